Background: an optimization exercise with open tools, aiming at small area. Do not read the settings as production practice.
At most, simulation tests tie the RTL to the original design; equivalence was not proved.
Order is by start time. A run may have started before the one above it ended, and the first run may already hold edits.
Some runs may be left out. An edit can pass the tests and still lose a function that they never use.
Only the layout flow was run in runs 2, 3, 6, 7, 12 and 13; the RTL was not checked for function there.

<file path="run.sh">
#!/bin/bash
# synth_recipe.tcl (not shown) runs the flow's synth.tcl, then flattens the netlist and writes it again
# the make line also repeats each setting of config.mk as NAME=value (left out here)
make -C /OpenROAD-flow-scripts/flow DESIGN_CONFIG=/design/flow/config.mk WORK_HOME=/design/flow/orfs CLKGATE_MAP_FILE= SYNTH_SCRIPT=/design/flow/synth_recipe.tcl finish
</file>
<file path="config.mk">
export PLATFORM = sky130hd
export DESIGN_NAME = pps_synch
export DESIGN_NICKNAME = pps_synch
export VERILOG_FILES = /design/flow/design.v
export SDC_FILE = /design/flow/constraint.sdc
export NUM_CORES = 4
export LEC_CHECK = 0
export CAP_MARGIN = 20
export CORE_MARGIN = 2
export CORE_UTILIZATION = 40
export SLEW_MARGIN = 20
</file>
<file path="design.v">
module pps_synch(
	input		clk,
	input		rst,
	input	[2:0]	pps,
	input	[2:0]	pps_sel,
	input		sysref,
	input	[31:0]	load_secs,
	input	[31:0]	load_ns,
	input	[7:0]	load_subns,
	input	[5:0]	ns_per_clk,
	input	[7:0]	subns_per_clk,
	input	[31:0]	delay_ns,
	input	[3:0]	mode,
	input	[2:0]	sanity_mode,
	input	[15:0]	lockout_ns,
	input	[31:0]	rollover_thresh_ns,
	input	[1:0]	capture_mode,
	output	[31:0]	captured_secs,
	output	[31:0]	captured_ns,
	output	[7:0]	captured_subns,
	output		captured,
	output	[31:0]	secs,
	output	[31:0]	ns,
	output	[7:0]	subns,
	output		running,
	output  [63:0]  timestamp_us,
	output          timestamp_valid
);
	reg	   started;
	reg [3:0]  mode_r;
	reg [1:0]  capture_mode_r;
	reg [2:0]  sanity_mode_r;
	reg [5:0]  ns_per_clk_r;
	reg [7:0]  subns_per_clk_r;
	reg [31:0] delay_ns_r;
	reg [31:0] rollover_thresh_ns_r;
	reg [15:0] lockout_ns_r;
	reg resync;
	assign running = started;
	reg [31:0] secs_r;
	reg [39:0] ns_r;
	reg [39:0] ns_r_pipe;
	reg [39:0] delay;
	assign secs = secs_r;
	assign ns = ns_r[39:8];
	assign subns = ns_r[7:0];
	reg captured_r;
	reg [31:0] captured_secs_r;
	reg [31:0] captured_ns_r;
	reg [7:0]  captured_subns_r;
	assign captured = captured_r;
	assign captured_secs = captured_secs_r;
	assign captured_ns = captured_ns_r;
	assign captured_subns = captured_subns_r;
	reg pps_internal;
	reg last_pps;
	reg last_pps_ext;
	reg sysref_internal;
	reg last_sysref;
	timestamptous tstous (clk, rst, secs, ns, subns, started, timestamp_valid, timestamp_us);
	always @(posedge clk) begin
		if (rst) begin
			started <= 0;
			mode_r <= 0;
			capture_mode_r <= 0;
			sanity_mode_r <= 0;
			ns_per_clk_r <= 0;
			subns_per_clk_r <= 0;
			delay_ns_r <= 0;
			rollover_thresh_ns_r <= 0;
			lockout_ns_r <= 0;
			resync <= 0;
			secs_r <= 0;
			ns_r <= 0;
			ns_r_pipe <= 0;
			delay <= 0;
			captured_r <= 0;
			captured_secs_r <= 0;
			captured_ns_r <= 0;
			captured_subns_r <= 0;
			pps_internal <= 0;
			last_pps <= 0;
			last_pps_ext <= 0;
			sysref_internal <= 0;
			last_sysref <= 0;
		end else begin
		mode_r <= mode;
		sanity_mode_r <= sanity_mode;
		ns_per_clk_r <= ns_per_clk;
		subns_per_clk_r <= subns_per_clk;
		capture_mode_r <= capture_mode;
		delay_ns_r <= delay_ns;
		rollover_thresh_ns_r <= rollover_thresh_ns;
		lockout_ns_r <= lockout_ns;
		sysref_internal <= sysref;
		last_pps <= pps_internal;
		last_sysref <= sysref_internal;
		last_pps_ext <= |(pps & pps_sel);
		if (pps_internal) pps_internal <= 0;
		if (last_pps_ext == 0 && (|(pps & pps_sel)) == 1) begin
			if (delay_ns_r != 0)
				delay <= delay + {26'b0, ns_per_clk_r, subns_per_clk_r};
			else pps_internal <= 1;
		end
		if (delay != 0) delay <= delay + {26'b0, ns_per_clk_r, subns_per_clk_r};
		if (delay[39:8] >= delay_ns_r && delay_ns_r != 0) begin
			pps_internal <= 1;
			delay <= 0;
		end
		if (captured_r == 0 && capture_mode_r == 1) begin
			if (pps_internal == 1 && last_pps == 0) begin
				captured_r <= 1;
				captured_secs_r <= secs_r;
				captured_ns_r <= ns_r[39:8];
				captured_subns_r <= ns_r[7:0];
			end
		end
		if (captured_r == 0 && capture_mode_r == 2) begin
			if (sysref_internal == 1 && last_sysref == 0) begin
				captured_r <= 1;
				captured_secs_r <= secs_r;
				captured_ns_r <= ns_r[39:8];
				captured_subns_r <= ns_r[7:0];
			end
		end
		if (captured_r == 1 && capture_mode_r == 0) captured_r <= 0;
		if (started == 1) begin
			ns_r <= ns_r + {26'b0, ns_per_clk_r, subns_per_clk_r};
			ns_r_pipe <= ns_r +
				{25'b0, ns_per_clk_r, subns_per_clk_r, 1'b0};
			if (mode_r == 1 || mode_r == 2 || mode_r == 5) begin
				if (ns_r_pipe >= 1000*1000*1000*256) begin
					ns_r <= 0;
					secs_r <= secs_r + 1;
					ns_r_pipe <= 0;
				end
			end
			else begin
				if (pps_internal == 1 && last_pps == 0) begin
					if (ns_r_pipe[39:8] < lockout_ns_r & sanity_mode_r[0]) begin
						resync <= sanity_mode_r[2];
					end
					else if (ns_r_pipe[39:8] >= rollover_thresh_ns_r & ~resync & sanity_mode_r[1]) begin
						ns_r <= 0;
						secs_r <= secs_r + 1;
						ns_r_pipe <= 0;
					end else begin
						resync <= 0;
						ns_r <= 0;
						secs_r <= secs_r + 1;
					end
				end
			end
		end
		if (started == 0) begin
			case (mode_r)
				1: begin
					started <= 1;
					secs_r <= load_secs;
					ns_r <= {load_ns, load_subns};
				end
				2,
			        3: begin
					started <= pps_internal;
					secs_r <= load_secs;
					ns_r <= {load_ns, load_subns};
				end
				4,
				5: begin
					started <= sysref_internal & ~last_sysref;
					secs_r <= load_secs;
					ns_r <= {load_ns, load_subns};
				end
			endcase
		end
		if (started == 1 && mode == 0) started <= 0;
		end
	end
endmodule
module timestamptous(
    input       clk,
    input       rst,
    input   [31:0]  secs,
    input   [31:0]  ns,
    input   [7:0]   subns,
    input           started,
    output          valid,
    output  [63:0]  us
);
    reg     [63:0]  us_oreg;
    reg     [63:0]  us_holdreg;
    reg     [63:0]  us_sumreg;
    reg     [5:0]   validdly;
    wire    [31:0]  div_manual;
    wire    [63:0]  ns_pad;
    wire    [63:0]  secs_pad;
    reg     [63:0]  ns_d0_l0;
    reg     [63:0]  ns_d0_l1;
    reg     [63:0]  ns_d0_l2;
    reg     [63:0]  ns_d0_l3;
    reg     [63:0]  ns_d0_l4;
    reg     [63:0]  ns_d1_l0;
    reg     [63:0]  ns_d1_l1;
    reg     [63:0]  ns_d1_l2;
    reg     [63:0]  ns_d2_l0;
    reg     [63:0]  ns_d2_l1;
    reg     [63:0]  ns_d3;
    reg     [63:0]  secs_d0_l0;
    reg     [63:0]  secs_d0_l1;
    reg     [63:0]  secs_d0_l2;
    reg     [63:0]  secs_d0_l3;
    reg     [63:0]  secs_d1_l0;
    reg     [63:0]  secs_d1_l1;
    reg     [63:0]  secs_d2;
    reg     [63:0]  secs_d3;
    assign us = us_oreg;
    assign valid = validdly[5];
    assign ns_pad = {ns, subns, 24'b0};
    assign secs_pad = {32'b0, secs};
    always @(posedge clk) begin
      if (rst) begin
        us_oreg <= 0;
        us_holdreg <= 0;
        us_sumreg <= 0;
        validdly <= 0;
        ns_d0_l0 <= 0;
        ns_d0_l1 <= 0;
        ns_d0_l2 <= 0;
        ns_d0_l3 <= 0;
        ns_d0_l4 <= 0;
        ns_d1_l0 <= 0;
        ns_d1_l1 <= 0;
        ns_d1_l2 <= 0;
        ns_d2_l0 <= 0;
        ns_d2_l1 <= 0;
        ns_d3 <= 0;
        secs_d0_l0 <= 0;
        secs_d0_l1 <= 0;
        secs_d0_l2 <= 0;
        secs_d0_l3 <= 0;
        secs_d1_l0 <= 0;
        secs_d1_l1 <= 0;
        secs_d2 <= 0;
        secs_d3 <= 0;
      end else begin
        us_oreg <= us_holdreg;
        us_sumreg <= secs_d3 + ns_d3;
        if (us_sumreg > us_holdreg) us_holdreg <= us_sumreg;
        ns_d0_l0 <= (ns_pad >> 10) + (ns_pad >> 16);
        ns_d0_l1 <= (ns_pad >> 17) + (ns_pad >> 21);
        ns_d0_l2 <= (ns_pad >> 24) + (ns_pad >> 27);
        ns_d0_l3 <= (ns_pad >> 28) + (ns_pad >> 30);
        ns_d0_l4 <= (ns_pad >> 31) + (ns_pad >> 32);
        ns_d1_l0 <= ns_d0_l1 + ns_d0_l4;
        ns_d1_l1 <= ns_d0_l2 + ns_d0_l3;
        ns_d1_l2 <= ns_d0_l0;
        ns_d2_l0 <= ns_d1_l2 + ns_d1_l0;
        ns_d2_l1 <= ns_d1_l1;
        ns_d3 <= (ns_d2_l0 + ns_d2_l1) >> 32;
        secs_d0_l0 <= (secs_pad << 19) + (secs_pad << 18);
        secs_d0_l1 <= (secs_pad << 17) + (secs_pad << 16);
        secs_d0_l2 <= (secs_pad << 14) + (secs_pad << 9);
        secs_d0_l3 <= (secs_pad << 6);
        secs_d1_l0 <= secs_d0_l0 + secs_d0_l2;
        secs_d1_l1 <= secs_d0_l1 + secs_d0_l3;
        secs_d2 <= secs_d1_l0 + secs_d1_l1;
        secs_d3 <= secs_d2;
        validdly[5] <= validdly[4];
        validdly[4] <= validdly[3];
        validdly[3] <= validdly[2];
        validdly[2] <= validdly[1];
        validdly[1] <= validdly[0];
        validdly[0] <= started;
      end
    end
endmodule
</file>
<file path="constraint.sdc">
create_clock -name core_clock -period 5.0 [get_ports {clk}]
set_input_delay 1.0000 -clock core_clock [delete_from_list [all_inputs] [get_ports {clk}]]
set_output_delay 1.0000 -clock core_clock [all_outputs]
set_load 0.01 [all_outputs]
</file>
==> results of run 1 <==
[area by class of cell]
| class | count | area [µm²] |
|---|---|---|
| fill | 16100 | 88300 |
| multi-input combinational | 5935 | 39900 |
| sequential | 1237 | 24800 |
| timing repair buffer | 483 | 4640 |
| clock buffer | 187 | 3910 |
| tap | 2204 | 2760 |
| inverter | 346 | 1300 |
| clock inverter | 74 | 1170 |
| antenna | 7 | 17.5 |
[routing by layer]
metal,wire length [µm],GRT usage,vias up
met5,79,0,-
met4,9910,0.106,12
met3,11800,0.0396,396
met2,90900,0.375,1629
met1,96400,0.321,26600
li1,-,-,28200
[flip-flops by register name, indices dropped and copies added (netlist names), 33 cells and up]
register           cells
tstous.us_oreg        55
tstous.secs_d2        48
tstous.ns_d0_l4       34
tstous.ns_d0_l0       47
tstous.ns_d2_l1       42
tstous.ns_d1_l0       49
tstous.ns_d1_l1       42
tstous.us_holdreg     55
tstous.ns_d0_l2       41
tstous.secs_d1_l1     45
ns_r                  40
tstous.ns_d2_l0       56
tstous.secs_d0_l0     33
tstous.ns_d1_l2       47
tstous.secs_d3        48
delay                 40
tstous.ns_d0_l3       37
tstous.us_sumreg      55
tstous.ns_d0_l1       41
tstous.secs_d1_l0     39
tstous.secs_d0_l2     33
[placed cells by master, fill, tap and decap left out, types with 267 or more instances in the layout]
master	count
clkdlybuf4s50_1	384
nor2_1	783
ha_1	671
a21oi_1	610
nand2_1	598
a21o_1	326
dfxtp_1	1235
nor2b_1	434
xnor2_1	267
o21ai_0	334
inv_1	344
[worst paths after layout]
check / end / slack [ns]
max reg2reg: tstous.ns_d0_l0[52] / 0.70
min: tstous.ns_d1_l2[19] / 0.43
max: tstous.ns_d0_l0[52] / 0.70
min reg2reg: tstous.ns_d1_l2[19] / 0.43
[through the flow]
step,hold WS (ns),setup WS [ns],utilization,std cells,area (µm²)
global placement,0.417,0.840,0.440,10200,73400
detailed placement,0.420,0.806,0.440,10200,73400
floorplan,0.414,1.72,-,7796,67100
CTS,0.426,0.768,0.470,10500,78500
finish,0.431,0.702,0.470,10500,78500
global route,0.450,0.347,0.470,10500,78500
[cell families after synthesis]
logic type | share of synthesized area
XOR/XNOR | 0.0592
other | 0.0000559
AND/OR/NAND/NOR | 0.194
adder cells (fa/ha/maj) | 0.130
buffers and inverters | 0.0363
multiplexers | 0.0120
AO/OA/AOI/OAI | 0.198
flip-flops | 0.369
==> flow_summary_export.csv, run 1 <==
group,metric,value,unit
setup_path,end_kind,"flip-flop",
place,portBuffers,385,
setup_path,worst_path_max_delay_cell,"o31ai_1",
sta,slew_viol_final,0,
detailed_routing,viasPerCell,5.43,
min_path,whs_path_depth,1,
floorplan,start_util,0.402,
detailed_routing,drt-wirelength-per-cell,20.0,µm
setup_path,worst-path-stages,13,
sta,max_slew_margin,0.218,
yosys,synth-seq-cells,1237,
sta,hold_viol,0,
detailed_routing,postRouteAntennaNets,0,
sta,fmax,0.233,GHz
floorplan,die_w,413,µm
sta,min_period,4.30,ns
clock_tree,cts.repair.resized,0,
clock_tree,clk_pin_slew_worst_paths,0.06,ns
yosys,synthCells,7788,
setup_path,cp_top_family,"compound AO/OA/AOI/OAI gates",
yosys,ys_async_sr_fraction,0,
clock_tree,clkSinkCount,1237,
sta,tightestPinTransition,1.17,ns
detailed_routing,drt_first_pass_iters,6,
sta,rsz0062_at_grt,"false",
place,gp_congestion,0.980,
job,drv_cap,0,
yosys,synth_edf_count,0,
setup_path,crit_path_frequent_cell,"o21ai_0",
clock_tree,cts_made_buffers,141,
detailed_routing,drt_iter0_markers,3935,
min_path,min_from,"tstous.ns_d0_l0[19]",
setup_path,worstPathCellList,"ha_1 > inv_1 > fa_1 > nor2b_1 > o21ai_0 > a21oi_1 > o22a_1 > a21oi_1 > o21ai_0 > o21ai_0 > o31ai_1 > nor4_1 > a211o_1",
finish,area_delta_synth_final,17.1,%
yosys,avgSynthCellArea,8.61,µm²
detailed_routing,remaining_drc_errors,0,
setup_path,startpoint_type,"flip-flop",
yosys,synthTopCellsByCount,"1237 x dfxtp_1, 787 x nor2_1, 671 x ha_1",
global_routing,grt_overflow_total,0,
sta,setup_viol,0,
finish,nets,9016,
sta,clock_skew,0.0330,ns
setup_path,cp_data_arrival_time,4.97,ns
clock_tree,clk_latency,0.81,ns
yosys,yosysMostFrequentCell,"dfxtp_1",
setup_path,worstPathMaxFanout,13,
min_path,hold_class,"flip-flop to flip-flop",
yosys,syn_area,67000,µm²
clock_tree,hold_buffers,0,
floorplan,die_h,413,µm
yosys,synth-warning-count,2,
global_routing,globalRouteTotalUtil,0.239,
sta,timing.setup.tns,0,ns
setup_path,r2r_cells,13,
place,dp_hpwl,160000,µm
sta,finalCritPeriodShare,0.860,
setup_path,critPathRequiredTime,5.68,ns
clock_tree,cts_max_path_buffers,3,
detailed_routing,vias,56800,
finish,layout-drive-gt1-share,0.0597,
yosys,yosysSeqAreaShare,0.369,
setup_path,crit_buf_inv,1,
global_routing,grt_max_degree,186,
clock_tree,post_cts_buffers,0,
floorplan,dieArea,171000,µm²
floorplan,io_pins,395,
yosys,synth_top_area_frac,0.369,
floorplan,rows,150,
yosys,synthFlopType,"dfxtp_1",
yosys,synth_area_leader_cell,"dfxtp_1",
clock_tree,cts_tree,"yes",
global_routing,grt_pass1_vias,54800,
setup_path,crit_type,"flip-flop to flip-flop",
global_routing,grt_pass1_wl,320000,µm
setup_path,startpoint,"ns_r[6]",
setup_path,cpPeakStageDelay,0.71,ns
detailed_routing,wl,209000,µm
yosys,synth_cell_type_count,101,
clock_tree,root_buffer,"clkbuf_16",
floorplan,core-area,167000,µm²
setup_path,r2r_start,"ns_r[6]",
outcome,outcome,"timing/DRC/antenna clean",
global_routing,grt_antenna_before_repair,11,
yosys,synth_area_leaders,"dfxtp_1 37%, ha_1 13%, a21oi_1 4.6%",
clock_tree,cts_max_level,4,
Power of run 1 is not shown: the default activity estimate is doubtful for this run.
==> run 2, diff against run 1 <==
==> design.v (replaced) <==
module pps_synch(
	input		clk,
	input		rst,
	input	[2:0]	pps,
	input	[2:0]	pps_sel,
	input		sysref,
	input	[31:0]	load_secs,
	input	[31:0]	load_ns,
	input	[7:0]	load_subns,
	input	[5:0]	ns_per_clk,
	input	[7:0]	subns_per_clk,
	input	[31:0]	delay_ns,
	input	[3:0]	mode,
	input	[2:0]	sanity_mode,
	input	[15:0]	lockout_ns,
	input	[31:0]	rollover_thresh_ns,
	input	[1:0]	capture_mode,
	output	[31:0]	captured_secs,
	output	[31:0]	captured_ns,
	output	[7:0]	captured_subns,
	output		captured,
	output	[31:0]	secs,
	output	[31:0]	ns,
	output	[7:0]	subns,
	output		running,
	output  [63:0]  timestamp_us,
	output          timestamp_valid
);
	reg        started;
	reg [2:0]  mode_r;
	reg [1:0]  capture_mode_r;
	reg [2:0]  sanity_mode_r;
	reg [13:0] step_r;
	reg        resync;
	reg        delay_nz_r;     
	reg        delay_ge_r;     
	reg        lock_lt_r;      
	reg        thr_ge_r;       
	reg [31:0] secs_r;
	reg [39:0] ns_r;
	reg [31:0] pipe_r;         
	reg [39:0] delay;
	reg        captured_r;
	reg [31:0] captured_secs_r;
	reg [39:0] captured_ns_r;
	reg pps_internal;
	reg last_pps;
	reg last_pps_ext;
	reg sysref_internal;
	reg last_sysref;
	assign running = started;
	assign secs = secs_r;
	assign ns = ns_r[39:8];
	assign subns = ns_r[7:0];
	assign captured = captured_r;
	assign captured_secs = captured_secs_r;
	assign captured_ns = captured_ns_r[39:8];
	assign captured_subns = captured_ns_r[7:0];
	wire pps_ext  = |(pps & pps_sel);
	wire edge_ext = ~last_pps_ext & pps_ext;
	wire ev_pps   = pps_internal & ~last_pps;
	wire ev_sys   = sysref_internal & ~last_sysref;
	wire delay_hit = delay_ge_r & delay_nz_r;
	wire delay_inc = (edge_ext & delay_nz_r) | (|delay);
	wire [39:0] delay_sum = delay + {26'b0, step_r};
	wire [39:0] delay_nx = (delay_inc & ~delay_hit) ? delay_sum : 40'd0;
	wire pps_int_nx = (edge_ext & ~delay_nz_r) | delay_hit;
	wire freerun = (mode_r == 3'd1) | (mode_r == 3'd2) | (mode_r == 3'd5);
	wire ge_sec  = pipe_r >= 32'd1000000000;
	wire lock    = lock_lt_r & sanity_mode_r[0];
	wire thr     = thr_ge_r & ~resync & sanity_mode_r[1];
	wire pps_roll = ~freerun & ev_pps & ~lock;
	wire roll     = freerun ? ge_sec : pps_roll;
	wire pipe_clr = freerun ? ge_sec : (pps_roll & thr);
	wire [39:0] ns_inc   = ns_r + {26'b0, step_r};
	wire [39:0] pipe_full = ns_r + {25'b0, step_r, 1'b0};
	wire [31:0] pipe_nx = started ? (pipe_clr ? 32'd0 : pipe_full[39:8]) : pipe_r;
	always @(posedge clk) begin
		step_r <= {ns_per_clk, subns_per_clk};
		sanity_mode_r <= sanity_mode;
		capture_mode_r <= capture_mode;
		last_pps <= pps_internal;
		last_sysref <= sysref_internal;
		delay_ge_r <= delay_nx[39:8] >= delay_ns;
		lock_lt_r <= pipe_nx < {16'b0, lockout_ns};
		thr_ge_r <= pipe_nx >= rollover_thresh_ns;
		if (~captured_r & ((capture_mode_r == 2'd1 & ev_pps) | (capture_mode_r == 2'd2 & ev_sys))) begin
			captured_secs_r <= secs_r;
			captured_ns_r <= ns_r;
		end
		if (rst) begin
			started <= 0;
			mode_r <= 0;
			resync <= 0;
			delay_nz_r <= 0;
			secs_r <= 0;
			ns_r <= 0;
			pipe_r <= 0;
			delay <= 0;
			captured_r <= 0;
			pps_internal <= 0;
			last_pps_ext <= 0;
			sysref_internal <= 0;
		end else begin
			mode_r <= (mode[3] | (mode[2:1] == 2'b11)) ? 3'd0 : mode[2:0];
			delay_nz_r <= |delay_ns;
			sysref_internal <= sysref;
			last_pps_ext <= pps_ext;
			delay <= delay_nx;
			pps_internal <= pps_int_nx;
			pipe_r <= pipe_nx;
			if (~captured_r & ((capture_mode_r == 2'd1 & ev_pps) | (capture_mode_r == 2'd2 & ev_sys)))
				captured_r <= 1;
			if (captured_r & (capture_mode_r == 2'd0))
				captured_r <= 0;
			if (started) begin
				ns_r <= roll ? 40'd0 : ns_inc;
				if (roll) secs_r <= secs_r + 1;
				if (~freerun & ev_pps) begin
					if (lock) resync <= sanity_mode_r[2];
					else if (~thr) resync <= 0;
				end
				if (mode == 4'd0) started <= 0;
			end else if (mode_r != 3'd0) begin
				secs_r <= load_secs;
				ns_r <= {load_ns, load_subns};
				case (mode_r)
					3'd1: started <= 1;
					3'd2, 3'd3: started <= pps_internal;
					default: started <= ev_sys;
				endcase
			end
		end
	end
	timestamptous tstous (clk, rst, secs_r, ns_r, started, timestamp_valid, timestamp_us);
endmodule
module timestamptous(
	input         clk,
	input         rst,
	input  [31:0] secs,
	input  [39:0] x,
	input         started,
	output        valid,
	output [63:0] us
);
	wire [31:0] q = x[39:8];
	wire [7:0]  r = x[7:0];
	wire [54:0] s_q = ({q, 22'b0} + {q, 17'b0} + {q, 11'b0} + {q, 8'b0} + {q, 6'b0})
	                - ({q, 15'b0} + {q, 3'b0} + q);
	wire [22:0] s_r = {r, 14'b0} + {r, 8'b0} + {r, 7'b0} + {r, 3'b0} + r
	                + (r >> 3) + (r >> 4) + (r >> 6) + (r >> 7);
	wire [54:0] s_all = s_q + s_r;
	wire [22:0] nsus = s_all[54:32];
	reg [31:0] a_secs;
	reg [22:0] a_us;
	reg [51:0] b, d1, d2, d3, d4, u;
	reg [5:0]  validdly;
	reg [2:0]  cnt;
	wire [45:0] secs_m = ({a_secs, 14'b0} + {a_secs, 8'b0} + {a_secs, 3'b0} + a_secs)
	                   - {a_secs, 10'b0};
	wire [51:0] m = {secs_m, 6'b0} + a_us;
	wire settled = &cnt;
	always @(posedge clk) begin
		a_secs <= secs;
		a_us <= nsus;
		b <= m;
		d1 <= b;
		d2 <= d1;
		d3 <= d2;
		d4 <= d3;
		if (~settled | (d4 > u)) u <= d4;
		if (rst) begin
			validdly <= 0;
			cnt <= 0;
		end else begin
			validdly <= {validdly[4:0], started};
			if (~settled) cnt <= cnt + 1;
		end
	end
	assign us = {12'b0, u};
	assign valid = validdly[5];
endmodule
==> run 2 against run 1 <==
Net effect: the layout now fails its checks (setup timing); non-clock buffer count grew 460; register-to-register slack lost 2.3 ns; final area shrank 34%; synthesized area shrank 42%; count of clock-buffer cells in the layout shrank 89; die area shrank 42%; clock skew grew 0.0039 ns; hold slack lost 0.12 ns; sequential share of layout area shrank 5.0 points; critical endpoint is now tstous.a_us[22]; largest cell class unchanged.
==> flow_summary_export.csv, run 2 <==
group,metric,value,unit
finish,layout-drive-gt1-share,0.196,
detailed_routing,viasPerCell,5.07,
min_path,hold_class,"flip-flop to flip-flop",
finish,layout_common_cells,"536 x buf_4, 501 x inv_1, 472 x dfxtp_1, 417 x ha_1, 381 x clkdlybuf4s50_1",
job,drv_cap,0,
setup_path,critPathRequiredTime,5.51,ns
setup_path,cp_data_arrival_time,7.12,ns
finish,final_common_cell,"buf_4",
finish,fillers,8657,
sta,clock_skew,0.0369,ns
sta,hold_viol,0,
yosys,yosysMostFrequentCell,"inv_1",
global_routing,busiest_layer,"met2",
setup_path,endpoint,"tstous.a_us[22]",
setup_path,crit_type,"flip-flop to flip-flop",
yosys,synth_area_leader_cell,"dfxtp_1",
setup_path,startpoint,"ns_r[8]",
global_routing,use_met1,0.293,
place,gp_congestion,0.920,
place,portBuffers,382,
setup_path,end_kind,"flip-flop",
global_routing,grt_pass1_vias,31100,
detailed_routing,wl,116000,µm
setup_path,r2r-end,"tstous.a_us[22]",
global_routing,grt_max_degree,73,
floorplan,dieArea,99500,µm²
clock_tree,root_buffer,"clkbuf_16",
sta,setup_slack,-1.61,ns
clock_tree,cts_max_path_buffers,3,
yosys,yosysSeqAreaShare,0.355,
global_routing,globalRouteTotalUtil,0.230,
global_routing,met3_usage,0.0594,
sta,setup_viol,31,
detailed_routing,drt_first_pass_iters,6,
global_routing,met2_usage,0.375,
outcome,outcome,"complete, but fails checks",
floorplan,core-area,96400,µm²
yosys,synthCells,3906,
sta,finalCritPeriodShare,1.32,
global_routing,grt_pass1_wl,175000,µm
setup_path,r2r_cells,27,
sta,tightestPinTransition,1.06,ns
floorplan,rows,114,
clock_tree,clk_latency,0.64,ns
detailed_routing,postRouteAntennaNets,0,
yosys,synth_area_leaders,"dfxtp_1 26%, ha_1 14%, fa_1 14%",
sta,slew_viol_final,0,
detailed_routing,drt-wirelength-per-cell,18.8,µm
detailed_routing,remaining_drc_errors,0,
clock_tree,cts_max_level,3,
detailed_routing,vias,31300,
yosys,synth-warning-count,2,
floorplan,start_util,0.402,
floorplan,die_w,315,µm
yosys,synthFlopType,"dfxtp_1",
sta,max_slew_margin,0.290,
finish,instances_no_fill,6165,
yosys,syn_area,38800,µm²
yosys,synth_top_area_frac,0.259,
clock_tree,cts_tree,"yes",
place,dp_hpwl,92000,µm
place,dp.cells,5987,
finish,multi_input_area,24000,µm²
finish,area_delta_synth_final,34.3,%
min_path,whs_path_depth,0,
setup_path,startpoint_type,"flip-flop",
setup_path,r2r_start,"ns_r[8]",
setup_path,rrSetupSlack,-1.61,ns
clock_tree,hold_buffers,0,
setup_path,worstPathMaxFanout,3,
yosys,synth_cell_type_count,79,
sta,min_period,6.61,ns
yosys,synth-seq-cells,626,
floorplan,die_h,315,µm
clock_tree,cts_made_buffers,71,
sta,fmax,0.151,GHz
yosys,synth_edf_count,124,
yosys,synthTopCellsByCount,"514 x inv_1, 502 x dfxtp_1, 447 x ha_1",
clock_tree,clkSinkCount,626,
outcome,violations,"setup timing",
finish,final-seq-area,13800,µm²
sta,rsz0062_at_grt,"true",
clock_tree,clk_pin_slew_worst_paths,0.06,ns
yosys,ys_async_sr_fraction,0,
finish,nets,5721,
yosys,avgSynthCellArea,9.93,µm²
floorplan,io_pins,395,
sta,fin_hold_ws,0.312,ns
global_routing,grt_overflow_total,0,
global_routing,grt_antenna_before_repair,21,
detailed_routing,drt_iter0_markers,1816,
## run 2: cell count changes after synthesis, sizes merged, moves of 142 or more
cell	delta
o21ai	-226
nand2	-433
dfxtp	-735
a21o	-219
inv	+169
nor2	-493
ha	-224
fa	+248
clkbuf	-142
nor2b	-367
a21oi	-376
## run 2: kinds of logic after synthesis
logic type,synth area share
AND/OR/NAND/NOR,0.117
AO/OA/AOI/OAI,0.135
adder cells (fa/ha/maj),0.281
flip-flops,0.355
buffers and inverters,0.0615
XOR/XNOR,0.0454
multiplexers,0.00490
other,0.0000967
## run 2: worst min-delay path by stage
stage	start	endpoint	slack [ns]
floorplan	tstous.a_us[0]	tstous.b[0]	0.31
global placement	tstous.d1[50]	tstous.d2[50]	0.31
detailed placement	tstous.b[19]	tstous.d1[19]	0.31
CTS	tstous.d2[36]	tstous.d3[36]	0.32
global route	tstous.b[32]	tstous.d1[32]	0.32
finish	tstous.d2[36]	tstous.d3[36]	0.31
## run 2: critical path, cell delays in order, from the launching register on
cell and delay [ns]:
dfxtp_4 0.35, ha_4 0.16, fa_2 0.34, a21o_1 0.17, a21oi_2 0.16, o21bai_2 0.09
a21boi_2 0.19, o21ai_2 0.11, o311ai_4 0.27, a311oi_2 0.16, buf_4 0.15, nor2_1 0.09
ha_1 0.25, fa_1 0.52, fa_1 0.55, inv_1 0.06, fa_1 0.47, ha_1 0.32
and3_4 0.20, a221o_1 0.36, a21oi_2 0.16, a21o_1 0.24, a31oi_4 0.13, a21oi_2 0.18
o21bai_1 0.10, a2111o_1 0.43, a31oi_1 0.18, xnor2_1 0.09
## run 2: repair_timing
action                                  in CTS  in global routing
pin swaps                                   74                123
resized for setup                           94                141
endpoints found under the setup margin      42                 48
setup buffers                               32                 32
## run 2: metrics by stage
stage | setup slack (ns) | setup TNS [ns] | cell area [µm²] | utilization
after CTS | -1.73 | -31.60 | 51300 | 0.532
after global routing | -1.92 | -40.92 | 52100 | 0.540
final | -1.61 | -30.90 | 52100 | 0.540
after global placement | -1.78 | -32.89 | 48200 | 0.500
after detailed placement | -1.83 | -34.67 | 48200 | 0.500
after floorplan | -1.47 | -21.92 | 39200 | -
## run 2: cell type report
class,instances,area share
clock inverter,32,0.00723
inverter,515,0.0372
sequential,626,0.265
multi-input combinational,2668,0.461
antenna,7,0.000336
timing repair buffer,943,0.157
clock buffer,98,0.0408
tap,1276,0.0306
## run 2: per-layer routing
| layer | part of all wire | up-vias |
|---|---|---|
| met5 | 0.0013 | - |
| met4 | 0.034 | 24 |
| met3 | 0.073 | 224 |
| met2 | 0.46 | 890 |
| met1 | 0.43 | 14800 |
| li1 | - | 15300 |
Power of run 2 is not shown: the default activity estimate is doubtful for this run.
==> run 3, diff against run 2 <==
--- a/design.v
+++ b/design.v
@@ -147,20 +147,27 @@
 	wire [7:0]  r = x[7:0];
-	wire [54:0] s_q = ({q, 22'b0} + {q, 17'b0} + {q, 11'b0} + {q, 8'b0} + {q, 6'b0})
-	                - ({q, 15'b0} + {q, 3'b0} + q);
-	wire [22:0] s_r = {r, 14'b0} + {r, 8'b0} + {r, 7'b0} + {r, 3'b0} + r
-	                + (r >> 3) + (r >> 4) + (r >> 6) + (r >> 7);
-	wire [54:0] s_all = s_q + s_r;
-	wire [22:0] nsus = s_all[54:32];
-	reg [31:0] a_secs;
-	reg [22:0] a_us;
-	reg [51:0] b, d1, d2, d3, d4, u;
+	wire [35:0] lo = {4'b0, q[9:0], 22'b0} + {4'b0, q[14:0], 17'b0} + {4'b0, q[20:0], 11'b0}
+	               + {4'b0, q[23:0], 8'b0} + {4'b0, q[25:0], 6'b0}
+	               + {r, 14'b0} + {r, 8'b0} + {r, 7'b0} + {r, 3'b0} + r
+	               + (r >> 3) + (r >> 4) + (r >> 6) + (r >> 7)
+	               - {4'b0, q[16:0], 15'b0} - {4'b0, q[28:0], 3'b0} - {4'b0, q};
+	reg [31:0] s1_secs;
+	reg [21:0] s1_q;       
+	reg [3:0]  s1_c;       
+	wire [22:0] nsus = {1'b0, s1_q} + (s1_q >> 5) + (s1_q >> 11) + (s1_q >> 14) + (s1_q >> 16)
+	                 - (s1_q >> 7) - (s1_q >> 19) + {{19{s1_c[3]}}, s1_c};
+	reg [31:0] s2_secs;
+	reg [22:0] s2_us;
+	wire [45:0] secs_m = {s2_secs, 14'b0} + {s2_secs, 8'b0} + {s2_secs, 3'b0} + s2_secs
+	                   - {s2_secs, 10'b0};
+	wire [51:0] m = {secs_m, 6'b0} + s2_us;
+	reg [51:0] b, d1, d2, d3, u;
 	reg [5:0]  validdly;
 	reg [2:0]  cnt;
-	wire [45:0] secs_m = ({a_secs, 14'b0} + {a_secs, 8'b0} + {a_secs, 3'b0} + a_secs)
-	                   - {a_secs, 10'b0};
-	wire [51:0] m = {secs_m, 6'b0} + a_us;
 	wire settled = &cnt;
 	always @(posedge clk) begin
-		a_secs <= secs;
-		a_us <= nsus;
+		s1_secs <= secs;
+		s1_q <= q[31:10];
+		s1_c <= lo[35:32];
+		s2_secs <= s1_secs;
+		s2_us <= nsus;
 		b <= m;
@@ -169,4 +176,3 @@
 		d3 <= d2;
-		d4 <= d3;
-		if (~settled | (d4 > u)) u <= d4;
+		if (~settled | (d3 > u)) u <= d3;
 		if (rst) begin
==> run 3 against run 2 <==
Net effect: the layout still fails its checks (setup timing); largest cell class unchanged; sequential share of layout area is 1.3 points higher; die area down 0.33%; wire length fell by 5.2%; via count is 4.9% lower; final area is 3.7% lower; clock skew down 0.0032 ns; critical path type unchanged; count of clock-buffer cells in the layout shrank 2; critical path depth shrank 1; highest routed layer unchanged; synthesized area shrank 0.33%; fmax is 26% higher.
==> flow_summary_export.csv, run 3 <==
group,metric,value,unit
place,gp_congestion,0.917,
floorplan,start_util,0.401,
sta,setup_slack,-0.250,ns
detailed_routing,drt-wirelength-per-cell,18.6,µm
yosys,synthTopCellsByCount,"577 x inv_1, 508 x dfxtp_1, 439 x ha_1",
detailed_routing,wl,110000,µm
finish,instances_no_fill,5925,
global_routing,grt_overflow_total,0,
setup_path,worstPathMaxFanout,3,
sta,clock_skew,0.0336,ns
global_routing,grt_pass1_vias,30100,
setup_path,r2r-end,"tstous.s1_c[2]",
sta,rsz0062_at_grt,"true",
clock_tree,clkSinkCount,632,
floorplan,core-area,96300,µm²
sta,tightestPinTransition,0.966,ns
sta,hold_viol,0,
sta,timing.setup.tns,-0.747,ns
detailed_routing,drt_first_pass_iters,7,
sta,setup_viol,4,
yosys,synth-warning-count,2,
yosys,synth_cell_type_count,93,
setup_path,r2r_start,"ns_r[8]",
detailed_routing,postRouteAntennaNets,0,
setup_path,end_kind,"flip-flop",
yosys,synthCells,3825,
place,portBuffers,382,
setup_path,startpoint,"ns_r[8]",
yosys,synth_top_area_frac,0.263,
yosys,yosysMostFrequentCell,"inv_1",
floorplan,rows,114,
global_routing,grt_antenna_before_repair,11,
sta,max_slew_margin,0.354,
clock_tree,hold_buffers,0,
finish,fin_area,50100,µm²
clock_tree,cts_tree,"yes",
setup_path,r2r_cells,26,
setup_path,startpoint_type,"flip-flop",
global_routing,globalRouteTotalUtil,0.221,
clock_tree,cts_made_buffers,73,
finish,multi_input_area,23100,µm²
clock_tree,root_buffer,"clkbuf_16",
sta,finalCritPeriodShare,1.05,
finish,layout_common_cells,"559 x inv_1, 482 x dfxtp_1, 412 x ha_1, 381 x clkdlybuf4s50_1, 373 x buf_4",
place,dp.cells,5752,
clock_tree,clk_latency,0.65,ns
setup_path,endpoint,"tstous.s1_c[2]",
yosys,synth_area_leader_cell,"dfxtp_1",
global_routing,grt_pass1_wl,169000,µm
job,drv_cap,0,
detailed_routing,drt_iter0_markers,1691,
place,place_area,46500,µm²
clock_tree,cts_max_path_buffers,3,
global_routing,grt_max_degree,74,
setup_path,cp_data_arrival_time,5.78,ns
sta,min_period,5.25,ns
yosys,syn_area,38700,µm²
finish,fillers,8720,
floorplan,io_pins,395,
floorplan,dieArea,99100,µm²
yosys,avgSynthCellArea,10.1,µm²
floorplan,die_h,315,µm
yosys,ys_async_sr_fraction,0,
yosys,synthFlopType,"dfxtp_1",
finish,area_delta_synth_final,29.7,%
clock_tree,clk_pin_slew_worst_paths,0.07,ns
yosys,synth_edf_count,124,
place,dp_slack,-0.310,ns
setup_path,crit_type,"flip-flop to flip-flop",
detailed_routing,remaining_drc_errors,0,
place,dp_hpwl,87400,µm
clock_tree,cts_max_level,3,
finish,nets,5505,
floorplan,die_w,315,µm
detailed_routing,vias,29700,
sta,slew_viol_final,0,
yosys,synth_area_leaders,"dfxtp_1 26%, fa_1 15%, ha_1 14%",
yosys,synth-seq-cells,632,
sta,fmax,0.190,GHz
outcome,outcome,"complete, but fails checks",
finish,final-seq-area,14000,µm²
min_path,hold_class,"flip-flop to flip-flop",
outcome,violations,"setup timing",
finish,layout-drive-gt1-share,0.153,
yosys,yosysSeqAreaShare,0.359,
setup_path,critPathRequiredTime,5.53,ns
finish,final_common_cell,"inv_1",
setup_path,rrSetupSlack,-0.25,ns
detailed_routing,viasPerCell,5.02,
[run 3: how the worst min path moves through the flow]
stage | from | slack (ns) | to | cells past startpoint
final | tstous.s1_secs[8] | 0.30 | tstous.s2_secs[8] | 0
after global routing | tstous.s1_secs[6] | 0.31 | tstous.s2_secs[6] | 0
after CTS | tstous.s1_secs[8] | 0.30 | tstous.s2_secs[8] | 0
after detailed placement | tstous.s1_secs[14] | 0.31 | tstous.s2_secs[14] | 0
after global placement | tstous.s1_secs[17] | 0.31 | tstous.s2_secs[17] | 0
after floorplan | tstous.s1_secs[14] | 0.31 | tstous.s2_secs[14] | 0
[run 3: cell families (layout without fill, tap and decap cells)]
family                     Yosys count  after routing  synth area share
AOI/OAI and AO/OA                  695            695             0.121
xor gates and xnor gates           164            164            0.0379
adders and majority gates          732            732             0.294
buffers and inverters              665           1473            0.0659
DFF                                632            632             0.359
muxes                               14             14           0.00363
other                                1             17         0.0000970
and+or+nand+nor                    922            922             0.118
[run 3: metal layers]
layer | vias up | GRT usage | wire length (µm)
met5 | - | 0 | 80
met4 | 12 | 0.0775 | 3740
met3 | 212 | 0.0463 | 6780
met2 | 822 | 0.377 | 52900
met1 | 14100 | 0.277 | 46400
li1 | 14600 | - | -
[run 3: worst max-delay path, stage by stage (launching register included)]
cell and delay, ns:
dfxtp_4 0.35, ha_4 0.16, fa_2 0.39, a21oi_2 0.13, nor2_1 0.06, nor2_1 0.14, o21bai_1 0.10, a21oi_2 0.16
o21bai_1 0.09, a21oi_2 0.18, xnor2_1 0.10, fa_1 0.48, inv_1 0.04, fa_1 0.47, inv_1 0.05, fa_1 0.47
inv_1 0.05, fa_1 0.51, inv_2 0.05, ha_4 0.27, nand3_2 0.10, o21ai_2 0.13, a21o_1 0.18, a21oi_4 0.08
a21oi_2 0.16, a21oi_2 0.07, xor2_1 0.15
[run 3: layout make-up]
type | instances | area share
inverter | 577 | 0.0432
multi-input combinational | 2539 | 0.461
clock buffer | 96 | 0.0427
clock inverter | 34 | 0.00754
timing repair buffer | 766 | 0.135
sequential | 632 | 0.278
tap | 1276 | 0.0318
antenna | 5 | 0.000250
[run 3: through the flow]
| step | utilization | hold slack [ns] |
|---|---|---|
| floorplan | - | 0.310 |
| global placement | 0.483 | 0.310 |
| detailed placement | 0.483 | 0.312 |
| CTS | 0.514 | 0.299 |
| global route | 0.521 | 0.314 |
| finish | 0.521 | 0.300 |
[run 3: timing repair]
item                       CTS  global route
setup endpoints to repair   21            34
pin swaps                   74           112
cloned                       0             0
gates resized for setup     85           106
setup buffers               13            25
Power of run 3 is not shown: the default activity estimate is doubtful for this run.
==> run 4, diff against run 3 <==
--- a/design.v
+++ b/design.v
@@ -147,17 +147,749 @@
 	wire [7:0]  r = x[7:0];
-	wire [35:0] lo = {4'b0, q[9:0], 22'b0} + {4'b0, q[14:0], 17'b0} + {4'b0, q[20:0], 11'b0}
-	               + {4'b0, q[23:0], 8'b0} + {4'b0, q[25:0], 6'b0}
-	               + {r, 14'b0} + {r, 8'b0} + {r, 7'b0} + {r, 3'b0} + r
-	               + (r >> 3) + (r >> 4) + (r >> 6) + (r >> 7)
-	               - {4'b0, q[16:0], 15'b0} - {4'b0, q[28:0], 3'b0} - {4'b0, q};
 	reg [31:0] s1_secs;
 	reg [21:0] s1_q;       
-	reg [3:0]  s1_c;       
-	wire [22:0] nsus = {1'b0, s1_q} + (s1_q >> 5) + (s1_q >> 11) + (s1_q >> 14) + (s1_q >> 16)
-	                 - (s1_q >> 7) - (s1_q >> 19) + {{19{s1_c[3]}}, s1_c};
+	reg [3:0]  s1_c;
 	reg [31:0] s2_secs;
 	reg [22:0] s2_us;
-	wire [45:0] secs_m = {s2_secs, 14'b0} + {s2_secs, 8'b0} + {s2_secs, 3'b0} + s2_secs
-	                   - {s2_secs, 10'b0};
-	wire [51:0] m = {secs_m, 6'b0} + s2_us;
+	wire t1_s1 = r[0] ^ r[3];
+	wire t1_c2 = r[0] & r[3];
+	wire t1_s3 = r[0] ^ r[3];
+	wire t1_c4 = r[0] & r[3];
+	wire t1_s5 = q[0] ^ q[2];
+	wire t1_c6 = q[0] & q[2];
+	wire t1_s7 = q[1] ^ q[3] ^ r[1];
+	wire t1_c8 = (q[1] & q[3]) | (q[1] & r[1]) | (q[3] & r[1]);
+	wire t1_s9 = q[2] ^ q[4] ^ r[2];
+	wire t1_c10 = (q[2] & q[4]) | (q[2] & r[2]) | (q[4] & r[2]);
+	wire t1_s11 = q[0] ^ q[3] ^ q[5];
+	wire t1_c12 = (q[0] & q[3]) | (q[0] & q[5]) | (q[3] & q[5]);
+	wire t1_s13 = q[1] ^ q[4] ^ q[6];
+	wire t1_c14 = (q[1] & q[4]) | (q[1] & q[6]) | (q[4] & q[6]);
+	wire t1_s15 = q[2] ^ q[5] ^ q[7];
+	wire t1_c16 = (q[2] & q[5]) | (q[2] & q[7]) | (q[5] & q[7]);
+	wire t1_s17 = q[3] ^ q[6] ^ q[8];
+	wire t1_c18 = (q[3] & q[6]) | (q[3] & q[8]) | (q[6] & q[8]);
+	wire t1_s19 = r[0] ^ r[6];
+	wire t1_c20 = r[0] & r[6];
+	wire t1_s21 = q[4] ^ q[7] ^ q[9];
+	wire t1_c22 = (q[4] & q[7]) | (q[4] & q[9]) | (q[7] & q[9]);
+	wire t1_s23 = r[1] ^ r[7] ^ ~q[0];
+	wire t1_c24 = (r[1] & r[7]) | (r[1] & ~q[0]) | (r[7] & ~q[0]);
+	wire t1_s25 = ~q[12] ^ ~q[15];
+	wire t1_c26 = ~q[12] & ~q[15];
+	wire t1_s27 = q[5] ^ q[8] ^ q[10];
+	wire t1_c28 = (q[5] & q[8]) | (q[5] & q[10]) | (q[8] & q[10]);
+	wire t1_s29 = r[2] ^ ~q[1] ^ ~q[13];
+	wire t1_c30 = (r[2] & ~q[1]) | (r[2] & ~q[13]) | (~q[1] & ~q[13]);
+	wire t1_s31 = q[0] ^ q[6] ^ q[9];
+	wire t1_c32 = (q[0] & q[6]) | (q[0] & q[9]) | (q[6] & q[9]);
+	wire t1_s33 = q[11] ^ r[3] ^ ~q[2];
+	wire t1_c34 = (q[11] & r[3]) | (q[11] & ~q[2]) | (r[3] & ~q[2]);
+	wire t1_s35 = q[1] ^ q[7] ^ q[10];
+	wire t1_c36 = (q[1] & q[7]) | (q[1] & q[10]) | (q[7] & q[10]);
+	wire t1_s37 = q[12] ^ r[4] ^ ~q[3];
+	wire t1_c38 = (q[12] & r[4]) | (q[12] & ~q[3]) | (r[4] & ~q[3]);
+	wire t1_s39 = q[2] ^ q[8] ^ q[11];
+	wire t1_c40 = (q[2] & q[8]) | (q[2] & q[11]) | (q[8] & q[11]);
+	wire t1_s41 = q[13] ^ r[5] ^ ~q[4];
+	wire t1_c42 = (q[13] & r[5]) | (q[13] & ~q[4]) | (r[5] & ~q[4]);
+	wire t1_s43 = q[3] ^ q[9] ^ q[12];
+	wire t1_c44 = (q[3] & q[9]) | (q[3] & q[12]) | (q[9] & q[12]);
+	wire t1_s45 = q[14] ^ r[6] ^ ~q[5];
+	wire t1_c46 = (q[14] & r[6]) | (q[14] & ~q[5]) | (r[6] & ~q[5]);
+	wire t1_s47 = q[4] ^ q[10] ^ q[13];
+	wire t1_c48 = (q[4] & q[10]) | (q[4] & q[13]) | (q[10] & q[13]);
+	wire t1_s49 = q[15] ^ r[7] ^ ~q[6];
+	wire t1_c50 = (q[15] & r[7]) | (q[15] & ~q[6]) | (r[7] & ~q[6]);
+	wire t1_s51 = q[0] ^ q[5] ^ q[11];
+	wire t1_c52 = (q[0] & q[5]) | (q[0] & q[11]) | (q[5] & q[11]);
+	wire t1_s53 = q[14] ^ q[16] ^ ~q[7];
+	wire t1_c54 = (q[14] & q[16]) | (q[14] & ~q[7]) | (q[16] & ~q[7]);
+	wire t1_s55 = q[1] ^ q[6] ^ q[12];
+	wire t1_c56 = (q[1] & q[6]) | (q[1] & q[12]) | (q[6] & q[12]);
+	wire t1_s57 = q[15] ^ q[17] ^ ~q[8];
+	wire t1_c58 = (q[15] & q[17]) | (q[15] & ~q[8]) | (q[17] & ~q[8]);
+	wire t1_s59 = q[2] ^ q[7] ^ q[13];
+	wire t1_c60 = (q[2] & q[7]) | (q[2] & q[13]) | (q[7] & q[13]);
+	wire t1_s61 = q[16] ^ q[18] ^ ~q[9];
+	wire t1_c62 = (q[16] & q[18]) | (q[16] & ~q[9]) | (q[18] & ~q[9]);
+	wire t1_s63 = q[3] ^ q[8] ^ q[14];
+	wire t1_c64 = (q[3] & q[8]) | (q[3] & q[14]) | (q[8] & q[14]);
+	wire t1_s65 = q[17] ^ q[19] ^ ~q[10];
+	wire t1_c66 = (q[17] & q[19]) | (q[17] & ~q[10]) | (q[19] & ~q[10]);
+	wire t1_s67 = q[4] ^ q[9] ^ q[15];
+	wire t1_c68 = (q[4] & q[9]) | (q[4] & q[15]) | (q[9] & q[15]);
+	wire t1_s69 = q[18] ^ q[20] ^ ~q[11];
+	wire t1_c70 = (q[18] & q[20]) | (q[18] & ~q[11]) | (q[20] & ~q[11]);
+	wire t1_s71 = q[5] ^ q[10] ^ q[16];
+	wire t1_c72 = (q[5] & q[10]) | (q[5] & q[16]) | (q[10] & q[16]);
+	wire t1_s73 = q[19] ^ q[21] ^ ~q[12];
+	wire t1_c74 = (q[19] & q[21]) | (q[19] & ~q[12]) | (q[21] & ~q[12]);
+	wire t1_s75 = q[6] ^ q[11] ^ q[17];
+	wire t1_c76 = (q[6] & q[11]) | (q[6] & q[17]) | (q[11] & q[17]);
+	wire t1_s77 = q[20] ^ q[22] ^ ~q[13];
+	wire t1_c78 = (q[20] & q[22]) | (q[20] & ~q[13]) | (q[22] & ~q[13]);
+	wire t1_s79 = q[7] ^ q[12] ^ q[18];
+	wire t1_c80 = (q[7] & q[12]) | (q[7] & q[18]) | (q[12] & q[18]);
+	wire t1_s81 = q[21] ^ q[23] ^ ~q[14];
+	wire t1_c82 = (q[21] & q[23]) | (q[21] & ~q[14]) | (q[23] & ~q[14]);
+	wire t1_s83 = q[8] ^ q[13] ^ q[19];
+	wire t1_c84 = (q[8] & q[13]) | (q[8] & q[19]) | (q[13] & q[19]);
+	wire t1_s85 = q[22] ^ q[24] ^ ~q[15];
+	wire t1_c86 = (q[22] & q[24]) | (q[22] & ~q[15]) | (q[24] & ~q[15]);
+	wire t1_s87 = q[9] ^ q[14] ^ q[20];
+	wire t1_c88 = (q[9] & q[14]) | (q[9] & q[20]) | (q[14] & q[20]);
+	wire t1_s89 = q[23] ^ q[25] ^ ~q[16];
+	wire t1_c90 = (q[23] & q[25]) | (q[23] & ~q[16]) | (q[25] & ~q[16]);
+	wire t1_s91 = t1_s1 ^ r[4] ^ r[6];
+	wire t1_c92 = (t1_s1 & r[4]) | (t1_s1 & r[6]) | (r[4] & r[6]);
+	wire t1_s93 = r[1] ^ r[4] ^ r[5];
+	wire t1_c94 = (r[1] & r[4]) | (r[1] & r[5]) | (r[4] & r[5]);
+	wire t1_s95 = r[7] ^ ~q[1];
+	wire t1_c96 = r[7] & ~q[1];
+	wire t1_s97 = r[2] ^ r[5] ^ r[6];
+	wire t1_c98 = (r[2] & r[5]) | (r[2] & r[6]) | (r[5] & r[6]);
+	wire t1_s99 = t1_s3 ^ r[6] ^ r[7];
+	wire t1_c100 = (t1_s3 & r[6]) | (t1_s3 & r[7]) | (r[6] & r[7]);
+	wire t1_s101 = ~q[0] ^ ~q[3];
+	wire t1_c102 = ~q[0] & ~q[3];
+	wire t1_s103 = r[1] ^ r[4] ^ r[7];
+	wire t1_c104 = (r[1] & r[4]) | (r[1] & r[7]) | (r[4] & r[7]);
+	wire t1_s105 = ~q[1] ^ ~q[4] ^ t1_c4;
+	wire t1_c106 = (~q[1] & ~q[4]) | (~q[1] & t1_c4) | (~q[4] & t1_c4);
+	wire t1_s107 = r[2] ^ r[5] ^ ~q[2];
+	wire t1_c108 = (r[2] & r[5]) | (r[2] & ~q[2]) | (r[5] & ~q[2]);
+	wire t1_s109 = q[0] ^ r[3] ^ r[6];
+	wire t1_c110 = (q[0] & r[3]) | (q[0] & r[6]) | (r[3] & r[6]);
+	wire t1_s111 = q[1] ^ r[0] ^ r[4];
+	wire t1_c112 = (q[1] & r[0]) | (q[1] & r[4]) | (r[0] & r[4]);
+	wire t1_s113 = r[7] ^ ~q[4];
+	wire t1_c114 = r[7] & ~q[4];
+	wire t1_s115 = t1_s5 ^ r[0] ^ r[1];
+	wire t1_c116 = (t1_s5 & r[0]) | (t1_s5 & r[1]) | (r[0] & r[1]);
+	wire t1_s117 = r[5] ^ ~q[5] ^ ~q[8];
+	wire t1_c118 = (r[5] & ~q[5]) | (r[5] & ~q[8]) | (~q[5] & ~q[8]);
+	wire t1_s119 = t1_s7 ^ r[2] ^ r[6];
+	wire t1_c120 = (t1_s7 & r[2]) | (t1_s7 & r[6]) | (r[2] & r[6]);
+	wire t1_s121 = ~q[6] ^ ~q[9] ^ t1_c6;
+	wire t1_c122 = (~q[6] & ~q[9]) | (~q[6] & t1_c6) | (~q[9] & t1_c6);
+	wire t1_s123 = t1_s9 ^ r[3] ^ r[7];
+	wire t1_c124 = (t1_s9 & r[3]) | (t1_s9 & r[7]) | (r[3] & r[7]);
+	wire t1_s125 = ~q[7] ^ ~q[10] ^ t1_c8;
+	wire t1_c126 = (~q[7] & ~q[10]) | (~q[7] & t1_c8) | (~q[10] & t1_c8);
+	wire t1_s127 = t1_s11 ^ r[3] ^ r[4];
+	wire t1_c128 = (t1_s11 & r[3]) | (t1_s11 & r[4]) | (r[3] & r[4]);
+	wire t1_s129 = ~q[8] ^ ~q[11] ^ t1_c10;
+	wire t1_c130 = (~q[8] & ~q[11]) | (~q[8] & t1_c10) | (~q[11] & t1_c10);
+	wire t1_s131 = t1_s13 ^ r[4] ^ r[5];
+	wire t1_c132 = (t1_s13 & r[4]) | (t1_s13 & r[5]) | (r[4] & r[5]);
+	wire t1_s133 = ~q[9] ^ ~q[12] ^ t1_c12;
+	wire t1_c134 = (~q[9] & ~q[12]) | (~q[9] & t1_c12) | (~q[12] & t1_c12);
+	wire t1_s135 = t1_s15 ^ r[5] ^ r[6];
+	wire t1_c136 = (t1_s15 & r[5]) | (t1_s15 & r[6]) | (r[5] & r[6]);
+	wire t1_s137 = ~q[10] ^ ~q[13] ^ t1_c14;
+	wire t1_c138 = (~q[10] & ~q[13]) | (~q[10] & t1_c14) | (~q[13] & t1_c14);
+	wire t1_s139 = t1_s17 ^ t1_s19 ^ r[7];
+	wire t1_c140 = (t1_s17 & t1_s19) | (t1_s17 & r[7]) | (t1_s19 & r[7]);
+	wire t1_s141 = ~q[11] ^ ~q[14] ^ t1_c16;
+	wire t1_c142 = (~q[11] & ~q[14]) | (~q[11] & t1_c16) | (~q[14] & t1_c16);
+	wire t1_s143 = t1_s21 ^ t1_s23 ^ t1_s25;
+	wire t1_c144 = (t1_s21 & t1_s23) | (t1_s21 & t1_s25) | (t1_s23 & t1_s25);
+	wire t1_s145 = 1'b1 ^ t1_c18 ^ t1_c20;
+	wire t1_c146 = (1'b1 & t1_c18) | (1'b1 & t1_c20) | (t1_c18 & t1_c20);
+	wire t1_s147 = t1_s27 ^ t1_s29 ^ ~q[16];
+	wire t1_c148 = (t1_s27 & t1_s29) | (t1_s27 & ~q[16]) | (t1_s29 & ~q[16]);
+	wire t1_s149 = t1_c22 ^ t1_c24 ^ t1_c26;
+	wire t1_c150 = (t1_c22 & t1_c24) | (t1_c22 & t1_c26) | (t1_c24 & t1_c26);
+	wire t1_s151 = t1_s31 ^ t1_s33 ^ ~q[14];
+	wire t1_c152 = (t1_s31 & t1_s33) | (t1_s31 & ~q[14]) | (t1_s33 & ~q[14]);
+	wire t1_s153 = ~q[17] ^ t1_c28 ^ t1_c30;
+	wire t1_c154 = (~q[17] & t1_c28) | (~q[17] & t1_c30) | (t1_c28 & t1_c30);
+	wire t1_s155 = t1_s35 ^ t1_s37 ^ ~q[15];
+	wire t1_c156 = (t1_s35 & t1_s37) | (t1_s35 & ~q[15]) | (t1_s37 & ~q[15]);
+	wire t1_s157 = ~q[18] ^ t1_c32 ^ t1_c34;
+	wire t1_c158 = (~q[18] & t1_c32) | (~q[18] & t1_c34) | (t1_c32 & t1_c34);
+	wire t1_s159 = t1_s39 ^ t1_s41 ^ ~q[16];
+	wire t1_c160 = (t1_s39 & t1_s41) | (t1_s39 & ~q[16]) | (t1_s41 & ~q[16]);
+	wire t1_s161 = ~q[19] ^ t1_c36 ^ t1_c38;
+	wire t1_c162 = (~q[19] & t1_c36) | (~q[19] & t1_c38) | (t1_c36 & t1_c38);
+	wire t1_s163 = t1_s43 ^ t1_s45 ^ ~q[17];
+	wire t1_c164 = (t1_s43 & t1_s45) | (t1_s43 & ~q[17]) | (t1_s45 & ~q[17]);
+	wire t1_s165 = ~q[20] ^ t1_c40 ^ t1_c42;
+	wire t1_c166 = (~q[20] & t1_c40) | (~q[20] & t1_c42) | (t1_c40 & t1_c42);
+	wire t1_s167 = t1_s47 ^ t1_s49 ^ ~q[18];
+	wire t1_c168 = (t1_s47 & t1_s49) | (t1_s47 & ~q[18]) | (t1_s49 & ~q[18]);
+	wire t1_s169 = ~q[21] ^ t1_c44 ^ t1_c46;
+	wire t1_c170 = (~q[21] & t1_c44) | (~q[21] & t1_c46) | (t1_c44 & t1_c46);
+	wire t1_s171 = t1_s51 ^ t1_s53 ^ ~q[19];
+	wire t1_c172 = (t1_s51 & t1_s53) | (t1_s51 & ~q[19]) | (t1_s53 & ~q[19]);
+	wire t1_s173 = ~q[22] ^ t1_c48 ^ t1_c50;
+	wire t1_c174 = (~q[22] & t1_c48) | (~q[22] & t1_c50) | (t1_c48 & t1_c50);
+	wire t1_s175 = t1_s55 ^ t1_s57 ^ ~q[20];
+	wire t1_c176 = (t1_s55 & t1_s57) | (t1_s55 & ~q[20]) | (t1_s57 & ~q[20]);
+	wire t1_s177 = ~q[23] ^ t1_c52 ^ t1_c54;
+	wire t1_c178 = (~q[23] & t1_c52) | (~q[23] & t1_c54) | (t1_c52 & t1_c54);
+	wire t1_s179 = t1_s59 ^ t1_s61 ^ ~q[21];
+	wire t1_c180 = (t1_s59 & t1_s61) | (t1_s59 & ~q[21]) | (t1_s61 & ~q[21]);
+	wire t1_s181 = ~q[24] ^ t1_c56 ^ t1_c58;
+	wire t1_c182 = (~q[24] & t1_c56) | (~q[24] & t1_c58) | (t1_c56 & t1_c58);
+	wire t1_s183 = t1_s63 ^ t1_s65 ^ ~q[22];
+	wire t1_c184 = (t1_s63 & t1_s65) | (t1_s63 & ~q[22]) | (t1_s65 & ~q[22]);
+	wire t1_s185 = ~q[25] ^ t1_c60 ^ t1_c62;
+	wire t1_c186 = (~q[25] & t1_c60) | (~q[25] & t1_c62) | (t1_c60 & t1_c62);
+	wire t1_s187 = t1_s67 ^ t1_s69 ^ ~q[23];
+	wire t1_c188 = (t1_s67 & t1_s69) | (t1_s67 & ~q[23]) | (t1_s69 & ~q[23]);
+	wire t1_s189 = ~q[26] ^ t1_c64 ^ t1_c66;
+	wire t1_c190 = (~q[26] & t1_c64) | (~q[26] & t1_c66) | (t1_c64 & t1_c66);
+	wire t1_s191 = t1_s71 ^ t1_s73 ^ ~q[24];
+	wire t1_c192 = (t1_s71 & t1_s73) | (t1_s71 & ~q[24]) | (t1_s73 & ~q[24]);
+	wire t1_s193 = ~q[27] ^ t1_c68 ^ t1_c70;
+	wire t1_c194 = (~q[27] & t1_c68) | (~q[27] & t1_c70) | (t1_c68 & t1_c70);
+	wire t1_s195 = t1_s75 ^ t1_s77 ^ ~q[25];
+	wire t1_c196 = (t1_s75 & t1_s77) | (t1_s75 & ~q[25]) | (t1_s77 & ~q[25]);
+	wire t1_s197 = ~q[28] ^ t1_c72 ^ t1_c74;
+	wire t1_c198 = (~q[28] & t1_c72) | (~q[28] & t1_c74) | (t1_c72 & t1_c74);
+	wire t1_s199 = t1_s79 ^ t1_s81 ^ ~q[26];
+	wire t1_c200 = (t1_s79 & t1_s81) | (t1_s79 & ~q[26]) | (t1_s81 & ~q[26]);
+	wire t1_s201 = ~q[29] ^ t1_c76 ^ t1_c78;
+	wire t1_c202 = (~q[29] & t1_c76) | (~q[29] & t1_c78) | (t1_c76 & t1_c78);
+	wire t1_s203 = t1_s83 ^ t1_s85 ^ ~q[27];
+	wire t1_c204 = (t1_s83 & t1_s85) | (t1_s83 & ~q[27]) | (t1_s85 & ~q[27]);
+	wire t1_s205 = ~q[30] ^ t1_c80 ^ t1_c82;
+	wire t1_c206 = (~q[30] & t1_c80) | (~q[30] & t1_c82) | (t1_c80 & t1_c82);
+	wire t1_s207 = t1_s87 ^ t1_s89 ^ ~q[28];
+	wire t1_c208 = (t1_s87 & t1_s89) | (t1_s87 & ~q[28]) | (t1_s89 & ~q[28]);
+	wire t1_s209 = ~q[31] ^ t1_c84 ^ t1_c86;
+	wire t1_c210 = (~q[31] & t1_c84) | (~q[31] & t1_c86) | (t1_c84 & t1_c86);
+	wire t1_s211 = 1'b1 ^ t1_c88;
+	wire t1_c212 = 1'b1 & t1_c88;
+	wire t1_s213 = t1_s91 ^ r[7];
+	wire t1_c214 = t1_s91 & r[7];
+	wire t1_s215 = t1_s93 ^ t1_s95 ^ t1_c2;
+	wire t1_c216 = (t1_s93 & t1_s95) | (t1_s93 & t1_c2) | (t1_s95 & t1_c2);
+	wire t1_s217 = t1_s97 ^ ~q[2] ^ t1_c94;
+	wire t1_c218 = (t1_s97 & ~q[2]) | (t1_s97 & t1_c94) | (~q[2] & t1_c94);
+	wire t1_s219 = t1_s99 ^ t1_s101 ^ 1'b1;
+	wire t1_c220 = (t1_s99 & t1_s101) | (t1_s99 & 1'b1) | (t1_s101 & 1'b1);
+	wire t1_s221 = t1_s103 ^ t1_s105 ^ t1_c100;
+	wire t1_c222 = (t1_s103 & t1_s105) | (t1_s103 & t1_c100) | (t1_s105 & t1_c100);
+	wire t1_s223 = t1_s107 ^ ~q[5] ^ t1_c104;
+	wire t1_c224 = (t1_s107 & ~q[5]) | (t1_s107 & t1_c104) | (~q[5] & t1_c104);
+	wire t1_s225 = t1_s109 ^ ~q[3] ^ ~q[6];
+	wire t1_c226 = (t1_s109 & ~q[3]) | (t1_s109 & ~q[6]) | (~q[3] & ~q[6]);
+	wire t1_s227 = t1_s111 ^ t1_s113 ^ ~q[7];
+	wire t1_c228 = (t1_s111 & t1_s113) | (t1_s111 & ~q[7]) | (t1_s113 & ~q[7]);
+	wire t1_s229 = t1_s115 ^ t1_s117 ^ t1_c112;
+	wire t1_c230 = (t1_s115 & t1_s117) | (t1_s115 & t1_c112) | (t1_s117 & t1_c112);
+	wire t1_s231 = t1_s119 ^ t1_s121 ^ t1_c116;
+	wire t1_c232 = (t1_s119 & t1_s121) | (t1_s119 & t1_c116) | (t1_s121 & t1_c116);
+	wire t1_s233 = t1_s123 ^ t1_s125 ^ t1_c120;
+	wire t1_c234 = (t1_s123 & t1_s125) | (t1_s123 & t1_c120) | (t1_s125 & t1_c120);
+	wire t1_s235 = t1_s127 ^ t1_s129 ^ t1_c124;
+	wire t1_c236 = (t1_s127 & t1_s129) | (t1_s127 & t1_c124) | (t1_s129 & t1_c124);
+	wire t1_s237 = t1_s131 ^ t1_s133 ^ t1_c128;
+	wire t1_c238 = (t1_s131 & t1_s133) | (t1_s131 & t1_c128) | (t1_s133 & t1_c128);
+	wire t1_s239 = t1_s135 ^ t1_s137 ^ t1_c132;
+	wire t1_c240 = (t1_s135 & t1_s137) | (t1_s135 & t1_c132) | (t1_s137 & t1_c132);
+	wire t1_s241 = t1_s139 ^ t1_s141 ^ t1_c136;
+	wire t1_c242 = (t1_s139 & t1_s141) | (t1_s139 & t1_c136) | (t1_s141 & t1_c136);
+	wire t1_s243 = t1_s143 ^ t1_s145 ^ t1_c140;
+	wire t1_c244 = (t1_s143 & t1_s145) | (t1_s143 & t1_c140) | (t1_s145 & t1_c140);
+	wire t1_s245 = t1_s147 ^ t1_s149 ^ t1_c144;
+	wire t1_c246 = (t1_s147 & t1_s149) | (t1_s147 & t1_c144) | (t1_s149 & t1_c144);
+	wire t1_s247 = t1_s151 ^ t1_s153 ^ t1_c148;
+	wire t1_c248 = (t1_s151 & t1_s153) | (t1_s151 & t1_c148) | (t1_s153 & t1_c148);
+	wire t1_s249 = t1_s155 ^ t1_s157 ^ t1_c152;
+	wire t1_c250 = (t1_s155 & t1_s157) | (t1_s155 & t1_c152) | (t1_s157 & t1_c152);
+	wire t1_s251 = t1_s159 ^ t1_s161 ^ t1_c156;
+	wire t1_c252 = (t1_s159 & t1_s161) | (t1_s159 & t1_c156) | (t1_s161 & t1_c156);
+	wire t1_s253 = t1_s163 ^ t1_s165 ^ t1_c160;
+	wire t1_c254 = (t1_s163 & t1_s165) | (t1_s163 & t1_c160) | (t1_s165 & t1_c160);
+	wire t1_s255 = t1_s167 ^ t1_s169 ^ t1_c164;
+	wire t1_c256 = (t1_s167 & t1_s169) | (t1_s167 & t1_c164) | (t1_s169 & t1_c164);
+	wire t1_s257 = t1_s171 ^ t1_s173 ^ t1_c168;
+	wire t1_c258 = (t1_s171 & t1_s173) | (t1_s171 & t1_c168) | (t1_s173 & t1_c168);
+	wire t1_s259 = t1_s175 ^ t1_s177 ^ t1_c172;
+	wire t1_c260 = (t1_s175 & t1_s177) | (t1_s175 & t1_c172) | (t1_s177 & t1_c172);
+	wire t1_s261 = t1_s179 ^ t1_s181 ^ t1_c176;
+	wire t1_c262 = (t1_s179 & t1_s181) | (t1_s179 & t1_c176) | (t1_s181 & t1_c176);
+	wire t1_s263 = t1_s183 ^ t1_s185 ^ t1_c180;
+	wire t1_c264 = (t1_s183 & t1_s185) | (t1_s183 & t1_c180) | (t1_s185 & t1_c180);
+	wire t1_s265 = t1_s187 ^ t1_s189 ^ t1_c184;
+	wire t1_c266 = (t1_s187 & t1_s189) | (t1_s187 & t1_c184) | (t1_s189 & t1_c184);
+	wire t1_s267 = t1_s191 ^ t1_s193 ^ t1_c188;
+	wire t1_c268 = (t1_s191 & t1_s193) | (t1_s191 & t1_c188) | (t1_s193 & t1_c188);
+	wire t1_s269 = t1_s195 ^ t1_s197 ^ t1_c192;
+	wire t1_c270 = (t1_s195 & t1_s197) | (t1_s195 & t1_c192) | (t1_s197 & t1_c192);
+	wire t1_s271 = t1_s199 ^ t1_s201 ^ t1_c196;
+	wire t1_c272 = (t1_s199 & t1_s201) | (t1_s199 & t1_c196) | (t1_s201 & t1_c196);
+	wire t1_s273 = t1_s203 ^ t1_s205 ^ t1_c200;
+	wire t1_c274 = (t1_s203 & t1_s205) | (t1_s203 & t1_c200) | (t1_s205 & t1_c200);
+	wire t1_s275 = t1_s207 ^ t1_s209 ^ t1_c204;
+	wire t1_c276 = (t1_s207 & t1_s209) | (t1_s207 & t1_c204) | (t1_s209 & t1_c204);
+	wire t1_s277 = t1_s211 ^ t1_c90 ^ t1_c208;
+	wire t1_c278 = (t1_s211 & t1_c90) | (t1_s211 & t1_c208) | (t1_c90 & t1_c208);
+	wire t1_s279 = t1_s213 ^ ~q[0];
+	wire t1_c280 = t1_s213 & ~q[0];
+	wire t1_s281 = t1_s215 ^ t1_c92 ^ t1_c214;
+	wire t1_c282 = (t1_s215 & t1_c92) | (t1_s215 & t1_c214) | (t1_c92 & t1_c214);
+	wire t1_s283 = t1_s217 ^ t1_c96 ^ t1_c216;
+	wire t1_c284 = (t1_s217 & t1_c96) | (t1_s217 & t1_c216) | (t1_c96 & t1_c216);
+	wire t1_s285 = t1_s219 ^ t1_c98 ^ t1_c218;
+	wire t1_c286 = (t1_s219 & t1_c98) | (t1_s219 & t1_c218) | (t1_c98 & t1_c218);
+	wire t1_s287 = t1_s221 ^ t1_c102 ^ t1_c220;
+	wire t1_c288 = (t1_s221 & t1_c102) | (t1_s221 & t1_c220) | (t1_c102 & t1_c220);
+	wire t1_s289 = t1_s223 ^ t1_c106 ^ t1_c222;
+	wire t1_c290 = (t1_s223 & t1_c106) | (t1_s223 & t1_c222) | (t1_c106 & t1_c222);
+	wire t1_s291 = t1_s225 ^ t1_c108 ^ t1_c224;
+	wire t1_c292 = (t1_s225 & t1_c108) | (t1_s225 & t1_c224) | (t1_c108 & t1_c224);
+	wire t1_s293 = t1_s227 ^ t1_c110 ^ t1_c226;
+	wire t1_c294 = (t1_s227 & t1_c110) | (t1_s227 & t1_c226) | (t1_c110 & t1_c226);
+	wire t1_s295 = t1_s229 ^ t1_c114 ^ t1_c228;
+	wire t1_c296 = (t1_s229 & t1_c114) | (t1_s229 & t1_c228) | (t1_c114 & t1_c228);
+	wire t1_s297 = t1_s231 ^ t1_c118 ^ t1_c230;
+	wire t1_c298 = (t1_s231 & t1_c118) | (t1_s231 & t1_c230) | (t1_c118 & t1_c230);
+	wire t1_s299 = t1_s233 ^ t1_c122 ^ t1_c232;
+	wire t1_c300 = (t1_s233 & t1_c122) | (t1_s233 & t1_c232) | (t1_c122 & t1_c232);
+	wire t1_s301 = t1_s235 ^ t1_c126 ^ t1_c234;
+	wire t1_c302 = (t1_s235 & t1_c126) | (t1_s235 & t1_c234) | (t1_c126 & t1_c234);
+	wire t1_s303 = t1_s237 ^ t1_c130 ^ t1_c236;
+	wire t1_c304 = (t1_s237 & t1_c130) | (t1_s237 & t1_c236) | (t1_c130 & t1_c236);
+	wire t1_s305 = t1_s239 ^ t1_c134 ^ t1_c238;
+	wire t1_c306 = (t1_s239 & t1_c134) | (t1_s239 & t1_c238) | (t1_c134 & t1_c238);
+	wire t1_s307 = t1_s241 ^ t1_c138 ^ t1_c240;
+	wire t1_c308 = (t1_s241 & t1_c138) | (t1_s241 & t1_c240) | (t1_c138 & t1_c240);
+	wire t1_s309 = t1_s243 ^ t1_c142 ^ t1_c242;
+	wire t1_c310 = (t1_s243 & t1_c142) | (t1_s243 & t1_c242) | (t1_c142 & t1_c242);
+	wire t1_s311 = t1_s245 ^ t1_c146 ^ t1_c244;
+	wire t1_c312 = (t1_s245 & t1_c146) | (t1_s245 & t1_c244) | (t1_c146 & t1_c244);
+	wire t1_s313 = t1_s247 ^ t1_c150 ^ t1_c246;
+	wire t1_c314 = (t1_s247 & t1_c150) | (t1_s247 & t1_c246) | (t1_c150 & t1_c246);
+	wire t1_s315 = t1_s249 ^ t1_c154 ^ t1_c248;
+	wire t1_c316 = (t1_s249 & t1_c154) | (t1_s249 & t1_c248) | (t1_c154 & t1_c248);
+	wire t1_s317 = t1_s251 ^ t1_c158 ^ t1_c250;
+	wire t1_c318 = (t1_s251 & t1_c158) | (t1_s251 & t1_c250) | (t1_c158 & t1_c250);
+	wire t1_s319 = t1_s253 ^ t1_c162 ^ t1_c252;
+	wire t1_c320 = (t1_s253 & t1_c162) | (t1_s253 & t1_c252) | (t1_c162 & t1_c252);
+	wire t1_s321 = t1_s255 ^ t1_c166 ^ t1_c254;
+	wire t1_c322 = (t1_s255 & t1_c166) | (t1_s255 & t1_c254) | (t1_c166 & t1_c254);
+	wire t1_s323 = t1_s257 ^ t1_c170 ^ t1_c256;
+	wire t1_c324 = (t1_s257 & t1_c170) | (t1_s257 & t1_c256) | (t1_c170 & t1_c256);
+	wire t1_s325 = t1_s259 ^ t1_c174 ^ t1_c258;
+	wire t1_c326 = (t1_s259 & t1_c174) | (t1_s259 & t1_c258) | (t1_c174 & t1_c258);
+	wire t1_s327 = t1_s261 ^ t1_c178 ^ t1_c260;
+	wire t1_c328 = (t1_s261 & t1_c178) | (t1_s261 & t1_c260) | (t1_c178 & t1_c260);
+	wire t1_s329 = t1_s263 ^ t1_c182 ^ t1_c262;
+	wire t1_c330 = (t1_s263 & t1_c182) | (t1_s263 & t1_c262) | (t1_c182 & t1_c262);
+	wire t1_s331 = t1_s265 ^ t1_c186 ^ t1_c264;
+	wire t1_c332 = (t1_s265 & t1_c186) | (t1_s265 & t1_c264) | (t1_c186 & t1_c264);
+	wire t1_s333 = t1_s267 ^ t1_c190 ^ t1_c266;
+	wire t1_c334 = (t1_s267 & t1_c190) | (t1_s267 & t1_c266) | (t1_c190 & t1_c266);
+	wire t1_s335 = t1_s269 ^ t1_c194 ^ t1_c268;
+	wire t1_c336 = (t1_s269 & t1_c194) | (t1_s269 & t1_c268) | (t1_c194 & t1_c268);
+	wire t1_s337 = t1_s271 ^ t1_c198 ^ t1_c270;
+	wire t1_c338 = (t1_s271 & t1_c198) | (t1_s271 & t1_c270) | (t1_c198 & t1_c270);
+	wire t1_s339 = t1_s273 ^ t1_c202 ^ t1_c272;
+	wire t1_c340 = (t1_s273 & t1_c202) | (t1_s273 & t1_c272) | (t1_c202 & t1_c272);
+	wire t1_s341 = t1_s275 ^ t1_c206 ^ t1_c274;
+	wire t1_c342 = (t1_s275 & t1_c206) | (t1_s275 & t1_c274) | (t1_c206 & t1_c274);
+	wire t1_s343 = t1_s277 ^ t1_c210 ^ t1_c276;
+	wire t1_c344 = (t1_s277 & t1_c210) | (t1_s277 & t1_c276) | (t1_c210 & t1_c276);
+	wire t1_s345 = t1_c212 ^ t1_c278;
+	wire t1_c346 = t1_c212 & t1_c278;
+	wire [35:0] lo = {1'b1, 1'b1, t1_s345, t1_s343, t1_s341, t1_s339, t1_s337, t1_s335, t1_s333, t1_s331, t1_s329, t1_s327, t1_s325, t1_s323, t1_s321, t1_s319, t1_s317, t1_s315, t1_s313, t1_s311, t1_s309, t1_s307, t1_s305, t1_s303, t1_s301, t1_s299, t1_s297, t1_s295, t1_s293, t1_s291, t1_s289, t1_s287, t1_s285, t1_s283, t1_s281, t1_s279}
+	               + {1'b0, t1_c346, t1_c344, t1_c342, t1_c340, t1_c338, t1_c336, t1_c334, t1_c332, t1_c330, t1_c328, t1_c326, t1_c324, t1_c322, t1_c320, t1_c318, t1_c316, t1_c314, t1_c312, t1_c310, t1_c308, t1_c306, t1_c304, t1_c302, t1_c300, t1_c298, t1_c296, t1_c294, t1_c292, t1_c290, t1_c288, t1_c286, t1_c284, t1_c282, t1_c280, 1'b1};
+	wire t2_s1 = s1_q[0] ^ s1_q[5] ^ s1_q[11];
+	wire t2_c2 = (s1_q[0] & s1_q[5]) | (s1_q[0] & s1_q[11]) | (s1_q[5] & s1_q[11]);
+	wire t2_s3 = s1_q[1] ^ s1_q[6] ^ s1_q[12];
+	wire t2_c4 = (s1_q[1] & s1_q[6]) | (s1_q[1] & s1_q[12]) | (s1_q[6] & s1_q[12]);
+	wire t2_s5 = s1_q[15] ^ s1_q[17] ^ ~s1_q[8];
+	wire t2_c6 = (s1_q[15] & s1_q[17]) | (s1_q[15] & ~s1_q[8]) | (s1_q[17] & ~s1_q[8]);
+	wire t2_s7 = s1_q[2] ^ s1_q[7] ^ s1_q[13];
+	wire t2_c8 = (s1_q[2] & s1_q[7]) | (s1_q[2] & s1_q[13]) | (s1_q[7] & s1_q[13]);
+	wire t2_s9 = s1_q[16] ^ s1_q[18] ^ ~s1_q[9];
+	wire t2_c10 = (s1_q[16] & s1_q[18]) | (s1_q[16] & ~s1_q[9]) | (s1_q[18] & ~s1_q[9]);
+	wire t2_s11 = s1_q[3] ^ s1_q[8] ^ s1_q[14];
+	wire t2_c12 = (s1_q[3] & s1_q[8]) | (s1_q[3] & s1_q[14]) | (s1_q[8] & s1_q[14]);
+	wire t2_s13 = s1_q[17] ^ s1_q[19] ^ ~s1_q[10];
+	wire t2_c14 = (s1_q[17] & s1_q[19]) | (s1_q[17] & ~s1_q[10]) | (s1_q[19] & ~s1_q[10]);
+	wire t2_s15 = s1_q[4] ^ s1_q[9] ^ s1_q[15];
+	wire t2_c16 = (s1_q[4] & s1_q[9]) | (s1_q[4] & s1_q[15]) | (s1_q[9] & s1_q[15]);
+	wire t2_s17 = s1_q[18] ^ s1_q[20];
+	wire t2_c18 = s1_q[18] & s1_q[20];
+	wire t2_s19 = s1_q[5] ^ s1_q[10] ^ s1_q[16];
+	wire t2_c20 = (s1_q[5] & s1_q[10]) | (s1_q[5] & s1_q[16]) | (s1_q[10] & s1_q[16]);
+	wire t2_s21 = s1_q[19] ^ s1_q[21];
+	wire t2_c22 = s1_q[19] & s1_q[21];
+	wire t2_s23 = s1_q[6] ^ s1_q[11] ^ s1_q[17];
+	wire t2_c24 = (s1_q[6] & s1_q[11]) | (s1_q[6] & s1_q[17]) | (s1_q[11] & s1_q[17]);
+	wire t2_s25 = s1_q[7] ^ s1_q[12];
+	wire t2_c26 = s1_q[7] & s1_q[12];
+	wire t2_s27 = t2_s1 ^ s1_q[14] ^ s1_q[16];
+	wire t2_c28 = (t2_s1 & s1_q[14]) | (t2_s1 & s1_q[16]) | (s1_q[14] & s1_q[16]);
+	wire t2_s29 = t2_s3 ^ t2_s5 ^ ~s1_q[20];
+	wire t2_c30 = (t2_s3 & t2_s5) | (t2_s3 & ~s1_q[20]) | (t2_s5 & ~s1_q[20]);
+	wire t2_s31 = s1_c[1] ^ 1'b1;
+	wire t2_c32 = s1_c[1] & 1'b1;
+	wire t2_s33 = t2_s7 ^ t2_s9 ^ ~s1_q[21];
+	wire t2_c34 = (t2_s7 & t2_s9) | (t2_s7 & ~s1_q[21]) | (t2_s9 & ~s1_q[21]);
+	wire t2_s35 = s1_c[2] ^ t2_c4 ^ t2_c6;
+	wire t2_c36 = (s1_c[2] & t2_c4) | (s1_c[2] & t2_c6) | (t2_c4 & t2_c6);
+	wire t2_s37 = t2_s11 ^ t2_s13 ^ ~s1_c[3];
+	wire t2_c38 = (t2_s11 & t2_s13) | (t2_s11 & ~s1_c[3]) | (t2_s13 & ~s1_c[3]);
+	wire t2_s39 = ~1'b1 ^ t2_c8 ^ t2_c10;
+	wire t2_c40 = (~1'b1 & t2_c8) | (~1'b1 & t2_c10) | (t2_c8 & t2_c10);
+	wire t2_s41 = t2_s15 ^ t2_s17 ^ ~s1_q[11];
+	wire t2_c42 = (t2_s15 & t2_s17) | (t2_s15 & ~s1_q[11]) | (t2_s17 & ~s1_q[11]);
+	wire t2_s43 = 1'b1 ^ t2_c12 ^ t2_c14;
+	wire t2_c44 = (1'b1 & t2_c12) | (1'b1 & t2_c14) | (t2_c12 & t2_c14);
+	wire t2_s45 = t2_s19 ^ t2_s21 ^ ~s1_q[12];
+	wire t2_c46 = (t2_s19 & t2_s21) | (t2_s19 & ~s1_q[12]) | (t2_s21 & ~s1_q[12]);
+	wire t2_s47 = 1'b1 ^ t2_c16 ^ t2_c18;
+	wire t2_c48 = (1'b1 & t2_c16) | (1'b1 & t2_c18) | (t2_c16 & t2_c18);
+	wire t2_s49 = t2_s23 ^ s1_q[20] ^ ~s1_q[13];
+	wire t2_c50 = (t2_s23 & s1_q[20]) | (t2_s23 & ~s1_q[13]) | (s1_q[20] & ~s1_q[13]);
+	wire t2_s51 = 1'b1 ^ t2_c20 ^ t2_c22;
+	wire t2_c52 = (1'b1 & t2_c20) | (1'b1 & t2_c22) | (t2_c20 & t2_c22);
+	wire t2_s53 = t2_s25 ^ s1_q[18] ^ s1_q[21];
+	wire t2_c54 = (t2_s25 & s1_q[18]) | (t2_s25 & s1_q[21]) | (s1_q[18] & s1_q[21]);
+	wire t2_s55 = ~s1_q[14] ^ 1'b1 ^ t2_c24;
+	wire t2_c56 = (~s1_q[14] & 1'b1) | (~s1_q[14] & t2_c24) | (1'b1 & t2_c24);
+	wire t2_s57 = s1_q[8] ^ s1_q[13] ^ s1_q[19];
+	wire t2_c58 = (s1_q[8] & s1_q[13]) | (s1_q[8] & s1_q[19]) | (s1_q[13] & s1_q[19]);
+	wire t2_s59 = ~s1_q[15] ^ 1'b1 ^ t2_c26;
+	wire t2_c60 = (~s1_q[15] & 1'b1) | (~s1_q[15] & t2_c26) | (1'b1 & t2_c26);
+	wire t2_s61 = s1_q[9] ^ s1_q[14] ^ s1_q[20];
+	wire t2_c62 = (s1_q[9] & s1_q[14]) | (s1_q[9] & s1_q[20]) | (s1_q[14] & s1_q[20]);
+	wire t2_s63 = ~s1_q[16] ^ 1'b1;
+	wire t2_c64 = ~s1_q[16] & 1'b1;
+	wire t2_s65 = s1_q[10] ^ s1_q[15] ^ s1_q[21];
+	wire t2_c66 = (s1_q[10] & s1_q[15]) | (s1_q[10] & s1_q[21]) | (s1_q[15] & s1_q[21]);
+	wire t2_s67 = ~s1_q[17] ^ 1'b1;
+	wire t2_c68 = ~s1_q[17] & 1'b1;
+	wire t2_s69 = s1_q[11] ^ s1_q[16] ^ ~s1_q[18];
+	wire t2_c70 = (s1_q[11] & s1_q[16]) | (s1_q[11] & ~s1_q[18]) | (s1_q[16] & ~s1_q[18]);
+	wire t2_s71 = s1_q[12] ^ s1_q[17];
+	wire t2_c72 = s1_q[12] & s1_q[17];
+	wire t2_s73 = s1_q[13] ^ s1_q[18];
+	wire t2_c74 = s1_q[13] & s1_q[18];
+	wire t2_s75 = s1_q[14] ^ s1_q[19];
+	wire t2_c76 = s1_q[14] & s1_q[19];
+	wire t2_s77 = t2_s27 ^ ~s1_q[7];
+	wire t2_c78 = t2_s27 & ~s1_q[7];
+	wire t2_s79 = t2_s29 ^ t2_s31 ^ t2_c2;
+	wire t2_c80 = (t2_s29 & t2_s31) | (t2_s29 & t2_c2) | (t2_s31 & t2_c2);
+	wire t2_s81 = t2_s33 ^ t2_s35 ^ t2_c30;
+	wire t2_c82 = (t2_s33 & t2_s35) | (t2_s33 & t2_c30) | (t2_s35 & t2_c30);
+	wire t2_s83 = t2_s37 ^ t2_s39 ^ t2_c34;
+	wire t2_c84 = (t2_s37 & t2_s39) | (t2_s37 & t2_c34) | (t2_s39 & t2_c34);
+	wire t2_s85 = t2_s41 ^ t2_s43 ^ t2_c38;
+	wire t2_c86 = (t2_s41 & t2_s43) | (t2_s41 & t2_c38) | (t2_s43 & t2_c38);
+	wire t2_s87 = t2_s45 ^ t2_s47 ^ t2_c42;
+	wire t2_c88 = (t2_s45 & t2_s47) | (t2_s45 & t2_c42) | (t2_s47 & t2_c42);
+	wire t2_s89 = t2_s49 ^ t2_s51 ^ t2_c46;
+	wire t2_c90 = (t2_s49 & t2_s51) | (t2_s49 & t2_c46) | (t2_s51 & t2_c46);
+	wire t2_s91 = t2_s53 ^ t2_s55 ^ t2_c50;
+	wire t2_c92 = (t2_s53 & t2_s55) | (t2_s53 & t2_c50) | (t2_s55 & t2_c50);
+	wire t2_s93 = t2_s57 ^ t2_s59 ^ t2_c54;
+	wire t2_c94 = (t2_s57 & t2_s59) | (t2_s57 & t2_c54) | (t2_s59 & t2_c54);
+	wire t2_s95 = t2_s61 ^ t2_s63 ^ t2_c58;
+	wire t2_c96 = (t2_s61 & t2_s63) | (t2_s61 & t2_c58) | (t2_s63 & t2_c58);
+	wire t2_s97 = t2_s65 ^ t2_s67 ^ t2_c62;
+	wire t2_c98 = (t2_s65 & t2_s67) | (t2_s65 & t2_c62) | (t2_s67 & t2_c62);
+	wire t2_s99 = t2_s69 ^ 1'b1 ^ t2_c66;
+	wire t2_c100 = (t2_s69 & 1'b1) | (t2_s69 & t2_c66) | (1'b1 & t2_c66);
+	wire t2_s101 = t2_s71 ^ ~s1_q[19] ^ 1'b1;
+	wire t2_c102 = (t2_s71 & ~s1_q[19]) | (t2_s71 & 1'b1) | (~s1_q[19] & 1'b1);
+	wire t2_s103 = t2_s73 ^ ~s1_q[20] ^ 1'b1;
+	wire t2_c104 = (t2_s73 & ~s1_q[20]) | (t2_s73 & 1'b1) | (~s1_q[20] & 1'b1);
+	wire t2_s105 = t2_s75 ^ ~s1_q[21] ^ 1'b1;
+	wire t2_c106 = (t2_s75 & ~s1_q[21]) | (t2_s75 & 1'b1) | (~s1_q[21] & 1'b1);
+	wire t2_s107 = s1_q[15] ^ s1_q[20];
+	wire t2_c108 = s1_q[15] & s1_q[20];
+	wire t2_s109 = s1_q[16] ^ s1_q[21];
+	wire t2_c110 = s1_q[16] & s1_q[21];
+	wire t2_s111 = t2_s77 ^ ~s1_q[19];
+	wire t2_c112 = t2_s77 & ~s1_q[19];
+	wire t2_s113 = t2_s79 ^ t2_c28 ^ t2_c78;
+	wire t2_c114 = (t2_s79 & t2_c28) | (t2_s79 & t2_c78) | (t2_c28 & t2_c78);
+	wire t2_s115 = t2_s81 ^ t2_c32 ^ t2_c80;
+	wire t2_c116 = (t2_s81 & t2_c32) | (t2_s81 & t2_c80) | (t2_c32 & t2_c80);
+	wire t2_s117 = t2_s83 ^ t2_c36 ^ t2_c82;
+	wire t2_c118 = (t2_s83 & t2_c36) | (t2_s83 & t2_c82) | (t2_c36 & t2_c82);
+	wire t2_s119 = t2_s85 ^ t2_c40 ^ t2_c84;
+	wire t2_c120 = (t2_s85 & t2_c40) | (t2_s85 & t2_c84) | (t2_c40 & t2_c84);
+	wire t2_s121 = t2_s87 ^ t2_c44 ^ t2_c86;
+	wire t2_c122 = (t2_s87 & t2_c44) | (t2_s87 & t2_c86) | (t2_c44 & t2_c86);
+	wire t2_s123 = t2_s89 ^ t2_c48 ^ t2_c88;
+	wire t2_c124 = (t2_s89 & t2_c48) | (t2_s89 & t2_c88) | (t2_c48 & t2_c88);
+	wire t2_s125 = t2_s91 ^ t2_c52 ^ t2_c90;
+	wire t2_c126 = (t2_s91 & t2_c52) | (t2_s91 & t2_c90) | (t2_c52 & t2_c90);
+	wire t2_s127 = t2_s93 ^ t2_c56 ^ t2_c92;
+	wire t2_c128 = (t2_s93 & t2_c56) | (t2_s93 & t2_c92) | (t2_c56 & t2_c92);
+	wire t2_s129 = t2_s95 ^ t2_c60 ^ t2_c94;
+	wire t2_c130 = (t2_s95 & t2_c60) | (t2_s95 & t2_c94) | (t2_c60 & t2_c94);
+	wire t2_s131 = t2_s97 ^ t2_c64 ^ t2_c96;
+	wire t2_c132 = (t2_s97 & t2_c64) | (t2_s97 & t2_c96) | (t2_c64 & t2_c96);
+	wire t2_s133 = t2_s99 ^ t2_c68 ^ t2_c98;
+	wire t2_c134 = (t2_s99 & t2_c68) | (t2_s99 & t2_c98) | (t2_c68 & t2_c98);
+	wire t2_s135 = t2_s101 ^ t2_c70 ^ t2_c100;
+	wire t2_c136 = (t2_s101 & t2_c70) | (t2_s101 & t2_c100) | (t2_c70 & t2_c100);
+	wire t2_s137 = t2_s103 ^ t2_c72 ^ t2_c102;
+	wire t2_c138 = (t2_s103 & t2_c72) | (t2_s103 & t2_c102) | (t2_c72 & t2_c102);
+	wire t2_s139 = t2_s105 ^ t2_c74 ^ t2_c104;
+	wire t2_c140 = (t2_s105 & t2_c74) | (t2_s105 & t2_c104) | (t2_c74 & t2_c104);
+	wire t2_s141 = t2_s107 ^ t2_c76 ^ t2_c106;
+	wire t2_c142 = (t2_s107 & t2_c76) | (t2_s107 & t2_c106) | (t2_c76 & t2_c106);
+	wire t2_s143 = t2_s109 ^ 1'b1 ^ t2_c108;
+	wire t2_c144 = (t2_s109 & 1'b1) | (t2_s109 & t2_c108) | (1'b1 & t2_c108);
+	wire t2_s145 = s1_q[17] ^ 1'b1 ^ t2_c110;
+	wire t2_c146 = (s1_q[17] & 1'b1) | (s1_q[17] & t2_c110) | (1'b1 & t2_c110);
+	wire t2_s147 = s1_q[18] ^ 1'b1;
+	wire t2_c148 = s1_q[18] & 1'b1;
+	wire t2_s149 = s1_q[19] ^ 1'b1;
+	wire t2_c150 = s1_q[19] & 1'b1;
+	wire t2_s151 = s1_q[20] ^ 1'b1;
+	wire t2_c152 = s1_q[20] & 1'b1;
+	wire t2_s153 = s1_q[21] ^ 1'b1;
+	wire t2_c154 = s1_q[21] & 1'b1;
+	wire [22:0] nsus = {1'b1, t2_s153, t2_s151, t2_s149, t2_s147, t2_s145, t2_s143, t2_s141, t2_s139, t2_s137, t2_s135, t2_s133, t2_s131, t2_s129, t2_s127, t2_s125, t2_s123, t2_s121, t2_s119, t2_s117, t2_s115, t2_s113, t2_s111}
+	                 + {t2_c154, t2_c152, t2_c150, t2_c148, t2_c146, t2_c144, t2_c142, t2_c140, t2_c138, t2_c136, t2_c134, t2_c132, t2_c130, t2_c128, t2_c126, t2_c124, t2_c122, t2_c120, t2_c118, t2_c116, t2_c114, t2_c112, s1_c[0]};
+	wire t3_s1 = ~s2_secs[0] ^ s2_secs[2] ^ s2_secs[7];
+	wire t3_c2 = (~s2_secs[0] & s2_secs[2]) | (~s2_secs[0] & s2_secs[7]) | (s2_secs[2] & s2_secs[7]);
+	wire t3_s3 = ~s2_secs[1] ^ s2_secs[3] ^ s2_secs[8];
+	wire t3_c4 = (~s2_secs[1] & s2_secs[3]) | (~s2_secs[1] & s2_secs[8]) | (s2_secs[3] & s2_secs[8]);
+	wire t3_s5 = ~s2_secs[2] ^ s2_secs[4] ^ s2_secs[9];
+	wire t3_c6 = (~s2_secs[2] & s2_secs[4]) | (~s2_secs[2] & s2_secs[9]) | (s2_secs[4] & s2_secs[9]);
+	wire t3_s7 = ~s2_secs[3] ^ s2_secs[5] ^ s2_secs[10];
+	wire t3_c8 = (~s2_secs[3] & s2_secs[5]) | (~s2_secs[3] & s2_secs[10]) | (s2_secs[5] & s2_secs[10]);
+	wire t3_s9 = s2_secs[0] ^ ~s2_secs[4] ^ s2_secs[6];
+	wire t3_c10 = (s2_secs[0] & ~s2_secs[4]) | (s2_secs[0] & s2_secs[6]) | (~s2_secs[4] & s2_secs[6]);
+	wire t3_s11 = s2_secs[11] ^ s2_secs[14];
+	wire t3_c12 = s2_secs[11] & s2_secs[14];
+	wire t3_s13 = s2_secs[1] ^ ~s2_secs[5] ^ s2_secs[7];
+	wire t3_c14 = (s2_secs[1] & ~s2_secs[5]) | (s2_secs[1] & s2_secs[7]) | (~s2_secs[5] & s2_secs[7]);
+	wire t3_s15 = s2_secs[12] ^ s2_secs[15] ^ s2_us[21];
+	wire t3_c16 = (s2_secs[12] & s2_secs[15]) | (s2_secs[12] & s2_us[21]) | (s2_secs[15] & s2_us[21]);
+	wire t3_s17 = s2_secs[2] ^ ~s2_secs[6] ^ s2_secs[8];
+	wire t3_c18 = (s2_secs[2] & ~s2_secs[6]) | (s2_secs[2] & s2_secs[8]) | (~s2_secs[6] & s2_secs[8]);
+	wire t3_s19 = s2_secs[13] ^ s2_secs[16] ^ s2_us[22];
+	wire t3_c20 = (s2_secs[13] & s2_secs[16]) | (s2_secs[13] & s2_us[22]) | (s2_secs[16] & s2_us[22]);
+	wire t3_s21 = s2_secs[3] ^ ~s2_secs[7] ^ s2_secs[9];
+	wire t3_c22 = (s2_secs[3] & ~s2_secs[7]) | (s2_secs[3] & s2_secs[9]) | (~s2_secs[7] & s2_secs[9]);
+	wire t3_s23 = s2_secs[14] ^ s2_secs[17];
+	wire t3_c24 = s2_secs[14] & s2_secs[17];
+	wire t3_s25 = s2_secs[4] ^ ~s2_secs[8] ^ s2_secs[10];
+	wire t3_c26 = (s2_secs[4] & ~s2_secs[8]) | (s2_secs[4] & s2_secs[10]) | (~s2_secs[8] & s2_secs[10]);
+	wire t3_s27 = s2_secs[15] ^ s2_secs[18];
+	wire t3_c28 = s2_secs[15] & s2_secs[18];
+	wire t3_s29 = s2_secs[5] ^ ~s2_secs[9] ^ s2_secs[11];
+	wire t3_c30 = (s2_secs[5] & ~s2_secs[9]) | (s2_secs[5] & s2_secs[11]) | (~s2_secs[9] & s2_secs[11]);
+	wire t3_s31 = s2_secs[16] ^ s2_secs[19];
+	wire t3_c32 = s2_secs[16] & s2_secs[19];
+	wire t3_s33 = s2_secs[6] ^ ~s2_secs[10] ^ s2_secs[12];
+	wire t3_c34 = (s2_secs[6] & ~s2_secs[10]) | (s2_secs[6] & s2_secs[12]) | (~s2_secs[10] & s2_secs[12]);
+	wire t3_s35 = s2_secs[17] ^ s2_secs[20];
+	wire t3_c36 = s2_secs[17] & s2_secs[20];
+	wire t3_s37 = s2_secs[7] ^ ~s2_secs[11] ^ s2_secs[13];
+	wire t3_c38 = (s2_secs[7] & ~s2_secs[11]) | (s2_secs[7] & s2_secs[13]) | (~s2_secs[11] & s2_secs[13]);
+	wire t3_s39 = s2_secs[18] ^ s2_secs[21];
+	wire t3_c40 = s2_secs[18] & s2_secs[21];
+	wire t3_s41 = s2_secs[8] ^ ~s2_secs[12] ^ s2_secs[14];
+	wire t3_c42 = (s2_secs[8] & ~s2_secs[12]) | (s2_secs[8] & s2_secs[14]) | (~s2_secs[12] & s2_secs[14]);
+	wire t3_s43 = s2_secs[19] ^ s2_secs[22];
+	wire t3_c44 = s2_secs[19] & s2_secs[22];
+	wire t3_s45 = s2_secs[9] ^ ~s2_secs[13] ^ s2_secs[15];
+	wire t3_c46 = (s2_secs[9] & ~s2_secs[13]) | (s2_secs[9] & s2_secs[15]) | (~s2_secs[13] & s2_secs[15]);
+	wire t3_s47 = s2_secs[20] ^ s2_secs[23];
+	wire t3_c48 = s2_secs[20] & s2_secs[23];
+	wire t3_s49 = s2_secs[10] ^ ~s2_secs[14] ^ s2_secs[16];
+	wire t3_c50 = (s2_secs[10] & ~s2_secs[14]) | (s2_secs[10] & s2_secs[16]) | (~s2_secs[14] & s2_secs[16]);
+	wire t3_s51 = s2_secs[21] ^ s2_secs[24];
+	wire t3_c52 = s2_secs[21] & s2_secs[24];
+	wire t3_s53 = s2_secs[11] ^ ~s2_secs[15] ^ s2_secs[17];
+	wire t3_c54 = (s2_secs[11] & ~s2_secs[15]) | (s2_secs[11] & s2_secs[17]) | (~s2_secs[15] & s2_secs[17]);
+	wire t3_s55 = s2_secs[22] ^ s2_secs[25];
+	wire t3_c56 = s2_secs[22] & s2_secs[25];
+	wire t3_s57 = s2_secs[12] ^ ~s2_secs[16] ^ s2_secs[18];
+	wire t3_c58 = (s2_secs[12] & ~s2_secs[16]) | (s2_secs[12] & s2_secs[18]) | (~s2_secs[16] & s2_secs[18]);
+	wire t3_s59 = s2_secs[23] ^ s2_secs[26];
+	wire t3_c60 = s2_secs[23] & s2_secs[26];
+	wire t3_s61 = s2_secs[13] ^ ~s2_secs[17] ^ s2_secs[19];
+	wire t3_c62 = (s2_secs[13] & ~s2_secs[17]) | (s2_secs[13] & s2_secs[19]) | (~s2_secs[17] & s2_secs[19]);
+	wire t3_s63 = s2_secs[24] ^ s2_secs[27];
+	wire t3_c64 = s2_secs[24] & s2_secs[27];
+	wire t3_s65 = s2_secs[14] ^ ~s2_secs[18] ^ s2_secs[20];
+	wire t3_c66 = (s2_secs[14] & ~s2_secs[18]) | (s2_secs[14] & s2_secs[20]) | (~s2_secs[18] & s2_secs[20]);
+	wire t3_s67 = s2_secs[25] ^ s2_secs[28];
+	wire t3_c68 = s2_secs[25] & s2_secs[28];
+	wire t3_s69 = s2_secs[15] ^ ~s2_secs[19] ^ s2_secs[21];
+	wire t3_c70 = (s2_secs[15] & ~s2_secs[19]) | (s2_secs[15] & s2_secs[21]) | (~s2_secs[19] & s2_secs[21]);
+	wire t3_s71 = s2_secs[26] ^ s2_secs[29];
+	wire t3_c72 = s2_secs[26] & s2_secs[29];
+	wire t3_s73 = s2_secs[16] ^ ~s2_secs[20] ^ s2_secs[22];
+	wire t3_c74 = (s2_secs[16] & ~s2_secs[20]) | (s2_secs[16] & s2_secs[22]) | (~s2_secs[20] & s2_secs[22]);
+	wire t3_s75 = s2_secs[27] ^ s2_secs[30];
+	wire t3_c76 = s2_secs[27] & s2_secs[30];
+	wire t3_s77 = s2_secs[17] ^ ~s2_secs[21] ^ s2_secs[23];
+	wire t3_c78 = (s2_secs[17] & ~s2_secs[21]) | (s2_secs[17] & s2_secs[23]) | (~s2_secs[21] & s2_secs[23]);
+	wire t3_s79 = s2_secs[28] ^ s2_secs[31];
+	wire t3_c80 = s2_secs[28] & s2_secs[31];
+	wire t3_s81 = s2_secs[18] ^ ~s2_secs[22] ^ s2_secs[24];
+	wire t3_c82 = (s2_secs[18] & ~s2_secs[22]) | (s2_secs[18] & s2_secs[24]) | (~s2_secs[22] & s2_secs[24]);
+	wire t3_s83 = s2_secs[19] ^ ~s2_secs[23];
+	wire t3_c84 = s2_secs[19] & ~s2_secs[23];
+	wire t3_s85 = s2_secs[20] ^ ~s2_secs[24];
+	wire t3_c86 = s2_secs[20] & ~s2_secs[24];
+	wire t3_s87 = s2_secs[0] ^ s2_secs[5];
+	wire t3_c88 = s2_secs[0] & s2_secs[5];
+	wire t3_s89 = s2_secs[1] ^ s2_secs[6] ^ s2_secs[9];
+	wire t3_c90 = (s2_secs[1] & s2_secs[6]) | (s2_secs[1] & s2_secs[9]) | (s2_secs[6] & s2_secs[9]);
+	wire t3_s91 = t3_s1 ^ s2_secs[10] ^ s2_us[16];
+	wire t3_c92 = (t3_s1 & s2_secs[10]) | (t3_s1 & s2_us[16]) | (s2_secs[10] & s2_us[16]);
+	wire t3_s93 = t3_s3 ^ s2_secs[11] ^ s2_us[17];
+	wire t3_c94 = (t3_s3 & s2_secs[11]) | (t3_s3 & s2_us[17]) | (s2_secs[11] & s2_us[17]);
+	wire t3_s95 = t3_s5 ^ s2_secs[12] ^ s2_us[18];
+	wire t3_c96 = (t3_s5 & s2_secs[12]) | (t3_s5 & s2_us[18]) | (s2_secs[12] & s2_us[18]);
+	wire t3_s97 = t3_s7 ^ s2_secs[13] ^ s2_us[19];
+	wire t3_c98 = (t3_s7 & s2_secs[13]) | (t3_s7 & s2_us[19]) | (s2_secs[13] & s2_us[19]);
+	wire t3_s99 = t3_s9 ^ t3_s11 ^ s2_us[20];
+	wire t3_c100 = (t3_s9 & t3_s11) | (t3_s9 & s2_us[20]) | (t3_s11 & s2_us[20]);
+	wire t3_s101 = t3_s13 ^ t3_s15 ^ t3_c10;
+	wire t3_c102 = (t3_s13 & t3_s15) | (t3_s13 & t3_c10) | (t3_s15 & t3_c10);
+	wire t3_s103 = t3_s17 ^ t3_s19 ^ t3_c14;
+	wire t3_c104 = (t3_s17 & t3_s19) | (t3_s17 & t3_c14) | (t3_s19 & t3_c14);
+	wire t3_s105 = t3_s21 ^ t3_s23 ^ t3_c18;
+	wire t3_c106 = (t3_s21 & t3_s23) | (t3_s21 & t3_c18) | (t3_s23 & t3_c18);
+	wire t3_s107 = t3_s25 ^ t3_s27 ^ t3_c22;
+	wire t3_c108 = (t3_s25 & t3_s27) | (t3_s25 & t3_c22) | (t3_s27 & t3_c22);
+	wire t3_s109 = t3_s29 ^ t3_s31 ^ t3_c26;
+	wire t3_c110 = (t3_s29 & t3_s31) | (t3_s29 & t3_c26) | (t3_s31 & t3_c26);
+	wire t3_s111 = t3_s33 ^ t3_s35 ^ t3_c30;
+	wire t3_c112 = (t3_s33 & t3_s35) | (t3_s33 & t3_c30) | (t3_s35 & t3_c30);
+	wire t3_s113 = t3_s37 ^ t3_s39 ^ t3_c34;
+	wire t3_c114 = (t3_s37 & t3_s39) | (t3_s37 & t3_c34) | (t3_s39 & t3_c34);
+	wire t3_s115 = t3_s41 ^ t3_s43 ^ t3_c38;
+	wire t3_c116 = (t3_s41 & t3_s43) | (t3_s41 & t3_c38) | (t3_s43 & t3_c38);
+	wire t3_s117 = t3_s45 ^ t3_s47 ^ t3_c42;
+	wire t3_c118 = (t3_s45 & t3_s47) | (t3_s45 & t3_c42) | (t3_s47 & t3_c42);
+	wire t3_s119 = t3_s49 ^ t3_s51 ^ t3_c46;
+	wire t3_c120 = (t3_s49 & t3_s51) | (t3_s49 & t3_c46) | (t3_s51 & t3_c46);
+	wire t3_s121 = t3_s53 ^ t3_s55 ^ t3_c50;
+	wire t3_c122 = (t3_s53 & t3_s55) | (t3_s53 & t3_c50) | (t3_s55 & t3_c50);
+	wire t3_s123 = t3_s57 ^ t3_s59 ^ t3_c54;
+	wire t3_c124 = (t3_s57 & t3_s59) | (t3_s57 & t3_c54) | (t3_s59 & t3_c54);
+	wire t3_s125 = t3_s61 ^ t3_s63 ^ t3_c58;
+	wire t3_c126 = (t3_s61 & t3_s63) | (t3_s61 & t3_c58) | (t3_s63 & t3_c58);
+	wire t3_s127 = t3_s65 ^ t3_s67 ^ t3_c62;
+	wire t3_c128 = (t3_s65 & t3_s67) | (t3_s65 & t3_c62) | (t3_s67 & t3_c62);
+	wire t3_s129 = t3_s69 ^ t3_s71 ^ t3_c66;
+	wire t3_c130 = (t3_s69 & t3_s71) | (t3_s69 & t3_c66) | (t3_s71 & t3_c66);
+	wire t3_s131 = t3_s73 ^ t3_s75 ^ t3_c70;
+	wire t3_c132 = (t3_s73 & t3_s75) | (t3_s73 & t3_c70) | (t3_s75 & t3_c70);
+	wire t3_s133 = t3_s77 ^ t3_s79 ^ t3_c74;
+	wire t3_c134 = (t3_s77 & t3_s79) | (t3_s77 & t3_c74) | (t3_s79 & t3_c74);
+	wire t3_s135 = t3_s81 ^ s2_secs[29] ^ t3_c78;
+	wire t3_c136 = (t3_s81 & s2_secs[29]) | (t3_s81 & t3_c78) | (s2_secs[29] & t3_c78);
+	wire t3_s137 = t3_s83 ^ s2_secs[25] ^ s2_secs[30];
+	wire t3_c138 = (t3_s83 & s2_secs[25]) | (t3_s83 & s2_secs[30]) | (s2_secs[25] & s2_secs[30]);
+	wire t3_s139 = t3_s85 ^ s2_secs[26] ^ s2_secs[31];
+	wire t3_c140 = (t3_s85 & s2_secs[26]) | (t3_s85 & s2_secs[31]) | (s2_secs[26] & s2_secs[31]);
+	wire t3_s141 = s2_secs[21] ^ ~s2_secs[25] ^ s2_secs[27];
+	wire t3_c142 = (s2_secs[21] & ~s2_secs[25]) | (s2_secs[21] & s2_secs[27]) | (~s2_secs[25] & s2_secs[27]);
+	wire t3_s143 = s2_secs[22] ^ ~s2_secs[26];
+	wire t3_c144 = s2_secs[22] & ~s2_secs[26];
+	wire t3_s145 = s2_secs[23] ^ ~s2_secs[27];
+	wire t3_c146 = s2_secs[23] & ~s2_secs[27];
+	wire t3_s147 = s2_secs[24] ^ ~s2_secs[28];
+	wire t3_c148 = s2_secs[24] & ~s2_secs[28];
+	wire t3_s149 = s2_secs[25] ^ ~s2_secs[29];
+	wire t3_c150 = s2_secs[25] & ~s2_secs[29];
+	wire t3_s151 = s2_secs[0] ^ s2_secs[3];
+	wire t3_c152 = s2_secs[0] & s2_secs[3];
+	wire t3_s153 = s2_secs[1] ^ s2_secs[4] ^ s2_us[10];
+	wire t3_c154 = (s2_secs[1] & s2_secs[4]) | (s2_secs[1] & s2_us[10]) | (s2_secs[4] & s2_us[10]);
+	wire t3_s155 = s2_secs[2] ^ s2_secs[5] ^ s2_us[11];
+	wire t3_c156 = (s2_secs[2] & s2_secs[5]) | (s2_secs[2] & s2_us[11]) | (s2_secs[5] & s2_us[11]);
+	wire t3_s157 = s2_secs[3] ^ s2_secs[6] ^ s2_us[12];
+	wire t3_c158 = (s2_secs[3] & s2_secs[6]) | (s2_secs[3] & s2_us[12]) | (s2_secs[6] & s2_us[12]);
+	wire t3_s159 = s2_secs[4] ^ s2_secs[7] ^ s2_us[13];
+	wire t3_c160 = (s2_secs[4] & s2_secs[7]) | (s2_secs[4] & s2_us[13]) | (s2_secs[7] & s2_us[13]);
+	wire t3_s161 = t3_s87 ^ s2_secs[8] ^ s2_us[14];
+	wire t3_c162 = (t3_s87 & s2_secs[8]) | (t3_s87 & s2_us[14]) | (s2_secs[8] & s2_us[14]);
+	wire t3_s163 = t3_s89 ^ s2_us[15] ^ t3_c88;
+	wire t3_c164 = (t3_s89 & s2_us[15]) | (t3_s89 & t3_c88) | (s2_us[15] & t3_c88);
+	wire t3_s165 = t3_s91 ^ 1'b1 ^ t3_c90;
+	wire t3_c166 = (t3_s91 & 1'b1) | (t3_s91 & t3_c90) | (1'b1 & t3_c90);
+	wire t3_s167 = t3_s93 ^ t3_c2 ^ t3_c92;
+	wire t3_c168 = (t3_s93 & t3_c2) | (t3_s93 & t3_c92) | (t3_c2 & t3_c92);
+	wire t3_s169 = t3_s95 ^ t3_c4 ^ t3_c94;
+	wire t3_c170 = (t3_s95 & t3_c4) | (t3_s95 & t3_c94) | (t3_c4 & t3_c94);
+	wire t3_s171 = t3_s97 ^ t3_c6 ^ t3_c96;
+	wire t3_c172 = (t3_s97 & t3_c6) | (t3_s97 & t3_c96) | (t3_c6 & t3_c96);
+	wire t3_s173 = t3_s99 ^ t3_c8 ^ t3_c98;
+	wire t3_c174 = (t3_s99 & t3_c8) | (t3_s99 & t3_c98) | (t3_c8 & t3_c98);
+	wire t3_s175 = t3_s101 ^ t3_c12 ^ t3_c100;
+	wire t3_c176 = (t3_s101 & t3_c12) | (t3_s101 & t3_c100) | (t3_c12 & t3_c100);
+	wire t3_s177 = t3_s103 ^ t3_c16 ^ t3_c102;
+	wire t3_c178 = (t3_s103 & t3_c16) | (t3_s103 & t3_c102) | (t3_c16 & t3_c102);
+	wire t3_s179 = t3_s105 ^ t3_c20 ^ t3_c104;
+	wire t3_c180 = (t3_s105 & t3_c20) | (t3_s105 & t3_c104) | (t3_c20 & t3_c104);
+	wire t3_s181 = t3_s107 ^ t3_c24 ^ t3_c106;
+	wire t3_c182 = (t3_s107 & t3_c24) | (t3_s107 & t3_c106) | (t3_c24 & t3_c106);
+	wire t3_s183 = t3_s109 ^ t3_c28 ^ t3_c108;
+	wire t3_c184 = (t3_s109 & t3_c28) | (t3_s109 & t3_c108) | (t3_c28 & t3_c108);
+	wire t3_s185 = t3_s111 ^ t3_c32 ^ t3_c110;
+	wire t3_c186 = (t3_s111 & t3_c32) | (t3_s111 & t3_c110) | (t3_c32 & t3_c110);
+	wire t3_s187 = t3_s113 ^ t3_c36 ^ t3_c112;
+	wire t3_c188 = (t3_s113 & t3_c36) | (t3_s113 & t3_c112) | (t3_c36 & t3_c112);
+	wire t3_s189 = t3_s115 ^ t3_c40 ^ t3_c114;
+	wire t3_c190 = (t3_s115 & t3_c40) | (t3_s115 & t3_c114) | (t3_c40 & t3_c114);
+	wire t3_s191 = t3_s117 ^ t3_c44 ^ t3_c116;
+	wire t3_c192 = (t3_s117 & t3_c44) | (t3_s117 & t3_c116) | (t3_c44 & t3_c116);
+	wire t3_s193 = t3_s119 ^ t3_c48 ^ t3_c118;
+	wire t3_c194 = (t3_s119 & t3_c48) | (t3_s119 & t3_c118) | (t3_c48 & t3_c118);
+	wire t3_s195 = t3_s121 ^ t3_c52 ^ t3_c120;
+	wire t3_c196 = (t3_s121 & t3_c52) | (t3_s121 & t3_c120) | (t3_c52 & t3_c120);
+	wire t3_s197 = t3_s123 ^ t3_c56 ^ t3_c122;
+	wire t3_c198 = (t3_s123 & t3_c56) | (t3_s123 & t3_c122) | (t3_c56 & t3_c122);
+	wire t3_s199 = t3_s125 ^ t3_c60 ^ t3_c124;
+	wire t3_c200 = (t3_s125 & t3_c60) | (t3_s125 & t3_c124) | (t3_c60 & t3_c124);
+	wire t3_s201 = t3_s127 ^ t3_c64 ^ t3_c126;
+	wire t3_c202 = (t3_s127 & t3_c64) | (t3_s127 & t3_c126) | (t3_c64 & t3_c126);
+	wire t3_s203 = t3_s129 ^ t3_c68 ^ t3_c128;
+	wire t3_c204 = (t3_s129 & t3_c68) | (t3_s129 & t3_c128) | (t3_c68 & t3_c128);
+	wire t3_s205 = t3_s131 ^ t3_c72 ^ t3_c130;
+	wire t3_c206 = (t3_s131 & t3_c72) | (t3_s131 & t3_c130) | (t3_c72 & t3_c130);
+	wire t3_s207 = t3_s133 ^ t3_c76 ^ t3_c132;
+	wire t3_c208 = (t3_s133 & t3_c76) | (t3_s133 & t3_c132) | (t3_c76 & t3_c132);
+	wire t3_s209 = t3_s135 ^ t3_c80 ^ t3_c134;
+	wire t3_c210 = (t3_s135 & t3_c80) | (t3_s135 & t3_c134) | (t3_c80 & t3_c134);
+	wire t3_s211 = t3_s137 ^ t3_c82 ^ t3_c136;
+	wire t3_c212 = (t3_s137 & t3_c82) | (t3_s137 & t3_c136) | (t3_c82 & t3_c136);
+	wire t3_s213 = t3_s139 ^ t3_c84 ^ t3_c138;
+	wire t3_c214 = (t3_s139 & t3_c84) | (t3_s139 & t3_c138) | (t3_c84 & t3_c138);
+	wire t3_s215 = t3_s141 ^ t3_c86 ^ t3_c140;
+	wire t3_c216 = (t3_s141 & t3_c86) | (t3_s141 & t3_c140) | (t3_c86 & t3_c140);
+	wire t3_s217 = t3_s143 ^ s2_secs[28] ^ t3_c142;
+	wire t3_c218 = (t3_s143 & s2_secs[28]) | (t3_s143 & t3_c142) | (s2_secs[28] & t3_c142);
+	wire t3_s219 = t3_s145 ^ s2_secs[29] ^ t3_c144;
+	wire t3_c220 = (t3_s145 & s2_secs[29]) | (t3_s145 & t3_c144) | (s2_secs[29] & t3_c144);
+	wire t3_s221 = t3_s147 ^ s2_secs[30] ^ t3_c146;
+	wire t3_c222 = (t3_s147 & s2_secs[30]) | (t3_s147 & t3_c146) | (s2_secs[30] & t3_c146);
+	wire t3_s223 = t3_s149 ^ s2_secs[31] ^ t3_c148;
+	wire t3_c224 = (t3_s149 & s2_secs[31]) | (t3_s149 & t3_c148) | (s2_secs[31] & t3_c148);
+	wire t3_s225 = s2_secs[26] ^ ~s2_secs[30] ^ t3_c150;
+	wire t3_c226 = (s2_secs[26] & ~s2_secs[30]) | (s2_secs[26] & t3_c150) | (~s2_secs[30] & t3_c150);
+	wire t3_s227 = s2_secs[27] ^ ~s2_secs[31];
+	wire t3_c228 = s2_secs[27] & ~s2_secs[31];
+	wire t3_s229 = s2_secs[28] ^ 1'b1;
+	wire t3_c230 = s2_secs[28] & 1'b1;
+	wire t3_s231 = s2_secs[29] ^ 1'b1;
+	wire t3_c232 = s2_secs[29] & 1'b1;
+	wire t3_s233 = s2_secs[30] ^ 1'b1;
+	wire t3_c234 = s2_secs[30] & 1'b1;
+	wire t3_s235 = s2_secs[31] ^ 1'b1;
+	wire t3_c236 = s2_secs[31] & 1'b1;
+	wire [51:0] m = {t3_s235, t3_s233, t3_s231, t3_s229, t3_s227, t3_s225, t3_s223, t3_s221, t3_s219, t3_s217, t3_s215, t3_s213, t3_s211, t3_s209, t3_s207, t3_s205, t3_s203, t3_s201, t3_s199, t3_s197, t3_s195, t3_s193, t3_s191, t3_s189, t3_s187, t3_s185, t3_s183, t3_s181, t3_s179, t3_s177, t3_s175, t3_s173, t3_s171, t3_s169, t3_s167, t3_s165, t3_s163, t3_s161, t3_s159, t3_s157, t3_s155, t3_s153, t3_s151, s2_secs[2], s2_secs[1], s2_secs[0], s2_us[5], s2_us[4], s2_us[3], s2_us[2], s2_us[1], s2_us[0]}
+	              + {t3_c234, t3_c232, t3_c230, t3_c228, t3_c226, t3_c224, t3_c222, t3_c220, t3_c218, t3_c216, t3_c214, t3_c212, t3_c210, t3_c208, t3_c206, t3_c204, t3_c202, t3_c200, t3_c198, t3_c196, t3_c194, t3_c192, t3_c190, t3_c188, t3_c186, t3_c184, t3_c182, t3_c180, t3_c178, t3_c176, t3_c174, t3_c172, t3_c170, t3_c168, t3_c166, t3_c164, t3_c162, t3_c160, t3_c158, t3_c156, t3_c154, t3_c152, s2_us[9], s2_us[8], s2_us[7], s2_us[6], 1'b0, 1'b0, 1'b0, 1'b0, 1'b0, 1'b0};
 	reg [51:0] b, d1, d2, d3, u;
==> run 4 against run 3 <==
Net effect: non-clock buffer count fell by 232; sequential share of layout area grew 3.5 points; via count fell by 13%; critical path type unchanged; now clean on timing, DRC and antenna; final area shrank 11%; synthesized area decreased by 7.7%.
==> flow_summary_export.csv, run 4 <==
group,metric,value,unit
yosys,syn_area,35700,µm²
sta,clock_skew,0.0195,ns
yosys,ys_async_sr_fraction,0,
setup_path,worstPathMaxFanout,5,
yosys,synth_cell_type_count,74,
setup_path,critPathRequiredTime,5.54,ns
clock_tree,cts_max_path_buffers,3,
setup_path,worstPathCellList,"inv_1 > fa_1 > inv_1 > fa_1 > fa_1 > fa_1 > ha_1 > a21o_1 > a21o_1 > a211o_1 > o41ai_1 > o211ai_1 > a21oi_2 > nor2_1 > nor2_1 > xor2_1",
floorplan,dieArea,91600,µm²
sta,min_period,4.78,ns
job,drv_cap,0,
yosys,yosysMostFrequentCell,"dfxtp_1",
yosys,yosysSeqAreaShare,0.390,
global_routing,grt_max_degree,59,
detailed_routing,drt-wirelength-per-cell,19.0,µm
sta,finalCritPeriodShare,0.956,
setup_path,cpPeakStageDelay,0.53,ns
floorplan,core-area,88400,µm²
yosys,synth_top_area_frac,0.285,
finish,layout-drive-gt1-share,0.0841,
detailed_routing,drt_iter0_markers,1337,
clock_tree,root_buffer,"clkbuf_16",
floorplan,rows,109,
setup_path,startpoint_type,"flip-flop",
place,portBuffers,382,
global_routing,globalRouteTotalUtil,0.213,
global_routing,grt_antenna_before_repair,3,
clock_tree,cts_made_buffers,71,
detailed_routing,remaining_drc_errors,0,
yosys,synthTopCellsByCount,"508 x dfxtp_1, 493 x inv_1, 335 x ha_1",
place,gp_congestion,0.912,
min_path,hold_class,"flip-flop to flip-flop",
yosys,synth-warning-count,2,
floorplan,start_util,0.404,
clock_tree,cts_tree,"yes",
place,dp_slack,-0.126,ns
setup_path,worst_path_max_delay_cell,"fa_1",
sta,max_slew_margin,0.400,
sta,slew_viol_final,0,
clock_tree,clk_pin_slew_worst_paths,0.07,ns
detailed_routing,vias,25900,
sta,setup_viol,0,
floorplan,io_pins,395,
yosys,synthFlopType,"dfxtp_1",
detailed_routing,drt_first_pass_iters,5,
detailed_routing,viasPerCell,5.01,
setup_path,crit_type,"flip-flop to flip-flop",
global_routing,grt_pass1_vias,25800,
yosys,synth_area_leaders,"dfxtp_1 29%, fa_1 17%, ha_1 12%",
outcome,outcome,"timing/DRC/antenna clean",
global_routing,grt_pass1_wl,149000,µm
floorplan,die_w,303,µm
yosys,avgSynthCellArea,10.5,µm²
yosys,synth_edf_count,124,
global_routing,grt_overflow_total,0,
clock_tree,clk_latency,0.62,ns
sta,hold_viol,0,
place,dp_hpwl,78800,µm
yosys,synth_area_leader_cell,"dfxtp_1",
setup_path,crit_path_frequent_cell,"fa_1",
setup_path,end_kind,"flip-flop",
detailed_routing,postRouteAntennaNets,0,
yosys,synth-seq-cells,632,
finish,final_common_cell,"dfxtp_1",
finish,layout_common_cells,"495 x dfxtp_1, 485 x inv_1, 381 x clkdlybuf4s50_1, 334 x ha_1, 299 x fa_1",
finish,nets,4770,
clock_tree,clkSinkCount,632,
yosys,synthCells,3413,
sta,setup_slack,0.220,ns
finish,area_delta_synth_final,24.6,%
clock_tree,hold_buffers,0,
floorplan,die_h,303,µm
setup_path,cp_data_arrival_time,5.32,ns
sta,tightestPinTransition,0.901,ns
detailed_routing,wl,98200,µm
clock_tree,cts_max_level,3,
sta,fmax,0.209,GHz
[run 4: cells by family (layout without fill, tap and decap cells)]
logic type               after synthesis  count (layout)  share of synthesized area
flip-flops                           632             632                      0.390
AO/OA/AOI/OAI                        625             625                      0.113
AND/OR/NAND/NOR                      785             785                      0.109
XOR/XNOR                             134             134                     0.0329
other                                  1              14                   0.000105
adder cells (fa/ha/maj)              635             635                      0.286
buffers and inverters                573            1158                     0.0616
multiplexers                          28              28                    0.00786
[run 4: path summary, 6_finish.rpt]
| path | endpoint | start | cells past startpoint | slack (ns) |
|---|---|---|---|---|
| min | tstous.d2[4] | tstous.d1[4] | 0 | 0.31 |
| min reg2reg | tstous.d2[4] | tstous.d1[4] | 0 | 0.31 |
| max | tstous.s1_c[2] | ns_r[7] | 16 | 0.22 |
| max reg2reg | tstous.s1_c[2] | ns_r[7] | 16 | 0.22 |
[run 4: area by class of cell]
| cell class | count | area, µm² |
|---|---|---|
| Tap cell | 1165 | 1460 |
| Multi-Input combinational cell | 2219 | 19800 |
| Fill cell | 8080 | 43900 |
| Clock inverter | 32 | 338 |
| Timing Repair Buffer | 534 | 5010 |
| Clock buffer | 99 | 2110 |
| Inverter | 493 | 1860 |
| Antenna cell | 2 | 5.00 |
| Sequential cell | 632 | 13900 |
[run 4: layer usage]
metal,vias up,global-route usage,wire (µm)
li1,12600,-,-
met1,12300,0.277,42600
met2,776,0.358,46900
met3,183,0.0344,5490
met4,0,0.0742,3270
met5,-,0,0
[run 4: worst max-delay path: cells and delay by family, from the launching register on]
family                   cells  cell delay [ns]
flip-flops                   1             0.46
adder cells (fa/ha/maj)      5             2.26
AND/OR/NAND/NOR              2             0.16
AO/OA/AOI/OAI                6             1.51
XOR/XNOR                     1             0.14
buffers and inverters        2             0.19
[run 4: what timing repair did]
action | in CTS | in global routing
resized for setup | 8 | 32
buffers inserted | 0 | 4
endpoints found under the setup margin | 2 | 12
pin swaps | 14 | 18
[run 4: stage by stage]
step	util	hold slack (ns)	instances	TNS, ns	instance area (µm²)
after CTS	0.501	0.307	5169	0	44300
after global routing	0.503	0.313	5176	-0.0249	44500
final	0.503	0.308	5176	0	44500
after detailed placement	0.473	0.312	5038	-0.126	41800
after global placement	0.473	0.310	5038	-0.0661	41800
after floorplan	-	0.310	3424	0	35700
Power of run 4 is not shown: the default activity estimate is doubtful for this run.
==> run 5, diff against run 4 <==
==> flow/run.sh (new file) <==
#!/bin/bash
export BUFFER_PORTS_ARGS="-buffer_cell sky130_fd_sc_hd__buf_1"
bash standard.sh > standard.log 2>&1
==> standard.sh (new file) <==
#!/bin/bash
# synth_recipe.tcl (not shown) runs the flow's synth.tcl, then flattens the netlist and writes it again
# the make line also repeats each setting of config.mk as NAME=value (left out here)
make -C /OpenROAD-flow-scripts/flow DESIGN_CONFIG=/design/flow/config.mk WORK_HOME=/design/flow/orfs CLKGATE_MAP_FILE= SYNTH_SCRIPT=/design/flow/synth_recipe.tcl "${@:-finish}"
removed: run.sh
==> run 5 against run 4 <==
Net effect: die area is the same; via count grew 0.40%; fmax shrank 1.5%; wire length shrank 0.23%; highest routed layer is now met5.
==> flow_summary_export.csv, run 5 <==
group,metric,value,unit
setup_path,cp_data_arrival_time,5.37,ns
min_path,hold_class,"flip-flop to flip-flop",
sta,setup_viol,0,
global_routing,grt_overflow_total,0,
setup_path,end_kind,"flip-flop",
floorplan,die_w,303,µm
clock_tree,cts_made_buffers,71,
finish,nets,4769,
job,drv_cap,0,
place,dp_slack,-0.168,ns
sta,min_period,4.85,ns
detailed_routing,viasPerCell,5.03,
yosys,synth_area_leaders,"dfxtp_1 29%, fa_1 17%, ha_1 12%",
clock_tree,root_buffer,"clkbuf_16",
sta,max_slew_margin,0.389,
finish,area_delta_synth_final,18.4,%
finish,multi_input_area,19800,µm²
detailed_routing,vias,26000,
sta,fin_hold_ws,0.316,ns
yosys,syn_area,35700,µm²
place,dp_hpwl,77900,µm
setup_path,crit_type,"flip-flop to flip-flop",
global_routing,grt_pass1_wl,149000,µm
setup_path,crit_path_frequent_cell,"fa_1",
clock_tree,hold_buffers,0,
setup_path,startpoint_type,"flip-flop",
setup_path,worst_path_max_delay_cell,"fa_1",
floorplan,die_h,303,µm
place,gp_congestion,0.924,
finish,fillers,8325,
yosys,synthFlopType,"dfxtp_1",
setup_path,critPathRequiredTime,5.52,ns
global_routing,met3_usage,0.0350,
yosys,avgSynthCellArea,10.5,µm²
sta,rsz0062_at_grt,"true",
global_routing,use_met1,0.277,
setup_path,crit_buf_inv,4,
global_routing,grt_antenna_before_repair,6,
global_routing,grt_max_degree,55,
clock_tree,cts_max_level,3,
finish,layout_common_cells,"497 x dfxtp_1, 487 x inv_1, 381 x buf_1, 335 x ha_1, 299 x fa_1",
clock_tree,cts_max_path_buffers,3,
sta,tightestPinTransition,0.917,ns
yosys,yosysSeqAreaShare,0.390,
setup_path,cp_top_family,"adder cells",
floorplan,start_util,0.404,
yosys,ys_async_sr_fraction,0,
clock_tree,clkSinkCount,632,
sta,fmax,0.206,GHz
yosys,yosysMostFrequentCell,"dfxtp_1",
place,place_area,39500,µm²
yosys,synth_area_leader_cell,"dfxtp_1",
finish,layout-drive-gt1-share,0.0824,
detailed_routing,drt-wirelength-per-cell,18.9,µm
yosys,synthCells,3413,
yosys,synthTopCellsByCount,"508 x dfxtp_1, 493 x inv_1, 335 x ha_1",
outcome,outcome,"timing/DRC/antenna clean",
finish,final-seq-area,13900,µm²
detailed_routing,remaining_drc_errors,0,
setup_path,worstPathCellList,"inv_2 > fa_1 > inv_2 > fa_1 > fa_1 > inv_1 > fa_1 > inv_2 > fa_2 > a21o_1 > a21oi_2 > o21bai_1 > a221o_1 > a31oi_4 > nor3_4 > o41ai_2 > a21boi_1 > nor2_1 > xnor2_1",
detailed_routing,drt_first_pass_iters,7,
floorplan,io_pins,395,
floorplan,rows,109,
detailed_routing,wl,98000,µm
floorplan,core-area,88400,µm²
sta,finalCritPeriodShare,0.970,
yosys,synth_cell_type_count,74,
yosys,synth_top_area_frac,0.285,
clock_tree,clk_latency,0.63,ns
sta,hold_viol,0,
yosys,synth_edf_count,124,
place,portBuffers,382,
setup_path,cpPeakStageDelay,0.55,ns
sta,clock_skew,0.0207,ns
sta,slew_viol_final,0,
global_routing,met2_usage,0.361,
global_routing,busiest_layer,"met2",
clock_tree,clk_pin_slew_worst_paths,0.06,ns
global_routing,grt_pass1_vias,26000,
floorplan,dieArea,91600,µm²
clock_tree,cts_tree,"yes",
sta,setup_slack,0.149,ns
finish,final_common_cell,"dfxtp_1",
setup_path,worstPathMaxFanout,3,
global_routing,globalRouteTotalUtil,0.214,
detailed_routing,drt_iter0_markers,1369,
detailed_routing,postRouteAntennaNets,0,
finish,fin_area,42200,µm²
yosys,synth-warning-count,2,
yosys,synth-seq-cells,632,
run 5: changes by cell type in the layout (fill, tap and decap cells not counted), moves of 3 or more:
cell,change
clkinv_2,-9
clkdlybuf4s50_1,-381
clkbuf_16,-3
buf_4,-3
bufinv_16,+8
clkinv_1,+6
clkbuf_1,-5
buf_1,+381
run 5: kinds of logic (layout without fill, tap and decap cells):
group | after synthesis | count (layout) | synth area share
simple gates | 785 | 785 | 0.109
fa+ha+maj | 635 | 635 | 0.286
flops | 632 | 632 | 0.390
compound gates | 625 | 625 | 0.113
buf+inv | 573 | 1156 | 0.0616
xor+xnor | 134 | 134 | 0.0329
mux | 28 | 28 | 0.00786
other cells | 1 | 16 | 0.000105
run 5: cell type report:
type                            count  share of cell area
Antenna cell                        4            0.000237
Clock buffer                       89              0.0471
Clock inverter                     41              0.0140
Inverter                          493              0.0439
Multi-Input combinational cell   2219               0.469
Sequential cell                   632               0.329
Tap cell                         1165              0.0345
Timing Repair Buffer              533              0.0621
run 5: path summary, 6_finish.rpt:
check | endpoint | cells past startpoint | slack [ns] | start
setup / recovery | tstous.s2_us[22] | 19 | 0.15 | tstous.s1_q[15]
hold / removal | tstous.d2[15] | 0 | 0.32 | tstous.d1[15]
setup reg to reg | tstous.s2_us[22] | 19 | 0.15 | tstous.s1_q[15]
hold reg to reg | tstous.d2[15] | 0 | 0.32 | tstous.d1[15]
run 5: layer usage:
layer	part of all wire	wire length [µm]
met1	0.43	42400
met2	0.48	46800
met3	0.059	5750
met4	0.031	3000
met5	0.00023	23
run 5: through the flow:
| step | cells | utilization | setup TNS (ns) |
|---|---|---|---|
| floorplan | 3424 | - | 0 |
| global placement | 5038 | 0.447 | -0.116 |
| detailed placement | 5038 | 0.447 | -0.169 |
| CTS | 5168 | 0.476 | 0 |
| global route | 5174 | 0.478 | -0.119 |
| finish | 5176 | 0.478 | 0 |
run 5: timing repair:
item	in CTS	in global routing
gates cloned	0	0
resized for setup	3	35
buffers inserted	0	4
setup endpoints to repair	2	12
pin swaps	1	18
Power of run 5 is not shown: the default activity estimate is doubtful for this run.
## Run 6: large edit since run 5, in outline
design.v: 920 -> 976 lines; modules unchanged: 0
  pps_synch: edited, 136 -> 147 lines
  pfx_and: new, 20 lines
  timestamptous: edited, 784 -> 809 lines, shown in part
==> module pps_synch, changes in run 6 <==
@@ -64,3 +64,6 @@
 	wire delay_inc = (edge_ext & delay_nz_r) | (|delay);
-	wire [39:0] delay_sum = delay + {26'b0, step_r};
+	wire [14:0] delay_lo = {1'b0, delay[13:0]} + {1'b0, step_r};
+	wire [26:0] delay_p;
+	pfx_and #(26) u_dp (delay[39:14], delay_p);
+	wire [39:0] delay_sum = {delay[39:14] ^ ({26{delay_lo[14]}} & delay_p[25:0]), delay_lo[13:0]};
 	wire [39:0] delay_nx = (delay_inc & ~delay_hit) ? delay_sum : 40'd0;
@@ -74,4 +77,12 @@
 	wire pipe_clr = freerun ? ge_sec : (pps_roll & thr);
-	wire [39:0] ns_inc   = ns_r + {26'b0, step_r};
-	wire [39:0] pipe_full = ns_r + {25'b0, step_r, 1'b0};
+	wire [14:0] ns_lo   = {1'b0, ns_r[13:0]} + {1'b0, step_r};
+	wire [15:0] pipe_lo = {1'b0, ns_r[14:0]} + {1'b0, step_r, 1'b0};
+	wire [25:0] ns_p;
+	pfx_and #(25) u_nsp (ns_r[39:15], ns_p);
+	wire        ns_c15 = ns_lo[14] & ns_r[14];
+	wire [39:0] ns_inc = {ns_r[39:15] ^ ({25{ns_c15}} & ns_p[24:0]), ns_r[14] ^ ns_lo[14], ns_lo[13:0]};
+	wire [39:0] pipe_full = {ns_r[39:15] ^ ({25{pipe_lo[15]}} & ns_p[24:0]), pipe_lo[14:0]};
+	wire [32:0] secs_p;
+	pfx_and #(32) u_sp (secs_r, secs_p);
+	wire [31:0] secs_inc = secs_r ^ secs_p[31:0];
 	wire [31:0] pipe_nx = started ? (pipe_clr ? 32'd0 : pipe_full[39:8]) : pipe_r;
@@ -83,3 +94,3 @@
 		last_sysref <= sysref_internal;
-		delay_ge_r <= delay_nx[39:8] >= delay_ns;
+		delay_ge_r <= (delay_inc & ~delay_hit) & (delay_sum[39:8] >= delay_ns);
 		lock_lt_r <= pipe_nx < {16'b0, lockout_ns};
@@ -117,3 +128,3 @@
 				ns_r <= roll ? 40'd0 : ns_inc;
-				if (roll) secs_r <= secs_r + 1;
+				if (roll) secs_r <= secs_inc;
 				if (~freerun & ev_pps) begin
==> module pfx_and as of run 6 <==
module pfx_and #(parameter W = 8) (
	input  [W-1:0] x,
	output [W:0]   p
);
	localparam NG = (W + 3) / 4;
	wire [4*NG-1:0] xp = {{(4*NG-W){1'b1}}, x};
	wire [NG:0] gc;
	wire [4*NG:0] pp;
	assign gc[0] = 1'b1;
	genvar j;
	generate for (j = 0; j < NG; j = j + 1) begin : g
		assign gc[j+1] = gc[j] & (&xp[4*j+3:4*j]);
		assign pp[4*j]   = gc[j];
		assign pp[4*j+1] = gc[j] & xp[4*j];
		assign pp[4*j+2] = gc[j] & (&xp[4*j+1:4*j]);
		assign pp[4*j+3] = gc[j] & (&xp[4*j+2:4*j]);
	end endgenerate
	assign pp[4*NG] = gc[NG];
	assign p = pp[W:0];
endmodule
==> module timestamptous as of run 6, first 49 of 809 lines <==
module timestamptous(
	input         clk,
	input         rst,
	input  [31:0] secs,
	input  [39:0] x,
	input         started,
	output        valid,
	output [63:0] us
);
	wire [31:0] q = x[39:8];
	wire [7:0]  r = x[7:0];
	reg [31:0] s1_secs;
	reg [22:0] s1_hi;
	reg [3:0]  s1_c;
	wire t1_s1 = r[0] ^ r[3];
	wire t1_c2 = r[0] & r[3];
	wire t1_s3 = r[0] ^ r[3];
	wire t1_c4 = r[0] & r[3];
	wire t1_s5 = q[0] ^ q[2];
	wire t1_c6 = q[0] & q[2];
	wire t1_s7 = q[1] ^ q[3] ^ r[1];
	wire t1_c8 = (q[1] & q[3]) | (q[1] & r[1]) | (q[3] & r[1]);
	wire t1_s9 = q[2] ^ q[4] ^ r[2];
	wire t1_c10 = (q[2] & q[4]) | (q[2] & r[2]) | (q[4] & r[2]);
	wire t1_s11 = q[0] ^ q[3] ^ q[5];
	wire t1_c12 = (q[0] & q[3]) | (q[0] & q[5]) | (q[3] & q[5]);
	wire t1_s13 = q[1] ^ q[4] ^ q[6];
	wire t1_c14 = (q[1] & q[4]) | (q[1] & q[6]) | (q[4] & q[6]);
	wire t1_s15 = q[2] ^ q[5] ^ q[7];
	wire t1_c16 = (q[2] & q[5]) | (q[2] & q[7]) | (q[5] & q[7]);
	wire t1_s17 = q[3] ^ q[6] ^ q[8];
	wire t1_c18 = (q[3] & q[6]) | (q[3] & q[8]) | (q[6] & q[8]);
	wire t1_s19 = r[0] ^ r[6];
	wire t1_c20 = r[0] & r[6];
	wire t1_s21 = q[4] ^ q[7] ^ q[9];
	wire t1_c22 = (q[4] & q[7]) | (q[4] & q[9]) | (q[7] & q[9]);
	wire t1_s23 = r[1] ^ r[7] ^ ~q[0];
	wire t1_c24 = (r[1] & r[7]) | (r[1] & ~q[0]) | (r[7] & ~q[0]);
	wire t1_s25 = ~q[12] ^ ~q[15];
	wire t1_c26 = ~q[12] & ~q[15];
	wire t1_s27 = q[5] ^ q[8] ^ q[10];
	wire t1_c28 = (q[5] & q[8]) | (q[5] & q[10]) | (q[8] & q[10]);
	wire t1_s29 = r[2] ^ ~q[1] ^ ~q[13];
	wire t1_c30 = (r[2] & ~q[1]) | (r[2] & ~q[13]) | (~q[1] & ~q[13]);
	wire t1_s31 = q[0] ^ q[6] ^ q[9];
	wire t1_c32 = (q[0] & q[6]) | (q[0] & q[9]) | (q[6] & q[9]);
	wire t1_s33 = q[11] ^ r[3] ^ ~q[2];
	wire t1_c34 = (q[11] & r[3]) | (q[11] & ~q[2]) | (r[3] & ~q[2]);
	wire t1_s35 = q[1] ^ q[7] ^ q[10];
==> flow/run.sh (replaced) <==
#!/bin/bash
export BUFFER_PORTS_ARGS="-buffer_cell sky130_fd_sc_hd__buf_1"
export CTS_ARGS="-sink_clustering_enable -repair_clock_nets -dont_use_dummy_load -buf_list {sky130_fd_sc_hd__clkbuf_4 sky130_fd_sc_hd__clkbuf_8} -root_buf sky130_fd_sc_hd__clkbuf_8"
bash standard.sh > standard.log 2>&1
--- a/config.mk
+++ b/config.mk
@@ -10,2 +10,3 @@
 export CORE_UTILIZATION = 40
+export SETUP_SLACK_MARGIN = 0.08
 export SLEW_MARGIN = 20
==> run 6 against run 5 <==
Net effect: sequential share of layout area rose by 0.085 points; largest cell class unchanged; highest routed layer unchanged; wire length fell by 1.0%; still clean on timing, DRC and antenna; hold slack got worse by 0.036 ns; synthesized area rose by 1.4%; utilization fell by 0.89 points.
==> flow_summary_export.csv, run 6 <==
group,metric,value,unit
outcome,outcome,"timing/DRC/antenna clean",
sta,fin_hold_ws,0.280,ns
setup_path,worst_path_max_delay_cell,"fa_2",
sta,max_slew_margin,0.371,
global_routing,grt_overflow_total,0,
finish,fillers,8515,
yosys,synthTopCellsByCount,"548 x inv_1, 506 x dfxtp_1, 368 x ha_1",
floorplan,rows,110,
global_routing,globalRouteTotalUtil,0.206,
setup_path,crit_path_frequent_cell,"fa_2",
detailed_routing,drt_iter0_markers,1411,
detailed_routing,postRouteAntennaNets,0,
place,gp_congestion,0.906,
setup_path,r2r_start,"ns_r[24]",
finish,layout_common_cells,"530 x inv_1, 484 x dfxtp_1, 381 x buf_1, 362 x ha_1, 293 x fa_1",
finish,multi_input_area,20200,µm²
detailed_routing,vias,26200,
floorplan,io_pins,395,
setup_path,startpoint_type,"flip-flop",
sta,setup_viol,0,
sta,clock_skew,0.0743,ns
setup_path,worstPathCellList,"buf_6 > fa_1 > inv_2 > fa_2 > fa_2 > inv_2 > fa_2 > ha_4 > a21o_1 > nor3_2 > o21ai_2 > a2111oi_2 > buf_4 > o31ai_4 > nor4_2 > nor3_2 > a211o_1 > a21oi_2 > xnor2_1",
sta,min_period,4.78,ns
sta,tightestPinTransition,0.944,ns
yosys,syn_area,36100,µm²
detailed_routing,wl,97000,µm
min_path,hold_class,"flip-flop to flip-flop",
yosys,synthFlopType,"dfxtp_1",
clock_tree,hold_buffers,0,
finish,final-seq-area,13900,µm²
global_routing,grt_pass1_wl,148000,µm
setup_path,crit_type,"flip-flop to flip-flop",
yosys,synth_cell_type_count,75,
yosys,synth_area_leaders,"dfxtp_1 28%, fa_1 16%, ha_1 13%",
yosys,synth_top_area_frac,0.280,
setup_path,rrSetupSlack,0.22,ns
setup_path,cp_top_family,"adder cells",
yosys,synth-warning-count,2,
setup_path,end_kind,"flip-flop",
detailed_routing,drt_first_pass_iters,5,
place,dp_hpwl,77200,µm
sta,slew_viol_final,0,
yosys,synthCells,3448,
sta,fmax,0.209,GHz
setup_path,r2r_cells,19,
setup_path,r2r-end,"tstous.s1_hi[22]",
min_path,whs_path_depth,0,
detailed_routing,viasPerCell,5.00,
sta,rsz0062_at_grt,"true",
setup_path,cp_data_arrival_time,5.40,ns
finish,area_delta_synth_final,16.4,%
yosys,synth_edf_count,124,
floorplan,start_util,0.403,
floorplan,dieArea,92800,µm²
clock_tree,cts_max_level,3,
yosys,yosysSeqAreaShare,0.383,
detailed_routing,remaining_drc_errors,0,
global_routing,grt_max_degree,73,
yosys,synth-seq-cells,630,
clock_tree,clk_latency,0.74,ns
clock_tree,root_buffer,"clkbuf_8",
global_routing,grt_pass1_vias,26100,
yosys,yosysMostFrequentCell,"inv_1",
sta,hold_viol,0,
floorplan,die_w,305,µm
clock_tree,cts_tree,"yes",
clock_tree,clk_pin_slew_worst_paths,0.06,ns
clock_tree,cts_made_buffers,107,
yosys,ys_async_sr_fraction,0,
yosys,synth_area_leader_cell,"dfxtp_1",
setup_path,worstPathMaxFanout,4,
setup_path,crit_buf_inv,4,
place,portBuffers,382,
setup_path,critPathRequiredTime,5.62,ns
detailed_routing,drt-wirelength-per-cell,18.5,µm
job,drv_cap,0,
global_routing,grt_antenna_before_repair,8,
clock_tree,cts_max_path_buffers,3,
yosys,avgSynthCellArea,10.5,µm²
finish,nets,4900,
clock_tree,clkSinkCount,630,
floorplan,core-area,89700,µm²
finish,final_common_cell,"inv_1",
floorplan,die_h,305,µm
finish,layout-drive-gt1-share,0.102,
setup_path,cpPeakStageDelay,0.57,ns
min_path,hold_end,"tstous.d1[15]",
sta,finalCritPeriodShare,0.956,
min_path,min_from,"tstous.b[15]",
-- run 6: cell types whose count changed after synthesis, sizes merged, moves of 11 or more --
cell     change
a21o        +18
ha          +33
inv         +56
mux2i       -12
nor2        -61
o22ai       -11
o2bb2ai     +12
xnor2       +11
-- run 6: worst max-delay path by stage --
stage | depth (start not counted) | slack [ns] | to | start
after floorplan | 19 | 0.08 | tstous.s1_hi[21] | ns_r[22]
after global placement | 17 | -0.16 | tstous.b[49] | tstous.s1_secs[13]
after detailed placement | 17 | -0.18 | tstous.b[49] | tstous.s1_secs[13]
after CTS | 18 | 0.03 | tstous.s1_hi[22] | ns_r[24]
after global routing | 19 | 0.008 | tstous.s1_hi[22] | ns_r[24]
final | 19 | 0.22 | tstous.s1_hi[22] | ns_r[24]
-- run 6: worst register-to-register path, cell delays in order, from the launching register on --
cell       delay [ns]
dfxtp_4          0.34
buf_6            0.11
fa_1             0.53
inv_2            0.05
fa_2             0.57
fa_2             0.43
inv_2            0.06
fa_2             0.44
ha_4             0.18
a21o_1           0.19
nor3_2           0.18
o21ai_2          0.10
a2111oi_2        0.37
buf_4            0.20
o31ai_4          0.06
nor4_2           0.20
nor3_2           0.12
a211o_1          0.31
a21oi_2          0.14
xnor2_1          0.08
-- run 6: timing repair --
action,CTS,global route
setup buffers,3,12
gates resized for setup,17,68
pin swaps,4,50
setup endpoints to repair,14,26
cloned,0,0
-- run 6: cell type report --
| class | instances | area share |
|---|---|---|
| diodes | 5 | 0.000297 |
| repair buffers | 570 | 0.0689 |
| flip-flops and latches | 630 | 0.330 |
| inverters | 549 | 0.0494 |
| multi-input cells | 2193 | 0.481 |
| well taps | 1176 | 0.0350 |
| clock buffers | 107 | 0.0350 |
-- run 6: routing by layer --
layer / vias up / track usage / part of all wire
met5: - / 0 / 0.00019
met4: 4 / 0.0629 / 0.022
met3: 140 / 0.0390 / 0.063
met2: 755 / 0.358 / 0.50
met1: 12400 / 0.259 / 0.42
li1: 12800 / - / -
-- run 6: metrics by stage --
step | util | instance area [µm²] | setup TNS [ns] | cells | setup slack (ns)
after global placement | 0.447 | 40100 | -0.530 | 5101 | -0.156
after global routing | 0.469 | 42100 | 0 | 5228 | 0.00794
after detailed placement | 0.447 | 40100 | -0.738 | 5102 | -0.183
final | 0.469 | 42100 | 0 | 5230 | 0.220
after floorplan | - | 36200 | 0 | 3459 | 0.0810
after CTS | 0.464 | 41700 | 0 | 5212 | 0.0342
-- run 6: cell families after synthesis --
family / share of synthesized area
and+or+nand+nor: 0.0992
adders and majority gates: 0.292
AOI/OAI and AO/OA: 0.120
buffers and inverters: 0.0679
DFF: 0.383
xor gates and xnor gates: 0.0337
muxes: 0.00443
other: 0.000104
Power of run 6 is not shown: the default activity estimate is doubtful for this run.
==> run 7, diff against run 6 <==
==> flow/run.sh (replaced) <==
#!/bin/bash
export BUFFER_PORTS_ARGS="-buffer_cell sky130_fd_sc_hd__buf_1"
export CTS_ARGS="-sink_clustering_enable -repair_clock_nets -dont_use_dummy_load -buf_list {sky130_fd_sc_hd__clkbuf_4} -root_buf sky130_fd_sc_hd__clkbuf_8"
bash standard.sh > standard.log 2>&1
==> run 7 against run 6 <==
Net effect: first-iteration DRC count grew 8.4%; utilization shrank 0.19 points; fmax shrank 0.73%; final area shrank 0.40%; clock skew grew 0.028 ns; final cell count grew 1.2%; hold slack lost 0.023 ns; sequential cell count is the same; still clean on timing, DRC and antenna.
==> flow_summary_export.csv, run 7 <==
group,metric,value,unit
finish,layout-drive-gt1-share,0.117,
floorplan,core-area,89700,µm²
clock_tree,cts_made_buffers,171,
setup_path,startpoint_type,"flip-flop",
floorplan,die_w,305,µm
yosys,syn_area,36100,µm²
clock_tree,root_buffer,"clkbuf_8",
finish,nets,4965,
global_routing,grt_max_degree,73,
sta,clock_skew,0.103,ns
setup_path,critPathRequiredTime,5.68,ns
yosys,ys_async_sr_fraction,0,
global_routing,grt_pass1_wl,149000,µm
sta,hold_viol,0,
sta,setup_viol,0,
detailed_routing,vias,26500,
floorplan,die_h,305,µm
finish,final_common_cell,"inv_1",
yosys,yosysSeqAreaShare,0.383,
finish,fillers,8571,
clock_tree,cts_tree,"yes",
yosys,synthFlopType,"dfxtp_1",
yosys,synth-seq-cells,630,
clock_tree,clk_pin_slew_worst_paths,0.06,ns
finish,area_delta_synth_final,15.9,%
setup_path,worstPathMaxFanout,4,
clock_tree,cts_max_level,4,
setup_path,end_kind,"flip-flop",
global_routing,globalRouteTotalUtil,0.208,
finish,layout_common_cells,"528 x inv_1, 483 x dfxtp_1, 381 x buf_1, 363 x ha_1, 293 x fa_1",
yosys,synth_area_leader_cell,"dfxtp_1",
clock_tree,clk_latency,0.82,ns
sta,finalCritPeriodShare,0.963,
place,portBuffers,382,
outcome,outcome,"timing/DRC/antenna clean",
sta,rsz0062_at_grt,"true",
yosys,synthCells,3448,
yosys,synth-warning-count,2,
sta,fmax,0.208,GHz
clock_tree,clkSinkCount,630,
detailed_routing,drt_first_pass_iters,5,
min_path,hold_class,"flip-flop to flip-flop",
detailed_routing,viasPerCell,5.00,
floorplan,start_util,0.403,
finish,final_util,0.467,
setup_path,crit_type,"flip-flop to flip-flop",
yosys,synthTopCellsByCount,"548 x inv_1, 506 x dfxtp_1, 368 x ha_1",
global_routing,grt_overflow_total,0,
detailed_routing,drt_iter0_markers,1530,
place,place_area,40100,µm²
sta,fin_hold_ws,0.257,ns
global_routing,grt_pass1_vias,26500,
detailed_routing,drt-wirelength-per-cell,18.3,µm
place,dp_slack,-0.183,ns
clock_tree,cts_max_path_buffers,3,
sta,slew_viol_final,0,
sta,min_period,4.81,ns
floorplan,dieArea,92800,µm²
yosys,synth_cell_type_count,75,
sta,tightestPinTransition,0.951,ns
clock_tree,hold_buffers,0,
sta,setup_slack,0.185,ns
yosys,yosysMostFrequentCell,"inv_1",
detailed_routing,remaining_drc_errors,0,
job,drv_cap,0,
place,dp_hpwl,77200,µm
yosys,synth_area_leaders,"dfxtp_1 28%, fa_1 16%, ha_1 13%",
floorplan,io_pins,395,
global_routing,grt_antenna_before_repair,9,
yosys,synth_edf_count,124,
place,gp_congestion,0.906,
detailed_routing,wl,96900,µm
setup_path,cp_data_arrival_time,5.49,ns
yosys,avgSynthCellArea,10.5,µm²
detailed_routing,postRouteAntennaNets,0,
yosys,synth_top_area_frac,0.280,
sta,max_slew_margin,0.366,
finish,fin_area,41900,µm²
floorplan,rows,110,
[run 7: changes by cell type in the layout (fill, tap and decap cells not counted), sizes merged]
cell	delta
clkbuf	+64
buf	+1
[run 7: layout make-up]
class	count	area, µm²	share of cell area
antenna	5	12.5	0.000299
multi-input combinational	2193	20200	0.483
clock buffer	171	1290	0.0308
inverter	549	2080	0.0496
tap	1176	1470	0.0351
sequential	630	13900	0.332
timing repair buffer	571	2900	0.0693
[run 7: path summary, 6_finish.rpt]
kind	startpoint	cells past startpoint	slack (ns)	endpoint
worst max-delay path	ns_r[24]	18	0.19	tstous.s1_hi[22]
worst max register to register	ns_r[24]	18	0.19	tstous.s1_hi[22]
worst min-delay path	tstous.d2[16]	0	0.26	tstous.d3[16]
worst min register to register	tstous.d2[16]	0	0.26	tstous.d3[16]
[run 7: layer usage]
| layer | track usage | part of all wire | routed length (µm) | vias up |
|---|---|---|---|---|
| met4 | 0.0710 | 0.026 | 2500 | 6 |
| met3 | 0.0485 | 0.063 | 6090 | 177 |
| li1 | - | - | - | 13000 |
| met2 | 0.357 | 0.49 | 47900 | 758 |
| met5 | 0 | 0.00033 | 32 | - |
| met1 | 0.256 | 0.42 | 40400 | 12500 |
[run 7: cell families (layout without fill, tap and decap cells)]
| group | count (synthesis) | count (layout) | share of synthesized area |
|---|---|---|---|
| xor gates and xnor gates | 139 | 139 | 0.0337 |
| DFF | 630 | 630 | 0.383 |
| buffers and inverters | 636 | 1291 | 0.0679 |
| other | 1 | 17 | 0.000104 |
| AOI/OAI and AO/OA | 650 | 650 | 0.120 |
| muxes | 16 | 16 | 0.00443 |
| and+or+nand+nor | 711 | 711 | 0.0992 |
| adders and majority gates | 665 | 665 | 0.292 |
[run 7: timing repair]
item | 4_1_cts | 5_1_grt
resized for setup | 23 | 69
endpoints found under the setup margin | 15 | 24
buffers inserted | 2 | 14
pin swaps | 9 | 56
[run 7: worst max-delay path, cell delays in order (launching register included)]
cell and delay, ns:
dfxtp_4 0.35, fa_1 0.56, fa_1 0.44, fa_1 0.54, inv_2 0.04, fa_1 0.49
inv_2 0.05, fa_2 0.33, a21o_1 0.17, a21oi_2 0.17, o21ai_2 0.10, a2111oi_2 0.36
buf_4 0.19, o31ai_4 0.06, nor4_2 0.19, nor3_2 0.11, a211o_1 0.31, a21oi_2 0.14
xnor2_1 0.08
[run 7: stage by stage]
step	instances	TNS [ns]
after floorplan	3459	0
final	5295	0
after global placement	5101	-0.530
after CTS	5275	0
after global routing	5293	-0.0396
after detailed placement	5102	-0.738
Power of run 7 is not shown: the default activity estimate is doubtful for this run.
==> run 8, diff against run 7 <==
==> design.v: back to that of run 4 <==
==> flow/run.sh (replaced) <==
#!/bin/bash
export BUFFER_PORTS_ARGS="-buffer_cell sky130_fd_sc_hd__buf_1"
export CTS_ARGS="-sink_clustering_enable -repair_clock_nets -dont_use_dummy_load -buf_list {sky130_fd_sc_hd__clkbuf_4 sky130_fd_sc_hd__clkbuf_8} -root_buf sky130_fd_sc_hd__clkbuf_8"
bash standard.sh > standard.log 2>&1
--- a/config.mk
+++ b/config.mk
@@ -10,3 +10,2 @@
 export CORE_UTILIZATION = 40
-export SETUP_SLACK_MARGIN = 0.08
 export SLEW_MARGIN = 20
==> run 8 against run 7 <==
Net effect: still clean on timing, DRC and antenna; sequential cell count increased by 2; synthesized area decreased by 1.3%; via count decreased by 2.1%; setup slack got worse by 0.050 ns; sequential share of layout area increased by 0.67 points; non-clock buffer count decreased by 38; fmax decreased by 1.0%; critical path depth increased by 1; final area decreased by 1.9%; die area decreased by 1.3%; clock skew decreased by 0.014 ns; largest cell class unchanged; highest routed layer unchanged.
==> flow_summary_export.csv, run 8 <==
group,metric,value,unit
clock_tree,clkSinkCount,632,
yosys,synth_xor_area_frac,0.0329,
min_path,min_from,"tstous.d1[42]",
floorplan,rows,109,
detailed_routing,viasPerCell,5.03,
setup_path,worst_path_max_delay_cell,"fa_1",
clock_tree,clk_pin_slew_worst_paths,0.06,ns
yosys,synth_area_leader_cell,"dfxtp_1",
place,gp_congestion,0.924,
floorplan,dieArea,91600,µm²
min_path,hold_class,"flip-flop to flip-flop",
setup_path,startpoint_type,"flip-flop",
setup_path,cp_data_arrival_time,5.46,ns
finish,area_delta_synth_final,15.2,%
sta,finalCritPeriodShare,0.973,
clock_tree,cts_max_level,3,
finish,final_common_cell,"dfxtp_1",
setup_path,startpoint,"tstous.s1_q[17]",
clock_tree,cts_made_buffers,106,
yosys,synth_compound_gate_area_share,0.113,
yosys,synth_area_leaders,"dfxtp_1 29%, fa_1 17%, ha_1 12%",
yosys,synth-seq-cells,632,
setup_path,r2r_start,"tstous.s1_q[17]",
setup_path,crit_path_frequent_cell,"fa_1",
setup_path,cp_top_family,"adder cells",
yosys,synth_edf_count,124,
yosys,synth-warning-count,2,
sta,setup_viol,0,
finish,final-seq-area,13900,µm²
floorplan,die_h,303,µm
yosys,synthTopCellsByCount,"508 x dfxtp_1, 493 x inv_1, 335 x ha_1",
setup_path,crit_type,"flip-flop to flip-flop",
detailed_routing,drt-wirelength-per-cell,19.0,µm
detailed_routing,postRouteAntennaNets,0,
setup_path,worstPathCellList,"inv_2 > fa_1 > inv_2 > fa_1 > fa_1 > inv_1 > fa_1 > inv_2 > fa_2 > a21o_1 > a21oi_2 > o21bai_1 > a221o_1 > a31oi_4 > nor3_4 > o41ai_2 > a21boi_1 > nor2_1 > xnor2_1",
sta,tightestPinTransition,0.890,ns
clock_tree,clk_latency,0.76,ns
setup_path,critPathRequiredTime,5.59,ns
sta,max_slew_margin,0.406,
sta,clock_skew,0.0889,ns
clock_tree,root_buffer,"clkbuf_8",
global_routing,grt_max_degree,55,
clock_tree,hold_buffers,0,
place,dp_slack,-0.168,ns
finish,layout_common_cells,"500 x dfxtp_1, 488 x inv_1, 381 x buf_1, 335 x ha_1, 299 x fa_1",
yosys,synth_cell_type_count,74,
global_routing,grt_pass1_wl,150000,µm
job,drv_cap,0,
yosys,ys_async_sr_fraction,0,
yosys,yosysMostFrequentCell,"dfxtp_1",
floorplan,die_w,303,µm
detailed_routing,vias,25900,
outcome,outcome,"timing/DRC/antenna clean",
detailed_routing,remaining_drc_errors,0,
detailed_routing,drt_first_pass_iters,5,
yosys,synth_fa_ha_area_frac,0.286,
place,dp_hpwl,77900,µm
sta,timing.setup.tns,0,ns
setup_path,crit_buf_inv,4,
finish,fin_area,41100,µm²
global_routing,grt_pass1_vias,26200,
yosys,synthSimpleGateAreaFrac,0.109,
floorplan,start_util,0.404,
sta,setup_slack,0.135,ns
yosys,syn_area,35700,µm²
clock_tree,cts_tree,"yes",
yosys,avgSynthCellArea,10.5,µm²
finish,fillers,8481,
place,portBuffers,382,
detailed_routing,drt_iter0_markers,1352,
yosys,synthCells,3413,
finish,final_util,0.465,
yosys,yosysSeqAreaShare,0.390,
sta,fmax,0.206,GHz
yosys,synthFlopType,"dfxtp_1",
sta,min_period,4.87,ns
sta,hold_viol,0,
floorplan,core-area,88400,µm²
yosys,synth_top_area_frac,0.285,
setup_path,cpPeakStageDelay,0.55,ns
global_routing,grt_antenna_before_repair,7,
finish,nets,4804,
finish,multi_input_area,19800,µm²
yosys,synthMuxAreaShare,0.00786,
setup_path,worstPathMaxFanout,3,
global_routing,grt_overflow_total,0,
finish,layout-drive-gt1-share,0.0783,
yosys,synth_top_family_by_area,"adder cells",
clock_tree,cts_max_path_buffers,3,
sta,rsz0062_at_grt,"true",
place,place_area,39500,µm²
setup_path,end_kind,"flip-flop",
detailed_routing,wl,97900,µm
floorplan,io_pins,395,
global_routing,globalRouteTotalUtil,0.214,
sta,slew_viol_final,0,
## run 8: final timing paths
check,slack [ns],to,cells after the start
setup / recovery,0.13,tstous.s2_us[22],19
hold / removal,0.28,tstous.d2[42],0
setup reg to reg,0.13,tstous.s2_us[22],19
hold reg to reg,0.28,tstous.d2[42],0
## run 8: kinds of logic (layout without fill, tap and decap cells)
logic type	after synthesis	after routing
other	1	18
adders and majority gates	635	635
xor gates and xnor gates	134	134
AOI/OAI and AO/OA	625	625
buffers and inverters	573	1132
DFF	632	632
muxes	28	28
and+or+nand+nor	785	785
## run 8: repair_timing
action,in CTS,in global routing
gates resized for setup,3,29
buffers inserted,0,4
pin swaps,1,18
endpoints found under the setup margin,2,12
## run 8: cell type report
type,count,share of cell area
Multi-Input combinational cell,2219,0.481
Sequential cell,632,0.338
Timing Repair Buffer,533,0.0638
Inverter,493,0.0451
Clock buffer,106,0.0355
Tap cell,1165,0.0355
Antenna cell,6,0.000365
## run 8: stage by stage
step,hold WS (ns),cells
global route,0.285,5153
CTS,0.286,5144
floorplan,0.310,3424
detailed placement,0.312,5038
global placement,0.310,5038
finish,0.284,5154
## run 8: per-layer routing
layer / GRT usage / wire [µm] / vias to the layer above
met1: 0.277 / 42200 / 12400
met3: 0.0351 / 5660 / 174
met4: 0.0799 / 3030 / 2
li1: - / - / 12600
met2: 0.361 / 47100 / 750
met5: 0 / 12 / -
Power of run 8 is not shown: the default activity estimate is doubtful for this run.
==> run 9, diff against run 8 <==
==> flow/run.sh (replaced) <==
#!/bin/bash
export BUFFER_PORTS_ARGS="-buffer_cell sky130_fd_sc_hd__buf_1"
export CTS_ARGS="-sink_clustering_enable -repair_clock_nets -dont_use_dummy_load -buf_list {sky130_fd_sc_hd__clkbuf_8} -root_buf sky130_fd_sc_hd__clkbuf_8 -sink_clustering_size 14 -sink_clustering_max_diameter 60"
bash standard.sh > standard.log 2>&1
--- a/config.mk
+++ b/config.mk
@@ -9,3 +9,3 @@
 export CORE_MARGIN = 2
-export CORE_UTILIZATION = 40
+export CORE_UTILIZATION = 55
 export SLEW_MARGIN = 20
==> run 9 against run 8 <==
Net effect: critical endpoint unchanged; die area fell by 27%; critical path type unchanged; hold slack got worse by 0.010 ns; synthesized cell count is the same; sequential share of layout area is 0.86 points higher; fmax grew 0.28%; largest cell class unchanged; wire length barely moved; count of clock-buffer cells in the layout fell by 48; clock skew grew 0.0026 ns.
==> flow_summary_export.csv, run 9 <==
group,metric,value,unit
outcome,outcome,"timing/DRC/antenna clean",
setup_path,startpoint,"tstous.s1_q[17]",
clock_tree,cts_max_path_buffers,3,
detailed_routing,wl,98000,µm
finish,nets,4758,
yosys,synth_top_area_frac,0.285,
yosys,synth_cell_type_count,74,
place,gp_congestion,0.979,
setup_path,r2r_cells,19,
floorplan,core-area,64200,µm²
setup_path,startpoint_type,"flip-flop",
global_routing,grt_pass1_vias,27100,
clock_tree,cts_tree,"yes",
sta,fmax,0.206,GHz
clock_tree,clk_latency,0.71,ns
sta,slew_viol_final,0,
yosys,synth-warning-count,2,
global_routing,met2_usage,0.501,
detailed_routing,postRouteAntennaNets,0,
sta,max_slew_margin,0.360,
finish,layout-drive-gt1-share,0.0686,
sta,min_period,4.85,ns
global_routing,globalRouteTotalUtil,0.292,
yosys,synthFlopType,"dfxtp_1",
min_path,whs_path_depth,0,
yosys,synth_edf_count,124,
sta,setup_viol,0,
setup_path,crit_path_frequent_cell,"fa_1",
setup_path,r2r-end,"tstous.s2_us[22]",
min_path,hold_end,"tstous.d2[30]",
floorplan,io_pins,395,
setup_path,critPathRequiredTime,5.56,ns
floorplan,rows,93,
place,dp_slack,-0.204,ns
global_routing,grt_overflow_total,0,
detailed_routing,drt-wirelength-per-cell,20.4,µm
clock_tree,cts_max_level,2,
min_path,min_from,"tstous.d1[30]",
yosys,yosysMostFrequentCell,"dfxtp_1",
floorplan,dieArea,66900,µm²
yosys,synthCells,3413,
setup_path,crit_type,"flip-flop to flip-flop",
global_routing,grt_pass1_wl,151000,µm
yosys,syn_area,35700,µm²
floorplan,start_util,0.555,
global_routing,grt_antenna_before_repair,6,
finish,fillers,5357,
global_routing,use_met1,0.375,
finish,final_common_cell,"dfxtp_1",
yosys,yosysSeqAreaShare,0.390,
setup_path,cpPeakStageDelay,0.53,ns
detailed_routing,remaining_drc_errors,0,
clock_tree,cts_made_buffers,58,
sta,setup_slack,0.148,ns
place,portBuffers,382,
finish,layout_common_cells,"497 x dfxtp_1, 489 x inv_1, 381 x buf_1, 334 x ha_1, 299 x fa_1",
sta,rsz0062_at_grt,"true",
floorplan,die_h,259,µm
setup_path,worst_path_max_delay_cell,"fa_1",
detailed_routing,viasPerCell,5.57,
setup_path,end_kind,"flip-flop",
yosys,synth-seq-cells,632,
sta,clock_skew,0.0915,ns
finish,area_delta_synth_final,12.4,%
yosys,ys_async_sr_fraction,0,
yosys,avgSynthCellArea,10.5,µm²
setup_path,r2r_start,"tstous.s1_q[17]",
detailed_routing,drt_iter0_markers,1747,
clock_tree,clkSinkCount,632,
global_routing,busiest_layer,"met2",
floorplan,die_w,259,µm
sta,hold_viol,0,
global_routing,grt_max_degree,87,
global_routing,met3_usage,0.0477,
job,drv_cap,0,
setup_path,cp_data_arrival_time,5.42,ns
clock_tree,root_buffer,"clkbuf_8",
detailed_routing,vias,26700,
detailed_routing,drt_first_pass_iters,6,
yosys,synth_area_leader_cell,"dfxtp_1",
sta,tightestPinTransition,0.960,ns
setup_path,worstPathCellList,"inv_2 > fa_1 > inv_1 > fa_1 > fa_1 > inv_2 > fa_1 > inv_2 > fa_2 > a21o_1 > a21oi_2 > o21bai_1 > a221o_1 > a31oi_4 > nor3_4 > o41ai_2 > a21boi_1 > nor2_1 > xnor2_1",
sta,finalCritPeriodShare,0.970,
clock_tree,clk_pin_slew_worst_paths,0.09,ns
place,dp_hpwl,78000,µm
setup_path,worstPathMaxFanout,2,
yosys,synth_area_leaders,"dfxtp_1 29%, fa_1 17%, ha_1 12%",
yosys,synthTopCellsByCount,"508 x dfxtp_1, 493 x inv_1, 335 x ha_1",
min_path,hold_class,"flip-flop to flip-flop",
setup_path,rrSetupSlack,0.15,ns
[run 9: cell counts after synthesis]
Identical to the previous run, type by type.
[run 9: area by class of cell]
type	instances	area, µm²	share of cell area
Sequential cell	632	13900	0.347
Clock buffer	58	798	0.0199
Timing Repair Buffer	535	2670	0.0666
Antenna cell	3	7.51	0.000187
Multi-Input combinational cell	2219	19800	0.493
Inverter	493	1850	0.0462
Tap cell	855	1070	0.0267
[run 9: per-layer routing]
layer	vias to the layer above	routed length (µm)
met5	-	41
li1	12600	-
met1	13000	40400
met4	6	3700
met2	974	47400
met3	216	6430
[run 9: repair_timing]
action	CTS	global route
setup buffers	1	5
hold buffers	0	0
resized for setup	6	30
hold endpoints to repair	0	0
endpoints found under the setup margin	2	11
pin swaps	4	18
[run 9: how the worst max path moves through the flow]
stage / end / slack [ns]
after floorplan: tstous.s2_us[22] / 0.007
after global placement: tstous.s2_us[22] / -0.20
after detailed placement: tstous.s2_us[22] / -0.20
after CTS: tstous.s2_us[22] / 0.03
after global routing: tstous.s2_us[22] / -0.1
final: tstous.s2_us[22] / 0.15
[run 9: cells by family (layout without fill, tap and decap cells)]
family | after synthesis | in the layout | synth area share
adders and majority gates | 635 | 635 | 0.286
and+or+nand+nor | 785 | 785 | 0.109
xor gates and xnor gates | 134 | 134 | 0.0329
DFF | 632 | 632 | 0.390
other | 1 | 15 | 0.000105
muxes | 28 | 28 | 0.00786
AOI/OAI and AO/OA | 625 | 625 | 0.113
buffers and inverters | 573 | 1086 | 0.0616
[run 9: critical path, delay by kind of cell, from the launching register on]
| kind | cells | cell delay (ns) |
|---|---|---|
| AOI/OAI and AO/OA | 7 | 1.55 |
| xor gates and xnor gates | 1 | 0.13 |
| adders and majority gates | 5 | 2.35 |
| buffers and inverters | 4 | 0.18 |
| DFF | 1 | 0.34 |
| and+or+nand+nor | 2 | 0.19 |
[run 9: stage by stage]
step	cells	utilization	instance area [µm²]	hold slack, ns	TNS, ns
after floorplan	3424	-	35700	0.310	0
after global placement	4726	0.608	39100	0.310	-0.206
after detailed placement	4727	0.608	39100	0.312	-0.236
after CTS	4786	0.621	39900	0.275	0
after global routing	4795	0.624	40100	0.268	-0.0961
final	4795	0.624	40100	0.274	0
Power of run 9 is not shown: the default activity estimate is doubtful for this run.
==> run 10, diff against run 9 <==
--- a/config.mk
+++ b/config.mk
@@ -7,5 +7,5 @@
 export LEC_CHECK = 0
-export CAP_MARGIN = 20
+export CAP_MARGIN = 0
 export CORE_MARGIN = 2
 export CORE_UTILIZATION = 55
-export SLEW_MARGIN = 20
+export SLEW_MARGIN = 0
==> run 10 against run 9 <==
Net effect: final cell count hardly changed; synthesized area did not move; hold slack got worse by 0.0030 ns; first-iteration DRC count grew 4.4%; critical path depth did not move; via count fell by 0.26%; wire length shrank 0.12%; non-clock buffer count fell by 1; utilization decreased by 0.080 points; clock skew decreased by 0.036 ns; highest routed layer unchanged.
==> flow_summary_export.csv, run 10 <==
group,metric,value,unit
yosys,yosysSeqAreaShare,0.390,
clock_tree,clk_pin_slew_worst_paths,0.08,ns
global_routing,use_met1,0.373,
yosys,yosysMostFrequentCell,"dfxtp_1",
place,portBuffers,382,
sta,min_period,4.84,ns
global_routing,globalRouteTotalUtil,0.291,
min_path,hold_class,"flip-flop to flip-flop",
detailed_routing,remaining_drc_errors,0,
yosys,synth-seq-cells,632,
clock_tree,cts_max_path_buffers,3,
yosys,syn_area,35700,µm²
sta,max_slew_margin,0.231,
sta,setup_viol,0,
finish,area_delta_synth_final,12.2,%
global_routing,grt_overflow_total,0,
setup_path,r2r_start,"tstous.s1_q[18]",
setup_path,worstPathMaxFanout,2,
sta,tightestPinTransition,1.15,ns
sta,rsz0062_at_grt,"true",
yosys,synth_area_leader_cell,"dfxtp_1",
sta,timing.setup.tns,0,ns
clock_tree,cts_made_buffers,56,
setup_path,crit_buf_inv,4,
yosys,avgSynthCellArea,10.5,µm²
job,drv_cap,0,
setup_path,r2r-end,"tstous.s2_us[22]",
detailed_routing,vias,26700,
setup_path,cp_top_family,"adder cells",
detailed_routing,drt_iter0_markers,1824,
setup_path,critPathRequiredTime,5.56,ns
global_routing,busiest_layer,"met2",
clock_tree,cts_max_level,2,
detailed_routing,drt_first_pass_iters,8,
yosys,synth_xor_area_frac,0.0329,
clock_tree,root_buffer,"clkbuf_8",
min_path,hold_end,"tstous.d1[30]",
place,gp_congestion,0.979,
global_routing,grt_max_degree,87,
clock_tree,clk_latency,0.67,ns
sta,slew_viol_final,0,
yosys,synth_cell_type_count,74,
yosys,synth_top_area_frac,0.285,
floorplan,start_util,0.555,
clock_tree,cts_tree,"yes",
sta,hold_viol,0,
place,dp_hpwl,78200,µm
finish,layout-drive-gt1-share,0.0686,
finish,layout_common_cells,"495 x dfxtp_1, 488 x inv_1, 381 x buf_1, 334 x ha_1, 299 x fa_1",
floorplan,die_w,259,µm
setup_path,r2r_cells,19,
yosys,synth_top_family_by_area,"adder cells",
yosys,synth_compound_gate_area_share,0.113,
setup_path,cpPeakStageDelay,0.56,ns
floorplan,dieArea,66900,µm²
detailed_routing,drt-wirelength-per-cell,20.4,µm
setup_path,worst_path_max_delay_cell,"fa_1",
floorplan,core-area,64200,µm²
yosys,synthCells,3413,
min_path,min_from,"tstous.b[30]",
sta,clock_skew,0.0554,ns
global_routing,grt_pass1_vias,27200,
setup_path,rrSetupSlack,0.16,ns
global_routing,grt_pass1_wl,151000,µm
outcome,outcome,"timing/DRC/antenna clean",
setup_path,worstPathCellList,"inv_1 > fa_1 > inv_1 > fa_1 > inv_1 > fa_1 > inv_1 > fa_1 > ha_4 > a21o_1 > a21oi_2 > o21bai_1 > a221o_1 > a31oi_4 > nor3_4 > o41ai_2 > a21boi_1 > nor2_1 > xnor2_1",
clock_tree,clkSinkCount,632,
detailed_routing,viasPerCell,5.56,
floorplan,rows,93,
yosys,synth_area_leaders,"dfxtp_1 29%, fa_1 17%, ha_1 12%",
yosys,synthMuxAreaShare,0.00786,
detailed_routing,postRouteAntennaNets,0,
finish,final_common_cell,"dfxtp_1",
detailed_routing,wl,97900,µm
floorplan,io_pins,395,
yosys,synth_edf_count,124,
yosys,synthFlopType,"dfxtp_1",
min_path,whs_path_depth,0,
finish,nets,4755,
setup_path,crit_type,"flip-flop to flip-flop",
global_routing,met2_usage,0.494,
floorplan,die_h,259,µm
setup_path,cp_data_arrival_time,5.40,ns
yosys,synthSimpleGateAreaFrac,0.109,
global_routing,grt_antenna_before_repair,6,
yosys,synthTopCellsByCount,"508 x dfxtp_1, 493 x inv_1, 335 x ha_1",
sta,fmax,0.207,GHz
yosys,synth-warning-count,2,
setup_path,startpoint_type,"flip-flop",
setup_path,end_kind,"flip-flop",
yosys,synth_fa_ha_area_frac,0.286,
yosys,ys_async_sr_fraction,0,
global_routing,met3_usage,0.0496,
sta,finalCritPeriodShare,0.968,
[run 10: logic make-up (layout without fill, tap and decap cells)]
group,Yosys count,after routing
AND/OR/NAND/NOR,785,785
flip-flops,632,632
AO/OA/AOI/OAI,625,625
multiplexers,28,28
buffers and inverters,573,1083
XOR/XNOR,134,134
other,1,14
adder cells (fa/ha/maj),635,635
[run 10: per-layer routing]
metal	wire, µm	part of all wire	up-vias
li1	-	-	12600
met5	33	0.00034	-
met1	40200	0.41	12900
met4	3910	0.040	6
met2	47100	0.48	989
met3	6650	0.068	233
[run 10: layout make-up]
cell class,instances,area [µm²]
multi-input cells,2219,19800
diodes,2,5.00
repair buffers,534,2640
inverters,493,1850
clock buffers,56,771
well taps,855,1070
flip-flops and latches,632,13900
fillers,5388,24200
[run 10: worst max-delay path by stage]
| stage | slack (ns) | cells past startpoint | to | start |
|---|---|---|---|---|
| floorplan | 0.007 | 19 | tstous.s2_us[22] | tstous.s1_q[17] |
| global placement | -0.20 | 19 | tstous.s2_us[22] | tstous.s1_q[17] |
| detailed placement | -0.19 | 19 | tstous.s2_us[22] | tstous.s1_q[17] |
| CTS | 0.0006 | 19 | tstous.s2_us[22] | tstous.s1_q[17] |
| global route | -0.06 | 24 | delay_ge_r | step_r[0] |
| finish | 0.16 | 19 | tstous.s2_us[22] | tstous.s1_q[18] |
[run 10: worst reg2reg max path, cell delays in order (launching register included)]
cell      delay [ns]
dfxtp_1         0.33
inv_1           0.07
fa_1            0.56
inv_1           0.06
fa_1            0.48
inv_1           0.06
fa_1            0.53
inv_1           0.05
fa_1            0.55
ha_4            0.22
a21o_1          0.16
a21oi_2         0.14
o21bai_1        0.11
a221o_1         0.40
a31oi_4         0.27
nor3_4          0.07
o41ai_2         0.33
a21boi_1        0.11
nor2_1          0.14
xnor2_1         0.12
[run 10: per-stage QoR]
| stage | hold WS, ns | util | instance area, µm² | std cells | worst slack (ns) |
|---|---|---|---|---|---|
| final | 0.271 | 0.623 | 40000 | 4791 | 0.159 |
| after global routing | 0.283 | 0.623 | 40000 | 4791 | -0.0626 |
| after CTS | 0.273 | 0.621 | 39900 | 4783 | 0.000624 |
| after detailed placement | 0.312 | 0.608 | 39100 | 4726 | -0.192 |
| after global placement | 0.310 | 0.608 | 39100 | 4726 | -0.204 |
| after floorplan | 0.310 | - | 35700 | 3424 | 0.00708 |
[run 10: repair_timing]
action,4_1_cts,5_1_grt
hold buffers,0,0
gates resized for setup,4,33
cloned,0,0
endpoints found under the setup margin,2,12
pin swaps,3,20
buffers inserted,1,5
Power of run 10 is not shown: the default activity estimate is doubtful for this run.
==> run 11, diff against run 10 <==
==> flow/run.sh (replaced) <==
#!/bin/bash
export BUFFER_PORTS_ARGS="-buffer_cell sky130_fd_sc_hd__buf_1"
export CTS_ARGS="-sink_clustering_enable -repair_clock_nets -dont_use_dummy_load -buf_list {sky130_fd_sc_hd__clkbuf_8} -root_buf sky130_fd_sc_hd__clkbuf_8 -sink_clustering_size 18 -sink_clustering_max_diameter 70"
bash standard.sh > standard.log 2>&1
--- a/config.mk
+++ b/config.mk
@@ -7,5 +7,5 @@
 export LEC_CHECK = 0
-export CAP_MARGIN = 0
+export CAP_MARGIN = 20
 export CORE_MARGIN = 2
-export CORE_UTILIZATION = 55
-export SLEW_MARGIN = 0
+export CORE_UTILIZATION = 60
+export SLEW_MARGIN = 20
==> run 11 against run 10 <==
Net effect: still clean; count of clock-buffer cells in the layout shrank 8; final area shrank 0.55%; utilization grew 5.3 points; wire length shrank 2.4%; fmax shrank 0.73%; sequential cell count is the same; critical path depth shrank 5; sequential share of layout area grew 0.20 points; largest cell class unchanged; highest routed layer unchanged.
==> flow_summary_export.csv, run 11 <==
group,metric,value,unit
outcome,outcome,"timing/DRC/antenna clean",
sta,finalCritPeriodShare,0.975,
place,portBuffers,382,
detailed_routing,vias,26600,
setup_path,worstPathMaxFanout,5,
floorplan,die_w,248,µm
clock_tree,cts_max_level,2,
clock_tree,root_buffer,"clkbuf_8",
setup_path,crit_path_frequent_cell,"fa_1",
sta,setup_viol,0,
clock_tree,cts_tree,"yes",
floorplan,start_util,0.605,
yosys,synth_area_leaders,"dfxtp_1 29%, fa_1 17%, ha_1 12%",
sta,hold_viol,0,
global_routing,grt_overflow_total,0,
clock_tree,clk_pin_slew_worst_paths,0.10,ns
detailed_routing,viasPerCell,5.67,
yosys,synthTopCellsByCount,"508 x dfxtp_1, 493 x inv_1, 335 x ha_1",
yosys,yosysSeqAreaShare,0.390,
sta,setup_slack,0.124,ns
finish,nets,4734,
detailed_routing,drt_iter0_markers,1822,
yosys,synth_top_area_frac,0.285,
place,dp_slack,-0.217,ns
finish,layout_common_cells,"494 x dfxtp_1, 488 x inv_1, 381 x buf_1, 333 x ha_1, 299 x fa_1",
place,dp_hpwl,76300,µm
detailed_routing,remaining_drc_errors,0,
sta,max_slew_margin,0.409,
finish,final_common_cell,"dfxtp_1",
floorplan,die_h,248,µm
sta,slew_viol_final,0,
setup_path,critPathRequiredTime,5.56,ns
global_routing,grt_pass1_wl,146000,µm
setup_path,crit_buf_inv,0,
finish,layout-drive-gt1-share,0.0654,
yosys,synthFlopType,"dfxtp_1",
yosys,synth-seq-cells,632,
yosys,ys_async_sr_fraction,0,
sta,min_period,4.88,ns
setup_path,end_kind,"flip-flop",
finish,area_delta_synth_final,11.6,%
clock_tree,hold_buffers,0,
yosys,yosysMostFrequentCell,"dfxtp_1",
yosys,avgSynthCellArea,10.5,µm²
floorplan,io_pins,395,
clock_tree,clk_latency,0.67,ns
sta,tightestPinTransition,0.886,ns
clock_tree,cts_max_path_buffers,3,
setup_path,cp_data_arrival_time,5.44,ns
setup_path,worstPathCellList,"fa_1 > fa_1 > fa_1 > fa_1 > ha_1 > a21o_1 > a21o_1 > a211o_1 > o41ai_2 > o211ai_1 > a21oi_2 > nor2_1 > nor2_1 > xor2_1",
job,drv_cap,0,
finish,final-seq-area,13900,µm²
sta,rsz0062_at_grt,"true",
yosys,synthCells,3413,
global_routing,grt_max_degree,87,
sta,fmax,0.205,GHz
floorplan,core-area,58900,µm²
detailed_routing,postRouteAntennaNets,0,
sta,clock_skew,0.0550,ns
setup_path,startpoint_type,"flip-flop",
detailed_routing,drt_first_pass_iters,5,
detailed_routing,wl,95600,µm
setup_path,cpPeakStageDelay,0.54,ns
global_routing,grt_pass1_vias,26900,
yosys,synth_area_leader_cell,"dfxtp_1",
finish,multi_input_area,19800,µm²
global_routing,grt_antenna_before_repair,9,
floorplan,dieArea,61400,µm²
yosys,synth_edf_count,124,
floorplan,rows,89,
global_routing,globalRouteTotalUtil,0.309,
yosys,synth-warning-count,2,
detailed_routing,drt-wirelength-per-cell,20.4,µm
setup_path,crit_type,"flip-flop to flip-flop",
setup_path,cp_top_family,"adder cells",
setup_path,rrSetupSlack,0.12,ns
yosys,syn_area,35700,µm²
setup_path,worst_path_max_delay_cell,"fa_1",
clock_tree,clkSinkCount,632,
clock_tree,cts_made_buffers,48,
finish,fillers,4754,
place,gp_congestion,0.951,
min_path,hold_class,"flip-flop to flip-flop",
yosys,synth_cell_type_count,74,
==> run 11: worst register-to-register path: stages, from the launching register on <==
cell	delay (ns)
dfxtp_1	0.53
fa_1	0.51
fa_1	0.51
fa_1	0.54
fa_1	0.50
ha_1	0.32
a21o_1	0.18
a21o_1	0.16
a211o_1	0.32
o41ai_2	0.31
o211ai_1	0.27
a21oi_2	0.24
nor2_1	0.07
nor2_1	0.14
xor2_1	0.20
==> run 11: worst paths after layout <==
kind | start | end | cells past startpoint
worst max-delay path | ns_r[19] | tstous.s1_c[2] | 14
worst max register to register | ns_r[19] | tstous.s1_c[2] | 14
worst min-delay path | tstous.b[6] | tstous.d1[6] | 0
worst min register to register | tstous.b[6] | tstous.d1[6] | 0
==> run 11: final cells by class <==
| type | count | share of cell area |
|---|---|---|
| multi-input combinational | 2219 | 0.498 |
| sequential | 632 | 0.349 |
| timing repair buffer | 521 | 0.0644 |
| inverter | 493 | 0.0466 |
| tap | 773 | 0.0243 |
| clock buffer | 48 | 0.0166 |
| antenna | 7 | 0.000440 |
==> run 11: timing repair <==
item / 4_1_cts / 5_1_grt
hold endpoints to repair: 0 / 0
pin swaps: 1 / 19
gates cloned: 0 / 0
gates resized for setup: 5 / 42
setup buffers: 0 / 5
endpoints found under the setup margin: 3 / 16
==> run 11: through the flow <==
step / hold slack (ns) / cells / setup TNS, ns / area, µm² / util
floorplan: 0.310 / 3424 / 0 / 35700 / -
detailed placement: 0.312 / 4632 / -0.260 / 38900 / 0.660
CTS: 0.289 / 4680 / 0 / 39600 / 0.672
finish: 0.286 / 4693 / 0 / 39800 / 0.676
global route: 0.282 / 4692 / -0.152 / 39800 / 0.676
global placement: 0.310 / 4632 / -0.143 / 38900 / 0.660
==> run 11: cells by family (layout without fill, tap and decap cells) <==
family          after synthesis  count (layout)  synth area share
xor+xnor                    134             134            0.0329
flops                       632             632             0.390
compound gates              625             625             0.113
other cells                   1              19          0.000105
fa+ha+maj                   635             635             0.286
buf+inv                     573            1062            0.0616
mux                          28              28           0.00786
simple gates                785             785             0.109
==> run 11: routing by layer <==
metal	vias up	wire length, µm	global-route usage
met3	212	5350	0.0402
met5	-	13	0
li1	12500	-	-
met4	2	3950	0.124
met1	12900	39600	0.399
met2	954	46600	0.526
Power of run 11 is not shown: the default activity estimate is doubtful for this run.
==> run 12, diff against run 11 <==
==> design.v: back to that of run 6 <==
==> run 12 against run 11 <==
Net effect: clock skew increased by 0.022 ns; highest routed layer unchanged; wire length increased by 0.80%; non-clock buffer count increased by 57; via count increased by 1.5%; setup slack improved by 0.0027 ns; die area increased by 1.3%; critical endpoint is now lock_lt_r.
==> flow_summary_export.csv, run 12 <==
group,metric,value,unit
clock_tree,hold_buffers,0,
detailed_routing,viasPerCell,5.64,
yosys,synth_top_area_frac,0.280,
global_routing,met3_usage,0.0461,
finish,area_delta_synth_final,12.6,%
finish,final_common_cell,"inv_1",
finish,layout-drive-gt1-share,0.0828,
sta,setup_slack,0.127,ns
place,portBuffers,382,
clock_tree,root_buffer,"clkbuf_8",
sta,tightestPinTransition,0.998,ns
clock_tree,cts_tree,"yes",
outcome,outcome,"timing/DRC/antenna clean",
global_routing,met2_usage,0.536,
setup_path,worst-path-stages,23,
yosys,synth_cell_type_count,75,
setup_path,cp_top_family,"compound AO/OA/AOI/OAI gates",
sta,clock_skew,0.0773,ns
floorplan,die_w,249,µm
yosys,synthFlopType,"dfxtp_1",
yosys,avgSynthCellArea,10.5,µm²
min_path,whs_path_depth,0,
finish,nets,4851,
setup_path,cp_data_arrival_time,5.45,ns
clock_tree,clk_pin_slew_worst_paths,0.11,ns
global_routing,grt_pass1_vias,27600,
sta,timing.setup.tns,0,ns
setup_path,startpoint_type,"flip-flop",
setup_path,worst_path_max_delay_cell,"or4_1",
global_routing,grt_max_degree,73,
clock_tree,clk_latency,0.67,ns
setup_path,crit_buf_inv,1,
yosys,yosysMostFrequentCell,"inv_1",
detailed_routing,drt-wirelength-per-cell,20.1,µm
global_routing,grt_antenna_before_repair,15,
floorplan,rows,89,
sta,fmax,0.205,GHz
sta,setup_viol,0,
global_routing,busiest_layer,"met2",
floorplan,start_util,0.610,
detailed_routing,drt_iter0_markers,1934,
clock_tree,cts_max_level,2,
place,gp_congestion,0.966,
sta,hold_viol,0,
job,drv_cap,0,
global_routing,grt_overflow_total,0,
detailed_routing,vias,27000,
global_routing,use_met1,0.379,
sta,max_slew_margin,0.333,
detailed_routing,drt_first_pass_iters,8,
global_routing,globalRouteTotalUtil,0.308,
detailed_routing,postRouteAntennaNets,0,
clock_tree,cts_made_buffers,50,
place,dp_hpwl,77800,µm
finish,final_util,0.687,
finish,layout_common_cells,"537 x inv_1, 493 x dfxtp_1, 381 x buf_1, 365 x ha_1, 295 x fa_1",
yosys,synth-seq-cells,630,
setup_path,cpPeakStageDelay,0.54,ns
sta,rsz0062_at_grt,"true",
setup_path,crit_type,"flip-flop to flip-flop",
floorplan,die_h,249,µm
yosys,synth_edf_count,124,
sta,slew_viol_final,0,
min_path,hold_class,"flip-flop to flip-flop",
sta,finalCritPeriodShare,0.975,
detailed_routing,wl,96300,µm
yosys,synth_area_leader_cell,"dfxtp_1",
setup_path,worstPathMaxFanout,5,
yosys,synthTopCellsByCount,"548 x inv_1, 506 x dfxtp_1, 368 x ha_1",
setup_path,worstPathCellList,"buf_6 > ha_1 > a21o_1 > a21o_1 > o2111ai_4 > a21oi_1 > or2_2 > a21o_1 > a21oi_2 > xnor2_1 > nand2_1 > nand2_2 > ha_1 > a21oi_1 > nor2b_1 > o21ai_0 > nand2b_1 > a21oi_1 > o21ai_0 > a221oi_1 > nand4_1 > or4_1 > nor4b_2",
setup_path,r2r_cells,23,
yosys,syn_area,36100,µm²
setup_path,critPathRequiredTime,5.58,ns
clock_tree,clkSinkCount,630,
yosys,synthCells,3448,
yosys,synth-warning-count,2,
yosys,synth_area_leaders,"dfxtp_1 28%, fa_1 16%, ha_1 13%",
floorplan,dieArea,62200,µm²
global_routing,grt_pass1_wl,150000,µm
floorplan,io_pins,395,
place,dp_slack,-0.294,ns
sta,min_period,4.87,ns
floorplan,core-area,59200,µm²
setup_path,end_kind,"flip-flop",
yosys,ys_async_sr_fraction,0,
detailed_routing,remaining_drc_errors,0,
yosys,yosysSeqAreaShare,0.383,
clock_tree,cts_max_path_buffers,3,
[run 12: cells by family (layout without fill, tap and decap cells)]
group,Yosys count,in the layout,share of synthesized area
AOI/OAI and AO/OA,650,650,0.120
xor gates and xnor gates,139,139,0.0337
adders and majority gates,665,665,0.292
buffers and inverters,636,1177,0.0679
DFF,630,630,0.383
muxes,16,16,0.00443
other,1,26,0.000104
and+or+nand+nor,711,711,0.0992
[run 12: metal layers]
metal  up-vias  wire length (µm)
met5         -                43
met4         6              4430
met3       228              5300
met2       883             47700
met1     13200             38900
li1      12700                 -
[run 12: worst paths after layout]
path / from / endpoint / slack, ns
setup / recovery: ns_r[5] / lock_lt_r / 0.13
hold / removal: tstous.b[20] / tstous.d1[20] / 0.28
setup reg to reg: ns_r[5] / lock_lt_r / 0.13
hold reg to reg: tstous.b[20] / tstous.d1[20] / 0.28
[run 12: cell type report]
| type | count | area [µm²] |
|---|---|---|
| multi-input combinational | 2193 | 20100 |
| fill | 4665 | 18500 |
| sequential | 630 | 13900 |
| timing repair buffer | 578 | 2960 |
| inverter | 549 | 2070 |
| tap | 773 | 967 |
| clock buffer | 50 | 688 |
| antenna | 14 | 35.0 |
[run 12: metrics by stage]
step                      std cells  instance area (µm²)  hold slack (ns)
after floorplan                3459                36200            0.310
after global placement         4710                39600            0.310
after detailed placement       4710                39600            0.312
after CTS                      4760                40300            0.282
after global routing           4785                40700            0.285
final                          4787                40700            0.277
[run 12: timing repair]
| item | CTS | global route |
|---|---|---|
| resized for setup | 7 | 39 |
| endpoints found under the setup margin | 8 | 16 |
| cloned | 0 | 0 |
| pin swaps | 3 | 26 |
| buffers inserted | 0 | 11 |
Power of run 12 is not shown: the default activity estimate is doubtful for this run.
==> run 13, diff against run 12 <==
==> design.v (replaced) <==
module pps_synch(
	input		clk,
	input		rst,
	input	[2:0]	pps,
	input	[2:0]	pps_sel,
	input		sysref,
	input	[31:0]	load_secs,
	input	[31:0]	load_ns,
	input	[7:0]	load_subns,
	input	[5:0]	ns_per_clk,
	input	[7:0]	subns_per_clk,
	input	[31:0]	delay_ns,
	input	[3:0]	mode,
	input	[2:0]	sanity_mode,
	input	[15:0]	lockout_ns,
	input	[31:0]	rollover_thresh_ns,
	input	[1:0]	capture_mode,
	output	[31:0]	captured_secs,
	output	[31:0]	captured_ns,
	output	[7:0]	captured_subns,
	output		captured,
	output	[31:0]	secs,
	output	[31:0]	ns,
	output	[7:0]	subns,
	output		running,
	output  [63:0]  timestamp_us,
	output          timestamp_valid
);
	reg        started;
	reg [2:0]  mode_r;
	reg [1:0]  capture_mode_r;
	reg [2:0]  sanity_mode_r;
	reg [13:0] step_r;
	reg        resync;
	reg        delay_nz_r;     
	reg        delay_ge_r;     
	reg        lock_lt_r;      
	reg        thr_ge_r;       
	reg [31:0] secs_r;
	reg [39:0] ns_r;
	reg [31:0] pipe_r;         
	reg [39:0] delay;
	reg        captured_r;
	reg [31:0] captured_secs_r;
	reg [39:0] captured_ns_r;
	reg pps_internal;
	reg last_pps;
	reg last_pps_ext;
	reg sysref_internal;
	reg last_sysref;
	assign running = started;
	assign secs = secs_r;
	assign ns = ns_r[39:8];
	assign subns = ns_r[7:0];
	assign captured = captured_r;
	assign captured_secs = captured_secs_r;
	assign captured_ns = captured_ns_r[39:8];
	assign captured_subns = captured_ns_r[7:0];
	wire pps_ext  = |(pps & pps_sel);
	wire edge_ext = ~last_pps_ext & pps_ext;
	wire ev_pps   = pps_internal & ~last_pps;
	wire ev_sys   = sysref_internal & ~last_sysref;
	wire delay_hit = delay_ge_r & delay_nz_r;
	wire delay_inc = (edge_ext & delay_nz_r) | (|delay);
	wire [14:0] delay_lo = {1'b0, delay[13:0]} + {1'b0, step_r};
	wire [26:0] delay_p;
	pfx_and #(26) u_dp (delay[39:14], delay_p);
	wire [39:0] delay_sum = {delay[39:14] ^ ({26{delay_lo[14]}} & delay_p[25:0]), delay_lo[13:0]};
	wire [39:0] delay_nx = (delay_inc & ~delay_hit) ? delay_sum : 40'd0;
	wire pps_int_nx = (edge_ext & ~delay_nz_r) | delay_hit;
	wire freerun = (mode_r == 3'd1) | (mode_r == 3'd2) | (mode_r == 3'd5);
	wire ge_sec  = pipe_r >= 32'd1000000000;
	wire lock    = lock_lt_r & sanity_mode_r[0];
	wire thr     = thr_ge_r & ~resync & sanity_mode_r[1];
	wire pps_roll = ~freerun & ev_pps & ~lock;
	wire roll     = freerun ? ge_sec : pps_roll;
	wire pipe_clr = freerun ? ge_sec : (pps_roll & thr);
	wire [14:0] ns_lo   = {1'b0, ns_r[13:0]} + {1'b0, step_r};
	wire [15:0] pipe_lo = {1'b0, ns_r[14:0]} + {1'b0, step_r, 1'b0};
	wire [25:0] ns_p;
	pfx_and #(25) u_nsp (ns_r[39:15], ns_p);
	wire        ns_c15 = ns_lo[14] & ns_r[14];
	wire [39:0] ns_inc = {ns_r[39:15] ^ ({25{ns_c15}} & ns_p[24:0]), ns_r[14] ^ ns_lo[14], ns_lo[13:0]};
	wire [39:0] pipe_full = {ns_r[39:15] ^ ({25{pipe_lo[15]}} & ns_p[24:0]), pipe_lo[14:0]};
	wire [32:0] secs_p;
	pfx_and #(32) u_sp (secs_r, secs_p);
	wire [31:0] secs_inc = secs_r ^ secs_p[31:0];
	wire [31:0] pipe_nx = started ? (pipe_clr ? 32'd0 : pipe_full[39:8]) : pipe_r;
	always @(posedge clk) begin
		step_r <= {ns_per_clk, subns_per_clk};
		sanity_mode_r <= sanity_mode;
		capture_mode_r <= capture_mode;
		last_pps <= pps_internal;
		last_sysref <= sysref_internal;
		delay_ge_r <= (delay_inc & ~delay_hit) & (delay_sum[39:8] >= delay_ns);
		lock_lt_r <= pipe_nx < {16'b0, lockout_ns};
		thr_ge_r <= pipe_nx >= rollover_thresh_ns;
		if (~captured_r & ((capture_mode_r == 2'd1 & ev_pps) | (capture_mode_r == 2'd2 & ev_sys))) begin
			captured_secs_r <= secs_r;
			captured_ns_r <= ns_r;
		end
		if (rst) begin
			started <= 0;
			mode_r <= 0;
			resync <= 0;
			delay_nz_r <= 0;
			secs_r <= 0;
			ns_r <= 0;
			pipe_r <= 0;
			delay <= 0;
			captured_r <= 0;
			pps_internal <= 0;
			last_pps_ext <= 0;
			sysref_internal <= 0;
		end else begin
			mode_r <= (mode[3] | (mode[2:1] == 2'b11)) ? 3'd0 : mode[2:0];
			delay_nz_r <= |delay_ns;
			sysref_internal <= sysref;
			last_pps_ext <= pps_ext;
			delay <= delay_nx;
			pps_internal <= pps_int_nx;
			pipe_r <= pipe_nx;
			if (~captured_r & ((capture_mode_r == 2'd1 & ev_pps) | (capture_mode_r == 2'd2 & ev_sys)))
				captured_r <= 1;
			if (captured_r & (capture_mode_r == 2'd0))
				captured_r <= 0;
			if (started) begin
				ns_r <= roll ? 40'd0 : ns_inc;
				if (roll) secs_r <= secs_inc;
				if (~freerun & ev_pps) begin
					if (lock) resync <= sanity_mode_r[2];
					else if (~thr) resync <= 0;
				end
				if (mode == 4'd0) started <= 0;
			end else if (mode_r != 3'd0) begin
				secs_r <= load_secs;
				ns_r <= {load_ns, load_subns};
				case (mode_r)
					3'd1: started <= 1;
					3'd2, 3'd3: started <= pps_internal;
					default: started <= ev_sys;
				endcase
			end
		end
	end
	timestamptous tstous (clk, rst, secs_r, ns_r, started, timestamp_valid, timestamp_us);
endmodule
module pfx_and #(parameter W = 8) (
	input  [W-1:0] x,
	output [W:0]   p
);
	localparam NG = (W + 3) / 4;
	wire [4*NG-1:0] xp = {{(4*NG-W){1'b1}}, x};
	wire [NG:0] gc;
	wire [4*NG:0] pp;
	assign gc[0] = 1'b1;
	genvar j;
	generate for (j = 0; j < NG; j = j + 1) begin : g
		assign gc[j+1] = gc[j] & (&xp[4*j+3:4*j]);
		assign pp[4*j]   = gc[j];
		assign pp[4*j+1] = gc[j] & xp[4*j];
		assign pp[4*j+2] = gc[j] & (&xp[4*j+1:4*j]);
		assign pp[4*j+3] = gc[j] & (&xp[4*j+2:4*j]);
	end endgenerate
	assign pp[4*NG] = gc[NG];
	assign p = pp[W:0];
endmodule
module timestamptous(
	input         clk,
	input         rst,
	input  [31:0] secs,
	input  [39:0] x,
	input         started,
	output        valid,
	output [63:0] us
);
	wire [31:0] q = x[39:8];
	wire [7:0]  r = x[7:0];
	reg [31:0] s1_secs;
	reg [21:0] s1_q;       
	reg [3:0]  s1_c;
	reg [31:0] s2_secs;
	reg [22:0] s2_us;
	wire t1_s1 = r[0] ^ r[3];
	wire t1_c2 = r[0] & r[3];
	wire t1_s3 = r[0] ^ r[3];
	wire t1_c4 = r[0] & r[3];
	wire t1_s5 = q[0] ^ q[2];
	wire t1_c6 = q[0] & q[2];
	wire t1_s7 = q[1] ^ q[3] ^ r[1];
	wire t1_c8 = (q[1] & q[3]) | (q[1] & r[1]) | (q[3] & r[1]);
	wire t1_s9 = q[2] ^ q[4] ^ r[2];
	wire t1_c10 = (q[2] & q[4]) | (q[2] & r[2]) | (q[4] & r[2]);
	wire t1_s11 = q[0] ^ q[3] ^ q[5];
	wire t1_c12 = (q[0] & q[3]) | (q[0] & q[5]) | (q[3] & q[5]);
	wire t1_s13 = q[1] ^ q[4] ^ q[6];
	wire t1_c14 = (q[1] & q[4]) | (q[1] & q[6]) | (q[4] & q[6]);
	wire t1_s15 = q[2] ^ q[5] ^ q[7];
	wire t1_c16 = (q[2] & q[5]) | (q[2] & q[7]) | (q[5] & q[7]);
	wire t1_s17 = q[3] ^ q[6] ^ q[8];
	wire t1_c18 = (q[3] & q[6]) | (q[3] & q[8]) | (q[6] & q[8]);
	wire t1_s19 = r[0] ^ r[6];
	wire t1_c20 = r[0] & r[6];
	wire t1_s21 = q[4] ^ q[7] ^ q[9];
	wire t1_c22 = (q[4] & q[7]) | (q[4] & q[9]) | (q[7] & q[9]);
	wire t1_s23 = r[1] ^ r[7] ^ ~q[0];
	wire t1_c24 = (r[1] & r[7]) | (r[1] & ~q[0]) | (r[7] & ~q[0]);
	wire t1_s25 = ~q[12] ^ ~q[15];
	wire t1_c26 = ~q[12] & ~q[15];
	wire t1_s27 = q[5] ^ q[8] ^ q[10];
	wire t1_c28 = (q[5] & q[8]) | (q[5] & q[10]) | (q[8] & q[10]);
	wire t1_s29 = r[2] ^ ~q[1] ^ ~q[13];
	wire t1_c30 = (r[2] & ~q[1]) | (r[2] & ~q[13]) | (~q[1] & ~q[13]);
	wire t1_s31 = q[0] ^ q[6] ^ q[9];
	wire t1_c32 = (q[0] & q[6]) | (q[0] & q[9]) | (q[6] & q[9]);
	wire t1_s33 = q[11] ^ r[3] ^ ~q[2];
	wire t1_c34 = (q[11] & r[3]) | (q[11] & ~q[2]) | (r[3] & ~q[2]);
	wire t1_s35 = q[1] ^ q[7] ^ q[10];
	wire t1_c36 = (q[1] & q[7]) | (q[1] & q[10]) | (q[7] & q[10]);
	wire t1_s37 = q[12] ^ r[4] ^ ~q[3];
	wire t1_c38 = (q[12] & r[4]) | (q[12] & ~q[3]) | (r[4] & ~q[3]);
	wire t1_s39 = q[2] ^ q[8] ^ q[11];
	wire t1_c40 = (q[2] & q[8]) | (q[2] & q[11]) | (q[8] & q[11]);
	wire t1_s41 = q[13] ^ r[5] ^ ~q[4];
	wire t1_c42 = (q[13] & r[5]) | (q[13] & ~q[4]) | (r[5] & ~q[4]);
	wire t1_s43 = q[3] ^ q[9] ^ q[12];
	wire t1_c44 = (q[3] & q[9]) | (q[3] & q[12]) | (q[9] & q[12]);
	wire t1_s45 = q[14] ^ r[6] ^ ~q[5];
	wire t1_c46 = (q[14] & r[6]) | (q[14] & ~q[5]) | (r[6] & ~q[5]);
	wire t1_s47 = q[4] ^ q[10] ^ q[13];
	wire t1_c48 = (q[4] & q[10]) | (q[4] & q[13]) | (q[10] & q[13]);
	wire t1_s49 = q[15] ^ r[7] ^ ~q[6];
	wire t1_c50 = (q[15] & r[7]) | (q[15] & ~q[6]) | (r[7] & ~q[6]);
	wire t1_s51 = q[0] ^ q[5] ^ q[11];
	wire t1_c52 = (q[0] & q[5]) | (q[0] & q[11]) | (q[5] & q[11]);
	wire t1_s53 = q[14] ^ q[16] ^ ~q[7];
	wire t1_c54 = (q[14] & q[16]) | (q[14] & ~q[7]) | (q[16] & ~q[7]);
	wire t1_s55 = q[1] ^ q[6] ^ q[12];
	wire t1_c56 = (q[1] & q[6]) | (q[1] & q[12]) | (q[6] & q[12]);
	wire t1_s57 = q[15] ^ q[17] ^ ~q[8];
	wire t1_c58 = (q[15] & q[17]) | (q[15] & ~q[8]) | (q[17] & ~q[8]);
	wire t1_s59 = q[2] ^ q[7] ^ q[13];
	wire t1_c60 = (q[2] & q[7]) | (q[2] & q[13]) | (q[7] & q[13]);
	wire t1_s61 = q[16] ^ q[18] ^ ~q[9];
	wire t1_c62 = (q[16] & q[18]) | (q[16] & ~q[9]) | (q[18] & ~q[9]);
	wire t1_s63 = q[3] ^ q[8] ^ q[14];
	wire t1_c64 = (q[3] & q[8]) | (q[3] & q[14]) | (q[8] & q[14]);
	wire t1_s65 = q[17] ^ q[19] ^ ~q[10];
	wire t1_c66 = (q[17] & q[19]) | (q[17] & ~q[10]) | (q[19] & ~q[10]);
	wire t1_s67 = q[4] ^ q[9] ^ q[15];
	wire t1_c68 = (q[4] & q[9]) | (q[4] & q[15]) | (q[9] & q[15]);
	wire t1_s69 = q[18] ^ q[20] ^ ~q[11];
	wire t1_c70 = (q[18] & q[20]) | (q[18] & ~q[11]) | (q[20] & ~q[11]);
	wire t1_s71 = q[5] ^ q[10] ^ q[16];
	wire t1_c72 = (q[5] & q[10]) | (q[5] & q[16]) | (q[10] & q[16]);
	wire t1_s73 = q[19] ^ q[21] ^ ~q[12];
	wire t1_c74 = (q[19] & q[21]) | (q[19] & ~q[12]) | (q[21] & ~q[12]);
	wire t1_s75 = q[6] ^ q[11] ^ q[17];
	wire t1_c76 = (q[6] & q[11]) | (q[6] & q[17]) | (q[11] & q[17]);
	wire t1_s77 = q[20] ^ q[22] ^ ~q[13];
	wire t1_c78 = (q[20] & q[22]) | (q[20] & ~q[13]) | (q[22] & ~q[13]);
	wire t1_s79 = q[7] ^ q[12] ^ q[18];
	wire t1_c80 = (q[7] & q[12]) | (q[7] & q[18]) | (q[12] & q[18]);
	wire t1_s81 = q[21] ^ q[23] ^ ~q[14];
	wire t1_c82 = (q[21] & q[23]) | (q[21] & ~q[14]) | (q[23] & ~q[14]);
	wire t1_s83 = q[8] ^ q[13] ^ q[19];
	wire t1_c84 = (q[8] & q[13]) | (q[8] & q[19]) | (q[13] & q[19]);
	wire t1_s85 = q[22] ^ q[24] ^ ~q[15];
	wire t1_c86 = (q[22] & q[24]) | (q[22] & ~q[15]) | (q[24] & ~q[15]);
	wire t1_s87 = q[9] ^ q[14] ^ q[20];
	wire t1_c88 = (q[9] & q[14]) | (q[9] & q[20]) | (q[14] & q[20]);
	wire t1_s89 = q[23] ^ q[25] ^ ~q[16];
	wire t1_c90 = (q[23] & q[25]) | (q[23] & ~q[16]) | (q[25] & ~q[16]);
	wire t1_s91 = t1_s1 ^ r[4] ^ r[6];
	wire t1_c92 = (t1_s1 & r[4]) | (t1_s1 & r[6]) | (r[4] & r[6]);
	wire t1_s93 = r[1] ^ r[4] ^ r[5];
	wire t1_c94 = (r[1] & r[4]) | (r[1] & r[5]) | (r[4] & r[5]);
	wire t1_s95 = r[7] ^ ~q[1];
	wire t1_c96 = r[7] & ~q[1];
	wire t1_s97 = r[2] ^ r[5] ^ r[6];
	wire t1_c98 = (r[2] & r[5]) | (r[2] & r[6]) | (r[5] & r[6]);
	wire t1_s99 = t1_s3 ^ r[6] ^ r[7];
	wire t1_c100 = (t1_s3 & r[6]) | (t1_s3 & r[7]) | (r[6] & r[7]);
	wire t1_s101 = ~q[0] ^ ~q[3];
	wire t1_c102 = ~q[0] & ~q[3];
	wire t1_s103 = r[1] ^ r[4] ^ r[7];
	wire t1_c104 = (r[1] & r[4]) | (r[1] & r[7]) | (r[4] & r[7]);
	wire t1_s105 = ~q[1] ^ ~q[4] ^ t1_c4;
	wire t1_c106 = (~q[1] & ~q[4]) | (~q[1] & t1_c4) | (~q[4] & t1_c4);
	wire t1_s107 = r[2] ^ r[5] ^ ~q[2];
	wire t1_c108 = (r[2] & r[5]) | (r[2] & ~q[2]) | (r[5] & ~q[2]);
	wire t1_s109 = q[0] ^ r[3] ^ r[6];
	wire t1_c110 = (q[0] & r[3]) | (q[0] & r[6]) | (r[3] & r[6]);
	wire t1_s111 = q[1] ^ r[0] ^ r[4];
	wire t1_c112 = (q[1] & r[0]) | (q[1] & r[4]) | (r[0] & r[4]);
	wire t1_s113 = r[7] ^ ~q[4];
	wire t1_c114 = r[7] & ~q[4];
	wire t1_s115 = t1_s5 ^ r[0] ^ r[1];
	wire t1_c116 = (t1_s5 & r[0]) | (t1_s5 & r[1]) | (r[0] & r[1]);
	wire t1_s117 = r[5] ^ ~q[5] ^ ~q[8];
	wire t1_c118 = (r[5] & ~q[5]) | (r[5] & ~q[8]) | (~q[5] & ~q[8]);
	wire t1_s119 = t1_s7 ^ r[2] ^ r[6];
	wire t1_c120 = (t1_s7 & r[2]) | (t1_s7 & r[6]) | (r[2] & r[6]);
	wire t1_s121 = ~q[6] ^ ~q[9] ^ t1_c6;
	wire t1_c122 = (~q[6] & ~q[9]) | (~q[6] & t1_c6) | (~q[9] & t1_c6);
	wire t1_s123 = t1_s9 ^ r[3] ^ r[7];
	wire t1_c124 = (t1_s9 & r[3]) | (t1_s9 & r[7]) | (r[3] & r[7]);
	wire t1_s125 = ~q[7] ^ ~q[10] ^ t1_c8;
	wire t1_c126 = (~q[7] & ~q[10]) | (~q[7] & t1_c8) | (~q[10] & t1_c8);
	wire t1_s127 = t1_s11 ^ r[3] ^ r[4];
	wire t1_c128 = (t1_s11 & r[3]) | (t1_s11 & r[4]) | (r[3] & r[4]);
	wire t1_s129 = ~q[8] ^ ~q[11] ^ t1_c10;
	wire t1_c130 = (~q[8] & ~q[11]) | (~q[8] & t1_c10) | (~q[11] & t1_c10);
	wire t1_s131 = t1_s13 ^ r[4] ^ r[5];
	wire t1_c132 = (t1_s13 & r[4]) | (t1_s13 & r[5]) | (r[4] & r[5]);
	wire t1_s133 = ~q[9] ^ ~q[12] ^ t1_c12;
	wire t1_c134 = (~q[9] & ~q[12]) | (~q[9] & t1_c12) | (~q[12] & t1_c12);
	wire t1_s135 = t1_s15 ^ r[5] ^ r[6];
	wire t1_c136 = (t1_s15 & r[5]) | (t1_s15 & r[6]) | (r[5] & r[6]);
	wire t1_s137 = ~q[10] ^ ~q[13] ^ t1_c14;
	wire t1_c138 = (~q[10] & ~q[13]) | (~q[10] & t1_c14) | (~q[13] & t1_c14);
	wire t1_s139 = t1_s17 ^ t1_s19 ^ r[7];
	wire t1_c140 = (t1_s17 & t1_s19) | (t1_s17 & r[7]) | (t1_s19 & r[7]);
	wire t1_s141 = ~q[11] ^ ~q[14] ^ t1_c16;
	wire t1_c142 = (~q[11] & ~q[14]) | (~q[11] & t1_c16) | (~q[14] & t1_c16);
	wire t1_s143 = t1_s21 ^ t1_s23 ^ t1_s25;
	wire t1_c144 = (t1_s21 & t1_s23) | (t1_s21 & t1_s25) | (t1_s23 & t1_s25);
	wire t1_s145 = 1'b1 ^ t1_c18 ^ t1_c20;
	wire t1_c146 = (1'b1 & t1_c18) | (1'b1 & t1_c20) | (t1_c18 & t1_c20);
	wire t1_s147 = t1_s27 ^ t1_s29 ^ ~q[16];
	wire t1_c148 = (t1_s27 & t1_s29) | (t1_s27 & ~q[16]) | (t1_s29 & ~q[16]);
	wire t1_s149 = t1_c22 ^ t1_c24 ^ t1_c26;
	wire t1_c150 = (t1_c22 & t1_c24) | (t1_c22 & t1_c26) | (t1_c24 & t1_c26);
	wire t1_s151 = t1_s31 ^ t1_s33 ^ ~q[14];
	wire t1_c152 = (t1_s31 & t1_s33) | (t1_s31 & ~q[14]) | (t1_s33 & ~q[14]);
	wire t1_s153 = ~q[17] ^ t1_c28 ^ t1_c30;
	wire t1_c154 = (~q[17] & t1_c28) | (~q[17] & t1_c30) | (t1_c28 & t1_c30);
	wire t1_s155 = t1_s35 ^ t1_s37 ^ ~q[15];
	wire t1_c156 = (t1_s35 & t1_s37) | (t1_s35 & ~q[15]) | (t1_s37 & ~q[15]);
	wire t1_s157 = ~q[18] ^ t1_c32 ^ t1_c34;
	wire t1_c158 = (~q[18] & t1_c32) | (~q[18] & t1_c34) | (t1_c32 & t1_c34);
	wire t1_s159 = t1_s39 ^ t1_s41 ^ ~q[16];
	wire t1_c160 = (t1_s39 & t1_s41) | (t1_s39 & ~q[16]) | (t1_s41 & ~q[16]);
	wire t1_s161 = ~q[19] ^ t1_c36 ^ t1_c38;
	wire t1_c162 = (~q[19] & t1_c36) | (~q[19] & t1_c38) | (t1_c36 & t1_c38);
	wire t1_s163 = t1_s43 ^ t1_s45 ^ ~q[17];
	wire t1_c164 = (t1_s43 & t1_s45) | (t1_s43 & ~q[17]) | (t1_s45 & ~q[17]);
	wire t1_s165 = ~q[20] ^ t1_c40 ^ t1_c42;
	wire t1_c166 = (~q[20] & t1_c40) | (~q[20] & t1_c42) | (t1_c40 & t1_c42);
	wire t1_s167 = t1_s47 ^ t1_s49 ^ ~q[18];
	wire t1_c168 = (t1_s47 & t1_s49) | (t1_s47 & ~q[18]) | (t1_s49 & ~q[18]);
	wire t1_s169 = ~q[21] ^ t1_c44 ^ t1_c46;
	wire t1_c170 = (~q[21] & t1_c44) | (~q[21] & t1_c46) | (t1_c44 & t1_c46);
	wire t1_s171 = t1_s51 ^ t1_s53 ^ ~q[19];
	wire t1_c172 = (t1_s51 & t1_s53) | (t1_s51 & ~q[19]) | (t1_s53 & ~q[19]);
	wire t1_s173 = ~q[22] ^ t1_c48 ^ t1_c50;
	wire t1_c174 = (~q[22] & t1_c48) | (~q[22] & t1_c50) | (t1_c48 & t1_c50);
	wire t1_s175 = t1_s55 ^ t1_s57 ^ ~q[20];
	wire t1_c176 = (t1_s55 & t1_s57) | (t1_s55 & ~q[20]) | (t1_s57 & ~q[20]);
	wire t1_s177 = ~q[23] ^ t1_c52 ^ t1_c54;
	wire t1_c178 = (~q[23] & t1_c52) | (~q[23] & t1_c54) | (t1_c52 & t1_c54);
	wire t1_s179 = t1_s59 ^ t1_s61 ^ ~q[21];
	wire t1_c180 = (t1_s59 & t1_s61) | (t1_s59 & ~q[21]) | (t1_s61 & ~q[21]);
	wire t1_s181 = ~q[24] ^ t1_c56 ^ t1_c58;
	wire t1_c182 = (~q[24] & t1_c56) | (~q[24] & t1_c58) | (t1_c56 & t1_c58);
	wire t1_s183 = t1_s63 ^ t1_s65 ^ ~q[22];
	wire t1_c184 = (t1_s63 & t1_s65) | (t1_s63 & ~q[22]) | (t1_s65 & ~q[22]);
	wire t1_s185 = ~q[25] ^ t1_c60 ^ t1_c62;
	wire t1_c186 = (~q[25] & t1_c60) | (~q[25] & t1_c62) | (t1_c60 & t1_c62);
	wire t1_s187 = t1_s67 ^ t1_s69 ^ ~q[23];
	wire t1_c188 = (t1_s67 & t1_s69) | (t1_s67 & ~q[23]) | (t1_s69 & ~q[23]);
	wire t1_s189 = ~q[26] ^ t1_c64 ^ t1_c66;
	wire t1_c190 = (~q[26] & t1_c64) | (~q[26] & t1_c66) | (t1_c64 & t1_c66);
	wire t1_s191 = t1_s71 ^ t1_s73 ^ ~q[24];
	wire t1_c192 = (t1_s71 & t1_s73) | (t1_s71 & ~q[24]) | (t1_s73 & ~q[24]);
	wire t1_s193 = ~q[27] ^ t1_c68 ^ t1_c70;
	wire t1_c194 = (~q[27] & t1_c68) | (~q[27] & t1_c70) | (t1_c68 & t1_c70);
	wire t1_s195 = t1_s75 ^ t1_s77 ^ ~q[25];
	wire t1_c196 = (t1_s75 & t1_s77) | (t1_s75 & ~q[25]) | (t1_s77 & ~q[25]);
	wire t1_s197 = ~q[28] ^ t1_c72 ^ t1_c74;
	wire t1_c198 = (~q[28] & t1_c72) | (~q[28] & t1_c74) | (t1_c72 & t1_c74);
	wire t1_s199 = t1_s79 ^ t1_s81 ^ ~q[26];
	wire t1_c200 = (t1_s79 & t1_s81) | (t1_s79 & ~q[26]) | (t1_s81 & ~q[26]);
	wire t1_s201 = ~q[29] ^ t1_c76 ^ t1_c78;
	wire t1_c202 = (~q[29] & t1_c76) | (~q[29] & t1_c78) | (t1_c76 & t1_c78);
	wire t1_s203 = t1_s83 ^ t1_s85 ^ ~q[27];
	wire t1_c204 = (t1_s83 & t1_s85) | (t1_s83 & ~q[27]) | (t1_s85 & ~q[27]);
	wire t1_s205 = ~q[30] ^ t1_c80 ^ t1_c82;
	wire t1_c206 = (~q[30] & t1_c80) | (~q[30] & t1_c82) | (t1_c80 & t1_c82);
	wire t1_s207 = t1_s87 ^ t1_s89 ^ ~q[28];
	wire t1_c208 = (t1_s87 & t1_s89) | (t1_s87 & ~q[28]) | (t1_s89 & ~q[28]);
	wire t1_s209 = ~q[31] ^ t1_c84 ^ t1_c86;
	wire t1_c210 = (~q[31] & t1_c84) | (~q[31] & t1_c86) | (t1_c84 & t1_c86);
	wire t1_s211 = 1'b1 ^ t1_c88;
	wire t1_c212 = 1'b1 & t1_c88;
	wire t1_s213 = t1_s91 ^ r[7];
	wire t1_c214 = t1_s91 & r[7];
	wire t1_s215 = t1_s93 ^ t1_s95 ^ t1_c2;
	wire t1_c216 = (t1_s93 & t1_s95) | (t1_s93 & t1_c2) | (t1_s95 & t1_c2);
	wire t1_s217 = t1_s97 ^ ~q[2] ^ t1_c94;
	wire t1_c218 = (t1_s97 & ~q[2]) | (t1_s97 & t1_c94) | (~q[2] & t1_c94);
	wire t1_s219 = t1_s99 ^ t1_s101 ^ 1'b1;
	wire t1_c220 = (t1_s99 & t1_s101) | (t1_s99 & 1'b1) | (t1_s101 & 1'b1);
	wire t1_s221 = t1_s103 ^ t1_s105 ^ t1_c100;
	wire t1_c222 = (t1_s103 & t1_s105) | (t1_s103 & t1_c100) | (t1_s105 & t1_c100);
	wire t1_s223 = t1_s107 ^ ~q[5] ^ t1_c104;
	wire t1_c224 = (t1_s107 & ~q[5]) | (t1_s107 & t1_c104) | (~q[5] & t1_c104);
	wire t1_s225 = t1_s109 ^ ~q[3] ^ ~q[6];
	wire t1_c226 = (t1_s109 & ~q[3]) | (t1_s109 & ~q[6]) | (~q[3] & ~q[6]);
	wire t1_s227 = t1_s111 ^ t1_s113 ^ ~q[7];
	wire t1_c228 = (t1_s111 & t1_s113) | (t1_s111 & ~q[7]) | (t1_s113 & ~q[7]);
	wire t1_s229 = t1_s115 ^ t1_s117 ^ t1_c112;
	wire t1_c230 = (t1_s115 & t1_s117) | (t1_s115 & t1_c112) | (t1_s117 & t1_c112);
	wire t1_s231 = t1_s119 ^ t1_s121 ^ t1_c116;
	wire t1_c232 = (t1_s119 & t1_s121) | (t1_s119 & t1_c116) | (t1_s121 & t1_c116);
	wire t1_s233 = t1_s123 ^ t1_s125 ^ t1_c120;
	wire t1_c234 = (t1_s123 & t1_s125) | (t1_s123 & t1_c120) | (t1_s125 & t1_c120);
	wire t1_s235 = t1_s127 ^ t1_s129 ^ t1_c124;
	wire t1_c236 = (t1_s127 & t1_s129) | (t1_s127 & t1_c124) | (t1_s129 & t1_c124);
	wire t1_s237 = t1_s131 ^ t1_s133 ^ t1_c128;
	wire t1_c238 = (t1_s131 & t1_s133) | (t1_s131 & t1_c128) | (t1_s133 & t1_c128);
	wire t1_s239 = t1_s135 ^ t1_s137 ^ t1_c132;
	wire t1_c240 = (t1_s135 & t1_s137) | (t1_s135 & t1_c132) | (t1_s137 & t1_c132);
	wire t1_s241 = t1_s139 ^ t1_s141 ^ t1_c136;
	wire t1_c242 = (t1_s139 & t1_s141) | (t1_s139 & t1_c136) | (t1_s141 & t1_c136);
	wire t1_s243 = t1_s143 ^ t1_s145 ^ t1_c140;
	wire t1_c244 = (t1_s143 & t1_s145) | (t1_s143 & t1_c140) | (t1_s145 & t1_c140);
	wire t1_s245 = t1_s147 ^ t1_s149 ^ t1_c144;
	wire t1_c246 = (t1_s147 & t1_s149) | (t1_s147 & t1_c144) | (t1_s149 & t1_c144);
	wire t1_s247 = t1_s151 ^ t1_s153 ^ t1_c148;
	wire t1_c248 = (t1_s151 & t1_s153) | (t1_s151 & t1_c148) | (t1_s153 & t1_c148);
	wire t1_s249 = t1_s155 ^ t1_s157 ^ t1_c152;
	wire t1_c250 = (t1_s155 & t1_s157) | (t1_s155 & t1_c152) | (t1_s157 & t1_c152);
	wire t1_s251 = t1_s159 ^ t1_s161 ^ t1_c156;
	wire t1_c252 = (t1_s159 & t1_s161) | (t1_s159 & t1_c156) | (t1_s161 & t1_c156);
	wire t1_s253 = t1_s163 ^ t1_s165 ^ t1_c160;
	wire t1_c254 = (t1_s163 & t1_s165) | (t1_s163 & t1_c160) | (t1_s165 & t1_c160);
	wire t1_s255 = t1_s167 ^ t1_s169 ^ t1_c164;
	wire t1_c256 = (t1_s167 & t1_s169) | (t1_s167 & t1_c164) | (t1_s169 & t1_c164);
	wire t1_s257 = t1_s171 ^ t1_s173 ^ t1_c168;
	wire t1_c258 = (t1_s171 & t1_s173) | (t1_s171 & t1_c168) | (t1_s173 & t1_c168);
	wire t1_s259 = t1_s175 ^ t1_s177 ^ t1_c172;
	wire t1_c260 = (t1_s175 & t1_s177) | (t1_s175 & t1_c172) | (t1_s177 & t1_c172);
	wire t1_s261 = t1_s179 ^ t1_s181 ^ t1_c176;
	wire t1_c262 = (t1_s179 & t1_s181) | (t1_s179 & t1_c176) | (t1_s181 & t1_c176);
	wire t1_s263 = t1_s183 ^ t1_s185 ^ t1_c180;
	wire t1_c264 = (t1_s183 & t1_s185) | (t1_s183 & t1_c180) | (t1_s185 & t1_c180);
	wire t1_s265 = t1_s187 ^ t1_s189 ^ t1_c184;
	wire t1_c266 = (t1_s187 & t1_s189) | (t1_s187 & t1_c184) | (t1_s189 & t1_c184);
	wire t1_s267 = t1_s191 ^ t1_s193 ^ t1_c188;
	wire t1_c268 = (t1_s191 & t1_s193) | (t1_s191 & t1_c188) | (t1_s193 & t1_c188);
	wire t1_s269 = t1_s195 ^ t1_s197 ^ t1_c192;
	wire t1_c270 = (t1_s195 & t1_s197) | (t1_s195 & t1_c192) | (t1_s197 & t1_c192);
	wire t1_s271 = t1_s199 ^ t1_s201 ^ t1_c196;
	wire t1_c272 = (t1_s199 & t1_s201) | (t1_s199 & t1_c196) | (t1_s201 & t1_c196);
	wire t1_s273 = t1_s203 ^ t1_s205 ^ t1_c200;
	wire t1_c274 = (t1_s203 & t1_s205) | (t1_s203 & t1_c200) | (t1_s205 & t1_c200);
	wire t1_s275 = t1_s207 ^ t1_s209 ^ t1_c204;
	wire t1_c276 = (t1_s207 & t1_s209) | (t1_s207 & t1_c204) | (t1_s209 & t1_c204);
	wire t1_s277 = t1_s211 ^ t1_c90 ^ t1_c208;
	wire t1_c278 = (t1_s211 & t1_c90) | (t1_s211 & t1_c208) | (t1_c90 & t1_c208);
	wire t1_s279 = t1_s213 ^ ~q[0];
	wire t1_c280 = t1_s213 & ~q[0];
	wire t1_s281 = t1_s215 ^ t1_c92 ^ t1_c214;
	wire t1_c282 = (t1_s215 & t1_c92) | (t1_s215 & t1_c214) | (t1_c92 & t1_c214);
	wire t1_s283 = t1_s217 ^ t1_c96 ^ t1_c216;
	wire t1_c284 = (t1_s217 & t1_c96) | (t1_s217 & t1_c216) | (t1_c96 & t1_c216);
	wire t1_s285 = t1_s219 ^ t1_c98 ^ t1_c218;
	wire t1_c286 = (t1_s219 & t1_c98) | (t1_s219 & t1_c218) | (t1_c98 & t1_c218);
	wire t1_s287 = t1_s221 ^ t1_c102 ^ t1_c220;
	wire t1_c288 = (t1_s221 & t1_c102) | (t1_s221 & t1_c220) | (t1_c102 & t1_c220);
	wire t1_s289 = t1_s223 ^ t1_c106 ^ t1_c222;
	wire t1_c290 = (t1_s223 & t1_c106) | (t1_s223 & t1_c222) | (t1_c106 & t1_c222);
	wire t1_s291 = t1_s225 ^ t1_c108 ^ t1_c224;
	wire t1_c292 = (t1_s225 & t1_c108) | (t1_s225 & t1_c224) | (t1_c108 & t1_c224);
	wire t1_s293 = t1_s227 ^ t1_c110 ^ t1_c226;
	wire t1_c294 = (t1_s227 & t1_c110) | (t1_s227 & t1_c226) | (t1_c110 & t1_c226);
	wire t1_s295 = t1_s229 ^ t1_c114 ^ t1_c228;
	wire t1_c296 = (t1_s229 & t1_c114) | (t1_s229 & t1_c228) | (t1_c114 & t1_c228);
	wire t1_s297 = t1_s231 ^ t1_c118 ^ t1_c230;
	wire t1_c298 = (t1_s231 & t1_c118) | (t1_s231 & t1_c230) | (t1_c118 & t1_c230);
	wire t1_s299 = t1_s233 ^ t1_c122 ^ t1_c232;
	wire t1_c300 = (t1_s233 & t1_c122) | (t1_s233 & t1_c232) | (t1_c122 & t1_c232);
	wire t1_s301 = t1_s235 ^ t1_c126 ^ t1_c234;
	wire t1_c302 = (t1_s235 & t1_c126) | (t1_s235 & t1_c234) | (t1_c126 & t1_c234);
	wire t1_s303 = t1_s237 ^ t1_c130 ^ t1_c236;
	wire t1_c304 = (t1_s237 & t1_c130) | (t1_s237 & t1_c236) | (t1_c130 & t1_c236);
	wire t1_s305 = t1_s239 ^ t1_c134 ^ t1_c238;
	wire t1_c306 = (t1_s239 & t1_c134) | (t1_s239 & t1_c238) | (t1_c134 & t1_c238);
	wire t1_s307 = t1_s241 ^ t1_c138 ^ t1_c240;
	wire t1_c308 = (t1_s241 & t1_c138) | (t1_s241 & t1_c240) | (t1_c138 & t1_c240);
	wire t1_s309 = t1_s243 ^ t1_c142 ^ t1_c242;
	wire t1_c310 = (t1_s243 & t1_c142) | (t1_s243 & t1_c242) | (t1_c142 & t1_c242);
	wire t1_s311 = t1_s245 ^ t1_c146 ^ t1_c244;
	wire t1_c312 = (t1_s245 & t1_c146) | (t1_s245 & t1_c244) | (t1_c146 & t1_c244);
	wire t1_s313 = t1_s247 ^ t1_c150 ^ t1_c246;
	wire t1_c314 = (t1_s247 & t1_c150) | (t1_s247 & t1_c246) | (t1_c150 & t1_c246);
	wire t1_s315 = t1_s249 ^ t1_c154 ^ t1_c248;
	wire t1_c316 = (t1_s249 & t1_c154) | (t1_s249 & t1_c248) | (t1_c154 & t1_c248);
	wire t1_s317 = t1_s251 ^ t1_c158 ^ t1_c250;
	wire t1_c318 = (t1_s251 & t1_c158) | (t1_s251 & t1_c250) | (t1_c158 & t1_c250);
	wire t1_s319 = t1_s253 ^ t1_c162 ^ t1_c252;
	wire t1_c320 = (t1_s253 & t1_c162) | (t1_s253 & t1_c252) | (t1_c162 & t1_c252);
	wire t1_s321 = t1_s255 ^ t1_c166 ^ t1_c254;
	wire t1_c322 = (t1_s255 & t1_c166) | (t1_s255 & t1_c254) | (t1_c166 & t1_c254);
	wire t1_s323 = t1_s257 ^ t1_c170 ^ t1_c256;
	wire t1_c324 = (t1_s257 & t1_c170) | (t1_s257 & t1_c256) | (t1_c170 & t1_c256);
	wire t1_s325 = t1_s259 ^ t1_c174 ^ t1_c258;
	wire t1_c326 = (t1_s259 & t1_c174) | (t1_s259 & t1_c258) | (t1_c174 & t1_c258);
	wire t1_s327 = t1_s261 ^ t1_c178 ^ t1_c260;
	wire t1_c328 = (t1_s261 & t1_c178) | (t1_s261 & t1_c260) | (t1_c178 & t1_c260);
	wire t1_s329 = t1_s263 ^ t1_c182 ^ t1_c262;
	wire t1_c330 = (t1_s263 & t1_c182) | (t1_s263 & t1_c262) | (t1_c182 & t1_c262);
	wire t1_s331 = t1_s265 ^ t1_c186 ^ t1_c264;
	wire t1_c332 = (t1_s265 & t1_c186) | (t1_s265 & t1_c264) | (t1_c186 & t1_c264);
	wire t1_s333 = t1_s267 ^ t1_c190 ^ t1_c266;
	wire t1_c334 = (t1_s267 & t1_c190) | (t1_s267 & t1_c266) | (t1_c190 & t1_c266);
	wire t1_s335 = t1_s269 ^ t1_c194 ^ t1_c268;
	wire t1_c336 = (t1_s269 & t1_c194) | (t1_s269 & t1_c268) | (t1_c194 & t1_c268);
	wire t1_s337 = t1_s271 ^ t1_c198 ^ t1_c270;
	wire t1_c338 = (t1_s271 & t1_c198) | (t1_s271 & t1_c270) | (t1_c198 & t1_c270);
	wire t1_s339 = t1_s273 ^ t1_c202 ^ t1_c272;
	wire t1_c340 = (t1_s273 & t1_c202) | (t1_s273 & t1_c272) | (t1_c202 & t1_c272);
	wire t1_s341 = t1_s275 ^ t1_c206 ^ t1_c274;
	wire t1_c342 = (t1_s275 & t1_c206) | (t1_s275 & t1_c274) | (t1_c206 & t1_c274);
	wire t1_s343 = t1_s277 ^ t1_c210 ^ t1_c276;
	wire t1_c344 = (t1_s277 & t1_c210) | (t1_s277 & t1_c276) | (t1_c210 & t1_c276);
	wire t1_s345 = t1_c212 ^ t1_c278;
	wire t1_c346 = t1_c212 & t1_c278;
	wire [35:0] lo = {1'b1, 1'b1, t1_s345, t1_s343, t1_s341, t1_s339, t1_s337, t1_s335, t1_s333, t1_s331, t1_s329, t1_s327, t1_s325, t1_s323, t1_s321, t1_s319, t1_s317, t1_s315, t1_s313, t1_s311, t1_s309, t1_s307, t1_s305, t1_s303, t1_s301, t1_s299, t1_s297, t1_s295, t1_s293, t1_s291, t1_s289, t1_s287, t1_s285, t1_s283, t1_s281, t1_s279}
	               + {1'b0, t1_c346, t1_c344, t1_c342, t1_c340, t1_c338, t1_c336, t1_c334, t1_c332, t1_c330, t1_c328, t1_c326, t1_c324, t1_c322, t1_c320, t1_c318, t1_c316, t1_c314, t1_c312, t1_c310, t1_c308, t1_c306, t1_c304, t1_c302, t1_c300, t1_c298, t1_c296, t1_c294, t1_c292, t1_c290, t1_c288, t1_c286, t1_c284, t1_c282, t1_c280, 1'b1};
	wire t2_s1 = s1_q[0] ^ s1_q[5] ^ s1_q[11];
	wire t2_c2 = (s1_q[0] & s1_q[5]) | (s1_q[0] & s1_q[11]) | (s1_q[5] & s1_q[11]);
	wire t2_s3 = s1_q[1] ^ s1_q[6] ^ s1_q[12];
	wire t2_c4 = (s1_q[1] & s1_q[6]) | (s1_q[1] & s1_q[12]) | (s1_q[6] & s1_q[12]);
	wire t2_s5 = s1_q[15] ^ s1_q[17] ^ ~s1_q[8];
	wire t2_c6 = (s1_q[15] & s1_q[17]) | (s1_q[15] & ~s1_q[8]) | (s1_q[17] & ~s1_q[8]);
	wire t2_s7 = s1_q[2] ^ s1_q[7] ^ s1_q[13];
	wire t2_c8 = (s1_q[2] & s1_q[7]) | (s1_q[2] & s1_q[13]) | (s1_q[7] & s1_q[13]);
	wire t2_s9 = s1_q[16] ^ s1_q[18] ^ ~s1_q[9];
	wire t2_c10 = (s1_q[16] & s1_q[18]) | (s1_q[16] & ~s1_q[9]) | (s1_q[18] & ~s1_q[9]);
	wire t2_s11 = s1_q[3] ^ s1_q[8] ^ s1_q[14];
	wire t2_c12 = (s1_q[3] & s1_q[8]) | (s1_q[3] & s1_q[14]) | (s1_q[8] & s1_q[14]);
	wire t2_s13 = s1_q[17] ^ s1_q[19] ^ ~s1_q[10];
	wire t2_c14 = (s1_q[17] & s1_q[19]) | (s1_q[17] & ~s1_q[10]) | (s1_q[19] & ~s1_q[10]);
	wire t2_s15 = s1_q[4] ^ s1_q[9] ^ s1_q[15];
	wire t2_c16 = (s1_q[4] & s1_q[9]) | (s1_q[4] & s1_q[15]) | (s1_q[9] & s1_q[15]);
	wire t2_s17 = s1_q[18] ^ s1_q[20];
	wire t2_c18 = s1_q[18] & s1_q[20];
	wire t2_s19 = s1_q[5] ^ s1_q[10] ^ s1_q[16];
	wire t2_c20 = (s1_q[5] & s1_q[10]) | (s1_q[5] & s1_q[16]) | (s1_q[10] & s1_q[16]);
	wire t2_s21 = s1_q[19] ^ s1_q[21];
	wire t2_c22 = s1_q[19] & s1_q[21];
	wire t2_s23 = s1_q[6] ^ s1_q[11] ^ s1_q[17];
	wire t2_c24 = (s1_q[6] & s1_q[11]) | (s1_q[6] & s1_q[17]) | (s1_q[11] & s1_q[17]);
	wire t2_s25 = s1_q[7] ^ s1_q[12];
	wire t2_c26 = s1_q[7] & s1_q[12];
	wire t2_s27 = t2_s1 ^ s1_q[14] ^ s1_q[16];
	wire t2_c28 = (t2_s1 & s1_q[14]) | (t2_s1 & s1_q[16]) | (s1_q[14] & s1_q[16]);
	wire t2_s29 = t2_s3 ^ t2_s5 ^ ~s1_q[20];
	wire t2_c30 = (t2_s3 & t2_s5) | (t2_s3 & ~s1_q[20]) | (t2_s5 & ~s1_q[20]);
	wire t2_s31 = s1_c[1] ^ 1'b1;
	wire t2_c32 = s1_c[1] & 1'b1;
	wire t2_s33 = t2_s7 ^ t2_s9 ^ ~s1_q[21];
	wire t2_c34 = (t2_s7 & t2_s9) | (t2_s7 & ~s1_q[21]) | (t2_s9 & ~s1_q[21]);
	wire t2_s35 = s1_c[2] ^ t2_c4 ^ t2_c6;
	wire t2_c36 = (s1_c[2] & t2_c4) | (s1_c[2] & t2_c6) | (t2_c4 & t2_c6);
	wire t2_s37 = t2_s11 ^ t2_s13 ^ ~s1_c[3];
	wire t2_c38 = (t2_s11 & t2_s13) | (t2_s11 & ~s1_c[3]) | (t2_s13 & ~s1_c[3]);
	wire t2_s39 = ~1'b1 ^ t2_c8 ^ t2_c10;
	wire t2_c40 = (~1'b1 & t2_c8) | (~1'b1 & t2_c10) | (t2_c8 & t2_c10);
	wire t2_s41 = t2_s15 ^ t2_s17 ^ ~s1_q[11];
	wire t2_c42 = (t2_s15 & t2_s17) | (t2_s15 & ~s1_q[11]) | (t2_s17 & ~s1_q[11]);
	wire t2_s43 = 1'b1 ^ t2_c12 ^ t2_c14;
	wire t2_c44 = (1'b1 & t2_c12) | (1'b1 & t2_c14) | (t2_c12 & t2_c14);
	wire t2_s45 = t2_s19 ^ t2_s21 ^ ~s1_q[12];
	wire t2_c46 = (t2_s19 & t2_s21) | (t2_s19 & ~s1_q[12]) | (t2_s21 & ~s1_q[12]);
	wire t2_s47 = 1'b1 ^ t2_c16 ^ t2_c18;
	wire t2_c48 = (1'b1 & t2_c16) | (1'b1 & t2_c18) | (t2_c16 & t2_c18);
	wire t2_s49 = t2_s23 ^ s1_q[20] ^ ~s1_q[13];
	wire t2_c50 = (t2_s23 & s1_q[20]) | (t2_s23 & ~s1_q[13]) | (s1_q[20] & ~s1_q[13]);
	wire t2_s51 = 1'b1 ^ t2_c20 ^ t2_c22;
	wire t2_c52 = (1'b1 & t2_c20) | (1'b1 & t2_c22) | (t2_c20 & t2_c22);
	wire t2_s53 = t2_s25 ^ s1_q[18] ^ s1_q[21];
	wire t2_c54 = (t2_s25 & s1_q[18]) | (t2_s25 & s1_q[21]) | (s1_q[18] & s1_q[21]);
	wire t2_s55 = ~s1_q[14] ^ 1'b1 ^ t2_c24;
	wire t2_c56 = (~s1_q[14] & 1'b1) | (~s1_q[14] & t2_c24) | (1'b1 & t2_c24);
	wire t2_s57 = s1_q[8] ^ s1_q[13] ^ s1_q[19];
	wire t2_c58 = (s1_q[8] & s1_q[13]) | (s1_q[8] & s1_q[19]) | (s1_q[13] & s1_q[19]);
	wire t2_s59 = ~s1_q[15] ^ 1'b1 ^ t2_c26;
	wire t2_c60 = (~s1_q[15] & 1'b1) | (~s1_q[15] & t2_c26) | (1'b1 & t2_c26);
	wire t2_s61 = s1_q[9] ^ s1_q[14] ^ s1_q[20];
	wire t2_c62 = (s1_q[9] & s1_q[14]) | (s1_q[9] & s1_q[20]) | (s1_q[14] & s1_q[20]);
	wire t2_s63 = ~s1_q[16] ^ 1'b1;
	wire t2_c64 = ~s1_q[16] & 1'b1;
	wire t2_s65 = s1_q[10] ^ s1_q[15] ^ s1_q[21];
	wire t2_c66 = (s1_q[10] & s1_q[15]) | (s1_q[10] & s1_q[21]) | (s1_q[15] & s1_q[21]);
	wire t2_s67 = ~s1_q[17] ^ 1'b1;
	wire t2_c68 = ~s1_q[17] & 1'b1;
	wire t2_s69 = s1_q[11] ^ s1_q[16] ^ ~s1_q[18];
	wire t2_c70 = (s1_q[11] & s1_q[16]) | (s1_q[11] & ~s1_q[18]) | (s1_q[16] & ~s1_q[18]);
	wire t2_s71 = s1_q[12] ^ s1_q[17];
	wire t2_c72 = s1_q[12] & s1_q[17];
	wire t2_s73 = s1_q[13] ^ s1_q[18];
	wire t2_c74 = s1_q[13] & s1_q[18];
	wire t2_s75 = s1_q[14] ^ s1_q[19];
	wire t2_c76 = s1_q[14] & s1_q[19];
	wire t2_s77 = t2_s27 ^ ~s1_q[7];
	wire t2_c78 = t2_s27 & ~s1_q[7];
	wire t2_s79 = t2_s29 ^ t2_s31 ^ t2_c2;
	wire t2_c80 = (t2_s29 & t2_s31) | (t2_s29 & t2_c2) | (t2_s31 & t2_c2);
	wire t2_s81 = t2_s33 ^ t2_s35 ^ t2_c30;
	wire t2_c82 = (t2_s33 & t2_s35) | (t2_s33 & t2_c30) | (t2_s35 & t2_c30);
	wire t2_s83 = t2_s37 ^ t2_s39 ^ t2_c34;
	wire t2_c84 = (t2_s37 & t2_s39) | (t2_s37 & t2_c34) | (t2_s39 & t2_c34);
	wire t2_s85 = t2_s41 ^ t2_s43 ^ t2_c38;
	wire t2_c86 = (t2_s41 & t2_s43) | (t2_s41 & t2_c38) | (t2_s43 & t2_c38);
	wire t2_s87 = t2_s45 ^ t2_s47 ^ t2_c42;
	wire t2_c88 = (t2_s45 & t2_s47) | (t2_s45 & t2_c42) | (t2_s47 & t2_c42);
	wire t2_s89 = t2_s49 ^ t2_s51 ^ t2_c46;
	wire t2_c90 = (t2_s49 & t2_s51) | (t2_s49 & t2_c46) | (t2_s51 & t2_c46);
	wire t2_s91 = t2_s53 ^ t2_s55 ^ t2_c50;
	wire t2_c92 = (t2_s53 & t2_s55) | (t2_s53 & t2_c50) | (t2_s55 & t2_c50);
	wire t2_s93 = t2_s57 ^ t2_s59 ^ t2_c54;
	wire t2_c94 = (t2_s57 & t2_s59) | (t2_s57 & t2_c54) | (t2_s59 & t2_c54);
	wire t2_s95 = t2_s61 ^ t2_s63 ^ t2_c58;
	wire t2_c96 = (t2_s61 & t2_s63) | (t2_s61 & t2_c58) | (t2_s63 & t2_c58);
	wire t2_s97 = t2_s65 ^ t2_s67 ^ t2_c62;
	wire t2_c98 = (t2_s65 & t2_s67) | (t2_s65 & t2_c62) | (t2_s67 & t2_c62);
	wire t2_s99 = t2_s69 ^ 1'b1 ^ t2_c66;
	wire t2_c100 = (t2_s69 & 1'b1) | (t2_s69 & t2_c66) | (1'b1 & t2_c66);
	wire t2_s101 = t2_s71 ^ ~s1_q[19] ^ 1'b1;
	wire t2_c102 = (t2_s71 & ~s1_q[19]) | (t2_s71 & 1'b1) | (~s1_q[19] & 1'b1);
	wire t2_s103 = t2_s73 ^ ~s1_q[20] ^ 1'b1;
	wire t2_c104 = (t2_s73 & ~s1_q[20]) | (t2_s73 & 1'b1) | (~s1_q[20] & 1'b1);
	wire t2_s105 = t2_s75 ^ ~s1_q[21] ^ 1'b1;
	wire t2_c106 = (t2_s75 & ~s1_q[21]) | (t2_s75 & 1'b1) | (~s1_q[21] & 1'b1);
	wire t2_s107 = s1_q[15] ^ s1_q[20];
	wire t2_c108 = s1_q[15] & s1_q[20];
	wire t2_s109 = s1_q[16] ^ s1_q[21];
	wire t2_c110 = s1_q[16] & s1_q[21];
	wire t2_s111 = t2_s77 ^ ~s1_q[19];
	wire t2_c112 = t2_s77 & ~s1_q[19];
	wire t2_s113 = t2_s79 ^ t2_c28 ^ t2_c78;
	wire t2_c114 = (t2_s79 & t2_c28) | (t2_s79 & t2_c78) | (t2_c28 & t2_c78);
	wire t2_s115 = t2_s81 ^ t2_c32 ^ t2_c80;
	wire t2_c116 = (t2_s81 & t2_c32) | (t2_s81 & t2_c80) | (t2_c32 & t2_c80);
	wire t2_s117 = t2_s83 ^ t2_c36 ^ t2_c82;
	wire t2_c118 = (t2_s83 & t2_c36) | (t2_s83 & t2_c82) | (t2_c36 & t2_c82);
	wire t2_s119 = t2_s85 ^ t2_c40 ^ t2_c84;
	wire t2_c120 = (t2_s85 & t2_c40) | (t2_s85 & t2_c84) | (t2_c40 & t2_c84);
	wire t2_s121 = t2_s87 ^ t2_c44 ^ t2_c86;
	wire t2_c122 = (t2_s87 & t2_c44) | (t2_s87 & t2_c86) | (t2_c44 & t2_c86);
	wire t2_s123 = t2_s89 ^ t2_c48 ^ t2_c88;
	wire t2_c124 = (t2_s89 & t2_c48) | (t2_s89 & t2_c88) | (t2_c48 & t2_c88);
	wire t2_s125 = t2_s91 ^ t2_c52 ^ t2_c90;
	wire t2_c126 = (t2_s91 & t2_c52) | (t2_s91 & t2_c90) | (t2_c52 & t2_c90);
	wire t2_s127 = t2_s93 ^ t2_c56 ^ t2_c92;
	wire t2_c128 = (t2_s93 & t2_c56) | (t2_s93 & t2_c92) | (t2_c56 & t2_c92);
	wire t2_s129 = t2_s95 ^ t2_c60 ^ t2_c94;
	wire t2_c130 = (t2_s95 & t2_c60) | (t2_s95 & t2_c94) | (t2_c60 & t2_c94);
	wire t2_s131 = t2_s97 ^ t2_c64 ^ t2_c96;
	wire t2_c132 = (t2_s97 & t2_c64) | (t2_s97 & t2_c96) | (t2_c64 & t2_c96);
	wire t2_s133 = t2_s99 ^ t2_c68 ^ t2_c98;
	wire t2_c134 = (t2_s99 & t2_c68) | (t2_s99 & t2_c98) | (t2_c68 & t2_c98);
	wire t2_s135 = t2_s101 ^ t2_c70 ^ t2_c100;
	wire t2_c136 = (t2_s101 & t2_c70) | (t2_s101 & t2_c100) | (t2_c70 & t2_c100);
	wire t2_s137 = t2_s103 ^ t2_c72 ^ t2_c102;
	wire t2_c138 = (t2_s103 & t2_c72) | (t2_s103 & t2_c102) | (t2_c72 & t2_c102);
	wire t2_s139 = t2_s105 ^ t2_c74 ^ t2_c104;
	wire t2_c140 = (t2_s105 & t2_c74) | (t2_s105 & t2_c104) | (t2_c74 & t2_c104);
	wire t2_s141 = t2_s107 ^ t2_c76 ^ t2_c106;
	wire t2_c142 = (t2_s107 & t2_c76) | (t2_s107 & t2_c106) | (t2_c76 & t2_c106);
	wire t2_s143 = t2_s109 ^ 1'b1 ^ t2_c108;
	wire t2_c144 = (t2_s109 & 1'b1) | (t2_s109 & t2_c108) | (1'b1 & t2_c108);
	wire t2_s145 = s1_q[17] ^ 1'b1 ^ t2_c110;
	wire t2_c146 = (s1_q[17] & 1'b1) | (s1_q[17] & t2_c110) | (1'b1 & t2_c110);
	wire t2_s147 = s1_q[18] ^ 1'b1;
	wire t2_c148 = s1_q[18] & 1'b1;
	wire t2_s149 = s1_q[19] ^ 1'b1;
	wire t2_c150 = s1_q[19] & 1'b1;
	wire t2_s151 = s1_q[20] ^ 1'b1;
	wire t2_c152 = s1_q[20] & 1'b1;
	wire t2_s153 = s1_q[21] ^ 1'b1;
	wire t2_c154 = s1_q[21] & 1'b1;
	wire [22:0] nsus = {1'b1, t2_s153, t2_s151, t2_s149, t2_s147, t2_s145, t2_s143, t2_s141, t2_s139, t2_s137, t2_s135, t2_s133, t2_s131, t2_s129, t2_s127, t2_s125, t2_s123, t2_s121, t2_s119, t2_s117, t2_s115, t2_s113, t2_s111}
	                 + {t2_c154, t2_c152, t2_c150, t2_c148, t2_c146, t2_c144, t2_c142, t2_c140, t2_c138, t2_c136, t2_c134, t2_c132, t2_c130, t2_c128, t2_c126, t2_c124, t2_c122, t2_c120, t2_c118, t2_c116, t2_c114, t2_c112, s1_c[0]};
	wire t3_s1 = ~s2_secs[0] ^ s2_secs[2] ^ s2_secs[7];
	wire t3_c2 = (~s2_secs[0] & s2_secs[2]) | (~s2_secs[0] & s2_secs[7]) | (s2_secs[2] & s2_secs[7]);
	wire t3_s3 = ~s2_secs[1] ^ s2_secs[3] ^ s2_secs[8];
	wire t3_c4 = (~s2_secs[1] & s2_secs[3]) | (~s2_secs[1] & s2_secs[8]) | (s2_secs[3] & s2_secs[8]);
	wire t3_s5 = ~s2_secs[2] ^ s2_secs[4] ^ s2_secs[9];
	wire t3_c6 = (~s2_secs[2] & s2_secs[4]) | (~s2_secs[2] & s2_secs[9]) | (s2_secs[4] & s2_secs[9]);
	wire t3_s7 = ~s2_secs[3] ^ s2_secs[5] ^ s2_secs[10];
	wire t3_c8 = (~s2_secs[3] & s2_secs[5]) | (~s2_secs[3] & s2_secs[10]) | (s2_secs[5] & s2_secs[10]);
	wire t3_s9 = s2_secs[0] ^ ~s2_secs[4] ^ s2_secs[6];
	wire t3_c10 = (s2_secs[0] & ~s2_secs[4]) | (s2_secs[0] & s2_secs[6]) | (~s2_secs[4] & s2_secs[6]);
	wire t3_s11 = s2_secs[11] ^ s2_secs[14];
	wire t3_c12 = s2_secs[11] & s2_secs[14];
	wire t3_s13 = s2_secs[1] ^ ~s2_secs[5] ^ s2_secs[7];
	wire t3_c14 = (s2_secs[1] & ~s2_secs[5]) | (s2_secs[1] & s2_secs[7]) | (~s2_secs[5] & s2_secs[7]);
	wire t3_s15 = s2_secs[12] ^ s2_secs[15] ^ s2_us[21];
	wire t3_c16 = (s2_secs[12] & s2_secs[15]) | (s2_secs[12] & s2_us[21]) | (s2_secs[15] & s2_us[21]);
	wire t3_s17 = s2_secs[2] ^ ~s2_secs[6] ^ s2_secs[8];
	wire t3_c18 = (s2_secs[2] & ~s2_secs[6]) | (s2_secs[2] & s2_secs[8]) | (~s2_secs[6] & s2_secs[8]);
	wire t3_s19 = s2_secs[13] ^ s2_secs[16] ^ s2_us[22];
	wire t3_c20 = (s2_secs[13] & s2_secs[16]) | (s2_secs[13] & s2_us[22]) | (s2_secs[16] & s2_us[22]);
	wire t3_s21 = s2_secs[3] ^ ~s2_secs[7] ^ s2_secs[9];
	wire t3_c22 = (s2_secs[3] & ~s2_secs[7]) | (s2_secs[3] & s2_secs[9]) | (~s2_secs[7] & s2_secs[9]);
	wire t3_s23 = s2_secs[14] ^ s2_secs[17];
	wire t3_c24 = s2_secs[14] & s2_secs[17];
	wire t3_s25 = s2_secs[4] ^ ~s2_secs[8] ^ s2_secs[10];
	wire t3_c26 = (s2_secs[4] & ~s2_secs[8]) | (s2_secs[4] & s2_secs[10]) | (~s2_secs[8] & s2_secs[10]);
	wire t3_s27 = s2_secs[15] ^ s2_secs[18];
	wire t3_c28 = s2_secs[15] & s2_secs[18];
	wire t3_s29 = s2_secs[5] ^ ~s2_secs[9] ^ s2_secs[11];
	wire t3_c30 = (s2_secs[5] & ~s2_secs[9]) | (s2_secs[5] & s2_secs[11]) | (~s2_secs[9] & s2_secs[11]);
	wire t3_s31 = s2_secs[16] ^ s2_secs[19];
	wire t3_c32 = s2_secs[16] & s2_secs[19];
	wire t3_s33 = s2_secs[6] ^ ~s2_secs[10] ^ s2_secs[12];
	wire t3_c34 = (s2_secs[6] & ~s2_secs[10]) | (s2_secs[6] & s2_secs[12]) | (~s2_secs[10] & s2_secs[12]);
	wire t3_s35 = s2_secs[17] ^ s2_secs[20];
	wire t3_c36 = s2_secs[17] & s2_secs[20];
	wire t3_s37 = s2_secs[7] ^ ~s2_secs[11] ^ s2_secs[13];
	wire t3_c38 = (s2_secs[7] & ~s2_secs[11]) | (s2_secs[7] & s2_secs[13]) | (~s2_secs[11] & s2_secs[13]);
	wire t3_s39 = s2_secs[18] ^ s2_secs[21];
	wire t3_c40 = s2_secs[18] & s2_secs[21];
	wire t3_s41 = s2_secs[8] ^ ~s2_secs[12] ^ s2_secs[14];
	wire t3_c42 = (s2_secs[8] & ~s2_secs[12]) | (s2_secs[8] & s2_secs[14]) | (~s2_secs[12] & s2_secs[14]);
	wire t3_s43 = s2_secs[19] ^ s2_secs[22];
	wire t3_c44 = s2_secs[19] & s2_secs[22];
	wire t3_s45 = s2_secs[9] ^ ~s2_secs[13] ^ s2_secs[15];
	wire t3_c46 = (s2_secs[9] & ~s2_secs[13]) | (s2_secs[9] & s2_secs[15]) | (~s2_secs[13] & s2_secs[15]);
	wire t3_s47 = s2_secs[20] ^ s2_secs[23];
	wire t3_c48 = s2_secs[20] & s2_secs[23];
	wire t3_s49 = s2_secs[10] ^ ~s2_secs[14] ^ s2_secs[16];
	wire t3_c50 = (s2_secs[10] & ~s2_secs[14]) | (s2_secs[10] & s2_secs[16]) | (~s2_secs[14] & s2_secs[16]);
	wire t3_s51 = s2_secs[21] ^ s2_secs[24];
	wire t3_c52 = s2_secs[21] & s2_secs[24];
	wire t3_s53 = s2_secs[11] ^ ~s2_secs[15] ^ s2_secs[17];
	wire t3_c54 = (s2_secs[11] & ~s2_secs[15]) | (s2_secs[11] & s2_secs[17]) | (~s2_secs[15] & s2_secs[17]);
	wire t3_s55 = s2_secs[22] ^ s2_secs[25];
	wire t3_c56 = s2_secs[22] & s2_secs[25];
	wire t3_s57 = s2_secs[12] ^ ~s2_secs[16] ^ s2_secs[18];
	wire t3_c58 = (s2_secs[12] & ~s2_secs[16]) | (s2_secs[12] & s2_secs[18]) | (~s2_secs[16] & s2_secs[18]);
	wire t3_s59 = s2_secs[23] ^ s2_secs[26];
	wire t3_c60 = s2_secs[23] & s2_secs[26];
	wire t3_s61 = s2_secs[13] ^ ~s2_secs[17] ^ s2_secs[19];
	wire t3_c62 = (s2_secs[13] & ~s2_secs[17]) | (s2_secs[13] & s2_secs[19]) | (~s2_secs[17] & s2_secs[19]);
	wire t3_s63 = s2_secs[24] ^ s2_secs[27];
	wire t3_c64 = s2_secs[24] & s2_secs[27];
	wire t3_s65 = s2_secs[14] ^ ~s2_secs[18] ^ s2_secs[20];
	wire t3_c66 = (s2_secs[14] & ~s2_secs[18]) | (s2_secs[14] & s2_secs[20]) | (~s2_secs[18] & s2_secs[20]);
	wire t3_s67 = s2_secs[25] ^ s2_secs[28];
	wire t3_c68 = s2_secs[25] & s2_secs[28];
	wire t3_s69 = s2_secs[15] ^ ~s2_secs[19] ^ s2_secs[21];
	wire t3_c70 = (s2_secs[15] & ~s2_secs[19]) | (s2_secs[15] & s2_secs[21]) | (~s2_secs[19] & s2_secs[21]);
	wire t3_s71 = s2_secs[26] ^ s2_secs[29];
	wire t3_c72 = s2_secs[26] & s2_secs[29];
	wire t3_s73 = s2_secs[16] ^ ~s2_secs[20] ^ s2_secs[22];
	wire t3_c74 = (s2_secs[16] & ~s2_secs[20]) | (s2_secs[16] & s2_secs[22]) | (~s2_secs[20] & s2_secs[22]);
	wire t3_s75 = s2_secs[27] ^ s2_secs[30];
	wire t3_c76 = s2_secs[27] & s2_secs[30];
	wire t3_s77 = s2_secs[17] ^ ~s2_secs[21] ^ s2_secs[23];
	wire t3_c78 = (s2_secs[17] & ~s2_secs[21]) | (s2_secs[17] & s2_secs[23]) | (~s2_secs[21] & s2_secs[23]);
	wire t3_s79 = s2_secs[28] ^ s2_secs[31];
	wire t3_c80 = s2_secs[28] & s2_secs[31];
	wire t3_s81 = s2_secs[18] ^ ~s2_secs[22] ^ s2_secs[24];
	wire t3_c82 = (s2_secs[18] & ~s2_secs[22]) | (s2_secs[18] & s2_secs[24]) | (~s2_secs[22] & s2_secs[24]);
	wire t3_s83 = s2_secs[19] ^ ~s2_secs[23];
	wire t3_c84 = s2_secs[19] & ~s2_secs[23];
	wire t3_s85 = s2_secs[20] ^ ~s2_secs[24];
	wire t3_c86 = s2_secs[20] & ~s2_secs[24];
	wire t3_s87 = s2_secs[0] ^ s2_secs[5];
	wire t3_c88 = s2_secs[0] & s2_secs[5];
	wire t3_s89 = s2_secs[1] ^ s2_secs[6] ^ s2_secs[9];
	wire t3_c90 = (s2_secs[1] & s2_secs[6]) | (s2_secs[1] & s2_secs[9]) | (s2_secs[6] & s2_secs[9]);
	wire t3_s91 = t3_s1 ^ s2_secs[10] ^ s2_us[16];
	wire t3_c92 = (t3_s1 & s2_secs[10]) | (t3_s1 & s2_us[16]) | (s2_secs[10] & s2_us[16]);
	wire t3_s93 = t3_s3 ^ s2_secs[11] ^ s2_us[17];
	wire t3_c94 = (t3_s3 & s2_secs[11]) | (t3_s3 & s2_us[17]) | (s2_secs[11] & s2_us[17]);
	wire t3_s95 = t3_s5 ^ s2_secs[12] ^ s2_us[18];
	wire t3_c96 = (t3_s5 & s2_secs[12]) | (t3_s5 & s2_us[18]) | (s2_secs[12] & s2_us[18]);
	wire t3_s97 = t3_s7 ^ s2_secs[13] ^ s2_us[19];
	wire t3_c98 = (t3_s7 & s2_secs[13]) | (t3_s7 & s2_us[19]) | (s2_secs[13] & s2_us[19]);
	wire t3_s99 = t3_s9 ^ t3_s11 ^ s2_us[20];
	wire t3_c100 = (t3_s9 & t3_s11) | (t3_s9 & s2_us[20]) | (t3_s11 & s2_us[20]);
	wire t3_s101 = t3_s13 ^ t3_s15 ^ t3_c10;
	wire t3_c102 = (t3_s13 & t3_s15) | (t3_s13 & t3_c10) | (t3_s15 & t3_c10);
	wire t3_s103 = t3_s17 ^ t3_s19 ^ t3_c14;
	wire t3_c104 = (t3_s17 & t3_s19) | (t3_s17 & t3_c14) | (t3_s19 & t3_c14);
	wire t3_s105 = t3_s21 ^ t3_s23 ^ t3_c18;
	wire t3_c106 = (t3_s21 & t3_s23) | (t3_s21 & t3_c18) | (t3_s23 & t3_c18);
	wire t3_s107 = t3_s25 ^ t3_s27 ^ t3_c22;
	wire t3_c108 = (t3_s25 & t3_s27) | (t3_s25 & t3_c22) | (t3_s27 & t3_c22);
	wire t3_s109 = t3_s29 ^ t3_s31 ^ t3_c26;
	wire t3_c110 = (t3_s29 & t3_s31) | (t3_s29 & t3_c26) | (t3_s31 & t3_c26);
	wire t3_s111 = t3_s33 ^ t3_s35 ^ t3_c30;
	wire t3_c112 = (t3_s33 & t3_s35) | (t3_s33 & t3_c30) | (t3_s35 & t3_c30);
	wire t3_s113 = t3_s37 ^ t3_s39 ^ t3_c34;
	wire t3_c114 = (t3_s37 & t3_s39) | (t3_s37 & t3_c34) | (t3_s39 & t3_c34);
	wire t3_s115 = t3_s41 ^ t3_s43 ^ t3_c38;
	wire t3_c116 = (t3_s41 & t3_s43) | (t3_s41 & t3_c38) | (t3_s43 & t3_c38);
	wire t3_s117 = t3_s45 ^ t3_s47 ^ t3_c42;
	wire t3_c118 = (t3_s45 & t3_s47) | (t3_s45 & t3_c42) | (t3_s47 & t3_c42);
	wire t3_s119 = t3_s49 ^ t3_s51 ^ t3_c46;
	wire t3_c120 = (t3_s49 & t3_s51) | (t3_s49 & t3_c46) | (t3_s51 & t3_c46);
	wire t3_s121 = t3_s53 ^ t3_s55 ^ t3_c50;
	wire t3_c122 = (t3_s53 & t3_s55) | (t3_s53 & t3_c50) | (t3_s55 & t3_c50);
	wire t3_s123 = t3_s57 ^ t3_s59 ^ t3_c54;
	wire t3_c124 = (t3_s57 & t3_s59) | (t3_s57 & t3_c54) | (t3_s59 & t3_c54);
	wire t3_s125 = t3_s61 ^ t3_s63 ^ t3_c58;
	wire t3_c126 = (t3_s61 & t3_s63) | (t3_s61 & t3_c58) | (t3_s63 & t3_c58);
	wire t3_s127 = t3_s65 ^ t3_s67 ^ t3_c62;
	wire t3_c128 = (t3_s65 & t3_s67) | (t3_s65 & t3_c62) | (t3_s67 & t3_c62);
	wire t3_s129 = t3_s69 ^ t3_s71 ^ t3_c66;
	wire t3_c130 = (t3_s69 & t3_s71) | (t3_s69 & t3_c66) | (t3_s71 & t3_c66);
	wire t3_s131 = t3_s73 ^ t3_s75 ^ t3_c70;
	wire t3_c132 = (t3_s73 & t3_s75) | (t3_s73 & t3_c70) | (t3_s75 & t3_c70);
	wire t3_s133 = t3_s77 ^ t3_s79 ^ t3_c74;
	wire t3_c134 = (t3_s77 & t3_s79) | (t3_s77 & t3_c74) | (t3_s79 & t3_c74);
	wire t3_s135 = t3_s81 ^ s2_secs[29] ^ t3_c78;
	wire t3_c136 = (t3_s81 & s2_secs[29]) | (t3_s81 & t3_c78) | (s2_secs[29] & t3_c78);
	wire t3_s137 = t3_s83 ^ s2_secs[25] ^ s2_secs[30];
	wire t3_c138 = (t3_s83 & s2_secs[25]) | (t3_s83 & s2_secs[30]) | (s2_secs[25] & s2_secs[30]);
	wire t3_s139 = t3_s85 ^ s2_secs[26] ^ s2_secs[31];
	wire t3_c140 = (t3_s85 & s2_secs[26]) | (t3_s85 & s2_secs[31]) | (s2_secs[26] & s2_secs[31]);
	wire t3_s141 = s2_secs[21] ^ ~s2_secs[25] ^ s2_secs[27];
	wire t3_c142 = (s2_secs[21] & ~s2_secs[25]) | (s2_secs[21] & s2_secs[27]) | (~s2_secs[25] & s2_secs[27]);
	wire t3_s143 = s2_secs[22] ^ ~s2_secs[26];
	wire t3_c144 = s2_secs[22] & ~s2_secs[26];
	wire t3_s145 = s2_secs[23] ^ ~s2_secs[27];
	wire t3_c146 = s2_secs[23] & ~s2_secs[27];
	wire t3_s147 = s2_secs[24] ^ ~s2_secs[28];
	wire t3_c148 = s2_secs[24] & ~s2_secs[28];
	wire t3_s149 = s2_secs[25] ^ ~s2_secs[29];
	wire t3_c150 = s2_secs[25] & ~s2_secs[29];
	wire t3_s151 = s2_secs[0] ^ s2_secs[3];
	wire t3_c152 = s2_secs[0] & s2_secs[3];
	wire t3_s153 = s2_secs[1] ^ s2_secs[4] ^ s2_us[10];
	wire t3_c154 = (s2_secs[1] & s2_secs[4]) | (s2_secs[1] & s2_us[10]) | (s2_secs[4] & s2_us[10]);
	wire t3_s155 = s2_secs[2] ^ s2_secs[5] ^ s2_us[11];
	wire t3_c156 = (s2_secs[2] & s2_secs[5]) | (s2_secs[2] & s2_us[11]) | (s2_secs[5] & s2_us[11]);
	wire t3_s157 = s2_secs[3] ^ s2_secs[6] ^ s2_us[12];
	wire t3_c158 = (s2_secs[3] & s2_secs[6]) | (s2_secs[3] & s2_us[12]) | (s2_secs[6] & s2_us[12]);
	wire t3_s159 = s2_secs[4] ^ s2_secs[7] ^ s2_us[13];
	wire t3_c160 = (s2_secs[4] & s2_secs[7]) | (s2_secs[4] & s2_us[13]) | (s2_secs[7] & s2_us[13]);
	wire t3_s161 = t3_s87 ^ s2_secs[8] ^ s2_us[14];
	wire t3_c162 = (t3_s87 & s2_secs[8]) | (t3_s87 & s2_us[14]) | (s2_secs[8] & s2_us[14]);
	wire t3_s163 = t3_s89 ^ s2_us[15] ^ t3_c88;
	wire t3_c164 = (t3_s89 & s2_us[15]) | (t3_s89 & t3_c88) | (s2_us[15] & t3_c88);
	wire t3_s165 = t3_s91 ^ 1'b1 ^ t3_c90;
	wire t3_c166 = (t3_s91 & 1'b1) | (t3_s91 & t3_c90) | (1'b1 & t3_c90);
	wire t3_s167 = t3_s93 ^ t3_c2 ^ t3_c92;
	wire t3_c168 = (t3_s93 & t3_c2) | (t3_s93 & t3_c92) | (t3_c2 & t3_c92);
	wire t3_s169 = t3_s95 ^ t3_c4 ^ t3_c94;
	wire t3_c170 = (t3_s95 & t3_c4) | (t3_s95 & t3_c94) | (t3_c4 & t3_c94);
	wire t3_s171 = t3_s97 ^ t3_c6 ^ t3_c96;
	wire t3_c172 = (t3_s97 & t3_c6) | (t3_s97 & t3_c96) | (t3_c6 & t3_c96);
	wire t3_s173 = t3_s99 ^ t3_c8 ^ t3_c98;
	wire t3_c174 = (t3_s99 & t3_c8) | (t3_s99 & t3_c98) | (t3_c8 & t3_c98);
	wire t3_s175 = t3_s101 ^ t3_c12 ^ t3_c100;
	wire t3_c176 = (t3_s101 & t3_c12) | (t3_s101 & t3_c100) | (t3_c12 & t3_c100);
	wire t3_s177 = t3_s103 ^ t3_c16 ^ t3_c102;
	wire t3_c178 = (t3_s103 & t3_c16) | (t3_s103 & t3_c102) | (t3_c16 & t3_c102);
	wire t3_s179 = t3_s105 ^ t3_c20 ^ t3_c104;
	wire t3_c180 = (t3_s105 & t3_c20) | (t3_s105 & t3_c104) | (t3_c20 & t3_c104);
	wire t3_s181 = t3_s107 ^ t3_c24 ^ t3_c106;
	wire t3_c182 = (t3_s107 & t3_c24) | (t3_s107 & t3_c106) | (t3_c24 & t3_c106);
	wire t3_s183 = t3_s109 ^ t3_c28 ^ t3_c108;
	wire t3_c184 = (t3_s109 & t3_c28) | (t3_s109 & t3_c108) | (t3_c28 & t3_c108);
	wire t3_s185 = t3_s111 ^ t3_c32 ^ t3_c110;
	wire t3_c186 = (t3_s111 & t3_c32) | (t3_s111 & t3_c110) | (t3_c32 & t3_c110);
	wire t3_s187 = t3_s113 ^ t3_c36 ^ t3_c112;
	wire t3_c188 = (t3_s113 & t3_c36) | (t3_s113 & t3_c112) | (t3_c36 & t3_c112);
	wire t3_s189 = t3_s115 ^ t3_c40 ^ t3_c114;
	wire t3_c190 = (t3_s115 & t3_c40) | (t3_s115 & t3_c114) | (t3_c40 & t3_c114);
	wire t3_s191 = t3_s117 ^ t3_c44 ^ t3_c116;
	wire t3_c192 = (t3_s117 & t3_c44) | (t3_s117 & t3_c116) | (t3_c44 & t3_c116);
	wire t3_s193 = t3_s119 ^ t3_c48 ^ t3_c118;
	wire t3_c194 = (t3_s119 & t3_c48) | (t3_s119 & t3_c118) | (t3_c48 & t3_c118);
	wire t3_s195 = t3_s121 ^ t3_c52 ^ t3_c120;
	wire t3_c196 = (t3_s121 & t3_c52) | (t3_s121 & t3_c120) | (t3_c52 & t3_c120);
	wire t3_s197 = t3_s123 ^ t3_c56 ^ t3_c122;
	wire t3_c198 = (t3_s123 & t3_c56) | (t3_s123 & t3_c122) | (t3_c56 & t3_c122);
	wire t3_s199 = t3_s125 ^ t3_c60 ^ t3_c124;
	wire t3_c200 = (t3_s125 & t3_c60) | (t3_s125 & t3_c124) | (t3_c60 & t3_c124);
	wire t3_s201 = t3_s127 ^ t3_c64 ^ t3_c126;
	wire t3_c202 = (t3_s127 & t3_c64) | (t3_s127 & t3_c126) | (t3_c64 & t3_c126);
	wire t3_s203 = t3_s129 ^ t3_c68 ^ t3_c128;
	wire t3_c204 = (t3_s129 & t3_c68) | (t3_s129 & t3_c128) | (t3_c68 & t3_c128);
	wire t3_s205 = t3_s131 ^ t3_c72 ^ t3_c130;
	wire t3_c206 = (t3_s131 & t3_c72) | (t3_s131 & t3_c130) | (t3_c72 & t3_c130);
	wire t3_s207 = t3_s133 ^ t3_c76 ^ t3_c132;
	wire t3_c208 = (t3_s133 & t3_c76) | (t3_s133 & t3_c132) | (t3_c76 & t3_c132);
	wire t3_s209 = t3_s135 ^ t3_c80 ^ t3_c134;
	wire t3_c210 = (t3_s135 & t3_c80) | (t3_s135 & t3_c134) | (t3_c80 & t3_c134);
	wire t3_s211 = t3_s137 ^ t3_c82 ^ t3_c136;
	wire t3_c212 = (t3_s137 & t3_c82) | (t3_s137 & t3_c136) | (t3_c82 & t3_c136);
	wire t3_s213 = t3_s139 ^ t3_c84 ^ t3_c138;
	wire t3_c214 = (t3_s139 & t3_c84) | (t3_s139 & t3_c138) | (t3_c84 & t3_c138);
	wire t3_s215 = t3_s141 ^ t3_c86 ^ t3_c140;
	wire t3_c216 = (t3_s141 & t3_c86) | (t3_s141 & t3_c140) | (t3_c86 & t3_c140);
	wire t3_s217 = t3_s143 ^ s2_secs[28] ^ t3_c142;
	wire t3_c218 = (t3_s143 & s2_secs[28]) | (t3_s143 & t3_c142) | (s2_secs[28] & t3_c142);
	wire t3_s219 = t3_s145 ^ s2_secs[29] ^ t3_c144;
	wire t3_c220 = (t3_s145 & s2_secs[29]) | (t3_s145 & t3_c144) | (s2_secs[29] & t3_c144);
	wire t3_s221 = t3_s147 ^ s2_secs[30] ^ t3_c146;
	wire t3_c222 = (t3_s147 & s2_secs[30]) | (t3_s147 & t3_c146) | (s2_secs[30] & t3_c146);
	wire t3_s223 = t3_s149 ^ s2_secs[31] ^ t3_c148;
	wire t3_c224 = (t3_s149 & s2_secs[31]) | (t3_s149 & t3_c148) | (s2_secs[31] & t3_c148);
	wire t3_s225 = s2_secs[26] ^ ~s2_secs[30] ^ t3_c150;
	wire t3_c226 = (s2_secs[26] & ~s2_secs[30]) | (s2_secs[26] & t3_c150) | (~s2_secs[30] & t3_c150);
	wire t3_s227 = s2_secs[27] ^ ~s2_secs[31];
	wire t3_c228 = s2_secs[27] & ~s2_secs[31];
	wire t3_s229 = s2_secs[28] ^ 1'b1;
	wire t3_c230 = s2_secs[28] & 1'b1;
	wire t3_s231 = s2_secs[29] ^ 1'b1;
	wire t3_c232 = s2_secs[29] & 1'b1;
	wire t3_s233 = s2_secs[30] ^ 1'b1;
	wire t3_c234 = s2_secs[30] & 1'b1;
	wire t3_s235 = s2_secs[31] ^ 1'b1;
	wire t3_c236 = s2_secs[31] & 1'b1;
	wire [51:0] m = {t3_s235, t3_s233, t3_s231, t3_s229, t3_s227, t3_s225, t3_s223, t3_s221, t3_s219, t3_s217, t3_s215, t3_s213, t3_s211, t3_s209, t3_s207, t3_s205, t3_s203, t3_s201, t3_s199, t3_s197, t3_s195, t3_s193, t3_s191, t3_s189, t3_s187, t3_s185, t3_s183, t3_s181, t3_s179, t3_s177, t3_s175, t3_s173, t3_s171, t3_s169, t3_s167, t3_s165, t3_s163, t3_s161, t3_s159, t3_s157, t3_s155, t3_s153, t3_s151, s2_secs[2], s2_secs[1], s2_secs[0], s2_us[5], s2_us[4], s2_us[3], s2_us[2], s2_us[1], s2_us[0]}
	              + {t3_c234, t3_c232, t3_c230, t3_c228, t3_c226, t3_c224, t3_c222, t3_c220, t3_c218, t3_c216, t3_c214, t3_c212, t3_c210, t3_c208, t3_c206, t3_c204, t3_c202, t3_c200, t3_c198, t3_c196, t3_c194, t3_c192, t3_c190, t3_c188, t3_c186, t3_c184, t3_c182, t3_c180, t3_c178, t3_c176, t3_c174, t3_c172, t3_c170, t3_c168, t3_c166, t3_c164, t3_c162, t3_c160, t3_c158, t3_c156, t3_c154, t3_c152, s2_us[9], s2_us[8], s2_us[7], s2_us[6], 1'b0, 1'b0, 1'b0, 1'b0, 1'b0, 1'b0};
	reg [51:0] b, d1, d2, d3, u;
	reg [5:0]  validdly;
	reg [2:0]  cnt;
	wire settled = &cnt;
	always @(posedge clk) begin
		s1_secs <= secs;
		s1_q <= q[31:10];
		s1_c <= lo[35:32];
		s2_secs <= s1_secs;
		s2_us <= nsus;
		b <= m;
		d1 <= b;
		d2 <= d1;
		d3 <= d2;
		if (~settled | (d3 > u)) u <= d3;
		if (rst) begin
			validdly <= 0;
			cnt <= 0;
		end else begin
			validdly <= {validdly[4:0], started};
			if (~settled) cnt <= cnt + 1;
		end
	end
	assign us = {12'b0, u};
	assign valid = validdly[5];
endmodule
==> run 13 against run 12 <==
Net effect: wire length down 1.5%; the layout now fails its checks (setup timing); synthesized cell count down 3.2%; synthesized area down 2.2%; hold slack better by 0.0025 ns; first-iteration DRC count down 15%; global-route usage up 0.28 points.
==> flow_summary_export.csv, run 13 <==
group,metric,value,unit
clock_tree,cts_tree,"yes",
detailed_routing,wl,94900,µm
setup_path,critPathRequiredTime,5.55,ns
yosys,yosysMostFrequentCell,"dfxtp_1",
yosys,synthTopCellsByCount,"508 x dfxtp_1, 493 x inv_1, 347 x ha_1",
setup_path,startpoint_type,"flip-flop",
sta,finalCritPeriodShare,1.02,
place,dp.cells,4599,
yosys,synth_cell_type_count,79,
detailed_routing,drt_iter0_markers,1653,
floorplan,rows,88,
sta,max_slew_margin,0.352,
global_routing,grt_max_degree,75,
sta,min_period,5.11,ns
sta,hold_viol,0,
place,dp_hpwl,76100,µm
setup_path,cpPeakStageDelay,0.55,ns
floorplan,core-area,58000,µm²
setup_path,crit_path_frequent_cell,"fa_1",
floorplan,io_pins,395,
finish,area_delta_synth_final,12.8,%
finish,nets,4729,
sta,tightestPinTransition,0.963,ns
global_routing,globalRouteTotalUtil,0.311,
detailed_routing,viasPerCell,5.62,
detailed_routing,wl_met3,6500,µm
yosys,synthCells,3337,
clock_tree,hold_buffers,0,
place,portBuffers,382,
place,gp_congestion,1.00,
sta,fmax,0.196,GHz
floorplan,start_util,0.609,
floorplan,die_w,247,µm
clock_tree,cts_made_buffers,48,
detailed_routing,remaining_drc_errors,0,
detailed_routing,postRouteAntennaNets,0,
outcome,violations,"setup timing",
job,drv_cap,0,
sta,fin_hold_ws,0.279,ns
clock_tree,clk_pin_slew_worst_paths,0.11,ns
clock_tree,cts_max_level,2,
yosys,synth-seq-cells,632,
detailed_routing,met2_length,45100,µm
detailed_routing,drt_first_pass_iters,5,
global_routing,grt_pass1_wl,145000,µm
finish,layout_common_cells,"494 x dfxtp_1, 488 x inv_1, 381 x buf_1, 346 x ha_1, 299 x fa_1",
finish,fin_area,39900,µm²
yosys,synth-warning-count,2,
floorplan,dieArea,60900,µm²
clock_tree,clk_latency,0.67,ns
clock_tree,cts_max_path_buffers,3,
detailed_routing,met1_length,39100,µm
setup_path,crit_type,"flip-flop to flip-flop",
global_routing,grt_antenna_before_repair,10,
detailed_routing,drt-wirelength-per-cell,20.3,µm
sta,rsz0062_at_grt,"true",
yosys,synth_edf_count,124,
yosys,avgSynthCellArea,10.6,µm²
sta,setup_slack,-0.106,ns
yosys,synth_top_area_frac,0.288,
detailed_routing,vias,26200,
setup_path,worstPathMaxFanout,2,
sta,slew_viol_final,0,
yosys,yosysSeqAreaShare,0.393,
yosys,ys_async_sr_fraction,0,
sta,clock_skew,0.0578,ns
finish,layout-drive-gt1-share,0.0819,
place,place_area,38900,µm²
sta,timing.setup.tns,-0.106,ns
setup_path,cp_data_arrival_time,5.65,ns
sta,setup_viol,1,
detailed_routing,top_layer,"met5",
yosys,synth_area_leaders,"dfxtp_1 29%, fa_1 17%, ha_1 12%",
global_routing,grt_overflow_total,0,
floorplan,die_h,247,µm
setup_path,worstPathCellList,"inv_2 > fa_1 > inv_2 > fa_1 > fa_1 > inv_1 > fa_1 > inv_2 > fa_2 > a21oi_2 > nor3b_2 > o31ai_1 > buf_4 > a211oi_2 > o41a_1 > o21a_1 > a2111o_1 > a21o_1 > a21oi_2 > xnor2_1",
setup_path,end_kind,"flip-flop",
finish,instances_no_fill,4667,
outcome,outcome,"complete, but fails checks",
yosys,synth_area_leader_cell,"dfxtp_1",
finish,final_common_cell,"dfxtp_1",
clock_tree,clkSinkCount,632,
min_path,hold_class,"flip-flop to flip-flop",
global_routing,grt_pass1_vias,27100,
setup_path,worst_path_max_delay_cell,"fa_1",
clock_tree,root_buffer,"clkbuf_8",
yosys,synthFlopType,"dfxtp_1",
yosys,syn_area,35400,µm²
-- run 13: cell families (layout without fill, tap and decap cells) --
logic type / after synthesis / count (layout) / synth area share
buf+inv: 570 / 1118 / 0.0618
mux: 15 / 15 / 0.00428
other cells: 1 / 18 / 0.000106
compound gates: 610 / 610 / 0.113
xor+xnor: 134 / 134 / 0.0332
simple gates: 728 / 728 / 0.102
flops: 632 / 632 / 0.393
fa+ha+maj: 647 / 647 / 0.293
-- run 13: metal layers --
metal / up-vias / GRT usage
met3: 245 / 0.0513
li1: 12400 / -
met2: 945 / 0.522
met1: 12700 / 0.399
met4: 10 / 0.131
met5: - / 0
-- run 13: path summary, 6_finish.rpt --
path                   start                to  slack [ns]  depth (start not counted)
max          tstous.s1_q[17]  tstous.s2_us[22]       -0.11                         20
min reg2reg    tstous.d1[34]     tstous.d2[34]        0.28                          0
min            tstous.d1[34]     tstous.d2[34]        0.28                          0
max reg2reg  tstous.s1_q[17]  tstous.s2_us[22]       -0.11                         20
-- run 13: cell type report --
cell class	count	area [µm²]
Timing Repair Buffer	576	2960
Tap cell	765	957
Fill cell	4510	18100
Antenna cell	6	15.0
Multi-Input combinational cell	2146	19500
Inverter	494	1860
Sequential cell	632	13900
Clock buffer	48	661
-- run 13: worst max-delay path, delay by kind of cell (launching register included) --
| kind | cells | cell delay, ns |
|---|---|---|
| fa+ha+maj | 5 | 2.40 |
| compound gates | 8 | 1.69 |
| flops | 1 | 0.36 |
| buf+inv | 5 | 0.35 |
| xor+xnor | 1 | 0.13 |
| simple gates | 1 | 0.07 |
-- run 13: what timing repair did --
item,in CTS,in global routing
setup buffers,2,9
pin swaps,2,24
hold endpoints to repair,0,0
gates resized for setup,3,52
gates cloned,0,1
setup endpoints to repair,5,22
-- run 13: metrics by stage --
stage / worst slack (ns) / utilization
after global placement: -0.101 / 0.671
after floorplan: 0.0453 / -
after CTS: -0.102 / 0.683
final: -0.106 / 0.688
after global routing: -0.291 / 0.687
after detailed placement: -0.145 / 0.671
Power of run 13 is not shown: the default activity estimate is doubtful for this run.
==> run 14, diff against run 13 <==
--- a/design.v
+++ b/design.v
@@ -64,6 +64,3 @@
 	wire delay_inc = (edge_ext & delay_nz_r) | (|delay);
-	wire [14:0] delay_lo = {1'b0, delay[13:0]} + {1'b0, step_r};
-	wire [26:0] delay_p;
-	pfx_and #(26) u_dp (delay[39:14], delay_p);
-	wire [39:0] delay_sum = {delay[39:14] ^ ({26{delay_lo[14]}} & delay_p[25:0]), delay_lo[13:0]};
+	wire [39:0] delay_sum = delay + {26'b0, step_r};
 	wire [39:0] delay_nx = (delay_inc & ~delay_hit) ? delay_sum : 40'd0;
@@ -77,12 +74,4 @@
 	wire pipe_clr = freerun ? ge_sec : (pps_roll & thr);
-	wire [14:0] ns_lo   = {1'b0, ns_r[13:0]} + {1'b0, step_r};
-	wire [15:0] pipe_lo = {1'b0, ns_r[14:0]} + {1'b0, step_r, 1'b0};
-	wire [25:0] ns_p;
-	pfx_and #(25) u_nsp (ns_r[39:15], ns_p);
-	wire        ns_c15 = ns_lo[14] & ns_r[14];
-	wire [39:0] ns_inc = {ns_r[39:15] ^ ({25{ns_c15}} & ns_p[24:0]), ns_r[14] ^ ns_lo[14], ns_lo[13:0]};
-	wire [39:0] pipe_full = {ns_r[39:15] ^ ({25{pipe_lo[15]}} & ns_p[24:0]), pipe_lo[14:0]};
-	wire [32:0] secs_p;
-	pfx_and #(32) u_sp (secs_r, secs_p);
-	wire [31:0] secs_inc = secs_r ^ secs_p[31:0];
+	wire [39:0] ns_inc   = ns_r + {26'b0, step_r};
+	wire [39:0] pipe_full = ns_r + {25'b0, step_r, 1'b0};
 	wire [31:0] pipe_nx = started ? (pipe_clr ? 32'd0 : pipe_full[39:8]) : pipe_r;
@@ -94,3 +83,3 @@
 		last_sysref <= sysref_internal;
-		delay_ge_r <= (delay_inc & ~delay_hit) & (delay_sum[39:8] >= delay_ns);
+		delay_ge_r <= delay_nx[39:8] >= delay_ns;
 		lock_lt_r <= pipe_nx < {16'b0, lockout_ns};
@@ -128,3 +117,3 @@
 				ns_r <= roll ? 40'd0 : ns_inc;
-				if (roll) secs_r <= secs_inc;
+				if (roll) secs_r <= secs_r + 1;
 				if (~freerun & ev_pps) begin
@@ -147,22 +136,2 @@
 endmodule
-module pfx_and #(parameter W = 8) (
-	input  [W-1:0] x,
-	output [W:0]   p
-);
-	localparam NG = (W + 3) / 4;
-	wire [4*NG-1:0] xp = {{(4*NG-W){1'b1}}, x};
-	wire [NG:0] gc;
-	wire [4*NG:0] pp;
-	assign gc[0] = 1'b1;
-	genvar j;
-	generate for (j = 0; j < NG; j = j + 1) begin : g
-		assign gc[j+1] = gc[j] & (&xp[4*j+3:4*j]);
-		assign pp[4*j]   = gc[j];
-		assign pp[4*j+1] = gc[j] & xp[4*j];
-		assign pp[4*j+2] = gc[j] & (&xp[4*j+1:4*j]);
-		assign pp[4*j+3] = gc[j] & (&xp[4*j+2:4*j]);
-	end endgenerate
-	assign pp[4*NG] = gc[NG];
-	assign p = pp[W:0];
-endmodule
 module timestamptous(
==> flow/run.sh (replaced) <==
#!/bin/bash
export BUFFER_PORTS_ARGS="-buffer_cell sky130_fd_sc_hd__buf_1"
export CTS_ARGS="-sink_clustering_enable -repair_clock_nets -dont_use_dummy_load -buf_list {sky130_fd_sc_hd__clkbuf_8} -root_buf sky130_fd_sc_hd__clkbuf_8 -sink_clustering_size 16 -sink_clustering_max_diameter 70"
bash standard.sh > standard.log 2>&1
--- a/config.mk
+++ b/config.mk
@@ -7,5 +7,5 @@
 export LEC_CHECK = 0
-export CAP_MARGIN = 20
+export CAP_MARGIN = 0
 export CORE_MARGIN = 2
-export CORE_UTILIZATION = 60
-export SLEW_MARGIN = 20
+export CORE_UTILIZATION = 65
+export SLEW_MARGIN = 0
==> run 14 against run 13 <==
Net effect: now clean on timing, DRC and antenna; wire length is 0.50% lower; utilization is 4.5 points higher; hold slack better by 0.015 ns; synthesized area is 0.88% higher; sequential share of layout area is 0.28 points higher; sequential cell count stayed put; register-to-register slack better by 0.26 ns; fmax is 5.3% higher; global-route usage is 1.8 points higher; critical path type unchanged; largest cell class unchanged; highest routed layer is now met4.
==> flow_summary_export.csv, run 14 <==
group,metric,value,unit
place,place_area,38700,µm²
place,gp_congestion,0.962,
floorplan,dieArea,56800,µm²
sta,hold_viol,0,
detailed_routing,drt-wirelength-per-cell,20.5,µm
place,dp_slack,-0.213,ns
min_path,min_from,"tstous.b[28]",
detailed_routing,viasPerCell,5.82,
outcome,outcome,"timing/DRC/antenna clean",
yosys,synth_cell_type_count,74,
setup_path,worst_path_max_delay_cell,"fa_1",
global_routing,grt_antenna_before_repair,3,
detailed_routing,vias,26800,
detailed_routing,drt_first_pass_iters,6,
global_routing,grt_pass1_wl,144000,µm
sta,fin_hold_ws,0.294,ns
yosys,synthFlopType,"dfxtp_1",
setup_path,cpPeakStageDelay,0.56,ns
setup_path,crit_buf_inv,4,
setup_path,crit_type,"flip-flop to flip-flop",
job,drv_cap,0,
sta,tightestPinTransition,1.12,ns
clock_tree,clkSinkCount,632,
clock_tree,cts_max_path_buffers,3,
clock_tree,cts_made_buffers,49,
yosys,yosysMostFrequentCell,"dfxtp_1",
finish,final_common_cell,"dfxtp_1",
place,dp.cells,4554,
finish,nets,4730,
finish,fin_area,39600,µm²
detailed_routing,postRouteAntennaNets,0,
setup_path,worstPathCellList,"inv_2 > fa_1 > inv_2 > fa_1 > fa_1 > inv_1 > fa_1 > inv_2 > fa_2 > a21o_1 > a21oi_2 > o21bai_1 > a221o_1 > a31oi_4 > nor3_4 > o41ai_2 > a21boi_1 > nor2_1 > xnor2_1",
clock_tree,cts_max_level,2,
detailed_routing,remaining_drc_errors,0,
clock_tree,cts_tree,"yes",
sta,setup_viol,0,
sta,slew_viol_final,0,
clock_tree,root_buffer,"clkbuf_8",
global_routing,grt_overflow_total,0,
setup_path,end_kind,"flip-flop",
floorplan,io_pins,395,
finish,layout-drive-gt1-share,0.0640,
yosys,yosysSeqAreaShare,0.390,
floorplan,rows,85,
sta,min_period,4.85,ns
yosys,avgSynthCellArea,10.5,µm²
clock_tree,clk_latency,0.68,ns
setup_path,worstPathMaxFanout,2,
setup_path,crit_path_frequent_cell,"fa_1",
yosys,synth_area_leaders,"dfxtp_1 29%, fa_1 17%, ha_1 12%",
setup_path,cp_top_family,"adder cells",
sta,max_slew_margin,0.253,
finish,layout_common_cells,"494 x dfxtp_1, 487 x inv_1, 381 x buf_1, 335 x ha_1, 299 x fa_1",
setup_path,r2r_start,"tstous.s1_q[15]",
yosys,synth_edf_count,124,
sta,fmax,0.206,GHz
finish,instances_no_fill,4609,
place,portBuffers,382,
setup_path,cp_data_arrival_time,5.47,ns
yosys,synth_area_leader_cell,"dfxtp_1",
floorplan,die_h,238,µm
detailed_routing,wl,94400,µm
yosys,synthTopCellsByCount,"508 x dfxtp_1, 493 x inv_1, 335 x ha_1",
sta,rsz0062_at_grt,"true",
detailed_routing,drt_iter0_markers,2022,
sta,setup_slack,0.152,ns
floorplan,die_w,238,µm
place,dp_hpwl,75300,µm
setup_path,startpoint_type,"flip-flop",
yosys,synth_top_area_frac,0.285,
setup_path,critPathRequiredTime,5.62,ns
setup_path,startpoint,"tstous.s1_q[15]",
clock_tree,clk_pin_slew_worst_paths,0.10,ns
floorplan,start_util,0.660,
yosys,syn_area,35700,µm²
yosys,synth-warning-count,2,
sta,finalCritPeriodShare,0.970,
yosys,ys_async_sr_fraction,0,
finish,area_delta_synth_final,10.9,%
min_path,hold_class,"flip-flop to flip-flop",
global_routing,globalRouteTotalUtil,0.329,
yosys,synth-seq-cells,632,
global_routing,grt_max_degree,88,
floorplan,core-area,54000,µm²
sta,clock_skew,0.0854,ns
yosys,synthCells,3413,
global_routing,grt_pass1_vias,26900,
==> run 14: cell families (layout without fill, tap and decap cells) <==
family | count (synthesis) | in the layout | synth area share
mux | 28 | 28 | 0.00786
xor+xnor | 134 | 134 | 0.0329
flops | 632 | 632 | 0.390
buf+inv | 573 | 1058 | 0.0616
other cells | 1 | 16 | 0.000105
compound gates | 625 | 625 | 0.113
simple gates | 785 | 785 | 0.109
fa+ha+maj | 635 | 635 | 0.286
==> run 14: path summary, 6_finish.rpt <==
| check | endpoint | slack (ns) | depth (start not counted) |
|---|---|---|---|
| setup reg to reg | tstous.s2_us[22] | 0.15 | 19 |
| hold / removal | tstous.d1[28] | 0.29 | 0 |
| hold reg to reg | tstous.d1[28] | 0.29 | 0 |
| setup / recovery | tstous.s2_us[22] | 0.15 | 19 |
==> run 14: metrics by stage <==
stage           util  TNS [ns]
2_1_floorplan      -         0
3_3_place_gp   0.717    -0.130
3_5_place_dp   0.717    -0.213
4_1_cts        0.730         0
5_1_grt        0.732   -0.0699
6_report       0.732         0
==> run 14: timing repair <==
action,in CTS,in global routing
pin swaps,3,21
endpoints found under the hold margin,0,0
endpoints found under the setup margin,3,16
gates cloned,0,0
hold buffers,0,0
gates resized for setup,5,38
buffers inserted,0,2
==> run 14: layer usage <==
| metal | GRT usage | wire, µm | vias up |
|---|---|---|---|
| li1 | - | - | 12500 |
| met1 | 0.420 | 37500 | 12800 |
| met2 | 0.550 | 44800 | 1199 |
| met3 | 0.0571 | 7480 | 313 |
| met4 | 0.146 | 4620 | 0 |
| met5 | 0 | 0 | - |
==> run 14: area by class of cell <==
class | instances | area (µm²)
timing repair buffer | 516 | 2440
tap | 696 | 871
sequential | 632 | 13900
inverter | 493 | 1850
clock buffer | 49 | 674
multi-input combinational | 2219 | 19800
fill | 3918 | 14500
antenna | 4 | 10.0
==> run 14: worst reg2reg max path: stages, from the launching register on <==
cell and delay, ns:
dfxtp_2 0.34, inv_2 0.04, fa_1 0.56, inv_2 0.04, fa_1 0.47, fa_1 0.51, inv_1 0.05, fa_1 0.49
inv_2 0.05, fa_2 0.33, a21o_1 0.17, a21oi_2 0.16, o21bai_1 0.12, a221o_1 0.40, a31oi_4 0.27, nor3_4 0.06
o41ai_2 0.32, a21boi_1 0.11, nor2_1 0.17, xnor2_1 0.13
Power of run 14 is not shown: the default activity estimate is doubtful for this run.
==> run 15, diff against run 14 <==
--- a/design.v
+++ b/design.v
@@ -64,3 +64,6 @@
 	wire delay_inc = (edge_ext & delay_nz_r) | (|delay);
-	wire [39:0] delay_sum = delay + {26'b0, step_r};
+	wire [14:0] delay_lo = {1'b0, delay[13:0]} + {1'b0, step_r};
+	wire [26:0] delay_p;
+	pfx_and #(26) u_dp (delay[39:14], delay_p);
+	wire [39:0] delay_sum = {delay[39:14] ^ ({26{delay_lo[14]}} & delay_p[25:0]), delay_lo[13:0]};
 	wire [39:0] delay_nx = (delay_inc & ~delay_hit) ? delay_sum : 40'd0;
@@ -74,4 +77,12 @@
 	wire pipe_clr = freerun ? ge_sec : (pps_roll & thr);
-	wire [39:0] ns_inc   = ns_r + {26'b0, step_r};
-	wire [39:0] pipe_full = ns_r + {25'b0, step_r, 1'b0};
+	wire [14:0] ns_lo   = {1'b0, ns_r[13:0]} + {1'b0, step_r};
+	wire [15:0] pipe_lo = {1'b0, ns_r[14:0]} + {1'b0, step_r, 1'b0};
+	wire [25:0] ns_p;
+	pfx_and #(25) u_nsp (ns_r[39:15], ns_p);
+	wire        ns_c15 = ns_lo[14] & ns_r[14];
+	wire [39:0] ns_inc = {ns_r[39:15] ^ ({25{ns_c15}} & ns_p[24:0]), ns_r[14] ^ ns_lo[14], ns_lo[13:0]};
+	wire [39:0] pipe_full = {ns_r[39:15] ^ ({25{pipe_lo[15]}} & ns_p[24:0]), pipe_lo[14:0]};
+	wire [32:0] secs_p;
+	pfx_and #(32) u_sp (secs_r, secs_p);
+	wire [31:0] secs_inc = secs_r ^ secs_p[31:0];
 	wire [31:0] pipe_nx = started ? (pipe_clr ? 32'd0 : pipe_full[39:8]) : pipe_r;
@@ -83,3 +94,3 @@
 		last_sysref <= sysref_internal;
-		delay_ge_r <= delay_nx[39:8] >= delay_ns;
+		delay_ge_r <= (delay_inc & ~delay_hit) & (delay_sum[39:8] >= delay_ns);
 		lock_lt_r <= pipe_nx < {16'b0, lockout_ns};
@@ -117,3 +128,3 @@
 				ns_r <= roll ? 40'd0 : ns_inc;
-				if (roll) secs_r <= secs_r + 1;
+				if (roll) secs_r <= secs_inc;
 				if (~freerun & ev_pps) begin
@@ -136,2 +147,22 @@
 endmodule
+module pfx_and #(parameter W = 8) (
+	input  [W-1:0] x,
+	output [W:0]   p
+);
+	localparam NG = (W + 3) / 4;
+	wire [4*NG-1:0] xp = {{(4*NG-W){1'b1}}, x};
+	wire [NG:0] gc;
+	wire [4*NG:0] pp;
+	assign gc[0] = 1'b1;
+	genvar j;
+	generate for (j = 0; j < NG; j = j + 1) begin : g
+		assign gc[j+1] = gc[j] & (&xp[4*j+3:4*j]);
+		assign pp[4*j]   = gc[j];
+		assign pp[4*j+1] = gc[j] & xp[4*j];
+		assign pp[4*j+2] = gc[j] & (&xp[4*j+1:4*j]);
+		assign pp[4*j+3] = gc[j] & (&xp[4*j+2:4*j]);
+	end endgenerate
+	assign pp[4*NG] = gc[NG];
+	assign p = pp[W:0];
+endmodule
 module timestamptous(
@@ -150,2 +181,3 @@
 	reg [3:0]  s1_c;
+	reg [11:0] s1_p;       
 	reg [31:0] s2_secs;
@@ -500,158 +532,184 @@
 	               + {1'b0, t1_c346, t1_c344, t1_c342, t1_c340, t1_c338, t1_c336, t1_c334, t1_c332, t1_c330, t1_c328, t1_c326, t1_c324, t1_c322, t1_c320, t1_c318, t1_c316, t1_c314, t1_c312, t1_c310, t1_c308, t1_c306, t1_c304, t1_c302, t1_c300, t1_c298, t1_c296, t1_c294, t1_c292, t1_c290, t1_c288, t1_c286, t1_c284, t1_c282, t1_c280, 1'b1};
-	wire t2_s1 = s1_q[0] ^ s1_q[5] ^ s1_q[11];
-	wire t2_c2 = (s1_q[0] & s1_q[5]) | (s1_q[0] & s1_q[11]) | (s1_q[5] & s1_q[11]);
-	wire t2_s3 = s1_q[1] ^ s1_q[6] ^ s1_q[12];
-	wire t2_c4 = (s1_q[1] & s1_q[6]) | (s1_q[1] & s1_q[12]) | (s1_q[6] & s1_q[12]);
-	wire t2_s5 = s1_q[15] ^ s1_q[17] ^ ~s1_q[8];
-	wire t2_c6 = (s1_q[15] & s1_q[17]) | (s1_q[15] & ~s1_q[8]) | (s1_q[17] & ~s1_q[8]);
-	wire t2_s7 = s1_q[2] ^ s1_q[7] ^ s1_q[13];
-	wire t2_c8 = (s1_q[2] & s1_q[7]) | (s1_q[2] & s1_q[13]) | (s1_q[7] & s1_q[13]);
-	wire t2_s9 = s1_q[16] ^ s1_q[18] ^ ~s1_q[9];
-	wire t2_c10 = (s1_q[16] & s1_q[18]) | (s1_q[16] & ~s1_q[9]) | (s1_q[18] & ~s1_q[9]);
-	wire t2_s11 = s1_q[3] ^ s1_q[8] ^ s1_q[14];
-	wire t2_c12 = (s1_q[3] & s1_q[8]) | (s1_q[3] & s1_q[14]) | (s1_q[8] & s1_q[14]);
-	wire t2_s13 = s1_q[17] ^ s1_q[19] ^ ~s1_q[10];
-	wire t2_c14 = (s1_q[17] & s1_q[19]) | (s1_q[17] & ~s1_q[10]) | (s1_q[19] & ~s1_q[10]);
-	wire t2_s15 = s1_q[4] ^ s1_q[9] ^ s1_q[15];
-	wire t2_c16 = (s1_q[4] & s1_q[9]) | (s1_q[4] & s1_q[15]) | (s1_q[9] & s1_q[15]);
-	wire t2_s17 = s1_q[18] ^ s1_q[20];
-	wire t2_c18 = s1_q[18] & s1_q[20];
-	wire t2_s19 = s1_q[5] ^ s1_q[10] ^ s1_q[16];
-	wire t2_c20 = (s1_q[5] & s1_q[10]) | (s1_q[5] & s1_q[16]) | (s1_q[10] & s1_q[16]);
-	wire t2_s21 = s1_q[19] ^ s1_q[21];
-	wire t2_c22 = s1_q[19] & s1_q[21];
-	wire t2_s23 = s1_q[6] ^ s1_q[11] ^ s1_q[17];
-	wire t2_c24 = (s1_q[6] & s1_q[11]) | (s1_q[6] & s1_q[17]) | (s1_q[11] & s1_q[17]);
-	wire t2_s25 = s1_q[7] ^ s1_q[12];
-	wire t2_c26 = s1_q[7] & s1_q[12];
-	wire t2_s27 = t2_s1 ^ s1_q[14] ^ s1_q[16];
-	wire t2_c28 = (t2_s1 & s1_q[14]) | (t2_s1 & s1_q[16]) | (s1_q[14] & s1_q[16]);
-	wire t2_s29 = t2_s3 ^ t2_s5 ^ ~s1_q[20];
-	wire t2_c30 = (t2_s3 & t2_s5) | (t2_s3 & ~s1_q[20]) | (t2_s5 & ~s1_q[20]);
-	wire t2_s31 = s1_c[1] ^ 1'b1;
-	wire t2_c32 = s1_c[1] & 1'b1;
-	wire t2_s33 = t2_s7 ^ t2_s9 ^ ~s1_q[21];
-	wire t2_c34 = (t2_s7 & t2_s9) | (t2_s7 & ~s1_q[21]) | (t2_s9 & ~s1_q[21]);
-	wire t2_s35 = s1_c[2] ^ t2_c4 ^ t2_c6;
-	wire t2_c36 = (s1_c[2] & t2_c4) | (s1_c[2] & t2_c6) | (t2_c4 & t2_c6);
-	wire t2_s37 = t2_s11 ^ t2_s13 ^ ~s1_c[3];
-	wire t2_c38 = (t2_s11 & t2_s13) | (t2_s11 & ~s1_c[3]) | (t2_s13 & ~s1_c[3]);
-	wire t2_s39 = ~1'b1 ^ t2_c8 ^ t2_c10;
-	wire t2_c40 = (~1'b1 & t2_c8) | (~1'b1 & t2_c10) | (t2_c8 & t2_c10);
-	wire t2_s41 = t2_s15 ^ t2_s17 ^ ~s1_q[11];
-	wire t2_c42 = (t2_s15 & t2_s17) | (t2_s15 & ~s1_q[11]) | (t2_s17 & ~s1_q[11]);
-	wire t2_s43 = 1'b1 ^ t2_c12 ^ t2_c14;
-	wire t2_c44 = (1'b1 & t2_c12) | (1'b1 & t2_c14) | (t2_c12 & t2_c14);
-	wire t2_s45 = t2_s19 ^ t2_s21 ^ ~s1_q[12];
-	wire t2_c46 = (t2_s19 & t2_s21) | (t2_s19 & ~s1_q[12]) | (t2_s21 & ~s1_q[12]);
-	wire t2_s47 = 1'b1 ^ t2_c16 ^ t2_c18;
-	wire t2_c48 = (1'b1 & t2_c16) | (1'b1 & t2_c18) | (t2_c16 & t2_c18);
-	wire t2_s49 = t2_s23 ^ s1_q[20] ^ ~s1_q[13];
-	wire t2_c50 = (t2_s23 & s1_q[20]) | (t2_s23 & ~s1_q[13]) | (s1_q[20] & ~s1_q[13]);
-	wire t2_s51 = 1'b1 ^ t2_c20 ^ t2_c22;
-	wire t2_c52 = (1'b1 & t2_c20) | (1'b1 & t2_c22) | (t2_c20 & t2_c22);
-	wire t2_s53 = t2_s25 ^ s1_q[18] ^ s1_q[21];
-	wire t2_c54 = (t2_s25 & s1_q[18]) | (t2_s25 & s1_q[21]) | (s1_q[18] & s1_q[21]);
-	wire t2_s55 = ~s1_q[14] ^ 1'b1 ^ t2_c24;
-	wire t2_c56 = (~s1_q[14] & 1'b1) | (~s1_q[14] & t2_c24) | (1'b1 & t2_c24);
-	wire t2_s57 = s1_q[8] ^ s1_q[13] ^ s1_q[19];
-	wire t2_c58 = (s1_q[8] & s1_q[13]) | (s1_q[8] & s1_q[19]) | (s1_q[13] & s1_q[19]);
-	wire t2_s59 = ~s1_q[15] ^ 1'b1 ^ t2_c26;
-	wire t2_c60 = (~s1_q[15] & 1'b1) | (~s1_q[15] & t2_c26) | (1'b1 & t2_c26);
-	wire t2_s61 = s1_q[9] ^ s1_q[14] ^ s1_q[20];
-	wire t2_c62 = (s1_q[9] & s1_q[14]) | (s1_q[9] & s1_q[20]) | (s1_q[14] & s1_q[20]);
-	wire t2_s63 = ~s1_q[16] ^ 1'b1;
-	wire t2_c64 = ~s1_q[16] & 1'b1;
-	wire t2_s65 = s1_q[10] ^ s1_q[15] ^ s1_q[21];
-	wire t2_c66 = (s1_q[10] & s1_q[15]) | (s1_q[10] & s1_q[21]) | (s1_q[15] & s1_q[21]);
-	wire t2_s67 = ~s1_q[17] ^ 1'b1;
-	wire t2_c68 = ~s1_q[17] & 1'b1;
-	wire t2_s69 = s1_q[11] ^ s1_q[16] ^ ~s1_q[18];
-	wire t2_c70 = (s1_q[11] & s1_q[16]) | (s1_q[11] & ~s1_q[18]) | (s1_q[16] & ~s1_q[18]);
-	wire t2_s71 = s1_q[12] ^ s1_q[17];
-	wire t2_c72 = s1_q[12] & s1_q[17];
-	wire t2_s73 = s1_q[13] ^ s1_q[18];
-	wire t2_c74 = s1_q[13] & s1_q[18];
-	wire t2_s75 = s1_q[14] ^ s1_q[19];
-	wire t2_c76 = s1_q[14] & s1_q[19];
-	wire t2_s77 = t2_s27 ^ ~s1_q[7];
-	wire t2_c78 = t2_s27 & ~s1_q[7];
-	wire t2_s79 = t2_s29 ^ t2_s31 ^ t2_c2;
-	wire t2_c80 = (t2_s29 & t2_s31) | (t2_s29 & t2_c2) | (t2_s31 & t2_c2);
-	wire t2_s81 = t2_s33 ^ t2_s35 ^ t2_c30;
-	wire t2_c82 = (t2_s33 & t2_s35) | (t2_s33 & t2_c30) | (t2_s35 & t2_c30);
-	wire t2_s83 = t2_s37 ^ t2_s39 ^ t2_c34;
-	wire t2_c84 = (t2_s37 & t2_s39) | (t2_s37 & t2_c34) | (t2_s39 & t2_c34);
-	wire t2_s85 = t2_s41 ^ t2_s43 ^ t2_c38;
-	wire t2_c86 = (t2_s41 & t2_s43) | (t2_s41 & t2_c38) | (t2_s43 & t2_c38);
-	wire t2_s87 = t2_s45 ^ t2_s47 ^ t2_c42;
-	wire t2_c88 = (t2_s45 & t2_s47) | (t2_s45 & t2_c42) | (t2_s47 & t2_c42);
-	wire t2_s89 = t2_s49 ^ t2_s51 ^ t2_c46;
-	wire t2_c90 = (t2_s49 & t2_s51) | (t2_s49 & t2_c46) | (t2_s51 & t2_c46);
-	wire t2_s91 = t2_s53 ^ t2_s55 ^ t2_c50;
-	wire t2_c92 = (t2_s53 & t2_s55) | (t2_s53 & t2_c50) | (t2_s55 & t2_c50);
-	wire t2_s93 = t2_s57 ^ t2_s59 ^ t2_c54;
-	wire t2_c94 = (t2_s57 & t2_s59) | (t2_s57 & t2_c54) | (t2_s59 & t2_c54);
-	wire t2_s95 = t2_s61 ^ t2_s63 ^ t2_c58;
-	wire t2_c96 = (t2_s61 & t2_s63) | (t2_s61 & t2_c58) | (t2_s63 & t2_c58);
-	wire t2_s97 = t2_s65 ^ t2_s67 ^ t2_c62;
-	wire t2_c98 = (t2_s65 & t2_s67) | (t2_s65 & t2_c62) | (t2_s67 & t2_c62);
-	wire t2_s99 = t2_s69 ^ 1'b1 ^ t2_c66;
-	wire t2_c100 = (t2_s69 & 1'b1) | (t2_s69 & t2_c66) | (1'b1 & t2_c66);
-	wire t2_s101 = t2_s71 ^ ~s1_q[19] ^ 1'b1;
-	wire t2_c102 = (t2_s71 & ~s1_q[19]) | (t2_s71 & 1'b1) | (~s1_q[19] & 1'b1);
-	wire t2_s103 = t2_s73 ^ ~s1_q[20] ^ 1'b1;
-	wire t2_c104 = (t2_s73 & ~s1_q[20]) | (t2_s73 & 1'b1) | (~s1_q[20] & 1'b1);
-	wire t2_s105 = t2_s75 ^ ~s1_q[21] ^ 1'b1;
-	wire t2_c106 = (t2_s75 & ~s1_q[21]) | (t2_s75 & 1'b1) | (~s1_q[21] & 1'b1);
-	wire t2_s107 = s1_q[15] ^ s1_q[20];
-	wire t2_c108 = s1_q[15] & s1_q[20];
-	wire t2_s109 = s1_q[16] ^ s1_q[21];
-	wire t2_c110 = s1_q[16] & s1_q[21];
-	wire t2_s111 = t2_s77 ^ ~s1_q[19];
-	wire t2_c112 = t2_s77 & ~s1_q[19];
-	wire t2_s113 = t2_s79 ^ t2_c28 ^ t2_c78;
-	wire t2_c114 = (t2_s79 & t2_c28) | (t2_s79 & t2_c78) | (t2_c28 & t2_c78);
-	wire t2_s115 = t2_s81 ^ t2_c32 ^ t2_c80;
-	wire t2_c116 = (t2_s81 & t2_c32) | (t2_s81 & t2_c80) | (t2_c32 & t2_c80);
-	wire t2_s117 = t2_s83 ^ t2_c36 ^ t2_c82;
-	wire t2_c118 = (t2_s83 & t2_c36) | (t2_s83 & t2_c82) | (t2_c36 & t2_c82);
-	wire t2_s119 = t2_s85 ^ t2_c40 ^ t2_c84;
-	wire t2_c120 = (t2_s85 & t2_c40) | (t2_s85 & t2_c84) | (t2_c40 & t2_c84);
-	wire t2_s121 = t2_s87 ^ t2_c44 ^ t2_c86;
-	wire t2_c122 = (t2_s87 & t2_c44) | (t2_s87 & t2_c86) | (t2_c44 & t2_c86);
-	wire t2_s123 = t2_s89 ^ t2_c48 ^ t2_c88;
-	wire t2_c124 = (t2_s89 & t2_c48) | (t2_s89 & t2_c88) | (t2_c48 & t2_c88);
-	wire t2_s125 = t2_s91 ^ t2_c52 ^ t2_c90;
-	wire t2_c126 = (t2_s91 & t2_c52) | (t2_s91 & t2_c90) | (t2_c52 & t2_c90);
-	wire t2_s127 = t2_s93 ^ t2_c56 ^ t2_c92;
-	wire t2_c128 = (t2_s93 & t2_c56) | (t2_s93 & t2_c92) | (t2_c56 & t2_c92);
-	wire t2_s129 = t2_s95 ^ t2_c60 ^ t2_c94;
-	wire t2_c130 = (t2_s95 & t2_c60) | (t2_s95 & t2_c94) | (t2_c60 & t2_c94);
-	wire t2_s131 = t2_s97 ^ t2_c64 ^ t2_c96;
-	wire t2_c132 = (t2_s97 & t2_c64) | (t2_s97 & t2_c96) | (t2_c64 & t2_c96);
-	wire t2_s133 = t2_s99 ^ t2_c68 ^ t2_c98;
-	wire t2_c134 = (t2_s99 & t2_c68) | (t2_s99 & t2_c98) | (t2_c68 & t2_c98);
-	wire t2_s135 = t2_s101 ^ t2_c70 ^ t2_c100;
-	wire t2_c136 = (t2_s101 & t2_c70) | (t2_s101 & t2_c100) | (t2_c70 & t2_c100);
-	wire t2_s137 = t2_s103 ^ t2_c72 ^ t2_c102;
-	wire t2_c138 = (t2_s103 & t2_c72) | (t2_s103 & t2_c102) | (t2_c72 & t2_c102);
-	wire t2_s139 = t2_s105 ^ t2_c74 ^ t2_c104;
-	wire t2_c140 = (t2_s105 & t2_c74) | (t2_s105 & t2_c104) | (t2_c74 & t2_c104);
-	wire t2_s141 = t2_s107 ^ t2_c76 ^ t2_c106;
-	wire t2_c142 = (t2_s107 & t2_c76) | (t2_s107 & t2_c106) | (t2_c76 & t2_c106);
-	wire t2_s143 = t2_s109 ^ 1'b1 ^ t2_c108;
-	wire t2_c144 = (t2_s109 & 1'b1) | (t2_s109 & t2_c108) | (1'b1 & t2_c108);
-	wire t2_s145 = s1_q[17] ^ 1'b1 ^ t2_c110;
-	wire t2_c146 = (s1_q[17] & 1'b1) | (s1_q[17] & t2_c110) | (1'b1 & t2_c110);
-	wire t2_s147 = s1_q[18] ^ 1'b1;
-	wire t2_c148 = s1_q[18] & 1'b1;
-	wire t2_s149 = s1_q[19] ^ 1'b1;
-	wire t2_c150 = s1_q[19] & 1'b1;
-	wire t2_s151 = s1_q[20] ^ 1'b1;
-	wire t2_c152 = s1_q[20] & 1'b1;
-	wire t2_s153 = s1_q[21] ^ 1'b1;
-	wire t2_c154 = s1_q[21] & 1'b1;
-	wire [22:0] nsus = {1'b1, t2_s153, t2_s151, t2_s149, t2_s147, t2_s145, t2_s143, t2_s141, t2_s139, t2_s137, t2_s135, t2_s133, t2_s131, t2_s129, t2_s127, t2_s125, t2_s123, t2_s121, t2_s119, t2_s117, t2_s115, t2_s113, t2_s111}
-	                 + {t2_c154, t2_c152, t2_c150, t2_c148, t2_c146, t2_c144, t2_c142, t2_c140, t2_c138, t2_c136, t2_c134, t2_c132, t2_c130, t2_c128, t2_c126, t2_c124, t2_c122, t2_c120, t2_c118, t2_c116, t2_c114, t2_c112, s1_c[0]};
+	wire tp_s1 = q[21] ^ q[24];
+	wire tp_c2 = q[21] & q[24];
+	wire tp_s3 = q[22] ^ q[25];
+	wire tp_c4 = q[22] & q[25];
+	wire tp_s5 = q[23] ^ q[26];
+	wire tp_c6 = q[23] & q[26];
+	wire tp_s7 = q[24] ^ q[27];
+	wire tp_c8 = q[24] & q[27];
+	wire tp_s9 = q[25] ^ q[28];
+	wire tp_c10 = q[25] & q[28];
+	wire tp_s11 = q[26] ^ q[29];
+	wire tp_c12 = q[26] & q[29];
+	wire tp_s13 = tp_s1 ^ q[26];
+	wire tp_c14 = tp_s1 & q[26];
+	wire tp_s15 = tp_s3 ^ q[27] ^ ~q[30];
+	wire tp_c16 = (tp_s3 & q[27]) | (tp_s3 & ~q[30]) | (q[27] & ~q[30]);
+	wire tp_s17 = tp_s5 ^ q[28] ^ ~q[31];
+	wire tp_c18 = (tp_s5 & q[28]) | (tp_s5 & ~q[31]) | (q[28] & ~q[31]);
+	wire tp_s19 = tp_s7 ^ q[29] ^ 1'b1;
+	wire tp_c20 = (tp_s7 & q[29]) | (tp_s7 & 1'b1) | (q[29] & 1'b1);
+	wire tp_s21 = tp_s9 ^ q[30] ^ 1'b1;
+	wire tp_c22 = (tp_s9 & q[30]) | (tp_s9 & 1'b1) | (q[30] & 1'b1);
+	wire tp_s23 = tp_s11 ^ q[31] ^ 1'b1;
+	wire tp_c24 = (tp_s11 & q[31]) | (tp_s11 & 1'b1) | (q[31] & 1'b1);
+	wire tp_s25 = q[27] ^ q[30] ^ 1'b1;
+	wire tp_c26 = (q[27] & q[30]) | (q[27] & 1'b1) | (q[30] & 1'b1);
+	wire tp_s27 = q[28] ^ q[31];
+	wire tp_c28 = q[28] & q[31];
+	wire tp_s29 = tp_s13 ^ ~q[29];
+	wire tp_c30 = tp_s13 & ~q[29];
+	wire tp_s31 = tp_s15 ^ tp_c2 ^ tp_c14;
+	wire tp_c32 = (tp_s15 & tp_c2) | (tp_s15 & tp_c14) | (tp_c2 & tp_c14);
+	wire tp_s33 = tp_s17 ^ tp_c4 ^ tp_c16;
+	wire tp_c34 = (tp_s17 & tp_c4) | (tp_s17 & tp_c16) | (tp_c4 & tp_c16);
+	wire tp_s35 = tp_s19 ^ tp_c6 ^ tp_c18;
+	wire tp_c36 = (tp_s19 & tp_c6) | (tp_s19 & tp_c18) | (tp_c6 & tp_c18);
+	wire tp_s37 = tp_s21 ^ tp_c8 ^ tp_c20;
+	wire tp_c38 = (tp_s21 & tp_c8) | (tp_s21 & tp_c20) | (tp_c8 & tp_c20);
+	wire tp_s39 = tp_s23 ^ tp_c10 ^ tp_c22;
+	wire tp_c40 = (tp_s23 & tp_c10) | (tp_s23 & tp_c22) | (tp_c10 & tp_c22);
+	wire tp_s41 = tp_s25 ^ tp_c12 ^ tp_c24;
+	wire tp_c42 = (tp_s25 & tp_c12) | (tp_s25 & tp_c24) | (tp_c12 & tp_c24);
+	wire tp_s43 = tp_s27 ^ 1'b1 ^ tp_c26;
+	wire tp_c44 = (tp_s27 & 1'b1) | (tp_s27 & tp_c26) | (1'b1 & tp_c26);
+	wire tp_s45 = q[29] ^ 1'b1 ^ tp_c28;
+	wire tp_c46 = (q[29] & 1'b1) | (q[29] & tp_c28) | (1'b1 & tp_c28);
+	wire tp_s47 = q[30] ^ 1'b1;
+	wire tp_c48 = q[30] & 1'b1;
+	wire tp_s49 = q[31] ^ 1'b1;
+	wire tp_c50 = q[31] & 1'b1;
+	wire [11:0] p = {1'b1, tp_s49, tp_s47, tp_s45, tp_s43, tp_s41, tp_s39, tp_s37, tp_s35, tp_s33, tp_s31, tp_s29}
+	               + {tp_c50, tp_c48, tp_c46, tp_c44, tp_c42, tp_c40, tp_c38, tp_c36, tp_c34, tp_c32, tp_c30, 1'b1};
+	wire t2_s1 = s1_q[3] ^ s1_q[8];
+	wire t2_c2 = s1_q[3] & s1_q[8];
+	wire t2_s3 = s1_q[0] ^ s1_q[5] ^ ~s1_q[7];
+	wire t2_c4 = (s1_q[0] & s1_q[5]) | (s1_q[0] & ~s1_q[7]) | (s1_q[5] & ~s1_q[7]);
+	wire t2_s5 = s1_q[1] ^ s1_q[6] ^ ~s1_q[8];
+	wire t2_c6 = (s1_q[1] & s1_q[6]) | (s1_q[1] & ~s1_q[8]) | (s1_q[6] & ~s1_q[8]);
+	wire t2_s7 = s1_q[2] ^ s1_q[7] ^ ~s1_q[9];
+	wire t2_c8 = (s1_q[2] & s1_q[7]) | (s1_q[2] & ~s1_q[9]) | (s1_q[7] & ~s1_q[9]);
+	wire t2_s9 = t2_s1 ^ ~s1_q[10] ^ s1_p[3];
+	wire t2_c10 = (t2_s1 & ~s1_q[10]) | (t2_s1 & s1_p[3]) | (~s1_q[10] & s1_p[3]);
+	wire t2_s11 = ~s1_c[3] ^ ~1'b1;
+	wire t2_c12 = ~s1_c[3] & ~1'b1;
+	wire t2_s13 = s1_q[4] ^ s1_q[9] ^ ~s1_q[11];
+	wire t2_c14 = (s1_q[4] & s1_q[9]) | (s1_q[4] & ~s1_q[11]) | (s1_q[9] & ~s1_q[11]);
+	wire t2_s15 = s1_p[4] ^ 1'b1 ^ t2_c2;
+	wire t2_c16 = (s1_p[4] & 1'b1) | (s1_p[4] & t2_c2) | (1'b1 & t2_c2);
+	wire t2_s17 = s1_q[5] ^ s1_q[10] ^ ~s1_q[12];
+	wire t2_c18 = (s1_q[5] & s1_q[10]) | (s1_q[5] & ~s1_q[12]) | (s1_q[10] & ~s1_q[12]);
+	wire t2_s19 = s1_p[5] ^ 1'b1;
+	wire t2_c20 = s1_p[5] & 1'b1;
+	wire t2_s21 = s1_q[6] ^ s1_q[11] ^ ~s1_q[13];
+	wire t2_c22 = (s1_q[6] & s1_q[11]) | (s1_q[6] & ~s1_q[13]) | (s1_q[11] & ~s1_q[13]);
+	wire t2_s23 = s1_p[6] ^ 1'b1;
+	wire t2_c24 = s1_p[6] & 1'b1;
+	wire t2_s25 = s1_q[7] ^ s1_q[12] ^ ~s1_q[14];
+	wire t2_c26 = (s1_q[7] & s1_q[12]) | (s1_q[7] & ~s1_q[14]) | (s1_q[12] & ~s1_q[14]);
+	wire t2_s27 = s1_p[7] ^ 1'b1;
+	wire t2_c28 = s1_p[7] & 1'b1;
+	wire t2_s29 = s1_q[8] ^ s1_q[13] ^ ~s1_q[15];
+	wire t2_c30 = (s1_q[8] & s1_q[13]) | (s1_q[8] & ~s1_q[15]) | (s1_q[13] & ~s1_q[15]);
+	wire t2_s31 = s1_p[8] ^ 1'b1;
+	wire t2_c32 = s1_p[8] & 1'b1;
+	wire t2_s33 = s1_q[9] ^ s1_q[14] ^ ~s1_q[16];
+	wire t2_c34 = (s1_q[9] & s1_q[14]) | (s1_q[9] & ~s1_q[16]) | (s1_q[14] & ~s1_q[16]);
+	wire t2_s35 = s1_p[9] ^ 1'b1;
+	wire t2_c36 = s1_p[9] & 1'b1;
+	wire t2_s37 = s1_q[10] ^ s1_q[15] ^ ~s1_q[17];
+	wire t2_c38 = (s1_q[10] & s1_q[15]) | (s1_q[10] & ~s1_q[17]) | (s1_q[15] & ~s1_q[17]);
+	wire t2_s39 = s1_p[10] ^ 1'b1;
+	wire t2_c40 = s1_p[10] & 1'b1;
+	wire t2_s41 = s1_q[11] ^ s1_q[16] ^ ~s1_q[18];
+	wire t2_c42 = (s1_q[11] & s1_q[16]) | (s1_q[11] & ~s1_q[18]) | (s1_q[16] & ~s1_q[18]);
+	wire t2_s43 = s1_p[11] ^ 1'b1;
+	wire t2_c44 = s1_p[11] & 1'b1;
+	wire t2_s45 = s1_q[12] ^ s1_q[17] ^ ~s1_q[19];
+	wire t2_c46 = (s1_q[12] & s1_q[17]) | (s1_q[12] & ~s1_q[19]) | (s1_q[17] & ~s1_q[19]);
+	wire t2_s47 = s1_q[13] ^ s1_q[18];
+	wire t2_c48 = s1_q[13] & s1_q[18];
+	wire t2_s49 = s1_q[14] ^ s1_q[19];
+	wire t2_c50 = s1_q[14] & s1_q[19];
+	wire t2_s51 = t2_s3 ^ s1_p[0];
+	wire t2_c52 = t2_s3 & s1_p[0];
+	wire t2_s53 = t2_s5 ^ s1_p[1] ^ s1_c[1];
+	wire t2_c54 = (t2_s5 & s1_p[1]) | (t2_s5 & s1_c[1]) | (s1_p[1] & s1_c[1]);
+	wire t2_s55 = t2_s7 ^ s1_p[2] ^ s1_c[2];
+	wire t2_c56 = (t2_s7 & s1_p[2]) | (t2_s7 & s1_c[2]) | (s1_p[2] & s1_c[2]);
+	wire t2_s57 = t2_s9 ^ t2_s11 ^ 1'b1;
+	wire t2_c58 = (t2_s9 & t2_s11) | (t2_s9 & 1'b1) | (t2_s11 & 1'b1);
+	wire t2_s59 = t2_s13 ^ t2_s15 ^ t2_c10;
+	wire t2_c60 = (t2_s13 & t2_s15) | (t2_s13 & t2_c10) | (t2_s15 & t2_c10);
+	wire t2_s61 = t2_s17 ^ t2_s19 ^ t2_c14;
+	wire t2_c62 = (t2_s17 & t2_s19) | (t2_s17 & t2_c14) | (t2_s19 & t2_c14);
+	wire t2_s63 = t2_s21 ^ t2_s23 ^ t2_c18;
+	wire t2_c64 = (t2_s21 & t2_s23) | (t2_s21 & t2_c18) | (t2_s23 & t2_c18);
+	wire t2_s65 = t2_s25 ^ t2_s27 ^ t2_c22;
+	wire t2_c66 = (t2_s25 & t2_s27) | (t2_s25 & t2_c22) | (t2_s27 & t2_c22);
+	wire t2_s67 = t2_s29 ^ t2_s31 ^ t2_c26;
+	wire t2_c68 = (t2_s29 & t2_s31) | (t2_s29 & t2_c26) | (t2_s31 & t2_c26);
+	wire t2_s69 = t2_s33 ^ t2_s35 ^ t2_c30;
+	wire t2_c70 = (t2_s33 & t2_s35) | (t2_s33 & t2_c30) | (t2_s35 & t2_c30);
+	wire t2_s71 = t2_s37 ^ t2_s39 ^ t2_c34;
+	wire t2_c72 = (t2_s37 & t2_s39) | (t2_s37 & t2_c34) | (t2_s39 & t2_c34);
+	wire t2_s73 = t2_s41 ^ t2_s43 ^ t2_c38;
+	wire t2_c74 = (t2_s41 & t2_s43) | (t2_s41 & t2_c38) | (t2_s43 & t2_c38);
+	wire t2_s75 = t2_s45 ^ 1'b1 ^ t2_c42;
+	wire t2_c76 = (t2_s45 & 1'b1) | (t2_s45 & t2_c42) | (1'b1 & t2_c42);
+	wire t2_s77 = t2_s47 ^ ~s1_q[20] ^ 1'b1;
+	wire t2_c78 = (t2_s47 & ~s1_q[20]) | (t2_s47 & 1'b1) | (~s1_q[20] & 1'b1);
+	wire t2_s79 = t2_s49 ^ ~s1_q[21] ^ 1'b1;
+	wire t2_c80 = (t2_s49 & ~s1_q[21]) | (t2_s49 & 1'b1) | (~s1_q[21] & 1'b1);
+	wire t2_s81 = s1_q[15] ^ s1_q[20];
+	wire t2_c82 = s1_q[15] & s1_q[20];
+	wire t2_s83 = s1_q[16] ^ s1_q[21];
+	wire t2_c84 = s1_q[16] & s1_q[21];
+	wire t2_s85 = t2_s51 ^ s1_c[0];
+	wire t2_c86 = t2_s51 & s1_c[0];
+	wire t2_s87 = t2_s53 ^ t2_c4 ^ t2_c52;
+	wire t2_c88 = (t2_s53 & t2_c4) | (t2_s53 & t2_c52) | (t2_c4 & t2_c52);
+	wire t2_s89 = t2_s55 ^ t2_c6 ^ t2_c54;
+	wire t2_c90 = (t2_s55 & t2_c6) | (t2_s55 & t2_c54) | (t2_c6 & t2_c54);
+	wire t2_s91 = t2_s57 ^ t2_c8 ^ t2_c56;
+	wire t2_c92 = (t2_s57 & t2_c8) | (t2_s57 & t2_c56) | (t2_c8 & t2_c56);
+	wire t2_s93 = t2_s59 ^ t2_c12 ^ t2_c58;
+	wire t2_c94 = (t2_s59 & t2_c12) | (t2_s59 & t2_c58) | (t2_c12 & t2_c58);
+	wire t2_s95 = t2_s61 ^ t2_c16 ^ t2_c60;
+	wire t2_c96 = (t2_s61 & t2_c16) | (t2_s61 & t2_c60) | (t2_c16 & t2_c60);
+	wire t2_s97 = t2_s63 ^ t2_c20 ^ t2_c62;
+	wire t2_c98 = (t2_s63 & t2_c20) | (t2_s63 & t2_c62) | (t2_c20 & t2_c62);
+	wire t2_s99 = t2_s65 ^ t2_c24 ^ t2_c64;
+	wire t2_c100 = (t2_s65 & t2_c24) | (t2_s65 & t2_c64) | (t2_c24 & t2_c64);
+	wire t2_s101 = t2_s67 ^ t2_c28 ^ t2_c66;
+	wire t2_c102 = (t2_s67 & t2_c28) | (t2_s67 & t2_c66) | (t2_c28 & t2_c66);
+	wire t2_s103 = t2_s69 ^ t2_c32 ^ t2_c68;
+	wire t2_c104 = (t2_s69 & t2_c32) | (t2_s69 & t2_c68) | (t2_c32 & t2_c68);
+	wire t2_s105 = t2_s71 ^ t2_c36 ^ t2_c70;
+	wire t2_c106 = (t2_s71 & t2_c36) | (t2_s71 & t2_c70) | (t2_c36 & t2_c70);
+	wire t2_s107 = t2_s73 ^ t2_c40 ^ t2_c72;
+	wire t2_c108 = (t2_s73 & t2_c40) | (t2_s73 & t2_c72) | (t2_c40 & t2_c72);
+	wire t2_s109 = t2_s75 ^ t2_c44 ^ t2_c74;
+	wire t2_c110 = (t2_s75 & t2_c44) | (t2_s75 & t2_c74) | (t2_c44 & t2_c74);
+	wire t2_s111 = t2_s77 ^ t2_c46 ^ t2_c76;
+	wire t2_c112 = (t2_s77 & t2_c46) | (t2_s77 & t2_c76) | (t2_c46 & t2_c76);
+	wire t2_s113 = t2_s79 ^ t2_c48 ^ t2_c78;
+	wire t2_c114 = (t2_s79 & t2_c48) | (t2_s79 & t2_c78) | (t2_c48 & t2_c78);
+	wire t2_s115 = t2_s81 ^ t2_c50 ^ t2_c80;
+	wire t2_c116 = (t2_s81 & t2_c50) | (t2_s81 & t2_c80) | (t2_c50 & t2_c80);
+	wire t2_s117 = t2_s83 ^ 1'b1 ^ t2_c82;
+	wire t2_c118 = (t2_s83 & 1'b1) | (t2_s83 & t2_c82) | (1'b1 & t2_c82);
+	wire t2_s119 = s1_q[17] ^ 1'b1 ^ t2_c84;
+	wire t2_c120 = (s1_q[17] & 1'b1) | (s1_q[17] & t2_c84) | (1'b1 & t2_c84);
+	wire t2_s121 = s1_q[18] ^ 1'b1;
+	wire t2_c122 = s1_q[18] & 1'b1;
+	wire t2_s123 = s1_q[19] ^ 1'b1;
+	wire t2_c124 = s1_q[19] & 1'b1;
+	wire t2_s125 = s1_q[20] ^ 1'b1;
+	wire t2_c126 = s1_q[20] & 1'b1;
+	wire t2_s127 = s1_q[21] ^ 1'b1;
+	wire t2_c128 = s1_q[21] & 1'b1;
+	wire [22:0] nsus = {1'b1, t2_s127, t2_s125, t2_s123, t2_s121, t2_s119, t2_s117, t2_s115, t2_s113, t2_s111, t2_s109, t2_s107, t2_s105, t2_s103, t2_s101, t2_s99, t2_s97, t2_s95, t2_s93, t2_s91, t2_s89, t2_s87, t2_s85}
+	               + {t2_c128, t2_c126, t2_c124, t2_c122, t2_c120, t2_c118, t2_c116, t2_c114, t2_c112, t2_c110, t2_c108, t2_c106, t2_c104, t2_c102, t2_c100, t2_c98, t2_c96, t2_c94, t2_c92, t2_c90, t2_c88, t2_c86, 1'b1};
 	wire t3_s1 = ~s2_secs[0] ^ s2_secs[2] ^ s2_secs[7];
@@ -893,3 +951,3 @@
 	wire [51:0] m = {t3_s235, t3_s233, t3_s231, t3_s229, t3_s227, t3_s225, t3_s223, t3_s221, t3_s219, t3_s217, t3_s215, t3_s213, t3_s211, t3_s209, t3_s207, t3_s205, t3_s203, t3_s201, t3_s199, t3_s197, t3_s195, t3_s193, t3_s191, t3_s189, t3_s187, t3_s185, t3_s183, t3_s181, t3_s179, t3_s177, t3_s175, t3_s173, t3_s171, t3_s169, t3_s167, t3_s165, t3_s163, t3_s161, t3_s159, t3_s157, t3_s155, t3_s153, t3_s151, s2_secs[2], s2_secs[1], s2_secs[0], s2_us[5], s2_us[4], s2_us[3], s2_us[2], s2_us[1], s2_us[0]}
-	              + {t3_c234, t3_c232, t3_c230, t3_c228, t3_c226, t3_c224, t3_c222, t3_c220, t3_c218, t3_c216, t3_c214, t3_c212, t3_c210, t3_c208, t3_c206, t3_c204, t3_c202, t3_c200, t3_c198, t3_c196, t3_c194, t3_c192, t3_c190, t3_c188, t3_c186, t3_c184, t3_c182, t3_c180, t3_c178, t3_c176, t3_c174, t3_c172, t3_c170, t3_c168, t3_c166, t3_c164, t3_c162, t3_c160, t3_c158, t3_c156, t3_c154, t3_c152, s2_us[9], s2_us[8], s2_us[7], s2_us[6], 1'b0, 1'b0, 1'b0, 1'b0, 1'b0, 1'b0};
+	               + {t3_c234, t3_c232, t3_c230, t3_c228, t3_c226, t3_c224, t3_c222, t3_c220, t3_c218, t3_c216, t3_c214, t3_c212, t3_c210, t3_c208, t3_c206, t3_c204, t3_c202, t3_c200, t3_c198, t3_c196, t3_c194, t3_c192, t3_c190, t3_c188, t3_c186, t3_c184, t3_c182, t3_c180, t3_c178, t3_c176, t3_c174, t3_c172, t3_c170, t3_c168, t3_c166, t3_c164, t3_c162, t3_c160, t3_c158, t3_c156, t3_c154, t3_c152, s2_us[9], s2_us[8], s2_us[7], s2_us[6], 1'b0, 1'b0, 1'b0, 1'b0, 1'b0, 1'b0};
 	reg [51:0] b, d1, d2, d3, u;
@@ -902,2 +960,3 @@
 		s1_c <= lo[35:32];
+		s1_p <= p;
 		s2_secs <= s1_secs;
==> run 15 against run 14 <==
Net effect: global-route usage decreased by 0.24 points; synthesized area increased by 0.30%; first-iteration DRC count decreased by 15%; sequential cell count increased by 12; register-to-register slack got worse by 0.02 ns; non-clock buffer count decreased by 40; critical path depth decreased by 2; fmax decreased by 0.37%; final area decreased by 0.61%; count of clock-buffer cells in the layout unchanged; setup slack got worse by 0.018 ns; sequential share of layout area increased by 0.82 points; largest cell class unchanged; highest routed layer is now met5.
==> flow_summary_export.csv, run 15 <==
group,metric,value,unit
outcome,outcome,"timing/DRC/antenna clean",
yosys,synth_edf_count,124,
clock_tree,cts_max_level,2,
place,place_area,38500,µm²
yosys,yosysSeqAreaShare,0.395,
min_path,min_from,"tstous.s1_secs[0]",
sta,min_period,4.87,ns
detailed_routing,vias,25900,
detailed_routing,viasPerCell,5.73,
detailed_routing,drt_first_pass_iters,6,
yosys,avgSynthCellArea,10.7,µm²
setup_path,worstPathCellList,"inv_1 > fa_1 > fa_1 > fa_1 > inv_1 > ha_1 > nor2b_1 > o21ai_0 > a21boi_0 > o21ai_0 > a21boi_0 > o211ai_1 > a21oi_2 > o41ai_1 > o21ai_0 > a21oi_1 > xnor2_1",
min_path,hold_end,"tstous.s2_secs[0]",
yosys,synth_cell_type_count,78,
floorplan,start_util,0.661,
clock_tree,cts_max_path_buffers,3,
clock_tree,clk_latency,0.68,ns
yosys,synthFlopType,"dfxtp_1",
detailed_routing,wl,93300,µm
setup_path,r2r_start,"tstous.s1_q[7]",
place,dp_hpwl,74300,µm
finish,fillers,3857,
global_routing,grt_pass1_vias,26800,
finish,final_common_cell,"inv_1",
setup_path,startpoint_type,"flip-flop",
clock_tree,cts_tree,"yes",
finish,fin_area,39300,µm²
setup_path,r2r-end,"tstous.s2_us[22]",
yosys,ys_async_sr_fraction,0,
yosys,synth_area_leader_cell,"dfxtp_1",
sta,fin_hold_ws,0.259,ns
sta,clock_skew,0.0712,ns
detailed_routing,remaining_drc_errors,0,
setup_path,worstPathMaxFanout,3,
global_routing,globalRouteTotalUtil,0.326,
setup_path,worst_path_max_delay_cell,"fa_1",
clock_tree,clkSinkCount,644,
setup_path,cp_data_arrival_time,5.47,ns
sta,slew_viol_final,0,
sta,hold_viol,0,
global_routing,grt_antenna_before_repair,13,
finish,area_delta_synth_final,9.90,%
setup_path,cpPeakStageDelay,0.54,ns
floorplan,rows,85,
finish,nets,4661,
sta,setup_slack,0.134,ns
detailed_routing,drt_iter0_markers,1721,
yosys,synth_area_leaders,"dfxtp_1 29%, fa_1 17%, ha_1 13%",
floorplan,core-area,54100,µm²
place,portBuffers,382,
finish,layout_common_cells,"526 x inv_1, 509 x dfxtp_1, 381 x buf_1, 365 x ha_1, 297 x fa_1",
global_routing,grt_max_degree,84,
yosys,synth-seq-cells,644,
setup_path,r2r_cells,17,
sta,max_slew_margin,0.213,
floorplan,io_pins,395,
yosys,yosysMostFrequentCell,"inv_1",
sta,tightestPinTransition,1.18,ns
yosys,synth-warning-count,2,
sta,fmax,0.205,GHz
setup_path,cp_top_family,"compound AO/OA/AOI/OAI gates",
min_path,hold_class,"flip-flop to flip-flop",
place,gp_congestion,0.953,
clock_tree,clk_pin_slew_worst_paths,0.09,ns
global_routing,grt_pass1_wl,143000,µm
floorplan,die_w,239,µm
min_path,whs_path_depth,0,
floorplan,dieArea,56900,µm²
job,drv_cap,0,
setup_path,crit_buf_inv,2,
setup_path,rrSetupSlack,0.13,ns
detailed_routing,drt-wirelength-per-cell,20.7,µm
detailed_routing,postRouteAntennaNets,0,
sta,finalCritPeriodShare,0.973,
sta,setup_viol,0,
finish,layout-drive-gt1-share,0.0517,
place,dp_slack,-0.0397,ns
yosys,synthTopCellsByCount,"527 x inv_1, 520 x dfxtp_1, 365 x ha_1",
setup_path,crit_type,"flip-flop to flip-flop",
global_routing,grt_overflow_total,0,
yosys,syn_area,35800,µm²
setup_path,end_kind,"flip-flop",
yosys,synthCells,3354,
clock_tree,cts_made_buffers,49,
floorplan,die_h,239,µm
clock_tree,root_buffer,"clkbuf_8",
setup_path,critPathRequiredTime,5.60,ns
sta,timing.setup.tns,0,ns
yosys,synth_top_area_frac,0.291,
==> run 15: changes by cell type in the layout (fill, tap and decap cells not counted), moves of 13 or more <==
cell | before | now
buf_4 | 134 | 93
dfxtp_1 | 494 | 509
ha_1 | 335 | 365
inv_1 | 487 | 526
mux2i_1 | 28 | 13
nand2_1 | 127 | 142
nand2b_1 | 33 | 20
nor2_1 | 264 | 191
o21ai_0 | 122 | 109
o22ai_1 | 18 | 3
xnor2_1 | 93 | 126
==> run 15: layer usage <==
metal / vias up / global-route usage / share of wire
li1: 12100 / - / -
met1: 12500 / 0.411 / 0.40
met2: 995 / 0.560 / 0.49
met3: 268 / 0.0510 / 0.064
met4: 12 / 0.140 / 0.043
met5: - / 0 / 0.00086
==> run 15: layout make-up <==
| cell class | instances | area (µm²) | share of cell area |
|---|---|---|---|
| Tap cell | 696 | 871 | 0.0221 |
| Antenna cell | 5 | 12.5 | 0.000318 |
| Sequential cell | 644 | 14100 | 0.360 |
| Clock buffer | 49 | 674 | 0.0172 |
| Multi-Input combinational cell | 2116 | 19500 | 0.495 |
| Timing Repair Buffer | 476 | 2160 | 0.0548 |
| Inverter | 527 | 1980 | 0.0503 |
==> run 15: logic make-up after synthesis <==
kind of cell	share of synthesized area
AO/OA/AOI/OAI	0.107
XOR/XNOR	0.0389
adder cells (fa/ha/maj)	0.294
buffers and inverters	0.0651
flip-flops	0.395
multiplexers	0.00364
other	0.000105
AND/OR/NAND/NOR	0.0957
==> run 15: how the worst max path moves through the flow <==
stage                           start                to  cells after the start
floorplan                 tstous.u[1]       tstous.u[0]                     13
global placement            step_r[0]        delay_ge_r                     24
detailed placement          step_r[0]        delay_ge_r                     24
CTS                         step_r[0]        delay_ge_r                     24
global route        tstous.s2_secs[9]      tstous.b[48]                     17
finish                 tstous.s1_q[7]  tstous.s2_us[22]                     17
==> run 15: repair_timing <==
item,CTS,global route
endpoints found under the setup margin,1,25
gates resized for setup,1,25
pin swaps,0,8
setup buffers,0,4
hold buffers,0,0
==> run 15: through the flow <==
stage,util,instances
after CTS,0.724,4504
after floorplan,-,3365
after detailed placement,0.712,4455
final,0.726,4513
after global routing,0.726,4510
after global placement,0.712,4455
==> run 15: worst reg2reg max path, cell delays in order (launching register included) <==
cell,delay (ns)
dfxtp_1,0.41
inv_1,0.13
fa_1,0.53
fa_1,0.44
fa_1,0.54
inv_1,0.04
ha_1,0.31
nor2b_1,0.14
o21ai_0,0.23
a21boi_0,0.17
o21ai_0,0.33
a21boi_0,0.19
o211ai_1,0.32
a21oi_2,0.12
o41ai_1,0.38
o21ai_0,0.17
a21oi_1,0.19
xnor2_1,0.13
Power of run 15 is not shown: the default activity estimate is doubtful for this run.
==> run 16, diff against run 15 <==
==> flow/run.sh (replaced) <==
#!/bin/bash
export BUFFER_PORTS_ARGS="-buffer_cell sky130_fd_sc_hd__buf_1"
export CTS_ARGS="-sink_clustering_enable -repair_clock_nets -dont_use_dummy_load -buf_list {sky130_fd_sc_hd__clkbuf_16} -root_buf sky130_fd_sc_hd__clkbuf_16 -sink_clustering_size 28 -sink_clustering_max_diameter 90"
bash standard.sh > standard.log 2>&1
==> run 16 against run 15 <==
Net effect: final area increased by 0.24%; critical path type unchanged; register-to-register slack better by 0.12 ns; synthesized cell count is the same; largest cell class unchanged.
==> flow_summary_export.csv, run 16 <==
group,metric,value,unit
clock_tree,cts_made_buffers,30,
setup_path,worstPathMaxFanout,6,
yosys,synthCells,3354,
clock_tree,cts_max_path_buffers,3,
yosys,synth-warning-count,2,
yosys,synthTopCellsByCount,"527 x inv_1, 520 x dfxtp_1, 365 x ha_1",
floorplan,rows,85,
yosys,yosysSeqAreaShare,0.395,
detailed_routing,drt-wirelength-per-cell,20.7,µm
job,drv_cap,0,
floorplan,die_w,239,µm
place,gp_congestion,0.953,
setup_path,r2r_cells,17,
finish,final_common_cell,"inv_1",
setup_path,worst_path_max_delay_cell,"fa_1",
yosys,syn_area,35800,µm²
yosys,synth_top_area_frac,0.291,
clock_tree,clk_latency,0.62,ns
finish,layout_common_cells,"526 x inv_1, 509 x dfxtp_1, 381 x buf_1, 365 x ha_1, 297 x fa_1",
place,dp_hpwl,74300,µm
sta,fmax,0.211,GHz
sta,slew_viol_final,0,
finish,fillers,3835,
clock_tree,cts_tree,"yes",
detailed_routing,drt_first_pass_iters,6,
detailed_routing,drt_iter0_markers,1734,
sta,tightestPinTransition,1.19,ns
setup_path,cp_data_arrival_time,5.26,ns
clock_tree,clk_pin_slew_worst_paths,0.10,ns
floorplan,dieArea,56900,µm²
finish,nets,4643,
outcome,outcome,"timing/DRC/antenna clean",
yosys,synth_cell_type_count,78,
detailed_routing,postRouteAntennaNets,0,
yosys,yosysMostFrequentCell,"inv_1",
sta,finalCritPeriodShare,0.949,
place,portBuffers,382,
setup_path,crit_buf_inv,2,
global_routing,grt_antenna_before_repair,14,
yosys,avgSynthCellArea,10.7,µm²
sta,hold_viol,0,
detailed_routing,wl,93200,µm
min_path,hold_class,"flip-flop to flip-flop",
detailed_routing,viasPerCell,5.74,
global_routing,globalRouteTotalUtil,0.325,
sta,rsz0062_at_grt,"false",
global_routing,grt_max_degree,84,
clock_tree,hold_buffers,0,
global_routing,grt_overflow_total,0,
sta,clock_skew,0.103,ns
sta,setup_viol,0,
finish,area_delta_synth_final,10.2,%
setup_path,critPathRequiredTime,5.51,ns
setup_path,rrSetupSlack,0.26,ns
yosys,synth-seq-cells,644,
finish,layout-drive-gt1-share,0.0477,
floorplan,die_h,239,µm
clock_tree,clkSinkCount,644,
yosys,synth_area_leader_cell,"dfxtp_1",
detailed_routing,vias,25800,
yosys,synth_area_leaders,"dfxtp_1 29%, fa_1 17%, ha_1 13%",
floorplan,io_pins,395,
setup_path,worstPathCellList,"inv_1 > fa_1 > fa_1 > fa_1 > inv_1 > ha_1 > nand2_1 > nor2_1 > a211oi_2 > a2111oi_4 > o311ai_2 > a21oi_2 > o21ai_1 > a211oi_2 > o21ai_0 > o2bb2ai_1 > xnor2_1",
yosys,synthFlopType,"dfxtp_1",
clock_tree,cts_max_level,1,
setup_path,r2r-end,"tstous.b[48]",
min_path,whs_path_depth,0,
setup_path,end_kind,"flip-flop",
sta,timing.setup.tns,0,ns
floorplan,start_util,0.661,
yosys,ys_async_sr_fraction,0,
setup_path,cpPeakStageDelay,0.55,ns
min_path,hold_end,"tstous.d1[29]",
yosys,synth_edf_count,124,
floorplan,core-area,54100,µm²
setup_path,crit_path_frequent_cell,"fa_1",
clock_tree,root_buffer,"clkbuf_16",
sta,min_period,4.74,ns
global_routing,grt_pass1_wl,143000,µm
finish,final_util,0.728,
setup_path,crit_type,"flip-flop to flip-flop",
min_path,min_from,"tstous.b[29]",
setup_path,r2r_start,"tstous.s2_secs[8]",
setup_path,startpoint_type,"flip-flop",
detailed_routing,remaining_drc_errors,0,
sta,max_slew_margin,0.203,
setup_path,cp_top_family,"adder cells",
global_routing,grt_pass1_vias,26700,
[run 16: changes by cell type in the layout (fill, tap and decap cells not counted), sizes merged]
| cell | previous run | this run |
|---|---|---|
| clkbuf | 50 | 31 |
| buf | 475 | 476 |
[run 16: how the worst max path moves through the flow]
stage / slack, ns / endpoint / from / cells after the start
finish: 0.26 / tstous.b[48] / tstous.s2_secs[8] / 17
global route: 0.01 / delay_ge_r / step_r[0] / 24
CTS: 0.005 / delay_ge_r / step_r[0] / 24
detailed placement: -0.04 / delay_ge_r / step_r[0] / 24
global placement: 0.05 / delay_ge_r / step_r[0] / 24
floorplan: 0.08 / tstous.u[0] / tstous.u[1] / 13
[run 16: cells by family (layout without fill, tap and decap cells)]
family          count (synthesis)  count (layout)  synth area share
mux                            13              13           0.00364
flops                         644             644             0.395
fa+ha+maj                     663             663             0.294
other cells                     1              17          0.000105
simple gates                  679             679            0.0957
buf+inv                       605            1034            0.0651
xor+xnor                      159             159            0.0389
compound gates                590             590             0.107
[run 16: worst register-to-register path: stages (launching register included)]
cell and delay [ns]:
dfxtp_1 0.42, inv_1 0.16, fa_1 0.49, fa_1 0.52, fa_1 0.55, inv_1 0.04
ha_1 0.38, nand2_1 0.13, nor2_1 0.17, a211oi_2 0.09, a2111oi_4 0.45, o311ai_2 0.21
a21oi_2 0.20, o21ai_1 0.12, a211oi_2 0.26, o21ai_0 0.16, o2bb2ai_1 0.16, xnor2_1 0.12
[run 16: final cells by class]
cell class	instances	area, µm²	share of cell area
tap	696	871	0.0221
multi-input combinational	2116	19500	0.494
inverter	527	1980	0.0502
sequential	644	14100	0.359
timing repair buffer	477	2160	0.0549
antenna	5	12.5	0.000317
clock buffer	30	751	0.0190
[run 16: per-stage QoR]
stage	setup WS (ns)	hold WS (ns)	area, µm²	cells
2_1_floorplan	0.0782	0.310	35800	3365
3_3_place_gp	0.0500	0.310	38500	4455
3_5_place_dp	-0.0397	0.312	38500	4455
4_1_cts	0.00466	0.294	39300	4485
5_1_grt	0.00993	0.291	39400	4491
6_report	0.256	0.289	39400	4495
[run 16: layer usage]
layer,wire (µm),vias up,share of wire,global-route usage
met5,101,-,0.0011,0
met4,4080,16,0.044,0.132
met3,5870,260,0.063,0.0433
met2,45200,1010,0.48,0.559
met1,38000,12500,0.41,0.415
li1,-,12100,-,-
[run 16: timing repair]
item,CTS,global route
setup buffers,0,5
gates resized for setup,1,29
setup endpoints to repair,1,27
pin swaps,0,6
Power of run 16 is not shown: the default activity estimate is doubtful for this run.
==> run 17, diff against run 16 <==
==> flow/run.sh (replaced) <==
#!/bin/bash
export BUFFER_PORTS_ARGS="-buffer_cell sky130_fd_sc_hd__buf_1"
export CTS_ARGS="-sink_clustering_enable -repair_clock_nets -dont_use_dummy_load -buf_list {sky130_fd_sc_hd__clkbuf_8} -root_buf sky130_fd_sc_hd__clkbuf_8 -sink_clustering_size 20 -sink_clustering_max_diameter 60"
bash standard.sh > standard.log 2>&1
==> run 17 against run 16 <==
Net effect: setup slack got worse by 0.046 ns; synthesized cell count did not move; die area did not move; synthesized area did not move; critical path depth did not move; sequential share of layout area rose by 0.079 points; critical path type unchanged; largest cell class unchanged.
==> flow_summary_export.csv, run 17 <==
group,metric,value,unit
detailed_routing,drt_first_pass_iters,5,
sta,setup_viol,0,
yosys,synth-seq-cells,644,
clock_tree,hold_buffers,0,
yosys,synth_cell_type_count,78,
finish,area_delta_synth_final,9.91,%
job,drv_cap,0,
floorplan,die_h,239,µm
floorplan,dieArea,56900,µm²
finish,final_util,0.726,
global_routing,met3_usage,0.0548,
finish,final_common_cell,"inv_1",
global_routing,grt_overflow_total,0,
finish,layout_common_cells,"526 x inv_1, 509 x dfxtp_1, 381 x buf_1, 365 x ha_1, 297 x fa_1",
place,gp_congestion,0.953,
clock_tree,cts_max_path_buffers,3,
setup_path,worst_path_max_delay_cell,"fa_1",
clock_tree,root_buffer,"clkbuf_8",
yosys,yosysMostFrequentCell,"inv_1",
clock_tree,cts_tree,"yes",
detailed_routing,wl,92600,µm
yosys,synth_top_area_frac,0.291,
floorplan,io_pins,395,
setup_path,cp_data_arrival_time,5.35,ns
detailed_routing,postRouteAntennaNets,0,
yosys,synth_area_leaders,"dfxtp_1 29%, fa_1 17%, ha_1 13%",
setup_path,critPathRequiredTime,5.56,ns
floorplan,start_util,0.661,
sta,clock_skew,0.0707,ns
floorplan,rows,85,
global_routing,grt_pass1_wl,142000,µm
sta,fmax,0.209,GHz
setup_path,worstPathCellList,"inv_1 > fa_1 > fa_1 > fa_1 > inv_1 > ha_1 > nor2b_1 > o21ai_0 > a21boi_0 > o21ai_1 > a21boi_0 > o211ai_1 > a21oi_1 > o41ai_1 > o21ai_0 > a21oi_1 > xnor2_1",
sta,min_period,4.79,ns
finish,layout-drive-gt1-share,0.0522,
finish,fillers,3850,
floorplan,die_w,239,µm
yosys,synthFlopType,"dfxtp_1",
detailed_routing,vias,25800,
floorplan,core-area,54100,µm²
global_routing,busiest_layer,"met2",
sta,max_slew_margin,0.197,
setup_path,startpoint_type,"flip-flop",
setup_path,crit_type,"flip-flop to flip-flop",
yosys,synth_edf_count,124,
yosys,avgSynthCellArea,10.7,µm²
setup_path,worstPathMaxFanout,3,
yosys,syn_area,35800,µm²
global_routing,grt_pass1_vias,26600,
yosys,synth_area_leader_cell,"dfxtp_1",
sta,finalCritPeriodShare,0.958,
global_routing,met2_usage,0.555,
clock_tree,cts_max_level,2,
detailed_routing,remaining_drc_errors,0,
clock_tree,clk_latency,0.68,ns
sta,tightestPinTransition,1.20,ns
detailed_routing,drt-wirelength-per-cell,20.5,µm
global_routing,grt_max_degree,84,
place,portBuffers,382,
outcome,outcome,"timing/DRC/antenna clean",
clock_tree,cts_made_buffers,48,
finish,nets,4661,
global_routing,use_met1,0.408,
setup_path,cpPeakStageDelay,0.54,ns
yosys,synth-warning-count,2,
place,dp_hpwl,74300,µm
detailed_routing,viasPerCell,5.72,
global_routing,grt_antenna_before_repair,16,
yosys,synthCells,3354,
global_routing,globalRouteTotalUtil,0.323,
setup_path,end_kind,"flip-flop",
clock_tree,clkSinkCount,644,
yosys,ys_async_sr_fraction,0,
sta,slew_viol_final,0,
yosys,yosysSeqAreaShare,0.395,
min_path,hold_class,"flip-flop to flip-flop",
setup_path,crit_path_frequent_cell,"fa_1",
detailed_routing,drt_iter0_markers,1769,
sta,hold_viol,0,
clock_tree,clk_pin_slew_worst_paths,0.12,ns
yosys,synthTopCellsByCount,"527 x inv_1, 520 x dfxtp_1, 365 x ha_1",
run 17: cell types whose count changed in the layout (fill, tap and decap cells not counted), sizes merged:
cell    delta
clkbuf    +18
diode      +1
run 17: per-layer routing:
layer,wire length (µm),share of wire,up-vias
li1,-,-,12100
met1,37300,0.40,12500
met2,45300,0.49,1018
met3,6360,0.069,241
met4,3460,0.037,16
met5,99,0.0011,-
run 17: layout make-up:
| type | instances | area (µm²) | area share |
|---|---|---|---|
| multi-input cells | 2116 | 19500 | 0.496 |
| repair buffers | 477 | 2160 | 0.0550 |
| clock buffers | 48 | 661 | 0.0168 |
| diodes | 6 | 15.0 | 0.000382 |
| inverters | 527 | 1980 | 0.0503 |
| well taps | 696 | 871 | 0.0221 |
| flip-flops and latches | 644 | 14100 | 0.360 |
run 17: cells by family (layout without fill, tap and decap cells):
group           Yosys count  after routing  share of synthesized area
compound gates          590            590                      0.107
fa+ha+maj               663            663                      0.294
xor+xnor                159            159                     0.0389
other cells               1             18                   0.000105
buf+inv                 605           1052                     0.0651
simple gates            679            679                     0.0957
flops                   644            644                      0.395
mux                      13             13                    0.00364
run 17: worst paths after layout:
check        depth (start not counted)  slack, ns            from                to
min                                  0       0.28    tstous.b[22]     tstous.d1[22]
min reg2reg                          0       0.28    tstous.b[22]     tstous.d1[22]
max                                 17       0.21  tstous.s1_q[7]  tstous.s2_us[22]
max reg2reg                         17       0.21  tstous.s1_q[7]  tstous.s2_us[22]
run 17: what timing repair did:
item	in CTS	in global routing
buffers inserted	0	5
gates resized for setup	1	28
endpoints found under the setup margin	1	28
pin swaps	0	7
run 17: per-stage QoR:
| stage | hold WS, ns | instance area (µm²) | setup WS, ns | TNS [ns] | cells |
|---|---|---|---|---|---|
| 6_report | 0.283 | 39300 | 0.210 | 0 | 4514 |
| 5_1_grt | 0.284 | 39300 | -0.00561 | -0.00945 | 4510 |
| 4_1_cts | 0.289 | 39200 | 0.0212 | 0 | 4503 |
| 3_5_place_dp | 0.312 | 38500 | -0.0397 | -0.0397 | 4455 |
| 3_3_place_gp | 0.310 | 38500 | 0.0500 | 0 | 4455 |
| 2_1_floorplan | 0.310 | 35800 | 0.0782 | 0 | 3365 |
run 17: worst max-delay path: cells and delay by family, from the launching register on:
family | cells | cell delay (ns)
fa+ha+maj | 4 | 1.83
compound gates | 9 | 1.97
xor+xnor | 1 | 0.13
simple gates | 1 | 0.14
buf+inv | 2 | 0.17
flops | 1 | 0.41
Power of run 17 is not shown: the default activity estimate is doubtful for this run.

-- port drivers added, routing unchanged --
In the flow no input, the clock included, has a driving cell. The finished layouts below were timed again as built, in two steps.
Step 1: set_driving_cell puts a clkbuf_16 on clk and a buf_2 on each other input, an assumption about the parent block.
Step 2 also shifts input and output timing later by t, the mid clock arrival at the registers, as if the neighbouring blocks saw the same clock.
Slacks: ideal ports / drivers / drivers and shift; pairs: ideal ports / drivers.
| run | t (ns) | slack for setup (ns) | worst setup path at the end | latest minus earliest clock arrival (ns) | pins driven straight from the clock port |
|---|---|---|---|---|---|
| run 1 | 0.875 | 0.702 / 0.702 / 0.702 | register to register | 0.033 / 0.033 | 1 |
| run 2 | 0.685 | -1.610 / -1.610 / -1.610 | register to register | 0.046 / 0.045 | 1 |
| run 3 | 0.698 | -0.250 / -0.250 / -0.250 | register to register | 0.036 / 0.036 | 1 |
| run 4 | 0.673 | 0.220 / 0.220 / 0.167 | input to register | 0.023 / 0.023 | 1 |
| run 5 | 0.683 | 0.149 / 0.149 / 0.149 | register to register | 0.028 / 0.029 | 1 |
| run 6 | 0.762 | 0.220 / 0.220 / 0.220 | register to register | 0.085 / 0.086 | 1 |
| run 7 | 0.829 | 0.185 / 0.185 / 0.185 | register to register | 0.106 / 0.106 | 1 |
| run 8 | 0.779 | 0.135 / 0.135 / 0.135 | register to register | 0.089 / 0.089 | 1 |
| run 9 | 0.723 | 0.148 / 0.148 / 0.148 | register to register | 0.092 / 0.092 | 1 |
| run 10 | 0.712 | 0.159 / 0.159 / 0.142 | input to register | 0.060 / 0.060 | 1 |
| run 11 | 0.697 | 0.124 / 0.124 / 0.124 | register to register | 0.089 / 0.088 | 1 |
| run 12 | 0.690 | 0.127 / 0.127 / 0.127 | register to register | 0.077 / 0.078 | 1 |
| run 13 | 0.708 | -0.106 / -0.106 / -0.106 | register to register | 0.063 / 0.062 | 1 |
| run 14 | 0.707 | 0.152 / 0.152 / 0.152 | register to register | 0.090 / 0.090 | 1 |
| run 15 | 0.704 | 0.134 / 0.134 / 0.134 | register to register | 0.079 / 0.079 | 1 |
| run 16 | 0.635 | 0.256 / 0.256 / 0.256 | register to register | 0.103 / 0.103 | 1 |
| run 17 | 0.696 | 0.210 / 0.210 / 0.210 | register to register | 0.076 / 0.076 | 1 |
For run 4, which loses most, drivers alone change the setup slack by 0.000 ns; drivers and shift together by -0.053 ns.
